Background: an optimization exercise with open tools, aiming at small area, a short achievable clock period and few clock cycles. Do not read the settings as production practice.
RTL that was checked went through simulation tests only; none was proved equivalent to the original.
Runs are listed by start time; runs that overlapped did not see each other's results, and the first one shown may already differ from the original design.
Some runs may be left out. An edit can pass the tests and still lose a function that they never use.
Only the layout flow was run in runs 2 to 7, 10, 11, 14 to 16, 18, 21 to 24, 30 and 35; the RTL was not checked for function there.
Power and IR drop assume default switching activity.

`flow/config.mk`:
```
export PLATFORM = sky130hd
export DESIGN_NAME = coprocessador
export DESIGN_NICKNAME = coprocessador
export VERILOG_FILES = /design/flow/design.v
export SDC_FILE = /design/flow/constraint.sdc
export NUM_CORES = 8
export LEC_CHECK = 0
export CAP_MARGIN = 40
export CORE_MARGIN = 2
export CORE_UTILIZATION = 40
export SLEW_MARGIN = 40
```
`flow/constraint.sdc`:
```
create_clock -name core_clock -period 20.0 [get_ports {clk}]
set_input_delay 4.0000 -clock core_clock [delete_from_list [all_inputs] [get_ports {clk}]]
set_output_delay 4.0000 -clock core_clock [all_outputs]
set_load 0.01 [all_outputs]
```
`flow/design.v`:
```
module mul8bc2(a, b, p, ovf);
	input  [7:0] a, b;
	output [7:0] p;
	output ovf;
	assign p = a * b;
	function [3:0] hexp(input [7:0] x);
		reg [7:0] t; reg pw; reg [3:0] l;
		begin
			t = x ^ {8{x[7]}};
			l = t[6] ? 4'd6 : t[5] ? 4'd5 : t[4] ? 4'd4 : t[3] ? 4'd3 :
			    t[2] ? 4'd2 : t[1] ? 4'd1 : t[0] ? 4'd0 : 4'd15;
			pw = x[7] & ((t & (t + 8'd1)) == 8'd0);
			hexp = l + {3'b0, pw};
		end
	endfunction
	wire [3:0] ha = hexp(a);
	wire [3:0] hb = hexp(b);
	wire [3:0] hs = ha + hb;
	wire nz = (a != 8'd0) && (b != 8'd0);
	wire neg = a[7] ^ b[7];
	assign ovf = nz & ((hs >= 4'd8) | ((hs == 4'd7) & ~(neg & (p == 8'h80))) |
	                   ((hs == 4'd6) & (p[7] ^ neg)));
endmodule
module coprocessador(
	instruction,
	clk,
	rst,
	wr,
	dataOut,
	incorrect_addr_flag,
	overflow_flag,
	done_flag
);
	input [17:0] instruction;
	input clk, rst, wr;
	output reg [7:0] dataOut;
	output reg incorrect_addr_flag;
	output overflow_flag;
	output done_flag;
	localparam NOP = 3'b000, LOAD = 3'b001, STORE = 3'b010, ADD = 3'b011,
	           SUB = 3'b100, MULE = 3'b101, MULM = 3'b110, RST = 3'b111;
	wire [2:0] opcode = instruction[2:0];
	reg armed;         
	reg done;
	reg [17:0] ir;     
	reg ir_wr;
	reg st_pend;       
	reg clr_pend;      
	reg czero;         
	reg ovf;
	wire start = armed & (opcode != NOP) & ~rst;
	wire start_op = start & (opcode == ADD || opcode == SUB || opcode == MULE || opcode == MULM);
	assign done_flag = done;
	assign overflow_flag = ovf;
	wire [2:0] op = ir[2:0];
	wire is_mulm = (op == MULM);
	wire is_mule = (op == MULE);
	wire is_add = (op == ADD);
	wire is_sub = (op == SUB);
	wire [7:0] scal = ir[10:3];
	reg act1;
	reg [2:0] j1, k1;
	reg act2, first2, last2;
	reg [2:0] j2;
	reg [7:0] p2 [0:4];
	reg pov2;
	wire last1 = is_mulm ? (j1 == 3'd4 && k1 == 3'd4) : (j1 == 3'd4);
	always @(posedge clk) begin
		ir <= instruction;
		ir_wr <= wr;
		if (rst) begin
			armed <= 1'b1;
			done <= 1'b0;
			st_pend <= 1'b0;
			clr_pend <= 1'b0;
			act1 <= 1'b0;
			act2 <= 1'b0;
		end else begin
			armed <= (opcode == NOP);
			st_pend <= start & (opcode == STORE);
			clr_pend <= start & (opcode == RST);
			if (start) begin
				done <= ~start_op;
			end else if (act2 & last2) begin
				done <= 1'b1;
			end
			if (start_op) begin
				act1 <= 1'b1;
				j1 <= 3'd0;
				k1 <= 3'd0;
			end else if (act1) begin
				if (last1) act1 <= 1'b0;
				if (is_mulm && k1 != 3'd4) begin
					k1 <= k1 + 3'd1;
				end else begin
					k1 <= 3'd0;
					j1 <= j1 + 3'd1;
				end
			end
			act2 <= act1;
		end
		first2 <= ~is_mulm | (k1 == 3'd0);
		last2 <= last1;
		j2 <= j1;
	end
	always @(posedge clk) begin
		if (rst) begin
			incorrect_addr_flag <= 1'b0;
		end else if (start & (opcode == LOAD)) begin
			incorrect_addr_flag <= (instruction[5:3] > 3'd4) | (instruction[8:6] > 3'd4);
		end else if (start & (opcode == STORE)) begin
			incorrect_addr_flag <= (instruction[6:4] > 3'd4) | (instruction[9:7] > 3'd4);
		end
	end
	reg [7:0] A [0:4][0:4];
	reg [7:0] B [0:4][0:4];
	wire clear = rst | clr_pend;
	wire [7:0] wdata = ir[17:10] & {8{~clear}};
	wire st_ok = st_pend & ir_wr & (ir[9:7] <= 3'd4) & (ir[6:4] <= 3'd4);
	genvar r, c;
	generate
		for (r = 0; r < 5; r = r + 1) begin : gr
			for (c = 0; c < 5; c = c + 1) begin : gc
				wire hit = st_ok & (ir[9:7] == r) & (ir[6:4] == c);
				always @(posedge clk) begin
					if (clear | (hit & ~ir[3])) A[r][c] <= wdata;
					if (clear | (hit & ir[3])) B[r][c] <= wdata;
				end
			end
		end
	endgenerate
	reg [7:0] C [0:4][0:4];
	always @(posedge clk) begin
		if (rst | (start & (opcode == RST))) czero <= 1'b1;
		else if (act2) czero <= 1'b0;
	end
	always @(posedge clk) begin
		if (start & (opcode == LOAD)) begin
			if (czero || instruction[8:6] > 3'd4 || instruction[5:3] > 3'd4)
				dataOut <= 8'd0;
			else
				dataOut <= C[instruction[8:6]][instruction[5:3]];
		end
	end
	wire [2:0] selA = is_mulm ? k1 : j1;       
	wire [2:0] selB = is_mulm ? j1 : j2;       
	reg [7:0] bcol [0:4];
	reg [7:0] acol [0:4];
	integer i;
	always @(*) begin
		for (i = 0; i < 5; i = i + 1) begin
			acol[i] = A[i][selA];
			bcol[i] = B[i][selB];
		end
	end
	wire [7:0] y = is_mulm ? bcol[k1] : is_mule ? scal : 8'd1;
	wire [4:0] mov;
	wire [7:0] prod [0:4];
	wire [4:0] aov;
	wire [4:0] b80;
	generate
		for (r = 0; r < 5; r = r + 1) begin : lane
			mul8bc2 m(acol[r], y, prod[r], mov[r]);
			always @(posedge clk) p2[r] <= prod[r];
			wire [7:0] left = is_mulm ? (first2 ? 8'd0 : C[r][4]) :
			                  is_add ? bcol[r] : is_sub ? ~bcol[r] : 8'd0;
			wire [7:0] sum = left + p2[r] + {7'd0, is_sub};
			assign aov[r] = (left[7] == p2[r][7]) & (sum[7] != left[7]);
			assign b80[r] = is_sub & (bcol[r] == 8'h80);
			always @(posedge clk) begin
				if (act2) begin
					if (first2) begin
						C[r][0] <= C[r][1];
						C[r][1] <= C[r][2];
						C[r][2] <= C[r][3];
						C[r][3] <= C[r][4];
					end
					C[r][4] <= sum;
				end
			end
		end
	endgenerate
	always @(posedge clk) begin
		pov2 <= |mov;
		if (start_op) ovf <= 1'b0;
		else if (act2) ovf <= ovf | pov2 | (|aov) | (|b80);
	end
endmodule
```
`flow/run.sh`:
```
#!/bin/bash
# synth_recipe.tcl (not shown) runs the flow's synth.tcl, then flattens the netlist and writes it again
# the make line also repeats each setting of config.mk as NAME=value (left out here)
make -C /OpenROAD-flow-scripts/flow DESIGN_CONFIG=/design/flow/config.mk WORK_HOME=/design/flow/orfs CLKGATE_MAP_FILE= SYNTH_SCRIPT=/design/flow/synth_recipe.tcl finish
```
==> summary.txt, run 1 <==
Setup path
  • Slowest library cell on the worst path: a21oi_4
  • Critical path fanouts, max: 37
  • CP endpoint kind: register
  • Crit path largest cell delay: 0.83 ns
  • Arrival time worst endpoint: 11.36 ns
  • Setup CP Type: register to register
  • Startpoint Class: register
  • Most frequent CP cell: buf_4
  • WP data required: approximately 21 ns

Layout
  • Most frequent cells in the layout: edfxtp_1, nor2_1, nand2_1
  • Layout cells sized above 1: 11.66%
  • Commonest non-fill, non-tap cell in the layout: edfxtp_1
  • Layout area overhead: 11.79%
  • Fin nets: approximately 4200

Place
  • Routability cong.: 1.085
  • DP Worst Slack: between 9 and 10 ns
  • DPL Wire Length: 138.1 mm
  • Port Buffers: 31

Logic synthesis
  • FF+latch count, synth: 688
  • Post-synthesis async set-or-reset flop share: 0%
  • Yosys cell types: 108
  • Syn_area_per_cell: 10.69 µm²
  • Synth Warn #: 14
  • Synthesized area: 42370 µm²
  • Post-synth EDFFs: just over 600
  • Post-synthesis sequential area ratio: 47.02%
  • Mapped Cells: 3964
  • Ys flop type: edfxtp_1

Routing
  • DRC violation count after routing: 0
  • Drt initial violations: between 5000 and 6000
  • DRT Wirelength: 192.1 mm
  • Via count: 36956
  • Routed length per placed instance: 35.36 µm
  • Number of routed nets with antenna violations: 0
  • Pre-Repair DR Iteration Count: 8
  • Vias per std cell: 6.805

Global routing
  • Total track usage: between 30% and 40%
  • First-pass GRT wire length: 270.0 mm
  • Global routing usage on met3: 7.847%
  • GR Layer Usage met1: 45.25%
  • Pin count of the biggest net entering global routing: 82
  • M2 GR Usage: 53.32%
  • Total gr overflow: 0
  • Vias in the first global route: 35025
  • Initial antenna violation count: 6
  • Global route hottest layer: met2

Die
  • FP Rows: roughly 120
  • Ports: 32
  • Chip Width: 329.4 µm
  • Die Footprint: approximately 110000 µm²
  • Core area: approximately 110000 µm²
  • Die H: 329.4 µm
  • Initial Utilization: 40.30%

Power
  • Power Density: 104.6 nW/µm²
  • Maximum VDD drop: 0.08776 mV
  • Combinational Power Share: 33.1%
  • Clk pwr share: 29.2%
  • Internal power: between 3 and 4 mW
  • Net switching power: 1.848 mW
  • Switching share of power: 37.28%
  • Leak: 17.47 nW
  • Seq pwr share: 37.7%

Timing
  • Final Hold Vio Count: 0
  • Fmax: 92.57 MHz
  • Slew Viols, Final: 0
  • Period utilisation layout: between 50% and 60%
  • Worst Tran Pin Value: 0.9407 ns
  • Total negative setup slack: 0 ns
  • Final setup viols: 0
  • Worst Clk Skew: 0.05674 ns
  • Min Tclk post-route: 10.80 ns
  • Worst slew margin: 36.63%
  • RSZ-0062 raised after global routing: false
  • Final worst setup slack: 9.198 ns

CTS
  • Bufs on Longest Clock Path: 3
  • Post-CTS Setup Bufs: 0
  • CTS tree: done
  • Clk slew on worst S/H paths: 0.07 ns
  • Clock Latency Late Sink: 0.69 ns
  • Clk root buf: clkbuf_16
  • Num CTS Buffers: 77
  • Post-CTS sizing: 0
  • Hold-fix buffers at CTS: 0
  • Clk sink count: 688
  • Level count of the clock H-tree: 3

Run status
  • Run status: timing/DRC/antenna clean

Hold path
  • Hold Crit Class: register to register

Flow run
  • Maxcap violations: 0
==> stage by stage <==
stage | utilization (%) | hold slack (ns) | std cells | power (mW) | area, µm²
after detailed placement | 42.59 | 0.4342 | 5287 | 3.471 | 44770
after CTS | 45.02 | 0.4488 | 5429 | 4.917 | 47330
after global routing | 45.05 | 0.4465 | 5429 | 5.143 | 47360
after floorplan | - | 0.3757 | 3964 | 2.857 | 42370
final | 45.06 | 0.4403 | 5431 | 4.956 | 47360
after global placement | 42.35 | 0.4290 | 5283 | 3.454 | 44520
==> critical path, delay by kind of cell (launching register included) <==
kind	cells	cell delay, ns
simple gates	7	1.52
buf+inv	7	1.99
flops	1	0.30
compound gates	8	3.05
xor+xnor	4	1.03
fa+ha+maj	6	2.72
==> sequential cells by signal, indices dropped and copies added (netlist names), 3 cells and up <==
name     count
A          200
B          200
C          200
p2          40
ir          18
dataOut      8
j1           3
j2           3
k1           3
==> cells in the mapped netlist (34+ instances only) <==
| cell | instances | share of area [%] |
|---|---|---|
| inv_1 | 202 | 1.8 |
| a22oi_1 | 196 | 3.5 |
| ha_1 | 158 | 4.7 |
| nor2b_1 | 35 | 0.52 |
| a22o_1 | 52 | 1.1 |
| o22ai_1 | 49 | 0.72 |
| a221oi_1 | 54 | 1.1 |
| nor2_1 | 334 | 3.0 |
| a222oi_1 | 52 | 1.2 |
| nand3_1 | 177 | 2.1 |
| nor3_1 | 75 | 0.89 |
| fa_1 | 81 | 3.8 |
| nand2_1 | 234 | 2.1 |
| buf_2 | 62 | 0.73 |
| and3_1 | 49 | 0.72 |
| dfxtp_1 | 74 | 3.5 |
| and2_1 | 37 | 0.55 |
| mux2i_1 | 81 | 1.9 |
| o21ai_0 | 162 | 1.9 |
| edfxtp_1 | 614 | 44 |
| clkbuf_1 | 147 | 1.3 |
| a21oi_1 | 172 | 2.0 |
| nand2b_1 | 37 | 0.55 |
| xnor2_1 | 98 | 2.0 |
| mux2_2 | 55 | 1.5 |
| a21o_1 | 34 | 0.60 |
| nand4_1 | 60 | 0.89 |
==> power groups by stage <==
stage	clock [mW]	combinational [mW]	sequential, mW
CTS	1.46	1.59	1.86
detailed placement	0	1.58	1.89
floorplan	0	1.06	1.80
finish	1.45	1.64	1.87
global route	1.52	1.75	1.87
global placement	0	1.56	1.89
==> layer usage <==
metal / vias to the layer above / routed length [µm]
li1: 15342 / -
met4: 6 / 14280
met2: 2569 / 83980
met3: 661 / 19270
met5: - / 37
met1: 18378 / 74480
==> cell type report <==
type | instances | area, µm²
flip-flops and latches | 688 | 19920
multi-input cells | 2824 | 20940
inverters | 210 | 788.3
well taps | 1391 | 1740
diodes | 2 | 5.005
clock buffers | 97 | 2053
clock inverters | 45 | 504.2
fillers | 9956 | 57760
repair buffers | 174 | 1414
==> path summary, 6_finish.rpt <==
path,cells after the start,end,slack (ns),startpoint
setup reg to reg,32,pov2,9.20,ir[1]
hold / removal,0,C[21][4],0.44,C[22][4]
setup / recovery,32,pov2,9.20,ir[1]
hold reg to reg,0,C[21][4],0.44,C[22][4]
==> kinds of logic after synthesis <==
family / Yosys count / synth area share [%]
muxes: 147 / 3.839
and+or+nand+nor: 1182 / 13.78
AOI/OAI and AO/OA: 1121 / 19.44
adders and majority gates: 242 / 8.565
buffers and inverters: 452 / 4.365
DFF: 688 / 47.02
xor gates and xnor gates: 132 / 2.992
Testbench counts, summed over its fixed seeds: cycles 27,240.
==> inputs of run 2 (changes only) <==
--- a/flow/design.v
+++ b/flow/design.v
@@ -49,22 +49,24 @@
 	reg czero;         
 	reg ovf;
 	wire start = armed & (opcode != NOP) & ~rst;
-	wire start_op = start & (opcode == ADD || opcode == SUB || opcode == MULE || opcode == MULM);
+	wire op_in = (opcode == ADD) | (opcode == SUB) | (opcode == MULE) | (opcode == MULM);
+	wire start_op = start & op_in;
 	assign done_flag = done;
 	assign overflow_flag = ovf;
-	wire [2:0] op = ir[2:0];
-	wire is_mulm = (op == MULM);
-	wire is_mule = (op == MULE);
-	wire is_add = (op == ADD);
-	wire is_sub = (op == SUB);
-	wire [7:0] scal = ir[10:3];
-	reg act1;
-	reg [2:0] j1, k1;
+	reg is_mulm, is_mule, is_add, is_sub;
+	wire [7:0] scal = ir[10:3];    
+	reg act1;                  
+	reg first1, last1;
+	reg [4:0] sa;              
+	reg [4:0] jn, kn;          
 	reg act2, first2, last2;
-	reg [2:0] j2;
+	reg [4:0] b2;              
+	reg [7:0] yq;
 	reg [7:0] p2 [0:4];
 	reg pov2;
-	wire last1 = is_mulm ? (j1 == 3'd4 && k1 == 3'd4) : (j1 == 3'd4);
+	wire nlast = is_mulm ? (jn[4] & kn[4]) : jn[4];
+	wire [4:0] jrot = {jn[3:0], jn[4]};
+	wire [4:0] krot = {kn[3:0], kn[4]};
 	always @(posedge clk) begin
 		ir <= instruction;
 		ir_wr <= wr;
@@ -80,33 +82,49 @@
 			st_pend <= start & (opcode == STORE);
 			clr_pend <= start & (opcode == RST);
 			if (start) begin
-				done <= ~start_op;
+				done <= ~op_in;
 			end else if (act2 & last2) begin
 				done <= 1'b1;
 			end
 			if (start_op) begin
 				act1 <= 1'b1;
-				j1 <= 3'd0;
-				k1 <= 3'd0;
-			end else if (act1) begin
-				if (last1) act1 <= 1'b0;
-				if (is_mulm && k1 != 3'd4) begin
-					k1 <= k1 + 3'd1;
-				end else begin
-					k1 <= 3'd0;
-					j1 <= j1 + 3'd1;
-				end
+			end else if (act1 & last1) begin
+				act1 <= 1'b0;
 			end
 			act2 <= act1;
 		end
-		first2 <= ~is_mulm | (k1 == 3'd0);
+		if (start_op) begin
+			is_mulm <= (opcode == MULM);
+			is_mule <= (opcode == MULE);
+			is_add <= (opcode == ADD);
+			is_sub <= (opcode == SUB);
+			sa <= 5'b00001;
+			first1 <= 1'b1;
+			last1 <= 1'b0;
+			if (opcode == MULM) begin
+				jn <= 5'b00001;
+				kn <= 5'b00010;
+			end else begin
+				jn <= 5'b00010;
+				kn <= 5'b00001;
+			end
+		end else begin
+			sa <= is_mulm ? kn : jn;
+			first1 <= ~is_mulm | kn[0];
+			last1 <= nlast;
+			if (is_mulm) begin
+				kn <= krot;
+				if (kn[4]) jn <= jrot;
+			end else begin
+				jn <= jrot;
+			end
+		end
+		first2 <= first1;
 		last2 <= last1;
-		j2 <= j1;
-	end
-	always @(posedge clk) begin
-		if (rst) begin
-			incorrect_addr_flag <= 1'b0;
-		end else if (start & (opcode == LOAD)) begin
+		b2 <= sa;
+	end
+	always @(posedge clk) begin
+		if (start & (opcode == LOAD)) begin
 			incorrect_addr_flag <= (instruction[5:3] > 3'd4) | (instruction[8:6] > 3'd4);
 		end else if (start & (opcode == STORE)) begin
 			incorrect_addr_flag <= (instruction[6:4] > 3'd4) | (instruction[9:7] > 3'd4);
@@ -116,7 +134,7 @@
 	reg [7:0] B [0:4][0:4];
 	wire clear = rst | clr_pend;
 	wire [7:0] wdata = ir[17:10] & {8{~clear}};
-	wire st_ok = st_pend & ir_wr & (ir[9:7] <= 3'd4) & (ir[6:4] <= 3'd4);
+	wire st_ok = st_pend & ir_wr;
 	genvar r, c;
 	generate
 		for (r = 0; r < 5; r = r + 1) begin : gr
@@ -134,33 +152,57 @@
 		if (rst | (start & (opcode == RST))) czero <= 1'b1;
 		else if (act2) czero <= 1'b0;
 	end
-	always @(posedge clk) begin
-		if (start & (opcode == LOAD)) begin
-			if (czero || instruction[8:6] > 3'd4 || instruction[5:3] > 3'd4)
-				dataOut <= 8'd0;
-			else
-				dataOut <= C[instruction[8:6]][instruction[5:3]];
-		end
-	end
-	wire [2:0] selA = is_mulm ? k1 : j1;       
-	wire [2:0] selB = is_mulm ? j1 : j2;       
+	wire [4:0] lrow, lcol;
+	generate
+		for (c = 0; c < 5; c = c + 1) begin : ld
+			assign lrow[c] = (instruction[8:6] == c);
+			assign lcol[c] = (instruction[5:3] == c);
+		end
+	endgenerate
+	reg [7:0] lrowv [0:4];
+	reg [7:0] lval;
+	integer i, k;
+	always @(*) begin
+		lval = 8'd0;
+		for (i = 0; i < 5; i = i + 1) begin
+			lrowv[i] = 8'd0;
+			for (k = 0; k < 5; k = k + 1)
+				lrowv[i] = lrowv[i] | (C[i][k] & {8{lcol[k]}});
+			lval = lval | (lrowv[i] & {8{lrow[i]}});
+		end
+	end
+	always @(posedge clk) begin
+		if (start & (opcode == LOAD)) dataOut <= lval & {8{~czero}};
+	end
+	wire [4:0] sb = is_mulm ? jn : b2;     
+	reg [7:0] acol [0:4];
 	reg [7:0] bcol [0:4];
-	reg [7:0] acol [0:4];
-	integer i;
+	reg [7:0] bnext;
 	always @(*) begin
+		bnext = 8'd0;
 		for (i = 0; i < 5; i = i + 1) begin
-			acol[i] = A[i][selA];
-			bcol[i] = B[i][selB];
-		end
-	end
-	wire [7:0] y = is_mulm ? bcol[k1] : is_mule ? scal : 8'd1;
+			acol[i] = 8'd0;
+			bcol[i] = 8'd0;
+			for (k = 0; k < 5; k = k + 1) begin
+				acol[i] = acol[i] | (A[i][k] & {8{sa[k]}});
+				bcol[i] = bcol[i] | (B[i][k] & {8{sb[k]}});
+			end
+			bnext = bnext | (bcol[i] & {8{kn[i]}});
+		end
+	end
+	always @(posedge clk) begin
+		if (start_op)
+			yq <= (opcode == MULM) ? B[0][0] : (opcode == MULE) ? instruction[10:3] : 8'd1;
+		else
+			yq <= is_mulm ? bnext : is_mule ? scal : 8'd1;
+	end
 	wire [4:0] mov;
 	wire [7:0] prod [0:4];
 	wire [4:0] aov;
 	wire [4:0] b80;
 	generate
 		for (r = 0; r < 5; r = r + 1) begin : lane
-			mul8bc2 m(acol[r], y, prod[r], mov[r]);
+			mul8bc2 m(acol[r], yq, prod[r], mov[r]);
 			always @(posedge clk) p2[r] <= prod[r];
 			wire [7:0] left = is_mulm ? (first2 ? 8'd0 : C[r][4]) :
 			                  is_add ? bcol[r] : is_sub ? ~bcol[r] : 8'd0;
==> run 2 against run 1 <==
Die area down 19%. Core utilization up 0.40 points. Sequential power about the same. First-iteration DRC count down 55%. Combinational power down 18%. Clock skew down 0.022 ns. Critical path type is now primary input to register.
==> summary.txt, run 2 <==
Run status
  • Run status: timing/DRC/antenna clean

Timing
  • Final hold slack: 0.3292 ns
  • Period utilisation layout: 30.81%
  • Min Tclk post-route: 6.163 ns
  • Worst Tran Pin Value: between 0.8 and 0.9 ns
  • Final Hold Vio Count: 0
  • Worst slew margin: 44.80%
  • Worst Clk Skew: about 0.035 ns
  • Total negative setup slack: 0 ns
  • Fmax: between 150 and 200 MHz
  • RSZ-0062 raised after global routing: false
  • Final setup viols: 0
  • Slew Viols, Final: 0

Die
  • Die Footprint: between 80000 and 90000 µm²
  • FP Rows: 107
  • Ports: 32
  • Initial Utilization: 40.28%
  • Core area: 84880 µm²
  • Chip Width: 296.4 µm
  • Die H: 296.4 µm

Layout
  • Fin nets: 2830
  • Commonest non-fill, non-tap cell in the layout: edfxtp_1
  • Layout area overhead: 12.83%
  • Most frequent cells in the layout: edfxtp_1, nand2_1, inv_1
  • Layout cells sized above 1: 10.40%
  • Fillers: 7543
  • Top Registers: A x200, B x200, C x200

Power
  • Maximum VDD drop: 0.07148 mV
  • Leak: 14.53 nW
  • Power Density: 121.8 nW/µm²

Global routing
  • First-pass GRT wire length: ~140 mm
  • Initial antenna violation count: 1
  • Total track usage: 21.07%
  • Vias in the first global route: 22020
  • Pin count of the biggest net entering global routing: 69
  • Total gr overflow: 0

Setup path
  • Worst R2R Setup Slack: 13.85 ns
  • Startpoint Class: primary input
  • WP data required: 20.38 ns
  • CP endpoint kind: register
  • Reg2reg start: sa[0]
  • Arrival time worst endpoint: roughly 6.5 ns
  • CP startpoint: instruction[2]
  • Worst Reg-to-Reg Cells: 22
  • Reg-to-Reg End: pov2
  • CP endpoint: kn[0]
  • Setup CP Type: primary input to register
  • Critical path fanouts, max: 25

Routing
  • DRC violation count after routing: 0
  • DRT Wirelength: 92.11 mm
  • Number of routed nets with antenna violations: 0
  • Vias per std cell: 5.787
  • Routed length per placed instance: 24.19 µm
  • Drt initial violations: 2599
  • Via count: between 20000 and 25000
  • Pre-Repair DR Iteration Count: 9

Place
  • Routability cong.: 0.8653
  • Port Buffers: 31
  • DPL Wire Length: 62.79 mm

CTS
  • Level count of the clock H-tree: 3
  • Clk root buf: clkbuf_16
  • Hold-fix buffers at CTS: 0
  • Num CTS Buffers: 74
  • Clk sink count: 710
  • CTS tree: done
  • Bufs on Longest Clock Path: 3
  • Clk slew on worst S/H paths: about 0.06 ns
  • Post-CTS sizing: 0
  • Post-CTS Setup Bufs: 0
  • Clock Latency Late Sink: 0.63 ns

Logic synthesis
  • Yosys cell types: 76
  • Post-synth top area cell: edfxtp_1
  • Commonest cells post-synth: edfxtp_1, nand2_1, inv_1
  • Mapped Cells: 2565
  • Post-synthesis async set-or-reset flop share: 0%
  • Post-synthesis sequential area ratio: approximately three fifths
  • FF+latch count, synth: 710
  • Syn_area_per_cell: around 13 µm²
  • Yosys top cell area share: 54.71%
  • Top-count cell post-synth: edfxtp_1
  • Synthesized area: 34190 µm²
  • Synth Warn #: 16
  • Post-synth EDFFs: approximately 620
  • Synth area leaders: edfxtp_1, dfxtp_1, fa_1
  • Ys flop type: edfxtp_1

Flow run
  • Maxcap violations: 0

Hold path
  • Hold Crit Class: register to register
[run 2: through the flow]
step	cells	power (mW)	instance area (µm²)	util [%]	setup slack (ns)
2_1_floorplan	2565	2.799	34190	-	13.57
3_3_place_gp	3652	3.173	35720	42.08	13.30
3_5_place_dp	3667	3.207	35810	42.19	13.23
4_1_cts	3805	4.714	38520	45.38	13.84
5_1_grt	3807	4.926	38580	45.45	13.57
6_report	3808	4.700	38580	45.45	13.84
[run 2: how the worst min path moves through the flow]
stage	depth (start not counted)	from	to
2_1_floorplan	0	first1	first2
3_3_place_gp	0	first1	first2
5_1_grt	0	first1	first2
6_report	0	first1	first2
4_1_cts	0	first1	first2
3_5_place_dp	0	first1	first2
[run 2: power breakdown]
part	switching, mW	internal [mW]	leakage (nW)
sequential	0.0772	1.77	6.93
combinational	0.811	0.534	6.29
clock	0.610	0.894	1.31
[run 2: layer usage]
layer / global-route usage, % / wire, µm / vias to the layer above
met2: 34.30 / 43640 / 1000
met5: 0 / 0 / -
met4: 8.512 / 3757 / 0
met1: 28.34 / 37970 / 11019
li1: - / - / 9817
met3: 3.190 / 6737 / 200
[run 2: cells by family (layout without fill, tap and decap cells)]
family,Yosys count,count (layout),share of synthesized area (%)
flip-flops,710,710,59.81
AO/OA/AOI/OAI,606,606,12.28
AND/OR/NAND/NOR,513,513,6.938
buffers and inverters,308,406,3.608
adder cells (fa/ha/maj),208,208,9.368
XOR/XNOR,128,128,3.846
multiplexers,92,92,4.150
other,0,1,0
[run 2: critical path, stage by stage]
cell	delay [ns]
clkdlybuf4s50_1	0.65
nor3_1	0.11
nor2_1	0.16
and2_1	0.18
nand2_1	0.30
inv_1	0.72
nand2_1	0.24
o21a_1	0.17
[run 2: cell type report]
cell class	instances	area [µm²]	area share [%]
Timing Repair Buffer	93	737.0	1.910
Inverter	175	656.9	1.703
Tap cell	1144	1431	3.710
Antenna cell	1	2.502	0.006486
Multi-Input combinational cell	1547	12590	32.63
Clock buffer	90	2027	5.254
Sequential cell	710	20450	53.01
Clock inverter	48	685.7	1.777
==> inputs of run 3 (changes only) <==
--- a/flow/config.mk
+++ b/flow/config.mk
@@ -5,6 +5,7 @@
 export SDC_FILE = /design/flow/constraint.sdc
 export NUM_CORES = 8
 export LEC_CHECK = 0
+export ABC_CLOCK_PERIOD_IN_PS = 4000
 export CAP_MARGIN = 40
 export CORE_MARGIN = 2
 export CORE_UTILIZATION = 40
==> run 3 against run 2 <==
Still clean. Area after synthesis unchanged. Clock power barely moved. Via count did not move. Count of clock-buffer cells in the layout is the same. Global-route usage unchanged. Setup slack unchanged. Clock skew unchanged. Sequential share of layout area stayed put. Total power stayed put. Die area stayed put. Register-to-register slack barely moved. Cell area unchanged.
==> summary.txt, run 3 <==
Setup path
  • Worst path depth: 8
  • Crit path largest cell delay: 0.72 ns
  • Reg2reg start: sa[0]
  • Most frequent CP cell: nand2_1
  • Worst path cell trace: clkdlybuf4s50_1 -> nor3_1 -> nor2_1 -> and2_1 -> nand2_1 -> inv_1 -> nand2_1 -> o21a_1
  • CP startpoint: instruction[2]
  • Setup CP Type: primary input to register
  • Slowest library cell on the worst path: inv_1
  • Worst Reg-to-Reg Cells: 22
  • Critical path fanouts, max: 25
  • Arrival time worst endpoint: 6.54 ns
  • Worst R2R Setup Slack: 13.85 ns
  • CP top delay family: buffers and inverters
  • WP buf/inv: 2
  • CP endpoint kind: register
  • CP endpoint: kn[0]
  • Reg-to-Reg End: pov2
  • WP data required: 20.38 ns
  • Startpoint Class: primary input

CTS
  • Post-CTS Setup Bufs: 0
  • Bufs on Longest Clock Path: 3
  • Clock Latency Late Sink: 0.63 ns
  • Level count of the clock H-tree: 3
  • Num CTS Buffers: 74
  • Clk root buf: clkbuf_16
  • Hold-fix buffers at CTS: 0
  • Clk slew on worst S/H paths: 0.06 ns
  • Clk sink count: 710
  • Post-CTS sizing: 0
  • CTS tree: done

Global routing
  • Total track usage: 21.07%
  • First-pass GRT wire length: 138.2 mm
  • Pin count of the biggest net entering global routing: 69
  • Total gr overflow: 0
  • Vias in the first global route: 22020
  • Initial antenna violation count: 1

Logic synthesis
  • Synth Warn #: 16
  • Post-synthesis sequential area ratio: between 50 and 60%
  • Commonest cells post-synth: edfxtp_1, nand2_1, inv_1
  • Synth area leaders: edfxtp_1, dfxtp_1, fa_1
  • Post-synth EDFFs: 623
  • Post-synthesis xor/xnor area fraction: under 10%
  • Largest family of logic cells by synthesized area: compound AO/OA/AOI/OAI gates
  • Synthesized area: 34190 µm²
  • Top-count cell post-synth: edfxtp_1
  • Simple-gate share of the synthesized area: approximately 7%
  • Post-synth top area cell: edfxtp_1
  • Yosys top cell area share: 54.71%
  • Compound-Gate Fraction of Synth Area: 12.28%
  • Mapped Cells: between 2000 and 3000
  • Yosys cell types: 76
  • Adder-cell share of the synthesized area: a little under a tenth
  • Post-synthesis mux area share: 4.150%
  • Post-synthesis async set-or-reset flop share: 0%
  • FF+latch count, synth: 710
  • Ys flop type: edfxtp_1
  • Syn_area_per_cell: 13.33 µm²

Die
  • Chip Width: 296.4 µm
  • Die H: slightly below 300 µm
  • Die Footprint: 87840 µm²
  • Ports: 32
  • Initial Utilization: 40.28%
  • Core area: 84880 µm²
  • FP Rows: 107

Timing
  • RSZ-0062 raised after global routing: false
  • Final Hold Vio Count: 0
  • Slew Viols, Final: 0
  • Total negative setup slack: 0 ns
  • Worst Tran Pin Value: just over 0.8 ns
  • Period utilisation layout: 30.81%
  • Min Tclk post-route: just over 6 ns
  • Final setup viols: 0
  • Worst Clk Skew: 0.03502 ns
  • Final worst setup slack: between 10 and 15 ns
  • Worst slew margin: 44.80%
  • Fmax: 162.3 MHz

Power
  • Maximum VDD drop: 0.07148 mV
  • Leak: 14.53 nW
  • Tot Pwr: 4.700 mW
  • Power Density: approximately 120 nW/µm²

Run status
  • Run status: timing/DRC/antenna clean

Place
  • Routability cong.: slightly below 0.9
  • Port Buffers: 31
  • DPL Wire Length: between 60 and 70 mm
  • Inst Count DP: 3667
  • DP Worst Slack: around 13 ns

Flow run
  • Maxcap violations: 0

Layout
  • Top Registers: A x200, B x200, C x200
  • Non-filler cells, final: 3808
  • Layout cells sized above 1: between 10% and 20%
  • Layout area overhead: 12.83%
  • Fillers: 7543
  • Most frequent cells in the layout: edfxtp_1, nand2_1, inv_1
  • Commonest non-fill, non-tap cell in the layout: edfxtp_1
  • Fin nets: 2830

Routing
  • DRT Wirelength: 92.11 mm
  • Number of routed nets with antenna violations: 0
  • Pre-Repair DR Iteration Count: 9
  • DRC violation count after routing: 0
  • Drt initial violations: 2599
  • Via count: 22036
  • Routed length per placed instance: 24.19 µm
  • Vias per std cell: 5.787

Hold path
  • Hold Crit Class: register to register
## run 3: area by class of cell
cell class              count  area, µm²  area share, %
diodes                      1      2.502       0.006486
flip-flops and latches    710      20450          53.01
well taps                1144       1431          3.710
clock inverters            48      685.7          1.777
repair buffers             93      737.0          1.910
inverters                 175      656.9          1.703
multi-input cells        1547      12590          32.63
clock buffers              90       2027          5.254
## run 3: metrics by stage
step | utilization (%) | cell area [µm²] | hold WS, ns
final | 45.45 | 38580 | 0.3292
after CTS | 45.38 | 38520 | 0.3287
after global routing | 45.45 | 38580 | 0.3305
after floorplan | - | 34190 | 0.3096
after global placement | 42.08 | 35720 | 0.3191
after detailed placement | 42.19 | 35810 | 0.3136
## run 3: worst register-to-register path, stage by stage (launching register included)
cell,delay (ns)
dfxtp_1,0.30
buf_4,0.26
a222oi_1,0.77
nand2_1,0.34
inv_1,0.28
nor2_1,0.09
fa_1,0.46
fa_1,0.46
ha_1,0.30
inv_1,0.05
fa_1,0.47
inv_1,0.04
ha_1,0.31
a21o_1,0.17
a21oi_1,0.16
xor2_1,0.18
xnor3_1,0.25
xnor3_2,0.27
xnor2_1,0.14
o21ai_1,0.28
o21ai_1,0.16
nor4_1,0.19
a41oi_1,0.06
## run 3: report_power, final
| part | switching (mW) | internal, mW | leakage, nW |
|---|---|---|---|
| clock network | 0.610 | 0.894 | 1.31 |
| registers | 0.0772 | 1.77 | 6.93 |
| logic | 0.811 | 0.534 | 6.29 |
| total | 1.50 | 3.20 | 14.5 |
## run 3: metal layers
| metal | global-route usage, % | wire length (µm) | vias to the layer above |
|---|---|---|---|
| li1 | - | - | 9817 |
| met1 | 28.34 | 37970 | 11019 |
| met2 | 34.30 | 43640 | 1000 |
| met3 | 3.190 | 6737 | 200 |
| met4 | 8.512 | 3757 | 0 |
| met5 | 0 | 0 | - |
## run 3: cell families (layout without fill, tap and decap cells)
kind of cell	count (synthesis)	after routing
other cells	0	1
xor+xnor	128	128
buf+inv	308	406
compound gates	606	606
simple gates	513	513
flops	710	710
fa+ha+maj	208	208
mux	92	92
## run 3: worst min path at each step
stage,cells past startpoint,endpoint,startpoint
2_1_floorplan,0,first2,first1
4_1_cts,0,first2,first1
3_5_place_dp,0,first2,first1
6_report,0,first2,first1
3_3_place_gp,0,first2,first1
5_1_grt,0,first2,first1
==> inputs of run 4 (changes only) <==
==> flow/flow/run.sh (new file) <==
#!/bin/bash
# Standard layout (standard synthesis, standard steps), with timing repair
# aimed at a setup slack of SETUP_SLACK_MARGIN ns at the design's clock
# period, and plain buffers (instead of delay cells) on the ports.
set -euo pipefail
bash standard.sh SETUP_SLACK_MARGIN=14.5 'BUFFER_PORTS_ARGS=-buffer_cell sky130_fd_sc_hd__buf_4' finish > flow_make.log 2>&1
==> flow/standard.sh (new file) <==
#!/bin/bash
# synth_recipe.tcl (not shown) runs the flow's synth.tcl, then flattens the netlist and writes it again
# the make line also repeats each setting of config.mk as NAME=value (left out here)
make -C /OpenROAD-flow-scripts/flow DESIGN_CONFIG=/design/flow/config.mk WORK_HOME=/design/flow/orfs CLKGATE_MAP_FILE= SYNTH_SCRIPT=/design/flow/synth_recipe.tcl "${@:-finish}"
--- a/flow/config.mk
+++ b/flow/config.mk
@@ -5,7 +5,6 @@
 export SDC_FILE = /design/flow/constraint.sdc
 export NUM_CORES = 8
 export LEC_CHECK = 0
-export ABC_CLOCK_PERIOD_IN_PS = 4000
 export CAP_MARGIN = 40
 export CORE_MARGIN = 2
 export CORE_UTILIZATION = 40
removed: flow/run.sh
==> run 4 against run 3 <==
Still clean on timing, DRC and antenna. Maximum frequency is 12% higher. Cell area is 0.14% higher. Core utilization is 0.062 points higher. Cell count is 0.47% higher. Setup slack better by 0.66 ns. Total power is 1.7% lower. Worst hold slack better by 0.0047 ns. Largest power group unchanged.
==> summary.txt, run 4 <==
Run status
  • Run status: timing/DRC/antenna clean

Layout
  • Commonest non-fill, non-tap cell in the layout: edfxtp_1
  • Most frequent cells in the layout: edfxtp_1, nand2_1, inv_1
  • Fin nets: 2845
  • Layout cells sized above 1: 13.28%
  • Non-filler cells, final: 3826
  • Layout area overhead: 12.98%
  • Top Registers: A x200, B x200, C x200

Timing
  • RSZ-0062 raised after global routing: true
  • Fmax: 181.8 MHz
  • Slew Viols, Final: 0
  • Final hold slack: between 0.3 and 0.4 ns
  • Min Tclk post-route: 5.500 ns
  • Total negative setup slack: 0 ns
  • Final setup viols: 0
  • Worst Clk Skew: 0.03155 ns
  • Worst Tran Pin Value: approximately 0.90 ns
  • Final Hold Vio Count: 0
  • Period utilisation layout: 27.50%
  • Worst slew margin: 40.30%

Die
  • Ports: 32
  • Chip Width: roughly 300 µm
  • FP Rows: approximately 110
  • Initial Utilization: 40.28%
  • Die Footprint: 87840 µm²
  • Die H: 296.4 µm
  • Core area: 84880 µm²

CTS
  • Clock Latency Late Sink: 0.63 ns
  • Num CTS Buffers: slightly below 80
  • Bufs on Longest Clock Path: 3
  • CTS tree: done
  • Level count of the clock H-tree: 3
  • Clk root buf: clkbuf_16
  • Clk slew on worst S/H paths: 0.06 ns
  • Clk sink count: 710

Routing
  • DRT Wirelength: 92.20 mm
  • Vias per std cell: around 5.8
  • Drt initial violations: 2403
  • Via count: 22021
  • DRC violation count after routing: 0
  • Routed length per placed instance: between 20 and 25 µm
  • Pre-Repair DR Iteration Count: 7
  • Number of routed nets with antenna violations: 0

Logic synthesis
  • Largest family of logic cells by synthesized area: compound AO/OA/AOI/OAI gates
  • Compound-Gate Fraction of Synth Area: between 10% and 20%
  • Post-synthesis mux area share: ~4.1%
  • Mapped Cells: between 2000 and 3000
  • Post-synthesis sequential area ratio: 59.81%
  • Synthesized area: 34190 µm²
  • Post-synthesis async set-or-reset flop share: 0%
  • Simple-gate share of the synthesized area: 6.938%
  • Synth Warn #: 16
  • Syn_area_per_cell: about 13 µm²
  • Top-count cell post-synth: edfxtp_1
  • Ys flop type: edfxtp_1
  • Post-synth EDFFs: 623
  • Adder-cell share of the synthesized area: 9.368%
  • Yosys top cell area share: 54.71%
  • Synth area leaders: edfxtp_1, dfxtp_1, fa_1
  • Post-synthesis xor/xnor area fraction: 3.846%
  • Yosys cell types: 76
  • Post-synth top area cell: edfxtp_1
  • Commonest cells post-synth: edfxtp_1, nand2_1, inv_1
  • FF+latch count, synth: slightly above 700

Place
  • DPL Wire Length: 61.88 mm
  • Inst Count DP: 3655
  • Routability cong.: slightly above 0.9
  • Port Buffers: 31

Setup path
  • Arrival time worst endpoint: 5.98 ns
  • CP endpoint kind: register
  • Reg-to-Reg End: pov2
  • Worst path cell trace: buf_12 -> a222oi_1 -> nand2_2 -> inv_2 -> nor2_1 -> fa_1 -> fa_1 -> ha_1 -> fa_1 -> ha_1 -> a21o_1 -> a21oi_1 -> xnor2_1 -> xnor3_1 -> xnor3_2 -> nand4b_1 -> nand4_1 -> o32ai_1 -> nor4_2 -> a41oi_1
  • Critical path fanouts, max: 41
  • CP startpoint: sa[1]
  • Startpoint Class: register
  • Reg2reg start: sa[1]
  • Crit path largest cell delay: roughly 0.53 ns
  • Worst Reg-to-Reg Cells: 20
  • Slowest library cell on the worst path: a222oi_1
  • Most frequent CP cell: fa_1
  • Setup CP Type: register to register
  • CP endpoint: pov2
  • Worst R2R Setup Slack: approximately 14 ns
  • WP data required: a little over 20 ns

Power
  • Power Density: 119.5 nW/µm²
  • Maximum VDD drop: 0.07571 mV
  • Leak: 14.55 nW

Global routing
  • Total track usage: 20.95%
  • Initial antenna violation count: 5
  • First-pass GRT wire length: ~140 mm
  • Vias in the first global route: 21976
  • Total gr overflow: 0
  • Pin count of the biggest net entering global routing: 81

Hold path
  • Hold Crit Class: register to register

Flow run
  • Maxcap violations: 0
-- run 4: cell counts after synthesis --
No cell type changed its count.
-- run 4: area by class of cell --
class	instances	area, µm²
Antenna cell	1	2.502
Clock buffer	96	2028
Clock inverter	48	439.2
Fill cell	7565	46250
Inverter	175	671.9
Multi-Input combinational cell	1547	12750
Sequential cell	710	20450
Tap cell	1144	1431
Timing Repair Buffer	104	850.8
Timing Repair inverter	1	7.507
-- run 4: critical path, delay by kind of cell, from the launching register on --
family,cells,cell delay [ns]
compound gates,5,1.09
xor+xnor,3,0.71
buf+inv,2,0.31
flops,1,0.34
simple gates,5,0.86
fa+ha+maj,5,1.99
-- run 4: worst min-delay path by stage --
stage,startpoint,end,slack (ns),cells past startpoint
final,first1,first2,0.33,0
after global routing,first1,first2,0.35,0
after CTS,first1,first2,0.34,0
after detailed placement,first1,first2,0.33,0
after global placement,first1,first2,0.32,0
after floorplan,first1,first2,0.31,0
-- run 4: power breakdown --
part / total [mW] / switching, mW / leakage [nW] / internal, mW
Combinational: 1.38 / 0.829 / 6.42 / 0.553
Clock: 1.39 / 0.613 / 1.20 / 0.773
Sequential: 1.85 / 0.0750 / 6.93 / 1.77
Total: 4.62 / 1.52 / 14.5 / 3.10
-- run 4: cells by family (layout without fill, tap and decap cells) --
logic type,count (synthesis),count (layout)
AO/OA/AOI/OAI,606,606
XOR/XNOR,128,128
adder cells (fa/ha/maj),208,208
buffers and inverters,308,424
flip-flops,710,710
multiplexers,92,92
other,0,1
AND/OR/NAND/NOR,513,513
-- run 4: repair_timing --
| item | CTS | global route |
|---|---|---|
| gates cloned | 0 | 1 |
| buffers inserted | 11 | 12 |
| setup endpoints to repair | 2 | 26 |
| pin swaps | 13 | 7 |
| gates resized for setup | 33 | 25 |
| hold buffers | 0 | 0 |
-- run 4: through the flow --
stage	worst slack (ns)	utilization (%)	total power [mW]	area, µm²
finish	14.50	45.51	4.618	38630
CTS	14.50	45.18	4.603	38350
global placement	13.71	41.94	3.162	35600
detailed placement	13.84	42.06	3.200	35700
global route	14.31	45.51	4.836	38630
floorplan	14.45	-	2.801	34310
-- run 4: layer usage --
layer	vias to the layer above	part of all wire [%]	global-route usage, %
li1	9825	-	-
met1	11070	42	29.00
met2	953	46	33.26
met3	173	8.2	3.250
met4	0	3.6	8.105
met5	-	0	0
==> inputs of run 5 (changes only) <==
--- a/flow/design.v
+++ b/flow/design.v
@@ -56,17 +56,17 @@
 	reg is_mulm, is_mule, is_add, is_sub;
 	wire [7:0] scal = ir[10:3];    
 	reg act1;                  
-	reg first1, last1;
-	reg [4:0] sa;              
-	reg [4:0] jn, kn;          
+	reg [4:0] j1, k1;          
 	reg act2, first2, last2;
 	reg [4:0] b2;              
+	reg [7:0] xq [0:4];
 	reg [7:0] yq;
 	reg [7:0] p2 [0:4];
 	reg pov2;
-	wire nlast = is_mulm ? (jn[4] & kn[4]) : jn[4];
-	wire [4:0] jrot = {jn[3:0], jn[4]};
-	wire [4:0] krot = {kn[3:0], kn[4]};
+	wire busy = act1 | act2;
+	wire last1 = is_mulm ? (j1[4] & k1[4]) : j1[4];
+	wire [4:0] kn = is_mulm ? {k1[3:0], k1[4]} : 5'b00001;
+	wire [4:0] jn = (is_mulm & ~k1[4]) ? j1 : {j1[3:0], j1[4]};
 	always @(posedge clk) begin
 		ir <= instruction;
 		ir_wr <= wr;
@@ -88,40 +88,27 @@
 			end
 			if (start_op) begin
 				act1 <= 1'b1;
-			end else if (act1 & last1) begin
+			end else if (last1) begin
 				act1 <= 1'b0;
 			end
 			act2 <= act1;
 		end
-		if (start_op) begin
+		if (~busy) begin
 			is_mulm <= (opcode == MULM);
 			is_mule <= (opcode == MULE);
 			is_add <= (opcode == ADD);
 			is_sub <= (opcode == SUB);
-			sa <= 5'b00001;
-			first1 <= 1'b1;
-			last1 <= 1'b0;
-			if (opcode == MULM) begin
-				jn <= 5'b00001;
-				kn <= 5'b00010;
-			end else begin
-				jn <= 5'b00010;
-				kn <= 5'b00001;
-			end
+		end
+		if (act1) begin
+			j1 <= jn;
+			k1 <= kn;
 		end else begin
-			sa <= is_mulm ? kn : jn;
-			first1 <= ~is_mulm | kn[0];
-			last1 <= nlast;
-			if (is_mulm) begin
-				kn <= krot;
-				if (kn[4]) jn <= jrot;
-			end else begin
-				jn <= jrot;
-			end
-		end
-		first2 <= first1;
+			j1 <= 5'b00001;
+			k1 <= 5'b00001;
+		end
+		first2 <= ~is_mulm | k1[0];
 		last2 <= last1;
-		b2 <= sa;
+		b2 <= j1;
 	end
 	always @(posedge clk) begin
 		if (start & (opcode == LOAD)) begin
@@ -174,7 +161,8 @@
 	always @(posedge clk) begin
 		if (start & (opcode == LOAD)) dataOut <= lval & {8{~czero}};
 	end
-	wire [4:0] sb = is_mulm ? jn : b2;     
+	wire [4:0] sa = ~act1 ? 5'b00001 : is_mulm ? kn : jn;    
+	wire [4:0] sb = is_mulm ? jn : b2;                       
 	reg [7:0] acol [0:4];
 	reg [7:0] bcol [0:4];
 	reg [7:0] bnext;
@@ -191,7 +179,8 @@
 		end
 	end
 	always @(posedge clk) begin
-		if (start_op)
+		for (i = 0; i < 5; i = i + 1) xq[i] <= acol[i];
+		if (~act1)
 			yq <= (opcode == MULM) ? B[0][0] : (opcode == MULE) ? instruction[10:3] : 8'd1;
 		else
 			yq <= is_mulm ? bnext : is_mule ? scal : 8'd1;
@@ -202,7 +191,7 @@
 	wire [4:0] b80;
 	generate
 		for (r = 0; r < 5; r = r + 1) begin : lane
-			mul8bc2 m(acol[r], yq, prod[r], mov[r]);
+			mul8bc2 m(xq[r], yq, prod[r], mov[r]);
 			always @(posedge clk) p2[r] <= prod[r];
 			wire [7:0] left = is_mulm ? (first2 ? 8'd0 : C[r][4]) :
 			                  is_add ? bcol[r] : is_sub ? ~bcol[r] : 8'd0;
==> flow/run.sh (new file) <==
#!/bin/bash
# synth_recipe.tcl (not shown) runs the flow's synth.tcl, then flattens the netlist and writes it again
# the make line also repeats each setting of config.mk as NAME=value (left out here)
make -C /OpenROAD-flow-scripts/flow DESIGN_CONFIG=/design/flow/config.mk WORK_HOME=/design/flow/orfs CLKGATE_MAP_FILE= SYNTH_SCRIPT=/design/flow/synth_recipe.tcl finish
removed: flow/flow/run.sh
removed: flow/standard.sh
==> run 5 against run 4 <==
Still clean. Sequential share of layout area up 0.52 points. Register-to-register slack got worse by 0.16 ns. Count of clock-buffer cells in the layout fell by 3. Non-clock buffer count fell by 33.
==> summary.txt, run 5 <==
Die
  • Core area: 86890 µm²
  • Die H: around 300 µm
  • Chip Width: 300.2 µm
  • Ports: 32
  • Die Footprint: around 90000 µm²
  • FP Rows: between 100 and 150
  • Initial Utilization: between 40 and 50%

CTS
  • CTS tree: done
  • Level count of the clock H-tree: 3
  • Post-CTS sizing: 0
  • Clk sink count: 743
  • Num CTS Buffers: 77
  • Clk slew on worst S/H paths: 0.06 ns
  • Clock Latency Late Sink: approximately 0.64 ns
  • Hold-fix buffers at CTS: 0
  • Post-CTS Setup Bufs: 0
  • Clk root buf: clkbuf_16
  • Bufs on Longest Clock Path: 3

Timing
  • RSZ-0062 raised after global routing: false
  • Final setup viols: 0
  • Final Hold Vio Count: 0
  • Total negative setup slack: 0 ns
  • Worst Tran Pin Value: 0.9027 ns
  • Fmax: 159.3 MHz
  • Slew Viols, Final: 0
  • Worst Clk Skew: 0.05175 ns
  • Worst slew margin: 39.82%
  • Min Tclk post-route: 6.279 ns
  • Period utilisation layout: 31.40%

Flow run
  • Maxcap violations: 0

Logic synthesis
  • Post-synth top area cell: edfxtp_1
  • Top-count cell post-synth: edfxtp_1
  • Post-synthesis async set-or-reset flop share: 0%
  • Post-synthesis sequential area ratio: between 50% and 60%
  • Synthesized area: 35100 µm²
  • Synth area leaders: edfxtp_1, dfxtp_1, fa_1
  • Yosys top cell area share: 52.44%
  • Synth Warn #: 18
  • FF+latch count, synth: 743
  • Post-synth EDFFs: 613
  • Mapped Cells: 2695
  • Yosys cell types: 69
  • Syn_area_per_cell: ~13 µm²
  • Commonest cells post-synth: edfxtp_1, nand2_1, inv_1
  • Ys flop type: edfxtp_1

Routing
  • Number of routed nets with antenna violations: 0
  • Vias per std cell: 5.707
  • DRT Wirelength: 90.55 mm
  • Via count: 22262
  • Pre-Repair DR Iteration Count: 9
  • DRC violation count after routing: 0
  • Routed length per placed instance: 23.21 µm
  • Drt initial violations: 2994

Setup path
  • WP data required: 20.48 ns
  • CP endpoint kind: register
  • CP startpoint: instruction[5]
  • Arrival time worst endpoint: 6.76 ns
  • Setup CP Type: primary input to register
  • Startpoint Class: primary input
  • Critical path fanouts, max: 31
  • Reg2reg start: is_mulm

Global routing
  • Total gr overflow: 0
  • Pin count of the biggest net entering global routing: 85
  • Initial antenna violation count: 3
  • First-pass GRT wire length: ~140 mm
  • Vias in the first global route: approximately 22000
  • Total track usage: 20.05%

Layout
  • Layout cells sized above 1: ~9%
  • Non-filler cells, final: a little under 4000
  • Fillers: 7611
  • Layout area overhead: 11.97%
  • Top Registers: A x200, B x200, C x200
  • Multi-input gate area: 12890 µm²
  • Commonest non-fill, non-tap cell in the layout: edfxtp_1
  • Most frequent cells in the layout: edfxtp_1, nand2_1, inv_1
  • FF+latch area: 21010 µm²
  • Fin nets: roughly 2900

Power
  • Maximum VDD drop: roughly 0.071 mV
  • Tot Pwr: 4.173 mW
  • Leak: between 10 and 15 nW
  • Power Density: 106.2 nW/µm²

Place
  • Routability cong.: about 0.90
  • DPL Wire Length: 60.62 mm
  • Port Buffers: 31
  • Inst Count DP: 3760

Run status
  • Run status: timing/DRC/antenna clean

Hold path
  • Worst hold start: j1[2]
  • Hold Crit Class: register to register
==> run 5: cell count changes after synthesis, moves of 14 or more <==
cell / previous run / this run
nand2_1: 257 / 276
and2_1: 24 / 109
a21oi_1: 148 / 68
clkbuf_1: 84 / 140
nand3_1: 18 / 43
o21ai_0: 111 / 97
o21bai_1: 18 / 3
buf_1: 29 / 9
a22oi_1: 113 / 138
dfxtp_1: 87 / 130
==> run 5: cell type report <==
| class | count | share of cell area [%] |
|---|---|---|
| timing repair buffer | 71 | 1.579 |
| multi-input combinational | 1611 | 32.80 |
| sequential | 743 | 53.46 |
| clock inverter | 47 | 1.538 |
| clock buffer | 93 | 5.224 |
| antenna | 1 | 0.006367 |
| tap | 1155 | 3.677 |
| inverter | 180 | 1.719 |
==> run 5: cells by family after synthesis <==
logic type	after synthesis	share of synthesized area [%]
flops	743	59.85
simple gates	660	9.043
compound gates	515	10.47
buf+inv	341	3.689
fa+ha+maj	208	9.125
xor+xnor	127	3.504
mux	101	4.317
==> run 5: path summary, 6_finish.rpt <==
check          endpoint  slack, ns  depth (start not counted)
max reg2reg         ovf      14.34                         18
max          dataOut[4]      13.72                          8
min               b2[2]       0.41                          0
min reg2reg       b2[2]       0.41                          0
==> run 5: per-stage QoR <==
step / hold WS, ns / util, % / cell area (µm²) / setup slack (ns)
3_5_place_dp: 0.4183 / 42.16 / 36640 / 13.16
5_1_grt: 0.4266 / 45.23 / 39300 / 13.64
2_1_floorplan: 0.3824 / - / 35100 / 13.91
4_1_cts: 0.4044 / 45.22 / 39290 / 13.82
3_3_place_gp: 0.4059 / 42.11 / 36590 / 13.16
6_report: 0.4107 / 45.24 / 39300 / 13.72
==> run 5: layer usage <==
metal / up-vias / wire length, µm / global-route usage, %
met5: - / 0 / 0
met4: 0 / 3121 / 7.071
met2: 963 / 41480 / 31.13
met1: 11142 / 39540 / 28.57
li1: 9992 / - / -
met3: 165 / 6410 / 3.230
==> run 5: worst max-delay path: stages <==
cell	delay [ns]
clkdlybuf4s50_1	0.76
inv_1	0.13
nor3_2	0.56
buf_4	0.45
a221oi_1	0.16
o32ai_1	0.45
a21oi_1	0.12
nor2_1	0.11
==> run 5: where the power goes <==
group | internal [mW] | leakage, nW | switching [mW]
Clock | 0.864 | 1.29 | 0.615
Combinational | 0.315 | 6.34 | 0.470
Sequential | 1.81 | 7.19 | 0.0951
==> inputs of run 6 (changes only) <==
==> flow/flow/run.sh (new file) <==
#!/bin/bash
# Standard layout (standard synthesis, standard steps), with timing repair
# aimed at a setup slack of SETUP_SLACK_MARGIN ns at the design's clock
# period, and plain buffers (instead of delay cells) on the ports.
set -euo pipefail
bash standard.sh SETUP_SLACK_MARGIN=15 'BUFFER_PORTS_ARGS=-buffer_cell sky130_fd_sc_hd__buf_4' finish > flow_make.log 2>&1
==> flow/standard.sh (new file) <==
#!/bin/bash
# synth_recipe.tcl (not shown) runs the flow's synth.tcl, then flattens the netlist and writes it again
# the make line also repeats each setting of config.mk as NAME=value (left out here)
make -C /OpenROAD-flow-scripts/flow DESIGN_CONFIG=/design/flow/config.mk WORK_HOME=/design/flow/orfs CLKGATE_MAP_FILE= SYNTH_SCRIPT=/design/flow/synth_recipe.tcl "${@:-finish}"
--- a/flow/config.mk
+++ b/flow/config.mk
@@ -7,5 +7,7 @@
 export LEC_CHECK = 0
 export CAP_MARGIN = 40
 export CORE_MARGIN = 2
-export CORE_UTILIZATION = 40
+export CORE_UTILIZATION = 65
+export CTS_BUF_LIST = sky130_fd_sc_hd__clkbuf_4 sky130_fd_sc_hd__clkbuf_8
+export PLACE_DENSITY = 0.75
 export SLEW_MARGIN = 40
removed: flow/run.sh
==> run 6 against run 5 <==
Clock power shrank 12%. Total power is 3.5% lower. Critical path depth down 7. Clock skew rose by 0.010 ns. Register-to-register slack improved by 0.80 ns.
==> summary.txt, run 6 <==
Setup path
  • CP endpoint kind: output pin
  • Startpoint Class: register
  • WP buf/inv: 1
  • WP data required: 16.00 ns
  • Critical path fanouts, max: 1
  • Slowest library cell on the worst path: edfxtp_1
  • CP top delay family: flip-flops
  • Setup CP Type: register to output pin
  • Arrival time worst endpoint: 1.37 ns
  • Crit path largest cell delay: 0.46 ns
  • Worst path cell trace: buf_6

Layout
  • Non-filler cells, final: 3535
  • Commonest non-fill, non-tap cell in the layout: edfxtp_1
  • Layout cells sized above 1: 15.12%
  • Post-Layout Inst Area: 39270 µm²
  • Fillers: between 3000 and 4000
  • Most frequent cells in the layout: edfxtp_1, nand2_1, inv_1
  • Multi-input gate area: 13180 µm²
  • FF+latch area: 21050 µm²
  • Fin nets: 2973
  • Top Registers: A x200, B x200, C x200
  • Layout area overhead: 11.86%
  • Final core utilization: 73.25%

Global routing
  • First-pass GRT wire length: 138.7 mm
  • Total gr overflow: 0
  • Total track usage: 33.10%
  • Initial antenna violation count: 4
  • Pin count of the biggest net entering global routing: 78
  • Vias in the first global route: 23126

Logic synthesis
  • Yosys cell types: 69
  • Syn_area_per_cell: 13.03 µm²
  • Post-synthesis async set-or-reset flop share: 0%
  • Synthesized area: 35100 µm²
  • Yosys top cell area share: 52.44%
  • FF+latch count, synth: approximately 740
  • Synth Warn #: 18
  • Mapped Cells: 2695
  • Post-synthesis sequential area ratio: 59.85%
  • Ys flop type: edfxtp_1
  • Synth area leaders: edfxtp_1, dfxtp_1, fa_1
  • Top-count cell post-synth: edfxtp_1
  • Post-synth top area cell: edfxtp_1
  • Post-synth EDFFs: 613
  • Commonest cells post-synth: edfxtp_1, nand2_1, inv_1

CTS
  • Num CTS Buffers: ~110
  • CTS tree: done
  • Clk slew on worst S/H paths: about 0.070 ns
  • Clk root buf: clkbuf_8
  • Clk sink count: 743
  • Level count of the clock H-tree: 3
  • Bufs on Longest Clock Path: 3
  • Clock Latency Late Sink: roughly 0.75 ns

Power
  • Combinational Power Share: 20.4%
  • Tot Pwr: between 4 and 5 mW
  • Maximum VDD drop: 0.08376 mV
  • Power Density: 102.6 nW/µm²
  • Net switching power: 1.182 mW
  • Internal power: between 2 and 3 mW
  • Clk pwr share: 32.3%
  • Switching share of power: 29.34%
  • Seq pwr share: 47.3%
  • Leak: 15.18 nW

Routing
  • Via count: 23584
  • DRC violation count after routing: 0
  • Drt initial violations: 3066
  • Vias per std cell: approximately 6.7
  • Metal-1 WL: between 30 and 40 mm
  • Max layer used: met5
  • WL met2: 44.29 mm
  • Met3 WL: 10.67 mm
  • Pre-Repair DR Iteration Count: 9
  • Number of routed nets with antenna violations: 0
  • Routed length per placed instance: 26.59 µm
  • DRT Wirelength: 94.01 mm

Timing
  • Final Hold Vio Count: 0
  • Min Tclk post-route: 5.373 ns
  • Period utilisation layout: 26.86%
  • Worst Clk Skew: 0.06208 ns
  • Final worst setup slack: between 10 and 15 ns
  • Fmax: 186.1 MHz
  • RSZ-0062 raised after global routing: true
  • Final hold slack: 0.4122 ns
  • Total negative setup slack: 0 ns
  • Final setup viols: 0
  • Worst slew margin: between 40% and 50%
  • Slew Viols, Final: 0
  • Worst Tran Pin Value: 0.8071 ns

Run status
  • Run status: timing/DRC/antenna clean

Die
  • Ports: 32
  • Chip Width: 236.4 µm
  • Initial Utilization: 65.49%
  • FP Rows: 85
  • Core area: roughly 54000 µm²
  • Die H: approximately 240 µm
  • Die Footprint: 55880 µm²

Flow run
  • Maxcap violations: 0

Hold path
  • Hold Crit Class: register to register

Place
  • DPL Wire Length: 58.04 mm
  • Routability cong.: 0.9337
  • Port Buffers: 31
  • Placed instance area: 36050 µm²
  • Inst Count DP: 3290
  • DP Worst Slack: 13.43 ns
-- run 6: cell families after synthesis --
group                    after synthesis  synth area share [%]
XOR/XNOR                             127                 3.504
flip-flops                           743                 59.85
adder cells (fa/ha/maj)              208                 9.125
buffers and inverters                341                 3.689
AO/OA/AOI/OAI                        515                 10.47
AND/OR/NAND/NOR                      660                 9.043
multiplexers                         101                 4.317
-- run 6: power groups by stage --
stage	clock (mW)	combinational (mW)	sequential, mW
6_report	1.30	0.821	1.91
5_1_grt	1.37	0.894	1.91
4_1_cts	1.31	0.792	1.90
3_5_place_dp	0	0.769	1.93
3_3_place_gp	0	0.738	1.93
2_1_floorplan	0	0.583	1.88
-- run 6: cell type report --
cell class / instances / area share (%)
flip-flops and latches: 743 / 53.60
multi-input cells: 1618 / 33.56
clock buffers: 162 / 4.961
repair buffers: 89 / 2.868
well taps: 696 / 2.218
inverters: 180 / 1.753
clock inverters: 46 / 1.036
diodes: 1 / 0.006373
-- run 6: routing by layer --
metal | global-route usage [%] | vias up
met2 | 51.98 | 1592
met4 | 13.33 | 2
met1 | 45.72 | 11584
met3 | 6.928 | 255
li1 | - | 10151
met5 | 0 | -
-- run 6: final timing paths --
path              start          to  slack (ns)  cells after the start
min            C[13][5]    C[12][5]        0.41                      0
max          dataOut[7]  dataOut[7]       14.63                      1
min reg2reg    C[13][5]    C[12][5]        0.41                      0
max reg2reg     is_mulm         ovf       15.14                     18
-- run 6: repair_timing --
item                       CTS  global route
hold buffers                 0             0
setup endpoints to repair  420            24
resized for setup           50            47
setup buffers                5            11
gates cloned                12             7
pin swaps                   11            12
==> inputs of run 7 (changes only) <==
--- a/flow/design.v
+++ b/flow/design.v
@@ -47,6 +47,8 @@
 	reg st_pend;       
 	reg clr_pend;      
 	reg czero;         
+	reg rst_q;         
+	reg go_pend;       
 	reg ovf;
 	wire start = armed & (opcode != NOP) & ~rst;
 	wire op_in = (opcode == ADD) | (opcode == SUB) | (opcode == MULE) | (opcode == MULM);
@@ -70,6 +72,7 @@
 	always @(posedge clk) begin
 		ir <= instruction;
 		ir_wr <= wr;
+		rst_q <= rst;
 		if (rst) begin
 			armed <= 1'b1;
 			done <= 1'b0;
@@ -77,6 +80,7 @@
 			clr_pend <= 1'b0;
 			act1 <= 1'b0;
 			act2 <= 1'b0;
+			go_pend <= 1'b0;
 		end else begin
 			armed <= (opcode == NOP);
 			st_pend <= start & (opcode == STORE);
@@ -86,14 +90,15 @@
 			end else if (act2 & last2) begin
 				done <= 1'b1;
 			end
-			if (start_op) begin
+			go_pend <= start_op & rst_q;
+			if ((start_op & ~rst_q) | go_pend) begin
 				act1 <= 1'b1;
 			end else if (last1) begin
 				act1 <= 1'b0;
 			end
 			act2 <= act1;
 		end
-		if (~busy) begin
+		if (~busy & ~go_pend) begin
 			is_mulm <= (opcode == MULM);
 			is_mule <= (opcode == MULE);
 			is_add <= (opcode == ADD);
@@ -119,7 +124,7 @@
 	end
 	reg [7:0] A [0:4][0:4];
 	reg [7:0] B [0:4][0:4];
-	wire clear = rst | clr_pend;
+	wire clear = rst_q | clr_pend;
 	wire [7:0] wdata = ir[17:10] & {8{~clear}};
 	wire st_ok = st_pend & ir_wr;
 	genvar r, c;
--- a/flow/config.mk
+++ b/flow/config.mk
@@ -8,6 +8,8 @@
 export CAP_MARGIN = 40
 export CORE_MARGIN = 2
 export CORE_UTILIZATION = 65
-export CTS_BUF_LIST = sky130_fd_sc_hd__clkbuf_4 sky130_fd_sc_hd__clkbuf_8
+export CTS_BUF_LIST = sky130_fd_sc_hd__clkbuf_8 sky130_fd_sc_hd__clkbuf_16
+export CTS_CLUSTER_DIAMETER = 60
+export CTS_CLUSTER_SIZE = 30
 export PLACE_DENSITY = 0.75
 export SLEW_MARGIN = 40
==> run 7 against run 6 <==
Combinational power increased by 2%. Sequential cell count increased by 2. Total power decreased by 7.5%. Cell area decreased by 2.0%. Register-to-register slack got worse by 0.22 ns. Setup slack improved by 0.11 ns. Critical path type unchanged. Critical endpoint unchanged.
==> summary.txt, run 7 <==
Run status
  • Run status: timing/DRC/antenna clean

Routing
  • Number of routed nets with antenna violations: 0
  • DRC violation count after routing: 0
  • Vias per std cell: 6.606
  • Via count: 22723
  • Pre-Repair DR Iteration Count: 7
  • Routed length per placed instance: 26.11 µm
  • DRT Wirelength: 89.83 mm
  • Drt initial violations: between 3000 and 4000

Place
  • Port Buffers: 31
  • Inst Count DP: 3332
  • DP Worst Slack: 13.77 ns
  • DPL Wire Length: 57.64 mm
  • Placed instance area: 36110 µm²
  • Routability cong.: 0.9566

Setup path
  • CP top delay family: flip-flops
  • Critical path fanouts, max: 1
  • WP buf/inv: 1
  • WP data required: 16.00 ns
  • Setup CP Type: register to output pin
  • Startpoint Class: register
  • Worst path depth: 1
  • Worst Reg-to-Reg Cells: 17
  • Crit path largest cell delay: 0.47 ns
  • CP endpoint kind: output pin
  • Worst path cell trace: buf_6
  • Slowest library cell on the worst path: edfxtp_1
  • Arrival time worst endpoint: roughly 1.3 ns

Global routing
  • Total gr overflow: 0
  • Total track usage: 32.02%
  • Initial antenna violation count: 2
  • First-pass GRT wire length: 134.2 mm
  • Vias in the first global route: 22280
  • Pin count of the biggest net entering global routing: 85

Logic synthesis
  • Synth Warn #: 18
  • Ys flop type: edfxtp_1
  • Post-synth top area cell: edfxtp_1
  • Post-synthesis sequential area ratio: 60.10%
  • FF+latch count, synth: 745
  • Post-synth EDFFs: approximately 600
  • Mapped Cells: 2696
  • Post-synthesis async set-or-reset flop share: 0%
  • Yosys top cell area share: 52.55%
  • Syn_area_per_cell: 12.99 µm²
  • Commonest cells post-synth: edfxtp_1, nand2_1, inv_1
  • Synth area leaders: edfxtp_1, dfxtp_1, fa_1
  • Yosys cell types: 75
  • Synthesized area: 35030 µm²
  • Top-count cell post-synth: edfxtp_1

Layout
  • Fin nets: 2940
  • Non-filler cells, final: between 3000 and 4000
  • Most frequent cells in the layout: edfxtp_1, nand2_1, inv_1
  • Top Registers: A x200, B x200, C x200
  • Layout area overhead: 9.884%
  • Post-Layout Inst Area: 38490 µm²
  • Final core utilization: 71.95%
  • Commonest non-fill, non-tap cell in the layout: edfxtp_1
  • Layout cells sized above 1: about an eighth

Timing
  • Slew Viols, Final: 0
  • Fmax: 189.9 MHz
  • Period utilisation layout: roughly a quarter
  • Total negative setup slack: 0 ns
  • Worst Clk Skew: 0.06527 ns
  • Min Tclk post-route: approximately 5.3 ns
  • Final setup viols: 0
  • Final hold slack: 0.4328 ns
  • RSZ-0062 raised after global routing: true
  • Final worst setup slack: about 15 ns
  • Worst Tran Pin Value: 0.8464 ns
  • Final Hold Vio Count: 0
  • Worst slew margin: a little over two fifths

CTS
  • Clk sink count: 745
  • Clock Latency Late Sink: 0.64 ns
  • Clk root buf: clkbuf_16
  • CTS tree: done
  • Clk slew on worst S/H paths: 0.11 ns
  • Level count of the clock H-tree: 2
  • Num CTS Buffers: 42
  • Bufs on Longest Clock Path: 3
  • Hold-fix buffers at CTS: 0

Die
  • Die Footprint: 55760 µm²
  • Initial Utilization: 65.48%
  • Ports: 32
  • FP Rows: 85
  • Chip Width: between 200 and 250 µm
  • Core area: 53500 µm²
  • Die H: 236.1 µm

Power
  • Combinational Power Share: 22.4%
  • Net switching power: about 1.1 mW
  • Seq pwr share: 51.1%
  • Leak: around 15 nW
  • Switching share of power: 30.45%
  • Tot Pwr: 3.729 mW
  • Internal power: between 2 and 3 mW
  • Clk pwr share: 26.5%
  • Power Density: just under 100 nW/µm²
  • Maximum VDD drop: 0.1217 mV

Hold path
  • Hold Crit Class: register to register
  • Worst Hold Path Cells: 0

Flow run
  • Maxcap violations: 0
[run 7: changes by cell type after synthesis, sizes merged, moves of 12 or more]
cell and delta:
a22oi -40, clkbuf -17, nand3 -16, a221oi +15, o21ai +14, xnor2 +14
a222oi +12, inv +12, or3 +12
[run 7: area by class of cell]
| type | instances | area (µm²) |
|---|---|---|
| flip-flops and latches | 745 | 21070 |
| fillers | 3485 | 15010 |
| multi-input cells | 1605 | 12950 |
| repair buffers | 124 | 1391 |
| clock buffers | 43 | 1076 |
| well taps | 696 | 870.8 |
| inverters | 193 | 740.7 |
| clock inverters | 33 | 390.4 |
| diodes | 1 | 2.502 |
[run 7: final timing paths]
kind | start | endpoint | slack [ns]
setup reg to reg | k1[4] | ovf | 14.92
hold reg to reg | j1[4] | b2[4] | 0.43
setup / recovery | dataOut[7] | dataOut[7] | 14.73
hold / removal | j1[4] | b2[4] | 0.43
[run 7: metal layers]
layer  vias to the layer above  part of all wire, %  track usage [%]  wire length (µm)
met4                         0                  4.1            12.39              3675
met5                         -                    0                0                 0
met3                       190                   11            5.348              9538
met2                      1301                   47            50.95             42190
met1                     11236                   38            44.82             34420
li1                       9996                    -                -                 -
[run 7: power by group through the flow]
stage          clock network [mW]  logic [mW]  registers (mW)
4_1_cts                     0.989       0.810            1.91
2_1_floorplan                   0       0.587            1.89
6_report                    0.988       0.834            1.91
3_3_place_gp                    0       0.759            1.94
3_5_place_dp                    0       0.789            1.94
5_1_grt                      1.04       0.915            1.92
[run 7: logic make-up (layout without fill, tap and decap cells)]
logic type	count (synthesis)	count (layout)	synth area share (%)
flops	745	745	60.10
simple gates	653	653	8.973
compound gates	524	524	10.72
buf+inv	346	393	3.794
fa+ha+maj	208	208	9.145
xor+xnor	132	132	3.419
mux	88	88	3.851
other cells	0	1	0
[run 7: what timing repair did]
item                                   in CTS  in global routing
endpoints found under the hold margin       0                  0
cloned                                      9                  2
setup endpoints to repair                  21                 21
setup buffers                              10                 10
pin swaps                                   8                 16
resized for setup                          52                 39
==> inputs of run 8 (changes only) <==
--- a/flow/design.v
+++ b/flow/design.v
@@ -59,14 +59,11 @@
 	wire [7:0] scal = ir[10:3];    
 	reg act1;                  
 	reg [4:0] j1, k1;          
-	reg act2, first2, last2;
-	reg [4:0] b2;              
 	reg [7:0] xq [0:4];
 	reg [7:0] yq;
-	reg [7:0] p2 [0:4];
-	reg pov2;
-	wire busy = act1 | act2;
+	wire busy = act1;
 	wire last1 = is_mulm ? (j1[4] & k1[4]) : j1[4];
+	wire first1 = ~is_mulm | k1[0];
 	wire [4:0] kn = is_mulm ? {k1[3:0], k1[4]} : 5'b00001;
 	wire [4:0] jn = (is_mulm & ~k1[4]) ? j1 : {j1[3:0], j1[4]};
 	always @(posedge clk) begin
@@ -79,7 +76,6 @@
 			st_pend <= 1'b0;
 			clr_pend <= 1'b0;
 			act1 <= 1'b0;
-			act2 <= 1'b0;
 			go_pend <= 1'b0;
 		end else begin
 			armed <= (opcode == NOP);
@@ -87,7 +83,7 @@
 			clr_pend <= start & (opcode == RST);
 			if (start) begin
 				done <= ~op_in;
-			end else if (act2 & last2) begin
+			end else if (act1 & last1) begin
 				done <= 1'b1;
 			end
 			go_pend <= start_op & rst_q;
@@ -96,7 +92,6 @@
 			end else if (last1) begin
 				act1 <= 1'b0;
 			end
-			act2 <= act1;
 		end
 		if (~busy & ~go_pend) begin
 			is_mulm <= (opcode == MULM);
@@ -111,16 +106,13 @@
 			j1 <= 5'b00001;
 			k1 <= 5'b00001;
 		end
-		first2 <= ~is_mulm | k1[0];
-		last2 <= last1;
-		b2 <= j1;
-	end
-	always @(posedge clk) begin
-		if (start & (opcode == LOAD)) begin
-			incorrect_addr_flag <= (instruction[5:3] > 3'd4) | (instruction[8:6] > 3'd4);
-		end else if (start & (opcode == STORE)) begin
-			incorrect_addr_flag <= (instruction[6:4] > 3'd4) | (instruction[9:7] > 3'd4);
-		end
+	end
+	wire ld_go = start & (opcode == LOAD);
+	wire st_go = start & (opcode == STORE);
+	wire bad_in = ld_go ? ((instruction[5:3] > 3'd4) | (instruction[8:6] > 3'd4)) :
+	                      ((instruction[6:4] > 3'd4) | (instruction[9:7] > 3'd4));
+	always @(posedge clk) begin
+		incorrect_addr_flag <= ((ld_go | st_go) & bad_in) | (~(ld_go | st_go) & incorrect_addr_flag);
 	end
 	reg [7:0] A [0:4][0:4];
 	reg [7:0] B [0:4][0:4];
@@ -142,7 +134,7 @@
 	reg [7:0] C [0:4][0:4];
 	always @(posedge clk) begin
 		if (rst | (start & (opcode == RST))) czero <= 1'b1;
-		else if (act2) czero <= 1'b0;
+		else if (act1) czero <= 1'b0;
 	end
 	wire [4:0] lrow, lcol;
 	generate
@@ -164,10 +156,10 @@
 		end
 	end
 	always @(posedge clk) begin
-		if (start & (opcode == LOAD)) dataOut <= lval & {8{~czero}};
+		dataOut <= (lval & {8{ld_go & ~czero}}) | (dataOut & {8{~ld_go}});
 	end
 	wire [4:0] sa = ~act1 ? 5'b00001 : is_mulm ? kn : jn;    
-	wire [4:0] sb = is_mulm ? jn : b2;                       
+	wire [4:0] sb = is_mulm ? jn : j1;                       
 	reg [7:0] acol [0:4];
 	reg [7:0] bcol [0:4];
 	reg [7:0] bnext;
@@ -197,15 +189,14 @@
 	generate
 		for (r = 0; r < 5; r = r + 1) begin : lane
 			mul8bc2 m(xq[r], yq, prod[r], mov[r]);
-			always @(posedge clk) p2[r] <= prod[r];
-			wire [7:0] left = is_mulm ? (first2 ? 8'd0 : C[r][4]) :
+			wire [7:0] left = is_mulm ? (first1 ? 8'd0 : C[r][4]) :
 			                  is_add ? bcol[r] : is_sub ? ~bcol[r] : 8'd0;
-			wire [7:0] sum = left + p2[r] + {7'd0, is_sub};
-			assign aov[r] = (left[7] == p2[r][7]) & (sum[7] != left[7]);
+			wire [7:0] sum = left + prod[r] + {7'd0, is_sub};
+			assign aov[r] = (left[7] == prod[r][7]) & (sum[7] != left[7]);
 			assign b80[r] = is_sub & (bcol[r] == 8'h80);
 			always @(posedge clk) begin
-				if (act2) begin
-					if (first2) begin
+				if (act1) begin
+					if (first1) begin
 						C[r][0] <= C[r][1];
 						C[r][1] <= C[r][2];
 						C[r][2] <= C[r][3];
@@ -217,8 +208,7 @@
 		end
 	endgenerate
 	always @(posedge clk) begin
-		pov2 <= |mov;
 		if (start_op) ovf <= 1'b0;
-		else if (act2) ovf <= ovf | pov2 | (|aov) | (|b80);
+		else if (act1) ovf <= ovf | (|mov) | (|aov) | (|b80);
 	end
 endmodule
--- a/flow/config.mk
+++ b/flow/config.mk
@@ -9,7 +9,7 @@
 export CORE_MARGIN = 2
 export CORE_UTILIZATION = 65
 export CTS_BUF_LIST = sky130_fd_sc_hd__clkbuf_8 sky130_fd_sc_hd__clkbuf_16
-export CTS_CLUSTER_DIAMETER = 60
-export CTS_CLUSTER_SIZE = 30
+export CTS_CLUSTER_DIAMETER = 45
+export CTS_CLUSTER_SIZE = 24
 export PLACE_DENSITY = 0.75
 export SLEW_MARGIN = 40
==> run 8 against run 7 <==
Critical path type is now primary input to register. Critical endpoint is now dataOut[1]. Still clean. Cell area increased by 1.1%. Critical path depth up 10. Largest power group unchanged. Cell count increased by 0.70%.
==> summary.txt, run 8 <==
Run status
  • Run status: timing/DRC/antenna clean

Routing
  • DRT Wirelength: about 92 mm
  • Pre-Repair DR Iteration Count: 7
  • Drt initial violations: 3205
  • Via count: 23251
  • Number of routed nets with antenna violations: 0
  • DRC violation count after routing: 0
  • Vias per std cell: 6.712
  • Routed length per placed instance: 26.60 µm

Layout
  • Commonest non-fill, non-tap cell in the layout: edfxtp_1
  • Most frequent cells in the layout: edfxtp_1, nand2_1, inv_1
  • Multi-input gate area: between 10000 and 15000 µm²
  • Post-Layout Inst Area: 38910 µm²
  • Final core utilization: 74.34%
  • Top Registers: A x200, B x200, C x200
  • Layout area overhead: 13.51%
  • Layout cells sized above 1: 15.14%
  • FF+latch area: ~20000 µm²
  • Fillers: roughly 3300
  • Fin nets: 2944

Global routing
  • Total track usage: between 30% and 40%
  • Pin count of the biggest net entering global routing: around 160
  • Total gr overflow: 0
  • First-pass GRT wire length: 135.4 mm
  • Vias in the first global route: ~22000
  • Initial antenna violation count: 5

Timing
  • Slew Viols, Final: 0
  • Final Hold Vio Count: 0
  • Final worst setup slack: 14.74 ns
  • RSZ-0062 raised after global routing: true
  • Min Tclk post-route: 5.256 ns
  • Worst slew margin: 41.72%
  • Fmax: around 190 MHz
  • Worst Tran Pin Value: around 0.87 ns
  • Final setup viols: 0
  • Period utilisation layout: 26.28%
  • Total negative setup slack: 0 ns
  • Worst Clk Skew: 0.03151 ns
  • Final hold slack: 0.4264 ns

Setup path
  • Critical path fanouts, max: 11
  • Startpoint Class: primary input
  • Crit path largest cell delay: 0.29 ns
  • Setup CP Type: primary input to register
  • Slowest library cell on the worst path: nor3_4
  • Worst path cell trace: buf_12 -> inv_6 -> buf_12 -> nor3_4 -> buf_4 -> clkbuf_16 -> a221oi_2 -> nor3_1 -> nor2_1 -> o22ai_1 -> a22o_1
  • Arrival time worst endpoint: 5.84 ns
  • WP data required: 20.58 ns
  • CP endpoint kind: register
  • Worst Reg-to-Reg Cells: 18
  • Most frequent CP cell: buf_12

Die
  • Initial Utilization: 65.49%
  • Ports: 32
  • Die Footprint: 54590 µm²
  • Die H: 233.6 µm
  • Chip Width: 233.6 µm
  • Core area: 52340 µm²
  • FP Rows: 84

Logic synthesis
  • Synthesized area: 34280 µm²
  • Yosys top cell area share: 53.00%
  • Syn_area_per_cell: 12.83 µm²
  • Mapped Cells: 2671
  • Post-synth EDFFs: 605
  • Post-synthesis async set-or-reset flop share: 0%
  • Synth area leaders: edfxtp_1, dfxtp_1, fa_1
  • Ys flop type: edfxtp_1
  • Top-count cell post-synth: edfxtp_1
  • FF+latch count, synth: around 700
  • Synth Warn #: 16
  • Post-synthesis sequential area ratio: roughly three fifths
  • Commonest cells post-synth: edfxtp_1, nand2_1, inv_1
  • Post-synth top area cell: edfxtp_1
  • Yosys cell types: 77

CTS
  • Hold-fix buffers at CTS: 0
  • Clock Latency Late Sink: about 0.64 ns
  • Clk sink count: 696
  • CTS tree: done
  • Clk slew on worst S/H paths: approximately 0.08 ns
  • Num CTS Buffers: 73
  • Level count of the clock H-tree: 3
  • Bufs on Longest Clock Path: 3
  • Clk root buf: clkbuf_16

Flow run
  • Maxcap violations: 0

Place
  • DP Worst Slack: 13.41 ns
  • Port Buffers: 31
  • DPL Wire Length: 58.01 mm
  • Placed instance area: 35450 µm²
  • Routability cong.: 0.9663

Hold path
  • Hold Crit Class: register to register
  • Worst Hold Path Cells: 0

Power
  • Maximum VDD drop: 0.09519 mV
  • Leak: between 15 and 20 nW
  • Power Density: 111.0 nW/µm²
-- run 8: cell types whose count changed after synthesis, moves of 10 or more --
cell,previous run,this run
a21oi_1,77,64
and3_1,13,29
mux2_2,4,18
a22oi_1,98,58
nand2_1,284,273
nor3_1,25,39
o21ai_0,121,111
o22ai_1,2,33
or3_1,19,6
a221oi_1,40,50
dfxtp_1,132,91
and2_1,102,115
clkbuf_1,123,133
-- run 8: area by class of cell --
cell class                 instances  share of cell area [%]
antenna                            1                0.006432
clock buffer                      73                   4.695
clock inverter                    62                   1.971
inverter                         192                   1.884
multi-input combinational       1623                   34.39
sequential                       696                   51.45
tap                              688                   2.213
timing repair buffer             129                   3.383
-- run 8: layer usage --
layer  vias to the layer above  routed length [µm]  GRT usage [%]
met5                         -                  27              0
met4                         4                4376          13.84
met3                       259                9557          6.665
met2                      1401               43120          51.84
met1                     11506               35070          46.74
li1                      10081                   -              -
-- run 8: repair_timing --
action	CTS	global route
resized for setup	66	38
endpoints found under the hold margin	0	0
buffers inserted	2	16
pin swaps	3	22
setup endpoints to repair	29	22
gates cloned	4	5
-- run 8: report_power, final --
group	internal [mW]	total, mW	switching, mW
sequential	1.75	1.86	0.117
clock	0.770	1.43	0.661
combinational	0.416	1.03	0.610
total	2.93	4.32	1.39
-- run 8: cell families after synthesis --
family                   after synthesis  share of synthesized area, %
flip-flops                           696                         58.32
AND/OR/NAND/NOR                      644                         9.067
AO/OA/AOI/OAI                        527                         11.23
buffers and inverters                353                         4.004
adder cells (fa/ha/maj)              208                         9.345
XOR/XNOR                             130                         3.322
multiplexers                         113                         4.713
-- run 8: critical path, delay by kind of cell --
kind / cells / cell delay (ns)
AND/OR/NAND/NOR: 3 / 0.62
buffers and inverters: 5 / 0.65
AO/OA/AOI/OAI: 3 / 0.54
-- run 8: final timing paths --
check / startpoint / end / slack [ns]
max: instruction[5] / dataOut[1] / 14.74
min: C[23][0] / C[22][0] / 0.43
max reg2reg: is_mulm / ovf / 14.88
min reg2reg: C[23][0] / C[22][0] / 0.43
-- run 8: through the flow --
stage | total power [mW] | cells
6_report | 4.319 | 3464
5_1_grt | 4.479 | 3463
4_1_cts | 4.287 | 3441
3_5_place_dp | 2.847 | 3300
3_3_place_gp | 2.802 | 3297
2_1_floorplan | 2.533 | 2671
Testbench counts for the RTL of run 8, summed over its fixed seeds: cycles 27,000.
==> inputs of run 9 (changes only) <==
--- a/flow/config.mk
+++ b/flow/config.mk
@@ -9,7 +9,7 @@
 export CORE_MARGIN = 2
 export CORE_UTILIZATION = 65
 export CTS_BUF_LIST = sky130_fd_sc_hd__clkbuf_8 sky130_fd_sc_hd__clkbuf_16
-export CTS_CLUSTER_DIAMETER = 45
-export CTS_CLUSTER_SIZE = 24
+export CTS_CLUSTER_DIAMETER = 60
+export CTS_CLUSTER_SIZE = 30
 export PLACE_DENSITY = 0.75
 export SLEW_MARGIN = 40
==> run 9 against run 8 <==
Core utilization decreased by 1.8 points. Setup slack improved by 0.11 ns. Combinational power about the same. Cell area decreased by 2.4%.
==> summary.txt, run 9 <==
Setup path
  • Reg-to-Reg End: ovf
  • Startpoint Class: primary input
  • Worst path cell trace: buf_12 -> inv_6 -> buf_12 -> nor3_4 -> buf_6 -> clkbuf_16 -> a221oi_2 -> nor3_1 -> nor2_1 -> o22ai_1 -> a22o_1
  • Worst R2R Setup Slack: 15.01 ns
  • Reg2reg start: is_mulm
  • Critical path fanouts, max: 10
  • Setup CP Type: primary input to register
  • CP endpoint kind: register
  • WP data required: 20.56 ns
  • Worst Reg-to-Reg Cells: 21
  • Slowest library cell on the worst path: nor3_4
  • Arrival time worst endpoint: between 5 and 6 ns
  • Crit path largest cell delay: 0.30 ns
  • Most frequent CP cell: buf_12

Routing
  • Routed length per placed instance: 27.04 µm
  • Via count: 23031
  • Drt initial violations: 3322
  • DRT Wirelength: slightly above 90 mm
  • Number of routed nets with antenna violations: 0
  • DRC violation count after routing: 0
  • Vias per std cell: 6.756
  • Pre-Repair DR Iteration Count: 8

Layout
  • Non-filler cells, final: 3409
  • Fin nets: roughly 2900
  • Most frequent cells in the layout: edfxtp_1, nand2_1, inv_1
  • Layout cells sized above 1: 13.39%
  • Top Registers: A x200, B x200, C x200
  • Commonest non-fill, non-tap cell in the layout: edfxtp_1
  • Final core utilization: approximately 73%
  • Layout area overhead: 10.82%
  • Post-Layout Inst Area: 37990 µm²

Logic synthesis
  • Post-synth top area cell: edfxtp_1
  • Synth area leaders: edfxtp_1, dfxtp_1, fa_1
  • Mapped Cells: 2671
  • Top-count cell post-synth: edfxtp_1
  • Yosys cell types: 77
  • Synthesized area: 34280 µm²
  • Yosys top cell area share: 53.00%
  • Post-synthesis sequential area ratio: 58.32%
  • Commonest cells post-synth: edfxtp_1, nand2_1, inv_1
  • Ys flop type: edfxtp_1
  • Post-synthesis async set-or-reset flop share: 0%
  • Post-synth EDFFs: 605
  • Syn_area_per_cell: 12.83 µm²
  • FF+latch count, synth: 696
  • Synth Warn #: 16

Hold path
  • Worst Hold Path Cells: 0
  • WHS Endpoint: C[20][5]
  • Hold Crit Class: register to register
  • Worst hold start: C[21][5]

Timing
  • Worst Tran Pin Value: 0.8483 ns
  • Fmax: 194.2 MHz
  • Worst Clk Skew: ~0.068 ns
  • Period utilisation layout: 25.75%
  • Total negative setup slack: 0 ns
  • Slew Viols, Final: 0
  • RSZ-0062 raised after global routing: true
  • Final hold slack: 0.4565 ns
  • Final setup viols: 0
  • Worst slew margin: 43.07%
  • Final Hold Vio Count: 0
  • Min Tclk post-route: 5.150 ns

Place
  • Placed instance area: 35450 µm²
  • Inst Count DP: 3300
  • Routability cong.: 0.9663
  • DPL Wire Length: 58.01 mm
  • Port Buffers: 31

CTS
  • Bufs on Longest Clock Path: 3
  • Level count of the clock H-tree: 2
  • Clk sink count: a little under 700
  • Clock Latency Late Sink: 0.63 ns
  • CTS tree: done
  • Num CTS Buffers: 43
  • Clk slew on worst S/H paths: around 0.11 ns
  • Clk root buf: clkbuf_16

Die
  • Die H: ~230 µm
  • Chip Width: about 230 µm
  • Ports: 32
  • Die Footprint: between 50000 and 60000 µm²
  • FP Rows: 84
  • Initial Utilization: 65.49%
  • Core area: between 50000 and 60000 µm²

Global routing
  • Total gr overflow: 0
  • Pin count of the biggest net entering global routing: 161
  • Initial antenna violation count: 1
  • Vias in the first global route: 21840
  • First-pass GRT wire length: 133.0 mm
  • Total track usage: about a third

Flow run
  • Maxcap violations: 0

Power
  • Leak: 14.61 nW
  • Maximum VDD drop: 0.1190 mV
  • Power Density: 103.1 nW/µm²

Run status
  • Run status: timing/DRC/antenna clean
run 9: cell count changes in the layout (fill, tap and decap cells not counted), moves of 3 or more:
cell	change
clkinv_2	-3
inv_6	-8
buf_12	-4
inv_1	+3
clkinv_8	-4
clkinvlp_4	-6
buf_4	-4
clkbuf_16	-27
inv_8	-5
clkinv_4	-7
run 9: repair_timing:
action	in CTS	in global routing
gates cloned	5	8
resized for setup	73	40
buffers inserted	3	9
hold buffers	0	0
pin swaps	5	22
endpoints found under the setup margin	30	23
run 9: worst max-delay path by stage:
stage	from	end	cells past startpoint
final	instruction[5]	dataOut[2]	11
after floorplan	instruction[3]	dataOut[4]	8
after detailed placement	instruction[5]	dataOut[4]	10
after global routing	is_mulm	ovf	21
after global placement	instruction[5]	dataOut[5]	10
after CTS	register	incorrect_addr_flag	1
run 9: report_power, final:
group	switching [mW]	leakage, nW	total [mW]	internal, mW
clock network	0.548	0.780	1.02	0.472
logic	0.613	7.00	1.03	0.421
registers	0.119	6.83	1.86	1.74
run 9: logic make-up (layout without fill, tap and decap cells):
family	after synthesis	after routing	share of synthesized area (%)
buffers and inverters	353	399	4.004
multiplexers	113	113	4.713
AO/OA/AOI/OAI	527	527	11.23
XOR/XNOR	130	130	3.322
AND/OR/NAND/NOR	644	645	9.067
adder cells (fa/ha/maj)	208	208	9.345
flip-flops	696	696	58.32
other	0	3	0
run 9: worst max-delay path: cells and delay by family:
family	cells	cell delay, ns
and+or+nand+nor	3	0.68
buffers and inverters	5	0.63
AOI/OAI and AO/OA	3	0.41
run 9: cell type report:
class / instances / area [µm²]
well taps: 688 / 860.8
repair buffers: 128 / 1365
clock inverters: 34 / 459.2
fillers: 3428 / 14360
multi-input cells: 1623 / 13420
clock buffers: 45 / 1115
diodes: 3 / 7.507
flip-flops and latches: 696 / 20020
inverters: 192 / 738.2
run 9: through the flow:
step	power, mW	worst slack, ns
6_report	3.917	14.85
5_1_grt	4.070	14.83
4_1_cts	3.869	14.85
3_5_place_dp	2.847	13.41
3_3_place_gp	2.802	13.56
2_1_floorplan	2.533	14.51
run 9: per-layer routing:
layer / GRT usage, % / part of all wire, %
met5: 0 / 0
met2: 50.99 / 47
met3: 4.321 / 9.9
met4: 12.58 / 4.9
met1: 47.44 / 38
==> inputs of run 10 (changes only) <==
--- a/flow/design.v
+++ b/flow/design.v
@@ -109,10 +109,10 @@
 	end
 	wire ld_go = start & (opcode == LOAD);
 	wire st_go = start & (opcode == STORE);
-	wire bad_in = ld_go ? ((instruction[5:3] > 3'd4) | (instruction[8:6] > 3'd4)) :
-	                      ((instruction[6:4] > 3'd4) | (instruction[9:7] > 3'd4));
-	always @(posedge clk) begin
-		incorrect_addr_flag <= ((ld_go | st_go) & bad_in) | (~(ld_go | st_go) & incorrect_addr_flag);
+	wire bad_in = (opcode == LOAD) ? ((instruction[5:3] > 3'd4) | (instruction[8:6] > 3'd4)) :
+	                                 ((instruction[6:4] > 3'd4) | (instruction[9:7] > 3'd4));
+	always @(posedge clk) begin
+		incorrect_addr_flag <= ((ld_go | st_go) & bad_in) | (~start & incorrect_addr_flag);
 	end
 	reg [7:0] A [0:4][0:4];
 	reg [7:0] B [0:4][0:4];
@@ -143,20 +143,21 @@
 			assign lcol[c] = (instruction[5:3] == c);
 		end
 	endgenerate
+	wire [4:0] lrowg = lrow & {5{ld_go & ~czero}};
 	reg [7:0] lrowv [0:4];
 	reg [7:0] lval;
 	integer i, k;
 	always @(*) begin
-		lval = 8'd0;
+		lval = dataOut & {8{~start}};
 		for (i = 0; i < 5; i = i + 1) begin
 			lrowv[i] = 8'd0;
 			for (k = 0; k < 5; k = k + 1)
 				lrowv[i] = lrowv[i] | (C[i][k] & {8{lcol[k]}});
-			lval = lval | (lrowv[i] & {8{lrow[i]}});
-		end
-	end
-	always @(posedge clk) begin
-		dataOut <= (lval & {8{ld_go & ~czero}}) | (dataOut & {8{~ld_go}});
+			lval = lval | (lrowv[i] & {8{lrowg[i]}});
+		end
+	end
+	always @(posedge clk) begin
+		dataOut <= lval;
 	end
 	wire [4:0] sa = ~act1 ? 5'b00001 : is_mulm ? kn : jn;    
 	wire [4:0] sb = is_mulm ? jn : j1;                       
==> flow/flow/run.sh (replaced) <==
#!/bin/bash
# Standard layout (standard synthesis, standard steps), with timing repair
# aimed at a setup slack of SETUP_SLACK_MARGIN ns at the design's clock
# period, plain buffers (instead of delay cells) on the ports, and a clock
# tree without dummy loads.
set -euo pipefail
CTS='-sink_clustering_enable -repair_clock_nets -sink_clustering_size 30 -sink_clustering_max_diameter 60 -buf_list {sky130_fd_sc_hd__clkbuf_8 sky130_fd_sc_hd__clkbuf_16} -dont_use_dummy_load'
bash standard.sh SETUP_SLACK_MARGIN=15 'BUFFER_PORTS_ARGS=-buffer_cell sky130_fd_sc_hd__buf_4' "CTS_ARGS=$CTS" finish > flow_make.log 2>&1
==> run 10 against run 9 <==
Clock skew up 0.022 ns. Count of clock-buffer cells in the layout down 4. Register-to-register slack worse by 0.04 ns. Die area down 0.11%. Via count down 2.1%. Cell count about the same. Setup slack better by 0.055 ns. Critical path depth down 10. First-iteration DRC count down 7.6%. Area after synthesis down 0.11%. Non-clock buffer count down 16. Largest power group unchanged.
==> summary.txt, run 10 <==
Run status
  • Run status: timing/DRC/antenna clean

Power
  • Clk pwr share: 21.9%
  • Net switching power: 1.117 mW
  • Tot Pwr: 3.627 mW
  • Combinational Power Share: 27.5%
  • Leak: 14.09 nW
  • Power Density: roughly 98 nW/µm²
  • Seq pwr share: 50.6%
  • Internal power: 2.509 mW
  • Switching share of power: between 30% and 40%
  • Maximum VDD drop: 0.07770 mV

Timing
  • Worst Tran Pin Value: approximately 0.85 ns
  • Total negative setup slack: 0 ns
  • RSZ-0062 raised after global routing: true
  • Final setup viols: 0
  • Period utilisation layout: ~25%
  • Fmax: 196.3 MHz
  • Final worst setup slack: 14.90 ns
  • Worst slew margin: 42.62%
  • Slew Viols, Final: 0
  • Worst Clk Skew: 0.09024 ns
  • Min Tclk post-route: 5.095 ns
  • Final Hold Vio Count: 0

Hold path
  • Hold Crit Class: register to register
  • Worst hold start: C[1][6]

Die
  • Die H: roughly 230 µm
  • Ports: 32
  • Chip Width: ~230 µm
  • Die Footprint: roughly 55000 µm²
  • Initial Utilization: 65.42%
  • Core area: ~52000 µm²
  • FP Rows: 84

CTS
  • Clock Latency Late Sink: 0.61 ns
  • Clk slew on worst S/H paths: 0.10 ns
  • CTS tree: done
  • Clk root buf: clkbuf_16
  • Num CTS Buffers: 41
  • Hold-fix buffers at CTS: 0
  • Bufs on Longest Clock Path: 3
  • Level count of the clock H-tree: 2
  • Clk sink count: 696

Place
  • Placed instance area: roughly 35000 µm²
  • Port Buffers: 31
  • DP Worst Slack: ~14 ns
  • Routability cong.: 0.9476
  • DPL Wire Length: 57.19 mm

Routing
  • Number of routed nets with antenna violations: 0
  • Vias per std cell: 6.611
  • DRC violation count after routing: 0
  • DRT Wirelength: 85.94 mm
  • Pre-Repair DR Iteration Count: 9
  • Via count: 22557
  • Drt initial violations: 3068
  • Routed length per placed instance: approximately 25 µm

Layout
  • Fillers: 3510
  • Layout cells sized above 1: 9.802%
  • Multi-input gate area: about 13000 µm²
  • FF+latch area: 20010 µm²
  • Commonest non-fill, non-tap cell in the layout: edfxtp_1
  • Top Registers: A x200, B x200, C x200
  • Layout area overhead: 7.754%
  • Post-Layout Inst Area: 36890 µm²
  • Most frequent cells in the layout: edfxtp_1, nand2_1, inv_1
  • Antenna Diode Count: 0
  • Fin nets: 2955
  • Final core utilization: 70.49%

Setup path
  • Worst R2R Setup Slack: about 15 ns
  • Arrival time worst endpoint: 1.10 ns
  • CP top delay family: flip-flops
  • Critical path fanouts, max: 2
  • CP startpoint: dataOut[6]
  • WP buf/inv: 1
  • WP data required: 16.00 ns
  • Startpoint Class: register
  • Worst path cell trace: buf_6
  • Crit path largest cell delay: 0.39 ns
  • Reg2reg start: yq[3]
  • Slowest library cell on the worst path: dfxtp_4
  • CP endpoint kind: output pin
  • Setup CP Type: register to output pin

Flow run
  • Maxcap violations: 0

Global routing
  • Total track usage: 31.92%
  • Initial antenna violation count: 1
  • Total gr overflow: 0
  • Vias in the first global route: approximately 22000
  • Pin count of the biggest net entering global routing: between 80 and 90
  • First-pass GRT wire length: around 130 mm

Logic synthesis
  • Yosys top cell area share: 52.97%
  • Post-synthesis async set-or-reset flop share: 0%
  • Ys flop type: edfxtp_1
  • Yosys cell types: 69
  • Post-synthesis sequential area ratio: 58.35%
  • Top-count cell post-synth: edfxtp_1
  • Commonest cells post-synth: edfxtp_1, nand2_1, inv_1
  • Synth Warn #: 16
  • Synth area leaders: edfxtp_1, dfxtp_1, fa_1
  • Synthesized area: approximately 34000 µm²
  • FF+latch count, synth: ~700
  • Post-synth top area cell: edfxtp_1
  • Mapped Cells: 2725
  • Post-synth EDFFs: 604
  • Syn_area_per_cell: around 13 µm²
==> run 10: worst paths after layout <==
path	to	cells past startpoint
min reg2reg	C[0][6]	0
max	dataOut[6]	1
min	C[0][6]	0
max reg2reg	ovf	19
==> run 10: cell families (layout without fill, tap and decap cells) <==
| kind of cell | count (synthesis) | after routing | synth area share (%) |
|---|---|---|---|
| multiplexers | 106 | 106 | 4.422 |
| XOR/XNOR | 124 | 124 | 3.413 |
| AO/OA/AOI/OAI | 498 | 498 | 9.954 |
| adder cells (fa/ha/maj) | 208 | 208 | 9.355 |
| buffers and inverters | 327 | 326 | 3.662 |
| AND/OR/NAND/NOR | 766 | 766 | 10.84 |
| flip-flops | 696 | 696 | 58.35 |
==> run 10: area by class of cell <==
cell class / instances / area share, %
clock buffer: 41 / 2.781
inverter: 173 / 1.784
timing repair buffer: 112 / 3.056
sequential: 696 / 54.24
tap: 688 / 2.333
multi-input combinational: 1702 / 35.81
==> run 10: what timing repair did <==
item	in CTS	in global routing
endpoints found under the hold margin	0	0
buffers inserted	11	8
cloned	3	2
endpoints found under the setup margin	21	22
gates resized for setup	65	38
pin swaps	6	14
==> run 10: power by group through the flow <==
stage          Sequential [mW]  Combinational (mW)  Clock, mW
4_1_cts                   1.83               0.976      0.801
2_1_floorplan             1.81               0.711          0
3_3_place_gp              1.86               0.915          0
3_5_place_dp              1.86               0.952          0
5_1_grt                   1.84                1.09      0.845
6_report                  1.83               0.999      0.793
==> run 10: metrics by stage <==
stage / std cells / hold WS [ns]
after CTS: 3402 / 0.4302
after detailed placement: 3347 / 0.4298
after floorplan: 2725 / 0.4207
after global placement: 3347 / 0.4242
final: 3412 / 0.4333
after global routing: 3412 / 0.4452
==> run 10: layer usage <==
layer	part of all wire (%)	global-route usage (%)	vias to the layer above
met3	9.7	4.492	183
li1	-	-	9974
met1	40	46.32	11126
met2	47	49.87	1274
met5	0	0	-
met4	3.9	11.39	0
==> inputs of run 11 (changes only) <==
--- a/flow/design.v
+++ b/flow/design.v
@@ -2,24 +2,113 @@
 	input  [7:0] a, b;
 	output [7:0] p;
 	output ovf;
-	assign p = a * b;
-	function [3:0] hexp(input [7:0] x);
-		reg [7:0] t; reg pw; reg [3:0] l;
-		begin
-			t = x ^ {8{x[7]}};
-			l = t[6] ? 4'd6 : t[5] ? 4'd5 : t[4] ? 4'd4 : t[3] ? 4'd3 :
-			    t[2] ? 4'd2 : t[1] ? 4'd1 : t[0] ? 4'd0 : 4'd15;
-			pw = x[7] & ((t & (t + 8'd1)) == 8'd0);
-			hexp = l + {3'b0, pw};
-		end
-	endfunction
-	wire [3:0] ha = hexp(a);
-	wire [3:0] hb = hexp(b);
-	wire [3:0] hs = ha + hb;
-	wire nz = (a != 8'd0) && (b != 8'd0);
-	wire neg = a[7] ^ b[7];
-	assign ovf = nz & ((hs >= 4'd8) | ((hs == 4'd7) & ~(neg & (p == 8'h80))) |
-	                   ((hs == 4'd6) & (p[7] ^ neg)));
+	wire t1 = a[0] & b[0];
+	wire t2 = a[0] & b[1];
+	wire t3 = a[0] & b[2];
+	wire t4 = a[0] & b[3];
+	wire t5 = a[0] & b[4];
+	wire t6 = a[0] & b[5];
+	wire t7 = a[0] & b[6];
+	wire t8 = a[0] & b[7];
+	wire t9 = a[1] & b[0];
+	wire t10 = a[1] & b[1];
+	wire t11 = a[1] & b[2];
+	wire t12 = a[1] & b[3];
+	wire t13 = a[1] & b[4];
+	wire t14 = a[1] & b[5];
+	wire t15 = a[1] & b[6];
+	wire t16 = a[2] & b[0];
+	wire t17 = a[2] & b[1];
+	wire t18 = a[2] & b[2];
+	wire t19 = a[2] & b[3];
+	wire t20 = a[2] & b[4];
+	wire t21 = a[2] & b[5];
+	wire t22 = a[3] & b[0];
+	wire t23 = a[3] & b[1];
+	wire t24 = a[3] & b[2];
+	wire t25 = a[3] & b[3];
+	wire t26 = a[3] & b[4];
+	wire t27 = a[4] & b[0];
+	wire t28 = a[4] & b[1];
+	wire t29 = a[4] & b[2];
+	wire t30 = a[4] & b[3];
+	wire t31 = a[5] & b[0];
+	wire t32 = a[5] & b[1];
+	wire t33 = a[5] & b[2];
+	wire t34 = a[6] & b[0];
+	wire t35 = a[6] & b[1];
+	wire t36 = a[7] & b[0];
+	wire t37 = t2 ^ t9;
+	wire t38 = t2 & t9;
+	wire t39 = t3 ^ t10 ^ t16;
+	wire t40 = (t3 & t10) | (t3 & t16) | (t10 & t16);
+	wire t41 = t38 ^ t39;
+	wire t42 = t38 & t39;
+	wire t43 = t4 ^ t11 ^ t17;
+	wire t44 = (t4 & t11) | (t4 & t17) | (t11 & t17);
+	wire t45 = t22 ^ t40 ^ t42;
+	wire t46 = (t22 & t40) | (t22 & t42) | (t40 & t42);
+	wire t47 = t43 ^ t45;
+	wire t48 = t43 & t45;
+	wire t49 = t5 ^ t12 ^ t18;
+	wire t50 = (t5 & t12) | (t5 & t18) | (t12 & t18);
+	wire t51 = t23 ^ t27 ^ t44;
+	wire t52 = (t23 & t27) | (t23 & t44) | (t27 & t44);
+	wire t53 = t46 ^ t48 ^ t49;
+	wire t54 = (t46 & t48) | (t46 & t49) | (t48 & t49);
+	wire t55 = t51 ^ t53;
+	wire t56 = t51 & t53;
+	wire t57 = t6 ^ t13 ^ t19;
+	wire t58 = (t6 & t13) | (t6 & t19) | (t13 & t19);
+	wire t59 = t24 ^ t28 ^ t31;
+	wire t60 = (t24 & t28) | (t24 & t31) | (t28 & t31);
+	wire t61 = t50 ^ t52 ^ t54;
+	wire t62 = (t50 & t52) | (t50 & t54) | (t52 & t54);
+	wire t63 = t56 ^ t57 ^ t59;
+	wire t64 = (t56 & t57) | (t56 & t59) | (t57 & t59);
+	wire t65 = t61 ^ t63;
+	wire t66 = t61 & t63;
+	wire t67 = t7 ^ t14 ^ t20;
+	wire t68 = (t7 & t14) | (t7 & t20) | (t14 & t20);
+	wire t69 = t25 ^ t29 ^ t32;
+	wire t70 = (t25 & t29) | (t25 & t32) | (t29 & t32);
+	wire t71 = t34 ^ t58 ^ t60;
+	wire t72 = (t34 & t58) | (t34 & t60) | (t58 & t60);
+	wire t73 = t62 ^ t64 ^ t66;
+	wire t74 = (t62 & t64) | (t62 & t66) | (t64 & t66);
+	wire t75 = t67 ^ t69 ^ t71;
+	wire t76 = (t67 & t69) | (t67 & t71) | (t69 & t71);
+	wire t77 = t73 ^ t75;
+	wire t78 = t73 & t75;
+	wire t79 = t8 ^ t15 ^ t21;
+	wire t80 = t26 ^ t30 ^ t33;
+	wire t81 = t35 ^ t36 ^ t68;
+	wire t82 = t70 ^ t72 ^ t74;
+	wire t83 = t76 ^ t78 ^ t79;
+	wire t84 = t80 ^ t81 ^ t82;
+	wire t85 = t83 ^ t84;
+	assign p = {t85, t77, t65, t55, t47, t41, t37, t1};
+	wire [6:0] da = a[7:1] ^ a[6:0];
+	wire [6:0] db = b[7:1] ^ b[6:0];
+	wire [8:0] ga, gb;
+	genvar n;
+	generate
+		for (n = 0; n < 9; n = n + 1) begin : th
+			if (n < 2) begin : lo
+				assign ga[n] = 1'b1;
+				assign gb[n] = 1'b1;
+			end else begin : hi
+				assign ga[n] = |da[6:n-2];
+				assign gb[n] = |db[6:n-2];
+			end
+		end
+	endgenerate
+	wire [8:0] hb = gb & ~{1'b0, gb[8:1]};
+	wire ge11 = |(hb[8:3] & {ga[3], ga[4], ga[5], ga[6], ga[7], ga[8]});
+	wire ge10 = |(hb[8:2] & {ga[2], ga[3], ga[4], ga[5], ga[6], ga[7], ga[8]});
+	wire ge9  = |(hb[8:1] & {ga[1], ga[2], ga[3], ga[4], ga[5], ga[6], ga[7], ga[8]});
+	wire sgn = a[7] ^ b[7];
+	assign ovf = ge11 | (ge10 & ((p[7] ^ sgn) | (p == 8'd0))) | (ge9 & ~sgn & (p == 8'h80));
 endmodule
 module coprocessador(
 	instruction,
==> run 11 against run 10 <==
Synthesized cell count fell by 5.5%. Highest routed layer unchanged. Maximum frequency fell by 15%. Clock power rose by 2%.
==> summary.txt, run 11 <==
Timing
  • Total negative setup slack: 0 ns
  • Final worst setup slack: about 14 ns
  • RSZ-0062 raised after global routing: true
  • Period utilisation layout: 29.99%
  • Final Hold Vio Count: 0
  • Worst Clk Skew: approximately 0.095 ns
  • Slew Viols, Final: 0
  • Fmax: 166.7 MHz
  • Final setup viols: 0
  • Worst slew margin: 42.67%
  • Worst Tran Pin Value: approximately 0.86 ns
  • Min Tclk post-route: approximately 6 ns
  • Final hold slack: 0.4181 ns

Logic synthesis
  • Post-synth EDFFs: 604
  • Post-synth top area cell: edfxtp_1
  • Largest family of logic cells by synthesized area: simple AND/OR/NAND/NOR gates
  • Synth area leaders: edfxtp_1, dfxtp_1, fa_1
  • Synthesized area: about 33000 µm²
  • Ys flop type: edfxtp_1
  • Post-synthesis xor/xnor area fraction: approximately 3%
  • Yosys cell types: 82
  • Syn_area_per_cell: about 13 µm²
  • Post-synthesis async set-or-reset flop share: 0%
  • Adder-cell share of the synthesized area: 7.391%
  • Top-count cell post-synth: edfxtp_1
  • FF+latch count, synth: 696
  • Post-synthesis mux area share: about 4.6%
  • Commonest cells post-synth: edfxtp_1, nand2_1, o21ai_0
  • Post-synthesis sequential area ratio: between 60% and 70%
  • Synth Warn #: 15
  • Yosys top cell area share: between 50 and 60%
  • Mapped Cells: 2576
  • Simple-gate share of the synthesized area: about 11%
  • Compound-Gate Fraction of Synth Area: between 10% and 20%

CTS
  • Clk sink count: 696
  • CTS tree: done
  • Bufs on Longest Clock Path: 3
  • Clk slew on worst S/H paths: 0.09 ns
  • Level count of the clock H-tree: 2
  • Clock Latency Late Sink: 0.61 ns
  • Clk root buf: clkbuf_16
  • Num CTS Buffers: 42
  • Hold-fix buffers at CTS: 0

Routing
  • Pre-Repair DR Iteration Count: 10
  • Via count: 22242
  • Drt initial violations: about 3400
  • DRT Wirelength: 91.27 mm
  • Vias per std cell: 6.724
  • Number of routed nets with antenna violations: 0
  • DRC violation count after routing: 0
  • Routed length per placed instance: 27.59 µm

Layout
  • Fillers: 3260
  • Top Registers: A x200, B x200, C x200
  • Fin nets: 2804
  • Antenna Diode Count: 0
  • Layout cells sized above 1: 15.36%
  • Most frequent cells in the layout: edfxtp_1, nand2_1, inv_1, a22oi_1, o21ai_0
  • Commonest non-fill, non-tap cell in the layout: edfxtp_1
  • Layout area overhead: 10.82%

Setup path
  • Reg-to-Reg End: ovf
  • Setup CP Type: register to register
  • Worst Reg-to-Reg Cells: 25
  • Worst R2R Setup Slack: roughly 14 ns
  • Crit path largest cell delay: 0.47 ns
  • WP buf/inv: 5
  • CP endpoint kind: register
  • Critical path fanouts, max: 6
  • CP startpoint: yq[1]
  • Reg2reg start: yq[1]
  • Arrival time worst endpoint: 6.47 ns
  • Startpoint Class: register
  • Worst path depth: 25
  • Slowest library cell on the worst path: fa_1
  • CP endpoint: ovf
  • WP data required: 20.47 ns
  • CP top delay family: adder cells

Die
  • Ports: 32
  • Die Footprint: 52870 µm²
  • Initial Utilization: 66.00%
  • FP Rows: 82
  • Die H: 229.9 µm
  • Chip Width: 229.9 µm
  • Core area: 50270 µm²

Global routing
  • First-pass GRT wire length: 135.7 mm
  • Initial antenna violation count: 5
  • Total track usage: 34.57%
  • Total gr overflow: 0
  • Pin count of the biggest net entering global routing: 161
  • Vias in the first global route: between 20000 and 25000

Flow run
  • Maxcap violations: 0

Power
  • Leak: 13.57 nW
  • Power Density: ~99 nW/µm²
  • Maximum VDD drop: roughly 0.11 mV
  • Tot Pwr: 3.628 mW

Place
  • Port Buffers: 31
  • Routability cong.: 0.9822
  • DPL Wire Length: about 60 mm
  • DP Worst Slack: 13.59 ns

Run status
  • Run status: timing/DRC/antenna clean

Hold path
  • Hold Crit Class: register to register
[run 11: cell types whose count changed in the layout (fill, tap and decap cells not counted), sizes merged, moves of 39 or more]
cell   previous run  this run
inv             170       131
nor2b            60        17
ha              128        60
a22oi            52       127
buf             109       150
a21oi            85        36
nand3            19        60
[run 11: cells by family after synthesis]
kind of cell / after synthesis
adder cells (fa/ha/maj): 145
XOR/XNOR: 109
flip-flops: 696
buffers and inverters: 277
AO/OA/AOI/OAI: 516
AND/OR/NAND/NOR: 729
multiplexers: 104
[run 11: final cells by class]
| cell class | instances | area, µm² | area share, % |
|---|---|---|---|
| inverters | 136 | 514.2 | 1.399 |
| clock buffers | 42 | 1051 | 2.858 |
| repair buffers | 159 | 1613 | 4.386 |
| flip-flops and latches | 696 | 20040 | 54.51 |
| well taps | 672 | 840.8 | 2.287 |
| multi-input cells | 1603 | 12710 | 34.56 |
[run 11: stage by stage]
stage | area (µm²) | instances | utilization [%]
detailed placement | 34460 | 3211 | 68.54
CTS | 36390 | 3289 | 72.39
global placement | 34440 | 3211 | 68.50
global route | 36770 | 3308 | 73.14
floorplan | 33520 | 2576 | -
finish | 36770 | 3308 | 73.14
[run 11: worst min-delay path by stage]
stage	startpoint	endpoint	cells after the start	slack [ns]
6_report	C[16][3]	C[15][3]	0	0.42
2_1_floorplan	C[12][0]	C[11][0]	0	0.42
3_5_place_dp	C[7][6]	C[6][6]	0	0.43
5_1_grt	C[16][0]	C[15][0]	0	0.42
4_1_cts	C[16][5]	C[15][5]	0	0.42
3_3_place_gp	C[3][2]	C[2][2]	0	0.42
[run 11: routing by layer]
metal,global-route usage [%],vias up,part of all wire (%),wire length (µm)
met5,0,-,0,0
met4,13.17,0,3.9,3529
met3,6.523,206,11,9974
met2,53.77,1358,47,42460
met1,49.07,11006,39,35300
li1,-,9672,-,-
[run 11: power breakdown]
group	internal [mW]	switching (mW)	total, mW
Clock	0.372	0.433	0.806
Combinational	0.427	0.560	0.987
Sequential	1.74	0.0987	1.84
Total	2.54	1.09	3.63
[run 11: what timing repair did]
action	CTS	global route
pin swaps	49	41
cloned	7	1
gates resized for setup	123	39
setup endpoints to repair	33	32
setup buffers	29	15
==> inputs of run 12 (changes only) <==
--- a/flow/design.v
+++ b/flow/design.v
@@ -38,56 +38,45 @@
 	wire t34 = a[6] & b[0];
 	wire t35 = a[6] & b[1];
 	wire t36 = a[7] & b[0];
-	wire t37 = t2 ^ t9;
-	wire t38 = t2 & t9;
-	wire t39 = t3 ^ t10 ^ t16;
-	wire t40 = (t3 & t10) | (t3 & t16) | (t10 & t16);
-	wire t41 = t38 ^ t39;
-	wire t42 = t38 & t39;
-	wire t43 = t4 ^ t11 ^ t17;
-	wire t44 = (t4 & t11) | (t4 & t17) | (t11 & t17);
-	wire t45 = t22 ^ t40 ^ t42;
-	wire t46 = (t22 & t40) | (t22 & t42) | (t40 & t42);
-	wire t47 = t43 ^ t45;
-	wire t48 = t43 & t45;
-	wire t49 = t5 ^ t12 ^ t18;
-	wire t50 = (t5 & t12) | (t5 & t18) | (t12 & t18);
-	wire t51 = t23 ^ t27 ^ t44;
-	wire t52 = (t23 & t27) | (t23 & t44) | (t27 & t44);
-	wire t53 = t46 ^ t48 ^ t49;
-	wire t54 = (t46 & t48) | (t46 & t49) | (t48 & t49);
-	wire t55 = t51 ^ t53;
-	wire t56 = t51 & t53;
-	wire t57 = t6 ^ t13 ^ t19;
-	wire t58 = (t6 & t13) | (t6 & t19) | (t13 & t19);
-	wire t59 = t24 ^ t28 ^ t31;
-	wire t60 = (t24 & t28) | (t24 & t31) | (t28 & t31);
-	wire t61 = t50 ^ t52 ^ t54;
-	wire t62 = (t50 & t52) | (t50 & t54) | (t52 & t54);
-	wire t63 = t56 ^ t57 ^ t59;
-	wire t64 = (t56 & t57) | (t56 & t59) | (t57 & t59);
-	wire t65 = t61 ^ t63;
-	wire t66 = t61 & t63;
-	wire t67 = t7 ^ t14 ^ t20;
-	wire t68 = (t7 & t14) | (t7 & t20) | (t14 & t20);
-	wire t69 = t25 ^ t29 ^ t32;
-	wire t70 = (t25 & t29) | (t25 & t32) | (t29 & t32);
-	wire t71 = t34 ^ t58 ^ t60;
-	wire t72 = (t34 & t58) | (t34 & t60) | (t58 & t60);
-	wire t73 = t62 ^ t64 ^ t66;
-	wire t74 = (t62 & t64) | (t62 & t66) | (t64 & t66);
-	wire t75 = t67 ^ t69 ^ t71;
-	wire t76 = (t67 & t69) | (t67 & t71) | (t69 & t71);
-	wire t77 = t73 ^ t75;
-	wire t78 = t73 & t75;
-	wire t79 = t8 ^ t15 ^ t21;
-	wire t80 = t26 ^ t30 ^ t33;
-	wire t81 = t35 ^ t36 ^ t68;
-	wire t82 = t70 ^ t72 ^ t74;
-	wire t83 = t76 ^ t78 ^ t79;
-	wire t84 = t80 ^ t81 ^ t82;
-	wire t85 = t83 ^ t84;
-	assign p = {t85, t77, t65, t55, t47, t41, t37, t1};
+	wire t37 = t7 ^ t14;
+	wire t38 = t7 & t14;
+	wire t39 = t8 ^ t15 ^ t21;
+	wire t40 = t26 ^ t30;
+	wire t41 = t5 ^ t12;
+	wire t42 = t5 & t12;
+	wire t43 = t6 ^ t13 ^ t19;
+	wire t44 = (t6 & t13) | (t6 & t19) | (t13 & t19);
+	wire t45 = t24 ^ t28;
+	wire t46 = t24 & t28;
+	wire t47 = t20 ^ t25 ^ t29;
+	wire t48 = (t20 & t25) | (t20 & t29) | (t25 & t29);
+	wire t49 = t32 ^ t34 ^ t37;
+	wire t50 = (t32 & t34) | (t32 & t37) | (t34 & t37);
+	wire t51 = t33 ^ t35 ^ t36;
+	wire t52 = t39 ^ t40 ^ t38;
+	wire t53 = t4 ^ t11;
+	wire t54 = t4 & t11;
+	wire t55 = t18 ^ t23 ^ t27;
+	wire t56 = (t18 & t23) | (t18 & t27) | (t23 & t27);
+	wire t57 = t31 ^ t43 ^ t45;
+	wire t58 = (t31 & t43) | (t31 & t45) | (t43 & t45);
+	wire t59 = t47 ^ t49 ^ t44;
+	wire t60 = (t47 & t49) | (t47 & t44) | (t49 & t44);
+	wire t61 = t51 ^ t52 ^ t48;
+	wire t62 = t3 ^ t10;
+	wire t63 = t3 & t10;
+	wire t64 = t17 ^ t22 ^ t53;
+	wire t65 = (t17 & t22) | (t17 & t53) | (t22 & t53);
+	wire t66 = t41 ^ t55 ^ t54;
+	wire t67 = (t41 & t55) | (t41 & t54) | (t55 & t54);
+	wire t68 = t42 ^ t57 ^ t56;
+	wire t69 = (t42 & t57) | (t42 & t56) | (t57 & t56);
+	wire t70 = t46 ^ t59 ^ t58;
+	wire t71 = (t46 & t59) | (t46 & t58) | (t59 & t58);
+	wire t72 = t50 ^ t61 ^ t60;
+	wire [7:0] ra = {t72, t70, t68, t66, t64, t16, t2, t1};
+	wire [7:0] rb = {t71, t69, t67, t65, t63, t62, t9, 1'b0};
+	assign p = ra + rb;
 	wire [6:0] da = a[7:1] ^ a[6:0];
 	wire [6:0] db = b[7:1] ^ b[6:0];
 	wire [8:0] ga, gb;
==> run 12 against run 11 <==
Largest power group unchanged. Global-route usage is 1.4 points lower. Setup slack better by 0.89 ns. Still clean on timing, DRC and antenna. Worst hold slack worse by 0.010 ns. Core utilization is 1.5 points lower. Highest routed layer unchanged. Cell count is 0.91% lower. Critical endpoint is now dataOut[4]. Maximum frequency is 18% higher. Via count is 1.4% higher.
==> summary.txt, run 12 <==
Routing
  • DRT Wirelength: 89.49 mm
  • Number of routed nets with antenna violations: 0
  • Pre-Repair DR Iteration Count: 10
  • Drt initial violations: 3531
  • Routed length per placed instance: between 20 and 30 µm
  • Via count: 22543
  • Vias per std cell: approximately 7
  • DRC violation count after routing: 0

Timing
  • Worst Tran Pin Value: 0.8582 ns
  • Final hold slack: 0.4080 ns
  • Total negative setup slack: 0 ns
  • Final setup viols: 0
  • Worst Clk Skew: 0.1042 ns
  • Fmax: 195.9 MHz
  • RSZ-0062 raised after global routing: true
  • Final Hold Vio Count: 0
  • Slew Viols, Final: 0
  • Worst slew margin: 42.40%
  • Min Tclk post-route: 5.105 ns
  • Period utilisation layout: 25.53%

Power
  • Maximum VDD drop: 0.09967 mV
  • Leak: around 14 nW
  • Power Density: 98.71 nW/µm²

Layout
  • Layout area overhead: 9.400%
  • Commonest non-fill, non-tap cell in the layout: edfxtp_1
  • Fin nets: 2771
  • Layout cells sized above 1: 13.01%
  • Fillers: about 3400
  • Top Registers: A x200, B x200, C x200
  • Final core utilization: between 70% and 80%
  • Antenna Diode Count: 0
  • Most frequent cells in the layout: edfxtp_1, nand2_1, inv_1

Die
  • FP Rows: 83
  • Core area: a little over 50000 µm²
  • Chip Width: 230.9 µm
  • Ports: 32
  • Die H: ~230 µm
  • Initial Utilization: 65.52%
  • Die Footprint: 53340 µm²

Logic synthesis
  • Ys flop type: edfxtp_1
  • Commonest cells post-synth: edfxtp_1, nand2_1, inv_1
  • Post-synth top area cell: edfxtp_1
  • Top-count cell post-synth: edfxtp_1
  • Post-synth EDFFs: between 600 and 700
  • Yosys cell types: 83
  • Mapped Cells: between 2000 and 3000
  • FF+latch count, synth: around 700
  • Synth Warn #: 15
  • Yosys top cell area share: 54.18%
  • Synth area leaders: edfxtp_1, dfxtp_1, fa_1
  • Syn_area_per_cell: ~13 µm²
  • Post-synthesis sequential area ratio: 59.68%
  • Post-synthesis async set-or-reset flop share: 0%
  • Synthesized area: 33480 µm²

Global routing
  • Total track usage: 33.20%
  • Vias in the first global route: 21712
  • First-pass GRT wire length: around 130 mm
  • Pin count of the biggest net entering global routing: 93
  • Initial antenna violation count: 2
  • Total gr overflow: 0

Setup path
  • CP endpoint kind: output pin
  • WP buf/inv: 1
  • CP startpoint: dataOut[4]
  • CP top delay family: flip-flops
  • WP data required: 16.00 ns
  • Critical path fanouts, max: 2
  • Crit path largest cell delay: between 0.3 and 0.4 ns
  • Worst path cell trace: buf_6
  • Worst Reg-to-Reg Cells: 18
  • Reg2reg start: xq[0][1]
  • Arrival time worst endpoint: 1.10 ns
  • Slowest library cell on the worst path: dfxtp_4
  • Setup CP Type: register to output pin
  • Worst path depth: 1
  • Startpoint Class: register
  • Worst R2R Setup Slack: 14.96 ns

CTS
  • Clk slew on worst S/H paths: 0.11 ns
  • Clk root buf: clkbuf_16
  • Bufs on Longest Clock Path: 3
  • Clock Latency Late Sink: 0.62 ns
  • Num CTS Buffers: 41
  • Clk sink count: 696
  • Level count of the clock H-tree: 2
  • Hold-fix buffers at CTS: 0
  • CTS tree: done

Flow run
  • Maxcap violations: 0

Run status
  • Run status: timing/DRC/antenna clean

Place
  • Port Buffers: 31
  • Routability cong.: just under 1
  • DPL Wire Length: 58.77 mm

Hold path
  • Worst hold start: C[12][0]
  • Hold Crit Class: register to register
  • Worst Hold Path Cells: 0
run 12: cell type report:
cell class	instances	area [µm²]	share of cell area, %
sequential	696	20020	54.67
multi-input combinational	1602	13020	35.54
timing repair buffer	116	1166	3.184
clock buffer	41	1026	2.801
tap	680	850.8	2.323
inverter	143	540.5	1.476
run 12: final timing paths:
check | end
max | dataOut[4]
min | C[11][0]
max reg2reg | ovf
min reg2reg | C[11][0]
run 12: per-stage QoR:
| step | std cells | instance area, µm² | total power [mW] | setup WS, ns |
|---|---|---|---|---|
| 6_report | 3278 | 36620 | 3.615 | 14.90 |
| 2_1_floorplan | 2587 | 33610 | 2.463 | 14.51 |
| 3_3_place_gp | 3211 | 34490 | 2.712 | 13.63 |
| 4_1_cts | 3269 | 36180 | 3.563 | 14.88 |
| 5_1_grt | 3278 | 36620 | 3.754 | 14.79 |
| 3_5_place_dp | 3211 | 34520 | 2.745 | 13.40 |
run 12: where the power goes:
group | switching (mW) | leakage, nW | internal, mW | total (mW)
Combinational | 0.581 | 6.24 | 0.398 | 0.979
Clock | 0.431 | 0.505 | 0.364 | 0.795
Sequential | 0.102 | 6.82 | 1.74 | 1.84
run 12: kinds of logic after synthesis:
family | synth area share, %
flip-flops | 59.68
AND/OR/NAND/NOR | 9.497
AO/OA/AOI/OAI | 12.26
buffers and inverters | 3.371
adder cells (fa/ha/maj) | 7.064
XOR/XNOR | 3.315
multiplexers | 4.818
run 12: metal layers:
layer	GRT usage (%)	share of wire, %
met5	0	0
met4	12.94	4.1
met3	5.595	11
met2	51.81	47
met1	47.20	38
run 12: what timing repair did:
item	CTS	global route
pin swaps	16	25
endpoints found under the setup margin	46	21
resized for setup	98	65
setup buffers	13	5
endpoints found under the hold margin	0	0
gates cloned	4	2
Testbench counts for the RTL of run 12, summed over its fixed seeds: cycles 27,000.
==> inputs of run 13 (changes only) <==
==> flow/flow/run.sh (replaced) <==
#!/bin/bash
# The standard layout with these changes:
#  - after the standard synthesis, its combinational logic is mapped again by
#    abc with an area-recovering script (flow/reabc.tcl, flow/area.abc); the
#    flip-flops, tie cells and adder cells stay as the standard synthesis made
#    them, with their names;
#  - plain buffers (instead of delay cells) on the ports;
#  - a clock tree without dummy loads.
set -euo pipefail
R="$PWD/orfs/results/${FLOW_PLATFORM}/coprocessador/base"
CTS='-sink_clustering_enable -repair_clock_nets -sink_clustering_size 30 -sink_clustering_max_diameter 60 -buf_list {sky130_fd_sc_hd__clkbuf_8 sky130_fd_sc_hd__clkbuf_16} -dont_use_dummy_load'
ARGS=(SETUP_SLACK_MARGIN=15 'BUFFER_PORTS_ARGS=-buffer_cell sky130_fd_sc_hd__buf_4' "CTS_ARGS=$CTS")
bash standard.sh "${ARGS[@]}" "$R/1_2_yosys.v" > flow_synth.log 2>&1
cp "$R/1_2_yosys.v" "$R/1_2_yosys_standard.v"
REABC_LIB="${FLOW_HOME}/platforms/${FLOW_PLATFORM}/lib/sky130_fd_sc_hd__tt_025C_1v80.lib" \
REABC_IN="$R/1_2_yosys_standard.v" REABC_OUT="$R/1_2_yosys.v" REABC_TOP="$FLOW_TOP" \
REABC_SCRIPT="$PWD/flow/area.abc" \
  yosys -c flow/reabc.tcl > flow_reabc.log 2>&1
bash standard.sh "${ARGS[@]}" finish > flow_make.log 2>&1
==> flow/flow/area.abc (new file) <==
strash
&get -n
&dch -f
&nf -R 1000
&put
==> flow/flow/reabc.tcl (new file) <==
# Re-maps the combinational logic of the standard synthesis for area.
# The flip-flops (and tie cells) are kept as they are, with their names.
yosys -import
set lib $::env(REABC_LIB)
read_liberty -ignore_miss_func $lib
set keep {}
# flip-flops, tie cells and the standard synthesis's adder cells stay as they are
foreach c [list dfxtp_1 edfxtp_1 conb_1 fa_1 ha_1] { lappend keep sky130_fd_sc_hd__$c }
blackbox {*}$keep
read_verilog $::env(REABC_IN)
hierarchy -top $::env(REABC_TOP)
flatten
opt_clean -purge
# cell definitions (as black boxes) for the cells abc puts back
read_liberty -lib -nooverwrite $lib
abc -liberty $lib -script $::env(REABC_SCRIPT) -dont_use sky130_fd_sc_hd__fa_1 -dont_use sky130_fd_sc_hd__fa_2 -dont_use sky130_fd_sc_hd__fa_4 -dont_use sky130_fd_sc_hd__fah_1 -dont_use sky130_fd_sc_hd__fahcin_1 -dont_use sky130_fd_sc_hd__fahcon_1 -dont_use sky130_fd_sc_hd__ha_1 -dont_use sky130_fd_sc_hd__ha_2 -dont_use sky130_fd_sc_hd__ha_4 -dont_use sky130_fd_sc_hd__lpflow_bleeder_1 -dont_use sky130_fd_sc_hd__lpflow_clkbufkapwr_1 -dont_use sky130_fd_sc_hd__lpflow_clkbufkapwr_16 -dont_use sky130_fd_sc_hd__lpflow_clkbufkapwr_2 -dont_use sky130_fd_sc_hd__lpflow_clkbufkapwr_4 -dont_use sky130_fd_sc_hd__lpflow_clkbufkapwr_8 -dont_use sky130_fd_sc_hd__lpflow_clkinvkapwr_1 -dont_use sky130_fd_sc_hd__lpflow_clkinvkapwr_16 -dont_use sky130_fd_sc_hd__lpflow_clkinvkapwr_2 -dont_use sky130_fd_sc_hd__lpflow_clkinvkapwr_4 -dont_use sky130_fd_sc_hd__lpflow_clkinvkapwr_8 -dont_use sky130_fd_sc_hd__lpflow_decapkapwr_12 -dont_use sky130_fd_sc_hd__lpflow_decapkapwr_3 -dont_use sky130_fd_sc_hd__lpflow_decapkapwr_4 -dont_use sky130_fd_sc_hd__lpflow_decapkapwr_6 -dont_use sky130_fd_sc_hd__lpflow_decapkapwr_8 -dont_use sky130_fd_sc_hd__lpflow_inputiso0n_1 -dont_use sky130_fd_sc_hd__lpflow_inputiso0p_1 -dont_use sky130_fd_sc_hd__lpflow_inputiso1n_1 -dont_use sky130_fd_sc_hd__lpflow_inputiso1p_1 -dont_use sky130_fd_sc_hd__lpflow_inputisolatch_1 -dont_use sky130_fd_sc_hd__lpflow_isobufsrc_1 -dont_use sky130_fd_sc_hd__lpflow_isobufsrc_16 -dont_use sky130_fd_sc_hd__lpflow_isobufsrc_2 -dont_use sky130_fd_sc_hd__lpflow_isobufsrc_4 -dont_use sky130_fd_sc_hd__lpflow_isobufsrc_8 -dont_use sky130_fd_sc_hd__lpflow_isobufsrckapwr_16 -dont_use sky130_fd_sc_hd__lpflow_lsbuf_lh_hl_isowell_tap_1 -dont_use sky130_fd_sc_hd__lpflow_lsbuf_lh_hl_isowell_tap_2 -dont_use sky130_fd_sc_hd__lpflow_lsbuf_lh_hl_isowell_tap_4 -dont_use sky130_fd_sc_hd__lpflow_lsbuf_lh_isowell_4 -dont_use sky130_fd_sc_hd__lpflow_lsbuf_lh_isowell_tap_1 -dont_use sky130_fd_sc_hd__lpflow_lsbuf_lh_isowell_tap_2 -dont_use sky130_fd_sc_hd__lpflow_lsbuf_lh_isowell_tap_4 -dont_use sky130_fd_sc_hd__probe_p_8 -dont_use sky130_fd_sc_hd__probec_p_8 
opt_clean -purge
setundef -zero
splitnets
opt_clean -purge
hilomap -singleton -hicell sky130_fd_sc_hd__conb_1 HI -locell sky130_fd_sc_hd__conb_1 LO
insbuf -buf sky130_fd_sc_hd__buf_4 A X
check -assert
stat -liberty $lib
write_verilog -noattr -nohex -nodec $::env(REABC_OUT)
==> run 13 against run 12 <==
Count of clock-buffer cells in the layout shrank 1. Global-route usage is 0.51 points higher. Sequential share of layout area grew 0.65 points. Clock skew is 0.023 ns lower. Cell count increased by 4.0%. Area after synthesis is 3.0% lower. Worst hold slack better by 0.022 ns. Sequential cell count unchanged. Non-clock buffer count rose by 8. Critical path depth is the same. Largest cell class unchanged. Largest power group unchanged. Highest routed layer unchanged.
==> summary.txt, run 13 <==
Run status
  • Run status: timing/DRC/antenna clean

Die
  • Initial Utilization: between 60% and 70%
  • Die H: ~230 µm
  • Core area: 49150 µm²
  • Chip Width: approximately 230 µm
  • FP Rows: 81
  • Die Footprint: 51750 µm²
  • Ports: 32

Setup path
  • CP startpoint: incorrect_addr_flag
  • Crit path largest cell delay: 0.40 ns
  • CP top delay family: flip-flops
  • WP data required: ~16 ns
  • Worst path cell trace: buf_6
  • Reg2reg start: yq[6]
  • WP buf/inv: 1
  • Startpoint Class: register
  • Critical path fanouts, max: 2
  • Setup CP Type: register to output pin
  • Arrival time worst endpoint: about 1.1 ns
  • CP endpoint kind: output pin
  • Slowest library cell on the worst path: dfxtp_4

CTS
  • Clock Latency Late Sink: 0.62 ns
  • Clk sink count: 696
  • Clk root buf: clkbuf_16
  • Bufs on Longest Clock Path: 3
  • CTS tree: done
  • Num CTS Buffers: 40
  • Level count of the clock H-tree: 2
  • Hold-fix buffers at CTS: 0
  • Clk slew on worst S/H paths: about 0.10 ns

Timing
  • Min Tclk post-route: 5.116 ns
  • Worst slew margin: 43.22%
  • Fmax: 195.5 MHz
  • Slew Viols, Final: 0
  • Worst Clk Skew: 0.08113 ns
  • Total negative setup slack: 0 ns
  • Worst Tran Pin Value: 0.8517 ns
  • Final Hold Vio Count: 0
  • Period utilisation layout: 25.58%
  • RSZ-0062 raised after global routing: true
  • Final worst setup slack: between 10 and 15 ns
  • Final setup viols: 0
  • Final hold slack: 0.4295 ns

Logic synthesis
  • Synth Warn #: 15
  • Mapped Cells: 2582
  • Syn_area_per_cell: 12.57 µm²
  • Synthesized area: 32460 µm²

Global routing
  • Total track usage: 33.71%
  • Initial antenna violation count: 0
  • Vias in the first global route: 21445
  • Total gr overflow: 0
  • First-pass GRT wire length: roughly 130 mm
  • Pin count of the biggest net entering global routing: 88

Place
  • Port Buffers: 31
  • DPL Wire Length: between 50 and 60 mm
  • DP Worst Slack: 13.68 ns
  • Routability cong.: 0.9457

Layout
  • Commonest non-fill, non-tap cell in the layout: edfxtp_1
  • Most frequent cells in the layout: edfxtp_1, nand2_1, clkinv_1
  • Layout cells sized above 1: 10.39%
  • Fin nets: between 2000 and 3000
  • Top Registers: A x200, B x200, C x200
  • Layout area overhead: 11.43%

Routing
  • Number of routed nets with antenna violations: 0
  • Pre-Repair DR Iteration Count: 7
  • Drt initial violations: around 3400
  • DRT Wirelength: between 80 and 90 mm
  • Via count: roughly 23000
  • Vias per std cell: 6.718
  • Routed length per placed instance: 25.96 µm
  • DRC violation count after routing: 0

Power
  • Power Density: 98.62 nW/µm²
  • Maximum VDD drop: 0.08691 mV
  • Leak: 12.94 nW

Hold path
  • Worst hold start: C[3][1]
  • Hold Crit Class: register to register

Flow run
  • Maxcap violations: 0
[run 13: path summary, 6_finish.rpt]
check / endpoint / slack, ns / cells after the start
worst max register to register: ovf / 15.00 / 20
worst max-delay path: incorrect_addr_flag / 14.88 / 1
worst min-delay path: C[2][1] / 0.43 / 0
worst min register to register: C[2][1] / 0.43 / 0
[run 13: what timing repair did]
item	CTS	global route
cloned	3	6
setup endpoints to repair	25	22
pin swaps	18	22
buffers inserted	16	13
endpoints found under the hold margin	0	0
resized for setup	82	74
[run 13: report_power, final]
| part | internal (mW) | total, mW | switching (mW) |
|---|---|---|---|
| registers | 1.74 | 1.84 | 0.104 |
| logic | 0.360 | 0.937 | 0.577 |
| clock network | 0.356 | 0.787 | 0.431 |
| total | 2.46 | 3.57 | 1.11 |
[run 13: layout make-up]
type                    count  area (µm²)
diodes                      1       2.502
well taps                 664       830.8
repair buffers            124        1169
multi-input cells        1700       12470
flip-flops and latches    696       20010
clock buffers              40        1001
fillers                  3151       12980
inverters                 184       690.7
[run 13: through the flow]
stage / power [mW] / util [%] / instances / area, µm²
floorplan: 2.430 / - / 2582 / 32560
detailed placement: 2.730 / 69.28 / 3327 / 34060
global placement: 2.699 / 69.14 / 3324 / 33990
global route: 3.707 / 73.59 / 3408 / 36170
CTS: 3.516 / 72.34 / 3386 / 35560
finish: 3.568 / 73.60 / 3409 / 36180
[run 13: layer usage]
| layer | track usage [%] | share of wire, % |
|---|---|---|
| met2 | 52.98 | 47 |
| met3 | 5.098 | 11 |
| met1 | 49.03 | 39 |
| met4 | 10.75 | 3.7 |
| met5 | 0 | 0 |
==> inputs of run 14 (changes only) <==
--- a/flow/design.v
+++ b/flow/design.v
@@ -185,12 +185,12 @@
 			k1 <= 5'b00001;
 		end
 	end
-	wire ld_go = start & (opcode == LOAD);
-	wire st_go = start & (opcode == STORE);
-	wire bad_in = (opcode == LOAD) ? ((instruction[5:3] > 3'd4) | (instruction[8:6] > 3'd4)) :
-	                                 ((instruction[6:4] > 3'd4) | (instruction[9:7] > 3'd4));
-	always @(posedge clk) begin
-		incorrect_addr_flag <= ((ld_go | st_go) & bad_in) | (~start & incorrect_addr_flag);
+	wire ld_in = (opcode == LOAD);
+	wire st_in = (opcode == STORE);
+	wire bad_in = ld_in ? ((instruction[5:3] > 3'd4) | (instruction[8:6] > 3'd4)) :
+	                      ((instruction[6:4] > 3'd4) | (instruction[9:7] > 3'd4));
+	always @(posedge clk) begin
+		incorrect_addr_flag <= ((ld_in | st_in) & bad_in) | ((opcode == NOP) & incorrect_addr_flag);
 	end
 	reg [7:0] A [0:4][0:4];
 	reg [7:0] B [0:4][0:4];
@@ -221,12 +221,12 @@
 			assign lcol[c] = (instruction[5:3] == c);
 		end
 	endgenerate
-	wire [4:0] lrowg = lrow & {5{ld_go & ~czero}};
+	wire [4:0] lrowg = lrow & {5{ld_in & ~czero}};
 	reg [7:0] lrowv [0:4];
 	reg [7:0] lval;
 	integer i, k;
 	always @(*) begin
-		lval = dataOut & {8{~start}};
+		lval = dataOut & {8{opcode == NOP}};
 		for (i = 0; i < 5; i = i + 1) begin
 			lrowv[i] = 8'd0;
 			for (k = 0; k < 5; k = k + 1)
==> run 14 against run 13 <==
Total power decreased by 5.8%. Largest cell class unchanged. Register-to-register slack lost 0.13 ns. Count of clock-buffer cells in the layout is 2 higher. Clock skew is 0.050 ns higher. Cell count decreased by 2.6%. First-iteration DRC count down 0.56%. Sequential cell count did not move. Largest power group unchanged. Sequential share of layout area is 0.28 points higher. Worst hold slack worse by 0.031 ns.
==> summary.txt, run 14 <==
CTS
  • Level count of the clock H-tree: 2
  • Clk root buf: clkbuf_16
  • Clock Latency Late Sink: 0.63 ns
  • CTS tree: done
  • Bufs on Longest Clock Path: 3
  • Num CTS Buffers: 42
  • Clk sink count: around 700
  • Hold-fix buffers at CTS: 0
  • Clk slew on worst S/H paths: 0.07 ns

Die
  • Core area: around 50000 µm²
  • Initial Utilization: 65.35%
  • Chip Width: 227.9 µm
  • Ports: 32
  • FP Rows: between 80 and 90
  • Die Footprint: 51940 µm²
  • Die H: 227.9 µm

Global routing
  • Total track usage: 33.80%
  • First-pass GRT wire length: 132.8 mm
  • Pin count of the biggest net entering global routing: ~100
  • Total gr overflow: 0
  • Vias in the first global route: 21953
  • Initial antenna violation count: 1

Layout
  • Post-Layout Inst Area: 36000 µm²
  • Layout area overhead: 10.46%
  • Fin nets: ~2800
  • Commonest non-fill, non-tap cell in the layout: edfxtp_1
  • Most frequent cells in the layout: edfxtp_1, nand2_1, clkinv_1
  • Final core utilization: between 70% and 80%
  • Top Registers: A x200, B x200, C x200
  • Layout cells sized above 1: a little over a tenth

Setup path
  • CP endpoint: ovf
  • Worst R2R Setup Slack: ~15 ns
  • Crit path largest cell delay: 0.43 ns
  • Setup CP Type: register to register
  • Arrival time worst endpoint: 5.50 ns
  • Critical path fanouts, max: 31
  • CP endpoint kind: register
  • WP data required: 20.38 ns
  • Slowest library cell on the worst path: a2111oi_2
  • CP startpoint: is_mulm
  • CP top delay family: compound AO/OA/AOI/OAI gates
  • Worst Reg-to-Reg Cells: 22
  • Worst path depth: 22
  • Worst path cell trace: buf_12 -> nand2_8 -> mux2_4 -> buf_4 -> a222oi_1 -> clkinv_1 -> a221oi_4 -> nand2_1 -> o21ai_0 -> nand2_1 -> ha_1 -> a21o_1 -> a21oi_1 -> o21bai_1 -> a21oi_1 -> o21bai_1 -> a21oi_2 -> nor2_1 -> a2111oi_2 -> o221ai_1 -> nor2_1 -> nor3_1
  • Startpoint Class: register
  • WP buf/inv: 3
  • Reg-to-Reg End: ovf
  • Reg2reg start: is_mulm

Timing
  • Min Tclk post-route: 5.126 ns
  • Final setup viols: 0
  • Fmax: around 200 MHz
  • Total negative setup slack: 0 ns
  • Worst slew margin: 41.80%
  • Final Hold Vio Count: 0
  • Worst Clk Skew: 0.1315 ns
  • Period utilisation layout: around a quarter
  • Slew Viols, Final: 0
  • Worst Tran Pin Value: 0.8639 ns
  • RSZ-0062 raised after global routing: true

Routing
  • Vias per std cell: 6.770
  • DRT Wirelength: 87.72 mm
  • Routed length per placed instance: 26.41 µm
  • Via count: between 20000 and 25000
  • Drt initial violations: 3390
  • DRC violation count after routing: 0
  • Number of routed nets with antenna violations: 0
  • Pre-Repair DR Iteration Count: 8

Logic synthesis
  • Synth Warn #: 15
  • Mapped Cells: 2500
  • Synthesized area: 32590 µm²
  • Syn_area_per_cell: 13.04 µm²

Place
  • DPL Wire Length: slightly below 60 mm
  • Routability cong.: 0.9754
  • Port Buffers: 31
  • Placed instance area: 34110 µm²

Power
  • Maximum VDD drop: between 0.08 and 0.09 mV
  • Leak: 12.96 nW
  • Power Density: 93.40 nW/µm²

Flow run
  • Maxcap violations: 0

Run status
  • Run status: timing/DRC/antenna clean

Hold path
  • Worst Hold Path Cells: 0
  • Hold Crit Class: register to register
==> run 14: repair_timing <==
action | in CTS | in global routing
resized for setup | 89 | 43
buffers inserted | 22 | 6
hold endpoints to repair | 0 | 0
endpoints found under the setup margin | 26 | 21
cloned | 7 | 0
pin swaps | 18 | 10
==> run 14: where the power goes <==
group / switching (mW) / total [mW] / internal (mW)
combinational: 0.454 / 0.753 / 0.299
clock: 0.435 / 0.808 / 0.372
sequential: 0.0884 / 1.80 / 1.71
total: 0.978 / 3.36 / 2.38
==> run 14: worst reg2reg max path, delay by kind of cell, from the launching register on <==
kind | cells | cell delay (ns)
AND/OR/NAND/NOR | 6 | 0.67
AO/OA/AOI/OAI | 11 | 2.59
multiplexers | 1 | 0.35
buffers and inverters | 3 | 0.56
flip-flops | 1 | 0.42
adder cells (fa/ha/maj) | 1 | 0.29
==> run 14: per-layer routing <==
metal  share of wire [%]  up-vias  wire length (µm)  GRT usage [%]
li1                    -     9807                 -              -
met1                  39    11071             34060          47.98
met2                  46     1367             40690          52.80
met3                  11      238              9295          5.638
met4                 4.2        0              3677          13.83
met5                   0        -                 0              0
==> run 14: metrics by stage <==
stage          std cells  power [mW]  worst slack (ns)  hold WS [ns]
3_3_place_gp        3238       2.495             13.78        0.4253
5_1_grt             3320       3.485             14.64        0.4065
4_1_cts             3313       3.338             14.88        0.3917
3_5_place_dp        3242       2.522             13.92        0.4293
2_1_floorplan       2500       2.279             14.62        0.4207
6_report            3321       3.362             14.87        0.3987
==> run 14: worst min path at each step <==
stage	start	end	slack, ns
finish	C[21][7]	C[20][7]	0.40
global route	C[21][7]	C[20][7]	0.41
CTS	C[21][7]	C[20][7]	0.39
detailed placement	C[17][3]	C[16][3]	0.43
global placement	C[11][6]	C[10][6]	0.43
floorplan	C[12][0]	C[11][0]	0.42
==> run 14: area by class of cell <==
cell class	instances	area, µm²
Multi-Input combinational cell	1663	12480
Clock buffer	42	1051
Fill cell	3340	13870
Timing Repair Buffer	109	1062
Antenna cell	1	2.502
Inverter	138	548.0
Tap cell	672	840.8
Sequential cell	696	20010
==> inputs of run 15 (changes only) <==
--- a/flow/design.v
+++ b/flow/design.v
@@ -180,9 +180,11 @@
 		if (act1) begin
 			j1 <= jn;
 			k1 <= kn;
+			sb <= (is_mulm & kn[4]) ? {jn[3:0], jn[4]} : jn;
 		end else begin
 			j1 <= 5'b00001;
 			k1 <= 5'b00001;
+			sb <= 5'b00001;
 		end
 	end
 	wire ld_in = (opcode == LOAD);
@@ -238,7 +240,7 @@
 		dataOut <= lval;
 	end
 	wire [4:0] sa = ~act1 ? 5'b00001 : is_mulm ? kn : jn;    
-	wire [4:0] sb = is_mulm ? jn : j1;                       
+	reg [4:0] sb;
 	reg [7:0] acol [0:4];
 	reg [7:0] bcol [0:4];
 	reg [7:0] bnext;
==> run 15 against run 14 <==
Cell count up 0.42%. Clock skew down 0.010 ns. First-iteration DRC count up 1.5%. Count of clock-buffer cells in the layout unchanged. Synthesized cell count down 0.16%. Clock power up 1%. Critical path type is now primary input to register. Largest power group unchanged. Highest routed layer unchanged.
==> summary.txt, run 15 <==
Run status
  • Run status: timing/DRC/antenna clean

Global routing
  • Total gr overflow: 0
  • Pin count of the biggest net entering global routing: 94
  • Initial antenna violation count: 2
  • Vias in the first global route: 21384
  • First-pass GRT wire length: 132.2 mm
  • Total track usage: 33.55%

Die
  • Die H: 228.5 µm
  • Core area: 49970 µm²
  • FP Rows: 82
  • Ports: 32
  • Chip Width: 228.5 µm
  • Die Footprint: approximately 52000 µm²
  • Initial Utilization: between 60% and 70%

Hold path
  • Hold Crit Class: register to register
  • Worst hold start: C[23][5]

Layout
  • Most frequent cells in the layout: edfxtp_1, nand2_1, clkinv_1
  • Layout area overhead: 11.45%
  • Layout cells sized above 1: 11.68%
  • Fin nets: 2836
  • Antenna Diode Count: 0
  • Fillers: ~3200
  • Commonest non-fill, non-tap cell in the layout: edfxtp_1
  • Top Registers: A x200, B x200, C x200

Power
  • Power Density: 93.46 nW/µm²
  • Leak: 13.07 nW
  • Maximum VDD drop: 0.1062 mV
  • Tot Pwr: 3.411 mW

Timing
  • Worst slew margin: 39.78%
  • Worst Clk Skew: 0.1214 ns
  • Worst Tran Pin Value: 0.8984 ns
  • Fmax: 190.9 MHz
  • Final setup viols: 0
  • RSZ-0062 raised after global routing: true
  • Period utilisation layout: a little over a quarter
  • Final Hold Vio Count: 0
  • Total negative setup slack: 0 ns
  • Slew Viols, Final: 0
  • Min Tclk post-route: 5.238 ns

Setup path
  • CP endpoint kind: register
  • Slowest library cell on the worst path: mux4_2
  • WP buf/inv: 2
  • Crit path largest cell delay: between 0.5 and 0.6 ns
  • Worst Reg-to-Reg Cells: 19
  • Setup CP Type: primary input to register
  • Most frequent CP cell: buf_16
  • Worst path depth: 9
  • Worst R2R Setup Slack: 15.00 ns
  • WP data required: 20.49 ns
  • Critical path fanouts, max: 7
  • Reg-to-Reg End: ovf
  • Reg2reg start: yq[5]
  • Arrival time worst endpoint: approximately 5.7 ns
  • Worst path cell trace: buf_16 -> buf_16 -> mux4_2 -> a21oi_2 -> o21bai_1 -> o32ai_2 -> nor3_1 -> o31a_1 -> o21ai_1
  • CP top delay family: compound AO/OA/AOI/OAI gates
  • CP startpoint: instruction[3]
  • Startpoint Class: primary input
  • CP endpoint: dataOut[7]

Logic synthesis
  • Synth Warn #: 15
  • Synthesized area: 32750 µm²
  • Mapped Cells: between 2000 and 2500
  • Syn_area_per_cell: 13.12 µm²

CTS
  • Bufs on Longest Clock Path: 3
  • CTS tree: done
  • Clk slew on worst S/H paths: 0.09 ns
  • Clk root buf: clkbuf_16
  • Clock Latency Late Sink: roughly 0.63 ns
  • Level count of the clock H-tree: 2
  • Num CTS Buffers: 42
  • Clk sink count: 701

Place
  • Routability cong.: 0.9500
  • Port Buffers: 31
  • DPL Wire Length: roughly 59 mm

Routing
  • DRC violation count after routing: 0
  • DRT Wirelength: 90.33 mm
  • Vias per std cell: 6.795
  • Routed length per placed instance: 27.08 µm
  • Number of routed nets with antenna violations: 0
  • Pre-Repair DR Iteration Count: 8
  • Via count: 22660
  • Drt initial violations: 3440

Flow run
  • Maxcap violations: 0
run 15: routing by layer:
layer	global-route usage, %	vias up	part of all wire [%]
met5	0	-	0
met4	12.19	0	3.9
met3	3.543	227	9.2
met2	52.71	1330	48
met1	49.36	11299	39
li1	-	9804	-
run 15: per-stage QoR:
step	std cells	hold slack, ns	worst slack, ns	area (µm²)	utilization, %
2_1_floorplan	2496	0.4207	14.50	32830	-
3_3_place_gp	3244	0.4282	13.79	34270	68.58
3_5_place_dp	3245	0.4320	13.73	34290	68.63
4_1_cts	3315	0.3964	14.84	35980	72.02
5_1_grt	3335	0.3946	14.72	36500	73.06
6_report	3335	0.3719	14.76	36500	73.06
run 15: cell type report:
class | count | area [µm²] | area share, %
Sequential cell | 701 | 20100 | 55.07
Multi-Input combinational cell | 1650 | 12640 | 34.64
Timing Repair Buffer | 133 | 1324 | 3.626
Clock buffer | 42 | 1051 | 2.879
Tap cell | 672 | 840.8 | 2.303
Inverter | 137 | 540.5 | 1.481
run 15: what timing repair did:
| item | in CTS | in global routing |
|---|---|---|
| endpoints found under the hold margin | 0 | 0 |
| gates resized for setup | 82 | 52 |
| gates cloned | 3 | 2 |
| pin swaps | 22 | 22 |
| endpoints found under the setup margin | 20 | 20 |
| hold buffers | 0 | 0 |
| setup buffers | 25 | 17 |
run 15: worst min path at each step:
stage / to / slack, ns / cells past startpoint
global route: C[22][5] / 0.39 / 0
floorplan: C[11][0] / 0.42 / 0
CTS: C[22][5] / 0.40 / 0
detailed placement: C[2][1] / 0.43 / 0
finish: C[22][5] / 0.37 / 0
global placement: C[6][4] / 0.43 / 0
run 15: where the power goes:
group,leakage (nW),switching (mW),internal (mW),total [mW]
Clock,0.518,0.444,0.373,0.816
Combinational,5.69,0.479,0.294,0.773
Sequential,6.86,0.0910,1.73,1.82
run 15: worst reg2reg max path: cells and delay by family, from the launching register on:
| family | cells | cell delay (ns) |
|---|---|---|
| buffers and inverters | 3 | 0.38 |
| XOR/XNOR | 1 | 0.17 |
| AND/OR/NAND/NOR | 5 | 0.95 |
| flip-flops | 1 | 0.30 |
| AO/OA/AOI/OAI | 4 | 0.59 |
| adder cells (fa/ha/maj) | 6 | 2.49 |
==> inputs of run 16 (changes only) <==
==> flow/flow/run.sh (replaced) <==
#!/bin/bash
# Standard layout (standard synthesis, standard steps), with timing repair
# aimed at a setup slack of SETUP_SLACK_MARGIN ns at the design's clock
# period, plain buffers (instead of delay cells) on the ports, and a clock
# tree without dummy loads.
set -euo pipefail
CTS='-sink_clustering_enable -repair_clock_nets -sink_clustering_size 30 -sink_clustering_max_diameter 60 -buf_list {sky130_fd_sc_hd__clkbuf_8 sky130_fd_sc_hd__clkbuf_16} -dont_use_dummy_load'
bash standard.sh SETUP_SLACK_MARGIN=15 'BUFFER_PORTS_ARGS=-buffer_cell sky130_fd_sc_hd__buf_4' "CTS_ARGS=$CTS" finish > flow_make.log 2>&1
removed: flow/flow/area.abc
removed: flow/flow/reabc.tcl
==> run 16 against run 15 <==
Still clean on timing, DRC and antenna. Sequential cell count unchanged. Die area increased by 2.3%. Setup slack improved by 0.16 ns. Total power decreased by 2.4%. Global-route usage shrank 1.0 points. Largest power group unchanged.
==> summary.txt, run 16 <==
Global routing
  • Pin count of the biggest net entering global routing: 82
  • Total gr overflow: 0
  • First-pass GRT wire length: 130.3 mm
  • Vias in the first global route: 21214
  • Total track usage: 32.52%
  • Initial antenna violation count: 0

Setup path
  • Slowest library cell on the worst path: dfxtp_4
  • Setup CP Type: register to output pin
  • Reg-to-Reg End: ovf
  • Worst path depth: 1
  • WP buf/inv: 1
  • CP top delay family: flip-flops
  • Critical path fanouts, max: 2
  • Worst R2R Setup Slack: 15.09 ns
  • Arrival time worst endpoint: 1.08 ns
  • WP data required: 16.00 ns
  • Reg2reg start: yq[5]
  • CP endpoint kind: output pin
  • Worst Reg-to-Reg Cells: 21
  • Crit path largest cell delay: ~0.40 ns
  • Worst path cell trace: buf_6
  • Startpoint Class: register

Logic synthesis
  • Post-synthesis mux area share: 4.207%
  • Post-synthesis sequential area ratio: between 50% and 60%
  • Yosys top cell area share: 54.11%
  • Commonest cells post-synth: edfxtp_1, nand2_1, inv_1
  • Adder-cell share of the synthesized area: 7.055%
  • Largest family of logic cells by synthesized area: compound AO/OA/AOI/OAI gates
  • Post-synthesis async set-or-reset flop share: 0%
  • Post-synth top area cell: edfxtp_1
  • Compound-Gate Fraction of Synth Area: 12.44%
  • Top-count cell post-synth: edfxtp_1
  • Syn_area_per_cell: 12.95 µm²
  • FF+latch count, synth: 701
  • Simple-gate share of the synthesized area: 9.530%
  • Synth area leaders: edfxtp_1, dfxtp_1, fa_1
  • Synth Warn #: 15
  • Mapped Cells: 2589
  • Yosys cell types: between 80 and 90
  • Post-synthesis xor/xnor area fraction: 3.446%
  • Synthesized area: roughly 34000 µm²
  • Ys flop type: edfxtp_1
  • Post-synth EDFFs: 604

CTS
  • Clock Latency Late Sink: 0.63 ns
  • Clk sink count: 701
  • Level count of the clock H-tree: 2
  • Num CTS Buffers: 40
  • Clk root buf: clkbuf_16
  • CTS tree: done
  • Clk slew on worst S/H paths: around 0.08 ns
  • Bufs on Longest Clock Path: 3

Place
  • Routability cong.: 0.9495
  • DPL Wire Length: between 50 and 60 mm
  • Port Buffers: 31
  • Inst Count DP: around 3200
  • DP Worst Slack: 13.95 ns
  • Placed instance area: 34390 µm²

Die
  • Core area: about 51000 µm²
  • Die Footprint: 53400 µm²
  • FP Rows: 83
  • Ports: 32
  • Initial Utilization: between 60% and 70%
  • Die H: 231.1 µm
  • Chip Width: 231.1 µm

Hold path
  • Worst Hold Path Cells: 0
  • Worst hold start: C[21][4]
  • Hold Crit Class: register to register
  • WHS Endpoint: C[20][4]

Layout
  • Top Registers: A x200, B x200, C x200
  • Fin nets: 2745
  • Fillers: about 3400
  • Most frequent cells in the layout: edfxtp_1, nand2_1, inv_1
  • Commonest non-fill, non-tap cell in the layout: edfxtp_1
  • Layout area overhead: 8.052%
  • Post-Layout Inst Area: 36220 µm²
  • Non-filler cells, final: 3252
  • Layout cells sized above 1: 10.77%
  • Antenna Diode Count: 0

Timing
  • Fmax: between 150 and 200 MHz
  • Final worst setup slack: 14.92 ns
  • Slew Viols, Final: 0
  • Worst Clk Skew: around 0.070 ns
  • Worst Tran Pin Value: 0.8936 ns
  • RSZ-0062 raised after global routing: true
  • Min Tclk post-route: 5.079 ns
  • Total negative setup slack: 0 ns
  • Final Hold Vio Count: 0
  • Final setup viols: 0
  • Period utilisation layout: 25.39%
  • Worst slew margin: 40.02%

Routing
  • Drt initial violations: 3300
  • Via count: 22355
  • DRC violation count after routing: 0
  • Vias per std cell: 6.874
  • Number of routed nets with antenna violations: 0
  • DRT Wirelength: 87.64 mm
  • Pre-Repair DR Iteration Count: 9
  • Routed length per placed instance: 26.95 µm

Power
  • Leak: 13.30 nW
  • Maximum VDD drop: slightly above 0.09 mV
  • Power Density: 91.90 nW/µm²

Flow run
  • Maxcap violations: 0

Run status
  • Run status: timing/DRC/antenna clean
==> run 16: cell type report <==
class                           count  area [µm²]  area share (%)
Clock buffer                       40        1001           2.764
Inverter                          140       530.5           1.465
Multi-Input combinational cell   1592       12670           34.98
Sequential cell                   701       20130           55.59
Tap cell                          680       850.8           2.349
Timing Repair Buffer               99        1035           2.857
==> run 16: cells by family after synthesis <==
group | Yosys count
and+or+nand+nor | 648
buffers and inverters | 296
muxes | 93
AOI/OAI and AO/OA | 577
xor gates and xnor gates | 124
DFF | 701
adders and majority gates | 150
==> run 16: timing repair <==
action | 4_1_cts | 5_1_grt
setup buffers | 6 | 12
setup endpoints to repair | 23 | 22
gates resized for setup | 57 | 49
gates cloned | 2 | 6
pin swaps | 4 | 23
hold buffers | 0 | 0
==> run 16: per-stage QoR <==
| step | hold WS (ns) | util [%] | power (mW) |
|---|---|---|---|
| 2_1_floorplan | 0.4207 | - | 2.282 |
| 3_3_place_gp | 0.4255 | 67.10 | 2.469 |
| 5_1_grt | 0.4448 | 70.74 | 3.448 |
| 6_report | 0.4370 | 70.74 | 3.328 |
| 3_5_place_dp | 0.4298 | 67.17 | 2.495 |
| 4_1_cts | 0.4315 | 69.72 | 3.271 |
==> run 16: how the worst max path moves through the flow <==
stage	startpoint	endpoint	slack, ns
finish	done	done_flag	14.92
detailed placement	instruction[1]	dataOut[0]	13.95
floorplan	instruction[3]	dataOut[0]	14.57
global placement	instruction[3]	dataOut[1]	13.93
global route	yq[1]	ovf	14.88
CTS	done	done_flag	14.92
==> run 16: where the power goes <==
group	total, mW	internal (mW)	switching [mW]
registers	1.78	1.71	0.0688
clock network	0.787	0.356	0.431
logic	0.766	0.306	0.460
==> run 16: routing by layer <==
metal  GRT usage, %  share of wire (%)  vias to the layer above
met2          48.94                 45                     1366
met5              0                  0                        -
met4          11.92                3.8                        0
met3          5.782                 11                      217
met1          48.09                 40                    11055
li1               -                  -                     9717
==> inputs of run 17 (changes only) <==
--- a/flow/design.v
+++ b/flow/design.v
@@ -118,15 +118,11 @@
 	localparam NOP = 3'b000, LOAD = 3'b001, STORE = 3'b010, ADD = 3'b011,
 	           SUB = 3'b100, MULE = 3'b101, MULM = 3'b110, RST = 3'b111;
 	wire [2:0] opcode = instruction[2:0];
+	wire [7:0] scal = instruction[10:3];    
 	reg armed;         
 	reg done;
-	reg [17:0] ir;     
-	reg ir_wr;
-	reg st_pend;       
 	reg clr_pend;      
 	reg czero;         
-	reg rst_q;         
-	reg go_pend;       
 	reg ovf;
 	wire start = armed & (opcode != NOP) & ~rst;
 	wire op_in = (opcode == ADD) | (opcode == SUB) | (opcode == MULE) | (opcode == MULM);
@@ -134,44 +130,36 @@
 	assign done_flag = done;
 	assign overflow_flag = ovf;
 	reg is_mulm, is_mule, is_add, is_sub;
-	wire [7:0] scal = ir[10:3];    
 	reg act1;                  
 	reg [4:0] j1, k1;          
+	reg [4:0] sb;              
 	reg [7:0] xq [0:4];
 	reg [7:0] yq;
-	wire busy = act1;
 	wire last1 = is_mulm ? (j1[4] & k1[4]) : j1[4];
 	wire first1 = ~is_mulm | k1[0];
 	wire [4:0] kn = is_mulm ? {k1[3:0], k1[4]} : 5'b00001;
 	wire [4:0] jn = (is_mulm & ~k1[4]) ? j1 : {j1[3:0], j1[4]};
 	always @(posedge clk) begin
-		ir <= instruction;
-		ir_wr <= wr;
-		rst_q <= rst;
 		if (rst) begin
 			armed <= 1'b1;
 			done <= 1'b0;
-			st_pend <= 1'b0;
 			clr_pend <= 1'b0;
 			act1 <= 1'b0;
-			go_pend <= 1'b0;
 		end else begin
 			armed <= (opcode == NOP);
-			st_pend <= start & (opcode == STORE);
 			clr_pend <= start & (opcode == RST);
 			if (start) begin
 				done <= ~op_in;
 			end else if (act1 & last1) begin
 				done <= 1'b1;
 			end
-			go_pend <= start_op & rst_q;
-			if ((start_op & ~rst_q) | go_pend) begin
+			if (start_op) begin
 				act1 <= 1'b1;
 			end else if (last1) begin
 				act1 <= 1'b0;
 			end
 		end
-		if (~busy & ~go_pend) begin
+		if (~act1) begin
 			is_mulm <= (opcode == MULM);
 			is_mule <= (opcode == MULE);
 			is_add <= (opcode == ADD);
@@ -196,17 +184,17 @@
 	end
 	reg [7:0] A [0:4][0:4];
 	reg [7:0] B [0:4][0:4];
-	wire clear = rst_q | clr_pend;
-	wire [7:0] wdata = ir[17:10] & {8{~clear}};
-	wire st_ok = st_pend & ir_wr;
+	wire clear = rst | clr_pend;
+	wire [7:0] wdata = instruction[17:10] & {8{~clear}};
+	wire st_ok = st_in & wr;
 	genvar r, c;
 	generate
 		for (r = 0; r < 5; r = r + 1) begin : gr
 			for (c = 0; c < 5; c = c + 1) begin : gc
-				wire hit = st_ok & (ir[9:7] == r) & (ir[6:4] == c);
+				wire hit = st_ok & (instruction[9:7] == r) & (instruction[6:4] == c);
 				always @(posedge clk) begin
-					if (clear | (hit & ~ir[3])) A[r][c] <= wdata;
-					if (clear | (hit & ir[3])) B[r][c] <= wdata;
+					if (clear | (hit & ~instruction[3])) A[r][c] <= wdata;
+					if (clear | (hit & instruction[3])) B[r][c] <= wdata;
 				end
 			end
 		end
@@ -240,7 +228,6 @@
 		dataOut <= lval;
 	end
 	wire [4:0] sa = ~act1 ? 5'b00001 : is_mulm ? kn : jn;    
-	reg [4:0] sb;
 	reg [7:0] acol [0:4];
 	reg [7:0] bcol [0:4];
 	reg [7:0] bnext;
@@ -253,13 +240,13 @@
 				acol[i] = acol[i] | (A[i][k] & {8{sa[k]}});
 				bcol[i] = bcol[i] | (B[i][k] & {8{sb[k]}});
 			end
-			bnext = bnext | (bcol[i] & {8{kn[i]}});
+			bnext = bnext | (bcol[i] & {8{k1[(i + 4) % 5]}});
 		end
 	end
 	always @(posedge clk) begin
 		for (i = 0; i < 5; i = i + 1) xq[i] <= acol[i];
 		if (~act1)
-			yq <= (opcode == MULM) ? B[0][0] : (opcode == MULE) ? instruction[10:3] : 8'd1;
+			yq <= (opcode == MULM) ? B[0][0] : (opcode == MULE) ? scal : 8'd1;
 		else
 			yq <= is_mulm ? bnext : is_mule ? scal : 8'd1;
 	end
==> run 17 against run 16 <==
Still clean. Sequential power about the same. Wire length up 4.6%. Register-to-register slack worse by 0.12 ns. Worst hold slack got worse by 0.023 ns. Combinational power grew about 20%. Cell count grew 2.0%. Critical endpoint unchanged. Maximum frequency fell by 0.83%. Non-clock buffer count grew 26. Die area down 0.40%. Area after synthesis down 0.40%. Count of clock-buffer cells in the layout rose by 3.
==> summary.txt, run 17 <==
Timing
  • Min Tclk post-route: about 5.1 ns
  • Period utilisation layout: 25.61%
  • Final worst setup slack: 14.88 ns
  • Final setup viols: 0
  • Total negative setup slack: 0 ns
  • Fmax: 195.3 MHz
  • Slew Viols, Final: 0
  • Worst slew margin: 39.48%
  • RSZ-0062 raised after global routing: true
  • Worst Clk Skew: 0.1060 ns
  • Worst Tran Pin Value: ~0.90 ns
  • Final Hold Vio Count: 0

Routing
  • Via count: between 20000 and 25000
  • Vias per std cell: 6.858
  • Drt initial violations: approximately 3200
  • Routed length per placed instance: 27.64 µm
  • Pre-Repair DR Iteration Count: 9
  • DRT Wirelength: 91.66 mm
  • Number of routed nets with antenna violations: 0
  • DRC violation count after routing: 0

Logic synthesis
  • Post-synthesis async set-or-reset flop share: 0%
  • Synth Warn #: 15
  • FF+latch count, synth: approximately 680
  • Post-synthesis sequential area ratio: 59.01%
  • Commonest cells post-synth: edfxtp_1, nand2_1, clkbuf_1
  • Yosys cell types: 90
  • Mapped Cells: ~2600
  • Ys flop type: edfxtp_1
  • Synth area leaders: edfxtp_1, dfxtp_1, fa_1
  • Post-synth EDFFs: a little over 600
  • Top-count cell post-synth: edfxtp_1
  • Synthesized area: 33380 µm²
  • Syn_area_per_cell: 12.73 µm²
  • Post-synth top area cell: edfxtp_1
  • Yosys top cell area share: a little over half

CTS
  • CTS tree: done
  • Hold-fix buffers at CTS: 0
  • Clock Latency Late Sink: 0.63 ns
  • Num CTS Buffers: 43
  • Clk slew on worst S/H paths: 0.09 ns
  • Clk sink count: 682
  • Bufs on Longest Clock Path: 3
  • Clk root buf: clkbuf_16
  • Level count of the clock H-tree: 2

Die
  • Ports: 32
  • Chip Width: between 200 and 250 µm
  • Die Footprint: 53190 µm²
  • Initial Utilization: 65.33%
  • Core area: around 51000 µm²
  • Die H: ~230 µm
  • FP Rows: 83

Global routing
  • Global route hottest layer: met2
  • Total gr overflow: 0
  • M2 GR Usage: 53.40%
  • GR Layer Usage met1: 46.97%
  • First-pass GRT wire length: 133.3 mm
  • Total track usage: 33.45%
  • Pin count of the biggest net entering global routing: between 90 and 100
  • Initial antenna violation count: 2
  • Vias in the first global route: 21921
  • Global routing usage on met3: between 5 and 6%

Power
  • Maximum VDD drop: 0.08964 mV
  • Power Density: 92.64 nW/µm²
  • Switching share of power: 29.67%
  • Net switching power: between 1 and 1.5 mW
  • Clk pwr share: 23.3%
  • Internal power: 2.451 mW
  • Combinational Power Share: 26.4%
  • Seq pwr share: 50.3%
  • Leak: 13.77 nW

Place
  • Port Buffers: 31
  • Inst Count DP: 3202
  • Routability cong.: 1.001
  • DPL Wire Length: just under 60 mm
  • DP Worst Slack: 13.40 ns

Flow run
  • Maxcap violations: 0

Hold path
  • Hold Crit Class: register to register

Layout
  • Fillers: 3287
  • Most frequent cells in the layout: edfxtp_1, nand2_1, inv_1
  • Commonest non-fill, non-tap cell in the layout: edfxtp_1
  • Fin nets: 2807
  • Non-filler cells, final: approximately 3300
  • Top Registers: A x200, B x200, C x200
  • Layout cells sized above 1: approximately 17%
  • Layout area overhead: 12.67%

Setup path
  • CP endpoint kind: output pin
  • Arrival time worst endpoint: 1.12 ns
  • CP top delay family: flip-flops
  • WP data required: 16.00 ns
  • Startpoint Class: register
  • Critical path fanouts, max: 2
  • Slowest library cell on the worst path: dfxtp_4
  • Setup CP Type: register to output pin
  • WP buf/inv: 1
  • Worst path cell trace: buf_6
  • Crit path largest cell delay: 0.39 ns

Run status
  • Run status: timing/DRC/antenna clean
-- run 17: changes by cell type after synthesis, sizes merged, moves of 8 or more --
| cell | delta |
|---|---|
| a21oi | +59 |
| a22oi | -46 |
| nor2b | +40 |
| dfxtp | -19 |
| clkbuf | +11 |
| xor2 | -11 |
| xnor2 | +10 |
| inv | -8 |
| nand3 | -8 |
| or3 | +8 |
-- run 17: per-stage QoR --
step | power, mW | utilization (%) | area, µm² | hold slack, ns
5_1_grt | 3.604 | 73.61 | 37610 | 0.4315
3_5_place_dp | 2.521 | 67.99 | 34740 | 0.4293
3_3_place_gp | 2.495 | 67.96 | 34720 | 0.4230
6_report | 3.485 | 73.61 | 37610 | 0.4137
2_1_floorplan | 2.300 | - | 34250 | 0.4207
4_1_cts | 3.397 | 72.24 | 36910 | 0.4198
-- run 17: logic make-up after synthesis --
kind of cell             Yosys count  synth area share [%]
flip-flops                       682                 59.01
XOR/XNOR                         123                 3.433
multiplexers                      96                 4.344
adder cells (fa/ha/maj)          150                 7.084
buffers and inverters            295                 3.549
AND/OR/NAND/NOR                  688                 10.36
AO/OA/AOI/OAI                    588                 12.22
-- run 17: layout make-up --
type | instances | area [µm²] | area share, %
diodes | 2 | 5.005 | 0.01331
clock buffers | 43 | 1076 | 2.861
inverters | 131 | 491.7 | 1.307
multi-input cells | 1653 | 13960 | 37.12
flip-flops and latches | 682 | 19750 | 52.52
well taps | 680 | 850.8 | 2.262
repair buffers | 125 | 1474 | 3.919
-- run 17: per-layer routing --
layer,share of wire (%),vias up,wire (µm)
met2,47,1379,43320
met5,0.014,-,13
met3,11,222,9654
met1,38,11285,35200
li1,-,9853,-
met4,3.8,2,3471
-- run 17: worst paths after layout --
check	start	to	slack [ns]	depth (start not counted)
worst max register to register	yq[5]	ovf	14.97	19
worst min-delay path	C[23][0]	C[22][0]	0.41	0
worst min register to register	C[23][0]	C[22][0]	0.41	0
worst max-delay path	done	done_flag	14.88	1
-- run 17: power by group through the flow --
stage	clock network, mW	logic, mW	registers [mW]
final	0.813	0.919	1.75
after global routing	0.861	0.983	1.76
after CTS	0.817	0.831	1.75
after detailed placement	0	0.741	1.78
after global placement	0	0.719	1.78
after floorplan	0	0.564	1.74
-- run 17: what timing repair did --
action	4_1_cts	5_1_grt
setup buffers	33	17
endpoints found under the setup margin	825	642
endpoints found under the hold margin	0	0
cloned	8	10
gates resized for setup	130	102
pin swaps	50	58
Testbench counts for the RTL of run 17, summed over its fixed seeds: cycles 27,000.
==> inputs of run 18 (changes only) <==
==> flow/design.v: back to that of run 15 <==
--- a/flow/flow/run.sh
+++ b/flow/flow/run.sh
@@ -5,4 +5,4 @@
 # tree without dummy loads.
 set -euo pipefail
 CTS='-sink_clustering_enable -repair_clock_nets -sink_clustering_size 30 -sink_clustering_max_diameter 60 -buf_list {sky130_fd_sc_hd__clkbuf_8 sky130_fd_sc_hd__clkbuf_16} -dont_use_dummy_load'
-bash standard.sh SETUP_SLACK_MARGIN=15 'BUFFER_PORTS_ARGS=-buffer_cell sky130_fd_sc_hd__buf_4' "CTS_ARGS=$CTS" finish > flow_make.log 2>&1
+bash standard.sh SETUP_SLACK_MARGIN=14.9 'BUFFER_PORTS_ARGS=-buffer_cell sky130_fd_sc_hd__buf_4' "CTS_ARGS=$CTS" finish > flow_make.log 2>&1
==> run 18 against run 17 <==
Sequential power about the same. Critical path depth unchanged. Clock skew down 0.012 ns. Total power down 4.0%. Area after synthesis up 0.40%. Sequential share of layout area up 3.4 points. Core utilization down 3.3 points. Cell area down 4.3%. Largest power group unchanged.
==> summary.txt, run 18 <==
Run status
  • Run status: timing/DRC/antenna clean

Logic synthesis
  • Yosys top cell area share: 54.11%
  • Post-synthesis sequential area ratio: between 50% and 60%
  • Synth area leaders: edfxtp_1, dfxtp_1, fa_1
  • Mapped Cells: 2589
  • Post-synth EDFFs: 604
  • Top-count cell post-synth: edfxtp_1
  • Post-synthesis async set-or-reset flop share: 0%
  • Post-synth top area cell: edfxtp_1
  • Commonest cells post-synth: edfxtp_1, nand2_1, inv_1
  • Yosys cell types: 83
  • Synth Warn #: 15
  • Synthesized area: 33520 µm²
  • Syn_area_per_cell: 12.95 µm²
  • Ys flop type: edfxtp_1
  • FF+latch count, synth: roughly 700

Timing
  • Slew Viols, Final: 0
  • Worst slew margin: around 45%
  • Total negative setup slack: 0 ns
  • Final setup viols: 0
  • Min Tclk post-route: 5.131 ns
  • Final Hold Vio Count: 0
  • RSZ-0062 raised after global routing: true
  • Period utilisation layout: 25.65%
  • Worst Clk Skew: 0.09407 ns
  • Fmax: just under 200 MHz
  • Worst Tran Pin Value: 0.8082 ns

Setup path
  • Crit path largest cell delay: about 0.41 ns
  • Worst path depth: 1
  • Startpoint Class: register
  • Slowest library cell on the worst path: dfxtp_4
  • Arrival time worst endpoint: 1.13 ns
  • Setup CP Type: register to output pin
  • Critical path fanouts, max: 2
  • CP endpoint kind: output pin
  • WP data required: 16.00 ns
  • WP buf/inv: 1
  • Worst Reg-to-Reg Cells: 21
  • CP top delay family: flip-flops
  • Worst path cell trace: buf_6

Hold path
  • Worst Hold Path Cells: 0
  • Hold Crit Class: register to register

Layout
  • Top Registers: A x200, B x200, C x200
  • Non-filler cells, final: 3242
  • Fin nets: about 2700
  • Most frequent cells in the layout: edfxtp_1, nand2_1, inv_1
  • Final core utilization: 70.30%
  • Antenna Diode Count: 0
  • Layout cells sized above 1: between 10 and 15%
  • Commonest non-fill, non-tap cell in the layout: edfxtp_1
  • Layout area overhead: 7.376%

CTS
  • Bufs on Longest Clock Path: 3
  • Clock Latency Late Sink: 0.62 ns
  • Clk sink count: 701
  • Num CTS Buffers: between 40 and 50
  • Level count of the clock H-tree: 2
  • CTS tree: done
  • Clk slew on worst S/H paths: 0.07 ns
  • Clk root buf: clkbuf_16

Global routing
  • Vias in the first global route: around 22000
  • Total gr overflow: 0
  • Initial antenna violation count: 2
  • First-pass GRT wire length: 132.3 mm
  • Global routing usage on met3: under 10%
  • Total track usage: approximately 33%
  • M2 GR Usage: 50.83%
  • GR Layer Usage met1: roughly 48%
  • Global route hottest layer: met2
  • Pin count of the biggest net entering global routing: 97

Routing
  • DRT Wirelength: 88.14 mm
  • Vias per std cell: slightly below 7
  • Pre-Repair DR Iteration Count: 7
  • Routed length per placed instance: 27.19 µm
  • Drt initial violations: about 3200
  • Via count: 22282
  • DRC violation count after routing: 0
  • Number of routed nets with antenna violations: 0

Die
  • Die Footprint: 53400 µm²
  • FP Rows: between 80 and 90
  • Chip Width: between 200 and 250 µm
  • Core area: 51200 µm²
  • Initial Utilization: approximately 65%
  • Die H: 231.1 µm
  • Ports: 32

Place
  • Inst Count DP: 3191
  • Routability cong.: 1.007
  • DPL Wire Length: 58.39 mm
  • Port Buffers: 31

Power
  • Power Density: 92.97 nW/µm²
  • Maximum VDD drop: 0.1115 mV
  • Tot Pwr: 3.346 mW
  • Leak: 13.21 nW

Flow run
  • Maxcap violations: 0
==> run 18: final timing paths <==
kind / from / to / slack, ns
max reg2reg: yq[6] / ovf / 14.96
max: done / done_flag / 14.87
min reg2reg: C[6][6] / C[5][6] / 0.43
min: C[6][6] / C[5][6] / 0.43
==> run 18: through the flow <==
step           area (µm²)  hold slack (ns)  worst slack [ns]
2_1_floorplan       33600           0.4207             14.57
3_3_place_gp        34380           0.4248             13.91
3_5_place_dp        34420           0.4285             14.06
4_1_cts             35590           0.4253             14.86
5_1_grt             35990           0.4545             14.78
6_report            35990           0.4294             14.87
==> run 18: cell families (layout without fill, tap and decap cells) <==
group | count (synthesis) | after routing | share of synthesized area (%)
simple gates | 648 | 648 | 9.530
xor+xnor | 124 | 124 | 3.446
fa+ha+maj | 150 | 150 | 7.055
buf+inv | 296 | 269 | 3.412
flops | 701 | 701 | 59.91
mux | 93 | 93 | 4.207
compound gates | 577 | 577 | 12.44
==> run 18: final cells by class <==
cell class | instances | area (µm²)
Fill cell | 3465 | 15210
Clock buffer | 43 | 1076
Multi-Input combinational cell | 1592 | 12590
Inverter | 140 | 529.3
Sequential cell | 701 | 20120
Timing Repair Buffer | 86 | 827.0
Tap cell | 680 | 850.8
==> run 18: what timing repair did <==
action / CTS / global route
endpoints found under the setup margin: 19 / 18
resized for setup: 25 / 59
buffers inserted: 2 / 3
gates cloned: 0 / 2
pin swaps: 4 / 20
hold buffers: 0 / 0
==> run 18: worst register-to-register path, delay by kind of cell (launching register included) <==
family,cells,cell delay (ns)
compound gates,3,0.40
buf+inv,4,0.35
simple gates,8,1.47
flops,1,0.33
fa+ha+maj,6,2.33
==> run 18: layer usage <==
metal | vias to the layer above | share of wire (%)
met5 | - | 0.015
met4 | 2 | 3.8
met3 | 196 | 11
met2 | 1284 | 46
met1 | 11113 | 39
li1 | 9687 | -
==> run 18: power breakdown <==
group	switching (mW)	internal (mW)	leakage [nW]	total (mW)
Combinational	0.455	0.295	5.84	0.750
Sequential	0.0677	1.71	6.84	1.77
Clock	0.440	0.381	0.530	0.821
Total	0.963	2.38	13.2	3.35
==> inputs of run 19 (changes only) <==
==> flow/design.v: back to that of run 17 <==
==> run 19 against run 18 <==
Combinational power up 13%. Sequential power barely moved. Cell area is 2.8% higher. Largest power group unchanged. Still clean. Via count up 1.4%. Maximum frequency rose by 0.74%.
==> summary.txt, run 19 <==
Logic synthesis
  • Post-synthesis async set-or-reset flop share: 0%
  • FF+latch count, synth: 682
  • Ys flop type: edfxtp_1
  • Mapped Cells: 2622
  • Commonest cells post-synth: edfxtp_1, nand2_1, clkbuf_1
  • Synth Warn #: 15
  • Synth area leaders: edfxtp_1, dfxtp_1, fa_1
  • Top-count cell post-synth: edfxtp_1
  • Yosys cell types: 90
  • Synthesized area: 33380 µm²
  • Syn_area_per_cell: 12.73 µm²
  • Post-synth EDFFs: around 600
  • Yosys top cell area share: 54.33%
  • Post-synthesis sequential area ratio: 59.01%
  • Post-synth top area cell: edfxtp_1

Timing
  • Worst Tran Pin Value: approximately 0.85 ns
  • Slew Viols, Final: 0
  • RSZ-0062 raised after global routing: true
  • Worst slew margin: a little over two fifths
  • Final setup viols: 0
  • Total negative setup slack: 0 ns
  • Worst Clk Skew: approximately 0.078 ns
  • Fmax: 196.4 MHz
  • Min Tclk post-route: roughly 5 ns
  • Final hold slack: 0.4209 ns
  • Period utilisation layout: 25.46%
  • Final Hold Vio Count: 0
  • Final worst setup slack: around 15 ns

Die
  • Core area: 51090 µm²
  • Die Footprint: 53190 µm²
  • Chip Width: 230.6 µm
  • Ports: 32
  • Die H: 230.6 µm
  • Initial Utilization: between 60% and 70%
  • FP Rows: 83

Layout
  • Layout area overhead: 10.86%
  • Final core utilization: 72.43%
  • Most frequent cells in the layout: edfxtp_1, nand2_1, inv_1
  • Commonest non-fill, non-tap cell in the layout: edfxtp_1
  • Antenna Diode Count: 0
  • Post-Layout Inst Area: 37010 µm²
  • Layout cells sized above 1: 14.15%
  • Top Registers: A x200, B x200, C x200
  • Fin nets: 2781
  • Non-filler cells, final: 3288

Power
  • Maximum VDD drop: 0.07510 mV
  • Power Density: around 92 nW/µm²
  • Tot Pwr: 3.419 mW
  • Leak: 13.50 nW

Routing
  • Number of routed nets with antenna violations: 0
  • DRC violation count after routing: 0
  • Via count: 22586
  • Drt initial violations: roughly 3400
  • Pre-Repair DR Iteration Count: 9
  • DRT Wirelength: around 92 mm
  • Routed length per placed instance: 27.89 µm
  • Vias per std cell: 6.869

Hold path
  • Worst hold start: C[8][7]
  • Hold Crit Class: register to register

Global routing
  • Vias in the first global route: 21947
  • Pin count of the biggest net entering global routing: between 80 and 90
  • First-pass GRT wire length: approximately 140 mm
  • Initial antenna violation count: 0
  • Total track usage: between 30% and 40%
  • Total gr overflow: 0

Setup path
  • Most frequent CP cell: buf_12
  • Arrival time worst endpoint: between 5 and 6 ns
  • CP endpoint kind: register
  • CP startpoint: instruction[1]
  • WP data required: 20.24 ns
  • Reg2reg start: yq[5]
  • Worst path cell trace: buf_4 -> nor2b_4 -> and3b_2 -> buf_12 -> nand3_4 -> buf_12 -> o21ai_4
  • Crit path largest cell delay: 0.31 ns
  • Setup CP Type: primary input to register
  • Slowest library cell on the worst path: o21ai_4
  • Startpoint Class: primary input
  • Critical path fanouts, max: 10

Run status
  • Run status: timing/DRC/antenna clean

CTS
  • Bufs on Longest Clock Path: 3
  • Clk slew on worst S/H paths: 0.08 ns
  • Hold-fix buffers at CTS: 0
  • CTS tree: done
  • Clk sink count: ~680
  • Level count of the clock H-tree: 2
  • Clk root buf: clkbuf_16
  • Num CTS Buffers: 43
  • Clock Latency Late Sink: 0.60 ns

Flow run
  • Maxcap violations: 0

Place
  • DP Worst Slack: 13.45 ns
  • Placed instance area: 34760 µm²
  • Inst Count DP: approximately 3200
  • DPL Wire Length: about 58 mm
  • Port Buffers: 31
  • Routability cong.: between 0.9 and 1
-- run 19: changes by cell type in the layout (fill, tap and decap cells not counted), sizes merged, moves of 8 or more --
| cell | delta |
|---|---|
| a21oi | +59 |
| a22oi | -46 |
| and2 | +13 |
| buf | +8 |
| dfxtp | -19 |
| nand3 | -8 |
| nor2b | +40 |
| or3 | +8 |
| xnor2 | +10 |
| xor2 | -11 |
-- run 19: cell type report --
type	count	area, µm²
tap	680	850.8
multi-input combinational	1658	13740
fill	3349	14090
clock buffer	43	1076
timing repair buffer	94	1111
sequential	682	19740
inverter	131	491.7
-- run 19: worst paths after layout --
path	slack [ns]	depth (start not counted)	to
max	14.91	7	A[15][6]
min	0.42	0	C[7][7]
max reg2reg	14.93	19	ovf
min reg2reg	0.42	0	C[7][7]
-- run 19: power by group --
part           switching, mW  total, mW  internal [mW]
sequential            0.0760       1.75           1.68
clock                  0.434      0.815          0.381
combinational          0.502      0.851          0.349
total                   1.01       3.42           2.41
-- run 19: layer usage --
| layer | vias to the layer above | track usage, % | wire length [µm] |
|---|---|---|---|
| li1 | 9791 | - | - |
| met4 | 0 | 13.00 | 3805 |
| met2 | 1373 | 55.07 | 43230 |
| met3 | 206 | 6.336 | 10050 |
| met5 | - | 0 | 0 |
| met1 | 11216 | 48.26 | 34610 |
-- run 19: logic make-up after synthesis --
logic type | Yosys count | share of synthesized area, %
buffers and inverters | 295 | 3.549
adder cells (fa/ha/maj) | 150 | 7.084
AO/OA/AOI/OAI | 588 | 12.22
flip-flops | 682 | 59.01
AND/OR/NAND/NOR | 688 | 10.36
XOR/XNOR | 123 | 3.433
multiplexers | 96 | 4.344
-- run 19: worst max-delay path, delay by kind of cell --
kind,cells,cell delay [ns]
AND/OR/NAND/NOR,3,0.57
AO/OA/AOI/OAI,1,0.31
buffers and inverters,3,0.44
-- run 19: repair_timing --
item,CTS,global route
pin swaps,32,25
buffers inserted,16,7
setup endpoints to repair,820,501
cloned,18,2
gates resized for setup,102,62
Testbench counts for the RTL of run 19, summed over its fixed seeds: cycles 27,000.
==> inputs of run 20 (changes only) <==
==> flow/flow/run.sh (replaced) <==
#!/bin/bash
# The standard layout with these changes:
#  - after the standard synthesis, its combinational logic is mapped again by
#    abc with an area-recovering script (flow/reabc.tcl, flow/area.abc); the
#    flip-flops, tie cells and adder cells stay as the standard synthesis made
#    them, with their names;
#  - plain buffers (instead of delay cells) on the ports;
#  - a clock tree without dummy loads.
set -euo pipefail
R="$PWD/orfs/results/${FLOW_PLATFORM}/coprocessador/base"
CTS='-sink_clustering_enable -repair_clock_nets -sink_clustering_size 30 -sink_clustering_max_diameter 60 -buf_list {sky130_fd_sc_hd__clkbuf_8 sky130_fd_sc_hd__clkbuf_16} -dont_use_dummy_load'
ARGS=(SETUP_SLACK_MARGIN=15 'BUFFER_PORTS_ARGS=-buffer_cell sky130_fd_sc_hd__buf_4' "CTS_ARGS=$CTS")
bash standard.sh "${ARGS[@]}" "$R/1_2_yosys.v" > flow_synth.log 2>&1
cp "$R/1_2_yosys.v" "$R/1_2_yosys_standard.v"
REABC_LIB="${FLOW_HOME}/platforms/${FLOW_PLATFORM}/lib/sky130_fd_sc_hd__tt_025C_1v80.lib" \
REABC_IN="$R/1_2_yosys_standard.v" REABC_OUT="$R/1_2_yosys.v" REABC_TOP="$FLOW_TOP" \
REABC_SCRIPT="$PWD/flow/area.abc" \
  yosys -c flow/reabc.tcl > flow_reabc.log 2>&1
bash standard.sh "${ARGS[@]}" finish > flow_make.log 2>&1
==> flow/flow/area.abc (new file) <==
strash
&get -n
&dch -f
&nf -R 1000
&put
==> flow/flow/reabc.tcl: back to that of run 13 <==
==> run 20 against run 19 <==
Clock power shrank 2.9%. Sequential power grew 3%. Die area fell by 4.6%. Cell count fell by 1.7%. Count of clock-buffer cells in the layout decreased by 2. Setup slack got worse by 0.017 ns. Highest routed layer unchanged. Worst hold slack improved by 0.011 ns. First-iteration DRC count rose by 8.5%.
==> summary.txt, run 20 <==
Global routing
  • Vias in the first global route: roughly 21000
  • First-pass GRT wire length: 133.7 mm
  • Total gr overflow: 0
  • Initial antenna violation count: 0
  • Total track usage: 35.86%
  • Pin count of the biggest net entering global routing: 86

Layout
  • Fin nets: ~2800
  • Top Registers: A x200, B x200, C x200
  • Commonest non-fill, non-tap cell in the layout: edfxtp_1
  • Layout area overhead: 12.48%
  • Most frequent cells in the layout: edfxtp_1, nand2_1, a22oi_1
  • Layout cells sized above 1: 11.61%
  • Final core utilization: approximately three quarters

Logic synthesis
  • Synth Warn #: 15
  • Synthesized area: 31810 µm²
  • Mapped Cells: 2466
  • Syn_area_per_cell: 12.90 µm²

Setup path
  • WP buf/inv: 1
  • CP startpoint: dataOut[7]
  • Arrival time worst endpoint: 1.11 ns
  • Critical path fanouts, max: 2
  • Crit path largest cell delay: 0.38 ns
  • Setup CP Type: register to output pin
  • WP data required: 16.00 ns
  • Worst Reg-to-Reg Cells: 17
  • CP top delay family: flip-flops
  • CP endpoint kind: output pin
  • Worst path depth: 1
  • Worst R2R Setup Slack: 15.08 ns
  • Worst path cell trace: buf_6
  • Reg-to-Reg End: ovf
  • Slowest library cell on the worst path: dfxtp_4
  • Reg2reg start: yq[5]
  • Startpoint Class: register

Timing
  • Period utilisation layout: about 26%
  • Fmax: 195.7 MHz
  • Worst Clk Skew: 0.1075 ns
  • Min Tclk post-route: 5.109 ns
  • RSZ-0062 raised after global routing: true
  • Final Hold Vio Count: 0
  • Worst Tran Pin Value: 0.8253 ns
  • Slew Viols, Final: 0
  • Worst slew margin: 44.98%
  • Final setup viols: 0
  • Total negative setup slack: 0 ns

CTS
  • Level count of the clock H-tree: 2
  • CTS tree: done
  • Clock Latency Late Sink: 0.62 ns
  • Clk sink count: a little under 700
  • Clk root buf: clkbuf_16
  • Bufs on Longest Clock Path: 3
  • Num CTS Buffers: 41
  • Clk slew on worst S/H paths: 0.11 ns

Die
  • Initial Utilization: between 60% and 70%
  • Die H: 225.2 µm
  • Ports: 32
  • Die Footprint: around 50000 µm²
  • FP Rows: 81
  • Chip Width: about 230 µm
  • Core area: 48650 µm²

Hold path
  • Worst hold start: C[8][6]
  • Hold Crit Class: register to register
  • WHS Endpoint: C[7][6]
  • Worst Hold Path Cells: 0

Routing
  • Pre-Repair DR Iteration Count: 10
  • Number of routed nets with antenna violations: 0
  • DRC violation count after routing: 0
  • Via count: 22323
  • Vias per std cell: 6.907
  • DRT Wirelength: 90.54 mm
  • Routed length per placed instance: 28.01 µm
  • Drt initial violations: 3710

Power
  • Power Density: 97.20 nW/µm²
  • Leak: 12.79 nW
  • Maximum VDD drop: 0.1037 mV

Run status
  • Run status: timing/DRC/antenna clean

Place
  • Port Buffers: 31
  • DPL Wire Length: 55.95 mm
  • Routability cong.: 1.008

Flow run
  • Maxcap violations: 0
==> run 20: worst max-delay path by stage <==
stage,endpoint,slack [ns]
after floorplan,B[11][0],14.39
after CTS,dataOut[7],14.89
after global routing,ovf,14.85
after global placement,B[16][2],13.42
final,dataOut[7],14.89
after detailed placement,A[23][2],13.55
==> run 20: cell type report <==
type / count / area (µm²)
diodes: 1 / 2.502
clock buffers: 41 / 1026
fillers: 3078 / 12860
inverters: 130 / 501.7
multi-input cells: 1662 / 12690
flip-flops and latches: 682 / 19730
well taps: 622 / 778.2
repair buffers: 94 / 1055
==> run 20: what timing repair did <==
action,in CTS,in global routing
hold buffers,0,0
setup endpoints to repair,819,256
hold endpoints to repair,0,0
resized for setup,170,27
cloned,17,1
pin swaps,18,12
setup buffers,15,15
==> run 20: metrics by stage <==
step / setup WS (ns) / std cells / hold WS (ns) / power [mW] / area [µm²]
floorplan: 14.39 / 2466 / 0.4182 / 2.385 / 32140
global placement: 13.42 / 3140 / 0.4282 / 2.633 / 33330
detailed placement: 13.55 / 3142 / 0.4333 / 2.659 / 33380
CTS: 14.89 / 3215 / 0.4293 / 3.449 / 35490
global route: 14.85 / 3231 / 0.4377 / 3.604 / 35780
finish: 14.89 / 3232 / 0.4317 / 3.478 / 35780
==> run 20: power breakdown <==
| part | internal (mW) | total, mW | switching (mW) |
|---|---|---|---|
| registers | 1.71 | 1.81 | 0.101 |
| logic | 0.332 | 0.873 | 0.542 |
| clock network | 0.364 | 0.791 | 0.427 |
| total | 2.41 | 3.48 | 1.07 |
==> run 20: metal layers <==
layer / routed length, µm / GRT usage (%)
met3: 9825 / 7.080
met5: 0 / 0
met4: 4021 / 13.91
met1: 33860 / 48.64
met2: 42830 / 57.80
==> inputs of run 21 (changes only) <==
==> flow/design.v: back to that of run 15 <==
==> flow/flow/run.sh (replaced) <==
#!/bin/bash
# Standard layout (standard synthesis, standard steps), with timing repair
# aimed at a setup slack of SETUP_SLACK_MARGIN ns at the design's clock
# period, plain buffers (instead of delay cells) on the ports, and a clock
# tree without dummy loads.
set -euo pipefail
CTS='-sink_clustering_enable -repair_clock_nets -sink_clustering_size 30 -sink_clustering_max_diameter 60 -buf_list {sky130_fd_sc_hd__clkbuf_8 sky130_fd_sc_hd__clkbuf_16} -dont_use_dummy_load'
bash standard.sh SETUP_SLACK_MARGIN=15 'BUFFER_PORTS_ARGS=-buffer_cell sky130_fd_sc_hd__buf_4' "CTS_ARGS=$CTS" finish > flow_make.log 2>&1
--- a/flow/config.mk
+++ b/flow/config.mk
@@ -7,9 +7,9 @@
 export LEC_CHECK = 0
 export CAP_MARGIN = 40
 export CORE_MARGIN = 2
-export CORE_UTILIZATION = 65
+export CORE_UTILIZATION = 75
 export CTS_BUF_LIST = sky130_fd_sc_hd__clkbuf_8 sky130_fd_sc_hd__clkbuf_16
 export CTS_CLUSTER_DIAMETER = 60
 export CTS_CLUSTER_SIZE = 30
-export PLACE_DENSITY = 0.75
+export PLACE_DENSITY = 0.85
 export SLEW_MARGIN = 40
removed: flow/flow/area.abc
removed: flow/flow/reabc.tcl
==> run 21 against run 20 <==
Cell area increased by 0.76%. Core utilization increased by 8.2 points. Largest power group unchanged. Combinational power decreased by 9.3%. Largest cell class unchanged. Cell count decreased by 2.1%. Count of clock-buffer cells in the layout decreased by 2. Non-clock buffer count increased by 2. Total power decreased by 3.0%. Register-to-register slack got worse by 0.12 ns. Highest routed layer is now met5. Die area decreased by 8.5%. Critical path type unchanged. Wire length increased by 4.1%. Worst hold slack got worse by 0.0018 ns.
==> summary.txt, run 21 <==
Power
  • Power Density: 93.54 nW/µm²
  • Seq pwr share: 52.9%
  • Clk pwr share: 23.7%
  • Net switching power: 1.004 mW
  • Maximum VDD drop: 0.1058 mV
  • Tot Pwr: 3.372 mW
  • Switching share of power: 29.77%
  • Combinational Power Share: 23.5%
  • Internal power: 2.368 mW
  • Leak: between 10 and 15 nW

Setup path
  • Reg2reg start: yq[5]
  • Worst Reg-to-Reg Cells: 21
  • Slowest library cell on the worst path: dfxtp_4
  • WP buf/inv: 1
  • CP top delay family: flip-flops
  • Startpoint Class: register
  • Worst path cell trace: buf_6
  • Arrival time worst endpoint: 1.11 ns
  • WP data required: 16.00 ns
  • Setup CP Type: register to output pin
  • Worst R2R Setup Slack: between 10 and 15 ns
  • Critical path fanouts, max: 2
  • CP endpoint kind: output pin
  • Reg-to-Reg End: ovf
  • Crit path largest cell delay: 0.38 ns

CTS
  • Clock Latency Late Sink: 0.61 ns
  • Hold-fix buffers at CTS: 0
  • Clk sink count: 701
  • Level count of the clock H-tree: 2
  • Clk slew on worst S/H paths: 0.11 ns
  • Clk root buf: clkbuf_16
  • CTS tree: done
  • Num CTS Buffers: 39
  • Bufs on Longest Clock Path: 3

Hold path
  • Hold Crit Class: register to register
  • Worst hold start: C[8][3]
  • Worst Hold Path Cells: 0
  • WHS Endpoint: C[7][3]

Flow run
  • Maxcap violations: 0

Timing
  • Final Hold Vio Count: 0
  • Min Tclk post-route: 5.114 ns
  • Period utilisation layout: between 20% and 30%
  • Fmax: around 200 MHz
  • Final setup viols: 0
  • RSZ-0062 raised after global routing: true
  • Worst Tran Pin Value: approximately 0.95 ns
  • Worst Clk Skew: 0.08146 ns
  • Worst slew margin: about 37%
  • Total negative setup slack: 0 ns
  • Slew Viols, Final: 0

Logic synthesis
  • Post-synth EDFFs: 604
  • Yosys cell types: 83
  • Yosys top cell area share: 54.11%
  • Synthesized area: 33520 µm²
  • Post-synth top area cell: edfxtp_1
  • Synth Warn #: 15
  • Post-synthesis sequential area ratio: 59.91%
  • Syn_area_per_cell: about 13 µm²
  • Ys flop type: edfxtp_1
  • Commonest cells post-synth: edfxtp_1, nand2_1, inv_1
  • Post-synthesis async set-or-reset flop share: 0%
  • FF+latch count, synth: ~700
  • Synth area leaders: edfxtp_1, dfxtp_1, fa_1
  • Mapped Cells: around 2600
  • Top-count cell post-synth: edfxtp_1

Place
  • DPL Wire Length: 59.12 mm
  • Port Buffers: 31
  • Routability cong.: 1.012

Layout
  • Layout area overhead: 7.571%
  • Layout cells sized above 1: about 11%
  • Most frequent cells in the layout: edfxtp_1, nand2_1, inv_1
  • Fin nets: 2741
  • Commonest non-fill, non-tap cell in the layout: edfxtp_1
  • Top Registers: A x200, B x200, C x200

Routing
  • Drt initial violations: 4168
  • Via count: approximately 24000
  • Pre-Repair DR Iteration Count: 8
  • Routed length per placed instance: roughly 30 µm
  • Vias per std cell: 7.435
  • Number of routed nets with antenna violations: 0
  • DRC violation count after routing: 0
  • DRT Wirelength: 94.21 mm

Die
  • Ports: 32
  • FP Rows: 77
  • Chip Width: roughly 220 µm
  • Die Footprint: around 46000 µm²
  • Core area: 44120 µm²
  • Die H: between 200 and 250 µm
  • Initial Utilization: 75.96%

Global routing
  • Vias in the first global route: between 20000 and 25000
  • Initial antenna violation count: 3
  • Total track usage: 39.51%
  • Pin count of the biggest net entering global routing: 91
  • First-pass GRT wire length: 137.3 mm
  • Total gr overflow: 0

Run status
  • Run status: timing/DRC/antenna clean
run 21: cell type report:
cell class	count	area [µm²]
Multi-Input combinational cell	1592	12670
Clock buffer	39	975.9
Inverter	140	530.5
Fill cell	2334	8070
Sequential cell	701	20140
Tap cell	592	740.7
Timing Repair Buffer	96	994.7
Antenna cell	3	7.507
run 21: repair_timing:
action,CTS,global route
gates resized for setup,62,52
pin swaps,12,21
cloned,2,4
buffers inserted,8,11
hold endpoints to repair,0,0
endpoints found under the setup margin,20,21
run 21: how the worst max path moves through the flow:
| stage | start | to | slack [ns] | cells past startpoint |
|---|---|---|---|---|
| after floorplan | instruction[3] | dataOut[0] | 14.57 | 6 |
| after global placement | instruction[3] | dataOut[1] | 13.98 | 5 |
| after detailed placement | instruction[3] | dataOut[3] | 13.86 | 5 |
| after CTS | dataOut[3] | dataOut[3] | 14.90 | 1 |
| after global routing | yq[5] | ovf | 14.76 | 21 |
| final | dataOut[5] | dataOut[5] | 14.89 | 1 |
run 21: logic make-up after synthesis:
group / Yosys count / synth area share (%)
AOI/OAI and AO/OA: 577 / 12.44
xor gates and xnor gates: 124 / 3.446
adders and majority gates: 150 / 7.055
buffers and inverters: 296 / 3.412
DFF: 701 / 59.91
muxes: 93 / 4.207
and+or+nand+nor: 648 / 9.530
run 21: metrics by stage:
step	worst slack [ns]	hold slack, ns	utilization, %	cell area, µm²	cells
global route	14.76	0.4319	81.69	36050	3160
detailed placement	13.86	0.4308	77.65	34260	3095
floorplan	14.57	0.4207	-	33620	2589
finish	14.89	0.4299	81.71	36050	3163
CTS	14.90	0.4386	80.67	35590	3144
global placement	13.98	0.4239	77.56	34220	3095
run 21: power groups by stage:
stage,clock network (mW),registers (mW),logic (mW)
after floorplan,0,1.77,0.515
after global placement,0,1.80,0.656
after detailed placement,0,1.81,0.687
after CTS,0.775,1.78,0.721
after global routing,0.828,1.79,0.841
final,0.798,1.78,0.792
run 21: metal layers:
layer	routed length [µm]	track usage [%]	vias up
li1	-	-	9716
met5	9	0	-
met1	32400	54.73	11350
met4	5528	18.07	2
met2	43610	61.71	2064
met3	12660	7.851	384
run 21: worst reg2reg max path, stage by stage (launching register included):
cell	delay, ns
dfxtp_2	0.34
buf_12	0.15
and2_1	0.18
ha_1	0.27
inv_1	0.05
fa_1	0.49
fa_1	0.52
inv_1	0.06
fa_1	0.56
ha_4	0.23
inv_1	0.08
nor3_1	0.05
a221oi_1	0.22
nand2_1	0.17
ha_2	0.37
nor2_1	0.05
nor2_1	0.19
o41ai_4	0.15
or3b_1	0.43
nand4_1	0.12
nor4_2	0.06
a31oi_1	0.17
==> inputs of run 22 (changes only) <==
==> flow/flow/run.sh (replaced) <==
#!/bin/bash
# Standard layout (standard synthesis, standard steps), with timing repair
# aimed at a setup slack of SETUP_SLACK_MARGIN ns at the design's clock
# period, plain buffers (instead of delay cells) on the ports, and a clock
# tree without dummy loads.
set -euo pipefail
CTS='-sink_clustering_enable -repair_clock_nets -sink_clustering_size 40 -sink_clustering_max_diameter 60 -buf_list {sky130_fd_sc_hd__clkbuf_16} -dont_use_dummy_load'
bash standard.sh SETUP_SLACK_MARGIN=15 'BUFFER_PORTS_ARGS=-buffer_cell sky130_fd_sc_hd__buf_4' "CTS_ARGS=$CTS" finish > flow_make.log 2>&1
--- a/flow/config.mk
+++ b/flow/config.mk
@@ -7,9 +7,9 @@
 export LEC_CHECK = 0
 export CAP_MARGIN = 40
 export CORE_MARGIN = 2
-export CORE_UTILIZATION = 75
+export CORE_UTILIZATION = 65
 export CTS_BUF_LIST = sky130_fd_sc_hd__clkbuf_8 sky130_fd_sc_hd__clkbuf_16
 export CTS_CLUSTER_DIAMETER = 60
 export CTS_CLUSTER_SIZE = 30
-export PLACE_DENSITY = 0.85
+export PLACE_DENSITY = 0.75
 export SLEW_MARGIN = 40
==> run 22 against run 21 <==
Combinational power is 3.4% lower. Critical path type unchanged. Sequential cell count stayed put. Total power is 1.3% lower. Sequential share of layout area is 0.25 points lower. Largest power group unchanged.
==> summary.txt, run 22 <==
Logic synthesis
  • Post-synth EDFFs: 604
  • Synth Warn #: 15
  • Post-synthesis async set-or-reset flop share: 0%
  • Top-count cell post-synth: edfxtp_1
  • Simple-gate share of the synthesized area: 9.530%
  • Ys flop type: edfxtp_1
  • Synth area leaders: edfxtp_1, dfxtp_1, fa_1
  • Post-synthesis xor/xnor area fraction: under 10%
  • FF+latch count, synth: between 700 and 800
  • Post-synthesis mux area share: 4.207%
  • Post-synth top area cell: edfxtp_1
  • Synthesized area: 33520 µm²
  • Yosys cell types: 83
  • Largest family of logic cells by synthesized area: compound AO/OA/AOI/OAI gates
  • Commonest cells post-synth: edfxtp_1, nand2_1, inv_1
  • Yosys top cell area share: 54.11%
  • Syn_area_per_cell: 12.95 µm²
  • Post-synthesis sequential area ratio: 59.91%
  • Mapped Cells: roughly 2600
  • Adder-cell share of the synthesized area: 7.055%
  • Compound-Gate Fraction of Synth Area: 12.44%

Power
  • Maximum VDD drop: ~0.11 mV
  • Combinational Power Share: approximately 23%
  • Leak: 13.30 nW
  • Clk pwr share: 23.7%
  • Tot Pwr: 3.328 mW
  • Power Density: 91.91 nW/µm²
  • Net switching power: approximately 0.96 mW
  • Internal power: ~2.4 mW
  • Seq pwr share: 53.3%
  • Switching share of power: 28.81%

Setup path
  • Worst path cell trace: buf_6
  • Crit path largest cell delay: 0.41 ns
  • Slowest library cell on the worst path: dfxtp_4
  • CP top delay family: flip-flops
  • Critical path fanouts, max: 2
  • WP buf/inv: 1
  • WP data required: 16.00 ns
  • Arrival time worst endpoint: 1.08 ns
  • Setup CP Type: register to output pin
  • CP endpoint kind: output pin
  • Startpoint Class: register

Die
  • Chip Width: 231.1 µm
  • Die H: 231.1 µm
  • Ports: 32
  • Initial Utilization: 65.47%
  • FP Rows: 83
  • Core area: 51200 µm²
  • Die Footprint: around 53000 µm²

Routing
  • DRT Wirelength: 88.04 mm
  • Pre-Repair DR Iteration Count: 10
  • Routed length per placed instance: 27.06 µm
  • Number of routed nets with antenna violations: 0
  • Vias per std cell: around 6.9
  • Drt initial violations: 3314
  • Metal-1 WL: 35.00 mm
  • DRC violation count after routing: 0
  • Via count: around 22000
  • Met3 WL: roughly 9.7 mm
  • WL met2: 39.96 mm
  • Max layer used: met4

Timing
  • Final setup viols: 0
  • Worst Clk Skew: just under 0.08 ns
  • Final worst setup slack: 14.92 ns
  • Worst slew margin: 39.15%
  • RSZ-0062 raised after global routing: true
  • Min Tclk post-route: 5.080 ns
  • Final hold slack: roughly 0.44 ns
  • Final Hold Vio Count: 0
  • Period utilisation layout: roughly a quarter
  • Slew Viols, Final: 0
  • Total negative setup slack: 0 ns
  • Worst Tran Pin Value: 0.9066 ns
  • Fmax: 196.9 MHz

Layout
  • FF+latch area: about 20000 µm²
  • Layout cells sized above 1: a little over a tenth
  • Layout area overhead: 8.030%
  • Commonest non-fill, non-tap cell in the layout: edfxtp_1
  • Multi-input gate area: 12660 µm²
  • Fillers: between 3000 and 4000
  • Most frequent cells in the layout: edfxtp_1, nand2_1, inv_1
  • Top Registers: A x200, B x200, C x200
  • Fin nets: 2745

CTS
  • Clock Latency Late Sink: 0.63 ns
  • CTS tree: done
  • Num CTS Buffers: 40
  • Clk sink count: 701
  • Clk slew on worst S/H paths: 0.08 ns
  • Level count of the clock H-tree: 2
  • Clk root buf: clkbuf_16
  • Bufs on Longest Clock Path: 3

Place
  • DPL Wire Length: between 50 and 60 mm
  • Routability cong.: 0.9495
  • Port Buffers: 31
  • DP Worst Slack: 13.95 ns

Hold path
  • Hold Crit Class: register to register

Global routing
  • First-pass GRT wire length: ~130 mm
  • Initial antenna violation count: 0
  • Pin count of the biggest net entering global routing: 82
  • Vias in the first global route: about 21000
  • Total gr overflow: 0
  • Total track usage: approximately a third

Run status
  • Run status: timing/DRC/antenna clean

Flow run
  • Maxcap violations: 0
## run 22: cell counts after synthesis
No cell type changed its count.
## run 22: what timing repair did
item	4_1_cts	5_1_grt
setup buffers	6	12
hold buffers	0	0
cloned	2	6
endpoints found under the setup margin	23	22
gates resized for setup	58	46
pin swaps	4	23
## run 22: stage by stage
step / instance area, µm² / instances / utilization [%]
2_1_floorplan: 33620 / 2589 / -
3_3_place_gp: 34350 / 3185 / 67.10
3_5_place_dp: 34390 / 3185 / 67.17
4_1_cts: 35700 / 3233 / 69.73
5_1_grt: 36210 / 3252 / 70.72
6_report: 36210 / 3253 / 70.72
## run 22: layout make-up
cell class | instances | share of cell area, %
antenna | 1 | 0.006911
clock buffer | 40 | 2.764
inverter | 140 | 1.465
multi-input combinational | 1592 | 34.96
sequential | 701 | 55.60
tap | 680 | 2.350
timing repair buffer | 99 | 2.858
## run 22: worst paths after layout
| check | start | depth (start not counted) | endpoint | slack [ns] |
|---|---|---|---|---|
| max | done | 1 | done_flag | 14.92 |
| min | C[2][7] | 0 | C[1][7] | 0.44 |
| max reg2reg | yq[5] | 21 | ovf | 15.06 |
| min reg2reg | C[2][7] | 0 | C[1][7] | 0.44 |
## run 22: layer usage
layer	vias up	track usage, %
met5	-	0
met4	0	12.04
met3	225	5.955
met2	1398	48.81
met1	11076	47.93
li1	9715	-
## run 22: logic make-up after synthesis
kind of cell | count (synthesis)
muxes | 93
DFF | 701
adders and majority gates | 150
xor gates and xnor gates | 124
and+or+nand+nor | 648
AOI/OAI and AO/OA | 577
buffers and inverters | 296
## run 22: power groups by stage
stage	clock [mW]	combinational [mW]	sequential (mW)
3_5_place_dp	0	0.690	1.80
6_report	0.787	0.765	1.78
4_1_cts	0.789	0.708	1.77
3_3_place_gp	0	0.668	1.80
2_1_floorplan	0	0.515	1.77
5_1_grt	0.839	0.826	1.78
==> inputs of run 23 (changes only) <==
==> flow/design.v (replaced) <==
module mul8bc2(a, b, p, ovf);
	input  [7:0] a, b;
	output [7:0] p;
	output ovf;
	wire [8:0] be = {b, 1'b0};
	wire [3:0] bone, btwo, bneg;
	genvar m;
	generate
		for (m = 0; m < 4; m = m + 1) begin : bd
			assign bone[m] = be[2*m+1] ^ be[2*m];
			assign btwo[m] = (be[2*m+2] & ~be[2*m+1] & ~be[2*m]) | (~be[2*m+2] & be[2*m+1] & be[2*m]);
			assign bneg[m] = be[2*m+2];
		end
	endgenerate
	wire t1 = ((bone[0] & a[0]) | (btwo[0] & 1'b0)) ^ bneg[0];
	wire t2 = ((bone[0] & a[1]) | (btwo[0] & a[0])) ^ bneg[0];
	wire t3 = ((bone[0] & a[2]) | (btwo[0] & a[1])) ^ bneg[0];
	wire t4 = ((bone[0] & a[3]) | (btwo[0] & a[2])) ^ bneg[0];
	wire t5 = ((bone[0] & a[4]) | (btwo[0] & a[3])) ^ bneg[0];
	wire t6 = ((bone[0] & a[5]) | (btwo[0] & a[4])) ^ bneg[0];
	wire t7 = ((bone[0] & a[6]) | (btwo[0] & a[5])) ^ bneg[0];
	wire t8 = ((bone[0] & a[7]) | (btwo[0] & a[6])) ^ bneg[0];
	wire t9 = ((bone[1] & a[0]) | (btwo[1] & 1'b0)) ^ bneg[1];
	wire t10 = ((bone[1] & a[1]) | (btwo[1] & a[0])) ^ bneg[1];
	wire t11 = ((bone[1] & a[2]) | (btwo[1] & a[1])) ^ bneg[1];
	wire t12 = ((bone[1] & a[3]) | (btwo[1] & a[2])) ^ bneg[1];
	wire t13 = ((bone[1] & a[4]) | (btwo[1] & a[3])) ^ bneg[1];
	wire t14 = ((bone[1] & a[5]) | (btwo[1] & a[4])) ^ bneg[1];
	wire t15 = ((bone[2] & a[0]) | (btwo[2] & 1'b0)) ^ bneg[2];
	wire t16 = ((bone[2] & a[1]) | (btwo[2] & a[0])) ^ bneg[2];
	wire t17 = ((bone[2] & a[2]) | (btwo[2] & a[1])) ^ bneg[2];
	wire t18 = ((bone[2] & a[3]) | (btwo[2] & a[2])) ^ bneg[2];
	wire t19 = ((bone[3] & a[0]) | (btwo[3] & 1'b0)) ^ bneg[3];
	wire t20 = ((bone[3] & a[1]) | (btwo[3] & a[0])) ^ bneg[3];
	wire t21 = t7 ^ t13;
	wire t22 = t7 & t13;
	wire t23 = t8 ^ t14;
	wire t24 = t5 ^ t11;
	wire t25 = t5 & t11;
	wire t26 = t6 ^ t12;
	wire t27 = t6 & t12;
	wire t28 = t17 ^ t19 ^ bneg[3];
	wire t29 = (t17 & t19) | (t17 & bneg[3]) | (t19 & bneg[3]);
	wire t30 = t18 ^ t20 ^ t23;
	wire t31 = t3 ^ t9;
	wire t32 = t3 & t9;
	wire t33 = t4 ^ t10;
	wire t34 = t4 & t10;
	wire t35 = t15 ^ bneg[2] ^ t24;
	wire t36 = (t15 & bneg[2]) | (t15 & t24) | (bneg[2] & t24);
	wire t37 = t16 ^ t26 ^ t25;
	wire t38 = (t16 & t26) | (t16 & t25) | (t26 & t25);
	wire t39 = t21 ^ t28 ^ t27;
	wire t40 = (t21 & t28) | (t21 & t27) | (t28 & t27);
	wire t41 = t22 ^ t30 ^ t29;
	wire [7:0] ra = {t41, t39, t37, t35, t33, bneg[1], t2, t1};
	wire [7:0] rb = {t40, t38, t36, t34, t32, t31, 1'b0, bneg[0]};
	assign p = ra + rb;
	wire [6:0] da = a[7:1] ^ a[6:0];
	wire [6:0] db = b[7:1] ^ b[6:0];
	wire [8:0] ga, gb;
	genvar n;
	generate
		for (n = 0; n < 9; n = n + 1) begin : th
			if (n < 2) begin : lo
				assign ga[n] = 1'b1;
				assign gb[n] = 1'b1;
			end else begin : hi
				assign ga[n] = |da[6:n-2];
				assign gb[n] = |db[6:n-2];
			end
		end
	endgenerate
	wire [8:0] hb = gb & ~{1'b0, gb[8:1]};
	wire ge11 = |(hb[8:3] & {ga[3], ga[4], ga[5], ga[6], ga[7], ga[8]});
	wire ge10 = |(hb[8:2] & {ga[2], ga[3], ga[4], ga[5], ga[6], ga[7], ga[8]});
	wire ge9  = |(hb[8:1] & {ga[1], ga[2], ga[3], ga[4], ga[5], ga[6], ga[7], ga[8]});
	wire sgn = a[7] ^ b[7];
	assign ovf = ge11 | (ge10 & ((p[7] ^ sgn) | (p == 8'd0))) | (ge9 & ~sgn & (p == 8'h80));
endmodule
module coprocessador(
	instruction,
	clk,
	rst,
	wr,
	dataOut,
	incorrect_addr_flag,
	overflow_flag,
	done_flag
);
	input [17:0] instruction;
	input clk, rst, wr;
	output reg [7:0] dataOut;
	output reg incorrect_addr_flag;
	output overflow_flag;
	output done_flag;
	localparam NOP = 3'b000, LOAD = 3'b001, STORE = 3'b010, ADD = 3'b011,
	           SUB = 3'b100, MULE = 3'b101, MULM = 3'b110, RST = 3'b111;
	wire [2:0] opcode = instruction[2:0];
	wire [7:0] scal = instruction[10:3];    
	reg armed;         
	reg done;
	reg clr_pend;      
	reg czero;         
	reg ovf;
	wire start = armed & (opcode != NOP) & ~rst;
	wire op_in = (opcode == ADD) | (opcode == SUB) | (opcode == MULE) | (opcode == MULM);
	wire start_op = start & op_in;
	assign done_flag = done;
	assign overflow_flag = ovf;
	reg is_mulm, is_mule, is_add, is_sub;
	reg act1;                  
	reg [4:0] j1, k1;          
	reg [4:0] sb;              
	reg [7:0] xq [0:4];
	reg [7:0] yq;
	wire last1 = is_mulm ? (j1[4] & k1[4]) : j1[4];
	wire first1 = ~is_mulm | k1[0];
	wire [4:0] kn = is_mulm ? {k1[3:0], k1[4]} : 5'b00001;
	wire [4:0] jn = (is_mulm & ~k1[4]) ? j1 : {j1[3:0], j1[4]};
	always @(posedge clk) begin
		if (rst) begin
			armed <= 1'b1;
			done <= 1'b0;
			clr_pend <= 1'b0;
			act1 <= 1'b0;
		end else begin
			armed <= (opcode == NOP);
			clr_pend <= start & (opcode == RST);
			if (start) begin
				done <= ~op_in;
			end else if (act1 & last1) begin
				done <= 1'b1;
			end
			if (start_op) begin
				act1 <= 1'b1;
			end else if (last1) begin
				act1 <= 1'b0;
			end
		end
		if (~act1) begin
			is_mulm <= (opcode == MULM);
			is_mule <= (opcode == MULE);
			is_add <= (opcode == ADD);
			is_sub <= (opcode == SUB);
		end
		if (act1) begin
			j1 <= jn;
			k1 <= kn;
			sb <= (is_mulm & kn[4]) ? {jn[3:0], jn[4]} : jn;
		end else begin
			j1 <= 5'b00001;
			k1 <= 5'b00001;
			sb <= 5'b00001;
		end
	end
	wire ld_in = (opcode == LOAD);
	wire st_in = (opcode == STORE);
	wire bad_in = ld_in ? ((instruction[5:3] > 3'd4) | (instruction[8:6] > 3'd4)) :
	                      ((instruction[6:4] > 3'd4) | (instruction[9:7] > 3'd4));
	always @(posedge clk) begin
		incorrect_addr_flag <= ((ld_in | st_in) & bad_in) | ((opcode == NOP) & incorrect_addr_flag);
	end
	reg [7:0] A [0:4][0:4];
	reg [7:0] B [0:4][0:4];
	wire clear = rst | clr_pend;
	wire [7:0] wdata = instruction[17:10] & {8{~clear}};
	wire st_ok = st_in & wr;
	genvar r, c;
	generate
		for (r = 0; r < 5; r = r + 1) begin : gr
			for (c = 0; c < 5; c = c + 1) begin : gc
				wire hit = st_ok & (instruction[9:7] == r) & (instruction[6:4] == c);
				always @(posedge clk) begin
					if (clear | (hit & ~instruction[3])) A[r][c] <= wdata;
					if (clear | (hit & instruction[3])) B[r][c] <= wdata;
				end
			end
		end
	endgenerate
	reg [7:0] C [0:4][0:4];
	always @(posedge clk) begin
		if (rst | (start & (opcode == RST))) czero <= 1'b1;
		else if (act1) czero <= 1'b0;
	end
	wire [4:0] lrow, lcol;
	generate
		for (c = 0; c < 5; c = c + 1) begin : ld
			assign lrow[c] = (instruction[8:6] == c);
			assign lcol[c] = (instruction[5:3] == c);
		end
	endgenerate
	wire [4:0] lrowg = lrow & {5{ld_in & ~czero}};
	reg [7:0] lrowv [0:4];
	reg [7:0] lval;
	integer i, k;
	always @(*) begin
		lval = dataOut & {8{opcode == NOP}};
		for (i = 0; i < 5; i = i + 1) begin
			lrowv[i] = 8'd0;
			for (k = 0; k < 5; k = k + 1)
				lrowv[i] = lrowv[i] | (C[i][k] & {8{lcol[k]}});
			lval = lval | (lrowv[i] & {8{lrowg[i]}});
		end
	end
	always @(posedge clk) begin
		dataOut <= lval;
	end
	wire [4:0] sa = ~act1 ? 5'b00001 : is_mulm ? kn : jn;    
	reg [7:0] acol [0:4];
	reg [7:0] bcol [0:4];
	reg [7:0] bnext;
	always @(*) begin
		bnext = 8'd0;
		for (i = 0; i < 5; i = i + 1) begin
			acol[i] = 8'd0;
			bcol[i] = 8'd0;
			for (k = 0; k < 5; k = k + 1) begin
				acol[i] = acol[i] | (A[i][k] & {8{sa[k]}});
				bcol[i] = bcol[i] | (B[i][k] & {8{sb[k]}});
			end
			bnext = bnext | (bcol[i] & {8{k1[(i + 4) % 5]}});
		end
	end
	always @(posedge clk) begin
		for (i = 0; i < 5; i = i + 1) xq[i] <= acol[i];
		if (~act1)
			yq <= (opcode == MULM) ? B[0][0] : (opcode == MULE) ? scal : 8'd1;
		else
			yq <= is_mulm ? bnext : is_mule ? scal : 8'd1;
	end
	wire [4:0] mov;
	wire [7:0] prod [0:4];
	wire [4:0] aov;
	wire [4:0] b80;
	generate
		for (r = 0; r < 5; r = r + 1) begin : lane
			mul8bc2 m(xq[r], yq, prod[r], mov[r]);
			wire [7:0] left = is_mulm ? (first1 ? 8'd0 : C[r][4]) :
			                  is_add ? bcol[r] : is_sub ? ~bcol[r] : 8'd0;
			wire [7:0] sum = left + prod[r] + {7'd0, is_sub};
			assign aov[r] = (left[7] == prod[r][7]) & (sum[7] != left[7]);
			assign b80[r] = is_sub & (bcol[r] == 8'h80);
			always @(posedge clk) begin
				if (act1) begin
					if (first1) begin
						C[r][0] <= C[r][1];
						C[r][1] <= C[r][2];
						C[r][2] <= C[r][3];
						C[r][3] <= C[r][4];
					end
					C[r][4] <= sum;
				end
			end
		end
	endgenerate
	always @(posedge clk) begin
		if (start_op) ovf <= 1'b0;
		else if (act1) ovf <= ovf | (|mov) | (|aov) | (|b80);
	end
endmodule
==> flow/flow/run.sh (replaced) <==
#!/bin/bash
# The standard layout with these changes:
#  - after the standard synthesis, its combinational logic is mapped again by
#    abc with an area-recovering script (flow/reabc.tcl, flow/area.abc); the
#    flip-flops, tie cells and adder cells stay as the standard synthesis made
#    them, with their names;
#  - plain buffers (instead of delay cells) on the ports;
#  - a clock tree without dummy loads.
set -euo pipefail
R="$PWD/orfs/results/${FLOW_PLATFORM}/coprocessador/base"
CTS='-sink_clustering_enable -repair_clock_nets -sink_clustering_size 30 -sink_clustering_max_diameter 60 -buf_list {sky130_fd_sc_hd__clkbuf_8 sky130_fd_sc_hd__clkbuf_16} -dont_use_dummy_load'
ARGS=(SETUP_SLACK_MARGIN=15 'BUFFER_PORTS_ARGS=-buffer_cell sky130_fd_sc_hd__buf_4' "CTS_ARGS=$CTS")
bash standard.sh "${ARGS[@]}" "$R/1_2_yosys.v" > flow_synth.log 2>&1
cp "$R/1_2_yosys.v" "$R/1_2_yosys_standard.v"
REABC_LIB="${FLOW_HOME}/platforms/${FLOW_PLATFORM}/lib/sky130_fd_sc_hd__tt_025C_1v80.lib" \
REABC_IN="$R/1_2_yosys_standard.v" REABC_OUT="$R/1_2_yosys.v" REABC_TOP="$FLOW_TOP" \
REABC_SCRIPT="$PWD/flow/area.abc" \
  yosys -c flow/reabc.tcl > flow_reabc.log 2>&1
bash standard.sh "${ARGS[@]}" finish > flow_make.log 2>&1
==> flow/flow/area.abc (new file) <==
strash
&get -n
&dch -f
&nf -R 1000
&put
==> flow/flow/reabc.tcl: back to that of run 13 <==
--- a/flow/config.mk
+++ b/flow/config.mk
@@ -5,11 +5,11 @@
 export SDC_FILE = /design/flow/constraint.sdc
 export NUM_CORES = 8
 export LEC_CHECK = 0
-export CAP_MARGIN = 40
+export CAP_MARGIN = 10
 export CORE_MARGIN = 2
 export CORE_UTILIZATION = 65
 export CTS_BUF_LIST = sky130_fd_sc_hd__clkbuf_8 sky130_fd_sc_hd__clkbuf_16
 export CTS_CLUSTER_DIAMETER = 60
 export CTS_CLUSTER_SIZE = 30
 export PLACE_DENSITY = 0.75
-export SLEW_MARGIN = 40
+export SLEW_MARGIN = 10
==> run 23 against run 22 <==
Area after synthesis decreased by 6.0%. Critical path depth unchanged. Non-clock buffer count increased by 23. Sequential power increased by about 10%. Cell area decreased by 0.25%. First-iteration DRC count increased by 18%. Register-to-register slack got worse by 0.02 ns. Setup slack got worse by 0.035 ns. Sequential cell count decreased by 19. Clock skew decreased by 0.0016 ns. Wire length increased by 9.6%. Critical endpoint is now dataOut[4]. Cell count decreased by 1.3%. Still clean on timing, DRC and antenna. Largest power group unchanged.
==> summary.txt, run 23 <==
Setup path
  • CP endpoint kind: output pin
  • Setup CP Type: register to output pin
  • WP buf/inv: 1
  • WP data required: around 16 ns
  • CP top delay family: flip-flops
  • Worst path cell trace: buf_6
  • Slowest library cell on the worst path: dfxtp_2
  • Startpoint Class: register
  • Arrival time worst endpoint: around 1.1 ns
  • Critical path fanouts, max: 2
  • Crit path largest cell delay: 0.38 ns

Power
  • Tot Pwr: 4.433 mW
  • Clk pwr share: 18.2%
  • Switching share of power: between 30% and 40%
  • Net switching power: roughly 1.6 mW
  • Maximum VDD drop: 0.09307 mV
  • Leak: 12.60 nW
  • Internal power: 2.838 mW
  • Power Density: approximately 120 nW/µm²
  • Combinational Power Share: 37.6%
  • Seq pwr share: 44.2%

Routing
  • Vias per std cell: 7.234
  • DRC violation count after routing: 0
  • Via count: 23222
  • Number of routed nets with antenna violations: 0
  • Routed length per placed instance: 30.07 µm
  • Pre-Repair DR Iteration Count: 10
  • DRT Wirelength: 96.53 mm
  • Drt initial violations: about 3900

Flow run
  • Maxcap violations: 0

Timing
  • Worst Clk Skew: 0.07598 ns
  • Total negative setup slack: 0 ns
  • Final setup viols: 0
  • Fmax: 195.5 MHz
  • Min Tclk post-route: 5.115 ns
  • RSZ-0062 raised after global routing: true
  • Slew Viols, Final: 0
  • Period utilisation layout: 25.58%
  • Worst Tran Pin Value: roughly 1.2 ns
  • Final Hold Vio Count: 0
  • Worst slew margin: between 10% and 20%

Logic synthesis
  • Syn_area_per_cell: 12.99 µm²
  • Synth Warn #: 15
  • Mapped Cells: 2426
  • Synthesized area: about 32000 µm²

Global routing
  • Total gr overflow: 0
  • Initial antenna violation count: 2
  • Total track usage: a little under two fifths
  • First-pass GRT wire length: roughly 140 mm
  • Pin count of the biggest net entering global routing: 92
  • Vias in the first global route: 21697

Die
  • Initial Utilization: 65.99%
  • Core area: 47750 µm²
  • Chip Width: 224.2 µm
  • FP Rows: 80
  • Die H: 224.2 µm
  • Ports: 32
  • Die Footprint: 50250 µm²

Layout
  • Layout area overhead: 14.63%
  • Most frequent cells in the layout: edfxtp_1, a22oi_1, nand2_1
  • Layout cells sized above 1: around 14%
  • Antenna Diode Count: 0
  • Top Registers: A x200, B x200, C x200
  • Commonest non-fill, non-tap cell in the layout: edfxtp_1
  • Fin nets: 2735

CTS
  • Clk slew on worst S/H paths: 0.11 ns
  • Bufs on Longest Clock Path: 3
  • Num CTS Buffers: 42
  • Level count of the clock H-tree: 2
  • CTS tree: done
  • Clk root buf: clkbuf_16
  • Clk sink count: 682
  • Hold-fix buffers at CTS: 0
  • Clock Latency Late Sink: 0.61 ns

Place
  • Port Buffers: 31
  • Routability cong.: ~0.98
  • DPL Wire Length: 58.13 mm

Run status
  • Run status: timing/DRC/antenna clean

Hold path
  • Hold Crit Class: register to register
[run 23: timing repair]
action | CTS | global route
resized for setup | 187 | 64
cloned | 15 | 4
pin swaps | 30 | 29
setup buffers | 26 | 29
endpoints found under the setup margin | 828 | 371
[run 23: power by group through the flow]
stage / registers [mW] / logic, mW / clock network (mW)
6_report: 1.96 / 1.67 / 0.807
2_1_floorplan: 1.92 / 1.09 / 0
4_1_cts: 1.95 / 1.56 / 0.800
3_5_place_dp: 1.98 / 1.50 / 0
5_1_grt: 1.97 / 1.79 / 0.846
3_3_place_gp: 1.98 / 1.46 / 0
[run 23: final timing paths]
path,startpoint,to,slack [ns],depth (start not counted)
max,dataOut[4],dataOut[4],14.88,1
min,C[6][6],C[5][6],0.40,0
max reg2reg,yq[2],ovf,15.04,22
min reg2reg,C[6][6],C[5][6],0.40,0
[run 23: layout make-up]
cell class                 instances  area (µm²)
multi-input combinational       1675       12820
clock buffer                      42        1051
tap                              615       769.5
sequential                       682       19740
fill                            2924       11630
timing repair buffer             122        1446
inverter                          74       296.5
[run 23: routing by layer]
metal / up-vias / GRT usage (%) / part of all wire, %
met1: 11258 / 50.75 / 37
met2: 1722 / 57.68 / 46
met5: - / 0 / 0.013
li1: 9964 / - / -
met4: 2 / 16.19 / 4.9
met3: 276 / 8.250 / 12
[run 23: metrics by stage]
step	hold slack, ns	area, µm²	util (%)	worst slack (ns)	instances
after floorplan	0.4207	31870	-	14.36	2426
after global placement	0.4282	33050	69.22	13.44	3094
after detailed placement	0.4341	33050	69.22	13.43	3094
after CTS	0.4041	35380	74.11	14.87	3177
after global routing	0.4127	36120	75.65	14.84	3210
final	0.4043	36120	75.65	14.88	3210
==> inputs of run 24 (changes only) <==
==> flow/flow/run.sh (replaced) <==
#!/bin/bash
# Standard layout (standard synthesis, standard steps), with timing repair
# aimed at a setup slack of SETUP_SLACK_MARGIN ns at the design's clock
# period, plain buffers (instead of delay cells) on the ports, and a clock
# tree without dummy loads.
set -euo pipefail
CTS='-sink_clustering_enable -repair_clock_nets -sink_clustering_size 30 -sink_clustering_max_diameter 60 -buf_list {sky130_fd_sc_hd__clkbuf_8 sky130_fd_sc_hd__clkbuf_16} -dont_use_dummy_load'
bash standard.sh SETUP_SLACK_MARGIN=15 'BUFFER_PORTS_ARGS=-buffer_cell sky130_fd_sc_hd__buf_4' "CTS_ARGS=$CTS" finish > flow_make.log 2>&1
removed: flow/flow/area.abc
removed: flow/flow/reabc.tcl
==> run 24 against run 23 <==
Register-to-register slack got worse by 0.04 ns. Total power fell by 7.5%. Critical path type unchanged. Non-clock buffer count fell by 9. Cell area rose by 2.2%. Clock power fell by 4.8%. Cell count rose by 0.75%. Combinational power fell by about 10%. Sequential cell count did not move. Count of clock-buffer cells in the layout fell by 3.
==> summary.txt, run 24 <==
Layout
  • Most frequent cells in the layout: edfxtp_1, nand2_1, a22oi_1
  • Top Registers: A x200, B x200, C x200
  • Fin nets: 2702
  • Layout area overhead: 11.78%
  • Fillers: 3108
  • Layout cells sized above 1: 14.83%
  • Antenna Diode Count: 0
  • Post-Layout Inst Area: 36910 µm²
  • Commonest non-fill, non-tap cell in the layout: edfxtp_1
  • Multi-input gate area: between 10000 and 15000 µm²
  • FF+latch area: 19740 µm²

Power
  • Maximum VDD drop: 0.09022 mV
  • Internal power: about 2.7 mW
  • Combinational Power Share: a little over a third
  • Seq pwr share: 44.7%
  • Switching share of power: between 30 and 40%
  • Clk pwr share: about a fifth
  • Leak: 13.12 nW
  • Power Density: 111.0 nW/µm²
  • Net switching power: 1.379 mW

Setup path
  • WP buf/inv: 1
  • WP data required: approximately 16 ns
  • Critical path fanouts, max: 2
  • Arrival time worst endpoint: around 1.1 ns
  • Worst path cell trace: buf_6
  • Crit path largest cell delay: 0.42 ns
  • Setup CP Type: register to output pin
  • CP endpoint kind: output pin
  • Worst path depth: 1
  • Slowest library cell on the worst path: dfxtp_4
  • Startpoint Class: register
  • Worst Reg-to-Reg Cells: 19
  • CP top delay family: flip-flops

Timing
  • Worst slew margin: 30.24%
  • Fmax: roughly 200 MHz
  • Period utilisation layout: 25.54%
  • Min Tclk post-route: 5.107 ns
  • RSZ-0062 raised after global routing: true
  • Final setup viols: 0
  • Total negative setup slack: 0 ns
  • Worst Tran Pin Value: 1.046 ns
  • Worst Clk Skew: approximately 0.13 ns
  • Slew Viols, Final: 0
  • Final Hold Vio Count: 0

CTS
  • Num CTS Buffers: 39
  • Level count of the clock H-tree: 2
  • Clk root buf: clkbuf_16
  • CTS tree: done
  • Clk slew on worst S/H paths: around 0.11 ns
  • Bufs on Longest Clock Path: 3
  • Clk sink count: 682
  • Clock Latency Late Sink: 0.64 ns

Die
  • Initial Utilization: 65.81%
  • Die H: 229.4 µm
  • Die Footprint: 52620 µm²
  • Ports: 32
  • Chip Width: 229.4 µm
  • Core area: 50170 µm²
  • FP Rows: 82

Global routing
  • Pin count of the biggest net entering global routing: 69
  • Initial antenna violation count: 0
  • Total gr overflow: 0
  • Vias in the first global route: 21785
  • First-pass GRT wire length: 137.0 mm
  • Total track usage: 34.86%

Logic synthesis
  • Post-synthesis sequential area ratio: 59.66%
  • Synth Warn #: 15
  • Post-synth EDFFs: 604
  • Yosys top cell area share: 54.93%
  • Ys flop type: edfxtp_1
  • FF+latch count, synth: 682
  • Yosys cell types: 77
  • Commonest cells post-synth: edfxtp_1, nand2_1, a22oi_1
  • Mapped Cells: 2574
  • Syn_area_per_cell: 12.83 µm²
  • Post-synthesis async set-or-reset flop share: 0%
  • Post-synth top area cell: edfxtp_1
  • Synth area leaders: edfxtp_1, dfxtp_1, xnor2_1
  • Top-count cell post-synth: edfxtp_1
  • Synthesized area: approximately 33000 µm²

Routing
  • Drt initial violations: between 3000 and 4000
  • Pre-Repair DR Iteration Count: 13
  • DRT Wirelength: 94.10 mm
  • Routed length per placed instance: about 29 µm
  • Number of routed nets with antenna violations: 0
  • Via count: 23048
  • DRC violation count after routing: 0
  • Vias per std cell: just over 7

Place
  • Placed instance area: 34060 µm²
  • DPL Wire Length: a little under 60 mm
  • Port Buffers: 31
  • Routability cong.: roughly 0.99

Hold path
  • Worst Hold Path Cells: 0
  • Hold Crit Class: register to register

Run status
  • Run status: timing/DRC/antenna clean

Flow run
  • Maxcap violations: 0
## run 24: worst paths after layout
path                            slack [ns]         to     start
worst min register to register        0.41   C[11][6]  C[12][6]
worst max-delay path                 14.89  done_flag      done
worst max register to register       15.00        ovf     yq[3]
worst min-delay path                  0.41   C[11][6]  C[12][6]
## run 24: layer usage
layer / track usage [%] / share of wire, % / routed length, µm
met3: 5.179 / 11 / 10660
met5: 0 / 0 / 0
met4: 12.54 / 3.9 / 3636
met2: 54.66 / 46 / 43640
met1: 50.22 / 38 / 36170
## run 24: logic make-up (layout without fill, tap and decap cells)
| family | Yosys count | count (layout) | share of synthesized area (%) |
|---|---|---|---|
| compound gates | 684 | 684 | 14.56 |
| flops | 682 | 682 | 59.66 |
| simple gates | 526 | 534 | 7.533 |
| buf+inv | 260 | 238 | 3.013 |
| xor+xnor | 193 | 193 | 5.453 |
| fa+ha+maj | 117 | 117 | 4.888 |
| mux | 112 | 114 | 4.892 |
## run 24: cell type report
class	instances	area share, %
Clock buffer	39	2.644
Tap cell	672	2.278
Inverter	86	0.8814
Multi-Input combinational cell	1642	36.62
Sequential cell	682	53.50
Timing Repair Buffer	113	4.075
## run 24: power groups by stage
stage	sequential, mW	combinational (mW)	clock [mW]
after floorplan	1.79	1.02	0
after global placement	1.85	1.28	0
after detailed placement	1.86	1.32	0
after CTS	1.83	1.38	0.769
after global routing	1.84	1.61	0.816
final	1.83	1.50	0.768
## run 24: metrics by stage
stage / power (mW) / instances / util, % / setup WS, ns / hold WS (ns)
2_1_floorplan: 2.816 / 2574 / - / 14.15 / 0.4207
3_3_place_gp: 3.138 / 3131 / 67.89 / 13.28 / 0.4233
3_5_place_dp: 3.176 / 3131 / 67.89 / 13.11 / 0.4285
4_1_cts: 3.976 / 3211 / 72.14 / 14.82 / 0.4017
5_1_grt: 4.268 / 3234 / 73.56 / 14.84 / 0.4052
6_report: 4.098 / 3234 / 73.56 / 14.89 / 0.4123
## run 24: repair_timing
item,in CTS,in global routing
setup endpoints to repair,831,550
setup buffers,29,17
hold buffers,0,0
gates resized for setup,137,77
pin swaps,30,30
cloned,12,6
endpoints found under the hold margin,0,0
==> inputs of run 25 (changes only) <==
==> flow/design.v: back to that of run 17 <==
==> flow/flow/run.sh (replaced) <==
#!/bin/bash
# The standard layout with these changes:
#  - after the standard synthesis, its combinational logic is mapped again by
#    abc with an area-recovering script (flow/reabc.tcl, flow/area.abc); the
#    flip-flops, tie cells and adder cells stay as the standard synthesis made
#    them, with their names;
#  - plain buffers (instead of delay cells) on the ports;
#  - a clock tree without dummy loads.
set -euo pipefail
R="$PWD/orfs/results/${FLOW_PLATFORM}/coprocessador/base"
CTS='-sink_clustering_enable -repair_clock_nets -sink_clustering_size 30 -sink_clustering_max_diameter 60 -buf_list {sky130_fd_sc_hd__clkbuf_8 sky130_fd_sc_hd__clkbuf_16} -dont_use_dummy_load'
ARGS=(SETUP_SLACK_MARGIN=15 'BUFFER_PORTS_ARGS=-buffer_cell sky130_fd_sc_hd__buf_4' "CTS_ARGS=$CTS")
bash standard.sh "${ARGS[@]}" "$R/1_2_yosys.v" > flow_synth.log 2>&1
cp "$R/1_2_yosys.v" "$R/1_2_yosys_standard.v"
REABC_LIB="${FLOW_HOME}/platforms/${FLOW_PLATFORM}/lib/sky130_fd_sc_hd__tt_025C_1v80.lib" \
REABC_IN="$R/1_2_yosys_standard.v" REABC_OUT="$R/1_2_yosys.v" REABC_TOP="$FLOW_TOP" \
REABC_SCRIPT="$PWD/flow/area.abc" \
  yosys -c flow/reabc.tcl > flow_reabc.log 2>&1
bash standard.sh "${ARGS[@]}" finish > flow_make.log 2>&1
==> flow/flow/area.abc (new file) <==
strash
&get -n
&dch -f
&nf -R 1000
&put
==> flow/flow/reabc.tcl: back to that of run 13 <==
==> run 25 against run 24 <==
Still clean. Clock skew is 0.050 ns lower. Sequential share of layout area rose by 1.8 points. Sequential power hardly changed. Die area decreased by 3.6%. Critical path type unchanged.
==> summary.txt, run 25 <==
Setup path
  • Worst R2R Setup Slack: between 15 and 20 ns
  • Setup CP Type: register to output pin
  • CP top delay family: flip-flops
  • Arrival time worst endpoint: 1.09 ns
  • Reg-to-Reg End: ovf
  • WP buf/inv: 1
  • CP endpoint: done_flag
  • Crit path largest cell delay: just under 0.4 ns
  • CP endpoint kind: output pin
  • Slowest library cell on the worst path: dfxtp_4
  • Worst path depth: 1
  • WP data required: roughly 16 ns
  • Startpoint Class: register
  • Worst path cell trace: buf_6
  • CP startpoint: done
  • Worst Reg-to-Reg Cells: 17
  • Reg2reg start: yq[5]
  • Critical path fanouts, max: 2

Power
  • Power Density: 97.35 nW/µm²
  • Tot Pwr: 3.474 mW
  • Leak: 12.74 nW
  • Maximum VDD drop: between 0.1 and 0.15 mV

Die
  • Core area: about 49000 µm²
  • Die H: 225.2 µm
  • Ports: 32
  • FP Rows: 81
  • Chip Width: around 230 µm
  • Die Footprint: 50730 µm²
  • Initial Utilization: 65.40%

Timing
  • Worst slew margin: between 20% and 30%
  • RSZ-0062 raised after global routing: true
  • Fmax: between 150 and 200 MHz
  • Slew Viols, Final: 0
  • Period utilisation layout: 25.47%
  • Final setup viols: 0
  • Worst Tran Pin Value: 1.166 ns
  • Min Tclk post-route: 5.093 ns
  • Final hold slack: about 0.42 ns
  • Total negative setup slack: 0 ns
  • Final Hold Vio Count: 0
  • Worst Clk Skew: 0.08386 ns

CTS
  • Clk root buf: clkbuf_16
  • Level count of the clock H-tree: 2
  • Clk sink count: 682
  • Clock Latency Late Sink: around 0.6 ns
  • Num CTS Buffers: 40
  • Hold-fix buffers at CTS: 0
  • CTS tree: done
  • Bufs on Longest Clock Path: 3
  • Clk slew on worst S/H paths: roughly 0.10 ns

Place
  • DPL Wire Length: 55.90 mm
  • Routability cong.: 1.008
  • Port Buffers: 31

Routing
  • Routed length per placed instance: 28.13 µm
  • Number of routed nets with antenna violations: 0
  • Drt initial violations: roughly 3600
  • Pre-Repair DR Iteration Count: 10
  • DRC violation count after routing: 0
  • Vias per std cell: 6.958
  • Via count: 22391
  • DRT Wirelength: 90.52 mm

Global routing
  • Total track usage: 35.41%
  • Vias in the first global route: 21492
  • First-pass GRT wire length: 132.7 mm
  • Total gr overflow: 0
  • Pin count of the biggest net entering global routing: 86
  • Initial antenna violation count: 2

Flow run
  • Maxcap violations: 0

Logic synthesis
  • Synthesized area: 31810 µm²
  • Synth Warn #: 15
  • Syn_area_per_cell: 12.90 µm²
  • Mapped Cells: 2466

Layout
  • Final core utilization: 73.35%
  • Most frequent cells in the layout: edfxtp_1, nand2_1, a22oi_1
  • Layout area overhead: 12.16%
  • Antenna Diode Count: 0
  • Commonest non-fill, non-tap cell in the layout: edfxtp_1
  • Fin nets: 2769
  • Layout cells sized above 1: 11.09%
  • Top Registers: A x200, B x200, C x200

Run status
  • Run status: timing/DRC/antenna clean

Hold path
  • Hold Crit Class: register to register
run 25: routing by layer:
layer | track usage (%) | wire (µm) | vias up
li1 | - | - | 9672
met1 | 47.82 | 33740 | 10959
met2 | 56.50 | 42430 | 1494
met3 | 7.823 | 10240 | 264
met4 | 14.04 | 4094 | 2
met5 | 0 | 11 | -
run 25: area by class of cell:
class	instances	area, µm²
well taps	622	778.2
repair buffers	85	977.2
fillers	3095	12960
inverters	130	503.0
flip-flops and latches	682	19720
multi-input cells	1659	12700
clock buffers	40	1001
run 25: timing repair:
item | CTS | global route
cloned | 13 | 3
gates resized for setup | 158 | 36
hold endpoints to repair | 0 | 0
endpoints found under the setup margin | 820 | 390
setup buffers | 15 | 7
pin swaps | 23 | 9
run 25: worst min-delay path by stage:
stage | startpoint | to | slack [ns] | cells after the start
floorplan | A[4][6] | xq[0][6] | 0.42 | 2
global placement | C[1][3] | C[0][3] | 0.43 | 0
detailed placement | C[8][4] | C[7][4] | 0.43 | 0
CTS | C[13][7] | C[12][7] | 0.42 | 0
global route | C[8][3] | C[7][3] | 0.43 | 0
finish | C[13][7] | C[12][7] | 0.42 | 0
run 25: power breakdown:
group          switching (mW)  internal [mW]  total, mW
Clock                   0.431          0.356      0.787
Sequential              0.102           1.71       1.82
Combinational           0.542          0.329      0.872
Total                    1.07           2.40       3.47
run 25: per-stage QoR:
step | worst slack, ns | area (µm²) | cells
3_5_place_dp | 13.36 | 33330 | 3140
3_3_place_gp | 13.42 | 33330 | 3140
2_1_floorplan | 14.39 | 32140 | 2466
5_1_grt | 14.89 | 35680 | 3218
4_1_cts | 14.90 | 35390 | 3208
6_report | 14.91 | 35680 | 3218
Testbench counts for the RTL of run 25, summed over its fixed seeds: cycles 27,000.
==> inputs of run 26 (changes only) <==
--- a/flow/flow/run.sh
+++ b/flow/flow/run.sh
@@ -9,7 +9,7 @@
 set -euo pipefail
 R="$PWD/orfs/results/${FLOW_PLATFORM}/coprocessador/base"
 CTS='-sink_clustering_enable -repair_clock_nets -sink_clustering_size 30 -sink_clustering_max_diameter 60 -buf_list {sky130_fd_sc_hd__clkbuf_8 sky130_fd_sc_hd__clkbuf_16} -dont_use_dummy_load'
-ARGS=(SETUP_SLACK_MARGIN=15 'BUFFER_PORTS_ARGS=-buffer_cell sky130_fd_sc_hd__buf_4' "CTS_ARGS=$CTS")
+ARGS=(SETUP_SLACK_MARGIN=14.95 'BUFFER_PORTS_ARGS=-buffer_cell sky130_fd_sc_hd__buf_4' "CTS_ARGS=$CTS")
 bash standard.sh "${ARGS[@]}" "$R/1_2_yosys.v" > flow_synth.log 2>&1
 cp "$R/1_2_yosys.v" "$R/1_2_yosys_standard.v"
 REABC_LIB="${FLOW_HOME}/platforms/${FLOW_PLATFORM}/lib/sky130_fd_sc_hd__tt_025C_1v80.lib" \
==> run 26 against run 25 <==
Sequential power about the same. Clock skew decreased by 0.0028 ns. Largest cell class unchanged. Global-route usage decreased by 0.074 points. Critical path type unchanged. Total power about the same. Register-to-register slack improved by 0.07 ns. Die area unchanged. Largest power group unchanged. Still clean on timing, DRC and antenna. Via count increased by 0.17%. Highest routed layer unchanged. Wire length decreased by 0.89%. Maximum frequency about the same. Worst hold slack improved by 0.0017 ns.
==> summary.txt, run 26 <==
Place
  • DPL Wire Length: 55.90 mm
  • DP Worst Slack: about 13 ns
  • Port Buffers: 31
  • Routability cong.: ~1.0

Die
  • Die Footprint: about 50000 µm²
  • Core area: slightly below 50000 µm²
  • Die H: 225.2 µm
  • Chip Width: 225.2 µm
  • Ports: 32
  • FP Rows: 81
  • Initial Utilization: 65.40%

Routing
  • Via count: ~22000
  • DRT Wirelength: about 90 mm
  • Number of routed nets with antenna violations: 0
  • Routed length per placed instance: around 28 µm
  • Drt initial violations: around 3700
  • Vias per std cell: ~7.0
  • DRC violation count after routing: 0
  • Pre-Repair DR Iteration Count: 14

Logic synthesis
  • Synthesized area: ~32000 µm²
  • Syn_area_per_cell: 12.90 µm²
  • Mapped Cells: 2466
  • Synth Warn #: 15

CTS
  • Clk root buf: clkbuf_16
  • Level count of the clock H-tree: 2
  • Clk sink count: 682
  • Bufs on Longest Clock Path: 3
  • Num CTS Buffers: 40
  • CTS tree: done
  • Clock Latency Late Sink: roughly 0.60 ns
  • Clk slew on worst S/H paths: ~0.10 ns

Global routing
  • First-pass GRT wire length: between 100 and 150 mm
  • Total track usage: approximately a third
  • Vias in the first global route: 21378
  • M2 GR Usage: 55.88%
  • Pin count of the biggest net entering global routing: 86
  • Global route hottest layer: met2
  • Total gr overflow: 0
  • Initial antenna violation count: 2
  • GR Layer Usage met1: between 40% and 50%
  • Global routing usage on met3: between 7 and 8%

Layout
  • FF+latch area: 19720 µm²
  • Top Registers: A x200, B x200, C x200
  • Layout area overhead: 11.70%
  • Multi-input gate area: 12660 µm²
  • Final core utilization: 73.05%
  • Fillers: 3112
  • Most frequent cells in the layout: edfxtp_1, nand2_1, a22oi_1
  • Antenna Diode Count: 0
  • Commonest non-fill, non-tap cell in the layout: edfxtp_1
  • Layout cells sized above 1: between 10% and 20%
  • Fin nets: around 2800

Timing
  • Fmax: 196.4 MHz
  • Worst slew margin: 19.94%
  • Worst Clk Skew: ~0.081 ns
  • Total negative setup slack: 0 ns
  • Final hold slack: 0.4239 ns
  • Final worst setup slack: 14.91 ns
  • Min Tclk post-route: around 5 ns
  • Final Hold Vio Count: 0
  • Period utilisation layout: 25.45%
  • RSZ-0062 raised after global routing: true
  • Worst Tran Pin Value: 1.201 ns
  • Final setup viols: 0
  • Slew Viols, Final: 0

Setup path
  • Crit path largest cell delay: 0.38 ns
  • Startpoint Class: register
  • WP data required: roughly 16 ns
  • CP top delay family: flip-flops
  • CP endpoint kind: output pin
  • Critical path fanouts, max: 2
  • WP buf/inv: 1
  • Slowest library cell on the worst path: dfxtp_4
  • Arrival time worst endpoint: 1.09 ns
  • Worst path cell trace: buf_6
  • Setup CP Type: register to output pin

Power
  • Tot Pwr: 3.471 mW
  • Maximum VDD drop: 0.1008 mV
  • Power Density: 97.66 nW/µm²
  • Leak: 12.69 nW

Flow run
  • Maxcap violations: 0

Run status
  • Run status: timing/DRC/antenna clean

Hold path
  • Hold Crit Class: register to register
## run 26: final cells by class
class / instances / share of cell area [%]
Tap cell: 622 / 2.190
Inverter: 130 / 1.412
Timing Repair Buffer: 82 / 2.465
Multi-Input combinational cell: 1660 / 35.62
Clock buffer: 40 / 2.817
Sequential cell: 682 / 55.50
## run 26: per-stage QoR
stage / instances / area [µm²]
2_1_floorplan: 2466 / 32140
3_3_place_gp: 3140 / 33330
3_5_place_dp: 3140 / 33330
4_1_cts: 3203 / 35160
5_1_grt: 3216 / 35540
6_report: 3216 / 35540
## run 26: path summary, 6_finish.rpt
check        slack [ns]  cells past startpoint          to        from
min reg2reg        0.42                      0    C[12][7]    C[13][7]
min                0.42                      0    C[12][7]    C[13][7]
max reg2reg       15.17                     16         ovf    xq[3][0]
max               14.91                      1  dataOut[7]  dataOut[7]
## run 26: routing by layer
| metal | part of all wire, % | wire length (µm) | up-vias |
|---|---|---|---|
| met3 | 11 | 9979 | 279 |
| li1 | - | - | 9673 |
| met1 | 37 | 33440 | 10975 |
| met4 | 4.7 | 4226 | 2 |
| met5 | 0.0089 | 8 | - |
| met2 | 47 | 42050 | 1500 |
## run 26: power breakdown
| part | leakage (nW) | internal (mW) | switching (mW) |
|---|---|---|---|
| clock network | 0.493 | 0.356 | 0.426 |
| logic | 5.48 | 0.332 | 0.542 |
| registers | 6.72 | 1.71 | 0.101 |
## run 26: repair_timing
item / CTS / global route
hold buffers: 0 / 0
resized for setup: 133 / 52
gates cloned: 14 / 2
setup buffers: 9 / 10
pin swaps: 16 / 17
setup endpoints to repair: 819 / 533
==> inputs of run 27 (changes only) <==
--- a/flow/flow/run.sh
+++ b/flow/flow/run.sh
@@ -9,7 +9,7 @@
 set -euo pipefail
 R="$PWD/orfs/results/${FLOW_PLATFORM}/coprocessador/base"
 CTS='-sink_clustering_enable -repair_clock_nets -sink_clustering_size 30 -sink_clustering_max_diameter 60 -buf_list {sky130_fd_sc_hd__clkbuf_8 sky130_fd_sc_hd__clkbuf_16} -dont_use_dummy_load'
-ARGS=(SETUP_SLACK_MARGIN=14.95 'BUFFER_PORTS_ARGS=-buffer_cell sky130_fd_sc_hd__buf_4' "CTS_ARGS=$CTS")
+ARGS=(SETUP_SLACK_MARGIN=15 'BUFFER_PORTS_ARGS=-buffer_cell sky130_fd_sc_hd__buf_4' "CTS_ARGS=$CTS")
 bash standard.sh "${ARGS[@]}" "$R/1_2_yosys.v" > flow_synth.log 2>&1
 cp "$R/1_2_yosys.v" "$R/1_2_yosys_standard.v"
 REABC_LIB="${FLOW_HOME}/platforms/${FLOW_PLATFORM}/lib/sky130_fd_sc_hd__tt_025C_1v80.lib" \
--- a/flow/config.mk
+++ b/flow/config.mk
@@ -5,11 +5,11 @@
 export SDC_FILE = /design/flow/constraint.sdc
 export NUM_CORES = 8
 export LEC_CHECK = 0
-export CAP_MARGIN = 10
+export CAP_MARGIN = 0
 export CORE_MARGIN = 2
 export CORE_UTILIZATION = 65
 export CTS_BUF_LIST = sky130_fd_sc_hd__clkbuf_8 sky130_fd_sc_hd__clkbuf_16
 export CTS_CLUSTER_DIAMETER = 60
 export CTS_CLUSTER_SIZE = 30
 export PLACE_DENSITY = 0.75
-export SLEW_MARGIN = 10
+export SLEW_MARGIN = 0
==> run 27 against run 26 <==
Still clean. Setup slack got worse by 0.0024 ns. Wire length increased by 0.90%. Maximum frequency hardly changed. Area after synthesis unchanged. Critical endpoint is now done_flag.
==> summary.txt, run 27 <==
Hold path
  • Worst hold start: C[13][7]
  • Hold Crit Class: register to register

Setup path
  • CP endpoint kind: output pin
  • WP data required: 16.00 ns
  • Worst R2R Setup Slack: 15.10 ns
  • Reg2reg start: yq[5]
  • WP buf/inv: 1
  • CP top delay family: flip-flops
  • Worst Reg-to-Reg Cells: 17
  • Arrival time worst endpoint: 1.09 ns
  • Worst path cell trace: buf_6
  • Startpoint Class: register
  • Setup CP Type: register to output pin
  • Crit path largest cell delay: around 0.4 ns
  • CP startpoint: done
  • Critical path fanouts, max: 2
  • CP endpoint: done_flag
  • Slowest library cell on the worst path: dfxtp_4
  • Reg-to-Reg End: ovf
  • Worst path depth: 1

Global routing
  • First-pass GRT wire length: 132.7 mm
  • Pin count of the biggest net entering global routing: between 80 and 90
  • Vias in the first global route: 21492
  • Total track usage: roughly 35%
  • Total gr overflow: 0
  • Initial antenna violation count: 2

CTS
  • Clk root buf: clkbuf_16
  • Level count of the clock H-tree: 2
  • Clk sink count: 682
  • Bufs on Longest Clock Path: 3
  • Hold-fix buffers at CTS: 0
  • Clk slew on worst S/H paths: roughly 0.1 ns
  • Num CTS Buffers: 40
  • CTS tree: done
  • Clock Latency Late Sink: 0.61 ns

Run status
  • Run status: timing/DRC/antenna clean

Timing
  • Worst slew margin: 22.25%
  • Slew Viols, Final: 0
  • Final setup viols: 0
  • RSZ-0062 raised after global routing: true
  • Period utilisation layout: 25.47%
  • Final worst setup slack: 14.91 ns
  • Fmax: 196.3 MHz
  • Worst Tran Pin Value: ~1.2 ns
  • Worst Clk Skew: about 0.084 ns
  • Min Tclk post-route: between 5 and 6 ns
  • Total negative setup slack: 0 ns
  • Final Hold Vio Count: 0

Routing
  • Via count: around 22000
  • Pre-Repair DR Iteration Count: 10
  • Drt initial violations: around 3600
  • Number of routed nets with antenna violations: 0
  • Vias per std cell: 6.958
  • DRT Wirelength: approximately 90 mm
  • DRC violation count after routing: 0
  • Routed length per placed instance: 28.13 µm

Place
  • Routability cong.: 1.008
  • Port Buffers: 31
  • DPL Wire Length: 55.90 mm
  • Inst Count DP: 3140
  • DP Worst Slack: 13.36 ns

Power
  • Maximum VDD drop: 0.1015 mV
  • Power Density: between 90 and 100 nW/µm²
  • Leak: 12.74 nW
  • Tot Pwr: 3.474 mW

Die
  • Ports: 32
  • FP Rows: 81
  • Die Footprint: between 50000 and 60000 µm²
  • Chip Width: 225.2 µm
  • Core area: 48650 µm²
  • Initial Utilization: 65.40%
  • Die H: 225.2 µm

Layout
  • Fin nets: 2769
  • Multi-input gate area: 12700 µm²
  • Layout area overhead: 12.16%
  • FF+latch area: 19720 µm²
  • Layout cells sized above 1: 11.09%
  • Top Registers: A x200, B x200, C x200
  • Final core utilization: 73.35%
  • Non-filler cells, final: 3218
  • Fillers: 3095
  • Most frequent cells in the layout: edfxtp_1, nand2_1, a22oi_1
  • Commonest non-fill, non-tap cell in the layout: edfxtp_1
  • Antenna Diode Count: 0

Logic synthesis
  • Synth Warn #: 15
  • Mapped Cells: between 2000 and 2500
  • Syn_area_per_cell: 12.90 µm²
  • Synthesized area: 31810 µm²

Flow run
  • Maxcap violations: 0
-- run 27: metal layers --
layer  part of all wire [%]  vias to the layer above  global-route usage [%]
met1                     37                    10959                   47.82
met5                  0.012                        -                       0
met4                    4.5                        2                   14.04
li1                       -                     9672                       -
met2                     47                     1494                   56.50
met3                     11                      264                   7.823
-- run 27: power breakdown --
part | total (mW) | internal [mW] | switching (mW)
clock network | 0.787 | 0.356 | 0.431
registers | 1.82 | 1.71 | 0.102
logic | 0.872 | 0.329 | 0.542
-- run 27: repair_timing --
item | in CTS | in global routing
buffers inserted | 15 | 7
hold endpoints to repair | 0 | 0
gates cloned | 13 | 3
pin swaps | 23 | 9
endpoints found under the setup margin | 820 | 390
resized for setup | 158 | 36
-- run 27: cell type report --
cell class	count	share of cell area, %
Clock buffer	40	2.805
Inverter	130	1.410
Multi-Input combinational cell	1659	35.59
Sequential cell	682	55.27
Tap cell	622	2.181
Timing Repair Buffer	85	2.738
-- run 27: per-stage QoR --
stage	hold slack (ns)	instance area, µm²
detailed placement	0.4333	33330
floorplan	0.4182	32140
global route	0.4277	35680
finish	0.4222	35680
CTS	0.4218	35390
global placement	0.4282	33330
-- run 27: how the worst min path moves through the flow --
stage               endpoint  slack, ns  depth (start not counted)
floorplan           xq[0][6]       0.42                          2
detailed placement   C[7][4]       0.43                          0
CTS                 C[12][7]       0.42                          0
finish              C[12][7]       0.42                          0
global route         C[7][3]       0.43                          0
global placement     C[0][3]       0.43                          0
==> inputs of run 28 (changes only) <==
--- a/flow/flow/run.sh
+++ b/flow/flow/run.sh
@@ -9,7 +9,7 @@
 set -euo pipefail
 R="$PWD/orfs/results/${FLOW_PLATFORM}/coprocessador/base"
 CTS='-sink_clustering_enable -repair_clock_nets -sink_clustering_size 30 -sink_clustering_max_diameter 60 -buf_list {sky130_fd_sc_hd__clkbuf_8 sky130_fd_sc_hd__clkbuf_16} -dont_use_dummy_load'
-ARGS=(SETUP_SLACK_MARGIN=15 'BUFFER_PORTS_ARGS=-buffer_cell sky130_fd_sc_hd__buf_4' "CTS_ARGS=$CTS")
+ARGS=(REMOVE_ABC_BUFFERS=1 SETUP_SLACK_MARGIN=15 'BUFFER_PORTS_ARGS=-buffer_cell sky130_fd_sc_hd__buf_4' "CTS_ARGS=$CTS")
 bash standard.sh "${ARGS[@]}" "$R/1_2_yosys.v" > flow_synth.log 2>&1
 cp "$R/1_2_yosys.v" "$R/1_2_yosys_standard.v"
 REABC_LIB="${FLOW_HOME}/platforms/${FLOW_PLATFORM}/lib/sky130_fd_sc_hd__tt_025C_1v80.lib" \
--- a/flow/config.mk
+++ b/flow/config.mk
@@ -5,11 +5,11 @@
 export SDC_FILE = /design/flow/constraint.sdc
 export NUM_CORES = 8
 export LEC_CHECK = 0
-export CAP_MARGIN = 0
+export CAP_MARGIN = 10
 export CORE_MARGIN = 2
 export CORE_UTILIZATION = 65
 export CTS_BUF_LIST = sky130_fd_sc_hd__clkbuf_8 sky130_fd_sc_hd__clkbuf_16
 export CTS_CLUSTER_DIAMETER = 60
 export CTS_CLUSTER_SIZE = 30
 export PLACE_DENSITY = 0.75
-export SLEW_MARGIN = 0
+export SLEW_MARGIN = 10
==> run 28 against run 27 <==
Still clean on timing, DRC and antenna. Critical path depth is the same. Setup slack got worse by 0.017 ns. Clock power is 1% higher. Global-route usage down 0.57 points. Synthesized cell count stayed put. Cell area increased by 0.36%. Die area unchanged. Maximum frequency fell by 0.34%. Largest power group unchanged. Highest routed layer unchanged.
==> summary.txt, run 28 <==
Setup path
  • CP startpoint: done
  • Reg-to-Reg End: ovf
  • Arrival time worst endpoint: about 1.1 ns
  • Setup CP Type: register to output pin
  • CP endpoint kind: output pin
  • WP data required: 16.00 ns
  • Worst path cell trace: buf_6
  • Worst R2R Setup Slack: 15.15 ns
  • Worst Reg-to-Reg Cells: 17
  • Startpoint Class: register
  • CP top delay family: flip-flops
  • WP buf/inv: 1
  • Reg2reg start: yq[5]
  • Crit path largest cell delay: 0.40 ns
  • Critical path fanouts, max: 2
  • Slowest library cell on the worst path: dfxtp_4

Die
  • Die Footprint: 50730 µm²
  • Core area: between 40000 and 50000 µm²
  • Chip Width: about 230 µm
  • Initial Utilization: roughly 65%
  • FP Rows: 81
  • Ports: 32
  • Die H: 225.2 µm

Global routing
  • Vias in the first global route: 21702
  • First-pass GRT wire length: around 130 mm
  • Total track usage: approximately a third
  • Pin count of the biggest net entering global routing: 98
  • Initial antenna violation count: 5
  • Total gr overflow: 0

Hold path
  • Hold Crit Class: register to register
  • WHS Endpoint: C[22][7]
  • Worst Hold Path Cells: 0
  • Worst hold start: C[23][7]

Layout
  • Layout area overhead: 12.57%
  • Fin nets: 2770
  • Fillers: 3126
  • Final core utilization: between 70 and 80%
  • Antenna Diode Count: 0
  • Non-filler cells, final: approximately 3200
  • Commonest non-fill, non-tap cell in the layout: edfxtp_1
  • Most frequent cells in the layout: edfxtp_1, nand2_1, a21oi_1, a22oi_1, clkinv_1
  • Multi-input gate area: 12660 µm²
  • FF+latch area: 19730 µm²
  • Layout cells sized above 1: 11.67%
  • Top Registers: A x200, B x200, C x200

CTS
  • Level count of the clock H-tree: 2
  • Clk slew on worst S/H paths: 0.09 ns
  • Clock Latency Late Sink: approximately 0.62 ns
  • CTS tree: done
  • Clk root buf: clkbuf_16
  • Clk sink count: about 680
  • Bufs on Longest Clock Path: 3
  • Hold-fix buffers at CTS: 0
  • Num CTS Buffers: 42

Timing
  • RSZ-0062 raised after global routing: true
  • Worst Tran Pin Value: ~1.2 ns
  • Period utilisation layout: 25.55%
  • Final setup viols: 0
  • Slew Viols, Final: 0
  • Total negative setup slack: 0 ns
  • Fmax: 195.7 MHz
  • Worst slew margin: 18.37%
  • Worst Clk Skew: roughly 0.11 ns
  • Min Tclk post-route: 5.110 ns
  • Final Hold Vio Count: 0

Place
  • Inst Count DP: 3152
  • Routability cong.: 0.9591
  • Port Buffers: 31
  • DPL Wire Length: 57.31 mm

Run status
  • Run status: timing/DRC/antenna clean

Routing
  • Number of routed nets with antenna violations: 0
  • Vias per std cell: 6.891
  • Routed length per placed instance: ~27 µm
  • DRC violation count after routing: 0
  • Via count: 22183
  • Pre-Repair DR Iteration Count: 11
  • DRT Wirelength: 88.36 mm
  • Drt initial violations: 3164

Flow run
  • Maxcap violations: 0

Logic synthesis
  • Syn_area_per_cell: approximately 13 µm²
  • Synth Warn #: 15
  • Synthesized area: 31810 µm²
  • Mapped Cells: 2466

Power
  • Leak: 12.76 nW
  • Maximum VDD drop: 0.1040 mV
  • Power Density: 97.88 nW/µm²
run 28: repair_timing:
item,4_1_cts,5_1_grt
pin swaps,15,29
setup buffers,15,3
gates cloned,4,3
resized for setup,253,82
endpoints found under the hold margin,0,0
setup endpoints to repair,820,343
run 28: stage by stage:
stage	power, mW	hold slack, ns	worst slack [ns]	cell area (µm²)
CTS	3.459	0.3973	14.87	35360
global route	3.638	0.4278	14.87	35810
global placement	2.627	0.4263	13.45	33130
finish	3.505	0.4167	14.89	35810
detailed placement	2.656	0.4359	13.31	33130
floorplan	2.381	0.4182	9.275	31750
run 28: layer usage:
layer	GRT usage [%]	up-vias	part of all wire (%)
met2	55.17	1362	47
met5	0	-	0.060
met1	48.35	10906	38
met4	13.95	8	4.5
li1	-	9659	-
met3	6.349	248	10
run 28: power by group:
part / total (mW) / internal [mW] / switching, mW / leakage (nW)
Clock: 0.798 / 0.372 / 0.426 / 0.518
Sequential: 1.82 / 1.72 / 0.101 / 6.72
Combinational: 0.891 / 0.343 / 0.548 / 5.52
run 28: final cells by class:
| class | instances | share of cell area, % |
|---|---|---|
| Sequential cell | 682 | 55.09 |
| Multi-Input combinational cell | 1647 | 35.35 |
| Timing Repair Buffer | 96 | 3.071 |
| Clock buffer | 42 | 2.935 |
| Tap cell | 622 | 2.173 |
| Inverter | 130 | 1.380 |
run 28: worst reg2reg max path, cell delays in order (launching register included):
cell and delay (ns):
dfxtp_1 0.33, buf_8 0.17, and2_0 0.16, ha_1 0.28, clkinv_1 0.08, fa_1 0.51, fa_1 0.55, clkinv_1 0.09
fa_1 0.47, ha_1 0.34, xnor2_1 0.37, ha_1 0.33, a21oi_1 0.43, nor2_1 0.10, nand2_1 0.11, nand4_1 0.09
nor3_1 0.14, a21oi_1 0.09
run 28: worst max path at each step:
stage                end  slack (ns)  cells past startpoint
6_report       done_flag       14.89                      1
5_1_grt        done_flag       14.87                      1
4_1_cts        done_flag       14.87                      1
3_5_place_dp    A[24][7]       13.31                      4
3_3_place_gp    A[24][0]       13.45                      4
2_1_floorplan   xq[0][6]        9.27                      5
==> inputs of run 29 (changes only) <==
--- a/flow/flow/run.sh
+++ b/flow/flow/run.sh
@@ -8,8 +8,8 @@
 #  - a clock tree without dummy loads.
 set -euo pipefail
 R="$PWD/orfs/results/${FLOW_PLATFORM}/coprocessador/base"
-CTS='-sink_clustering_enable -repair_clock_nets -sink_clustering_size 30 -sink_clustering_max_diameter 60 -buf_list {sky130_fd_sc_hd__clkbuf_8 sky130_fd_sc_hd__clkbuf_16} -dont_use_dummy_load'
-ARGS=(REMOVE_ABC_BUFFERS=1 SETUP_SLACK_MARGIN=15 'BUFFER_PORTS_ARGS=-buffer_cell sky130_fd_sc_hd__buf_4' "CTS_ARGS=$CTS")
+CTS='-sink_clustering_enable -repair_clock_nets -sink_clustering_size 30 -sink_clustering_max_diameter 80 -buf_list {sky130_fd_sc_hd__clkbuf_16} -dont_use_dummy_load'
+ARGS=(SETUP_SLACK_MARGIN=15 'BUFFER_PORTS_ARGS=-buffer_cell sky130_fd_sc_hd__buf_4' "CTS_ARGS=$CTS")
 bash standard.sh "${ARGS[@]}" "$R/1_2_yosys.v" > flow_synth.log 2>&1
 cp "$R/1_2_yosys.v" "$R/1_2_yosys_standard.v"
 REABC_LIB="${FLOW_HOME}/platforms/${FLOW_PLATFORM}/lib/sky130_fd_sc_hd__tt_025C_1v80.lib" \
==> run 29 against run 28 <==
Sequential power about the same. Sequential cell count did not move. Core utilization shrank 0.99 points. Sequential share of layout area is 0.73 points higher. Critical path depth stayed put. Non-clock buffer count down 14. Maximum frequency is 0.76% lower. Clock power decreased by 16%. Worst hold slack better by 0.0048 ns.
==> summary.txt, run 29 <==
Flow run
  • Maxcap violations: 0

Routing
  • Number of routed nets with antenna violations: 0
  • Drt initial violations: 3574
  • Pre-Repair DR Iteration Count: 12
  • Via count: roughly 22000
  • DRC violation count after routing: 0
  • Routed length per placed instance: between 20 and 30 µm
  • DRT Wirelength: 89.78 mm
  • Vias per std cell: 6.948

Place
  • DPL Wire Length: 55.90 mm
  • Port Buffers: 31
  • Placed instance area: 33330 µm²
  • Inst Count DP: 3140
  • Routability cong.: 1.008

Power
  • Switching share of power: 31.20%
  • Maximum VDD drop: 0.1015 mV
  • Clk pwr share: between 20% and 30%
  • Leak: around 13 nW
  • Power Density: 94.97 nW/µm²
  • Combinational Power Share: roughly a quarter
  • Internal power: 2.309 mW
  • Net switching power: 1.047 mW
  • Seq pwr share: a little over half

Timing
  • Worst Clk Skew: 0.08288 ns
  • Min Tclk post-route: 5.150 ns
  • Worst Tran Pin Value: ~1.2 ns
  • Final setup viols: 0
  • RSZ-0062 raised after global routing: true
  • Slew Viols, Final: 0
  • Fmax: 194.2 MHz
  • Period utilisation layout: ~26%
  • Total negative setup slack: 0 ns
  • Worst slew margin: 21.08%
  • Final Hold Vio Count: 0
  • Final hold slack: about 0.42 ns

Die
  • FP Rows: between 80 and 90
  • Die H: approximately 230 µm
  • Core area: 48650 µm²
  • Ports: 32
  • Die Footprint: 50730 µm²
  • Chip Width: 225.2 µm
  • Initial Utilization: 65.40%

Layout
  • Fin nets: about 2800
  • Most frequent cells in the layout: edfxtp_1, nand2_1, a22oi_1
  • Antenna Diode Count: 0
  • Final core utilization: between 70% and 80%
  • Layout area overhead: 11.06%
  • Layout cells sized above 1: 10.64%
  • Post-Layout Inst Area: 35330 µm²
  • Commonest non-fill, non-tap cell in the layout: edfxtp_1
  • Non-filler cells, final: ~3200
  • Top Registers: A x200, B x200, C x200

Setup path
  • Startpoint Class: register
  • CP endpoint kind: output pin
  • WP data required: 16.00 ns
  • Slowest library cell on the worst path: dfxtp_4
  • WP buf/inv: 1
  • CP top delay family: flip-flops
  • Crit path largest cell delay: about 0.4 ns
  • Worst path cell trace: buf_6
  • Arrival time worst endpoint: 1.15 ns
  • Critical path fanouts, max: 2
  • Setup CP Type: register to output pin

CTS
  • Clk root buf: clkbuf_16
  • Hold-fix buffers at CTS: 0
  • Clock Latency Late Sink: 0.64 ns
  • Clk slew on worst S/H paths: roughly 0.12 ns
  • Level count of the clock H-tree: 1
  • CTS tree: done
  • Clk sink count: 682
  • Bufs on Longest Clock Path: 3
  • Num CTS Buffers: 30

Logic synthesis
  • Mapped Cells: between 2000 and 2500
  • Syn_area_per_cell: 12.90 µm²
  • Synth Warn #: 15
  • Synthesized area: 31810 µm²

Run status
  • Run status: timing/DRC/antenna clean

Global routing
  • Total gr overflow: 0
  • Vias in the first global route: between 20000 and 25000
  • First-pass GRT wire length: 132.0 mm
  • Initial antenna violation count: 1
  • Total track usage: around a third
  • Pin count of the biggest net entering global routing: 86

Hold path
  • Hold Crit Class: register to register
-- run 29: what timing repair did --
item	CTS	global route
resized for setup	157	30
buffers inserted	14	5
pin swaps	16	5
setup endpoints to repair	820	335
gates cloned	16	2
hold endpoints to repair	0	0
-- run 29: cell type report --
cell class              instances  area, µm²
clock buffers                  30      750.7
fillers                      3123      13310
inverters                     130      501.7
multi-input cells            1661      12660
flip-flops and latches        682      19730
well taps                     622      778.2
repair buffers                 82      915.9
-- run 29: worst paths after layout --
path	from	end	slack, ns	depth (start not counted)
setup / recovery	done	done_flag	14.85	1
hold / removal	C[7][0]	C[6][0]	0.42	0
setup reg to reg	yq[5]	ovf	15.08	17
hold reg to reg	C[7][0]	C[6][0]	0.42	0
-- run 29: stage by stage --
stage          power [mW]  setup slack [ns]
6_report            3.356             14.85
5_1_grt             3.478             14.83
4_1_cts             3.328             14.85
3_5_place_dp        2.658             13.36
3_3_place_gp        2.633             13.42
2_1_floorplan       2.385             14.39
-- run 29: per-layer routing --
metal  global-route usage (%)  share of wire (%)  up-vias
met3                    6.467                 11      222
met1                    47.61                 37    10871
met4                    13.01                3.9        2
met2                    57.34                 48     1528
li1                         -                  -     9660
met5                        0             0.0089        -
-- run 29: power by group through the flow --
stage | combinational [mW] | sequential [mW] | clock (mW)
2_1_floorplan | 0.572 | 1.81 | 0
3_3_place_gp | 0.792 | 1.84 | 0
3_5_place_dp | 0.813 | 1.85 | 0
4_1_cts | 0.843 | 1.81 | 0.672
5_1_grt | 0.938 | 1.83 | 0.715
6_report | 0.867 | 1.81 | 0.674
-- run 29: worst register-to-register path, stage by stage (launching register included) --
cell,delay [ns]
dfxtp_1,0.32
buf_4,0.22
and2_0,0.19
ha_1,0.28
clkinv_1,0.08
fa_1,0.50
fa_1,0.52
clkinv_1,0.08
fa_1,0.47
ha_1,0.35
xnor2_1,0.41
ha_1,0.34
a21oi_1,0.47
nor2_1,0.11
nand2_1,0.11
nand4_1,0.09
nor3_1,0.14
a21oi_1,0.09
==> inputs of run 30 (changes only) <==
==> flow/design.v: back to that of run 15 <==
--- a/flow/flow/run.sh
+++ b/flow/flow/run.sh
@@ -8,7 +8,7 @@
 #  - a clock tree without dummy loads.
 set -euo pipefail
 R="$PWD/orfs/results/${FLOW_PLATFORM}/coprocessador/base"
-CTS='-sink_clustering_enable -repair_clock_nets -sink_clustering_size 30 -sink_clustering_max_diameter 80 -buf_list {sky130_fd_sc_hd__clkbuf_16} -dont_use_dummy_load'
+CTS='-sink_clustering_enable -repair_clock_nets -sink_clustering_size 30 -sink_clustering_max_diameter 60 -buf_list {sky130_fd_sc_hd__clkbuf_8 sky130_fd_sc_hd__clkbuf_16} -dont_use_dummy_load'
 ARGS=(SETUP_SLACK_MARGIN=15 'BUFFER_PORTS_ARGS=-buffer_cell sky130_fd_sc_hd__buf_4' "CTS_ARGS=$CTS")
 bash standard.sh "${ARGS[@]}" "$R/1_2_yosys.v" > flow_synth.log 2>&1
 cp "$R/1_2_yosys.v" "$R/1_2_yosys_standard.v"
==> run 30 against run 29 <==
Area after synthesis rose by 3.0%. Die area up 2.9%. Cell count is 3.4% higher. Non-clock buffer count grew 30. Total power rose by 0.68%. Largest cell class unchanged. Largest power group unchanged.
==> summary.txt, run 30 <==
Routing
  • Met3 WL: about 8.3 mm
  • Max layer used: met4
  • DRT Wirelength: around 90 mm
  • Routed length per placed instance: ~27 µm
  • Number of routed nets with antenna violations: 0
  • WL met2: about 42 mm
  • Metal-1 WL: 35.17 mm
  • Pre-Repair DR Iteration Count: 9
  • Vias per std cell: 6.774
  • Via count: approximately 22000
  • Drt initial violations: 3151
  • DRC violation count after routing: 0

Timing
  • Period utilisation layout: 26.34%
  • Slew Viols, Final: 0
  • Worst slew margin: 18.99%
  • Min Tclk post-route: 5.269 ns
  • Worst Clk Skew: 0.07850 ns
  • RSZ-0062 raised after global routing: true
  • Fmax: 189.8 MHz
  • Final Hold Vio Count: 0
  • Worst Tran Pin Value: 1.215 ns
  • Final setup viols: 0
  • Total negative setup slack: 0 ns
  • Final worst setup slack: between 10 and 15 ns

Global routing
  • Vias in the first global route: 21177
  • Pin count of the biggest net entering global routing: 94
  • Initial antenna violation count: 3
  • Total gr overflow: 0
  • Total track usage: between 30 and 40%
  • First-pass GRT wire length: approximately 130 mm

Power
  • Power Density: between 90 and 100 nW/µm²
  • Combinational Power Share: 22.4%
  • Maximum VDD drop: ~0.085 mV
  • Internal power: 2.382 mW
  • Tot Pwr: 3.379 mW
  • Net switching power: 0.9963 mW
  • Clk pwr share: about a quarter
  • Seq pwr share: 54.0%
  • Switching share of power: 29.49%
  • Leak: 12.91 nW

Hold path
  • Hold Crit Class: register to register
  • Worst hold start: C[23][5]
  • Worst Hold Path Cells: 0

Layout
  • Top Registers: A x200, B x200, C x200
  • Multi-input gate area: 12550 µm²
  • FF+latch area: 20110 µm²
  • Layout area overhead: 10.29%
  • Fillers: 3247
  • Antenna Diode Count: 0
  • Fin nets: 2816
  • Most frequent cells in the layout: edfxtp_1, nand2_1, clkinv_1
  • Layout cells sized above 1: roughly a tenth
  • Commonest non-fill, non-tap cell in the layout: edfxtp_1

CTS
  • Bufs on Longest Clock Path: 3
  • Clock Latency Late Sink: 0.61 ns
  • Clk root buf: clkbuf_16
  • Clk slew on worst S/H paths: 0.09 ns
  • Num CTS Buffers: 41
  • CTS tree: done
  • Level count of the clock H-tree: 2
  • Hold-fix buffers at CTS: 0
  • Clk sink count: 701

Logic synthesis
  • Synth Warn #: 15
  • Synthesized area: 32750 µm²
  • Mapped Cells: approximately 2500
  • Syn_area_per_cell: 13.12 µm²

Place
  • Port Buffers: 31
  • Routability cong.: 0.9500
  • DPL Wire Length: a little under 60 mm
  • DP Worst Slack: 13.66 ns

Setup path
  • WP data required: 20.46 ns
  • Setup CP Type: primary input to register
  • Critical path fanouts, max: 6
  • Reg2reg start: yq[5]
  • Arrival time worst endpoint: 5.73 ns
  • CP startpoint: instruction[3]
  • CP endpoint kind: register
  • Startpoint Class: primary input
  • Worst Reg-to-Reg Cells: 20

Die
  • Die Footprint: 52200 µm²
  • Core area: around 50000 µm²
  • FP Rows: 82
  • Initial Utilization: 65.55%
  • Chip Width: approximately 230 µm
  • Ports: 32
  • Die H: 228.5 µm

Flow run
  • Maxcap violations: 0

Run status
  • Run status: timing/DRC/antenna clean
[run 30: layout make-up]
type	instances	share of cell area, %
Timing Repair Buffer	112	2.882
Tap cell	672	2.327
Clock buffer	41	2.840
Inverter	137	1.496
Multi-Input combinational cell	1650	34.73
Sequential cell	701	55.66
Timing Repair inverter	2	0.06234
[run 30: path summary, 6_finish.rpt]
path	endpoint	slack, ns
worst min-delay path	C[22][5]	0.41
worst max-delay path	dataOut[1]	14.73
worst max register to register	ovf	15.03
worst min register to register	C[22][5]	0.41
[run 30: metrics by stage]
stage / hold slack, ns / std cells / util (%) / cell area [µm²]
after floorplan: 0.4207 / 2496 / - / 32830
after global placement: 0.4282 / 3244 / 68.58 / 34270
after detailed placement: 0.4278 / 3244 / 68.58 / 34270
after CTS: 0.4320 / 3294 / 71.46 / 35710
after global routing: 0.4243 / 3315 / 72.30 / 36130
final: 0.4149 / 3315 / 72.30 / 36130
[run 30: metal layers]
layer	GRT usage, %	up-vias
li1	-	9771
met2	51.91	1367
met3	3.917	221
met4	11.97	0
met1	48.52	11098
met5	0	-
[run 30: critical path, stage by stage]
cell and delay, ns:
clkbuf_16 0.15, mux4_2 0.52, a21oi_1 0.20, o21bai_4 0.17
o32ai_4 0.11, nor2_1 0.23, o31a_1 0.26, o21ai_2 0.08
[run 30: power groups by stage]
stage | sequential, mW | clock, mW | combinational, mW
2_1_floorplan | 1.82 | 0 | 0.471
3_3_place_gp | 1.85 | 0 | 0.677
3_5_place_dp | 1.85 | 0 | 0.695
4_1_cts | 1.82 | 0.799 | 0.723
5_1_grt | 1.83 | 0.852 | 0.818
6_report | 1.82 | 0.797 | 0.757
[run 30: what timing repair did]
| item | in CTS | in global routing |
|---|---|---|
| gates cloned | 2 | 3 |
| pin swaps | 13 | 20 |
| resized for setup | 83 | 51 |
| setup buffers | 7 | 14 |
| endpoints found under the setup margin | 21 | 20 |
==> inputs of run 31 (changes only) <==
==> flow/design.v: back to that of run 17 <==
--- a/flow/config.mk
+++ b/flow/config.mk
@@ -13,3 +13,4 @@
 export CTS_CLUSTER_SIZE = 30
 export PLACE_DENSITY = 0.75
 export SLEW_MARGIN = 10
+export TNS_END_PERCENT = 5
==> run 31 against run 30 <==
Clock power fell by 2%. Register-to-register slack improved by 0.08 ns. Cell area is 0.87% lower. Synthesized cell count decreased by 1.2%. Sequential power hardly changed. Worst hold slack gained 0.026 ns.
==> summary.txt, run 31 <==
Run status
  • Run status: timing/DRC/antenna clean

Place
  • Placed instance area: 33220 µm²
  • Port Buffers: 31
  • Routability cong.: 1.034
  • DPL Wire Length: 56.40 mm

Die
  • Die H: 225.2 µm
  • Core area: 48650 µm²
  • Initial Utilization: 65.40%
  • FP Rows: 81
  • Ports: 32
  • Die Footprint: 50730 µm²
  • Chip Width: 225.2 µm

Timing
  • Min Tclk post-route: 5.099 ns
  • RSZ-0062 raised after global routing: true
  • Worst slew margin: 28.99%
  • Fmax: 196.1 MHz
  • Worst Tran Pin Value: 1.065 ns
  • Final setup viols: 0
  • Slew Viols, Final: 0
  • Period utilisation layout: 25.50%
  • Final Hold Vio Count: 0
  • Total negative setup slack: 0 ns
  • Worst Clk Skew: approximately 0.13 ns

Power
  • Leak: 12.73 nW
  • Power Density: 97.31 nW/µm²
  • Maximum VDD drop: 0.09480 mV

Setup path
  • CP endpoint kind: register
  • Critical path fanouts, max: 50
  • Reg2reg start: yq[4]
  • CP startpoint: rst
  • Arrival time worst endpoint: 5.42 ns
  • WP data required: 20.32 ns
  • Startpoint Class: primary input
  • Setup CP Type: primary input to register

Routing
  • DRT Wirelength: between 80 and 90 mm
  • Drt initial violations: around 3400
  • Vias per std cell: 6.949
  • Routed length per placed instance: 27.60 µm
  • Pre-Repair DR Iteration Count: 10
  • Via count: 22418
  • Number of routed nets with antenna violations: 0
  • DRC violation count after routing: 0

Layout
  • Layout area overhead: 12.56%
  • Most frequent cells in the layout: edfxtp_1, nand2_1, a21oi_1
  • Antenna Diode Count: 0
  • Post-Layout Inst Area: between 30000 and 40000 µm²
  • Fillers: 3106
  • Commonest non-fill, non-tap cell in the layout: edfxtp_1
  • Layout cells sized above 1: 12.02%
  • Fin nets: 2777
  • Top Registers: A x200, B x200, C x200

Global routing
  • First-pass GRT wire length: 130.5 mm
  • Pin count of the biggest net entering global routing: 86
  • Total gr overflow: 0
  • Vias in the first global route: 21391
  • Total track usage: between 30% and 40%
  • Initial antenna violation count: 0

Logic synthesis
  • Mapped Cells: 2466
  • Syn_area_per_cell: 12.90 µm²
  • Synth Warn #: 15
  • Synthesized area: 31810 µm²

CTS
  • Level count of the clock H-tree: 2
  • Num CTS Buffers: 40
  • Clk root buf: clkbuf_16
  • Clock Latency Late Sink: approximately 0.63 ns
  • CTS tree: done
  • Hold-fix buffers at CTS: 0
  • Bufs on Longest Clock Path: 3
  • Clk slew on worst S/H paths: ~0.080 ns
  • Clk sink count: 682

Hold path
  • Hold Crit Class: register to register
  • Worst hold start: C[3][4]

Flow run
  • Maxcap violations: 0
## run 31: cell types whose count changed in the layout (fill, tap and decap cells not counted), moves of 10 or more
| cell | change |
|---|---|
| mux4_2 | -38 |
| o21ai_1 | -29 |
| nand2_2 | +11 |
| o22ai_1 | +10 |
| nor2_1 | -42 |
| and2_2 | +10 |
| o21ai_4 | +45 |
| o21bai_1 | -12 |
| a22oi_1 | +41 |
| a21oi_1 | +10 |
| a22oi_2 | +31 |
| buf_4 | -20 |
| dfxtp_1 | -14 |
| o21ai_0 | -42 |
## run 31: critical path, cell delays in order
cell    delay, ns
buf_4        0.17
nor2_4       0.27
buf_16       0.30
and2_2       0.20
buf_6        0.36
## run 31: path summary, 6_finish.rpt
kind / end / slack [ns] / cells past startpoint
max reg2reg: ovf / 15.11 / 18
max: A[24][4] / 14.90 / 5
min: C[2][4] / 0.44 / 0
min reg2reg: C[2][4] / 0.44 / 0
## run 31: per-stage QoR
step / util [%] / hold slack (ns) / setup WS [ns] / instances / power, mW
6_report: 73.61 / 0.4411 / 14.90 / 3226 / 3.485
5_1_grt: 73.61 / 0.4477 / 14.89 / 3226 / 3.606
4_1_cts: 72.00 / 0.4399 / 14.86 / 3200 / 3.429
3_5_place_dp: 68.28 / 0.4340 / 13.39 / 3149 / 2.661
3_3_place_gp: 68.28 / 0.4292 / 13.50 / 3149 / 2.631
2_1_floorplan: - / 0.4182 / 14.36 / 2466 / 2.378
## run 31: metal layers
metal	routed length (µm)	global-route usage, %	vias to the layer above
li1	-	-	9691
met1	33750	48.13	11061
met2	41740	54.97	1434
met3	9683	6.180	232
met4	3845	12.63	0
met5	0	0	-
## run 31: power breakdown
group | leakage, nW | switching, mW | internal [mW] | total [mW]
Combinational | 5.52 | 0.549 | 0.336 | 0.885
Sequential | 6.72 | 0.105 | 1.71 | 1.82
Clock | 0.493 | 0.424 | 0.356 | 0.780
## run 31: what timing repair did
item,CTS,global route
pin swaps,8,24
setup endpoints to repair,821,819
cloned,5,9
hold endpoints to repair,0,0
buffers inserted,6,16
resized for setup,132,115
## run 31: final cells by class
type	count	area, µm²	share of cell area [%]
Clock buffer	40	1001	2.795
Sequential cell	682	19720	55.08
Inverter	130	504.2	1.408
Timing Repair Buffer	101	1161	3.242
Tap cell	622	778.2	2.173
Multi-Input combinational cell	1651	12640	35.31
Testbench counts for the RTL of run 31, summed over its fixed seeds: cycles 27,000.
==> inputs of run 32 (changes only) <==
--- a/flow/config.mk
+++ b/flow/config.mk
@@ -13,4 +13,4 @@
 export CTS_CLUSTER_SIZE = 30
 export PLACE_DENSITY = 0.75
 export SLEW_MARGIN = 10
-export TNS_END_PERCENT = 5
+export TNS_END_PERCENT = 20
==> run 32 against run 31 <==
Register-to-register slack got worse by 0.06 ns. First-iteration DRC count down 2.2%. Clock skew is 0.044 ns lower. Critical endpoint is now done_flag. Largest cell class unchanged. Highest routed layer is now met5.
==> summary.txt, run 32 <==
Layout
  • Commonest non-fill, non-tap cell in the layout: edfxtp_1
  • Most frequent cells in the layout: edfxtp_1, nand2_1, a21oi_1
  • Fin nets: 2767
  • Layout area overhead: 11.52%
  • Top Registers: A x200, B x200, C x200
  • Fillers: 3156
  • FF+latch area: 19710 µm²
  • Multi-input gate area: 12550 µm²
  • Layout cells sized above 1: 10.60%

CTS
  • Clk sink count: 682
  • Clock Latency Late Sink: around 0.6 ns
  • CTS tree: done
  • Clk root buf: clkbuf_16
  • Clk slew on worst S/H paths: roughly 0.070 ns
  • Bufs on Longest Clock Path: 3
  • Num CTS Buffers: 41
  • Level count of the clock H-tree: 2

Global routing
  • Pin count of the biggest net entering global routing: 82
  • First-pass GRT wire length: between 100 and 150 mm
  • Total track usage: between 30% and 40%
  • Total gr overflow: 0
  • Vias in the first global route: 21278
  • Initial antenna violation count: 2

Timing
  • Period utilisation layout: 26.17%
  • Total negative setup slack: 0 ns
  • RSZ-0062 raised after global routing: true
  • Min Tclk post-route: 5.235 ns
  • Final Hold Vio Count: 0
  • Worst Tran Pin Value: 1.220 ns
  • Worst slew margin: 18.65%
  • Slew Viols, Final: 0
  • Final setup viols: 0
  • Fmax: 191.0 MHz
  • Worst Clk Skew: around 0.085 ns

Place
  • Port Buffers: 31
  • DPL Wire Length: 57.01 mm
  • Routability cong.: 1.009

Setup path
  • Critical path fanouts, max: 2
  • Arrival time worst endpoint: about 1.2 ns
  • Slowest library cell on the worst path: dfxtp_1
  • Reg2reg start: xq[4][0]
  • WP data required: about 16 ns
  • Worst path cell trace: buf_4
  • Startpoint Class: register
  • CP startpoint: done
  • Crit path largest cell delay: 0.48 ns
  • Setup CP Type: register to output pin
  • CP endpoint kind: output pin
  • WP buf/inv: 1
  • CP top delay family: flip-flops

Die
  • Initial Utilization: around two thirds
  • Die H: about 230 µm
  • Ports: 32
  • FP Rows: 81
  • Die Footprint: 50730 µm²
  • Core area: between 40000 and 50000 µm²
  • Chip Width: 225.2 µm

Run status
  • Run status: timing/DRC/antenna clean

Logic synthesis
  • Synth Warn #: 15
  • Mapped Cells: 2466
  • Syn_area_per_cell: 12.90 µm²
  • Synthesized area: 31810 µm²

Routing
  • Via count: 22257
  • Routed length per placed instance: around 28 µm
  • Drt initial violations: 3313
  • Pre-Repair DR Iteration Count: 12
  • Number of routed nets with antenna violations: 0
  • DRC violation count after routing: 0
  • Vias per std cell: 6.919
  • DRT Wirelength: 88.71 mm

Power
  • Maximum VDD drop: 0.1154 mV
  • Power Density: 97.70 nW/µm²
  • Tot Pwr: 3.466 mW
  • Leak: around 13 nW

Flow run
  • Maxcap violations: 0

Hold path
  • Hold Crit Class: register to register
  • Worst hold start: C[16][7]
-- run 32: layer usage --
| layer | GRT usage [%] | routed length (µm) | share of wire (%) |
|---|---|---|---|
| met5 | 0 | 10 | 0.011 |
| met4 | 11.92 | 3459 | 3.9 |
| met3 | 5.737 | 9751 | 11 |
| met2 | 54.89 | 41620 | 47 |
| met1 | 49.14 | 33870 | 38 |
-- run 32: cell type report --
cell class,count,area share (%)
diodes,1,0.007053
clock buffers,41,2.892
inverters,130,1.407
multi-input cells,1651,35.38
flip-flops and latches,682,55.55
well taps,622,2.194
repair buffers,90,2.578
-- run 32: power breakdown --
group	internal (mW)	switching (mW)
Clock	0.364	0.427
Sequential	1.71	0.105
Combinational	0.324	0.532
-- run 32: worst reg2reg max path, cell delays in order (launching register included) --
cell	delay [ns]
dfxtp_1	0.49
and2_0	0.27
ha_1	0.28
clkinv_1	0.08
fa_1	0.50
fa_1	0.52
clkinv_1	0.08
fa_1	0.46
ha_1	0.34
xnor2_1	0.35
ha_1	0.23
o21ai_0	0.09
o21bai_1	0.26
nor3_1	0.09
nor3_1	0.18
nand3_1	0.11
a2111oi_0	0.35
a21oi_1	0.12
-- run 32: through the flow --
step                worst slack (ns)  area [µm²]  utilization, %  hold slack [ns]  cells
global placement               13.46       33180           68.21           0.4292   3143
global route                   14.61       35480           72.93           0.4382   3216
floorplan                      14.36       31970               -           0.4182   2466
detailed placement             13.38       33180           68.21           0.4357   3143
CTS                            14.70       34990           71.92           0.4188   3196
finish                         14.77       35480           72.93           0.4290   3217
-- run 32: final timing paths --
kind	endpoint	slack [ns]	cells past startpoint
max	done_flag	14.77	1
min reg2reg	C[15][7]	0.43	0
min	C[15][7]	0.43	0
max reg2reg	ovf	15.05	17
-- run 32: what timing repair did --
action                                 CTS  global route
gates resized for setup                122            76
hold buffers                             0             0
setup endpoints to repair              788           695
pin swaps                               10            17
endpoints found under the hold margin    0             0
setup buffers                            9            11
cloned                                   3             9
==> inputs of run 33 (changes only) <==
--- a/flow/config.mk
+++ b/flow/config.mk
@@ -11,6 +11,5 @@
 export CTS_BUF_LIST = sky130_fd_sc_hd__clkbuf_8 sky130_fd_sc_hd__clkbuf_16
 export CTS_CLUSTER_DIAMETER = 60
 export CTS_CLUSTER_SIZE = 30
-export PLACE_DENSITY = 0.75
+export PLACE_DENSITY = 0.85
 export SLEW_MARGIN = 10
-export TNS_END_PERCENT = 20
==> run 33 against run 32 <==
Still clean on timing, DRC and antenna. Clock power barely moved. Worst hold slack got worse by 0.0093 ns. Sequential power barely moved. Core utilization rose by 0.84 points. Die area did not move. First-iteration DRC count rose by 27%. Count of clock-buffer cells in the layout fell by 2. Critical endpoint is now dataOut[5]. Largest power group unchanged.
==> summary.txt, run 33 <==
Layout
  • Fin nets: 2785
  • Final core utilization: ~74%
  • Top Registers: A x200, B x200, C x200
  • Layout cells sized above 1: 12.14%
  • Commonest non-fill, non-tap cell in the layout: edfxtp_1
  • Layout area overhead: 12.80%
  • Most frequent cells in the layout: edfxtp_1, nand2_1, a22oi_1
  • Post-Layout Inst Area: 35890 µm²
  • Non-filler cells, final: around 3200

Place
  • Port Buffers: 31
  • Inst Count DP: between 3000 and 4000
  • Routability cong.: ~1.1
  • DP Worst Slack: between 10 and 15 ns
  • DPL Wire Length: 55.20 mm
  • Placed instance area: about 33000 µm²

Timing
  • Period utilisation layout: 25.51%
  • Total negative setup slack: 0 ns
  • Final setup viols: 0
  • Slew Viols, Final: 0
  • Fmax: 196.0 MHz
  • Worst Clk Skew: 0.1080 ns
  • Final Hold Vio Count: 0
  • Final worst setup slack: 14.90 ns
  • Worst Tran Pin Value: 1.261 ns
  • RSZ-0062 raised after global routing: true
  • Min Tclk post-route: 5.102 ns
  • Worst slew margin: between 15 and 20%

Global routing
  • Vias in the first global route: between 20000 and 25000
  • Initial antenna violation count: 3
  • First-pass GRT wire length: 138.5 mm
  • Total track usage: 36.94%
  • Pin count of the biggest net entering global routing: 85
  • Total gr overflow: 0

Routing
  • Drt initial violations: 4218
  • Number of routed nets with antenna violations: 0
  • Pre-Repair DR Iteration Count: 10
  • Vias per std cell: 7.268
  • DRC violation count after routing: 0
  • DRT Wirelength: 95.59 mm
  • Via count: 23541
  • Routed length per placed instance: 29.51 µm

Die
  • Core area: 48650 µm²
  • Ports: 32
  • Die H: 225.2 µm
  • Initial Utilization: between 60% and 70%
  • FP Rows: 81
  • Chip Width: about 230 µm
  • Die Footprint: 50730 µm²

CTS
  • Level count of the clock H-tree: 2
  • Clk root buf: clkbuf_16
  • CTS tree: done
  • Clk sink count: 682
  • Num CTS Buffers: 39
  • Bufs on Longest Clock Path: 3
  • Clk slew on worst S/H paths: 0.09 ns
  • Clock Latency Late Sink: 0.63 ns

Setup path
  • Setup CP Type: primary input to register
  • Critical path fanouts, max: 8
  • Arrival time worst endpoint: 5.60 ns
  • CP endpoint kind: register
  • Startpoint Class: primary input
  • WP data required: around 20 ns

Power
  • Power Density: 97.84 nW/µm²
  • Maximum VDD drop: 0.1005 mV
  • Leak: ~13 nW

Flow run
  • Maxcap violations: 0

Logic synthesis
  • Mapped Cells: 2466
  • Synth Warn #: 15
  • Syn_area_per_cell: ~13 µm²
  • Synthesized area: 31810 µm²

Run status
  • Run status: timing/DRC/antenna clean

Hold path
  • Hold Crit Class: register to register
run 33: area by class of cell:
cell class,instances,area (µm²)
Sequential cell,682,19720
Antenna cell,5,12.51
Timing Repair Buffer,97,1119
Multi-Input combinational cell,1664,12780
Tap cell,622,778.2
Inverter,130,501.7
Fill cell,2931,12760
Clock buffer,39,975.9
run 33: worst paths after layout:
path / start / to / slack [ns] / cells after the start
worst min-delay path: C[12][2] / C[11][2] / 0.42 / 0
worst max-delay path: instruction[0] / dataOut[5] / 14.90 / 8
worst min register to register: C[12][2] / C[11][2] / 0.42 / 0
worst max register to register: xq[0][0] / ovf / 15.14 / 15
run 33: timing repair:
item | CTS | global route
setup buffers | 20 | 17
pin swaps | 18 | 18
setup endpoints to repair | 821 | 258
resized for setup | 165 | 43
gates cloned | 18 | 2
hold buffers | 0 | 0
run 33: metrics by stage:
stage | total power, mW | hold WS [ns]
after CTS | 3.430 | 0.4301
after global routing | 3.616 | 0.4467
after floorplan | 2.385 | 0.4182
after global placement | 2.621 | 0.4282
final | 3.511 | 0.4197
after detailed placement | 2.660 | 0.4347
run 33: worst max-delay path, cell delays in order:
cell and delay, ns:
buf_12 0.08, nor2b_2 0.22, nor3b_4 0.27, nor2b_4 0.25, nand3b_1 0.11, buf_4 0.21, o21ai_0 0.26, or3_1 0.17
run 33: power by group:
part / switching (mW) / internal [mW] / total, mW
clock: 0.441 / 0.348 / 0.789
sequential: 0.107 / 1.71 / 1.82
combinational: 0.562 / 0.338 / 0.900
run 33: metal layers:
metal  wire [µm]  vias up  GRT usage [%]
li1            -     9707              -
met1       32770    11366          48.68
met2       44110     2041          57.94
met3       12260      423          7.523
met4        6414        4          20.79
met5          21        -              0
==> inputs of run 34 (changes only) <==
--- a/flow/config.mk
+++ b/flow/config.mk
@@ -11,5 +11,6 @@
 export CTS_BUF_LIST = sky130_fd_sc_hd__clkbuf_8 sky130_fd_sc_hd__clkbuf_16
 export CTS_CLUSTER_DIAMETER = 60
 export CTS_CLUSTER_SIZE = 30
-export PLACE_DENSITY = 0.85
+export GPL_ROUTABILITY_DRIVEN = 0
+export PLACE_DENSITY = 0.75
 export SLEW_MARGIN = 10
==> run 34 against run 33 <==
Still clean. Core utilization is 0.27 points lower. Synthesized cell count unchanged. First-iteration DRC count down 11%. Cell count down 0.49%. Die area is the same. Critical path depth down 7. Combinational power down 2.6%. Setup slack improved by 0.025 ns. Count of clock-buffer cells in the layout rose by 2. Wire length decreased by 7.5%. Via count decreased by 5.2%. Clock skew grew 0.012 ns. Critical endpoint is now done_flag.
==> summary.txt, run 34 <==
Place
  • Port Buffers: 31
  • DPL Wire Length: 55.45 mm
  • DP Worst Slack: ~13 ns

Setup path
  • Critical path fanouts, max: 2
  • Worst Reg-to-Reg Cells: 17
  • Setup CP Type: register to output pin
  • Slowest library cell on the worst path: dfxtp_4
  • Crit path largest cell delay: 0.39 ns
  • CP top delay family: flip-flops
  • Startpoint Class: register
  • Worst path depth: 1
  • Worst path cell trace: buf_6
  • Arrival time worst endpoint: ~1.1 ns
  • WP data required: between 15 and 20 ns
  • CP endpoint kind: output pin
  • WP buf/inv: 1

Routing
  • DRC violation count after routing: 0
  • DRT Wirelength: 88.45 mm
  • Number of routed nets with antenna violations: 0
  • Pre-Repair DR Iteration Count: 9
  • Via count: 22328
  • Vias per std cell: 6.928
  • Routed length per placed instance: ~27 µm
  • Drt initial violations: around 3800

Power
  • Internal power: about 2.4 mW
  • Net switching power: 1.070 mW
  • Switching share of power: 30.70%
  • Combinational Power Share: 25.2%
  • Power Density: approximately 97 nW/µm²
  • Clk pwr share: a little under a quarter
  • Seq pwr share: 52.2%
  • Leak: 12.77 nW
  • Maximum VDD drop: 0.09114 mV

Global routing
  • Initial antenna violation count: 1
  • Pin count of the biggest net entering global routing: 97
  • First-pass GRT wire length: 132.2 mm
  • GR Layer Usage met1: 48.78%
  • Global route hottest layer: met2
  • Global routing usage on met3: 6.871%
  • Total track usage: around a third
  • Vias in the first global route: 21280
  • M2 GR Usage: 55.40%
  • Total gr overflow: 0

Layout
  • Top Registers: A x200, B x200, C x200
  • Commonest non-fill, non-tap cell in the layout: edfxtp_1
  • Most frequent cells in the layout: edfxtp_1, nand2_1, a22oi_1
  • Final core utilization: about three quarters
  • Fillers: slightly above 3000
  • Layout area overhead: 12.39%
  • Layout cells sized above 1: a little under an eighth
  • Fin nets: 2773

Die
  • Die H: roughly 230 µm
  • Initial Utilization: 65.40%
  • Chip Width: 225.2 µm
  • Die Footprint: a little over 50000 µm²
  • FP Rows: 81
  • Ports: 32
  • Core area: 48650 µm²

CTS
  • Hold-fix buffers at CTS: 0
  • Clk root buf: clkbuf_16
  • Num CTS Buffers: just over 40
  • Clk sink count: roughly 680
  • Bufs on Longest Clock Path: 3
  • CTS tree: done
  • Clk slew on worst S/H paths: 0.11 ns
  • Level count of the clock H-tree: 2
  • Clock Latency Late Sink: 0.64 ns

Timing
  • Period utilisation layout: 25.38%
  • Worst Clk Skew: 0.1197 ns
  • Final worst setup slack: about 15 ns
  • Slew Viols, Final: 0
  • Min Tclk post-route: slightly above 5 ns
  • Worst slew margin: 19.71%
  • Worst Tran Pin Value: around 1.2 ns
  • Final setup viols: 0
  • Total negative setup slack: 0 ns
  • Fmax: ~200 MHz
  • RSZ-0062 raised after global routing: true
  • Final Hold Vio Count: 0

Run status
  • Run status: timing/DRC/antenna clean

Hold path
  • Hold Crit Class: register to register
  • Worst Hold Path Cells: 0

Flow run
  • Maxcap violations: 0

Logic synthesis
  • Synth Warn #: 15
  • Mapped Cells: 2466
  • Synthesized area: 31810 µm²
  • Syn_area_per_cell: 12.90 µm²
==> run 34: cell count changes in the layout (fill, tap and decap cells not counted), sizes merged <==
cell    change
and2        -3
buf         -7
clkbuf      +1
diode       -4
nor2b       -3
==> run 34: final timing paths <==
check / end / slack [ns] / from
worst max-delay path: done_flag / 14.92 / done
worst min-delay path: C[5][0] / 0.42 / C[6][0]
worst max register to register: ovf / 15.17 / yq[5]
worst min register to register: C[5][0] / 0.42 / C[6][0]
==> run 34: metal layers <==
metal	wire (µm)	share of wire, %	vias to the layer above
li1	-	-	9677
met1	32790	37	10896
met2	41710	47	1541
met3	10430	12	214
met4	3515	4.0	0
met5	0	0	-
==> run 34: area by class of cell <==
class,count,area [µm²],share of cell area (%)
repair buffers,89,1012,2.831
flip-flops and latches,682,19730,55.17
well taps,622,778.2,2.177
inverters,130,501.7,1.403
multi-input cells,1658,12710,35.54
clock buffers,41,1026,2.869
diodes,1,2.502,0.006999
==> run 34: stage by stage <==
step	cell area (µm²)	hold WS, ns	cells	power (mW)
6_report	35760	0.4172	3223	3.485
5_1_grt	35750	0.4335	3222	3.618
3_5_place_dp	33330	0.4344	3140	2.654
4_1_cts	35410	0.4205	3213	3.446
2_1_floorplan	32140	0.4182	2466	2.385
3_3_place_gp	33330	0.4278	3140	2.626
==> run 34: power by group through the flow <==
stage / Clock (mW) / Combinational, mW / Sequential, mW
floorplan: 0 / 0.572 / 1.81
CTS: 0.792 / 0.838 / 1.82
finish: 0.790 / 0.877 / 1.82
global route: 0.838 / 0.952 / 1.83
detailed placement: 0 / 0.807 / 1.85
global placement: 0 / 0.784 / 1.84
==> run 34: what timing repair did <==
| item | 4_1_cts | 5_1_grt |
|---|---|---|
| pin swaps | 20 | 16 |
| resized for setup | 158 | 46 |
| gates cloned | 13 | 1 |
| buffers inserted | 19 | 8 |
| endpoints found under the setup margin | 820 | 368 |
==> inputs of run 35 (changes only) <==
==> flow/design.v: back to that of run 15 <==
==> flow/run.sh (new file) <==
#!/bin/bash
# synth_recipe.tcl (not shown) runs the flow's synth.tcl, then flattens the netlist and writes it again
# the make line also repeats each setting of config.mk as NAME=value (left out here)
make -C /OpenROAD-flow-scripts/flow DESIGN_CONFIG=/design/flow/config.mk WORK_HOME=/design/flow/orfs CLKGATE_MAP_FILE= SYNTH_SCRIPT=/design/flow/synth_recipe.tcl finish
--- a/flow/config.mk
+++ b/flow/config.mk
@@ -11,6 +11,5 @@
 export CTS_BUF_LIST = sky130_fd_sc_hd__clkbuf_8 sky130_fd_sc_hd__clkbuf_16
 export CTS_CLUSTER_DIAMETER = 60
 export CTS_CLUSTER_SIZE = 30
-export GPL_ROUTABILITY_DRIVEN = 0
 export PLACE_DENSITY = 0.75
 export SLEW_MARGIN = 10
removed: flow/flow/run.sh
removed: flow/flow/area.abc
removed: flow/flow/reabc.tcl
removed: flow/standard.sh
==> run 35 against run 34 <==
Die area is 5.3% higher. Register-to-register slack lost 0.69 ns. Maximum frequency decreased by 22%. Global-route usage fell by 2.7 points. Highest routed layer is now met5.
==> summary.txt, run 35 <==
Logic synthesis
  • Top-count cell post-synth: edfxtp_1
  • Yosys top cell area share: 54.11%
  • Synthesized area: 33520 µm²
  • Synth area leaders: edfxtp_1, dfxtp_1, fa_1
  • Post-synthesis xor/xnor area fraction: between 3 and 4%
  • Ys flop type: edfxtp_1
  • FF+latch count, synth: 701
  • Yosys cell types: between 80 and 90
  • Post-synthesis mux area share: ~4.2%
  • Synth Warn #: 15
  • Post-synth EDFFs: 604
  • Adder-cell share of the synthesized area: 7.055%
  • Syn_area_per_cell: 12.95 µm²
  • Compound-Gate Fraction of Synth Area: between 10% and 20%
  • Post-synthesis sequential area ratio: 59.91%
  • Post-synth top area cell: edfxtp_1
  • Largest family of logic cells by synthesized area: compound AO/OA/AOI/OAI gates
  • Commonest cells post-synth: edfxtp_1, nand2_1, inv_1
  • Post-synthesis async set-or-reset flop share: 0%
  • Simple-gate share of the synthesized area: 9.530%
  • Mapped Cells: between 2000 and 3000

Power
  • Power Density: ~96 nW/µm²
  • Leak: between 10 and 15 nW
  • Maximum VDD drop: 0.09464 mV

Setup path
  • Arrival time worst endpoint: 7.06 ns
  • CP endpoint kind: register
  • Setup CP Type: primary input to register
  • Reg-to-Reg End: ovf
  • Worst Reg-to-Reg Cells: 18
  • Startpoint Class: primary input
  • Worst R2R Setup Slack: around 14 ns
  • WP data required: about 20 ns
  • Reg2reg start: xq[0][1]
  • Critical path fanouts, max: 40

Place
  • Placed instance area: 34430 µm²
  • Routability cong.: 0.9593
  • Inst Count DP: 3189
  • Port Buffers: 31
  • DPL Wire Length: 57.88 mm

Routing
  • Pre-Repair DR Iteration Count: 8
  • Routed length per placed instance: 26.16 µm
  • Number of routed nets with antenna violations: 0
  • DRT Wirelength: ~86 mm
  • Drt initial violations: between 2000 and 3000
  • Via count: 22071
  • Vias per std cell: about 6.7
  • DRC violation count after routing: 0

Timing
  • Total negative setup slack: 0 ns
  • RSZ-0062 raised after global routing: false
  • Final hold slack: 0.4459 ns
  • Worst slew margin: 14.95%
  • Final Hold Vio Count: 0
  • Final setup viols: 0
  • Fmax: 153.6 MHz
  • Slew Viols, Final: 0
  • Period utilisation layout: 32.55%
  • Worst Tran Pin Value: 1.262 ns
  • Worst Clk Skew: 0.03667 ns
  • Min Tclk post-route: 6.509 ns

Die
  • Die Footprint: 53400 µm²
  • Die H: 231.1 µm
  • Ports: 32
  • Chip Width: between 200 and 250 µm
  • FP Rows: 83
  • Core area: 51200 µm²
  • Initial Utilization: 65.47%

Layout
  • Commonest non-fill, non-tap cell in the layout: edfxtp_1
  • Most frequent cells in the layout: edfxtp_1, nand2_1, inv_1
  • Non-filler cells, final: 3270
  • Layout cells sized above 1: around 7.5%
  • Post-Layout Inst Area: 35950 µm²
  • Fin nets: 2726
  • Top Registers: A x200, B x200, C x200
  • Layout area overhead: 7.272%

CTS
  • CTS tree: done
  • Bufs on Longest Clock Path: 3
  • Clock Latency Late Sink: just over 0.6 ns
  • Level count of the clock H-tree: 2
  • Clk slew on worst S/H paths: 0.08 ns
  • Post-CTS Setup Bufs: 0
  • Clk sink count: 701
  • Hold-fix buffers at CTS: 0
  • Clk root buf: clkbuf_16
  • Post-CTS sizing: 0
  • Num CTS Buffers: 42

Global routing
  • Total gr overflow: 0
  • Initial antenna violation count: 3
  • Total track usage: 32.37%
  • First-pass GRT wire length: 129.8 mm
  • Vias in the first global route: roughly 21000
  • Pin count of the biggest net entering global routing: 83

Hold path
  • Worst hold start: C[6][5]
  • Hold Crit Class: register to register
  • Worst Hold Path Cells: 0
  • WHS Endpoint: C[5][5]

Run status
  • Run status: timing/DRC/antenna clean

Flow run
  • Maxcap violations: 0
==> run 35: cell types whose count changed in the layout (fill, tap and decap cells not counted), moves of 49 or more <==
cell      before  now
inv_1          0  139
clkinv_1     128    3
and2_0        97    0
and2_1         0   97
a21oi_1      120   54
o21ai_4       49    0
==> run 35: cells by family after synthesis <==
kind of cell	Yosys count
flops	701
mux	93
fa+ha+maj	150
xor+xnor	124
simple gates	648
buf+inv	296
compound gates	577
==> run 35: how the worst max path moves through the flow <==
stage                               from         end  slack (ns)  cells after the start
after floorplan                     act1    xq[0][0]       10.31                      6
after global placement    instruction[5]  dataOut[2]       13.05                      8
after detailed placement  instruction[5]  dataOut[2]       12.89                      8
after CTS                 instruction[5]  dataOut[2]       13.50                      8
after global routing      instruction[5]  dataOut[2]       13.30                      8
final                     instruction[5]  dataOut[2]       13.49                      8
==> run 35: per-stage QoR <==
step | utilization (%) | total power, mW | setup WS (ns)
finish | 70.23 | 3.453 | 13.49
global route | 70.22 | 3.580 | 13.30
CTS | 70.20 | 3.450 | 13.50
detailed placement | 67.25 | 2.495 | 12.89
global placement | 67.24 | 2.468 | 13.05
floorplan | - | 2.281 | 10.31
==> run 35: cell type report <==
type                            count  area (µm²)
Timing Repair Buffer               78       648.1
Clock buffer                       44        1090
Sequential cell                   701       20080
Multi-Input combinational cell   1592       12330
Tap cell                          680       850.8
Fill cell                        3484       15240
Inverter                          140       525.5
Clock inverter                     34       421.7
Antenna cell                        1       2.502
==> run 35: critical path, stage by stage <==
cell	delay, ns
clkdlybuf4s50_1	0.78
inv_1	0.09
buf_4	0.28
nor3_2	0.96
buf_4	0.41
a22oi_1	0.13
o22ai_1	0.25
or3_1	0.15
==> run 35: power by group <==
group          total (mW)  internal (mW)  switching (mW)
registers            1.77           1.71          0.0658
logic               0.705          0.272           0.433
clock network       0.976          0.436           0.540
total                3.45           2.41            1.04
==> run 35: layer usage <==
layer	part of all wire, %	global-route usage (%)
met1	40	47.73
met2	46	49.73
met3	11	5.684
met4	3.1	10.10
met5	0.014	0
==> inputs of run 36 (changes only) <==
==> flow/design.v: back to that of run 17 <==
==> run 36 against run 35 <==
Still clean. Cell count up 0.55%. Die area down 0.40%. Clock skew up 0.014 ns. Total power up 0.13%. Combinational power up 4.7%. Sequential cell count down 19. Sequential power about the same. Area after synthesis down 0.40%. Non-clock buffer count down 9. Wire length up 0.27%. Sequential share of layout area down 0.67 points. Count of clock-buffer cells in the layout unchanged. Critical endpoint is now A[18][1].
==> summary.txt, run 36 <==
CTS
  • Bufs on Longest Clock Path: 3
  • Clk root buf: clkbuf_16
  • Clock Latency Late Sink: 0.62 ns
  • CTS tree: done
  • Post-CTS sizing: 0
  • Clk slew on worst S/H paths: 0.09 ns
  • Num CTS Buffers: 43
  • Clk sink count: around 700
  • Hold-fix buffers at CTS: 0
  • Level count of the clock H-tree: 2
  • Post-CTS Setup Bufs: 0

Logic synthesis
  • Synthesized area: 33380 µm²
  • Post-synthesis async set-or-reset flop share: 0%
  • Commonest cells post-synth: edfxtp_1, nand2_1, clkbuf_1
  • Synth Warn #: 15
  • Top-count cell post-synth: edfxtp_1
  • Synth area leaders: edfxtp_1, dfxtp_1, fa_1
  • Ys flop type: edfxtp_1
  • Simple-gate share of the synthesized area: 10.36%
  • Post-synthesis xor/xnor area fraction: under 10%
  • Compound-Gate Fraction of Synth Area: 12.22%
  • Yosys top cell area share: 54.33%
  • Post-synth top area cell: edfxtp_1
  • Adder-cell share of the synthesized area: 7.084%
  • Syn_area_per_cell: roughly 13 µm²
  • FF+latch count, synth: 682
  • Post-synthesis mux area share: 4.344%
  • Largest family of logic cells by synthesized area: compound AO/OA/AOI/OAI gates
  • Post-synthesis sequential area ratio: 59.01%
  • Yosys cell types: 90
  • Post-synth EDFFs: 604
  • Mapped Cells: 2622

Power
  • Power Density: 96.84 nW/µm²
  • Combinational Power Share: 21.3%
  • Leak: around 13 nW
  • Maximum VDD drop: 0.08652 mV
  • Internal power: between 2 and 2.5 mW
  • Switching share of power: between 30% and 40%
  • Tot Pwr: ~3.5 mW
  • Seq pwr share: 50.5%
  • Clk pwr share: ~28%
  • Net switching power: 1.048 mW

Run status
  • Run status: timing/DRC/antenna clean

Setup path
  • CP endpoint: A[18][1]
  • Setup CP Type: primary input to register
  • Critical path fanouts, max: 10
  • WP buf/inv: 1
  • WP data required: 20.23 ns
  • Crit path largest cell delay: approximately 1.1 ns
  • Worst path depth: 5
  • Startpoint Class: primary input
  • Worst path cell trace: clkdlybuf4s50_1 -> nor2b_1 -> and3b_1 -> nand3_1 -> o21ai_0
  • CP top delay family: compound AO/OA/AOI/OAI gates
  • CP endpoint kind: register
  • Worst R2R Setup Slack: around 14 ns
  • Arrival time worst endpoint: 6.73 ns
  • Reg2reg start: yq[5]
  • Reg-to-Reg End: ovf
  • Worst Reg-to-Reg Cells: 18
  • CP startpoint: instruction[1]
  • Slowest library cell on the worst path: o21ai_0

Global routing
  • Total track usage: 32.62%
  • Vias in the first global route: 21343
  • Pin count of the biggest net entering global routing: 93
  • Total gr overflow: 0
  • Initial antenna violation count: 6
  • First-pass GRT wire length: 130.8 mm

Layout
  • Layout area overhead: 6.949%
  • Non-filler cells, final: around 3300
  • Fin nets: 2743
  • Fillers: 3541
  • Multi-input gate area: 12520 µm²
  • Top Registers: A x200, B x200, C x200
  • Commonest non-fill, non-tap cell in the layout: edfxtp_1
  • Layout cells sized above 1: under 10%
  • Final core utilization: a little over two thirds
  • FF+latch area: about 20000 µm²
  • Post-Layout Inst Area: 35700 µm²
  • Most frequent cells in the layout: edfxtp_1, nand2_1, inv_1

Timing
  • Final Hold Vio Count: 0
  • Worst slew margin: 20.58%
  • Final setup viols: 0
  • Worst Clk Skew: 0.05056 ns
  • Period utilisation layout: 32.50%
  • RSZ-0062 raised after global routing: false
  • Total negative setup slack: 0 ns
  • Worst Tran Pin Value: 1.179 ns
  • Final hold slack: roughly 0.45 ns
  • Final worst setup slack: between 10 and 15 ns
  • Min Tclk post-route: between 6 and 7 ns
  • Slew Viols, Final: 0
  • Fmax: 153.9 MHz

Routing
  • Pre-Repair DR Iteration Count: 9
  • Number of routed nets with antenna violations: 0
  • Routed length per placed instance: 26.09 µm
  • Via count: 22231
  • Drt initial violations: roughly 3600
  • DRC violation count after routing: 0
  • Vias per std cell: 6.761
  • DRT Wirelength: about 86 mm

Place
  • Port Buffers: 31
  • Inst Count DP: roughly 3200
  • DPL Wire Length: 57.74 mm
  • DP Worst Slack: 12.90 ns
  • Routability cong.: 0.9991
  • Placed instance area: 34140 µm²

Die
  • Initial Utilization: between 60% and 70%
  • Die Footprint: 53190 µm²
  • Core area: 51090 µm²
  • Ports: 32
  • FP Rows: between 80 and 90
  • Die H: 230.6 µm
  • Chip Width: about 230 µm

Hold path
  • Hold Crit Class: register to register

Flow run
  • Maxcap violations: 0
## run 36: cell count changes after synthesis, sizes merged, moves of 11 or more
cell    change
a21oi      +59
a22oi      -46
clkbuf     +11
dfxtp      -19
nor2b      +40
xor2       -11
## run 36: how the worst min path moves through the flow
stage / startpoint / to / slack (ns) / depth (start not counted)
floorplan: C[12][0] / C[11][0] / 0.42 / 0
global placement: C[23][0] / C[22][0] / 0.42 / 0
detailed placement: C[17][5] / C[16][5] / 0.43 / 0
CTS: C[1][1] / C[0][1] / 0.44 / 0
global route: C[2][4] / C[1][4] / 0.46 / 0
finish: C[2][7] / C[1][7] / 0.45 / 0
## run 36: layer usage
layer	wire length [µm]	global-route usage (%)	part of all wire (%)	vias up
li1	-	-	-	9726
met1	33320	46.96	39	10993
met2	40370	51.02	47	1323
met3	9180	6.102	11	181
met4	2859	10.30	3.3	8
met5	53	0	0.062	-
## run 36: power groups by stage
stage                     clock network (mW)  registers (mW)  logic (mW)
after floorplan                            0            1.74       0.547
after global placement                     0            1.77       0.702
after detailed placement                   0            1.78       0.723
after CTS                              0.978            1.75       0.727
after global routing                    1.03            1.76       0.804
final                                  0.972            1.75       0.738
## run 36: logic make-up after synthesis
family	Yosys count
AOI/OAI and AO/OA	588
buffers and inverters	295
DFF	682
xor gates and xnor gates	123
adders and majority gates	150
muxes	96
and+or+nand+nor	688
## run 36: layout make-up
type,count,share of cell area (%)
clock inverter,35,1.262
timing repair buffer,69,1.626
antenna,2,0.01402
multi-input combinational,1645,35.07
tap,680,2.383
clock buffer,44,3.084
sequential,682,55.18
inverter,131,1.377
Testbench counts for the RTL of run 36, summed over its fixed seeds: cycles 27,000.

[afterwards: timing with drivers on the ports]
In the flow no input, the clock included, has a driving cell. The finished layouts below were timed again as built, in two steps.
Step 1 (the two cells are an assumption about what drives the block):
set clk [get_ports {clk}]
set_driving_cell -lib_cell sky130_fd_sc_hd__clkbuf_16 $clk
set_driving_cell -lib_cell sky130_fd_sc_hd__buf_2 [delete_from_list [all_inputs] $clk]
Step 2 times the ports against the registers' clock, not the clock port: input delays grow and output delays shrink by t, the midpoint of the rising clock arrivals with the driver on.
a / b / c = no drivers / after step 1 / after step 2; a / b = the first two.
| run | t, ns | slack for setup (ns) | hold WS [ns] |
|---|---|---|---|
| run 1 | 0.739 | 9.198 / 9.198 / 9.198 | 0.440 / 0.440 / 0.440 |
| run 2 | 0.678 | 13.837 / 13.851 / 13.184 | 0.329 / 0.329 / 0.329 |
| run 3 | 0.678 | 13.837 / 13.851 / 13.184 | 0.329 / 0.329 / 0.329 |
| run 4 | 0.687 | 14.500 / 14.500 / 13.991 | 0.334 / 0.334 / 0.334 |
| run 5 | 0.679 | 13.721 / 13.753 / 13.074 | 0.411 / 0.411 / 0.411 |
| run 6 | 0.784 | 14.627 / 14.568 / 14.045 | 0.412 / 0.412 / 0.412 |
| run 7 | 0.662 | 14.734 / 14.522 / 13.860 | 0.433 / 0.433 / 0.433 |
| run 8 | 0.693 | 14.744 / 14.525 / 13.833 | 0.426 / 0.426 / 0.426 |
| run 9 | 0.653 | 14.850 / 14.614 / 13.961 | 0.457 / 0.457 / 0.457 |
| run 10 | 0.623 | 14.905 / 14.733 / 14.111 | 0.433 / 0.433 / 0.433 |
| run 11 | 0.624 | 14.002 / 14.002 / 14.002 | 0.418 / 0.418 / 0.418 |
| run 12 | 0.629 | 14.895 / 14.697 / 14.068 | 0.408 / 0.408 / 0.408 |
| run 13 | 0.647 | 14.884 / 14.819 / 14.220 | 0.430 / 0.430 / 0.430 |
| run 14 | 0.629 | 14.874 / 14.809 / 14.180 | 0.399 / 0.399 / 0.399 |
| run 15 | 0.634 | 14.762 / 14.674 / 14.039 | 0.372 / 0.372 / 0.372 |
| run 16 | 0.652 | 14.921 / 14.825 / 14.173 | 0.437 / 0.437 / 0.437 |
| run 17 | 0.639 | 14.879 / 14.763 / 14.124 | 0.414 / 0.414 / 0.414 |
| run 18 | 0.628 | 14.869 / 14.785 / 14.157 | 0.429 / 0.429 / 0.429 |
| run 19 | 0.624 | 14.907 / 14.793 / 14.169 | 0.421 / 0.421 / 0.421 |
| run 20 | 0.627 | 14.891 / 14.833 / 14.383 | 0.432 / 0.432 / 0.432 |
| run 21 | 0.630 | 14.886 / 14.820 / 14.190 | 0.430 / 0.430 / 0.430 |
| run 22 | 0.647 | 14.920 / 14.807 / 14.160 | 0.437 / 0.437 / 0.437 |
| run 23 | 0.633 | 14.885 / 14.825 / 14.335 | 0.404 / 0.404 / 0.404 |
| run 24 | 0.633 | 14.893 / 14.830 / 14.202 | 0.412 / 0.412 / 0.412 |
| run 25 | 0.627 | 14.907 / 14.849 / 14.358 | 0.422 / 0.422 / 0.422 |
| run 26 | 0.621 | 14.909 / 14.851 / 14.330 | 0.424 / 0.424 / 0.424 |
| run 27 | 0.627 | 14.907 / 14.849 / 14.358 | 0.422 / 0.422 / 0.422 |
| run 28 | 0.617 | 14.890 / 14.833 / 14.372 | 0.417 / 0.417 / 0.417 |
| run 29 | 0.657 | 14.850 / 14.793 / 14.357 | 0.421 / 0.421 / 0.421 |
| run 30 | 0.626 | 14.731 / 14.468 / 13.842 | 0.415 / 0.415 / 0.415 |
| run 31 | 0.620 | 14.901 / 14.855 / 14.307 | 0.441 / 0.441 / 0.441 |
| run 32 | 0.619 | 14.765 / 14.705 / 14.204 | 0.429 / 0.429 / 0.429 |
| run 33 | 0.623 | 14.898 / 14.849 / 14.265 | 0.420 / 0.420 / 0.420 |
| run 34 | 0.640 | 14.923 / 14.864 / 14.330 | 0.417 / 0.417 / 0.417 |
| run 35 | 0.670 | 13.491 / 13.532 / 12.862 | 0.446 / 0.446 / 0.446 |
| run 36 | 0.657 | 13.501 / 13.474 / 12.817 | 0.447 / 0.447 / 0.447 |
After both steps every run listed still meets setup and hold. The setup slack of run 8, which loses most, moves by -0.219 ns with the drivers and by -0.911 ns with both steps.
